Context: an optimization exercise on an open-source flow, tuned for small area and a short achievable clock period. The choices shown serve that exercise and are no tape-out recipe. RTL that was checked went through simulation tests only; none was proved equivalent to the original. Runs are listed by start time; runs that overlapped did not see each other's results, and the first one shown may already differ from the original design. Some runs may be left out. An edit can pass the tests and still lose a function that they never use. Function not checked in runs 24 and 25: the RTL went through the layout flow alone. No activity file was given, so power comes from the tool's default toggle rates.

[design/flow/config.mk]
export PLATFORM = sky130hd
export DESIGN_NAME = ALU_TOP
export DESIGN_NICKNAME = ALU_TOP
export VERILOG_FILES = /design/flow/design.v
export SDC_FILE = /design/flow/constraint.sdc
export NUM_CORES = 4
export LEC_CHECK = 0
export CAP_MARGIN = 20
export CORE_MARGIN = 2
export CORE_UTILIZATION = 40
export SLEW_MARGIN = 20
[design/flow/constraint.sdc]
create_clock -name core_clock -period 140.0 [get_ports {CLK_TOP}]
set_input_delay 28.0000 -clock core_clock [delete_from_list [all_inputs] [get_ports {CLK_TOP}]]
set_output_delay 28.0000 -clock core_clock [all_outputs]
set_load 0.01 [all_outputs]
[design/flow/design.v]
module DECODER_UNIT #(
parameter ALU_FUN_WIDTH = 2    )      
  (
  input wire [1:0] ALU_FUN,
  output reg Arith_Enable,
  output reg Logic_Enable,
  output reg CMP_Enable,
  output reg Shift_Enable
  );
always@(*)
      begin
        Arith_Enable = 1'b0;
        Logic_Enable = 1'b0;
        CMP_Enable = 1'b0;
        Shift_Enable = 1'b0;
    case(ALU_FUN)
      2'b00: Arith_Enable = 1'b1 ;  
      2'b01: Logic_Enable = 1'b1 ; 
      2'b10: CMP_Enable = 1'b1 ; 
      2'b11: Shift_Enable = 1'b1 ; 
endcase
  end
endmodule
module ARITHMETIC_UNIT #(
parameter A_WIDTH = 16             ,  
parameter B_WIDTH = 16             ,  
parameter ALU_FUN_WIDTH = 2        ,  
parameter ALU_ARITH_OUT_WIDTH = 32 ,  
parameter ALU_ARITH_OUT_D_WIDTH = 32 )  
(  
  input wire [A_WIDTH-1:0] A,
  input wire [B_WIDTH-1:0] B,
  input wire [ALU_FUN_WIDTH-1:0] ALU_FUN,
  input wire CLK,
  input wire RST,
  input wire Arith_Enable,
  output reg [ALU_ARITH_OUT_WIDTH-1:0] Arith_OUT,
  output reg Carry_OUT,
  output reg Arith_Flag
  );
  reg [ALU_ARITH_OUT_D_WIDTH-1:0] Arith_D;
  reg Carry_OUT_D;
always@(posedge CLK or negedge RST)
begin
  if(!RST)
    begin
    Arith_OUT <= 'b0;
    Carry_OUT <= 'b0;
    end
  else
    begin
    Arith_OUT <= Arith_D;
    Carry_OUT <= Carry_OUT_D;
    end
end
always@(*)
  begin
    if (Arith_Enable)
      begin
      Carry_OUT_D = 1'b0;
      Arith_Flag = 1'b0;
      Arith_D = 16'b0;
    case(ALU_FUN)
      2'b00: 
      begin
      {Carry_OUT_D,Arith_D[A_WIDTH-1:0]} = A + B;  
      Arith_Flag = 1'b1;
        end
      2'b01: 
      begin
      Arith_D = A - B;   
      Arith_Flag = 1'b1;
        end
      2'b10:
      begin
       Arith_D = A * B;   
       Arith_Flag = 1'b1;
        end
      2'b11: 
      begin
      Arith_D = (B == {B_WIDTH{1'b0}}) ? 32'h0000FFFF : A / B;   
      Arith_Flag = 1'b1;
        end
    default:
    begin
     Arith_D = 16'b0;
     Carry_OUT_D = 1'b0;
     Arith_Flag = 1'b0;
    end
  endcase
end
else
  begin
    Arith_D = 16'b0;
    Carry_OUT_D = 1'b0;
    Arith_Flag = 1'b0;
    end
  end
endmodule
module LOGIC_UNIT #(
parameter A_WIDTH = 16             ,  
parameter B_WIDTH = 16             ,  
parameter ALU_FUN_WIDTH = 2        ,  
parameter ALU_LOGIC_OUT_WIDTH = 16 ,  
parameter ALU_LOGIC_OUT_D_WIDTH = 16 )  
  (
  input wire [A_WIDTH-1:0] a,
  input wire [B_WIDTH-1:0] b,
  input wire [ALU_FUN_WIDTH-1:0] ALU_FUN,
  input wire CLK,
  input wire RST,
  input wire Logic_Enable,
  output reg [ALU_LOGIC_OUT_WIDTH-1:0] Logic_OUT,
  output reg Logic_Flag
  );
  reg [ALU_LOGIC_OUT_D_WIDTH-1:0] Logic_D;
always@(posedge CLK or negedge RST)
begin
  if(!RST)
    Logic_OUT <= 16'b0;
  else
    Logic_OUT <= Logic_D;
end
always@(*)
  begin
    if (Logic_Enable)
      begin
      Logic_D = 16'b0;
      Logic_Flag = 1'b0;
    case(ALU_FUN)
      2'b00:
      begin
       Logic_D = (a & b);  
       Logic_Flag = 1'b1;
        end
      2'b01:
      begin
       Logic_D = (a | b);   
       Logic_Flag = 1'b1;
        end
      2'b10:
      begin
       Logic_D = ~(a & b);   
       Logic_Flag = 1'b1;
        end
      2'b11:
      begin
       Logic_D = ~(a | b);   
       Logic_Flag = 1'b1;
        end
    default:
    begin
     Logic_D = 16'b0;
     Logic_Flag = 1'b0;
      end
  endcase
end
else
  begin
    Logic_D = 16'b0;
    Logic_Flag = 1'b0;
  end
  end
endmodule
module CMP_UNIT #(
parameter A_WIDTH = 16             ,  
parameter B_WIDTH = 16             ,  
parameter ALU_FUN_WIDTH = 2        ,  
parameter ALU_CMP_OUT_WIDTH = 2 ,  
parameter ALU_CMP_OUT_D_WIDTH = 2 )  
  (
  input wire [A_WIDTH-1:0] A,
  input wire [B_WIDTH-1:0] B,
  input wire [ALU_FUN_WIDTH-1:0] ALU_FUN,
  input wire CLK,
  input wire RST,
  input wire CMP_Enable,
  output reg [ALU_CMP_OUT_WIDTH-1:0] CMP_OUT,
  output reg CMP_Flag
  );
  reg [ALU_CMP_OUT_D_WIDTH-1:0] CMP_D;
always@(posedge CLK or negedge RST)
begin
  if(!RST)
    CMP_OUT <= 16'b0;
  else
    CMP_OUT <= CMP_D;
end
always@(*)
  begin
    if (CMP_Enable)
      begin
    case(ALU_FUN)
      2'b01:
      begin
       CMP_D = (A == B) ? 16'b1 : 16'b0;   
       CMP_Flag = 1'b1;
        end
      2'b10: 
      begin
       CMP_D = (A > B) ? 16'b10 : 16'b0 ;   
       CMP_Flag = 1'b1;
       end
      2'b11:
      begin
       CMP_D = (A < B) ? 16'b11 : 16'b0;   
       CMP_Flag = 1'b1;
        end
    default:
    begin
     CMP_D = 16'b0;
     CMP_Flag = 1'b1;
    end
  endcase
  end
else
  begin
    CMP_D = 16'b0;
    CMP_Flag = 1'b0;
  end
  end
endmodule
module SHIFT_UNIT #(
parameter A_WIDTH = 16             ,  
parameter B_WIDTH = 16             ,  
parameter ALU_FUN_WIDTH = 2        ,  
parameter ALU_SHIFT_OUT_WIDTH = 16 ,  
parameter ALU_SHIFT_OUT_D_WIDTH = 16 )  
  (
  input wire [A_WIDTH-1:0] A,
  input wire [B_WIDTH-1:0] B,
  input wire [ALU_FUN_WIDTH-1:0] ALU_FUN,
  input wire CLK,
  input wire RST,
  input wire Shift_Enable,
  output reg [ALU_SHIFT_OUT_WIDTH-1:0] Shift_OUT,
  output reg Shift_Flag
  );
  reg [ALU_SHIFT_OUT_D_WIDTH-1:0] Shift_D;
always@(posedge CLK or negedge RST)
begin
  if(!RST)
    Shift_OUT <= 16'b0;
  else
    Shift_OUT <= Shift_D;
end
always@(*)
  begin
    if (Shift_Enable)
      begin
    case(ALU_FUN)
      2'b00:
      begin
       Shift_D = A >> 1 ; 
       Shift_Flag = 1'b1;
         end
      2'b01:
      begin
       Shift_D = A << 1;   
       Shift_Flag = 1'b1;
        end
      2'b10:
      begin
       Shift_D = B >> 1;   
       Shift_Flag = 1'b1;
        end
      2'b11:
      begin
       Shift_D = B << 1;   
       Shift_Flag = 1'b1;
        end
    default:
    begin
     Shift_D = 16'b0;
     Shift_Flag = 1'b0;
      end
  endcase
  end
else
  begin
    Shift_D = 16'b0;
    Shift_Flag = 1'b0;
  end
  end
endmodule
module ALU_TOP #(
parameter A_WIDTH = 16             ,  
parameter B_WIDTH = 16             ,  
parameter ALU_FUN_WIDTH = 4        ,  
parameter ALU_ARITH_OUT_WIDTH = 32 ,  
parameter ALU_LOGIC_OUT_WIDTH = 16 ,  
parameter ALU_CMP_OUT_WIDTH   = 2  ,  
parameter ALU_SHIFT_OUT_WIDTH = 16 )  
( 
  input wire [A_WIDTH-1:0] A_TOP,
  input wire [B_WIDTH-1:0] B_TOP,
  input wire [ALU_FUN_WIDTH-1:0] ALU_FUN_TOP,
  input wire CLK_TOP,
  input wire RST_TOP,
  output wire [ALU_ARITH_OUT_WIDTH-1:0] Arith_OUT_TOP,
  output wire Carry_OUT_TOP,
  output wire Arith_Flag_TOP,
  output wire [ALU_LOGIC_OUT_WIDTH-1:0] Logic_OUT_TOP,
  output wire Logic_Flag_TOP, 
  output wire [ALU_CMP_OUT_WIDTH-1:0] CMP_OUT_TOP,
  output wire CMP_Flag_TOP,
  output wire [ALU_SHIFT_OUT_WIDTH-1:0] Shift_OUT_TOP,
  output wire Shift_Flag_TOP
   );
wire                                   Arith_Enable_TOP ;  
wire                                   Logic_Enable_TOP ; 
wire                                   CMP_Enable_TOP   ;  
wire                                   Shift_Enable_TOP ; 
DECODER_UNIT  U_decoder_unit  (
.ALU_FUN(ALU_FUN_TOP[3:2]),
.Arith_Enable(Arith_Enable_TOP),
.Logic_Enable(Logic_Enable_TOP),
.CMP_Enable(CMP_Enable_TOP),
.Shift_Enable(Shift_Enable_TOP)
);  
ARITHMETIC_UNIT U_arithmetic_unit (
.A(A_TOP),
.B(B_TOP),
.ALU_FUN(ALU_FUN_TOP[1:0]),
.CLK(CLK_TOP),
.RST(RST_TOP),
.Arith_Enable(Arith_Enable_TOP),
.Arith_OUT(Arith_OUT_TOP),
.Carry_OUT(Carry_OUT_TOP),
.Arith_Flag(Arith_Flag_TOP)
);
LOGIC_UNIT U_logic_unit (
.a(A_TOP),
.b(B_TOP),
.ALU_FUN(ALU_FUN_TOP[1:0]),
.CLK(CLK_TOP),
.RST(RST_TOP),
.Logic_Enable(Logic_Enable_TOP),
.Logic_OUT(Logic_OUT_TOP),
.Logic_Flag(Logic_Flag_TOP)
);
CMP_UNIT U_cmp_unit (
.A(A_TOP),
.B(B_TOP),
.ALU_FUN(ALU_FUN_TOP[1:0]),
.CLK(CLK_TOP),
.RST(RST_TOP),
.CMP_Enable(CMP_Enable_TOP),
.CMP_OUT(CMP_OUT_TOP),
.CMP_Flag(CMP_Flag_TOP)
);
SHIFT_UNIT U_shifter_unit (
.A(A_TOP),
.B(B_TOP),
.ALU_FUN(ALU_FUN_TOP[1:0]),
.CLK(CLK_TOP),
.RST(RST_TOP),
.Shift_Enable(Shift_Enable_TOP),
.Shift_OUT(Shift_OUT_TOP),
.Shift_Flag(Shift_Flag_TOP)
);
 endmodule
[design/flow/run.sh]
#!/bin/bash
# synth_recipe.tcl (not shown) runs the flow's synth.tcl, then flattens the netlist and writes it again
# the make line also repeats each setting of config.mk as NAME=value (left out here)
make -C /OpenROAD-flow-scripts/flow DESIGN_CONFIG=/design/flow/config.mk WORK_HOME=/design/flow/orfs CLKGATE_MAP_FILE= SYNTH_SCRIPT=/design/flow/synth_recipe.tcl finish
==> results of run 1 <==
-- state kept, by name, indices dropped and copies added (netlist names) --
register,flops
U_logic_unit.Logic_OUT,16
U_shifter_unit.Shift_OUT,16
U_arithmetic_unit.Carry_OUT,1
U_arithmetic_unit.Arith_OUT,32
U_cmp_unit.CMP_OUT,2
-- layer usage --
metal | vias up | share of wire, %
met4 | 0 | 3.4
met5 | - | 0
li1 | 16600 | -
met2 | 928 | 47
met3 | 190 | 5.5
met1 | 16200 | 44
-- critical path: cells and delay by family --
kind,cells,cell delay (ns)
fa+ha+maj,31,9.75
buf+inv,16,4.51
compound gates,261,59.42
simple gates,105,21.74
mux,10,3.50
-- area by class of cell --
type                       instances  area (um^2)
fill                            8769        48000
multi-input combinational       4012        31100
sequential                        67         1680
timing repair buffer             185         1650
tap                             1144         1430
inverter                         337         1260
clock buffer                       9          225
clock inverter                     7         80.1
-- through the flow --
stage | util [%] | hold slack (ns)
2_1_floorplan | - | 27.70
3_3_place_gp | 43.5 | 27.91
3_5_place_dp | 43.5 | 27.91
4_1_cts | 43.8 | 27.48
5_1_grt | 43.8 | 27.49
6_report | 43.8 | 27.47
-- cells in the final DEF, fill, tap and decap left out, types with 12 or more instances in the layout --
cell / instances
ha_1: 546
nand2_1: 486
nor2_1: 446
inv_1: 325
a21oi_1: 275
nor3_1: 223
o21a_1: 197
fa_1: 196
xnor2_1: 156
o21ai_0: 151
o31ai_1: 112
clkdlybuf4s50_1: 105
a21o_1: 103
mux2_2: 83
buf_4: 79
xor2_1: 78
nand3_1: 72
dfrtp_1: 67
nor2b_1: 54
or3_1: 51
or2_2: 49
o211ai_1: 46
a211oi_1: 45
nand2b_1: 41
a31oi_1: 39
mux2i_1: 36
and2_1: 34
o21bai_1: 29
and3_1: 28
nand4_1: 28
nor4_1: 27
o21ai_1: 22
a221oi_1: 20
conb_1: 16
o2111ai_1: 14
a21boi_0: 14
mux4_2: 14
a31o_2: 13
a211o_1: 12
-- logic make-up after synthesis --
kind of cell | Yosys count | share of synthesized area, %
compound gates | 1255 | 25.3
xor+xnor | 234 | 5.92
fa+ha+maj | 743 | 31.1
buf+inv | 497 | 5.50
flops | 67 | 4.84
mux | 138 | 4.86
other cells | 1 | 0.0108
simple gates | 1626 | 22.5
-- worst min-delay path by stage --
stage	startpoint	end
2_1_floorplan	RST_TOP	U_arithmetic_unit.Arith_OUT[0]
3_3_place_gp	RST_TOP	U_shifter_unit.Shift_OUT[1]
3_5_place_dp	RST_TOP	U_shifter_unit.Shift_OUT[1]
4_1_cts	RST_TOP	U_shifter_unit.Shift_OUT[1]
5_1_grt	RST_TOP	U_shifter_unit.Shift_OUT[5]
6_report	RST_TOP	U_logic_unit.Logic_OUT[6]
==> results_dict.tcl, run 1 <==
set metrics [dict create \
    setup_slack_ns 13.07 \
    syn_to_final_growth_pct 8.20 \
    rows 107 \
    post_drt_via_cell_ratio 5.89 \
    grt_pass1_wl_um 180000 \
    port_buffers 108 \
    cts-buffers-inserted 9 \
    netlist_instances 4561 \
    critPathSlowestCell "o311ai_1" \
    htreeDepth 3 \
    start_util_pct 40.5 \
    vias 33900 \
    criticalPathCategory "in2reg" \
    slew_headroom_pct 23.9 \
    cp.arrival_ns 127.21 \
    slew_violations 0 \
    cts-root-buf "clkbuf_16" \
    track_usage_pct 25.1 \
    gr-total-overflow 0 \
    ant_nets 0 \
    busiest_layer "met2" \
    cts.clk_slew.worst_paths_ns 0.08 \
    grtUsageMet2_pct 43.4 \
    drt_first_pass_iters 5 \
    rsz0062_at_grt "false" \
    post_cts_resized 0 \
    ios 109 \
    placedCellCount 5745 \
    ys_types 125 \
    crit_path_start_kind "input pin" \
    async_flop_share_pct 100 \
    cp-end-kind "register" \
    global_route.usage.met1_pct 32.5 \
    postCtsSetupBuffers 0 \
    critPathLaunch "B_TOP[10]" \
    core-area_um2 85400 \
    antenna_cells 0 \
    synth_edf_count 0 \
    yosysSeqAreaShare_pct 4.84 \
    min_path_type "in2async" \
    post-route-period-util_pct 90.7 \
    setup_viol_count_final 0 \
    synthTopCellsByArea "ha_1 20%, fa_1 11%, nand2_1 5.3%" \
    crit_path_end "U_arithmetic_unit.Arith_OUT[0]" \
    yosys_warnings 5 \
    fmax_mhz 7.88 \
    place_congestion 0.933 \
    drive_gt1_share_pct 7.26 \
    routed_wl_um 113000 \
    synth_area_leader_cell "ha_1" \
    cpPeakStageDelay_ns 0.92 \
    required_ns 140.29 \
    antenna_found_initial 1 \
    drtIter0Drc 2064 \
    path_common_cell "o21a_1" \
    synth_top_area_share_pct 19.7 \
    synth_most_common_cell "ha_1" \
    grt_max_degree 65 \
    cap_violations 0 \
    die_area_um2 88900 \
    instances_no_fill 5761 \
    cts_tree "yes" \
    cts_hold_buf 0 \
    dpl.hpwl_um 87800 \
    ys.flop_type "dfrtp_1" \
    yosys_register_bits 67 \
    finalNetCount 5392 \
    path_max_fanout 38 \
    min_period_ns 126.93 \
    status "finished clean" \
    drcViolationCount 0 \
    pre_cts_slack_ns 13.85 \
    synth_area_um2 34600 \
    finalSetupTns_ns 0 \
    clkSinkCount 67 \
    final_area_um2 37400 \
    die_width_um 298 \
    tightest_slew_ns 1.12 \
    die_h_um 298 \
    hold_viol 0 \
    grt_pass1_vias 33000 \
    synthTopCellsByCount "546 x ha_1, 486 x nand2_1, 448 x nor2_1" \
    post_drt_wl_per_cell_um 19.6 \
    clock_path_buffers 2 \
    avgSynthCellArea_um2 7.59 \
    met3_usage_pct 2.77 \
    place_area_um2 37100 \
]
Power of run 1 is left out: the tool's default activity adds up to more than one toggle a clock period on the data nets, which glitch-free logic cannot reach.
==> inputs of run 2 (changes only) <==
==> design/flow/design.v (replaced) <==
module DECODER_UNIT (
  input  wire [1:0] ALU_FUN,
  output wire       Arith_Enable,
  output wire       Logic_Enable,
  output wire       CMP_Enable,
  output wire       Shift_Enable
);
  assign Arith_Enable = ALU_FUN == 2'b00;
  assign Logic_Enable = ALU_FUN == 2'b01;
  assign CMP_Enable   = ALU_FUN == 2'b10;
  assign Shift_Enable = ALU_FUN == 2'b11;
endmodule
module ARITHMETIC_UNIT #(parameter K = 11) (
  input  wire [15:0]     A,
  input  wire [15:0]     B,
  input  wire [1:0]      ALU_FUN,
  input  wire            Arith_Enable,
  input  wire            Sub,
  input  wire [15:16-K]  QH,
  input  wire [K-1:0]    RH,
  output wire [15:0]     S,
  output wire            C16,
  output wire [31:0]     Arith_OUT,
  output wire            Carry_OUT
);
  ADDSUB U_addsub (.A(A), .B(B), .Sub(Sub), .S(S), .C16(C16));
  wire [31:0] p;
  MUL16 U_mul (.A(A), .B(B), .P(p));
  wire [15:0] q;
  assign q[15:16-K] = QH;
  DIV_TAIL #(.K(K)) U_div_tail (.A(A[15-K:0]), .B(B), .RH(RH), .Q(q[15-K:0]));
  wire [15:0] lo = ALU_FUN[1] ? (ALU_FUN[0] ? q : p[15:0]) : S;
  wire [15:0] hi = ALU_FUN[1] ? (ALU_FUN[0] ? 16'b0 : p[31:16])
                              : {16{ALU_FUN[0] & ~C16}};
  assign Arith_OUT = Arith_Enable ? {hi, lo} : 32'b0;
  assign Carry_OUT = Arith_Enable & (ALU_FUN == 2'b00) & C16;
endmodule
module ADDSUB (
  input  wire [15:0] A,
  input  wire [15:0] B,
  input  wire        Sub,
  output wire [15:0] S,
  output wire        C16
);
  wire [16:0] c;
  wire [15:0] bx = B ^ {16{Sub}};
  assign c[0] = Sub;
  genvar j;
  generate for (j = 0; j < 16; j = j + 1) begin : g
    assign S[j]   = A[j] ^ bx[j] ^ c[j];
    assign c[j+1] = (A[j] & bx[j]) | (c[j] & (A[j] ^ bx[j]));
  end endgenerate
  assign C16 = c[16];
endmodule
module MUL16 (
  input  wire [15:0] A,
  input  wire [15:0] B,
  output wire [31:0] P
);
  wire [16:0] sm [0:15];
  wire [15:0] cy [0:15];
  genvar i, j;
  generate
    for (j = 0; j < 16; j = j + 1) begin : r0
      assign sm[0][j] = A[j] & B[0];
      assign cy[0][j] = 1'b0;
    end
    assign sm[0][16] = 1'b0;
    assign P[0] = sm[0][0];
    for (i = 1; i < 16; i = i + 1) begin : row
      for (j = 0; j < 16; j = j + 1) begin : col
        wire x = A[j] & B[i];
        wire y = sm[i-1][j+1];
        wire z = cy[i-1][j];
        assign sm[i][j] = x ^ y ^ z;
        assign cy[i][j] = (x & y) | (z & (x ^ y));
      end
      assign sm[i][16] = 1'b0;
      assign P[i] = sm[i][0];
    end
  endgenerate
  wire [16:0] c;
  assign c[0] = 1'b0;
  generate for (j = 0; j < 16; j = j + 1) begin : fin
    wire y = sm[15][j+1];
    wire z = cy[15][j];
    assign P[16+j] = y ^ z ^ c[j];
    assign c[j+1]  = (y & z) | (c[j] & (y ^ z));
  end endgenerate
endmodule
module DIV_STEP #(parameter W = 1) (
  input  wire [W-1:0] T,
  input  wire [W-1:0] BL,
  input  wire         BHZ,
  output wire         Q,
  output wire [W-1:0] R
);
  wire [W:0]   c;
  wire [W-1:0] d;
  assign c[0] = 1'b1;
  genvar j;
  generate for (j = 0; j < W; j = j + 1) begin : g
    wire nb = ~BL[j];
    assign d[j]   = T[j] ^ nb ^ c[j];
    assign c[j+1] = (T[j] & nb) | (c[j] & (T[j] ^ nb));
  end endgenerate
  assign Q = BHZ & c[W];
  assign R = Q ? d : T;
endmodule
module DIV_LAST (
  input  wire [15:0] T,
  input  wire [15:0] B,
  output wire        Q
);
  wire [16:0] c;
  assign c[0] = 1'b1;
  genvar j;
  generate for (j = 0; j < 16; j = j + 1) begin : g
    wire nb = ~B[j];
    assign c[j+1] = (T[j] & nb) | (c[j] & (T[j] ^ nb));
  end endgenerate
  assign Q = c[16];
endmodule
module DIV_HEAD #(parameter K = 11) (
  input  wire [15:0]    A,
  input  wire [15:0]    B,
  output wire [15:16-K] Q,
  output wire [K-1:0]   R
);
  wire [16:1] nz;
  assign nz[16] = 1'b0;
  genvar w;
  generate
    for (w = 15; w >= 1; w = w - 1) begin : o
      assign nz[w] = nz[w+1] | B[w];
    end
    for (w = 1; w <= K; w = w + 1) begin : st
      wire [w-1:0] t;
      wire [w-1:0] r;
      if (w == 1) begin : f
        assign t = A[15];
      end else begin : n
        assign t = {st[w-1].r, A[16-w]};
      end
      DIV_STEP #(.W(w)) u (.T(t), .BL(B[w-1:0]), .BHZ(~nz[w]), .Q(Q[16-w]), .R(r));
    end
  endgenerate
  assign R = st[K].r;
endmodule
module DIV_TAIL #(parameter K = 11) (
  input  wire [15-K:0] A,
  input  wire [15:0]   B,
  input  wire [K-1:0]  RH,
  output wire [15-K:0] Q
);
  wire [16:1] nz;
  assign nz[16] = 1'b0;
  genvar w;
  generate
    for (w = 15; w >= 1; w = w - 1) begin : o
      assign nz[w] = nz[w+1] | B[w];
    end
    for (w = K + 1; w <= 15; w = w + 1) begin : st
      wire [w-1:0] t;
      wire [w-1:0] r;
      if (w == K + 1) begin : f
        assign t = {RH, A[16-w]};
      end else begin : n
        assign t = {st[w-1].r, A[16-w]};
      end
      DIV_STEP #(.W(w)) u (.T(t), .BL(B[w-1:0]), .BHZ(~nz[w]), .Q(Q[16-w]), .R(r));
    end
  endgenerate
  DIV_LAST u_last (.T({st[15].r, A[0]}), .B(B), .Q(Q[0]));
endmodule
module LOGIC_UNIT (
  input  wire [15:0] a,
  input  wire [15:0] b,
  input  wire [1:0]  ALU_FUN,
  input  wire        Logic_Enable,
  output wire [15:0] Logic_OUT
);
  wire [15:0] r = (ALU_FUN[0] ? (a | b) : (a & b)) ^ {16{ALU_FUN[1]}};
  assign Logic_OUT = Logic_Enable ? r : 16'b0;
endmodule
module CMP_UNIT (
  input  wire [15:0] S,
  input  wire        C16,
  input  wire [1:0]  ALU_FUN,
  input  wire        CMP_Enable,
  output wire [1:0]  CMP_OUT
);
  wire eq = ~|S;
  wire lt = ~C16;
  wire gt = C16 & ~eq;
  assign CMP_OUT[0] = CMP_Enable & ((ALU_FUN == 2'b01 & eq) | (ALU_FUN == 2'b11 & lt));
  assign CMP_OUT[1] = CMP_Enable & ((ALU_FUN == 2'b10 & gt) | (ALU_FUN == 2'b11 & lt));
endmodule
module SHIFT_UNIT (
  input  wire [15:0] A,
  input  wire [15:0] B,
  input  wire [1:0]  ALU_FUN,
  input  wire        Shift_Enable,
  output wire [15:0] Shift_OUT
);
  wire [15:0] x = ALU_FUN[1] ? B : A;
  wire [15:0] r = ALU_FUN[0] ? {x[14:0], 1'b0} : {1'b0, x[15:1]};
  assign Shift_OUT = Shift_Enable ? r : 16'b0;
endmodule
module ALU_TOP (
  input  wire [15:0] A_TOP,
  input  wire [15:0] B_TOP,
  input  wire [3:0]  ALU_FUN_TOP,
  input  wire        CLK_TOP,
  input  wire        RST_TOP,
  output wire [31:0] Arith_OUT_TOP,
  output wire        Carry_OUT_TOP,
  output wire        Arith_Flag_TOP,
  output wire [15:0] Logic_OUT_TOP,
  output wire        Logic_Flag_TOP,
  output wire [1:0]  CMP_OUT_TOP,
  output wire        CMP_Flag_TOP,
  output wire [15:0] Shift_OUT_TOP,
  output wire        Shift_Flag_TOP
);
  localparam DK = 11;             
  reg [15:0] a_r, b_r;
  reg [3:0]  f_r;
  reg [15:16-DK] dq_r;            
  reg [DK-1:0]   dr_r;            
  wire [15:16-DK] dq_d;
  wire [DK-1:0]   dr_d;
  always @(posedge CLK_TOP or negedge RST_TOP)
    if (!RST_TOP) begin
      a_r <= 16'b0;
      b_r <= 16'b0;
      f_r <= 4'b0;
    end else begin
      a_r <= A_TOP;
      b_r <= B_TOP;
      f_r <= ALU_FUN_TOP;
    end
  always @(posedge CLK_TOP) begin
    dq_r <= dq_d;
    dr_r <= dr_d;
  end
  DECODER_UNIT U_decoder_unit (
    .ALU_FUN(ALU_FUN_TOP[3:2]),
    .Arith_Enable(Arith_Flag_TOP),
    .Logic_Enable(Logic_Flag_TOP),
    .CMP_Enable(CMP_Flag_TOP),
    .Shift_Enable(Shift_Flag_TOP)
  );
  DIV_HEAD #(.K(DK)) U_div_head (
    .A(A_TOP), .B(B_TOP), .Q(dq_d), .R(dr_d)
  );
  wire        sub = f_r[0] | f_r[3];
  wire [15:0] s;
  wire        c16;
  ARITHMETIC_UNIT #(.K(DK)) U_arithmetic_unit (
    .A(a_r), .B(b_r), .ALU_FUN(f_r[1:0]), .Arith_Enable(f_r[3:2] == 2'b00),
    .Sub(sub), .QH(dq_r), .RH(dr_r),
    .S(s), .C16(c16),
    .Arith_OUT(Arith_OUT_TOP), .Carry_OUT(Carry_OUT_TOP)
  );
  LOGIC_UNIT U_logic_unit (
    .a(a_r), .b(b_r), .ALU_FUN(f_r[1:0]), .Logic_Enable(f_r[3:2] == 2'b01),
    .Logic_OUT(Logic_OUT_TOP)
  );
  CMP_UNIT U_cmp_unit (
    .S(s), .C16(c16), .ALU_FUN(f_r[1:0]), .CMP_Enable(f_r[3:2] == 2'b10),
    .CMP_OUT(CMP_OUT_TOP)
  );
  SHIFT_UNIT U_shifter_unit (
    .A(a_r), .B(b_r), .ALU_FUN(f_r[1:0]), .Shift_Enable(f_r[3:2] == 2'b11),
    .Shift_OUT(Shift_OUT_TOP)
  );
endmodule
==> results_dict.tcl, run 2 <==
set metrics [dict create \
    status "finished clean" \
    grt_pass1_wl_um 71000 \
    setup_viol_count_final 0 \
    post-route-period-util_pct 42.5 \
    required_ns 140.25 \
    synth_area_um2 14900 \
    syn_to_final_growth_pct 12.4 \
    ys_types 82 \
    drtIter0Drc 751 \
    die_h_um 197 \
    synth_most_common_cell "fa_1" \
    antenna_cells 0 \
    synth_top_area_share_pct 46.1 \
    ys.flop_type "dfrtp_1" \
    synthTopCellsByCount "344 x fa_1, 140 x nor2_1, 139 x inv_1" \
    cts-buffers-inserted 9 \
    slew_violations 0 \
    critPathSlowestCell "clkdlybuf4s50_1" \
    cts_hold_buf 0 \
    tightest_slew_ns 0.990 \
    clock_path_buffers 2 \
    yosysSeqAreaShare_pct 8.98 \
    antenna_found_initial 0 \
    async_flop_share_pct 62.1 \
    cap_violations 0 \
    yosys_warnings 2 \
    cpPeakStageDelay_ns 0.74 \
    postCtsSetupBuffers 0 \
    critPathLaunch "B_TOP[5]" \
    place_congestion 0.964 \
    hold_viol 0 \
    cts.clk_slew.worst_paths_ns 0.06 \
    min_period_ns 59.51 \
    rsz0062_at_grt "false" \
    die_width_um 197 \
    final_cell_mix "344 x fa_1, 140 x nor2_1, 139 x inv_1, 130 x and2_1, 120 x nand2_1" \
    vias 11100 \
    crit_cells 110 \
    path_common_cell "fa_1" \
    finalSetupTns_ns 0 \
    grt_pass1_vias 12300 \
    cp.arrival_ns 59.76 \
    synthTopCellsByArea "fa_1 46%, dfrtp_1 6.0%, and2_1 5.4%" \
    whs_ns 27.81 \
    critPathTopFamily "adder cells" \
    synth_area_leader_cell "fa_1" \
    core-area_um2 36700 \
    yosys_register_bits 58 \
    ant_nets 0 \
    dpl.hpwl_um 35100 \
    drive_gt1_share_pct 8.68 \
    synth_edf_count 0 \
    fillCellCount 3499 \
    routed_wl_um 43900 \
    clkSinkCount 58 \
    netlist_instances 1465 \
    post_drt_via_cell_ratio 5.54 \
    track_usage_pct 24.2 \
    crit_path_start_kind "input pin" \
    instances_no_fill 2011 \
    path_max_fanout 15 \
    min_path_type "in2async" \
    final_common_cell "fa_1" \
    criticalPathCategory "in2reg" \
    start_util_pct 40.7 \
    grt_max_degree 60 \
    placedCellCount 1995 \
    finalNetCount 1973 \
    cts-root-buf "clkbuf_16" \
    ios 109 \
    fmax_mhz 16.8 \
    drcViolationCount 0 \
    rows 70 \
    post_drt_wl_per_cell_um 21.9 \
    cp-end-kind "register" \
    reg.largest.list "a_r (16), b_r (16)" \
    htreeDepth 3 \
    gr-total-overflow 0 \
    drt_first_pass_iters 6 \
    slew_headroom_pct 34.0 \
    port_buffers 108 \
    cts_tree "yes" \
    post_cts_resized 0 \
    avgSynthCellArea_um2 10.2 \
    cp_num_buf_inv 17 \
    crit_path_end "dr_r[9]" \
    die_area_um2 38900 \
]
## run 2: kinds of logic (layout without fill, tap and decap cells)
| group | Yosys count | count (layout) | share of synthesized area, % |
|---|---|---|---|
| fa+ha+maj | 407 | 407 | 51.2 |
| buf+inv | 222 | 300 | 5.88 |
| mux | 95 | 95 | 7.68 |
| flops | 58 | 58 | 8.98 |
| compound gates | 159 | 159 | 7.27 |
| simple gates | 493 | 493 | 17.1 |
| xor+xnor | 31 | 31 | 1.82 |
## run 2: worst min path at each step
stage                 start  endpoint  cells past startpoint
floorplan           RST_TOP    a_r[0]                      0
global placement    RST_TOP    b_r[5]                      1
detailed placement  RST_TOP    b_r[5]                      1
CTS                 RST_TOP    b_r[5]                      1
global route        RST_TOP    b_r[5]                      1
finish              RST_TOP    b_r[5]                      1
## run 2: per-stage QoR
step                      worst slack, ns  cell area, um^2  utilization, %
after floorplan                     83.80            14900               -
after global placement              81.34            16500            45.0
after detailed placement            80.62            16500            45.0
after CTS                           80.90            16800            45.7
after global routing                78.46            16800            45.7
final                               80.49            16800            45.7
## run 2: layout make-up
type | instances | area, um^2 | area share [%]
repair buffers | 140 | 1320 | 7.84
clock buffers | 10 | 239 | 1.42
multi-input cells | 1185 | 12700 | 75.8
flip-flops and latches | 58 | 1340 | 8.01
inverters | 144 | 541 | 3.22
clock inverters | 6 | 41.3 | 0.246
well taps | 468 | 586 | 3.49
## run 2: per-layer routing
layer / vias up / track usage (%) / wire (um)
met2: 379 / 39.8 / 21000
met5: - / 0 / 0
met1: 5838 / 33.0 / 18900
met3: 58 / 4.73 / 2960
li1: 4874 / - / -
met4: 0 / 5.85 / 1080
Power of run 2 is not shown: the default activity estimate is doubtful for this run.
==> inputs of run 3 (changes only) <==
--- a/design/flow/design.v
+++ b/design/flow/design.v
@@ -53,40 +53,4 @@
   assign C16 = c[16];
 endmodule
-module MUL16 (
-  input  wire [15:0] A,
-  input  wire [15:0] B,
-  output wire [31:0] P
-);
-  wire [16:0] sm [0:15];
-  wire [15:0] cy [0:15];
-  genvar i, j;
-  generate
-    for (j = 0; j < 16; j = j + 1) begin : r0
-      assign sm[0][j] = A[j] & B[0];
-      assign cy[0][j] = 1'b0;
-    end
-    assign sm[0][16] = 1'b0;
-    assign P[0] = sm[0][0];
-    for (i = 1; i < 16; i = i + 1) begin : row
-      for (j = 0; j < 16; j = j + 1) begin : col
-        wire x = A[j] & B[i];
-        wire y = sm[i-1][j+1];
-        wire z = cy[i-1][j];
-        assign sm[i][j] = x ^ y ^ z;
-        assign cy[i][j] = (x & y) | (z & (x ^ y));
-      end
-      assign sm[i][16] = 1'b0;
-      assign P[i] = sm[i][0];
-    end
-  endgenerate
-  wire [16:0] c;
-  assign c[0] = 1'b0;
-  generate for (j = 0; j < 16; j = j + 1) begin : fin
-    wire y = sm[15][j+1];
-    wire z = cy[15][j];
-    assign P[16+j] = y ^ z ^ c[j];
-    assign c[j+1]  = (y & z) | (c[j] & (y ^ z));
-  end endgenerate
-endmodule
 module DIV_STEP #(parameter W = 1) (
   input  wire [W-1:0] T,
@@ -174,4 +138,1074 @@
   DIV_LAST u_last (.T({st[15].r, A[0]}), .B(B), .Q(Q[0]));
 endmodule
+module MUL16 (
+  input  wire [15:0] A,
+  input  wire [15:0] B,
+  output wire [31:0] P
+);
+  wire x1_0;
+  wire x2_0;
+  wire ng_0;
+  wire pp1;
+  wire pp2;
+  wire pp3;
+  wire pp4;
+  wire pp5;
+  wire pp6;
+  wire pp7;
+  wire pp8;
+  wire pp9;
+  wire pp10;
+  wire pp11;
+  wire pp12;
+  wire pp13;
+  wire pp14;
+  wire pp15;
+  wire pp16;
+  wire pp17;
+  wire sn18;
+  wire x1_1;
+  wire x2_1;
+  wire ng_1;
+  wire pp19;
+  wire pp20;
+  wire pp21;
+  wire pp22;
+  wire pp23;
+  wire pp24;
+  wire pp25;
+  wire pp26;
+  wire pp27;
+  wire pp28;
+  wire pp29;
+  wire pp30;
+  wire pp31;
+  wire pp32;
+  wire pp33;
+  wire pp34;
+  wire pp35;
+  wire sn36;
+  wire x1_2;
+  wire x2_2;
+  wire ng_2;
+  wire pp37;
+  wire pp38;
+  wire pp39;
+  wire pp40;
+  wire pp41;
+  wire pp42;
+  wire pp43;
+  wire pp44;
+  wire pp45;
+  wire pp46;
+  wire pp47;
+  wire pp48;
+  wire pp49;
+  wire pp50;
+  wire pp51;
+  wire pp52;
+  wire pp53;
+  wire sn54;
+  wire x1_3;
+  wire x2_3;
+  wire ng_3;
+  wire pp55;
+  wire pp56;
+  wire pp57;
+  wire pp58;
+  wire pp59;
+  wire pp60;
+  wire pp61;
+  wire pp62;
+  wire pp63;
+  wire pp64;
+  wire pp65;
+  wire pp66;
+  wire pp67;
+  wire pp68;
+  wire pp69;
+  wire pp70;
+  wire pp71;
+  wire sn72;
+  wire x1_4;
+  wire x2_4;
+  wire ng_4;
+  wire pp73;
+  wire pp74;
+  wire pp75;
+  wire pp76;
+  wire pp77;
+  wire pp78;
+  wire pp79;
+  wire pp80;
+  wire pp81;
+  wire pp82;
+  wire pp83;
+  wire pp84;
+  wire pp85;
+  wire pp86;
+  wire pp87;
+  wire pp88;
+  wire pp89;
+  wire sn90;
+  wire x1_5;
+  wire x2_5;
+  wire ng_5;
+  wire pp91;
+  wire pp92;
+  wire pp93;
+  wire pp94;
+  wire pp95;
+  wire pp96;
+  wire pp97;
+  wire pp98;
+  wire pp99;
+  wire pp100;
+  wire pp101;
+  wire pp102;
+  wire pp103;
+  wire pp104;
+  wire pp105;
+  wire pp106;
+  wire pp107;
+  wire sn108;
+  wire x1_6;
+  wire x2_6;
+  wire ng_6;
+  wire pp109;
+  wire pp110;
+  wire pp111;
+  wire pp112;
+  wire pp113;
+  wire pp114;
+  wire pp115;
+  wire pp116;
+  wire pp117;
+  wire pp118;
+  wire pp119;
+  wire pp120;
+  wire pp121;
+  wire pp122;
+  wire pp123;
+  wire pp124;
+  wire pp125;
+  wire sn126;
+  wire x1_7;
+  wire x2_7;
+  wire ng_7;
+  wire pp127;
+  wire pp128;
+  wire pp129;
+  wire pp130;
+  wire pp131;
+  wire pp132;
+  wire pp133;
+  wire pp134;
+  wire pp135;
+  wire pp136;
+  wire pp137;
+  wire pp138;
+  wire pp139;
+  wire pp140;
+  wire pp141;
+  wire pp142;
+  wire pp143;
+  wire sn144;
+  wire pr145;
+  wire pr146;
+  wire pr147;
+  wire pr148;
+  wire pr149;
+  wire pr150;
+  wire pr151;
+  wire pr152;
+  wire pr153;
+  wire pr154;
+  wire pr155;
+  wire pr156;
+  wire pr157;
+  wire pr158;
+  wire pr159;
+  wire pr160;
+  wire s161;
+  wire c162;
+  wire s163;
+  wire c164;
+  wire s165;
+  wire c166;
+  wire s167;
+  wire c168;
+  wire s169;
+  wire c170;
+  wire s171;
+  wire c172;
+  wire s173;
+  wire c174;
+  wire s175;
+  wire c176;
+  wire s177;
+  wire c178;
+  wire s179;
+  wire c180;
+  wire s181;
+  wire c182;
+  wire s183;
+  wire c184;
+  wire s185;
+  wire c186;
+  wire s187;
+  wire c188;
+  wire s189;
+  wire c190;
+  wire s191;
+  wire c192;
+  wire s193;
+  wire c194;
+  wire s195;
+  wire c196;
+  wire s197;
+  wire c198;
+  wire s199;
+  wire c200;
+  wire s201;
+  wire c202;
+  wire s203;
+  wire c204;
+  wire s205;
+  wire c206;
+  wire s207;
+  wire c208;
+  wire s209;
+  wire c210;
+  wire s211;
+  wire c212;
+  wire s213;
+  wire c214;
+  wire s215;
+  wire c216;
+  wire s217;
+  wire c218;
+  wire s219;
+  wire c220;
+  wire s221;
+  wire c222;
+  wire s223;
+  wire c224;
+  wire s225;
+  wire c226;
+  wire s227;
+  wire c228;
+  wire s229;
+  wire c230;
+  wire s231;
+  wire c232;
+  wire s233;
+  wire c234;
+  wire s235;
+  wire c236;
+  wire s237;
+  wire c238;
+  wire s239;
+  wire c240;
+  wire s241;
+  wire c242;
+  wire s243;
+  wire c244;
+  wire s245;
+  wire c246;
+  wire s247;
+  wire c248;
+  wire s249;
+  wire c250;
+  wire s251;
+  wire c252;
+  wire s253;
+  wire c254;
+  wire s255;
+  wire c256;
+  wire s257;
+  wire c258;
+  wire s259;
+  wire c260;
+  wire s261;
+  wire c262;
+  wire s263;
+  wire c264;
+  wire s265;
+  wire c266;
+  wire s267;
+  wire c268;
+  wire s269;
+  wire c270;
+  wire s271;
+  wire c272;
+  wire s273;
+  wire c274;
+  wire s275;
+  wire c276;
+  wire s277;
+  wire c278;
+  wire s279;
+  wire c280;
+  wire s281;
+  wire c282;
+  wire s283;
+  wire c284;
+  wire s285;
+  wire c286;
+  wire s287;
+  wire c288;
+  wire s289;
+  wire c290;
+  wire s291;
+  wire c292;
+  wire s293;
+  wire c294;
+  wire s295;
+  wire c296;
+  wire s297;
+  wire c298;
+  wire s299;
+  wire c300;
+  wire s301;
+  wire c302;
+  wire s303;
+  wire c304;
+  wire s305;
+  wire c306;
+  wire s307;
+  wire c308;
+  wire s309;
+  wire c310;
+  wire s311;
+  wire c312;
+  wire s313;
+  wire c314;
+  wire s315;
+  wire c316;
+  wire s317;
+  wire c318;
+  wire s319;
+  wire c320;
+  wire s321;
+  wire c322;
+  wire s323;
+  wire c324;
+  wire s325;
+  wire c326;
+  wire s327;
+  wire c328;
+  wire s329;
+  wire c330;
+  wire s331;
+  wire c332;
+  wire s333;
+  wire c334;
+  wire s335;
+  wire c336;
+  wire s337;
+  wire c338;
+  wire s339;
+  wire c340;
+  wire s341;
+  wire c342;
+  wire s343;
+  wire c344;
+  wire s345;
+  wire c346;
+  wire s347;
+  wire c348;
+  wire s349;
+  wire c350;
+  wire s351;
+  wire c352;
+  wire s353;
+  wire c354;
+  wire s355;
+  wire c356;
+  wire s357;
+  wire c358;
+  wire s359;
+  wire c360;
+  wire s361;
+  wire c362;
+  wire s363;
+  wire c364;
+  wire s365;
+  wire c366;
+  wire s367;
+  wire c368;
+  wire s369;
+  wire c370;
+  wire s371;
+  wire c372;
+  wire s373;
+  wire c374;
+  wire s375;
+  wire c376;
+  wire s377;
+  wire c378;
+  wire s379;
+  wire c380;
+  wire s381;
+  wire c382;
+  wire s383;
+  wire c384;
+  wire s385;
+  wire c386;
+  wire s387;
+  wire c388;
+  wire s389;
+  wire c390;
+  wire s391;
+  wire c392;
+  wire s393;
+  wire c394;
+  wire s395;
+  wire c396;
+  wire s397;
+  wire c398;
+  wire s399;
+  wire c400;
+  wire s401;
+  wire c402;
+  wire s403;
+  wire c404;
+  wire s405;
+  wire c406;
+  wire s407;
+  wire c408;
+  wire s409;
+  wire c410;
+  wire s411;
+  wire c412;
+  wire s413;
+  wire c414;
+  wire s415;
+  wire c416;
+  wire s417;
+  wire c418;
+  wire s419;
+  wire c420;
+  wire s421;
+  wire c422;
+  wire s423;
+  wire c424;
+  wire s425;
+  wire c426;
+  wire s427;
+  wire c428;
+  wire f429;
+  wire fc430;
+  wire f431;
+  wire fc432;
+  wire f433;
+  wire fc434;
+  wire f435;
+  wire fc436;
+  wire f437;
+  wire fc438;
+  wire f439;
+  wire fc440;
+  wire f441;
+  wire fc442;
+  wire f443;
+  wire fc444;
+  wire f445;
+  wire fc446;
+  wire f447;
+  wire fc448;
+  wire f449;
+  wire fc450;
+  wire f451;
+  wire fc452;
+  wire f453;
+  wire fc454;
+  wire f455;
+  wire fc456;
+  wire f457;
+  wire fc458;
+  wire f459;
+  wire fc460;
+  wire f461;
+  wire fc462;
+  wire f463;
+  wire fc464;
+  wire f465;
+  wire fc466;
+  wire f467;
+  wire fc468;
+  wire f469;
+  wire fc470;
+  wire f471;
+  wire fc472;
+  wire f473;
+  wire fc474;
+  wire f475;
+  wire fc476;
+  wire f477;
+  wire fc478;
+  wire f479;
+  wire fc480;
+  wire f481;
+  wire fc482;
+  wire f483;
+  wire fc484;
+  wire f485;
+  wire fc486;
+  wire f487;
+  wire fc488;
+  wire f489;
+  wire fc490;
+  wire f491;
+  wire fc492;
+  assign x1_0 = B[0] ^ 1'b0;
+  assign x2_0 = (B[1] & ~B[0] & ~1'b0) | (~B[1] & B[0] & 1'b0);
+  assign ng_0 = B[1];
+  assign pp1 = ((x1_0 & A[0])) ^ ng_0;
+  assign pp2 = ((x1_0 & A[1]) | (x2_0 & A[0])) ^ ng_0;
+  assign pp3 = ((x1_0 & A[2]) | (x2_0 & A[1])) ^ ng_0;
+  assign pp4 = ((x1_0 & A[3]) | (x2_0 & A[2])) ^ ng_0;
+  assign pp5 = ((x1_0 & A[4]) | (x2_0 & A[3])) ^ ng_0;
+  assign pp6 = ((x1_0 & A[5]) | (x2_0 & A[4])) ^ ng_0;
+  assign pp7 = ((x1_0 & A[6]) | (x2_0 & A[5])) ^ ng_0;
+  assign pp8 = ((x1_0 & A[7]) | (x2_0 & A[6])) ^ ng_0;
+  assign pp9 = ((x1_0 & A[8]) | (x2_0 & A[7])) ^ ng_0;
+  assign pp10 = ((x1_0 & A[9]) | (x2_0 & A[8])) ^ ng_0;
+  assign pp11 = ((x1_0 & A[10]) | (x2_0 & A[9])) ^ ng_0;
+  assign pp12 = ((x1_0 & A[11]) | (x2_0 & A[10])) ^ ng_0;
+  assign pp13 = ((x1_0 & A[12]) | (x2_0 & A[11])) ^ ng_0;
+  assign pp14 = ((x1_0 & A[13]) | (x2_0 & A[12])) ^ ng_0;
+  assign pp15 = ((x1_0 & A[14]) | (x2_0 & A[13])) ^ ng_0;
+  assign pp16 = ((x1_0 & A[15]) | (x2_0 & A[14])) ^ ng_0;
+  assign pp17 = ((x2_0 & A[15])) ^ ng_0;
+  assign sn18 = ~ng_0;
+  assign x1_1 = B[2] ^ B[1];
+  assign x2_1 = (B[3] & ~B[2] & ~B[1]) | (~B[3] & B[2] & B[1]);
+  assign ng_1 = B[3];
+  assign pp19 = ((x1_1 & A[0])) ^ ng_1;
+  assign pp20 = ((x1_1 & A[1]) | (x2_1 & A[0])) ^ ng_1;
+  assign pp21 = ((x1_1 & A[2]) | (x2_1 & A[1])) ^ ng_1;
+  assign pp22 = ((x1_1 & A[3]) | (x2_1 & A[2])) ^ ng_1;
+  assign pp23 = ((x1_1 & A[4]) | (x2_1 & A[3])) ^ ng_1;
+  assign pp24 = ((x1_1 & A[5]) | (x2_1 & A[4])) ^ ng_1;
+  assign pp25 = ((x1_1 & A[6]) | (x2_1 & A[5])) ^ ng_1;
+  assign pp26 = ((x1_1 & A[7]) | (x2_1 & A[6])) ^ ng_1;
+  assign pp27 = ((x1_1 & A[8]) | (x2_1 & A[7])) ^ ng_1;
+  assign pp28 = ((x1_1 & A[9]) | (x2_1 & A[8])) ^ ng_1;
+  assign pp29 = ((x1_1 & A[10]) | (x2_1 & A[9])) ^ ng_1;
+  assign pp30 = ((x1_1 & A[11]) | (x2_1 & A[10])) ^ ng_1;
+  assign pp31 = ((x1_1 & A[12]) | (x2_1 & A[11])) ^ ng_1;
+  assign pp32 = ((x1_1 & A[13]) | (x2_1 & A[12])) ^ ng_1;
+  assign pp33 = ((x1_1 & A[14]) | (x2_1 & A[13])) ^ ng_1;
+  assign pp34 = ((x1_1 & A[15]) | (x2_1 & A[14])) ^ ng_1;
+  assign pp35 = ((x2_1 & A[15])) ^ ng_1;
+  assign sn36 = ~ng_1;
+  assign x1_2 = B[4] ^ B[3];
+  assign x2_2 = (B[5] & ~B[4] & ~B[3]) | (~B[5] & B[4] & B[3]);
+  assign ng_2 = B[5];
+  assign pp37 = ((x1_2 & A[0])) ^ ng_2;
+  assign pp38 = ((x1_2 & A[1]) | (x2_2 & A[0])) ^ ng_2;
+  assign pp39 = ((x1_2 & A[2]) | (x2_2 & A[1])) ^ ng_2;
+  assign pp40 = ((x1_2 & A[3]) | (x2_2 & A[2])) ^ ng_2;
+  assign pp41 = ((x1_2 & A[4]) | (x2_2 & A[3])) ^ ng_2;
+  assign pp42 = ((x1_2 & A[5]) | (x2_2 & A[4])) ^ ng_2;
+  assign pp43 = ((x1_2 & A[6]) | (x2_2 & A[5])) ^ ng_2;
+  assign pp44 = ((x1_2 & A[7]) | (x2_2 & A[6])) ^ ng_2;
+  assign pp45 = ((x1_2 & A[8]) | (x2_2 & A[7])) ^ ng_2;
+  assign pp46 = ((x1_2 & A[9]) | (x2_2 & A[8])) ^ ng_2;
+  assign pp47 = ((x1_2 & A[10]) | (x2_2 & A[9])) ^ ng_2;
+  assign pp48 = ((x1_2 & A[11]) | (x2_2 & A[10])) ^ ng_2;
+  assign pp49 = ((x1_2 & A[12]) | (x2_2 & A[11])) ^ ng_2;
+  assign pp50 = ((x1_2 & A[13]) | (x2_2 & A[12])) ^ ng_2;
+  assign pp51 = ((x1_2 & A[14]) | (x2_2 & A[13])) ^ ng_2;
+  assign pp52 = ((x1_2 & A[15]) | (x2_2 & A[14])) ^ ng_2;
+  assign pp53 = ((x2_2 & A[15])) ^ ng_2;
+  assign sn54 = ~ng_2;
+  assign x1_3 = B[6] ^ B[5];
+  assign x2_3 = (B[7] & ~B[6] & ~B[5]) | (~B[7] & B[6] & B[5]);
+  assign ng_3 = B[7];
+  assign pp55 = ((x1_3 & A[0])) ^ ng_3;
+  assign pp56 = ((x1_3 & A[1]) | (x2_3 & A[0])) ^ ng_3;
+  assign pp57 = ((x1_3 & A[2]) | (x2_3 & A[1])) ^ ng_3;
+  assign pp58 = ((x1_3 & A[3]) | (x2_3 & A[2])) ^ ng_3;
+  assign pp59 = ((x1_3 & A[4]) | (x2_3 & A[3])) ^ ng_3;
+  assign pp60 = ((x1_3 & A[5]) | (x2_3 & A[4])) ^ ng_3;
+  assign pp61 = ((x1_3 & A[6]) | (x2_3 & A[5])) ^ ng_3;
+  assign pp62 = ((x1_3 & A[7]) | (x2_3 & A[6])) ^ ng_3;
+  assign pp63 = ((x1_3 & A[8]) | (x2_3 & A[7])) ^ ng_3;
+  assign pp64 = ((x1_3 & A[9]) | (x2_3 & A[8])) ^ ng_3;
+  assign pp65 = ((x1_3 & A[10]) | (x2_3 & A[9])) ^ ng_3;
+  assign pp66 = ((x1_3 & A[11]) | (x2_3 & A[10])) ^ ng_3;
+  assign pp67 = ((x1_3 & A[12]) | (x2_3 & A[11])) ^ ng_3;
+  assign pp68 = ((x1_3 & A[13]) | (x2_3 & A[12])) ^ ng_3;
+  assign pp69 = ((x1_3 & A[14]) | (x2_3 & A[13])) ^ ng_3;
+  assign pp70 = ((x1_3 & A[15]) | (x2_3 & A[14])) ^ ng_3;
+  assign pp71 = ((x2_3 & A[15])) ^ ng_3;
+  assign sn72 = ~ng_3;
+  assign x1_4 = B[8] ^ B[7];
+  assign x2_4 = (B[9] & ~B[8] & ~B[7]) | (~B[9] & B[8] & B[7]);
+  assign ng_4 = B[9];
+  assign pp73 = ((x1_4 & A[0])) ^ ng_4;
+  assign pp74 = ((x1_4 & A[1]) | (x2_4 & A[0])) ^ ng_4;
+  assign pp75 = ((x1_4 & A[2]) | (x2_4 & A[1])) ^ ng_4;
+  assign pp76 = ((x1_4 & A[3]) | (x2_4 & A[2])) ^ ng_4;
+  assign pp77 = ((x1_4 & A[4]) | (x2_4 & A[3])) ^ ng_4;
+  assign pp78 = ((x1_4 & A[5]) | (x2_4 & A[4])) ^ ng_4;
+  assign pp79 = ((x1_4 & A[6]) | (x2_4 & A[5])) ^ ng_4;
+  assign pp80 = ((x1_4 & A[7]) | (x2_4 & A[6])) ^ ng_4;
+  assign pp81 = ((x1_4 & A[8]) | (x2_4 & A[7])) ^ ng_4;
+  assign pp82 = ((x1_4 & A[9]) | (x2_4 & A[8])) ^ ng_4;
+  assign pp83 = ((x1_4 & A[10]) | (x2_4 & A[9])) ^ ng_4;
+  assign pp84 = ((x1_4 & A[11]) | (x2_4 & A[10])) ^ ng_4;
+  assign pp85 = ((x1_4 & A[12]) | (x2_4 & A[11])) ^ ng_4;
+  assign pp86 = ((x1_4 & A[13]) | (x2_4 & A[12])) ^ ng_4;
+  assign pp87 = ((x1_4 & A[14]) | (x2_4 & A[13])) ^ ng_4;
+  assign pp88 = ((x1_4 & A[15]) | (x2_4 & A[14])) ^ ng_4;
+  assign pp89 = ((x2_4 & A[15])) ^ ng_4;
+  assign sn90 = ~ng_4;
+  assign x1_5 = B[10] ^ B[9];
+  assign x2_5 = (B[11] & ~B[10] & ~B[9]) | (~B[11] & B[10] & B[9]);
+  assign ng_5 = B[11];
+  assign pp91 = ((x1_5 & A[0])) ^ ng_5;
+  assign pp92 = ((x1_5 & A[1]) | (x2_5 & A[0])) ^ ng_5;
+  assign pp93 = ((x1_5 & A[2]) | (x2_5 & A[1])) ^ ng_5;
+  assign pp94 = ((x1_5 & A[3]) | (x2_5 & A[2])) ^ ng_5;
+  assign pp95 = ((x1_5 & A[4]) | (x2_5 & A[3])) ^ ng_5;
+  assign pp96 = ((x1_5 & A[5]) | (x2_5 & A[4])) ^ ng_5;
+  assign pp97 = ((x1_5 & A[6]) | (x2_5 & A[5])) ^ ng_5;
+  assign pp98 = ((x1_5 & A[7]) | (x2_5 & A[6])) ^ ng_5;
+  assign pp99 = ((x1_5 & A[8]) | (x2_5 & A[7])) ^ ng_5;
+  assign pp100 = ((x1_5 & A[9]) | (x2_5 & A[8])) ^ ng_5;
+  assign pp101 = ((x1_5 & A[10]) | (x2_5 & A[9])) ^ ng_5;
+  assign pp102 = ((x1_5 & A[11]) | (x2_5 & A[10])) ^ ng_5;
+  assign pp103 = ((x1_5 & A[12]) | (x2_5 & A[11])) ^ ng_5;
+  assign pp104 = ((x1_5 & A[13]) | (x2_5 & A[12])) ^ ng_5;
+  assign pp105 = ((x1_5 & A[14]) | (x2_5 & A[13])) ^ ng_5;
+  assign pp106 = ((x1_5 & A[15]) | (x2_5 & A[14])) ^ ng_5;
+  assign pp107 = ((x2_5 & A[15])) ^ ng_5;
+  assign sn108 = ~ng_5;
+  assign x1_6 = B[12] ^ B[11];
+  assign x2_6 = (B[13] & ~B[12] & ~B[11]) | (~B[13] & B[12] & B[11]);
+  assign ng_6 = B[13];
+  assign pp109 = ((x1_6 & A[0])) ^ ng_6;
+  assign pp110 = ((x1_6 & A[1]) | (x2_6 & A[0])) ^ ng_6;
+  assign pp111 = ((x1_6 & A[2]) | (x2_6 & A[1])) ^ ng_6;
+  assign pp112 = ((x1_6 & A[3]) | (x2_6 & A[2])) ^ ng_6;
+  assign pp113 = ((x1_6 & A[4]) | (x2_6 & A[3])) ^ ng_6;
+  assign pp114 = ((x1_6 & A[5]) | (x2_6 & A[4])) ^ ng_6;
+  assign pp115 = ((x1_6 & A[6]) | (x2_6 & A[5])) ^ ng_6;
+  assign pp116 = ((x1_6 & A[7]) | (x2_6 & A[6])) ^ ng_6;
+  assign pp117 = ((x1_6 & A[8]) | (x2_6 & A[7])) ^ ng_6;
+  assign pp118 = ((x1_6 & A[9]) | (x2_6 & A[8])) ^ ng_6;
+  assign pp119 = ((x1_6 & A[10]) | (x2_6 & A[9])) ^ ng_6;
+  assign pp120 = ((x1_6 & A[11]) | (x2_6 & A[10])) ^ ng_6;
+  assign pp121 = ((x1_6 & A[12]) | (x2_6 & A[11])) ^ ng_6;
+  assign pp122 = ((x1_6 & A[13]) | (x2_6 & A[12])) ^ ng_6;
+  assign pp123 = ((x1_6 & A[14]) | (x2_6 & A[13])) ^ ng_6;
+  assign pp124 = ((x1_6 & A[15]) | (x2_6 & A[14])) ^ ng_6;
+  assign pp125 = ((x2_6 & A[15])) ^ ng_6;
+  assign sn126 = ~ng_6;
+  assign x1_7 = B[14] ^ B[13];
+  assign x2_7 = (B[15] & ~B[14] & ~B[13]) | (~B[15] & B[14] & B[13]);
+  assign ng_7 = B[15];
+  assign pp127 = ((x1_7 & A[0])) ^ ng_7;
+  assign pp128 = ((x1_7 & A[1]) | (x2_7 & A[0])) ^ ng_7;
+  assign pp129 = ((x1_7 & A[2]) | (x2_7 & A[1])) ^ ng_7;
+  assign pp130 = ((x1_7 & A[3]) | (x2_7 & A[2])) ^ ng_7;
+  assign pp131 = ((x1_7 & A[4]) | (x2_7 & A[3])) ^ ng_7;
+  assign pp132 = ((x1_7 & A[5]) | (x2_7 & A[4])) ^ ng_7;
+  assign pp133 = ((x1_7 & A[6]) | (x2_7 & A[5])) ^ ng_7;
+  assign pp134 = ((x1_7 & A[7]) | (x2_7 & A[6])) ^ ng_7;
+  assign pp135 = ((x1_7 & A[8]) | (x2_7 & A[7])) ^ ng_7;
+  assign pp136 = ((x1_7 & A[9]) | (x2_7 & A[8])) ^ ng_7;
+  assign pp137 = ((x1_7 & A[10]) | (x2_7 & A[9])) ^ ng_7;
+  assign pp138 = ((x1_7 & A[11]) | (x2_7 & A[10])) ^ ng_7;
+  assign pp139 = ((x1_7 & A[12]) | (x2_7 & A[11])) ^ ng_7;
+  assign pp140 = ((x1_7 & A[13]) | (x2_7 & A[12])) ^ ng_7;
+  assign pp141 = ((x1_7 & A[14]) | (x2_7 & A[13])) ^ ng_7;
+  assign pp142 = ((x1_7 & A[15]) | (x2_7 & A[14])) ^ ng_7;
+  assign pp143 = ((x2_7 & A[15])) ^ ng_7;
+  assign sn144 = ~ng_7;
+  assign pr145 = B[15] & A[0];
+  assign pr146 = B[15] & A[1];
+  assign pr147 = B[15] & A[2];
+  assign pr148 = B[15] & A[3];
+  assign pr149 = B[15] & A[4];
+  assign pr150 = B[15] & A[5];
+  assign pr151 = B[15] & A[6];
+  assign pr152 = B[15] & A[7];
+  assign pr153 = B[15] & A[8];
+  assign pr154 = B[15] & A[9];
+  assign pr155 = B[15] & A[10];
+  assign pr156 = B[15] & A[11];
+  assign pr157 = B[15] & A[12];
+  assign pr158 = B[15] & A[13];
+  assign pr159 = B[15] & A[14];
+  assign pr160 = B[15] & A[15];
+  assign s161 = sn18 ^ pp34;
+  assign c162 = sn18 & pp34;
+  assign s163 = pp35 ^ pp51;
+  assign c164 = pp35 & pp51;
+  assign s165 = pp11 ^ pp27;
+  assign c166 = pp11 & pp27;
+  assign s167 = pp12 ^ pp28;
+  assign c168 = pp12 & pp28;
+  assign s169 = pp13 ^ pp29 ^ pp45;
+  assign c170 = (pp13 & pp29) | (pp45 & (pp13 ^ pp29));
+  assign s171 = pp61 ^ pp77;
+  assign c172 = pp61 & pp77;
+  assign s173 = pp14 ^ pp30 ^ pp46;
+  assign c174 = (pp14 & pp30) | (pp46 & (pp14 ^ pp30));
+  assign s175 = pp62 ^ pp78;
+  assign c176 = pp62 & pp78;
+  assign s177 = pp15 ^ pp31 ^ pp47;
+  assign c178 = (pp15 & pp31) | (pp47 & (pp15 ^ pp31));
+  assign s179 = pp63 ^ pp79 ^ pp95;
+  assign c180 = (pp63 & pp79) | (pp95 & (pp63 ^ pp79));
+  assign s181 = pp111 ^ pp127;
+  assign c182 = pp111 & pp127;
+  assign s183 = pp16 ^ pp32 ^ pp48;
+  assign c184 = (pp16 & pp32) | (pp48 & (pp16 ^ pp32));
+  assign s185 = pp64 ^ pp80 ^ pp96;
+  assign c186 = (pp64 & pp80) | (pp96 & (pp64 ^ pp80));
+  assign s187 = pp112 ^ pp128;
+  assign c188 = pp112 & pp128;
+  assign s189 = pp17 ^ pp33 ^ pp49;
+  assign c190 = (pp17 & pp33) | (pp49 & (pp17 ^ pp33));
+  assign s191 = pp65 ^ pp81 ^ pp97;
+  assign c192 = (pp65 & pp81) | (pp97 & (pp65 ^ pp81));
+  assign s193 = pp113 ^ pp129 ^ pr145;
+  assign c194 = (pp113 & pp129) | (pr145 & (pp113 ^ pp129));
+  assign s195 = s161 ^ pp50 ^ pp66;
+  assign c196 = (s161 & pp50) | (pp66 & (s161 ^ pp50));
+  assign s197 = pp82 ^ pp98 ^ pp114;
+  assign c198 = (pp82 & pp98) | (pp114 & (pp82 ^ pp98));
+  assign s199 = pp130 ^ pr146 ^ 1'b1;
+  assign c200 = (pp130 & pr146) | (1'b1 & (pp130 ^ pr146));
+  assign s201 = c162 ^ s163 ^ pp67;
+  assign c202 = (c162 & s163) | (pp67 & (c162 ^ s163));
+  assign s203 = pp83 ^ pp99 ^ pp115;
+  assign c204 = (pp83 & pp99) | (pp115 & (pp83 ^ pp99));
+  assign s205 = pp131 ^ pr147 ^ 1'b1;
+  assign c206 = (pp131 & pr147) | (1'b1 & (pp131 ^ pr147));
+  assign s207 = c164 ^ sn36 ^ pp52;
+  assign c208 = (c164 & sn36) | (pp52 & (c164 ^ sn36));
+  assign s209 = pp68 ^ pp84 ^ pp100;
+  assign c210 = (pp68 & pp84) | (pp100 & (pp68 ^ pp84));
+  assign s211 = pp116 ^ pp132 ^ pr148;
+  assign c212 = (pp116 & pp132) | (pr148 & (pp116 ^ pp132));
+  assign s213 = pp53 ^ pp69 ^ pp85;
+  assign c214 = (pp53 & pp69) | (pp85 & (pp53 ^ pp69));
+  assign s215 = pp101 ^ pp117 ^ pp133;
+  assign c216 = (pp101 & pp117) | (pp133 & (pp101 ^ pp117));
+  assign s217 = pr149 ^ 1'b1;
+  assign c218 = pr149 & 1'b1;
+  assign s219 = sn54 ^ pp70 ^ pp86;
+  assign c220 = (sn54 & pp70) | (pp86 & (sn54 ^ pp70));
+  assign s221 = pp102 ^ pp118 ^ pp134;
+  assign c222 = (pp102 & pp118) | (pp134 & (pp102 ^ pp118));
+  assign s223 = pp71 ^ pp87 ^ pp103;
+  assign c224 = (pp71 & pp87) | (pp103 & (pp71 ^ pp87));
+  assign s225 = pp119 ^ pp135;
+  assign c226 = pp119 & pp135;
+  assign s227 = sn72 ^ pp88 ^ pp104;
+  assign c228 = (sn72 & pp88) | (pp104 & (sn72 ^ pp88));
+  assign s229 = pp89 ^ pp105;
+  assign c230 = pp89 & pp105;
+  assign s231 = pp7 ^ pp23;
+  assign c232 = pp7 & pp23;
+  assign s233 = pp8 ^ pp24;
+  assign c234 = pp8 & pp24;
+  assign s235 = pp9 ^ pp25 ^ pp41;
+  assign c236 = (pp9 & pp25) | (pp41 & (pp9 ^ pp25));
+  assign s237 = pp57 ^ pp73;
+  assign c238 = pp57 & pp73;
+  assign s239 = pp10 ^ pp26 ^ pp42;
+  assign c240 = (pp10 & pp26) | (pp42 & (pp10 ^ pp26));
+  assign s241 = pp58 ^ pp74;
+  assign c242 = pp58 & pp74;
+  assign s243 = s165 ^ pp43 ^ pp59;
+  assign c244 = (s165 & pp43) | (pp59 & (s165 ^ pp43));
+  assign s245 = pp75 ^ pp91 ^ ng_5;
+  assign c246 = (pp75 & pp91) | (ng_5 & (pp75 ^ pp91));
+  assign s247 = c166 ^ s167 ^ pp44;
+  assign c248 = (c166 & s167) | (pp44 & (c166 ^ s167));
+  assign s249 = pp60 ^ pp76 ^ pp92;
+  assign c250 = (pp60 & pp76) | (pp92 & (pp60 ^ pp76));
+  assign s251 = c168 ^ s169 ^ s171;
+  assign c252 = (c168 & s169) | (s171 & (c168 ^ s169));
+  assign s253 = pp93 ^ pp109 ^ ng_6;
+  assign c254 = (pp93 & pp109) | (ng_6 & (pp93 ^ pp109));
+  assign s255 = c170 ^ c172 ^ s173;
+  assign c256 = (c170 & c172) | (s173 & (c170 ^ c172));
+  assign s257 = s175 ^ pp94 ^ pp110;
+  assign c258 = (s175 & pp94) | (pp110 & (s175 ^ pp94));
+  assign s259 = c174 ^ c176 ^ s177;
+  assign c260 = (c174 & c176) | (s177 & (c174 ^ c176));
+  assign s261 = s179 ^ s181 ^ ng_7;
+  assign c262 = (s179 & s181) | (ng_7 & (s179 ^ s181));
+  assign s263 = c178 ^ c180 ^ c182;
+  assign c264 = (c178 & c180) | (c182 & (c178 ^ c180));
+  assign s265 = s183 ^ s185 ^ s187;
+  assign c266 = (s183 & s185) | (s187 & (s183 ^ s185));
+  assign s267 = c184 ^ c186 ^ c188;
+  assign c268 = (c184 & c186) | (c188 & (c184 ^ c186));
+  assign s269 = s189 ^ s191 ^ s193;
+  assign c270 = (s189 & s191) | (s193 & (s189 ^ s191));
+  assign s271 = c190 ^ c192 ^ c194;
+  assign c272 = (c190 & c192) | (c194 & (c190 ^ c192));
+  assign s273 = s195 ^ s197 ^ s199;
+  assign c274 = (s195 & s197) | (s199 & (s195 ^ s197));
+  assign s275 = c196 ^ c198 ^ c200;
+  assign c276 = (c196 & c198) | (c200 & (c196 ^ c198));
+  assign s277 = s201 ^ s203 ^ s205;
+  assign c278 = (s201 & s203) | (s205 & (s201 ^ s203));
+  assign s279 = c202 ^ c204 ^ c206;
+  assign c280 = (c202 & c204) | (c206 & (c202 ^ c204));
+  assign s281 = s207 ^ s209 ^ s211;
+  assign c282 = (s207 & s209) | (s211 & (s207 ^ s209));
+  assign s283 = c208 ^ c210 ^ c212;
+  assign c284 = (c208 & c210) | (c212 & (c208 ^ c210));
+  assign s285 = s213 ^ s215 ^ s217;
+  assign c286 = (s213 & s215) | (s217 & (s213 ^ s215));
+  assign s287 = c214 ^ c216 ^ c218;
+  assign c288 = (c214 & c216) | (c218 & (c214 ^ c216));
+  assign s289 = s219 ^ s221 ^ pr150;
+  assign c290 = (s219 & s221) | (pr150 & (s219 ^ s221));
+  assign s291 = c220 ^ c222 ^ s223;
+  assign c292 = (c220 & c222) | (s223 & (c220 ^ c222));
+  assign s293 = s225 ^ pr151 ^ 1'b1;
+  assign c294 = (s225 & pr151) | (1'b1 & (s225 ^ pr151));
+  assign s295 = c224 ^ c226 ^ s227;
+  assign c296 = (c224 & c226) | (s227 & (c224 ^ c226));
+  assign s297 = pp120 ^ pp136 ^ pr152;
+  assign c298 = (pp120 & pp136) | (pr152 & (pp120 ^ pp136));
+  assign s299 = c228 ^ s229 ^ pp121;
+  assign c300 = (c228 & s229) | (pp121 & (c228 ^ s229));
+  assign s301 = pp137 ^ pr153 ^ 1'b1;
+  assign c302 = (pp137 & pr153) | (1'b1 & (pp137 ^ pr153));
+  assign s303 = c230 ^ sn90 ^ pp106;
+  assign c304 = (c230 & sn90) | (pp106 & (c230 ^ sn90));
+  assign s305 = pp122 ^ pp138 ^ pr154;
+  assign c306 = (pp122 & pp138) | (pr154 & (pp122 ^ pp138));
+  assign s307 = pp107 ^ pp123 ^ pp139;
+  assign c308 = (pp107 & pp123) | (pp139 & (pp107 ^ pp123));
+  assign s309 = pr155 ^ 1'b1;
+  assign c310 = pr155 & 1'b1;
+  assign s311 = sn108 ^ pp124 ^ pp140;
+  assign c312 = (sn108 & pp124) | (pp140 & (sn108 ^ pp124));
+  assign s313 = pp125 ^ pp141;
+  assign c314 = pp125 & pp141;
+  assign s315 = pp5 ^ pp21;
+  assign c316 = pp5 & pp21;
+  assign s317 = pp6 ^ pp22;
+  assign c318 = pp6 & pp22;
+  assign s319 = s231 ^ pp39 ^ pp55;
+  assign c320 = (s231 & pp39) | (pp55 & (s231 ^ pp39));
+  assign s321 = c232 ^ s233 ^ pp40;
+  assign c322 = (c232 & s233) | (pp40 & (c232 ^ s233));
+  assign s323 = c234 ^ s235 ^ s237;
+  assign c324 = (c234 & s235) | (s237 & (c234 ^ s235));
+  assign s325 = c236 ^ c238 ^ s239;
+  assign c326 = (c236 & c238) | (s239 & (c236 ^ c238));
+  assign s327 = c240 ^ c242 ^ s243;
+  assign c328 = (c240 & c242) | (s243 & (c240 ^ c242));
+  assign s329 = c244 ^ c246 ^ s247;
+  assign c330 = (c244 & c246) | (s247 & (c244 ^ c246));
+  assign s331 = c248 ^ c250 ^ s251;
+  assign c332 = (c248 & c250) | (s251 & (c248 ^ c250));
+  assign s333 = c252 ^ c254 ^ s255;
+  assign c334 = (c252 & c254) | (s255 & (c252 ^ c254));
+  assign s335 = c256 ^ c258 ^ s259;
+  assign c336 = (c256 & c258) | (s259 & (c256 ^ c258));
+  assign s337 = c260 ^ c262 ^ s263;
+  assign c338 = (c260 & c262) | (s263 & (c260 ^ c262));
+  assign s339 = c264 ^ c266 ^ s267;
+  assign c340 = (c264 & c266) | (s267 & (c264 ^ c266));
+  assign s341 = c268 ^ c270 ^ s271;
+  assign c342 = (c268 & c270) | (s271 & (c268 ^ c270));
+  assign s343 = c272 ^ c274 ^ s275;
+  assign c344 = (c272 & c274) | (s275 & (c272 ^ c274));
+  assign s345 = c276 ^ c278 ^ s279;
+  assign c346 = (c276 & c278) | (s279 & (c276 ^ c278));
+  assign s347 = c280 ^ c282 ^ s283;
+  assign c348 = (c280 & c282) | (s283 & (c280 ^ c282));
+  assign s349 = c284 ^ c286 ^ s287;
+  assign c350 = (c284 & c286) | (s287 & (c284 ^ c286));
+  assign s351 = c288 ^ c290 ^ s291;
+  assign c352 = (c288 & c290) | (s291 & (c288 ^ c290));
+  assign s353 = c292 ^ c294 ^ s295;
+  assign c354 = (c292 & c294) | (s295 & (c292 ^ c294));
+  assign s355 = c296 ^ c298 ^ s299;
+  assign c356 = (c296 & c298) | (s299 & (c296 ^ c298));
+  assign s357 = c300 ^ c302 ^ s303;
+  assign c358 = (c300 & c302) | (s303 & (c300 ^ c302));
+  assign s359 = c304 ^ c306 ^ s307;
+  assign c360 = (c304 & c306) | (s307 & (c304 ^ c306));
+  assign s361 = c308 ^ c310 ^ s311;
+  assign c362 = (c308 & c310) | (s311 & (c308 ^ c310));
+  assign s363 = c312 ^ s313 ^ pr157;
+  assign c364 = (c312 & s313) | (pr157 & (c312 ^ s313));
+  assign s365 = c314 ^ sn126 ^ pp142;
+  assign c366 = (c314 & sn126) | (pp142 & (c314 ^ sn126));
+  assign s367 = pp143 ^ pr159;
+  assign c368 = pp143 & pr159;
+  assign s369 = pp3 ^ pp19;
+  assign c370 = pp3 & pp19;
+  assign s371 = pp4 ^ pp20;
+  assign c372 = pp4 & pp20;
+  assign s373 = s315 ^ pp37 ^ ng_2;
+  assign c374 = (s315 & pp37) | (ng_2 & (s315 ^ pp37));
+  assign s375 = c316 ^ s317 ^ pp38;
+  assign c376 = (c316 & s317) | (pp38 & (c316 ^ s317));
+  assign s377 = c318 ^ s319 ^ ng_3;
+  assign c378 = (c318 & s319) | (ng_3 & (c318 ^ s319));
+  assign s379 = c320 ^ s321 ^ pp56;
+  assign c380 = (c320 & s321) | (pp56 & (c320 ^ s321));
+  assign s381 = c322 ^ s323 ^ ng_4;
+  assign c382 = (c322 & s323) | (ng_4 & (c322 ^ s323));
+  assign s383 = c324 ^ s325 ^ s241;
+  assign c384 = (c324 & s325) | (s241 & (c324 ^ s325));
+  assign s385 = c326 ^ s327 ^ s245;
+  assign c386 = (c326 & s327) | (s245 & (c326 ^ s327));
+  assign s387 = c328 ^ s329 ^ s249;
+  assign c388 = (c328 & s329) | (s249 & (c328 ^ s329));
+  assign s389 = c330 ^ s331 ^ s253;
+  assign c390 = (c330 & s331) | (s253 & (c330 ^ s331));
+  assign s391 = c332 ^ s333 ^ s257;
+  assign c392 = (c332 & s333) | (s257 & (c332 ^ s333));
+  assign s393 = c334 ^ s335 ^ s261;
+  assign c394 = (c334 & s335) | (s261 & (c334 ^ s335));
+  assign s395 = c336 ^ s337 ^ s265;
+  assign c396 = (c336 & s337) | (s265 & (c336 ^ s337));
+  assign s397 = c338 ^ s339 ^ s269;
+  assign c398 = (c338 & s339) | (s269 & (c338 ^ s339));
+  assign s399 = c340 ^ s341 ^ s273;
+  assign c400 = (c340 & s341) | (s273 & (c340 ^ s341));
+  assign s401 = c342 ^ s343 ^ s277;
+  assign c402 = (c342 & s343) | (s277 & (c342 ^ s343));
+  assign s403 = c344 ^ s345 ^ s281;
+  assign c404 = (c344 & s345) | (s281 & (c344 ^ s345));
+  assign s405 = c346 ^ s347 ^ s285;
+  assign c406 = (c346 & s347) | (s285 & (c346 ^ s347));
+  assign s407 = c348 ^ s349 ^ s289;
+  assign c408 = (c348 & s349) | (s289 & (c348 ^ s349));
+  assign s409 = c350 ^ s351 ^ s293;
+  assign c410 = (c350 & s351) | (s293 & (c350 ^ s351));
+  assign s411 = c352 ^ s353 ^ s297;
+  assign c412 = (c352 & s353) | (s297 & (c352 ^ s353));
+  assign s413 = c354 ^ s355 ^ s301;
+  assign c414 = (c354 & s355) | (s301 & (c354 ^ s355));
+  assign s415 = c356 ^ s357 ^ s305;
+  assign c416 = (c356 & s357) | (s305 & (c356 ^ s357));
+  assign s417 = c358 ^ s359 ^ s309;
+  assign c418 = (c358 & s359) | (s309 & (c358 ^ s359));
+  assign s419 = c360 ^ s361 ^ pr156;
+  assign c420 = (c360 & s361) | (pr156 & (c360 ^ s361));
+  assign s421 = c362 ^ s363 ^ 1'b1;
+  assign c422 = (c362 & s363) | (1'b1 & (c362 ^ s363));
+  assign s423 = c364 ^ s365 ^ pr158;
+  assign c424 = (c364 & s365) | (pr158 & (c364 ^ s365));
+  assign s425 = c366 ^ s367 ^ 1'b1;
+  assign c426 = (c366 & s367) | (1'b1 & (c366 ^ s367));
+  assign s427 = c368 ^ sn144 ^ pr160;
+  assign c428 = (c368 & sn144) | (pr160 & (c368 ^ sn144));
+  assign f429 = pp1 ^ ng_0;
+  assign fc430 = pp1 & ng_0;
+  assign f431 = pp2 ^ fc430;
+  assign fc432 = pp2 & fc430;
+  assign f433 = s369 ^ ng_1 ^ fc432;
+  assign fc434 = (s369 & ng_1) | (fc432 & (s369 ^ ng_1));
+  assign f435 = c370 ^ s371 ^ fc434;
+  assign fc436 = (c370 & s371) | (fc434 & (c370 ^ s371));
+  assign f437 = c372 ^ s373 ^ fc436;
+  assign fc438 = (c372 & s373) | (fc436 & (c372 ^ s373));
+  assign f439 = c374 ^ s375 ^ fc438;
+  assign fc440 = (c374 & s375) | (fc438 & (c374 ^ s375));
+  assign f441 = c376 ^ s377 ^ fc440;
+  assign fc442 = (c376 & s377) | (fc440 & (c376 ^ s377));
+  assign f443 = c378 ^ s379 ^ fc442;
+  assign fc444 = (c378 & s379) | (fc442 & (c378 ^ s379));
+  assign f445 = c380 ^ s381 ^ fc444;
+  assign fc446 = (c380 & s381) | (fc444 & (c380 ^ s381));
+  assign f447 = c382 ^ s383 ^ fc446;
+  assign fc448 = (c382 & s383) | (fc446 & (c382 ^ s383));
+  assign f449 = c384 ^ s385 ^ fc448;
+  assign fc450 = (c384 & s385) | (fc448 & (c384 ^ s385));
+  assign f451 = c386 ^ s387 ^ fc450;
+  assign fc452 = (c386 & s387) | (fc450 & (c386 ^ s387));
+  assign f453 = c388 ^ s389 ^ fc452;
+  assign fc454 = (c388 & s389) | (fc452 & (c388 ^ s389));
+  assign f455 = c390 ^ s391 ^ fc454;
+  assign fc456 = (c390 & s391) | (fc454 & (c390 ^ s391));
+  assign f457 = c392 ^ s393 ^ fc456;
+  assign fc458 = (c392 & s393) | (fc456 & (c392 ^ s393));
+  assign f459 = c394 ^ s395 ^ fc458;
+  assign fc460 = (c394 & s395) | (fc458 & (c394 ^ s395));
+  assign f461 = c396 ^ s397 ^ fc460;
+  assign fc462 = (c396 & s397) | (fc460 & (c396 ^ s397));
+  assign f463 = c398 ^ s399 ^ fc462;
+  assign fc464 = (c398 & s399) | (fc462 & (c398 ^ s399));
+  assign f465 = c400 ^ s401 ^ fc464;
+  assign fc466 = (c400 & s401) | (fc464 & (c400 ^ s401));
+  assign f467 = c402 ^ s403 ^ fc466;
+  assign fc468 = (c402 & s403) | (fc466 & (c402 ^ s403));
+  assign f469 = c404 ^ s405 ^ fc468;
+  assign fc470 = (c404 & s405) | (fc468 & (c404 ^ s405));
+  assign f471 = c406 ^ s407 ^ fc470;
+  assign fc472 = (c406 & s407) | (fc470 & (c406 ^ s407));
+  assign f473 = c408 ^ s409 ^ fc472;
+  assign fc474 = (c408 & s409) | (fc472 & (c408 ^ s409));
+  assign f475 = c410 ^ s411 ^ fc474;
+  assign fc476 = (c410 & s411) | (fc474 & (c410 ^ s411));
+  assign f477 = c412 ^ s413 ^ fc476;
+  assign fc478 = (c412 & s413) | (fc476 & (c412 ^ s413));
+  assign f479 = c414 ^ s415 ^ fc478;
+  assign fc480 = (c414 & s415) | (fc478 & (c414 ^ s415));
+  assign f481 = c416 ^ s417 ^ fc480;
+  assign fc482 = (c416 & s417) | (fc480 & (c416 ^ s417));
+  assign f483 = c418 ^ s419 ^ fc482;
+  assign fc484 = (c418 & s419) | (fc482 & (c418 ^ s419));
+  assign f485 = c420 ^ s421 ^ fc484;
+  assign fc486 = (c420 & s421) | (fc484 & (c420 ^ s421));
+  assign f487 = c422 ^ s423 ^ fc486;
+  assign fc488 = (c422 & s423) | (fc486 & (c422 ^ s423));
+  assign f489 = c424 ^ s425 ^ fc488;
+  assign fc490 = (c424 & s425) | (fc488 & (c424 ^ s425));
+  assign f491 = c426 ^ s427 ^ fc490;
+  assign fc492 = (c426 & s427) | (fc490 & (c426 ^ s427));
+  assign P[0] = f429;
+  assign P[1] = f431;
+  assign P[2] = f433;
+  assign P[3] = f435;
+  assign P[4] = f437;
+  assign P[5] = f439;
+  assign P[6] = f441;
+  assign P[7] = f443;
+  assign P[8] = f445;
+  assign P[9] = f447;
+  assign P[10] = f449;
+  assign P[11] = f451;
+  assign P[12] = f453;
+  assign P[13] = f455;
+  assign P[14] = f457;
+  assign P[15] = f459;
+  assign P[16] = f461;
+  assign P[17] = f463;
+  assign P[18] = f465;
+  assign P[19] = f467;
+  assign P[20] = f469;
+  assign P[21] = f471;
+  assign P[22] = f473;
+  assign P[23] = f475;
+  assign P[24] = f477;
+  assign P[25] = f479;
+  assign P[26] = f481;
+  assign P[27] = f483;
+  assign P[28] = f485;
+  assign P[29] = f487;
+  assign P[30] = f489;
+  assign P[31] = f491;
+endmodule
 module LOGIC_UNIT (
   input  wire [15:0] a,
--- a/design/flow/config.mk
+++ b/design/flow/config.mk
@@ -6,4 +6,5 @@
 export NUM_CORES = 4
 export LEC_CHECK = 0
+export ABC_AREA = 1
 export CAP_MARGIN = 20
 export CORE_MARGIN = 2
==> results_dict.tcl, run 3 <==
set metrics [dict create \
    wl_met2_um 18400 \
    cts_hold_buf 0 \
    critPathTopFamily "buffers and inverters" \
    criticalPathCategory "in2out" \
    p_leak_nw 6.88 \
    synthTopCellsByCount "249 x fa_1, 247 x nand2_1, 175 x inv_1" \
    cp.arrival_ns 29.26 \
    place_area_um2 15100 \
    avgSynthCellArea_um2 8.70 \
    synthTopCellsByArea "fa_1 37%, xor2_1 9.8%, nand2_1 6.8%" \
    synth_area_leader_cell "fa_1" \
    final_common_cell "fa_1" \
    clkSinkCount 58 \
    cp_cell_sequence "clkdlybuf4s50_1 -> inv_1 -> nor2_1 -> clkdlybuf4s50_1" \
    final_area_um2 15500 \
    rsz0062_at_grt "false" \
    maxUsedRoutingLayer "met4" \
    cap_violations 0 \
    netlist_instances 1566 \
    status "finished clean" \
    routed_wl_um 41100 \
    grt_pass1_vias 11600 \
    drcViolationCount 0 \
    synth_top_area_share_pct 36.6 \
    drtIter0Drc 1008 \
    antenna_cells 0 \
    seq_area_um2 1340 \
    yosys_register_bits 58 \
    htreeDepth 3 \
    dpl.hpwl_um 32600 \
    internal_power_w 0.000106 \
    cts_tree "yes" \
    post_cts_resized 0 \
    drive_gt1_share_pct 6.86 \
    cp_num_buf_inv 3 \
    port_buffers 108 \
    ys_types 49 \
    antenna_found_initial 0 \
    path_max_fanout 5 \
    hold_viol 0 \
    clock_path_buffers 2 \
    post_drt_via_cell_ratio 5.48 \
    sw_frac_of_total_pct 46.9 \
    synth_area_um2 13600 \
    p_total_w 0.000199 \
    seqPwrFrac_pct 9.6 \
    post-route-period-util_pct 40.9 \
    grt_max_degree 56 \
    cts.clk_slew.worst_paths_ns 0.05 \
    instances_no_fill 2080 \
    finalSetupTns_ns 0 \
    clockPowerShare_pct 11.9 \
    gr-total-overflow 0 \
    post_drt_wl_per_cell_um 19.8 \
    placedCellCount 2064 \
    die_area_um2 35600 \
    setup_viol_count_final 0 \
    final_cell_mix "249 x fa_1, 247 x nand2_1, 175 x inv_1, 153 x xor2_1, 141 x o22ai_1" \
    power_frac_comb_pct 78.6 \
    cpPeakStageDelay_ns 0.56 \
    grt_pass1_wl_um 66000 \
    wl_met1_um 17300 \
    required_ns 112.00 \
    slew_headroom_pct 33.0 \
    cts-root-buf "clkbuf_16" \
    ios 109 \
    syn_to_final_growth_pct 13.5 \
    core-area_um2 33500 \
    start_util_pct 40.6 \
    cts-buffers-inserted 9 \
    dr_wl_met3_um 3890 \
    ant_nets 0 \
    p_switching_w 0.0000934 \
    track_usage_pct 24.0 \
    critPathSlowestCell "clkdlybuf4s50_1" \
    fillCellCount 3279 \
    slew_violations 0 \
    min_path_type "in2async" \
    die_width_um 189 \
    cp-end-kind "output pin" \
    path_common_cell "clkdlybuf4s50_1" \
    fmax_mhz 17.5 \
    multi_input_comb_area_um2 11200 \
    reg.largest.list "a_r (16), b_r (16)" \
    synth_edf_count 0 \
    power_density_nw_per_um2 12.9 \
    async_flop_share_pct 62.1 \
    synth_most_common_cell "fa_1" \
    min_period_ns 57.26 \
    postCtsSetupBuffers 0 \
    fin_util_pct 46.1 \
    rows 67 \
    yosysSeqAreaShare_pct 9.84 \
    crit_path_start_kind "input pin" \
    drt_first_pass_iters 5 \
    place_congestion 0.910 \
    yosys_warnings 1 \
    ys.flop_type "dfrtp_1" \
    tightest_slew_ns 1.00 \
    finalNetCount 1980 \
    ir_drop_v 0.0000137 \
    die_h_um 189 \
    vias 11400 \
]
[run 3: changes by cell type in the layout (fill, tap and decap cells not counted), sizes merged, moves of 41 or more]
cell   delta
o22ai   +138
xor2    +153
nand2   +135
and2    -121
o21ai    +41
fa       -95
[run 3: metrics by stage]
step	hold slack (ns)	setup slack, ns
final	27.80	82.74
after detailed placement	28.17	82.73
after global routing	27.87	82.51
after CTS	27.82	82.73
after global placement	28.16	82.79
after floorplan	27.70	83.82
[run 3: kinds of logic (layout without fill, tap and decap cells)]
| logic type | count (synthesis) | after routing | share of synthesized area [%] |
|---|---|---|---|
| AOI/OAI and AO/OA | 292 | 292 | 13.0 |
| xor gates and xnor gates | 156 | 156 | 10.0 |
| adders and majority gates | 315 | 315 | 42.6 |
| buffers and inverters | 285 | 351 | 7.90 |
| DFF | 58 | 58 | 9.84 |
| muxes | 30 | 30 | 2.24 |
| and+or+nand+nor | 430 | 430 | 14.4 |
[run 3: metal layers]
metal	up-vias	global-route usage (%)
met5	-	0
met4	0	9.25
met3	77	5.29
met2	506	36.7
met1	5607	33.3
li1	5198	-
[run 3: cell type report]
class / count / share of cell area (%)
Timing Repair Buffer: 133 / 8.17
Clock buffer: 11 / 1.57
Multi-Input combinational cell: 1223 / 72.5
Clock inverter: 5 / 0.510
Inverter: 202 / 4.92
Tap cell: 448 / 3.62
Sequential cell: 58 / 8.68
[run 3: worst max path at each step]
| stage | to | from | cells past startpoint |
|---|---|---|---|
| after floorplan | CMP_Flag_TOP | ALU_FUN_TOP[3] | 2 |
| after global placement | Logic_Flag_TOP | ALU_FUN_TOP[2] | 4 |
| after detailed placement | CMP_Flag_TOP | ALU_FUN_TOP[3] | 4 |
| after CTS | CMP_Flag_TOP | ALU_FUN_TOP[3] | 4 |
| after global routing | Arith_OUT_TOP[0] | a_r[4] | 101 |
| final | CMP_Flag_TOP | ALU_FUN_TOP[3] | 4 |
[run 3: power by group through the flow]
stage | Clock [W] | Combinational, W | Sequential [W]
finish | 0.0000236 | 0.000157 | 0.0000191
global route | 0.0000247 | 0.000187 | 0.0000192
CTS | 0.0000238 | 0.000163 | 0.0000191
global placement | 0 | 0.000161 | 0.0000194
floorplan | 0 | 0.000116 | 0.0000187
detailed placement | 0 | 0.000162 | 0.0000194
==> inputs of run 4 (changes only) <==
--- a/design/flow/config.mk
+++ b/design/flow/config.mk
@@ -9,4 +9,4 @@
 export CAP_MARGIN = 20
 export CORE_MARGIN = 2
-export CORE_UTILIZATION = 40
+export CORE_UTILIZATION = 65
 export SLEW_MARGIN = 20
==> results_dict.tcl, run 4 <==
set metrics [dict create \
    cpPeakStageDelay_ns 0.55 \
    grt_max_degree 56 \
    syn_to_final_growth_pct 11.5 \
    synth_area_um2 13600 \
    placedCellCount 1882 \
    core-area_um2 20400 \
    critPathLaunch "ALU_FUN_TOP[2]" \
    yosys_register_bits 58 \
    rsz0062_at_grt "false" \
    setup_viol_count_final 0 \
    track_usage_pct 39.3 \
    sw_frac_of_total_pct 48.4 \
    dpl.hpwl_um 31600 \
    fmax_mhz 17.5 \
    crit_path_start_kind "input pin" \
    internal_power_w 0.000108 \
    p_leak_nw 6.85 \
    critPathSlowestCell "clkdlybuf4s50_1" \
    instances_no_fill 1898 \
    grt_pass1_vias 12200 \
    cts.clk_slew.worst_paths_ns 0.06 \
    yosys_warnings 1 \
    port_buffers 108 \
    synth_area_leader_cell "fa_1" \
    antenna_found_initial 0 \
    seq_area_um2 1340 \
    routed_wl_um 41700 \
    p_total_w 0.000209 \
    finalNetCount 1976 \
    cp_cell_sequence "clkdlybuf4s50_1 -> inv_1 -> nor2_1 -> clkdlybuf4s50_1" \
    netlist_instances 1566 \
    yosysSeqAreaShare_pct 9.84 \
    die_h_um 149 \
    die_area_um2 22100 \
    post_drt_via_cell_ratio 6.28 \
    cts-root-buf "clkbuf_16" \
    avgSynthCellArea_um2 8.70 \
    antenna_cells 0 \
    async_flop_share_pct 62.1 \
    cp-end-kind "output pin" \
    start_util_pct 66.7 \
    path_common_cell "clkdlybuf4s50_1" \
    cts_tree "yes" \
    die_width_um 149 \
    synth_edf_count 0 \
    required_ns 112.00 \
    vias 11900 \
    gr-total-overflow 0 \
    drcViolationCount 0 \
    min_path_type "in2async" \
    slew_violations 0 \
    rows 52 \
    clkSinkCount 58 \
    clockPowerShare_pct 10.5 \
    final_cell_mix "249 x fa_1, 247 x nand2_1, 175 x inv_1, 153 x xor2_1, 141 x o22ai_1" \
    power_frac_comb_pct 80.3 \
    hold_viol 0 \
    final_area_um2 15200 \
    power_density_nw_per_um2 13.8 \
    cap_violations 0 \
    cp.arrival_ns 29.28 \
    finalSetupTns_ns 0 \
    htreeDepth 3 \
    crit_path_end "Logic_Flag_TOP" \
    drive_gt1_share_pct 6.63 \
    slew_headroom_pct 31.5 \
    ant_nets 0 \
    ys_types 49 \
    ir_drop_v 0.0000217 \
    tightest_slew_ns 1.02 \
    drt_first_pass_iters 5 \
    place_area_um2 14900 \
    multi_input_comb_area_um2 11200 \
    place_congestion 0.987 \
    final_common_cell "fa_1" \
    synth_top_area_share_pct 36.6 \
    postCtsSetupBuffers 0 \
    grt_pass1_wl_um 66200 \
    drtIter0Drc 1281 \
    min_period_ns 57.28 \
    cts_hold_buf 0 \
    post-route-period-util_pct 40.9 \
    seqPwrFrac_pct 9.2 \
    synthTopCellsByArea "fa_1 37%, xor2_1 9.8%, nand2_1 6.8%" \
    post_drt_wl_per_cell_um 22.0 \
    criticalPathCategory "in2out" \
    clock_path_buffers 2 \
    ios 109 \
    ys.flop_type "dfrtp_1" \
    fillCellCount 1602 \
    post_cts_resized 0 \
    path_max_fanout 5 \
    p_switching_w 0.000101 \
    synth_most_common_cell "fa_1" \
    cts-buffers-inserted 9 \
    reg.largest.list "a_r (16), b_r (16)" \
    status "finished clean" \
    synthTopCellsByCount "249 x fa_1, 247 x nand2_1, 175 x inv_1" \
]
==> run 4: cell counts after synthesis <==
Identical to the previous run, type by type.
==> run 4: worst min-delay path by stage <==
stage / start / endpoint / slack [ns] / cells after the start
2_1_floorplan: RST_TOP / a_r[0] / 27.70 / 0
3_3_place_gp: RST_TOP / b_r[7] / 28.18 / 1
3_5_place_dp: RST_TOP / b_r[7] / 28.18 / 1
4_1_cts: RST_TOP / b_r[7] / 27.83 / 1
5_1_grt: RST_TOP / b_r[6] / 27.87 / 1
6_report: RST_TOP / b_r[5] / 27.82 / 1
==> run 4: layer usage <==
| metal | GRT usage (%) | routed length, um |
|---|---|---|
| met5 | 0 | 0 |
| met4 | 18.5 | 2270 |
| met3 | 9.14 | 4760 |
| met2 | 59.7 | 18600 |
| met1 | 53.8 | 16100 |
==> run 4: through the flow <==
stage                     utilization, %  hold WS [ns]  setup slack, ns
after floorplan                        -         27.70            83.82
after global placement              72.9         28.18            82.79
after detailed placement            72.9         28.18            82.72
after CTS                           74.3         27.83            82.73
after global routing                74.3         27.87            82.51
final                               74.3         27.82            82.72
==> run 4: power by group through the flow <==
stage                     Clock (W)  Sequential [W]  Combinational [W]
after floorplan                   0       0.0000187           0.000116
after global placement            0       0.0000194           0.000165
after detailed placement          0       0.0000195           0.000168
after CTS                 0.0000222       0.0000191           0.000171
after global routing      0.0000230       0.0000193           0.000193
final                     0.0000221       0.0000192           0.000168
==> run 4: cells by family (layout without fill, tap and decap cells) <==
group | after synthesis | count (layout) | share of synthesized area, %
simple gates | 430 | 430 | 14.4
buf+inv | 285 | 347 | 7.90
mux | 30 | 30 | 2.24
compound gates | 292 | 292 | 13.0
fa+ha+maj | 315 | 315 | 42.6
xor+xnor | 156 | 156 | 10.0
flops | 58 | 58 | 9.84
==> run 4: layout make-up <==
class	instances	share of cell area (%)
clock inverter	7	0.461
inverter	202	5.01
clock buffer	9	1.48
timing repair buffer	129	8.12
multi-input combinational	1223	73.9
sequential	58	8.84
tap	270	2.22
==> run 4: worst max-delay path: cells and delay by family <==
family | cells | cell delay (ns)
simple gates | 1 | 0.11
buf+inv | 3 | 1.16
==> inputs of run 5 (changes only) <==
--- a/design/flow/design.v
+++ b/design/flow/design.v
@@ -54,35 +54,33 @@
 endmodule
 module DIV_STEP #(parameter W = 1) (
-  input  wire [W-1:0] T,
+  input  wire [W-1:0] U,
   input  wire [W-1:0] BL,
   input  wire         BHZ,
   output wire         Q,
-  output wire [W-1:0] R
+  output wire [W-1:0] UN
 );
   wire [W:0]   c;
-  wire [W-1:0] d;
-  assign c[0] = 1'b1;
+  wire [W-1:0] s;
+  assign c[0] = 1'b0;
   genvar j;
   generate for (j = 0; j < W; j = j + 1) begin : g
-    wire nb = ~BL[j];
-    assign d[j]   = T[j] ^ nb ^ c[j];
-    assign c[j+1] = (T[j] & nb) | (c[j] & (T[j] ^ nb));
+    assign s[j]   = U[j] ^ BL[j] ^ c[j];
+    assign c[j+1] = (U[j] & BL[j]) | (c[j] & (U[j] ^ BL[j]));
   end endgenerate
-  assign Q = BHZ & c[W];
-  assign R = Q ? d : T;
+  assign Q  = BHZ & ~c[W];
+  assign UN = Q ? s : U;
 endmodule
 module DIV_LAST (
-  input  wire [15:0] T,
+  input  wire [15:0] U,
   input  wire [15:0] B,
   output wire        Q
 );
   wire [16:0] c;
-  assign c[0] = 1'b1;
+  assign c[0] = 1'b0;
   genvar j;
   generate for (j = 0; j < 16; j = j + 1) begin : g
-    wire nb = ~B[j];
-    assign c[j+1] = (T[j] & nb) | (c[j] & (T[j] ^ nb));
+    assign c[j+1] = (U[j] & B[j]) | (c[j] & (U[j] ^ B[j]));
   end endgenerate
-  assign Q = c[16];
+  assign Q = ~c[16];
 endmodule
 module DIV_HEAD #(parameter K = 11) (
@@ -103,9 +101,9 @@
       wire [w-1:0] r;
       if (w == 1) begin : f
-        assign t = A[15];
+        assign t = ~A[15];
       end else begin : n
-        assign t = {st[w-1].r, A[16-w]};
+        assign t = {st[w-1].r, ~A[16-w]};
       end
-      DIV_STEP #(.W(w)) u (.T(t), .BL(B[w-1:0]), .BHZ(~nz[w]), .Q(Q[16-w]), .R(r));
+      DIV_STEP #(.W(w)) u (.U(t), .BL(B[w-1:0]), .BHZ(~nz[w]), .Q(Q[16-w]), .UN(r));
     end
   endgenerate
@@ -129,12 +127,12 @@
       wire [w-1:0] r;
       if (w == K + 1) begin : f
-        assign t = {RH, A[16-w]};
+        assign t = {RH, ~A[16-w]};
       end else begin : n
-        assign t = {st[w-1].r, A[16-w]};
+        assign t = {st[w-1].r, ~A[16-w]};
       end
-      DIV_STEP #(.W(w)) u (.T(t), .BL(B[w-1:0]), .BHZ(~nz[w]), .Q(Q[16-w]), .R(r));
+      DIV_STEP #(.W(w)) u (.U(t), .BL(B[w-1:0]), .BHZ(~nz[w]), .Q(Q[16-w]), .UN(r));
     end
   endgenerate
-  DIV_LAST u_last (.T({st[15].r, A[0]}), .B(B), .Q(Q[0]));
+  DIV_LAST u_last (.U({st[15].r, ~A[0]}), .B(B), .Q(Q[0]));
 endmodule
 module MUL16 (
@@ -1215,6 +1213,8 @@
   output wire [15:0] Logic_OUT
 );
-  wire [15:0] r = (ALU_FUN[0] ? (a | b) : (a & b)) ^ {16{ALU_FUN[1]}};
-  assign Logic_OUT = Logic_Enable ? r : 16'b0;
+  wire        k1 = Logic_Enable & ~ALU_FUN[1];
+  wire        k0 = Logic_Enable & ALU_FUN[1];
+  wire [15:0] m  = (a & b) | (a & {16{ALU_FUN[0]}}) | (b & {16{ALU_FUN[0]}});
+  assign Logic_OUT = (m & {16{k1}}) | (~m & {16{k0}});
 endmodule
 module CMP_UNIT (
@@ -1266,14 +1266,11 @@
   wire [DK-1:0]   dr_d;
   always @(posedge CLK_TOP or negedge RST_TOP)
-    if (!RST_TOP) begin
-      a_r <= 16'b0;
-      b_r <= 16'b0;
-      f_r <= 4'b0;
-    end else begin
-      a_r <= A_TOP;
-      b_r <= B_TOP;
+    if (!RST_TOP)
+      f_r <= 4'b1000;
+    else
       f_r <= ALU_FUN_TOP;
-    end
   always @(posedge CLK_TOP) begin
+    a_r  <= A_TOP;
+    b_r  <= B_TOP;
     dq_r <= dq_d;
     dr_r <= dr_d;
--- a/design/flow/config.mk
+++ b/design/flow/config.mk
@@ -9,4 +9,4 @@
 export CAP_MARGIN = 20
 export CORE_MARGIN = 2
-export CORE_UTILIZATION = 65
+export CORE_UTILIZATION = 60
 export SLEW_MARGIN = 20
==> results_dict.tcl, run 5 <==
set metrics [dict create \
    status "finished clean" \
    path_max_fanout 5 \
    die_width_um 153 \
    final_cell_mix "279 x nand2_1, 249 x fa_1, 182 x inv_1, 142 x o22ai_1, 139 x xor2_1" \
    cts-root-buf "clkbuf_16" \
    yosys_warnings 1 \
    antenna_found_initial 3 \
    clkSinkCount 58 \
    dpl.hpwl_um 31000 \
    p_leak_nw 6.78 \
    power_density_nw_per_um2 15.7 \
    drt_first_pass_iters 8 \
    fillCellCount 1858 \
    core-area_um2 21800 \
    htreeDepth 3 \
    reg.largest.list "a_r (16), b_r (16)" \
    clock_path_buffers 2 \
    min_path_type "in2async" \
    routed_wl_um 39800 \
    drtIter0Drc 1055 \
    fin_util_pct 68.6 \
    ys_types 46 \
    finalNetCount 1989 \
    synth_area_leader_cell "fa_1" \
    synthTopCellsByArea "fa_1 37%, xor2_1 9.1%, dfxtp_1 8.1%" \
    hold_viol 0 \
    place_congestion 1.01 \
    tightest_slew_ns 0.857 \
    grt_pass1_vias 11800 \
    placedCellCount 1907 \
    post_drt_via_cell_ratio 6.03 \
    grt_max_degree 48 \
    ios 109 \
    cap_violations 0 \
    cts.clk_slew.worst_paths_ns 0.06 \
    criticalPathCategory "in2out" \
    crit_path_start_kind "input pin" \
    ys.flop_type "dfxtp_1" \
    slew_headroom_pct 42.7 \
    required_ns 112.00 \
    drive_gt1_share_pct 5.78 \
    post_cts_resized 0 \
    postCtsSetupBuffers 0 \
    vias 11600 \
    setup_viol_count_final 0 \
    async_flop_share_pct 6.90 \
    synth_edf_count 0 \
    cp.arrival_ns 29.23 \
    cts_tree "yes" \
    gr-total-overflow 0 \
    rsz0062_at_grt "false" \
    die_area_um2 23400 \
    min_period_ns 57.23 \
    grt_pass1_wl_um 64500 \
    avgSynthCellArea_um2 8.44 \
    rows 54 \
    finalSetupTns_ns 0 \
    final_common_cell "nand2_1" \
    start_util_pct 61.0 \
    die_h_um 153 \
    ir_drop_v 0.0000173 \
    synth_area_um2 13300 \
    port_buffers 108 \
    cts-buffers-inserted 9 \
    cp-end-kind "output pin" \
    post-route-period-util_pct 40.9 \
    ant_nets 0 \
    track_usage_pct 35.3 \
    synth_most_common_cell "nand2_1" \
    yosys_register_bits 58 \
    post_drt_wl_per_cell_um 20.7 \
    fmax_mhz 17.5 \
    instances_no_fill 1925 \
    yosysSeqAreaShare_pct 8.87 \
    netlist_instances 1578 \
    synthTopCellsByCount "279 x nand2_1, 249 x fa_1, 182 x inv_1" \
    syn_to_final_growth_pct 12.4 \
    cts_hold_buf 0 \
    slew_violations 0 \
    synth_top_area_share_pct 37.4 \
    drcViolationCount 0 \
]
[run 5: changes by cell type after synthesis, moves of 15 or more]
cell      delta
o21ai_0     +27
nand2_1     +32
nor2_1      -21
dfrtp_1     -33
dfxtp_1     +32
clkbuf_1    +15
[run 5: logic make-up after synthesis]
group | after synthesis | synth area share [%]
and+or+nand+nor | 440 | 14.4
buffers and inverters | 292 | 8.29
DFF | 58 | 8.87
muxes | 29 | 2.19
AOI/OAI and AO/OA | 305 | 13.5
adders and majority gates | 313 | 43.4
xor gates and xnor gates | 141 | 9.27
[run 5: final cells by class]
type	count	area, um^2	area share (%)
multi-input cells	1228	11000	73.7
repair buffers	137	1300	8.67
flip-flops and latches	58	1180	7.90
inverters	204	771	5.15
well taps	280	350	2.34
clock buffers	12	256	1.71
clock inverters	4	73.8	0.493
diodes	2	5.00	0.0334
[run 5: through the flow]
stage | hold WS [ns] | setup slack, ns | total power [W] | cell area (um^2)
floorplan | 27.70 | 83.82 | 0.000135 | 13300
global placement | 28.21 | 82.78 | 0.000200 | 14600
detailed placement | 28.21 | 82.76 | 0.000201 | 14600
CTS | 27.85 | 82.77 | 0.000229 | 15000
global route | 27.86 | 81.82 | 0.000259 | 15000
finish | 27.85 | 82.77 | 0.000236 | 15000
[run 5: final timing paths]
path	from	endpoint	slack (ns)	depth (start not counted)
hold / removal	RST_TOP	f_r[2]	27.85	1
min in group core_clock	ALU_FUN_TOP[0]	f_r[0]	28.10	1
setup / recovery	ALU_FUN_TOP[2]	Logic_Flag_TOP	82.77	4
max in group asynchronous	RST_TOP	f_r[3]	111.92	1
[run 5: critical path: stages]
cell             delay, ns
clkdlybuf4s50_1       0.54
inv_1                 0.05
nor2_1                0.09
clkdlybuf4s50_1       0.55
[run 5: where the power goes]
part           internal, W  switching [W]
Clock            0.0000165     0.00000802
Sequential       0.0000173     0.00000128
Combinational    0.0000826       0.000110
[run 5: routing by layer]
metal	track usage (%)	share of wire, %	wire length [um]
met3	10.1	12	4680
met4	12.4	3.9	1540
met2	52.9	44	17400
met1	49.5	41	16200
met5	0	0.020	8
==> inputs of run 6 (changes only) <==
==> design/flow/flow/run.sh (new file) <==
#!/bin/bash
# The standard layout (standard.sh), with two changes: the port
# buffers are sky130_fd_sc_hd__buf_1 cells, and Yosys's synth skips its
# generic "abc -fast" pass before full-adder extraction (ABC still maps the
# design to cells afterwards).  Each tool's output is in this folder's logs.
set -euo pipefail
export BUFFER_PORTS_ARGS="-buffer_cell sky130_fd_sc_hd__buf_1"
export SYNTH_ARGS="-noabc"
bash standard.sh > standard.log 2>&1
==> design/flow/standard.sh (new file) <==
#!/bin/bash
# synth_recipe.tcl (not shown) runs the flow's synth.tcl, then flattens the netlist and writes it again
# the make line also repeats each setting of config.mk as NAME=value (left out here)
make -C /OpenROAD-flow-scripts/flow DESIGN_CONFIG=/design/flow/config.mk WORK_HOME=/design/flow/orfs CLKGATE_MAP_FILE= SYNTH_SCRIPT=/design/flow/synth_recipe.tcl "${@:-finish}"
removed: design/flow/run.sh
==> results_dict.tcl, run 6 <==
set metrics [dict create \
    ios 109 \
    fin_util_pct 65.5 \
    crit_path_start_kind "input pin" \
    die_width_um 153 \
    antenna_found_initial 0 \
    die_area_um2 23300 \
    synth_area_leader_cell "fa_1" \
    antenna_cells 0 \
    die_h_um 153 \
    gr-total-overflow 0 \
    path_common_cell "fa_1" \
    ant_nets 0 \
    synthTopCellsByArea "fa_1 39%, xor2_1 9.7%, nand2_1 9.4%" \
    synthTopCellsByCount "333 x nand2_1, 255 x fa_1, 147 x inv_1, 147 x xor2_1, 128 x o22ai_1" \
    synth_mux_area_share_pct 1.21 \
    finalNetCount 1995 \
    required_ns 140.20 \
    setup_slack_ns 81.83 \
    vias 11300 \
    cts-root-buf "clkbuf_16" \
    track_usage_pct 33.3 \
    cp-end-kind "register" \
    clkSinkCount 58 \
    dr_wl_met3_um 3520 \
    tightest_slew_ns 1.05 \
    finalSetupTns_ns 0 \
    synth-compound-area-share_pct 12.7 \
    min_path_type "in2async" \
    synth_most_common_cell "nand2_1" \
    hold_viol 0 \
    synth_top_family_by_area "adder cells" \
    cp.arrival_ns 58.37 \
    clock_path_buffers 2 \
    htreeDepth 3 \
    fmax_mhz 17.2 \
    slew_violations 0 \
    min_period_ns 58.17 \
    maxUsedRoutingLayer "met4" \
    place_congestion 0.938 \
    netlist_instances 1572 \
    syn_to_final_growth_pct 7.54 \
    synth_top_area_share_pct 38.5 \
    synth-adder-area-share_pct 44.5 \
    status "finished clean" \
    yosys_register_bits 58 \
    setup_viol_count_final 0 \
    synth_simple_gate_area_share_pct 15.5 \
    power_density_nw_per_um2 15.3 \
    async_flop_share_pct 6.90 \
    cts_tree "yes" \
    post_drt_wl_per_cell_um 19.7 \
    drt_first_pass_iters 6 \
    drcViolationCount 0 \
    grt_pass1_wl_um 61400 \
    pre_cts_slack_ns 81.39 \
    criticalPathCategory "in2reg" \
    synth_edf_count 0 \
    final_cell_mix "333 x nand2_1, 255 x fa_1, 147 x inv_1, 147 x xor2_1, 128 x o22ai_1" \
    synthXorXnorAreaFrac_pct 9.85 \
    synth_area_um2 13300 \
    core-area_um2 21800 \
    wl_met1_um 16400 \
    cts-buffers-inserted 9 \
    placedCellCount 1908 \
    path_max_fanout 13 \
    post_cts_resized 0 \
    yosysSeqAreaShare_pct 8.92 \
    grt_pass1_vias 11300 \
    final_common_cell "nand2_1" \
    instances_no_fill 1924 \
    avgSynthCellArea_um2 8.43 \
    start_util_pct 60.9 \
    rows 54 \
    cpPeakStageDelay_ns 0.49 \
    wl_met2_um 17100 \
    dpl.hpwl_um 29500 \
    p_leak_nw 6.43 \
    drive_gt1_share_pct 5.11 \
    cts.clk_slew.worst_paths_ns 0.06 \
    drtIter0Drc 967 \
    ys.flop_type "dfxtp_1" \
    slew_headroom_pct 30.1 \
    post_drt_via_cell_ratio 5.86 \
    grt_max_degree 39 \
    cap_violations 0 \
    yosys_warnings 1 \
    reg.largest.list "a_r (16), b_r (16)" \
    port_buffers 108 \
    ir_drop_v 0.0000179 \
    critPathSlowestCell "nor2_1" \
    routed_wl_um 37800 \
    postCtsSetupBuffers 0 \
    cts_hold_buf 0 \
    ys_types 42 \
    rsz0062_at_grt "false" \
    post-route-period-util_pct 41.6 \
]
==> run 6: logic make-up after synthesis <==
| family | count (synthesis) |
|---|---|
| simple gates | 502 |
| fa+ha+maj | 318 |
| compound gates | 273 |
| buf+inv | 256 |
| xor+xnor | 149 |
| flops | 58 |
| mux | 16 |
==> run 6: path summary, 6_finish.rpt <==
path,start,to,slack [ns],cells after the start
min in group core_clock,ALU_FUN_TOP[0],f_r[0],27.76,1
min,RST_TOP,f_r[1],27.48,1
max,B_TOP[13],dr_r[6],81.83,94
max in group asynchronous,RST_TOP,f_r[3],112.27,1
==> run 6: power by group <==
part | switching [W] | internal, W
clock | 0.00000843 | 0.0000157
combinational | 0.0000991 | 0.0000763
sequential | 0.00000134 | 0.0000173
total | 0.000109 | 0.000109
==> run 6: critical path: cells and delay by family <==
| kind | cells | cell delay (ns) |
|---|---|---|
| buf+inv | 5 | 1.01 |
| fa+ha+maj | 54 | 22.77 |
| compound gates | 8 | 1.26 |
| simple gates | 27 | 5.31 |
==> run 6: final cells by class <==
class | count | area (um^2)
inverters | 172 | 658
flip-flops and latches | 58 | 1180
multi-input cells | 1258 | 11100
fillers | 1941 | 7500
repair buffers | 140 | 646
well taps | 280 | 350
clock inverters | 7 | 101
clock buffers | 9 | 225
==> run 6: stage by stage <==
step,power [W],area (um^2),hold slack [ns]
finish,0.000218,14300,27.48
global route,0.000246,14300,27.49
CTS,0.000222,14300,27.48
detailed placement,0.000195,13900,27.84
global placement,0.000194,13900,27.83
floorplan,0.000141,13300,27.70
==> run 6: metal layers <==
| metal | GRT usage (%) | vias to the layer above |
|---|---|---|
| li1 | - | 5217 |
| met1 | 49.1 | 5443 |
| met2 | 52.1 | 546 |
| met3 | 5.75 | 64 |
| met4 | 7.72 | 0 |
| met5 | 0 | - |
==> inputs of run 7 (changes only) <==
--- a/design/flow/design.v
+++ b/design/flow/design.v
@@ -84,4 +84,26 @@
   assign Q = ~c[16];
 endmodule
+module HIGH_OR (
+  input  wire [15:0] B,
+  output wire [15:1] NZ
+);
+  wire [15:0] p;        
+  wire [3:0]  above;    
+  genvar k;
+  generate for (k = 0; k < 4; k = k + 1) begin : g
+    assign p[4*k+3] = B[4*k+3];
+    assign p[4*k+2] = B[4*k+3] | B[4*k+2];
+    assign p[4*k+1] = p[4*k+2] | B[4*k+1];
+    assign p[4*k]   = p[4*k+2] | (B[4*k+1] | B[4*k]);
+  end endgenerate
+  assign above[3] = 1'b0;
+  assign above[2] = p[12];
+  assign above[1] = p[12] | p[8];
+  assign above[0] = p[12] | (p[8] | p[4]);
+  genvar w;
+  generate for (w = 1; w < 16; w = w + 1) begin : o
+    assign NZ[w] = above[w/4] | p[w];
+  end endgenerate
+endmodule
 module DIV_HEAD #(parameter K = 11) (
   input  wire [15:0]    A,
@@ -90,11 +112,8 @@
   output wire [K-1:0]   R
 );
-  wire [16:1] nz;
-  assign nz[16] = 1'b0;
+  wire [15:1] nz;
+  HIGH_OR U_nz (.B(B), .NZ(nz));
   genvar w;
   generate
-    for (w = 15; w >= 1; w = w - 1) begin : o
-      assign nz[w] = nz[w+1] | B[w];
-    end
     for (w = 1; w <= K; w = w + 1) begin : st
       wire [w-1:0] t;
@@ -116,11 +135,8 @@
   output wire [15-K:0] Q
 );
-  wire [16:1] nz;
-  assign nz[16] = 1'b0;
+  wire [15:1] nz;
+  HIGH_OR U_nz (.B(B), .NZ(nz));
   genvar w;
   generate
-    for (w = 15; w >= 1; w = w - 1) begin : o
-      assign nz[w] = nz[w+1] | B[w];
-    end
     for (w = K + 1; w <= 15; w = w + 1) begin : st
       wire [w-1:0] t;
--- a/design/flow/config.mk
+++ b/design/flow/config.mk
@@ -10,3 +10,3 @@
 export CORE_MARGIN = 2
 export CORE_UTILIZATION = 60
-export SLEW_MARGIN = 20
+export SLEW_MARGIN = 60
==> results_dict.tcl, run 7 <==
set metrics [dict create \
    status "finished clean" \
    post_drt_wl_per_cell_um 19.6 \
    setup_viol_count_final 0 \
    dpl.hpwl_um 29600 \
    gr-total-overflow 0 \
    cp-end-kind "register" \
    path_common_cell "fa_1" \
    synth_edf_count 0 \
    grt_pass1_vias 11600 \
    yosys_warnings 1 \
    ir_drop_v 0.0000194 \
    synth_most_common_cell "nand2_1" \
    track_usage_pct 33.7 \
    grt_max_degree 42 \
    htreeDepth 3 \
    cts-root-buf "clkbuf_16" \
    die_area_um2 23200 \
    antenna_cells 0 \
    cts_hold_buf 0 \
    min_period_ns 57.63 \
    vias 11300 \
    synth_mux_area_share_pct 1.21 \
    async_flop_share_pct 6.90 \
    netlist_instances 1560 \
    yosysSeqAreaShare_pct 8.95 \
    port_buffers 108 \
    final_cell_mix "336 x nand2_1, 255 x fa_1, 147 x xor2_1, 132 x inv_1, 130 x o22ai_1" \
    synthXorXnorAreaFrac_pct 9.81 \
    critPathLaunch "B_TOP[15]" \
    antenna_found_initial 1 \
    rows 54 \
    critPathSlowestCell "fa_1" \
    p_leak_nw 6.39 \
    postCtsSetupBuffers 0 \
    ant_nets 0 \
    slew_violations 0 \
    finalNetCount 1986 \
    min_path_type "in2async" \
    reg.largest.list "a_r (16), b_r (16)" \
    final_common_cell "nand2_1" \
    cap_violations 0 \
    drcViolationCount 0 \
    fillCellCount 1903 \
    drt_first_pass_iters 6 \
    synth-adder-area-share_pct 44.6 \
    criticalPathCategory "in2reg" \
    ys.flop_type "dfxtp_1" \
    synth_simple_gate_area_share_pct 15.0 \
    fmax_mhz 17.4 \
    post_drt_via_cell_ratio 5.88 \
    core-area_um2 21700 \
    synth-compound-area-share_pct 13.2 \
    drtIter0Drc 1001 \
    rsz0062_at_grt "false" \
    cts-buffers-inserted 9 \
    post-route-period-util_pct 41.2 \
    synth_top_family_by_area "adder cells" \
    ios 109 \
    p_total_w 0.000218 \
    slew_headroom_pct 59.8 \
    required_ns 140.20 \
    place_congestion 0.939 \
    die_width_um 152 \
    hold_viol 0 \
    crit_path_start_kind "input pin" \
    synth_top_area_share_pct 38.6 \
    final_area_um2 14200 \
    grt_pass1_wl_um 62000 \
    cts_tree "yes" \
    tightest_slew_ns 0.596 \
    drive_gt1_share_pct 7.46 \
    cp.arrival_ns 57.83 \
    clkSinkCount 58 \
    finalSetupTns_ns 0 \
    path_max_fanout 14 \
    synth_area_um2 13200 \
    yosys_register_bits 58 \
    cts.clk_slew.worst_paths_ns 0.06 \
    start_util_pct 60.9 \
    avgSynthCellArea_um2 8.47 \
    clock_path_buffers 2 \
    multi_input_comb_area_um2 11100 \
    cpPeakStageDelay_ns 0.46 \
    synthTopCellsByCount "339 x nand2_1, 255 x fa_1, 147 x xor2_1" \
    seq_area_um2 1190 \
    synthTopCellsByArea "fa_1 39%, xor2_1 9.7%, nand2_1 9.6%" \
    syn_to_final_growth_pct 7.80 \
    synth_area_leader_cell "fa_1" \
    power_density_nw_per_um2 15.3 \
    place_area_um2 13900 \
    post_cts_resized 0 \
    routed_wl_um 37500 \
    ys_types 43 \
    die_h_um 152 \
]
run 7: cell type report:
| class | count | share of cell area, % |
|---|---|---|
| flip-flops and latches | 58 | 8.34 |
| repair buffers | 143 | 4.73 |
| multi-input cells | 1252 | 77.9 |
| well taps | 280 | 2.46 |
| clock inverters | 7 | 0.536 |
| clock buffers | 9 | 1.58 |
| inverters | 166 | 4.45 |
run 7: final timing paths:
check                      slack, ns  depth (start not counted)  endpoint
max in group asynchronous     112.28                          1    f_r[3]
worst min-delay path           27.47                          1    f_r[2]
min in group core_clock        27.75                          1    a_r[4]
worst max-delay path           82.37                         92   dr_r[7]
run 7: worst max-delay path, delay by kind of cell:
| kind | cells | cell delay [ns] |
|---|---|---|
| adders and majority gates | 55 | 23.34 |
| buffers and inverters | 4 | 0.53 |
| AOI/OAI and AO/OA | 9 | 1.41 |
| and+or+nand+nor | 24 | 4.55 |
run 7: layer usage:
layer  share of wire (%)  track usage (%)  up-vias
met4                 2.5             7.74        2
met1                  43             48.8     5473
met5               0.019                0        -
li1                    -                -     5182
met3                 9.5             7.11       67
met2                  45             52.6      527
run 7: kinds of logic (layout without fill, tap and decap cells):
family,after synthesis,count (layout)
compound gates,281,281
flops,58,58
xor+xnor,148,148
buf+inv,250,325
fa+ha+maj,318,318
mux,16,16
simple gates,489,489
run 7: power by group:
group	internal [W]	total, W	leakage, nW	switching [W]
combinational	0.0000768	0.000177	5.75	0.000100
clock	0.0000139	0.0000227	0.142	0.00000886
sequential	0.0000174	0.0000186	0.497	0.00000127
total	0.000108	0.000218	6.39	0.000110
run 7: through the flow:
| stage | utilization [%] | setup WS [ns] | hold WS, ns | instances |
|---|---|---|---|---|
| 2_1_floorplan | - | 83.55 | 27.70 | 1560 |
| 3_3_place_gp | 64.1 | 82.35 | 27.84 | 1899 |
| 3_5_place_dp | 64.2 | 81.94 | 27.84 | 1899 |
| 4_1_cts | 65.6 | 82.16 | 27.47 | 1915 |
| 5_1_grt | 65.7 | 80.78 | 27.48 | 1915 |
| 6_report | 65.7 | 82.37 | 27.47 | 1915 |
==> inputs of run 8 (changes only) <==
--- a/design/flow/config.mk
+++ b/design/flow/config.mk
@@ -10,3 +10,3 @@
 export CORE_MARGIN = 2
 export CORE_UTILIZATION = 60
-export SLEW_MARGIN = 60
+export SLEW_MARGIN = 20
==> results_dict.tcl, run 8 <==
set metrics [dict create \
    status "finished clean" \
    dpl.hpwl_um 29500 \
    synthTopCellsByCount "339 x nand2_1, 255 x fa_1, 147 x xor2_1" \
    min_period_ns 57.69 \
    fmax_mhz 17.3 \
    avgSynthCellArea_um2 8.47 \
    synth_area_um2 13200 \
    seq_area_um2 1180 \
    finalNetCount 1986 \
    grt_pass1_vias 11500 \
    port_buffers 108 \
    yosysSeqAreaShare_pct 8.95 \
    die_width_um 152 \
    drt_first_pass_iters 6 \
    power_density_nw_per_um2 15.4 \
    track_usage_pct 33.7 \
    synth_top_area_share_pct 38.6 \
    vias 11200 \
    fillCellCount 1926 \
    cts_hold_buf 0 \
    ir_drop_v 0.0000193 \
    synthTopCellsByArea "fa_1 39%, xor2_1 9.7%, nand2_1 9.6%" \
    drive_gt1_share_pct 5.99 \
    post-route-period-util_pct 41.2 \
    drtIter0Drc 953 \
    syn_to_final_growth_pct 7.55 \
    gr-total-overflow 0 \
    synth_area_leader_cell "fa_1" \
    cp-end-kind "register" \
    p_switching_w 0.000110 \
    synth_edf_count 0 \
    setup_slack_ns 82.31 \
    start_util_pct 60.9 \
    cts-root-buf "clkbuf_16" \
    final_area_um2 14200 \
    reg.largest.list "a_r (16), b_r (16)" \
    die_h_um 152 \
    yosys_register_bits 58 \
    pre_cts_slack_ns 81.79 \
    path_common_cell "fa_1" \
    final_common_cell "nand2_1" \
    async_flop_share_pct 6.90 \
    cpPeakStageDelay_ns 0.45 \
    crit_path_start_kind "input pin" \
    post_drt_wl_per_cell_um 19.6 \
    routed_wl_um 37600 \
    slew_violations 0 \
    setup_viol_count_final 0 \
    internal_power_w 0.000108 \
    rsz0062_at_grt "false" \
    post_cts_resized 0 \
    path_max_fanout 14 \
    postCtsSetupBuffers 0 \
    ios 109 \
    clockPowerShare_pct 10.4 \
    grt_pass1_wl_um 62100 \
    antenna_found_initial 1 \
    power_frac_comb_pct 81.1 \
    critPathSlowestCell "fa_1" \
    ys.flop_type "dfxtp_1" \
    synth_most_common_cell "nand2_1" \
    clkSinkCount 58 \
    cts_tree "yes" \
    required_ns 140.20 \
    cts.clk_slew.worst_paths_ns 0.06 \
    finalSetupTns_ns 0 \
    antenna_cells 0 \
    yosys_warnings 1 \
    criticalPathCategory "in2reg" \
    cap_violations 0 \
    min_path_type "in2async" \
    sw_frac_of_total_pct 50.5 \
    seqPwrFrac_pct 8.5 \
    place_congestion 0.939 \
    htreeDepth 3 \
    rows 54 \
    die_area_um2 23200 \
    post_drt_via_cell_ratio 5.82 \
    ant_nets 0 \
    ys_types 43 \
    core-area_um2 21700 \
    grt_max_degree 42 \
    netlist_instances 1560 \
    slew_headroom_pct 39.4 \
    p_leak_nw 6.36 \
    instances_no_fill 1915 \
    clock_path_buffers 2 \
    placedCellCount 1899 \
    cts-buffers-inserted 9 \
    p_total_w 0.000218 \
    hold_viol 0 \
    final_cell_mix "339 x nand2_1, 255 x fa_1, 147 x xor2_1, 135 x inv_1, 130 x o22ai_1" \
    multi_input_comb_area_um2 11100 \
    tightest_slew_ns 0.908 \
    drcViolationCount 0 \
    cp.arrival_ns 57.89 \
    place_area_um2 13900 \
]
run 8: changes by cell type in the layout (fill, tap and decap cells not counted), sizes merged:
cell    before  now
inv        148  145
clkinv      22   25
run 8: routing by layer:
layer	global-route usage (%)	up-vias	part of all wire [%]
li1	-	5179	-
met1	47.7	5418	43
met5	0	-	0.021
met3	8.16	51	9.4
met2	53.4	501	46
met4	7.39	2	2.0
run 8: logic make-up (layout without fill, tap and decap cells):
kind of cell,count (synthesis),count (layout),share of synthesized area (%)
simple gates,489,489,15.0
fa+ha+maj,318,318,44.6
compound gates,281,281,13.2
buf+inv,250,325,7.22
xor+xnor,148,148,9.81
flops,58,58,8.95
mux,16,16,1.21
run 8: final timing paths:
| kind | startpoint | to | slack, ns |
|---|---|---|---|
| worst max-delay path | B_TOP[15] | dr_r[4] | 82.31 |
| worst min-delay path | RST_TOP | f_r[2] | 27.48 |
| max in group asynchronous | RST_TOP | f_r[3] | 112.27 |
| min in group core_clock | A_TOP[4] | a_r[4] | 27.75 |
run 8: layout make-up:
type | count | share of cell area [%]
multi-input cells | 1252 | 78.0
flip-flops and latches | 58 | 8.32
repair buffers | 143 | 4.70
inverters | 166 | 4.42
well taps | 280 | 2.47
clock buffers | 9 | 1.59
clock inverters | 7 | 0.537
run 8: critical path: cells and delay by family:
| family | cells | cell delay (ns) |
|---|---|---|
| simple gates | 24 | 4.58 |
| fa+ha+maj | 55 | 23.28 |
| compound gates | 9 | 1.41 |
| buf+inv | 4 | 0.53 |
run 8: through the flow:
step	utilization [%]	hold WS, ns
CTS	65.5	27.48
floorplan	-	27.70
finish	65.5	27.48
global route	65.5	27.47
global placement	64.1	27.84
detailed placement	64.1	27.84
run 8: power by group through the flow:
stage	clock network, W	registers, W	logic (W)
floorplan	0	0.0000187	0.000122
global placement	0	0.0000189	0.000174
detailed placement	0	0.0000189	0.000177
CTS	0.0000229	0.0000186	0.000180
global route	0.0000237	0.0000187	0.000204
finish	0.0000227	0.0000186	0.000177
==> inputs of run 9 (changes only) <==
==> design/flow/flow/run.sh (replaced) <==
#!/bin/bash
# The standard layout (standard.sh) with these changes:
# - the port buffers are sky130_fd_sc_hd__buf_1 cells;
# - Yosys's synth skips its generic "abc -fast" pass before full-adder
#   extraction (ABC still maps the design to cells afterwards);
set -euo pipefail
export BUFFER_PORTS_ARGS="-buffer_cell sky130_fd_sc_hd__buf_1"
export SYNTH_ARGS="-noabc"
export SETUP_SLACK_MARGIN=82.8
bash standard.sh > standard.log 2>&1
==> results_dict.tcl, run 9 <==
set metrics [dict create \
    status "finished clean" \
    netlist_instances 1560 \
    placedCellCount 1899 \
    fillCellCount 1912 \
    antenna_cells 0 \
    setup_viol_count_final 0 \
    ios 109 \
    die_area_um2 23200 \
    yosys_warnings 1 \
    clock_path_buffers 2 \
    final_area_um2 14400 \
    core-area_um2 21700 \
    finalNetCount 2001 \
    grt_pass1_wl_um 62100 \
    cts_tree "yes" \
    drt_first_pass_iters 6 \
    place_congestion 0.939 \
    drcViolationCount 0 \
    ys.flop_type "dfxtp_1" \
    yosys_register_bits 58 \
    power_density_nw_per_um2 15.2 \
    syn_to_final_growth_pct 8.95 \
    slew_headroom_pct 40.1 \
    dpl.hpwl_um 29500 \
    clkSinkCount 58 \
    ant_nets 0 \
    criticalPathCategory "in2out" \
    synth_edf_count 0 \
    required_ns 112.00 \
    ir_drop_v 0.0000193 \
    tightest_slew_ns 0.898 \
    finalSetupTns_ns 0 \
    htreeDepth 3 \
    grt_pass1_vias 11600 \
    drtIter0Drc 900 \
    synthTopCellsByArea "fa_1 39%, xor2_1 9.7%, nand2_1 9.6%" \
    drive_gt1_share_pct 8.00 \
    cts-buffers-inserted 9 \
    gr-total-overflow 0 \
    synth_top_area_share_pct 38.6 \
    slew_violations 0 \
    reg.largest.list "a_r (16), b_r (16)" \
    antenna_found_initial 1 \
    path_max_fanout 5 \
    hold_viol 0 \
    post_drt_via_cell_ratio 5.85 \
    min_period_ns 56.46 \
    final_common_cell "nand2_1" \
    track_usage_pct 33.8 \
    ys_types 43 \
    final_cell_mix "337 x nand2_1, 252 x fa_1, 147 x xor2_1, 133 x inv_1, 130 x o22ai_1" \
    cap_violations 0 \
    cp-end-kind "output pin" \
    yosysSeqAreaShare_pct 8.95 \
    grt_max_degree 42 \
    async_flop_share_pct 6.90 \
    synth_most_common_cell "nand2_1" \
    rows 54 \
    min_path_type "in2async" \
    place_area_um2 13900 \
    post_drt_wl_per_cell_um 19.6 \
    p_leak_nw 6.43 \
    instances_no_fill 1930 \
    synth_area_leader_cell "fa_1" \
    rsz0062_at_grt "false" \
    die_width_um 152 \
    die_h_um 152 \
    synth_area_um2 13200 \
    vias 11300 \
    fmax_mhz 17.7 \
    avgSynthCellArea_um2 8.47 \
    port_buffers 108 \
    routed_wl_um 37900 \
    post-route-period-util_pct 40.3 \
    synthTopCellsByCount "339 x nand2_1, 255 x fa_1, 147 x xor2_1" \
    cts.clk_slew.worst_paths_ns 0.06 \
    cp.arrival_ns 28.46 \
    start_util_pct 60.9 \
    cts-root-buf "clkbuf_16" \
    crit_path_start_kind "input pin" \
]
==> run 9: critical path: stages <==
cell and delay, ns:
buf_1 0.16, inv_1 0.06, nor2_1 0.08, buf_1 0.15
==> run 9: worst paths after layout <==
check                                from            to  slack [ns]  cells after the start
min in group core_clock    ALU_FUN_TOP[0]        f_r[0]       27.75                      1
max in group asynchronous         RST_TOP        f_r[3]      112.27                      1
worst max-delay path       ALU_FUN_TOP[3]  CMP_Flag_TOP       83.54                      4
worst min-delay path              RST_TOP        f_r[2]       27.48                      1
==> run 9: cell type report <==
cell class	count	area, um^2	area share, %
clock inverters	7	76.3	0.530
repair buffers	156	767	5.33
clock buffers	9	225	1.56
flip-flops and latches	58	1180	8.22
inverters	166	646	4.49
multi-input cells	1252	11100	77.3
repair inverters	2	12.5	0.0869
well taps	280	350	2.43
==> run 9: cell families (layout without fill, tap and decap cells) <==
logic type	after synthesis	in the layout	synth area share, %
AO/OA/AOI/OAI	281	281	13.2
flip-flops	58	58	8.95
adder cells (fa/ha/maj)	318	318	44.6
XOR/XNOR	148	148	9.81
buffers and inverters	250	340	7.22
multiplexers	16	16	1.21
AND/OR/NAND/NOR	489	489	15.0
==> run 9: through the flow <==
step / hold WS (ns) / setup WS [ns] / utilization (%) / total power (W)
finish: 27.48 / 83.54 / 66.4 / 0.000219
CTS: 27.48 / 82.82 / 65.6 / 0.000221
global placement: 27.84 / 82.35 / 64.1 / 0.000193
global route: 27.47 / 82.75 / 66.4 / 0.000246
floorplan: 27.70 / 83.55 / - / 0.000141
detailed placement: 27.84 / 81.79 / 64.1 / 0.000196
==> run 9: layer usage <==
| metal | global-route usage, % | vias to the layer above | routed length (um) |
|---|---|---|---|
| met5 | 0 | - | 8 |
| met4 | 7.48 | 2 | 788 |
| met3 | 8.19 | 61 | 3270 |
| met2 | 53.4 | 486 | 17500 |
| met1 | 47.7 | 5521 | 16300 |
| li1 | - | 5212 | - |
==> run 9: report_power, final <==
group	leakage [nW]	internal (W)	switching, W
Clock	0.142	0.0000139	0.00000882
Combinational	5.79	0.0000770	0.000101
Sequential	0.497	0.0000173	0.00000124
Total	6.43	0.000108	0.000111
==> run 9: what timing repair did <==
item                       4_1_cts  5_1_grt
cloned                           0        2
gates resized for setup          8       22
buffers inserted                 0       13
pin swaps                        0       10
setup endpoints to repair       13       13
hold buffers                     0        0
==> inputs of run 10 (changes only) <==
--- a/design/flow/flow/run.sh
+++ b/design/flow/flow/run.sh
@@ -7,4 +7,4 @@
 export BUFFER_PORTS_ARGS="-buffer_cell sky130_fd_sc_hd__buf_1"
 export SYNTH_ARGS="-noabc"
-export SETUP_SLACK_MARGIN=82.8
+export SETUP_SLACK_MARGIN=83.5
 bash standard.sh > standard.log 2>&1
==> results_dict.tcl, run 10 <==
set metrics [dict create \
    routed_wl_um 38300 \
    grt_max_degree 42 \
    cpPeakStageDelay_ns 0.16 \
    yosysSeqAreaShare_pct 8.95 \
    cts-buffers-inserted 9 \
    cp_cell_sequence "buf_1 -> inv_1 -> nor2_1 -> buf_1" \
    clock_path_buffers 2 \
    start_util_pct 60.9 \
    dpl.hpwl_um 29500 \
    ir_drop_v 0.0000193 \
    finalNetCount 2010 \
    post_drt_via_cell_ratio 5.87 \
    finalSetupTns_ns 0 \
    pre_cts_slack_ns 81.79 \
    grt_pass1_vias 11600 \
    required_ns 112.00 \
    cap_violations 0 \
    sw_frac_of_total_pct 50.5 \
    status "finished clean" \
    path_common_cell "buf_1" \
    cp_num_buf_inv 3 \
    vias 11400 \
    yosys_warnings 1 \
    seq_area_um2 1190 \
    min_period_ns 56.46 \
    die_area_um2 23200 \
    p_switching_w 0.000111 \
    synthTopCellsByArea "fa_1 39%, xor2_1 9.7%, nand2_1 9.6%" \
    drtIter0Drc 950 \
    cts_tree "yes" \
    post-route-period-util_pct 40.3 \
    syn_to_final_growth_pct 9.85 \
    place_congestion 0.939 \
    die_width_um 152 \
    internal_power_w 0.000109 \
    crit_path_start_kind "input pin" \
    critPathTopFamily "buffers and inverters" \
    final_cell_mix "337 x nand2_1, 243 x fa_1, 147 x xor2_1, 132 x inv_1, 130 x o22ai_1" \
    cts_hold_buf 0 \
    seqPwrFrac_pct 8.5 \
    die_h_um 152 \
    ys_types 43 \
    async_flop_share_pct 6.90 \
    tightest_slew_ns 0.909 \
    clkSinkCount 58 \
    criticalPathCategory "in2out" \
    port_buffers 108 \
    ys.flop_type "dfxtp_1" \
    slew_violations 0 \
    netlist_instances 1560 \
    power_frac_comb_pct 81.2 \
    ant_nets 0 \
    hold_viol 0 \
    synth_most_common_cell "nand2_1" \
    setup_viol_count_final 0 \
    final_common_cell "nand2_1" \
    slew_headroom_pct 39.3 \
    setup_slack_ns 83.54 \
    min_path_type "in2async" \
    reg.largest.list "a_r (16), b_r (16)" \
    avgSynthCellArea_um2 8.47 \
    fillCellCount 1895 \
    antenna_found_initial 1 \
    cts.clk_slew.worst_paths_ns 0.06 \
    rows 54 \
    synth_area_um2 13200 \
    p_leak_nw 6.48 \
    fmax_mhz 17.7 \
    post_drt_wl_per_cell_um 19.8 \
    yosys_register_bits 58 \
    synth_area_leader_cell "fa_1" \
    drive_gt1_share_pct 9.22 \
    p_total_w 0.000219 \
    critPathSlowestCell "buf_1" \
    core-area_um2 21700 \
    path_max_fanout 5 \
    power_density_nw_per_um2 15.1 \
    ios 109 \
    cts-root-buf "clkbuf_16" \
    synthTopCellsByCount "339 x nand2_1, 255 x fa_1, 147 x xor2_1" \
    synth_top_area_share_pct 38.6 \
    synth_edf_count 0 \
    rsz0062_at_grt "true" \
    cp-end-kind "output pin" \
    gr-total-overflow 0 \
    track_usage_pct 33.9 \
    cp.arrival_ns 28.46 \
    clockPowerShare_pct 10.3 \
    multi_input_comb_area_um2 11200 \
    antenna_cells 0 \
    drcViolationCount 0 \
    htreeDepth 3 \
    grt_pass1_wl_um 62400 \
    drt_first_pass_iters 5 \
]
-- run 10: cell types whose count changed in the layout (fill, tap and decap cells not counted), moves of 2 or more --
cell and change:
nor2_4 +2, buf_4 +8, fa_1 -9, o21ai_0 -2
nor2_2 -2, fa_2 +9
-- run 10: kinds of logic after synthesis --
logic type / Yosys count / synth area share [%]
flip-flops: 58 / 8.95
AO/OA/AOI/OAI: 281 / 13.2
XOR/XNOR: 148 / 9.81
AND/OR/NAND/NOR: 489 / 15.0
adder cells (fa/ha/maj): 318 / 44.6
buffers and inverters: 250 / 7.22
multiplexers: 16 / 1.21
-- run 10: timing repair --
action                                  4_1_cts  5_1_grt
gates cloned                                  1        1
pin swaps                                     4        9
buffers inserted                              4       18
endpoints found under the setup margin       13       14
resized for setup                            18       32
-- run 10: final timing paths --
check	from	endpoint	slack [ns]	cells past startpoint
hold / removal	RST_TOP	f_r[2]	27.48	1
min in group core_clock	A_TOP[4]	a_r[4]	27.75	1
max in group asynchronous	RST_TOP	f_r[3]	112.27	1
setup / recovery	ALU_FUN_TOP[3]	CMP_Flag_TOP	83.54	4
-- run 10: final cells by class --
class	count	area share (%)
Timing Repair inverter	2	0.0862
Clock buffer	9	1.55
Tap cell	280	2.41
Inverter	166	4.50
Clock inverter	7	0.526
Sequential cell	58	8.17
Multi-Input combinational cell	1252	77.0
Timing Repair Buffer	165	5.78
-- run 10: per-stage QoR --
step	hold slack (ns)	cells	instance area (um^2)	util (%)
6_report	27.48	1939	14500	66.9
5_1_grt	27.47	1939	14500	66.9
4_1_cts	27.48	1920	14300	65.9
2_1_floorplan	27.70	1560	13200	-
3_5_place_dp	27.84	1899	13900	64.1
3_3_place_gp	27.84	1899	13900	64.1
-- run 10: routing by layer --
metal	routed length, um	track usage (%)
met4	815	7.48
met3	3690	8.19
met2	17800	53.8
met5	8	0
met1	16100	47.8
-- run 10: power groups by stage --
stage	clock (W)	combinational, W	sequential [W]
floorplan	0	0.000122	0.0000187
global placement	0	0.000174	0.0000189
detailed placement	0	0.000177	0.0000189
CTS	0.0000229	0.000180	0.0000186
global route	0.0000237	0.000205	0.0000187
finish	0.0000227	0.000178	0.0000186
==> inputs of run 11 (changes only) <==
--- a/design/flow/flow/run.sh
+++ b/design/flow/flow/run.sh
@@ -7,4 +7,4 @@
 export BUFFER_PORTS_ARGS="-buffer_cell sky130_fd_sc_hd__buf_1"
 export SYNTH_ARGS="-noabc"
-export SETUP_SLACK_MARGIN=83.5
+export SETUP_SLACK_MARGIN=82.8
 bash standard.sh > standard.log 2>&1
--- a/design/flow/config.mk
+++ b/design/flow/config.mk
@@ -10,3 +10,4 @@
 export CORE_MARGIN = 2
 export CORE_UTILIZATION = 60
+export CTS_BUF_LIST = sky130_fd_sc_hd__clkbuf_8
 export SLEW_MARGIN = 20
==> results_dict.tcl, run 11 <==
set metrics [dict create \
    cp_cell_sequence "buf_1 -> inv_1 -> nor2_1 -> buf_1" \
    vias 11200 \
    cts_tree "yes" \
    avgSynthCellArea_um2 8.47 \
    hold_viol 0 \
    ys_types 43 \
    cts-buffers-inserted 9 \
    routed_wl_um 37800 \
    slew_violations 0 \
    finalNetCount 2000 \
    cap_violations 0 \
    maxUsedRoutingLayer "met5" \
    place_area_um2 13900 \
    htreeDepth 3 \
    place_congestion 0.939 \
    fmax_mhz 17.7 \
    p_leak_nw 6.38 \
    ir_drop_v 0.0000193 \
    final_area_um2 14300 \
    cp.arrival_ns 28.46 \
    die_h_um 152 \
    critPathTopFamily "buffers and inverters" \
    reg.largest.list "a_r (16), b_r (16)" \
    critPathSlowestCell "buf_1" \
    rows 54 \
    cts_hold_buf 0 \
    clkSinkCount 58 \
    criticalPathCategory "in2out" \
    drcViolationCount 0 \
    syn_to_final_growth_pct 8.13 \
    grt_pass1_wl_um 62100 \
    path_common_cell "buf_1" \
    cts-root-buf "clkbuf_8" \
    cpPeakStageDelay_ns 0.16 \
    placedCellCount 1899 \
    clock_path_buffers 2 \
    drtIter0Drc 930 \
    fillCellCount 1923 \
    grt_pass1_vias 11600 \
    rsz0062_at_grt "false" \
    ant_nets 0 \
    synth_top_area_share_pct 38.6 \
    synthTopCellsByCount "339 x nand2_1, 255 x fa_1, 147 x xor2_1" \
    antenna_cells 0 \
    min_period_ns 56.46 \
    power_density_nw_per_um2 14.8 \
    antenna_found_initial 1 \
    core-area_um2 21700 \
    setup_viol_count_final 0 \
    cp-end-kind "output pin" \
    crit_path_start_kind "input pin" \
    ys.flop_type "dfxtp_1" \
    drive_gt1_share_pct 7.94 \
    synth_area_um2 13200 \
    min_path_type "in2async" \
    start_util_pct 60.9 \
    cts.clk_slew.worst_paths_ns 0.08 \
    synth_most_common_cell "nand2_1" \
    path_max_fanout 5 \
    die_width_um 152 \
    async_flop_share_pct 6.90 \
    post_drt_via_cell_ratio 5.82 \
    port_buffers 108 \
    wl_met1_um 16100 \
    slew_headroom_pct 40.0 \
    wl_met2_um 17400 \
    yosys_warnings 1 \
    drt_first_pass_iters 6 \
    synth_edf_count 0 \
    netlist_instances 1560 \
    yosys_register_bits 58 \
    status "finished clean" \
    final_cell_mix "337 x nand2_1, 252 x fa_1, 147 x xor2_1, 133 x inv_1, 130 x o22ai_1" \
    die_area_um2 23200 \
    gr-total-overflow 0 \
    post_drt_wl_per_cell_um 19.6 \
    finalSetupTns_ns 0 \
    dr_wl_met3_um 3490 \
    yosysSeqAreaShare_pct 8.95 \
    track_usage_pct 33.7 \
    instances_no_fill 1929 \
    post-route-period-util_pct 40.3 \
    cp_num_buf_inv 3 \
    tightest_slew_ns 0.899 \
    required_ns 112.00 \
    ios 109 \
    final_common_cell "nand2_1" \
    dpl.hpwl_um 29500 \
    synthTopCellsByArea "fa_1 39%, xor2_1 9.7%, nand2_1 9.6%" \
    grt_max_degree 42 \
    synth_area_leader_cell "fa_1" \
]
## run 11: cell types whose count changed in the layout (fill, tap and decap cells not counted), moves of 2 or more
cell	previous run	this run
fa_1	243	252
o21ai_0	53	55
clkbuf_8	0	9
nor2_2	1	3
clkbuf_16	9	0
fa_2	12	3
buf_4	56	47
nor2_4	11	9
## run 11: cell families after synthesis
family                   after synthesis  synth area share (%)
AO/OA/AOI/OAI                        281                  13.2
XOR/XNOR                             148                  9.81
adder cells (fa/ha/maj)              318                  44.6
buffers and inverters                250                  7.22
flip-flops                            58                  8.95
multiplexers                          16                  1.21
AND/OR/NAND/NOR                      489                  15.0
## run 11: worst max path at each step
stage | startpoint | slack (ns) | depth (start not counted) | to
6_report | ALU_FUN_TOP[3] | 83.54 | 4 | CMP_Flag_TOP
3_3_place_gp | B_TOP[5] | 82.35 | 89 | dr_r[2]
2_1_floorplan | B_TOP[13] | 83.55 | 92 | dr_r[9]
5_1_grt | B_TOP[13] | 82.75 | 92 | dr_r[4]
4_1_cts | B_TOP[15] | 82.84 | 92 | dr_r[4]
3_5_place_dp | B_TOP[5] | 81.79 | 89 | dr_r[7]
## run 11: area by class of cell
| class | count | area, um^2 | area share (%) |
|---|---|---|---|
| clock inverters | 7 | 76.3 | 0.534 |
| repair buffers | 155 | 759 | 5.32 |
| multi-input cells | 1252 | 11100 | 77.9 |
| well taps | 280 | 350 | 2.45 |
| inverters | 166 | 646 | 4.52 |
| repair inverters | 2 | 12.5 | 0.0876 |
| flip-flops and latches | 58 | 1180 | 8.29 |
| clock buffers | 9 | 124 | 0.867 |
## run 11: per-stage QoR
| step | power, W | hold WS, ns | util (%) | worst slack (ns) |
|---|---|---|---|---|
| global route | 0.000240 | 27.44 | 65.9 | 82.75 |
| global placement | 0.000193 | 27.84 | 64.1 | 82.35 |
| finish | 0.000212 | 27.45 | 65.9 | 83.54 |
| floorplan | 0.000141 | 27.70 | - | 83.55 |
| detailed placement | 0.000196 | 27.84 | 64.1 | 81.79 |
| CTS | 0.000215 | 27.44 | 65.1 | 82.84 |
## run 11: per-layer routing
layer,track usage [%],vias up
met5,0,-
met4,8.06,2
met3,8.05,51
met2,53.4,508
met1,47.4,5450
li1,-,5216
## run 11: report_power, final
group / total [W] / switching (W) / internal (W)
clock network: 0.0000163 / 0.00000794 / 0.00000832
registers: 0.0000186 / 0.00000125 / 0.0000173
logic: 0.000177 / 0.000100 / 0.0000770
total: 0.000212 / 0.000109 / 0.000103
## run 11: repair_timing
item,CTS,global route
endpoints found under the setup margin,13,13
pin swaps,0,10
setup buffers,0,12
cloned,0,2
gates resized for setup,8,22
==> inputs of run 12 (changes only) <==
--- a/design/flow/config.mk
+++ b/design/flow/config.mk
@@ -7,7 +7,7 @@
 export LEC_CHECK = 0
 export ABC_AREA = 1
-export CAP_MARGIN = 20
+export CAP_MARGIN = 5
 export CORE_MARGIN = 2
 export CORE_UTILIZATION = 60
 export CTS_BUF_LIST = sky130_fd_sc_hd__clkbuf_8
-export SLEW_MARGIN = 20
+export SLEW_MARGIN = 5
==> results_dict.tcl, run 12 <==
set metrics [dict create \
    ys_types 43 \
    required_ns 112.00 \
    status "finished clean" \
    cp.arrival_ns 28.46 \
    cts.clk_slew.worst_paths_ns 0.08 \
    cts_tree "yes" \
    post-route-period-util_pct 40.3 \
    post_drt_via_cell_ratio 5.82 \
    synth_most_common_cell "nand2_1" \
    die_area_um2 23200 \
    dr_wl_met3_um 3490 \
    ant_nets 0 \
    rsz0062_at_grt "false" \
    track_usage_pct 33.7 \
    whs_ns 27.45 \
    rows 54 \
    yosysSeqAreaShare_pct 8.95 \
    final_area_um2 14300 \
    vias 11200 \
    drive_gt1_share_pct 7.94 \
    cts-root-buf "clkbuf_8" \
    dpl.hpwl_um 29500 \
    ys.flop_type "dfxtp_1" \
    clock_path_buffers 2 \
    ios 109 \
    finalSetupTns_ns 0 \
    fmax_mhz 17.7 \
    avgSynthCellArea_um2 8.47 \
    pre_cts_slack_ns 81.79 \
    synth_area_um2 13200 \
    gr-total-overflow 0 \
    drcViolationCount 0 \
    place_congestion 0.939 \
    start_util_pct 60.9 \
    final_common_cell "nand2_1" \
    yosys_register_bits 58 \
    final_cell_mix "337 x nand2_1, 252 x fa_1, 147 x xor2_1, 133 x inv_1, 130 x o22ai_1" \
    maxUsedRoutingLayer "met5" \
    core-area_um2 21700 \
    drtIter0Drc 930 \
    post_drt_wl_per_cell_um 19.6 \
    synth_edf_count 0 \
    setup_viol_count_final 0 \
    drt_first_pass_iters 6 \
    htreeDepth 3 \
    cts-buffers-inserted 9 \
    grt_pass1_wl_um 62100 \
    fillCellCount 1923 \
    yosys_warnings 1 \
    antenna_found_initial 1 \
    tightest_slew_ns 0.899 \
    fin_util_pct 65.9 \
    power_density_nw_per_um2 14.8 \
    slew_violations 0 \
    criticalPathCategory "in2out" \
    hold_viol 0 \
    cp-end-kind "output pin" \
    p_leak_nw 6.38 \
    min_path_type "in2async" \
    netlist_instances 1560 \
    grt_pass1_vias 11600 \
    slew_headroom_pct 40.0 \
    async_flop_share_pct 6.90 \
    ir_drop_v 0.0000193 \
    port_buffers 108 \
    synthTopCellsByCount "339 x nand2_1, 255 x fa_1, 147 x xor2_1" \
    setup_slack_ns 83.54 \
    antenna_cells 0 \
    place_area_um2 13900 \
    crit_path_start_kind "input pin" \
    path_max_fanout 5 \
    synth_top_area_share_pct 38.6 \
    reg.largest.list "a_r (16), b_r (16)" \
    grt_max_degree 42 \
    syn_to_final_growth_pct 8.13 \
    synthTopCellsByArea "fa_1 39%, xor2_1 9.7%, nand2_1 9.6%" \
    routed_wl_um 37800 \
    wl_met1_um 16100 \
    die_h_um 152 \
    min_period_ns 56.46 \
    clkSinkCount 58 \
    die_width_um 152 \
    cap_violations 0 \
    wl_met2_um 17400 \
    finalNetCount 2000 \
    cts_hold_buf 0 \
    synth_area_leader_cell "fa_1" \
]
-- run 12: cell counts in the layout (fill, tap and decap cells not counted) --
Identical to the previous run, type by type.
-- run 12: logic make-up (layout without fill, tap and decap cells) --
logic type                 after synthesis  after routing  share of synthesized area, %
and+or+nand+nor                        489            489                          15.0
DFF                                     58             58                          8.95
AOI/OAI and AO/OA                      281            281                          13.2
buffers and inverters                  250            339                          7.22
muxes                                   16             16                          1.21
adders and majority gates              318            318                          44.6
xor gates and xnor gates               148            148                          9.81
-- run 12: repair_timing --
item	in CTS	in global routing
gates cloned	0	2
gates resized for setup	8	22
endpoints found under the setup margin	13	13
pin swaps	0	10
buffers inserted	0	12
-- run 12: layer usage --
layer  GRT usage (%)  vias to the layer above
li1                -                     5216
met1            47.4                     5450
met2            53.4                      508
met3            8.05                       51
met4            8.06                        2
met5               0                        -
-- run 12: final cells by class --
| class | instances | area (um^2) | area share (%) |
|---|---|---|---|
| clock inverter | 7 | 76.3 | 0.534 |
| inverter | 166 | 646 | 4.52 |
| clock buffer | 9 | 124 | 0.867 |
| sequential | 58 | 1180 | 8.29 |
| tap | 280 | 350 | 2.45 |
| multi-input combinational | 1252 | 11100 | 77.9 |
| timing repair inverter | 2 | 12.5 | 0.0876 |
| timing repair buffer | 155 | 759 | 5.32 |
-- run 12: critical path: stages --
cell and delay [ns]:
buf_1 0.16, inv_1 0.06, nor2_1 0.08, buf_1 0.15
-- run 12: per-stage QoR --
step,std cells,power [W]
6_report,1929,0.000212
5_1_grt,1929,0.000240
4_1_cts,1915,0.000215
3_5_place_dp,1899,0.000196
3_3_place_gp,1899,0.000193
2_1_floorplan,1560,0.000141
-- run 12: worst paths after layout --
check	startpoint	end	slack [ns]	cells past startpoint
min in group core_clock	ALU_FUN_TOP[0]	f_r[0]	27.73	1
max	ALU_FUN_TOP[3]	CMP_Flag_TOP	83.54	4
max in group asynchronous	RST_TOP	f_r[3]	112.30	1
min	RST_TOP	f_r[2]	27.45	1
-- run 12: power breakdown --
| part | leakage [nW] | switching [W] | total [W] | internal, W |
|---|---|---|---|---|
| sequential | 0.497 | 0.00000125 | 0.0000186 | 0.0000173 |
| clock | 0.0962 | 0.00000794 | 0.0000163 | 0.00000832 |
| combinational | 5.78 | 0.000100 | 0.000177 | 0.0000770 |
| total | 6.38 | 0.000109 | 0.000212 | 0.000103 |
==> inputs of run 13 (changes only) <==
--- a/design/flow/config.mk
+++ b/design/flow/config.mk
@@ -7,7 +7,7 @@
 export LEC_CHECK = 0
 export ABC_AREA = 1
-export CAP_MARGIN = 5
+export CAP_MARGIN = 20
 export CORE_MARGIN = 2
 export CORE_UTILIZATION = 60
-export CTS_BUF_LIST = sky130_fd_sc_hd__clkbuf_8
-export SLEW_MARGIN = 5
+export CTS_BUF_LIST = sky130_fd_sc_hd__clkbuf_4 sky130_fd_sc_hd__clkbuf_8
+export SLEW_MARGIN = 20
==> results_dict.tcl, run 13 <==
set metrics [dict create \
    status "finished clean" \
    synth_area_um2 13200 \
    cp.arrival_ns 28.46 \
    pre_cts_slack_ns 81.79 \
    port_buffers 108 \
    path_max_fanout 5 \
    power_density_nw_per_um2 14.8 \
    final_cell_mix "337 x nand2_1, 252 x fa_1, 147 x xor2_1, 133 x inv_1, 130 x o22ai_1" \
    ys.flop_type "dfxtp_1" \
    synthTopCellsByArea "fa_1 39%, xor2_1 9.7%, nand2_1 9.6%" \
    yosysSeqAreaShare_pct 8.95 \
    grt_max_degree 42 \
    yosys_warnings 1 \
    dpl.hpwl_um 29500 \
    cp-end-kind "output pin" \
    netlist_instances 1560 \
    critPathTopFamily "buffers and inverters" \
    avgSynthCellArea_um2 8.47 \
    final_common_cell "nand2_1" \
    grt_pass1_vias 11600 \
    gr-total-overflow 0 \
    setup_viol_count_final 0 \
    clock_path_buffers 2 \
    setup_slack_ns 83.54 \
    drive_gt1_share_pct 7.94 \
    criticalPathCategory "in2out" \
    cts-buffers-inserted 9 \
    ios 109 \
    ant_nets 0 \
    synth_edf_count 0 \
    post_drt_wl_per_cell_um 19.6 \
    synth_top_area_share_pct 38.6 \
    wl_met2_um 17400 \
    rows 54 \
    cpPeakStageDelay_ns 0.16 \
    vias 11200 \
    start_util_pct 60.9 \
    min_period_ns 56.46 \
    yosys_register_bits 58 \
    die_h_um 152 \
    async_flop_share_pct 6.90 \
    hold_viol 0 \
    p_leak_nw 6.38 \
    slew_violations 0 \
    synthTopCellsByCount "339 x nand2_1, 255 x fa_1, 147 x xor2_1" \
    ir_drop_v 0.0000193 \
    clkSinkCount 58 \
    reg.largest.list "a_r (16), b_r (16)" \
    core-area_um2 21700 \
    seq_area_um2 1180 \
    cts.clk_slew.worst_paths_ns 0.08 \
    routed_wl_um 37800 \
    cts-root-buf "clkbuf_8" \
    min_path_type "in2async" \
    drcViolationCount 0 \
    finalNetCount 2000 \
    path_common_cell "buf_1" \
    cp_num_buf_inv 3 \
    htreeDepth 3 \
    cts_tree "yes" \
    cap_violations 0 \
    wl_met1_um 16100 \
    grt_pass1_wl_um 62100 \
    dr_wl_met3_um 3490 \
    cp_cell_sequence "buf_1 -> inv_1 -> nor2_1 -> buf_1" \
    crit_path_start_kind "input pin" \
    slew_headroom_pct 40.0 \
    multi_input_comb_area_um2 11100 \
    drt_first_pass_iters 6 \
    antenna_found_initial 1 \
    post-route-period-util_pct 40.3 \
    die_area_um2 23200 \
    rsz0062_at_grt "false" \
    maxUsedRoutingLayer "met5" \
    drtIter0Drc 930 \
    required_ns 112.00 \
    fmax_mhz 17.7 \
    tightest_slew_ns 0.899 \
    ys_types 43 \
    post_drt_via_cell_ratio 5.82 \
    track_usage_pct 33.7 \
    syn_to_final_growth_pct 8.13 \
    finalSetupTns_ns 0 \
    place_congestion 0.939 \
    synth_area_leader_cell "fa_1" \
    synth_most_common_cell "nand2_1" \
    fillCellCount 1923 \
    antenna_cells 0 \
    die_width_um 152 \
    critPathSlowestCell "buf_1" \
]
[run 13: final cells by class]
type / count / share of cell area (%)
Sequential cell: 58 / 8.29
Multi-Input combinational cell: 1252 / 77.9
Clock buffer: 9 / 0.867
Clock inverter: 7 / 0.534
Tap cell: 280 / 2.45
Inverter: 166 / 4.52
Timing Repair Buffer: 155 / 5.32
Timing Repair inverter: 2 / 0.0876
[run 13: metal layers]
layer  track usage [%]  vias to the layer above
met5                 0                        -
li1                  -                     5216
met1              47.4                     5450
met2              53.4                      508
met4              8.06                        2
met3              8.05                       51
[run 13: path summary, 6_finish.rpt]
kind	startpoint	to	cells past startpoint	slack, ns
worst max-delay path	ALU_FUN_TOP[3]	CMP_Flag_TOP	4	83.54
min in group core_clock	ALU_FUN_TOP[0]	f_r[0]	1	27.73
worst min-delay path	RST_TOP	f_r[2]	1	27.45
max in group asynchronous	RST_TOP	f_r[3]	1	112.30
[run 13: repair_timing]
action / in CTS / in global routing
resized for setup: 8 / 22
pin swaps: 0 / 10
endpoints found under the setup margin: 13 / 13
endpoints found under the hold margin: 0 / 0
cloned: 0 / 2
hold buffers: 0 / 0
buffers inserted: 0 / 12
[run 13: where the power goes]
group / switching, W / internal [W]
logic: 0.000100 / 0.0000770
clock network: 0.00000794 / 0.00000832
registers: 0.00000125 / 0.0000173
[run 13: through the flow]
step	instances	power, W	instance area [um^2]	utilization, %	hold WS (ns)
3_3_place_gp	1899	0.000193	13900	64.1	27.84
3_5_place_dp	1899	0.000196	13900	64.1	27.84
5_1_grt	1929	0.000240	14300	65.9	27.44
2_1_floorplan	1560	0.000141	13200	-	27.70
6_report	1929	0.000212	14300	65.9	27.45
4_1_cts	1915	0.000215	14100	65.1	27.44
[run 13: kinds of logic after synthesis]
family / count (synthesis) / synth area share, %
AO/OA/AOI/OAI: 281 / 13.2
buffers and inverters: 250 / 7.22
AND/OR/NAND/NOR: 489 / 15.0
adder cells (fa/ha/maj): 318 / 44.6
XOR/XNOR: 148 / 9.81
flip-flops: 58 / 8.95
multiplexers: 16 / 1.21
==> inputs of run 14 (changes only) <==
--- a/design/flow/flow/run.sh
+++ b/design/flow/flow/run.sh
@@ -4,5 +4,11 @@
 # - Yosys's synth skips its generic "abc -fast" pass before full-adder
 #   extraction (ABC still maps the design to cells afterwards);
+# - ABC's area script (ABC_AREA = 1) is replaced by an area-recovering
+#   mapping without ABC's buffering and sizing: strash; dch; map -a; topo
+#   (a copy of ORFS's scripts folder, with only abc_area.script changed);
 set -euo pipefail
+cp -r "$FLOW_HOME/scripts" orfs_scripts
+printf 'strash\ndch\nmap -a\ntopo\n' > orfs_scripts/abc_area.script
+export SCRIPTS_DIR="$PWD/orfs_scripts"
 export BUFFER_PORTS_ARGS="-buffer_cell sky130_fd_sc_hd__buf_1"
 export SYNTH_ARGS="-noabc"
--- a/design/flow/config.mk
+++ b/design/flow/config.mk
@@ -10,4 +10,4 @@
 export CORE_MARGIN = 2
 export CORE_UTILIZATION = 60
-export CTS_BUF_LIST = sky130_fd_sc_hd__clkbuf_4 sky130_fd_sc_hd__clkbuf_8
+export CTS_BUF_LIST = sky130_fd_sc_hd__clkbuf_8
 export SLEW_MARGIN = 20
==> results_dict.tcl, run 14 <==
set metrics [dict create \
    p_leak_nw 5.46 \
    synth_top_area_share_pct 40.9 \
    criticalPathCategory "in2out" \
    die_area_um2 21900 \
    async_flop_share_pct 6.90 \
    hold_viol 0 \
    netlist_instances 1386 \
    cts.clk_slew.worst_paths_ns 0.08 \
    core-area_um2 20300 \
    clock_path_buffers 2 \
    cts-buffers-inserted 9 \
    syn_to_final_growth_pct 12.5 \
    drcViolationCount 0 \
    port_buffers 108 \
    clkSinkCount 58 \
    finalSetupTns_ns 0 \
    ys.flop_type "dfxtp_1" \
    cp.arrival_ns 28.53 \
    power_density_nw_per_um2 16.0 \
    drtIter0Drc 1091 \
    post_drt_wl_per_cell_um 20.4 \
    synth_area_leader_cell "fa_1" \
    synthTopCellsByArea "fa_1 41%, xor2_1 9.6%, dfxtp_1 8.7%" \
    die_width_um 148 \
    die_h_um 148 \
    antenna_cells 0 \
    ant_nets 0 \
    cp-end-kind "output pin" \
    antenna_found_initial 0 \
    setup_viol_count_final 0 \
    slew_violations 0 \
    post_drt_via_cell_ratio 6.13 \
    track_usage_pct 35.5 \
    rsz0062_at_grt "false" \
    final_cell_mix "245 x fa_1, 231 x nand2_1, 136 x xor2_1, 130 x o22ai_1, 118 x clkinv_1" \
    drt_first_pass_iters 5 \
    slew_headroom_pct 30.5 \
    path_max_fanout 4 \
    synth_area_um2 12500 \
    yosysSeqAreaShare_pct 9.48 \
    finalNetCount 1912 \
    synth_edf_count 0 \
    synth_most_common_cell "fa_1" \
    htreeDepth 3 \
    ios 109 \
    ys_types 26 \
    cts_tree "yes" \
    ir_drop_v 0.0000161 \
    post-route-period-util_pct 40.4 \
    dpl.hpwl_um 28500 \
    start_util_pct 61.4 \
    vias 11200 \
    fmax_mhz 17.7 \
    yosys_register_bits 58 \
    avgSynthCellArea_um2 8.99 \
    reg.largest.list "a_r (16), b_r (16)" \
    status "finished clean" \
    place_congestion 0.979 \
    fin_util_pct 69.1 \
    drive_gt1_share_pct 7.43 \
    tightest_slew_ns 1.04 \
    min_path_type "in2async" \
    min_period_ns 56.53 \
    fillCellCount 1713 \
    crit_path_start_kind "input pin" \
    final_common_cell "fa_1" \
    cap_violations 0 \
    yosys_warnings 1 \
    grt_max_degree 36 \
    rows 52 \
    cts-root-buf "clkbuf_8" \
    gr-total-overflow 0 \
    required_ns 112.00 \
    grt_pass1_vias 11100 \
    grt_pass1_wl_um 60600 \
    synthTopCellsByCount "255 x fa_1, 232 x nand2_1, 136 x xor2_1" \
    routed_wl_um 37300 \
]
## run 14: cell count changes after synthesis, moves of 14 or more
cell / before / now
xnor2_1: 1 / 15
a21boi_0: 0 / 14
clkinv_1: 22 / 127
a21oi_1: 21 / 39
clkbuf_1: 71 / 0
a22oi_1: 1 / 17
nand2_1: 339 / 232
inv_1: 135 / 0
mux2i_1: 16 / 0
o21ai_0: 59 / 105
## run 14: how the worst max path moves through the flow
stage	startpoint	end	slack, ns	cells after the start
after global placement	B_TOP[15]	dr_r[8]	81.36	89
after CTS	B_TOP[15]	dr_r[6]	82.79	88
final	ALU_FUN_TOP[2]	Shift_Flag_TOP	83.47	4
after floorplan	B_TOP[15]	dr_r[4]	82.80	88
after global routing	b_r[0]	Arith_OUT_TOP[0]	82.75	83
after detailed placement	B_TOP[15]	dr_r[6]	80.84	88
## run 14: power breakdown
part           switching [W]  leakage [nW]  internal (W)
clock network     0.00000781        0.0921    0.00000833
logic               0.000109          4.87     0.0000813
registers         0.00000148         0.497     0.0000173
## run 14: what timing repair did
item,in CTS,in global routing
pin swaps,9,8
buffers inserted,12,7
hold buffers,0,0
setup endpoints to repair,13,13
resized for setup,13,40
cloned,0,1
## run 14: layer usage
| metal | GRT usage (%) | up-vias | share of wire (%) |
|---|---|---|---|
| met5 | 0 | - | 0 |
| met1 | 53.2 | 5507 | 43 |
| met4 | 7.71 | 0 | 2.3 |
| met2 | 54.7 | 561 | 46 |
| li1 | - | 5078 | - |
| met3 | 6.26 | 76 | 8.9 |
## run 14: final cells by class
| cell class | count | area (um^2) | share of cell area, % |
|---|---|---|---|
| clock buffers | 9 | 124 | 0.883 |
| clock inverters | 7 | 78.8 | 0.562 |
| multi-input cells | 1201 | 11000 | 78.3 |
| repair buffers | 159 | 800 | 5.70 |
| flip-flops and latches | 58 | 1190 | 8.46 |
| well taps | 270 | 338 | 2.41 |
| inverters | 127 | 513 | 3.66 |
## run 14: stage by stage
stage | setup WS [ns] | area, um^2 | hold slack (ns) | power, W | std cells
2_1_floorplan | 82.80 | 12600 | 27.70 | 0.000139 | 1386
4_1_cts | 82.79 | 13900 | 27.46 | 0.000225 | 1823
3_3_place_gp | 81.36 | 13500 | 27.84 | 0.000199 | 1795
3_5_place_dp | 80.84 | 13500 | 27.84 | 0.000205 | 1795
6_report | 83.47 | 14000 | 27.46 | 0.000225 | 1831
5_1_grt | 82.75 | 14000 | 27.46 | 0.000248 | 1831
## run 14: cell families (layout without fill, tap and decap cells)
family | count (synthesis) | count (layout) | share of synthesized area (%)
AO/OA/AOI/OAI | 358 | 358 | 17.0
XOR/XNOR | 151 | 151 | 10.6
adder cells (fa/ha/maj) | 318 | 318 | 47.3
buffers and inverters | 127 | 302 | 3.82
flip-flops | 58 | 58 | 9.48
multiplexers | 1 | 1 | 0.0903
AND/OR/NAND/NOR | 373 | 373 | 11.7
## run 14: critical path, cell delays in order
cell and delay, ns:
buf_1 0.15, clkinv_1 0.11, nor2_1 0.11, buf_1 0.15
==> inputs of run 15 (changes only) <==
--- a/design/flow/flow/run.sh
+++ b/design/flow/flow/run.sh
@@ -5,9 +5,9 @@
 #   extraction (ABC still maps the design to cells afterwards);
 # - ABC's area script (ABC_AREA = 1) is replaced by an area-recovering
-#   mapping without ABC's buffering and sizing: strash; dch; map -a; topo
+#   mapping without ABC's buffering and sizing: strash; dch; map -a; strash; dch; map -a; topo
 #   (a copy of ORFS's scripts folder, with only abc_area.script changed);
 set -euo pipefail
 cp -r "$FLOW_HOME/scripts" orfs_scripts
-printf 'strash\ndch\nmap -a\ntopo\n' > orfs_scripts/abc_area.script
+printf 'strash\ndch\nmap -a\nstrash\ndch\nmap -a\ntopo\n' > orfs_scripts/abc_area.script
 export SCRIPTS_DIR="$PWD/orfs_scripts"
 export BUFFER_PORTS_ARGS="-buffer_cell sky130_fd_sc_hd__buf_1"
==> results_dict.tcl, run 15 <==
set metrics [dict create \
    core-area_um2 20300 \
    status "finished clean" \
    post-route-period-util_pct 40.4 \
    htreeDepth 3 \
    cts_tree "yes" \
    grt_pass1_vias 10700 \
    finalSetupTns_ns 0 \
    yosysSeqAreaShare_pct 9.49 \
    yosys_warnings 1 \
    final_common_cell "nand2_1" \
    synth_edf_count 0 \
    clock_path_buffers 2 \
    clkSinkCount 58 \
    fillCellCount 1717 \
    grt_max_degree 36 \
    power_density_nw_per_um2 16.1 \
    p_switching_w 0.000116 \
    slew_headroom_pct 29.5 \
    crit_path_start_kind "input pin" \
    post_drt_wl_per_cell_um 19.4 \
    drive_gt1_share_pct 6.78 \
    async_flop_share_pct 6.90 \
    ant_nets 0 \
    syn_to_final_growth_pct 12.2 \
    hold_viol 0 \
    routed_wl_um 35500 \
    final_cell_mix "262 x nand2_1, 249 x fa_1, 130 x o22ai_1, 129 x xor2_1, 115 x clkinv_1" \
    reg.largest.list "a_r (16), b_r (16)" \
    path_max_fanout 4 \
    antenna_cells 0 \
    ys_types 28 \
    criticalPathCategory "in2out" \
    ys.flop_type "dfxtp_1" \
    clockPowerShare_pct 8.9 \
    cp-end-kind "output pin" \
    cts-root-buf "clkbuf_8" \
    synth_most_common_cell "nand2_1" \
    pre_cts_slack_ns 80.35 \
    grt_pass1_wl_um 57400 \
    avgSynthCellArea_um2 8.96 \
    required_ns 112.00 \
    fmax_mhz 17.7 \
    synth_area_leader_cell "fa_1" \
    die_area_um2 21900 \
    place_congestion 0.953 \
    synthTopCellsByCount "264 x nand2_1, 255 x fa_1, 130 x o22ai_1" \
    cts.clk_slew.worst_paths_ns 0.08 \
    cp.arrival_ns 28.54 \
    post_drt_via_cell_ratio 5.99 \
    cts_hold_buf 0 \
    min_path_type "in2async" \
    netlist_instances 1391 \
    ir_drop_v 0.0000182 \
    vias 11000 \
    finalNetCount 1914 \
    drtIter0Drc 827 \
    die_h_um 148 \
    rsz0062_at_grt "false" \
    synth_area_um2 12500 \
    ios 109 \
    die_width_um 148 \
    rows 52 \
    port_buffers 108 \
    cts-buffers-inserted 9 \
    dpl.hpwl_um 27400 \
    track_usage_pct 33.4 \
    slew_violations 0 \
    tightest_slew_ns 1.06 \
    setup_slack_ns 83.46 \
    sw_frac_of_total_pct 51.9 \
    start_util_pct 61.4 \
    synthTopCellsByArea "fa_1 41%, xor2_1 9.1%, dfxtp_1 8.7%" \
    drcViolationCount 0 \
    setup_viol_count_final 0 \
    p_leak_nw 5.53 \
    power_frac_comb_pct 82.7 \
    seqPwrFrac_pct 8.4 \
    min_period_ns 56.54 \
    gr-total-overflow 0 \
    internal_power_w 0.000108 \
    drt_first_pass_iters 5 \
    yosys_register_bits 58 \
    antenna_found_initial 0 \
    cap_violations 0 \
    synth_top_area_share_pct 41.0 \
]
-- run 15: changes by cell type in the layout (fill, tap and decap cells not counted), sizes merged, moves of 3 or more --
cell / delta
nand2: +33
nor2: -16
o21a: -12
o21ai: -12
a21oi: +9
xor2: -7
o31ai: +6
o21bai: +4
buf: -3
clkinv: -3
clkinvlp: -3
-- run 15: cells by family (layout without fill, tap and decap cells) --
kind of cell	Yosys count	in the layout	synth area share [%]
adder cells (fa/ha/maj)	318	318	47.3
buffers and inverters	124	295	3.74
multiplexers	2	2	0.181
AND/OR/NAND/NOR	388	389	12.1
flip-flops	58	58	9.49
AO/OA/AOI/OAI	356	356	16.9
XOR/XNOR	145	145	10.2
-- run 15: final timing paths --
kind / slack [ns] / startpoint / depth (start not counted) / endpoint
worst max-delay path: 83.46 / ALU_FUN_TOP[2] / 4 / Shift_Flag_TOP
min in group core_clock: 27.74 / A_TOP[0] / 1 / a_r[0]
worst min-delay path: 27.45 / RST_TOP / 1 / f_r[0]
max in group asynchronous: 112.30 / RST_TOP / 1 / f_r[3]
-- run 15: per-layer routing --
metal  wire length (um)  GRT usage [%]
met5                  0              0
met4                765           7.38
met3               3240           7.52
met2              16200           51.7
met1              15300           48.8
-- run 15: layout make-up --
class | count | area [um^2] | share of cell area (%)
clock inverters | 7 | 125 | 0.895
flip-flops and latches | 58 | 1180 | 8.48
repair buffers | 154 | 762 | 5.45
repair inverters | 1 | 5.00 | 0.0358
inverters | 124 | 488 | 3.49
well taps | 270 | 338 | 2.42
clock buffers | 9 | 124 | 0.886
multi-input cells | 1210 | 11000 | 78.3
-- run 15: power by group through the flow --
| stage | Combinational [W] | Sequential [W] | Clock, W |
|---|---|---|---|
| final | 0.000186 | 0.0000187 | 0.0000200 |
| after global routing | 0.000209 | 0.0000189 | 0.0000206 |
| after CTS | 0.000185 | 0.0000187 | 0.0000201 |
| after detailed placement | 0.000181 | 0.0000191 | 0 |
| after global placement | 0.000180 | 0.0000191 | 0 |
| after floorplan | 0.000118 | 0.0000196 | 0 |
-- run 15: through the flow --
stage | hold WS (ns) | total power [W] | instances | cell area [um^2] | util [%]
floorplan | 27.70 | 0.000138 | 1391 | 12500 | -
CTS | 27.45 | 0.000224 | 1822 | 13800 | 68.1
finish | 27.45 | 0.000224 | 1833 | 14000 | 68.9
global route | 27.47 | 0.000249 | 1833 | 14000 | 68.9
detailed placement | 27.83 | 0.000200 | 1800 | 13500 | 66.3
global placement | 27.83 | 0.000199 | 1799 | 13400 | 66.2
-- run 15: what timing repair did --
action	4_1_cts	5_1_grt
gates resized for setup	19	38
buffers inserted	6	9
pin swaps	5	6
endpoints found under the setup margin	13	13
gates cloned	0	2
-- run 15: critical path: stages --
cell and delay, ns:
buf_1 0.17, clkinv_1 0.11, nor2_1 0.10, buf_1 0.16
==> inputs of run 16 (changes only) <==
--- a/design/flow/flow/run.sh
+++ b/design/flow/flow/run.sh
@@ -7,4 +7,6 @@
 #   mapping without ABC's buffering and sizing: strash; dch; map -a; strash; dch; map -a; topo
 #   (a copy of ORFS's scripts folder, with only abc_area.script changed);
+# - CTS builds a clock tree of clkbuf_8 cells, up to 20 registers per leaf buffer, without dummy loads
+#   (CTS_ARGS: -sink_clustering_enable -repair_clock_nets -buf_list sky130_fd_sc_hd__clkbuf_8 -sink_clustering_size 20 -sink_clustering_max_diameter 100 -dont_use_dummy_load);
 set -euo pipefail
 cp -r "$FLOW_HOME/scripts" orfs_scripts
@@ -14,3 +16,4 @@
 export SYNTH_ARGS="-noabc"
 export SETUP_SLACK_MARGIN=82.8
+export CTS_ARGS="-sink_clustering_enable -repair_clock_nets -buf_list sky130_fd_sc_hd__clkbuf_8 -sink_clustering_size 20 -sink_clustering_max_diameter 100 -dont_use_dummy_load"
 bash standard.sh > standard.log 2>&1
==> results_dict.tcl, run 16 <==
set metrics [dict create \
    status "finished clean" \
    yosys_register_bits 58 \
    clkSinkCount 58 \
    synth_top_area_share_pct 41.0 \
    min_path_type "in2async" \
    rsz0062_at_grt "false" \
    critPathLaunch "ALU_FUN_TOP[2]" \
    clock_path_buffers 2 \
    synth_area_leader_cell "fa_1" \
    post_drt_via_cell_ratio 6.03 \
    power_density_nw_per_um2 15.7 \
    port_buffers 108 \
    die_h_um 148 \
    place_congestion 0.953 \
    cpPeakStageDelay_ns 0.17 \
    netlist_instances 1391 \
    die_area_um2 21900 \
    gr-total-overflow 0 \
    ios 109 \
    grt_max_degree 36 \
    cp_cell_sequence "buf_1 -> clkinv_1 -> nor2_1 -> buf_1" \
    ys_types 28 \
    die_width_um 148 \
    synth_most_common_cell "nand2_1" \
    yosysSeqAreaShare_pct 9.49 \
    core-area_um2 20300 \
    ant_nets 0 \
    ir_drop_v 0.0000181 \
    path_common_cell "buf_1" \
    grt_pass1_wl_um 57300 \
    rows 52 \
    setup_viol_count_final 0 \
    final_common_cell "nand2_1" \
    cts-root-buf "clkbuf_8" \
    p_leak_nw 5.47 \
    required_ns 112.00 \
    finalSetupTns_ns 0 \
    grt_pass1_vias 10700 \
    finalNetCount 1914 \
    cts.clk_slew.worst_paths_ns 0.06 \
    final_cell_mix "262 x nand2_1, 248 x fa_1, 130 x o22ai_1, 129 x xor2_1, 115 x clkinv_1" \
    post-route-period-util_pct 40.4 \
    cp.arrival_ns 28.55 \
    track_usage_pct 33.3 \
    drtIter0Drc 781 \
    cp-end-kind "output pin" \
    antenna_found_initial 0 \
    min_period_ns 56.55 \
    fmax_mhz 17.7 \
    hold_viol 0 \
    synthTopCellsByCount "264 x nand2_1, 255 x fa_1, 130 x o22ai_1" \
    slew_violations 0 \
    cts_hold_buf 0 \
    slew_headroom_pct 29.4 \
    synth_edf_count 0 \
    antenna_cells 0 \
    routed_wl_um 35400 \
    drcViolationCount 0 \
    cts_tree "yes" \
    crit_path_start_kind "input pin" \
    path_max_fanout 4 \
    htreeDepth 3 \
    cap_violations 0 \
    async_flop_share_pct 6.90 \
    drt_first_pass_iters 5 \
    drive_gt1_share_pct 6.49 \
    criticalPathCategory "in2out" \
    critPathSlowestCell "buf_1" \
    start_util_pct 61.4 \
    reg.largest.list "a_r (16), b_r (16)" \
    fin_util_pct 68.3 \
    post_drt_wl_per_cell_um 19.4 \
    tightest_slew_ns 1.06 \
    vias 11000 \
    syn_to_final_growth_pct 11.3 \
    avgSynthCellArea_um2 8.96 \
    cts-buffers-inserted 9 \
    yosys_warnings 1 \
    synthTopCellsByArea "fa_1 41%, xor2_1 9.1%, dfxtp_1 8.7%" \
    fillCellCount 1734 \
    ys.flop_type "dfxtp_1" \
    synth_area_um2 12500 \
    dpl.hpwl_um 27400 \
]
## run 16: cell counts after synthesis
Identical to the previous run, type by type.
## run 16: area by class of cell
type,count,area (um^2),share of cell area [%]
Sequential cell,58,1180,8.55
Clock buffer,9,124,0.894
Multi-Input combinational cell,1210,11000,79.0
Timing Repair inverter,1,5.00,0.0361
Timing Repair Buffer,154,766,5.52
Tap cell,270,338,2.44
Inverter,124,488,3.52
## run 16: power by group
group / switching [W] / total, W / internal, W
Sequential: 0.00000143 / 0.0000188 / 0.0000173
Clock: 0.00000609 / 0.0000118 / 0.00000571
Combinational: 0.000108 / 0.000186 / 0.0000787
## run 16: path summary, 6_finish.rpt
| path | end | cells past startpoint |
|---|---|---|
| setup / recovery | Shift_Flag_TOP | 4 |
| hold / removal | f_r[0] | 1 |
| max in group asynchronous | f_r[3] | 1 |
| min in group core_clock | a_r[0] | 1 |
## run 16: worst max-delay path, delay by kind of cell
kind          cells  cell delay, ns
buf+inv           3            0.44
simple gates      1            0.11
## run 16: logic make-up (layout without fill, tap and decap cells)
family                     after synthesis  count (layout)  synth area share, %
and+or+nand+nor                        388             389                 12.1
DFF                                     58              58                 9.49
adders and majority gates              318             318                 47.3
AOI/OAI and AO/OA                      356             356                 16.9
xor gates and xnor gates               145             145                 10.2
muxes                                    2               2                0.181
buffers and inverters                  124             288                 3.74
## run 16: stage by stage
| stage | setup slack [ns] | hold WS (ns) | cells | area (um^2) | power (W) |
|---|---|---|---|---|---|
| final | 83.45 | 27.47 | 1826 | 13900 | 0.000217 |
| after global routing | 82.79 | 27.49 | 1826 | 13900 | 0.000241 |
| after CTS | 82.81 | 27.48 | 1815 | 13700 | 0.000216 |
| after detailed placement | 80.35 | 27.83 | 1800 | 13500 | 0.000200 |
| after global placement | 80.86 | 27.83 | 1799 | 13400 | 0.000199 |
| after floorplan | 82.88 | 27.70 | 1391 | 12500 | 0.000138 |
## run 16: what timing repair did
action / CTS / global route
gates resized for setup: 19 / 41
endpoints found under the setup margin: 13 / 13
pin swaps: 5 / 7
cloned: 0 / 2
endpoints found under the hold margin: 0 / 0
setup buffers: 6 / 9
## run 16: metal layers
metal | up-vias | GRT usage, % | part of all wire (%)
met5 | - | 0 | 0
met4 | 0 | 7.10 | 2.3
met3 | 55 | 6.90 | 9.3
met2 | 487 | 51.6 | 46
met1 | 5389 | 49.1 | 43
li1 | 5083 | - | -
==> inputs of run 17 (changes only) <==
==> design/flow/flow/run.sh (replaced) <==
#!/bin/bash
# The standard layout (standard.sh) with these changes:
# - the port buffers are sky130_fd_sc_hd__buf_1 cells;
# - Yosys's synth skips its generic "abc -fast" pass before full-adder
#   extraction (ABC still maps the design to cells afterwards);
# - ABC's area script (ABC_AREA = 1) is replaced by an area-recovering
#   mapping without ABC's buffering and sizing: strash; dch; amap; topo
#   (a copy of ORFS's scripts folder, with only abc_area.script changed);
# - CTS builds a clock tree of clkbuf_8 cells without dummy loads
#   (CTS_ARGS: -sink_clustering_enable -repair_clock_nets -buf_list sky130_fd_sc_hd__clkbuf_8 -dont_use_dummy_load);
set -euo pipefail
cp -r "$FLOW_HOME/scripts" orfs_scripts
printf 'strash\ndch\namap\ntopo\n' > orfs_scripts/abc_area.script
export SCRIPTS_DIR="$PWD/orfs_scripts"
export BUFFER_PORTS_ARGS="-buffer_cell sky130_fd_sc_hd__buf_1"
export SYNTH_ARGS="-noabc"
export SETUP_SLACK_MARGIN=82.8
export CTS_ARGS="-sink_clustering_enable -repair_clock_nets -buf_list sky130_fd_sc_hd__clkbuf_8 -dont_use_dummy_load"
bash standard.sh > standard.log 2>&1
==> results_dict.tcl, run 17 <==
set metrics [dict create \
    dpl.hpwl_um 28800 \
    finalSetupTns_ns 0 \
    path_max_fanout 4 \
    cp_num_buf_inv 3 \
    htreeDepth 3 \
    drive_gt1_share_pct 10.6 \
    cts-buffers-inserted 9 \
    die_width_um 146 \
    port_buffers 108 \
    drcViolationCount 0 \
    routed_wl_um 40500 \
    yosys_warnings 1 \
    place_congestion 0.942 \
    track_usage_pct 38.3 \
    vias 11900 \
    synth_edf_count 0 \
    die_area_um2 21400 \
    min_period_ns 56.51 \
    tightest_slew_ns 0.998 \
    critPathLaunch "ALU_FUN_TOP[2]" \
    p_leak_nw 5.02 \
    antenna_cells 0 \
    path_common_cell "buf_1" \
    rsz0062_at_grt "false" \
    netlist_instances 1374 \
    cp.arrival_ns 28.51 \
    ios 109 \
    cap_violations 0 \
    whs_ns 27.47 \
    cp_cell_sequence "buf_1 -> clkinv_1 -> nor2_1 -> buf_1" \
    multi_input_comb_area_um2 10700 \
    final_area_um2 13900 \
    die_h_um 146 \
    cp-end-kind "output pin" \
    placedCellCount 1784 \
    synth_area_um2 12100 \
    rows 51 \
    ant_nets 0 \
    antenna_found_initial 0 \
    cpPeakStageDelay_ns 0.16 \
    core-area_um2 19700 \
    final_cell_mix "226 x fa_1, 189 x o22ai_1, 161 x nor2_1, 128 x nand2_1, 120 x clkinv_1" \
    synth_top_area_share_pct 42.1 \
    clock_path_buffers 2 \
    grt_max_degree 47 \
    finalNetCount 1926 \
    ys.flop_type "dfxtp_1" \
    crit_path_start_kind "input pin" \
    post_drt_wl_per_cell_um 22.1 \
    final_common_cell "fa_1" \
    status "finished clean" \
    ys_types 28 \
    synthTopCellsByCount "255 x fa_1, 197 x o22ai_1, 171 x nor2_1" \
    grt_pass1_vias 11500 \
    synth_area_leader_cell "fa_1" \
    critPathSlowestCell "buf_1" \
    power_density_nw_per_um2 12.9 \
    min_path_type "in2async" \
    synth_most_common_cell "fa_1" \
    criticalPathCategory "in2out" \
    setup_viol_count_final 0 \
    seq_area_um2 1190 \
    avgSynthCellArea_um2 8.82 \
    p_total_w 0.000180 \
    fmax_mhz 17.7 \
    hold_viol 0 \
    cts-root-buf "clkbuf_8" \
    clkSinkCount 58 \
    reg.largest.list "a_r (16), b_r (16)" \
    critPathTopFamily "buffers and inverters" \
    ir_drop_v 0.00000997 \
    fillCellCount 1624 \
    cts_tree "yes" \
    yosys_register_bits 58 \
    gr-total-overflow 0 \
    cts.clk_slew.worst_paths_ns 0.07 \
    post-route-period-util_pct 40.4 \
    syn_to_final_growth_pct 14.8 \
    slew_violations 0 \
    synthTopCellsByArea "fa_1 42%, o22ai_1 10%, dfxtp_1 8.9%" \
    instances_no_fill 1833 \
    grt_pass1_wl_um 63800 \
    async_flop_share_pct 6.90 \
    slew_headroom_pct 33.4 \
    yosysSeqAreaShare_pct 9.76 \
    cts_hold_buf 0 \
    required_ns 112.00 \
    start_util_pct 61.7 \
    drt_first_pass_iters 6 \
    place_area_um2 13300 \
    drtIter0Drc 1367 \
    post_drt_via_cell_ratio 6.50 \
]
==> run 17: logic make-up after synthesis <==
kind of cell | after synthesis | synth area share, %
flops | 58 | 9.76
fa+ha+maj | 318 | 48.6
buf+inv | 129 | 4.00
simple gates | 342 | 11.2
compound gates | 526 | 26.3
xor+xnor | 1 | 0.0723
==> run 17: repair_timing <==
| action | in CTS | in global routing |
|---|---|---|
| pin swaps | 11 | 12 |
| resized for setup | 11 | 50 |
| cloned | 0 | 3 |
| buffers inserted | 19 | 18 |
| setup endpoints to repair | 13 | 13 |
==> run 17: layer usage <==
| layer | share of wire (%) | global-route usage [%] | up-vias |
|---|---|---|---|
| li1 | - | - | 5353 |
| met1 | 40 | 55.9 | 5646 |
| met2 | 44 | 56.1 | 793 |
| met3 | 12 | 8.88 | 119 |
| met4 | 4.8 | 14.4 | 0 |
| met5 | 0 | 0 | - |
==> run 17: worst paths after layout <==
| path | to | slack [ns] | cells after the start |
|---|---|---|---|
| setup / recovery | Shift_Flag_TOP | 83.49 | 4 |
| hold / removal | f_r[1] | 27.47 | 1 |
| max in group asynchronous | f_r[3] | 112.26 | 1 |
| min in group core_clock | a_r[4] | 27.72 | 1 |
==> run 17: power by group <==
| part | total, W | internal [W] | switching, W |
|---|---|---|---|
| logic | 0.000148 | 0.0000658 | 0.0000826 |
| registers | 0.0000191 | 0.0000173 | 0.00000176 |
| clock network | 0.0000122 | 0.00000571 | 0.00000651 |
==> run 17: stage by stage <==
stage | util [%] | setup slack, ns
after detailed placement | 67.7 | 81.23
after global routing | 70.8 | 82.68
after floorplan | - | 82.83
after CTS | 69.3 | 82.80
after global placement | 67.7 | 81.89
final | 70.8 | 83.49
==> run 17: cell type report <==
class / count / share of cell area [%]
Sequential cell: 58 / 8.57
Multi-Input combinational cell: 1187 / 77.2
Timing Repair Buffer: 185 / 7.25
Inverter: 129 / 3.69
Tap cell: 265 / 2.38
Clock buffer: 9 / 0.890
==> inputs of run 18 (changes only) <==
--- a/design/flow/flow/run.sh
+++ b/design/flow/flow/run.sh
@@ -5,5 +5,5 @@
 #   extraction (ABC still maps the design to cells afterwards);
 # - ABC's area script (ABC_AREA = 1) is replaced by an area-recovering
-#   mapping without ABC's buffering and sizing: strash; dch; amap; topo
+#   mapping without ABC's buffering and sizing: strash; &get -n; &deepsyn -T 30; &put; dch; amap; topo
 #   (a copy of ORFS's scripts folder, with only abc_area.script changed);
 # - CTS builds a clock tree of clkbuf_8 cells without dummy loads
@@ -11,5 +11,5 @@
 set -euo pipefail
 cp -r "$FLOW_HOME/scripts" orfs_scripts
-printf 'strash\ndch\namap\ntopo\n' > orfs_scripts/abc_area.script
+printf 'strash\n&get -n\n&deepsyn -T 30\n&put\ndch\namap\ntopo\n' > orfs_scripts/abc_area.script
 export SCRIPTS_DIR="$PWD/orfs_scripts"
 export BUFFER_PORTS_ARGS="-buffer_cell sky130_fd_sc_hd__buf_1"
==> results_dict.tcl, run 18 <==
set metrics [dict create \
    status "finished clean" \
    yosysSeqAreaShare_pct 9.71 \
    routed_wl_um 39900 \
    synthTopCellsByArea "fa_1 42%, o22ai_1 10%, dfxtp_1 8.9%" \
    synth_area_leader_cell "fa_1" \
    async_flop_share_pct 6.90 \
    post-route-period-util_pct 40.4 \
    cts_hold_buf 0 \
    cp-end-kind "output pin" \
    ys_types 28 \
    busiest_layer "met2" \
    clock_path_buffers 2 \
    synth_area_um2 12200 \
    internal_power_w 0.0000870 \
    power_frac_comb_pct 82.4 \
    power_density_nw_per_um2 12.5 \
    synth_top_area_share_pct 41.9 \
    netlist_instances 1401 \
    drcViolationCount 0 \
    synthTopCellsByCount "255 x fa_1, 211 x nor2_1, 203 x o22ai_1" \
    start_util_pct 60.6 \
    grtUsageMet2_pct 57.1 \
    gr-total-overflow 0 \
    die_area_um2 21400 \
    rsz0062_at_grt "false" \
    post_drt_via_cell_ratio 6.41 \
    clkSinkCount 58 \
    tightest_slew_ns 1.03 \
    required_ns 112.00 \
    cts_tree "yes" \
    final_cell_mix "201 x nor2_1, 197 x fa_1, 193 x o22ai_1, 134 x clkinv_1, 127 x o21ai_0" \
    post_drt_wl_per_cell_um 21.6 \
    min_path_type "in2async" \
    criticalPathCategory "in2out" \
    finalSetupTns_ns 0 \
    grt_max_degree 44 \
    ys.flop_type "dfxtp_1" \
    die_width_um 146 \
    grt_pass1_vias 11300 \
    rows 52 \
    drt_first_pass_iters 7 \
    crit_path_start_kind "input pin" \
    cts-root-buf "clkbuf_8" \
    cap_violations 0 \
    min_period_ns 56.53 \
    finalNetCount 1933 \
    setup_viol_count_final 0 \
    global_route.usage.met1_pct 55.5 \
    cts.clk_slew.worst_paths_ns 0.07 \
    seqPwrFrac_pct 10.8 \
    reg.largest.list "a_r (16), b_r (16)" \
    port_buffers 108 \
    synth_most_common_cell "fa_1" \
    track_usage_pct 37.5 \
    synth_edf_count 0 \
    place_congestion 0.985 \
    final_common_cell "nor2_1" \
    ios 109 \
    ir_drop_v 0.0000174 \
    cts-buffers-inserted 9 \
    grt_pass1_wl_um 62800 \
    whs_ns 27.48 \
    p_leak_nw 4.93 \
    slew_violations 0 \
    yosys_register_bits 58 \
    hold_viol 0 \
    path_max_fanout 4 \
    ant_nets 0 \
    clockPowerShare_pct 6.8 \
    yosys_warnings 1 \
    syn_to_final_growth_pct 14.3 \
    drive_gt1_share_pct 11.0 \
    sw_frac_of_total_pct 50.0 \
    dpl.hpwl_um 30100 \
    htreeDepth 3 \
    fmax_mhz 17.7 \
    p_switching_w 0.0000869 \
    die_h_um 146 \
    met3_usage_pct 8.22 \
    antenna_cells 0 \
    core-area_um2 20100 \
    avgSynthCellArea_um2 8.69 \
    antenna_found_initial 0 \
    cp.arrival_ns 28.53 \
    drtIter0Drc 1525 \
    slew_headroom_pct 30.7 \
    vias 11800 \
    fin_util_pct 69.2 \
]
run 18: cell types whose count changed in the layout (fill, tap and decap cells not counted), moves of 17 or more:
cell     delta
o22a_1     -18
nor2_1     +40
nand2_1    -35
fa_2       +29
buf_4      -17
fa_1       -29
o21ai_0    +20
run 18: per-layer routing:
layer | share of wire (%) | wire length [um] | vias to the layer above
li1 | - | - | 5372
met1 | 41 | 16200 | 5673
met2 | 45 | 17900 | 684
met3 | 12 | 4700 | 91
met4 | 2.9 | 1150 | 0
met5 | 0 | 0 | -
run 18: power by group through the flow:
stage	Combinational (W)	Sequential, W	Clock, W
2_1_floorplan	0.0000973	0.0000197	0
3_3_place_gp	0.000135	0.0000192	0
3_5_place_dp	0.000140	0.0000192	0
4_1_cts	0.000142	0.0000188	0.0000119
5_1_grt	0.000162	0.0000189	0.0000125
6_report	0.000143	0.0000189	0.0000118
run 18: cell families (layout without fill, tap and decap cells):
family	after synthesis	in the layout	synth area share, %
buffers and inverters	147	321	4.53
adder cells (fa/ha/maj)	318	318	48.4
AND/OR/NAND/NOR	351	351	11.6
AO/OA/AOI/OAI	527	527	25.8
flip-flops	58	58	9.71
run 18: metrics by stage:
step / setup WS (ns) / total power (W) / std cells / cell area, um^2
final: 83.47 / 0.000174 / 1845 / 13900
after global routing: 82.73 / 0.000194 / 1845 / 13900
after CTS: 82.84 / 0.000173 / 1832 / 13700
after detailed placement: 80.84 / 0.000160 / 1809 / 13400
after global placement: 81.01 / 0.000154 / 1809 / 13400
after floorplan: 82.81 / 0.000117 / 1401 / 12400
run 18: worst max-delay path by stage:
stage / from / end / slack (ns) / cells past startpoint
2_1_floorplan: B_TOP[11] / dr_r[2] / 82.81 / 105
3_3_place_gp: a_r[4] / Arith_OUT_TOP[0] / 81.01 / 92
3_5_place_dp: a_r[4] / Arith_OUT_TOP[0] / 80.84 / 92
4_1_cts: B_TOP[11] / dr_r[9] / 82.84 / 106
5_1_grt: B_TOP[11] / dr_r[2] / 82.73 / 106
6_report: ALU_FUN_TOP[2] / Logic_Flag_TOP / 83.47 / 4
run 18: timing repair:
action,4_1_cts,5_1_grt
setup buffers,14,10
resized for setup,8,47
setup endpoints to repair,13,13
pin swaps,11,7
cloned,0,2
run 18: cell type report:
class	instances	area, um^2
flip-flops and latches	58	1190
inverters	147	577
multi-input cells	1196	10800
repair buffers	165	878
well taps	270	338
fillers	1700	6190
clock buffers	9	124
run 18: critical path: stages:
cell	delay, ns
buf_1	0.14
clkinv_1	0.10
nor2_1	0.12
buf_1	0.17
==> inputs of run 19 (changes only) <==
--- a/design/flow/flow/run.sh
+++ b/design/flow/flow/run.sh
@@ -5,5 +5,5 @@
 #   extraction (ABC still maps the design to cells afterwards);
 # - ABC's area script (ABC_AREA = 1) is replaced by an area-recovering
-#   mapping without ABC's buffering and sizing: strash; &get -n; &deepsyn -T 30; &put; dch; amap; topo
+#   mapping without ABC's buffering and sizing: strash; dch; amap; topo
 #   (a copy of ORFS's scripts folder, with only abc_area.script changed);
 # - CTS builds a clock tree of clkbuf_8 cells without dummy loads
@@ -11,5 +11,5 @@
 set -euo pipefail
 cp -r "$FLOW_HOME/scripts" orfs_scripts
-printf 'strash\n&get -n\n&deepsyn -T 30\n&put\ndch\namap\ntopo\n' > orfs_scripts/abc_area.script
+printf 'strash\ndch\namap\ntopo\n' > orfs_scripts/abc_area.script
 export SCRIPTS_DIR="$PWD/orfs_scripts"
 export BUFFER_PORTS_ARGS="-buffer_cell sky130_fd_sc_hd__buf_1"
--- a/design/flow/config.mk
+++ b/design/flow/config.mk
@@ -10,4 +10,4 @@
 export CORE_MARGIN = 2
 export CORE_UTILIZATION = 60
-export CTS_BUF_LIST = sky130_fd_sc_hd__clkbuf_8
+export GPL_TIMING_DRIVEN = 0
 export SLEW_MARGIN = 20
==> results_dict.tcl, run 19 <==
set metrics [dict create \
    rows 51 \
    path_max_fanout 4 \
    yosysSeqAreaShare_pct 9.76 \
    cp.arrival_ns 28.52 \
    cts.clk_slew.worst_paths_ns 0.05 \
    drtIter0Drc 1222 \
    setup_viol_count_final 0 \
    required_ns 112.00 \
    p_leak_nw 4.96 \
    cts_hold_buf 0 \
    clock_path_buffers 2 \
    hold_viol 0 \
    slew_headroom_pct 26.8 \
    whs_ns 27.48 \
    final_cell_mix "228 x fa_1, 186 x o22ai_1, 159 x nor2_1, 127 x nand2_1, 118 x a21oi_1" \
    finalSetupTns_ns 0 \
    yosys_register_bits 58 \
    synth_area_um2 12100 \
    fillCellCount 1618 \
    syn_to_final_growth_pct 15.0 \
    criticalPathCategory "in2out" \
    die_h_um 146 \
    vias 11700 \
    synthTopCellsByArea "fa_1 42%, o22ai_1 10%, dfxtp_1 8.9%" \
    status "finished clean" \
    ys_types 28 \
    core-area_um2 19700 \
    track_usage_pct 37.5 \
    synth_edf_count 0 \
    grt_max_degree 41 \
    reg.largest.list "a_r (16), b_r (16)" \
    cts-root-buf "clkbuf_8" \
    grt_pass1_wl_um 62800 \
    dr_wl_met3_um 4350 \
    antenna_found_initial 0 \
    p_total_w 0.000180 \
    post_drt_wl_per_cell_um 21.7 \
    rsz0062_at_grt "false" \
    synth_most_common_cell "fa_1" \
    gr-total-overflow 0 \
    htreeDepth 3 \
    final_common_cell "fa_1" \
    drt_first_pass_iters 6 \
    fmax_mhz 17.7 \
    routed_wl_um 39200 \
    ios 109 \
    synth_top_area_share_pct 42.1 \
    min_period_ns 56.52 \
    post-route-period-util_pct 40.4 \
    maxUsedRoutingLayer "met4" \
    post_drt_via_cell_ratio 6.49 \
    cp-end-kind "output pin" \
    dpl.hpwl_um 29900 \
    synth_area_leader_cell "fa_1" \
    ir_drop_v 0.0000150 \
    drcViolationCount 0 \
    cap_violations 0 \
    power_density_nw_per_um2 12.9 \
    finalNetCount 1899 \
    wl_met1_um 16100 \
    wl_met2_um 17400 \
    port_buffers 108 \
    synthTopCellsByCount "255 x fa_1, 197 x o22ai_1, 171 x nor2_1" \
    netlist_instances 1374 \
    ys.flop_type "dfxtp_1" \
    grt_pass1_vias 11400 \
    antenna_cells 0 \
    avgSynthCellArea_um2 8.82 \
    cts_tree "yes" \
    crit_path_start_kind "input pin" \
    ant_nets 0 \
    yosys_warnings 1 \
    start_util_pct 61.7 \
    async_flop_share_pct 6.90 \
    cts-buffers-inserted 9 \
    place_congestion 0.998 \
    die_width_um 146 \
    slew_violations 0 \
    clkSinkCount 58 \
    die_area_um2 21400 \
    tightest_slew_ns 1.10 \
    min_path_type "in2async" \
    drive_gt1_share_pct 10.4 \
]
## run 19: changes by cell type after synthesis, moves of 8 or more
cell	change
a31oi_1	+12
o22a_1	+18
nor2_1	-40
nand2_1	+35
a221oi_1	-11
clkinv_1	-18
o21ai_0	-13
a222oi_1	+8
## run 19: logic make-up (layout without fill, tap and decap cells)
logic type                 Yosys count  in the layout  synth area share [%]
AOI/OAI and AO/OA                  526            526                  26.3
and+or+nand+nor                    342            345                  11.2
adders and majority gates          318            318                  48.6
buffers and inverters              129            293                  4.00
DFF                                 58             58                  9.76
xor gates and xnor gates             1              1                0.0723
## run 19: metal layers
metal	GRT usage, %	up-vias
met4	12.8	0
met3	9.09	96
met2	55.8	725
met5	0	-
met1	54.3	5598
li1	-	5307
## run 19: timing repair
item                                    CTS  global route
buffers inserted                         19             9
cloned                                    2             2
resized for setup                        17            46
endpoints found under the setup margin   13            13
pin swaps                                15            17
endpoints found under the hold margin     0             0
## run 19: worst max-delay path by stage
| stage | start | end | slack [ns] | cells after the start |
|---|---|---|---|---|
| floorplan | B_TOP[11] | dr_r[10] | 82.83 | 88 |
| global placement | a_r[4] | Arith_OUT_TOP[0] | 79.69 | 90 |
| detailed placement | a_r[4] | Arith_OUT_TOP[0] | 80.21 | 90 |
| CTS | a_r[4] | Arith_OUT_TOP[0] | 82.79 | 91 |
| global route | a_r[4] | Arith_OUT_TOP[0] | 82.82 | 92 |
| finish | ALU_FUN_TOP[2] | Logic_Flag_TOP | 83.48 | 4 |
## run 19: where the power goes
part           internal, W   total, W  switching (W)
clock network   0.00000570  0.0000121     0.00000644
registers        0.0000173  0.0000200     0.00000268
logic            0.0000656   0.000148      0.0000826
total            0.0000887   0.000180      0.0000917
## run 19: final cells by class
class                           instances  area, um^2  share of cell area, %
Tap cell                              265         332                   2.38
Timing Repair Buffer                  155         908                   6.52
Clock buffer                            9         124                  0.889
Sequential cell                        58        1200                   8.61
Multi-Input combinational cell       1190       10900                   77.9
Inverter                              129         514                   3.69
## run 19: worst max-delay path, cell delays in order
cell and delay, ns:
buf_1 0.15, clkinv_1 0.10, nor2_1 0.11, buf_1 0.16
## run 19: stage by stage
step / instances / utilization (%) / instance area (um^2) / worst slack (ns)
CTS: 1795 / 69.8 / 13700 / 82.79
detailed placement: 1765 / 68.2 / 13400 / 80.21
global placement: 1747 / 66.1 / 13000 / 79.69
floorplan: 1374 / - / 12300 / 82.83
global route: 1806 / 70.9 / 13900 / 82.82
finish: 1806 / 70.9 / 13900 / 83.48
==> inputs of run 20 (changes only) <==
--- a/design/flow/flow/run.sh
+++ b/design/flow/flow/run.sh
@@ -5,5 +5,5 @@
 #   extraction (ABC still maps the design to cells afterwards);
 # - ABC's area script (ABC_AREA = 1) is replaced by an area-recovering
-#   mapping without ABC's buffering and sizing: strash; dch; amap; topo
+#   mapping without ABC's buffering and sizing: strash; dch; map -a; strash; dch; map -a; topo
 #   (a copy of ORFS's scripts folder, with only abc_area.script changed);
 # - CTS builds a clock tree of clkbuf_8 cells without dummy loads
@@ -11,5 +11,5 @@
 set -euo pipefail
 cp -r "$FLOW_HOME/scripts" orfs_scripts
-printf 'strash\ndch\namap\ntopo\n' > orfs_scripts/abc_area.script
+printf 'strash\ndch\nmap -a\nstrash\ndch\nmap -a\ntopo\n' > orfs_scripts/abc_area.script
 export SCRIPTS_DIR="$PWD/orfs_scripts"
 export BUFFER_PORTS_ARGS="-buffer_cell sky130_fd_sc_hd__buf_1"
==> results_dict.tcl, run 20 <==
set metrics [dict create \
    status "finished clean" \
    grt_max_degree 36 \
    die_h_um 148 \
    grt_pass1_vias 11000 \
    core-area_um2 20300 \
    dpl.hpwl_um 27800 \
    drive_gt1_share_pct 6.87 \
    synth_edf_count 0 \
    ant_nets 0 \
    setup_viol_count_final 0 \
    min_path_type "in2async" \
    drt_first_pass_iters 5 \
    antenna_found_initial 0 \
    fillCellCount 1732 \
    criticalPathCategory "in2out" \
    avgSynthCellArea_um2 8.96 \
    cap_violations 0 \
    yosysSeqAreaShare_pct 9.49 \
    die_width_um 148 \
    ios 109 \
    p_leak_nw 5.45 \
    ys_types 28 \
    gr-total-overflow 0 \
    cts_tree "yes" \
    ir_drop_v 0.0000268 \
    synth_area_leader_cell "fa_1" \
    crit_path_end "Shift_Flag_TOP" \
    critPathLaunch "ALU_FUN_TOP[2]" \
    synth_area_um2 12500 \
    min_period_ns 56.57 \
    yosys_warnings 1 \
    cp.arrival_ns 28.57 \
    antenna_cells 0 \
    final_area_um2 13900 \
    die_area_um2 21900 \
    path_max_fanout 4 \
    final_cell_mix "260 x nand2_1, 245 x fa_1, 130 x o22ai_1, 129 x xor2_1, 114 x clkinv_1" \
    tightest_slew_ns 1.07 \
    async_flop_share_pct 6.90 \
    seq_area_um2 1190 \
    post_drt_via_cell_ratio 6.03 \
    ys.flop_type "dfxtp_1" \
    whs_ns 27.48 \
    crit_path_start_kind "input pin" \
    rsz0062_at_grt "false" \
    syn_to_final_growth_pct 11.7 \
    synth_most_common_cell "nand2_1" \
    fmax_mhz 17.7 \
    synthTopCellsByCount "264 x nand2_1, 255 x fa_1, 130 x o22ai_1" \
    finalSetupTns_ns 0 \
    track_usage_pct 34.3 \
    drtIter0Drc 957 \
    cts.clk_slew.worst_paths_ns 0.06 \
    clkSinkCount 58 \
    synthTopCellsByArea "fa_1 41%, xor2_1 9.1%, dfxtp_1 8.7%" \
    final_common_cell "nand2_1" \
    post_drt_wl_per_cell_um 19.7 \
    cp-end-kind "output pin" \
    htreeDepth 3 \
    routed_wl_um 35800 \
    drcViolationCount 0 \
    port_buffers 108 \
    power_density_nw_per_um2 15.7 \
    cts-root-buf "clkbuf_8" \
    hold_viol 0 \
    slew_headroom_pct 28.2 \
    slew_violations 0 \
    netlist_instances 1391 \
    synth_top_area_share_pct 41.0 \
    rows 52 \
    grt_pass1_wl_um 58800 \
    cts-buffers-inserted 9 \
    required_ns 112.00 \
    start_util_pct 61.4 \
    multi_input_comb_area_um2 11000 \
    place_congestion 0.942 \
    cts_hold_buf 0 \
    finalNetCount 1901 \
    vias 10900 \
    reg.largest.list "a_r (16), b_r (16)" \
    setup_slack_ns 83.43 \
    pre_cts_slack_ns 79.64 \
    yosys_register_bits 58 \
    place_area_um2 13400 \
    post-route-period-util_pct 40.4 \
    clock_path_buffers 2 \
]
## run 20: cell types whose count changed after synthesis, moves of 16 or more
cell     change
a22oi_1     +17
nand3_1     +16
o22a_1      -45
xnor2_1     +16
o21ai_0     -25
a21oi_1     -70
nand2_1    +136
xor2_1     +128
a31oi_1     +25
nor2_1      -84
o22ai_1     -67
## run 20: logic make-up (layout without fill, tap and decap cells)
group | after synthesis | count (layout) | share of synthesized area, %
compound gates | 356 | 356 | 16.9
xor+xnor | 145 | 145 | 10.2
fa+ha+maj | 318 | 318 | 47.3
buf+inv | 124 | 275 | 3.74
flops | 58 | 58 | 9.49
mux | 2 | 2 | 0.181
simple gates | 388 | 389 | 12.1
## run 20: metrics by stage
stage          total power, W  instances  utilization (%)
2_1_floorplan        0.000138       1391                -
3_3_place_gp         0.000199       1769             65.1
3_5_place_dp         0.000202       1778             66.1
4_1_cts              0.000217       1798             67.5
5_1_grt              0.000244       1813             68.6
6_report             0.000218       1813             68.6
## run 20: cell type report
cell class / instances / share of cell area, %
multi-input combinational: 1210 / 79.0
sequential: 58 / 8.58
timing repair buffer: 142 / 5.53
inverter: 124 / 3.53
tap: 270 / 2.43
clock buffer: 9 / 0.890
## run 20: report_power, final
| part | internal [W] | leakage [nW] | switching, W | total, W |
|---|---|---|---|---|
| combinational | 0.0000789 | 4.89 | 0.000108 | 0.000187 |
| clock | 0.00000570 | 0.0647 | 0.00000584 | 0.0000115 |
| sequential | 0.0000174 | 0.497 | 0.00000246 | 0.0000198 |
## run 20: worst max-delay path, stage by stage
cell and delay (ns):
buf_1 0.18, clkinv_1 0.12, nor2_1 0.12, buf_1 0.16
## run 20: how the worst min path moves through the flow
stage / cells past startpoint / slack, ns / to / startpoint
after floorplan: 0 / 27.70 / f_r[0] / RST_TOP
after global placement: 1 / 27.83 / f_r[0] / RST_TOP
after detailed placement: 1 / 27.83 / f_r[0] / RST_TOP
after CTS: 1 / 27.48 / f_r[0] / RST_TOP
after global routing: 1 / 27.50 / f_r[0] / RST_TOP
final: 1 / 27.48 / f_r[0] / RST_TOP
## run 20: layer usage
| metal | wire length (um) | vias to the layer above | track usage [%] |
|---|---|---|---|
| met5 | 0 | - | 0 |
| met4 | 809 | 0 | 8.00 |
| met3 | 3530 | 66 | 8.93 |
| met2 | 16700 | 483 | 53.9 |
| met1 | 14700 | 5328 | 48.3 |
| li1 | - | 5059 | - |
## run 20: repair_timing
| action | CTS | global route |
|---|---|---|
| gates cloned | 1 | 0 |
| pin swaps | 9 | 9 |
| buffers inserted | 10 | 14 |
| endpoints found under the hold margin | 0 | 0 |
| gates resized for setup | 27 | 37 |
| setup endpoints to repair | 13 | 13 |
==> inputs of run 21 (changes only) <==
--- a/design/flow/config.mk
+++ b/design/flow/config.mk
@@ -10,4 +10,4 @@
 export CORE_MARGIN = 2
 export CORE_UTILIZATION = 60
-export GPL_TIMING_DRIVEN = 0
+export CTS_BUF_LIST = sky130_fd_sc_hd__clkbuf_8
 export SLEW_MARGIN = 20
==> results_dict.tcl, run 21 <==
set metrics [dict create \
    status "finished clean" \
    post-route-period-util_pct 40.4 \
    power_density_nw_per_um2 15.7 \
    clock_path_buffers 2 \
    placedCellCount 1800 \
    crit_path_start_kind "input pin" \
    gr-total-overflow 0 \
    slew_violations 0 \
    post_drt_via_cell_ratio 6.03 \
    dpl.hpwl_um 27400 \
    routed_wl_um 35400 \
    post_drt_wl_per_cell_um 19.4 \
    avgSynthCellArea_um2 8.96 \
    synth_area_um2 12500 \
    final_cell_mix "262 x nand2_1, 248 x fa_1, 130 x o22ai_1, 129 x xor2_1, 115 x clkinv_1" \
    cts-buffers-inserted 9 \
    tightest_slew_ns 1.06 \
    vias 11000 \
    htreeDepth 3 \
    synth_area_leader_cell "fa_1" \
    cap_violations 0 \
    whs_ns 27.47 \
    ios 109 \
    instances_no_fill 1826 \
    path_max_fanout 4 \
    cp-end-kind "output pin" \
    fmax_mhz 17.7 \
    yosys_warnings 1 \
    seq_area_um2 1180 \
    drt_first_pass_iters 5 \
    clkSinkCount 58 \
    criticalPathCategory "in2out" \
    drcViolationCount 0 \
    die_width_um 148 \
    synthTopCellsByCount "264 x nand2_1, 255 x fa_1, 130 x o22ai_1" \
    die_h_um 148 \
    cts.clk_slew.worst_paths_ns 0.06 \
    port_buffers 108 \
    multi_input_comb_area_um2 11000 \
    p_leak_nw 5.47 \
    track_usage_pct 33.3 \
    setup_viol_count_final 0 \
    finalSetupTns_ns 0 \
    die_area_um2 21900 \
    place_congestion 0.953 \
    ys.flop_type "dfxtp_1" \
    async_flop_share_pct 6.90 \
    cts_tree "yes" \
    synth_most_common_cell "nand2_1" \
    cp.arrival_ns 28.55 \
    p_total_w 0.000217 \
    antenna_cells 0 \
    final_common_cell "nand2_1" \
    finalNetCount 1914 \
    required_ns 112.00 \
    slew_headroom_pct 29.4 \
    yosys_register_bits 58 \
    grt_pass1_vias 10700 \
    ant_nets 0 \
    rows 52 \
    drive_gt1_share_pct 6.49 \
    grt_pass1_wl_um 57300 \
    grt_max_degree 36 \
    ir_drop_v 0.0000181 \
    core-area_um2 20300 \
    drtIter0Drc 781 \
    cts-root-buf "clkbuf_8" \
    yosysSeqAreaShare_pct 9.49 \
    antenna_found_initial 0 \
    fin_util_pct 68.3 \
    synth_edf_count 0 \
    fillCellCount 1734 \
    ys_types 28 \
    syn_to_final_growth_pct 11.3 \
    rsz0062_at_grt "false" \
    hold_viol 0 \
    start_util_pct 61.4 \
    netlist_instances 1391 \
    reg.largest.list "a_r (16), b_r (16)" \
    cts_hold_buf 0 \
    synth_top_area_share_pct 41.0 \
    synthTopCellsByArea "fa_1 41%, xor2_1 9.1%, dfxtp_1 8.7%" \
    min_path_type "in2async" \
    min_period_ns 56.55 \
]
-- run 21: cell types whose count changed in the layout (fill, tap and decap cells not counted), sizes merged --
cell	delta
buf	+12
clkinv	-1
clkinvlp	+1
inv	+1
nand2	+1
nor2	-1
-- run 21: critical path, stage by stage --
cell      delay [ns]
buf_1           0.17
clkinv_1        0.11
nor2_1          0.11
buf_1           0.16
-- run 21: routing by layer --
metal / global-route usage (%) / wire length (um) / vias up
met1: 49.1 / 15100 / 5389
met5: 0 / 0 / -
met3: 6.90 / 3310 / 55
li1: - / - / 5083
met4: 7.10 / 815 / 0
met2: 51.6 / 16200 / 487
-- run 21: layout make-up --
| class | instances | area share [%] |
|---|---|---|
| Inverter | 124 | 3.52 |
| Clock buffer | 9 | 0.894 |
| Timing Repair inverter | 1 | 0.0361 |
| Sequential cell | 58 | 8.55 |
| Tap cell | 270 | 2.44 |
| Timing Repair Buffer | 154 | 5.52 |
| Multi-Input combinational cell | 1210 | 79.0 |
-- run 21: cell families after synthesis --
kind of cell | count (synthesis) | synth area share, %
simple gates | 388 | 12.1
buf+inv | 124 | 3.74
mux | 2 | 0.181
fa+ha+maj | 318 | 47.3
compound gates | 356 | 16.9
xor+xnor | 145 | 10.2
flops | 58 | 9.49
-- run 21: worst paths after layout --
path / from / end / slack [ns] / cells after the start
worst max-delay path: ALU_FUN_TOP[2] / Shift_Flag_TOP / 83.45 / 4
worst min-delay path: RST_TOP / f_r[0] / 27.47 / 1
max in group asynchronous: RST_TOP / f_r[3] / 112.28 / 1
min in group core_clock: A_TOP[0] / a_r[0] / 27.76 / 1
-- run 21: metrics by stage --
stage / setup slack, ns / instance area [um^2]
2_1_floorplan: 82.88 / 12500
3_3_place_gp: 80.86 / 13400
3_5_place_dp: 80.35 / 13500
4_1_cts: 82.81 / 13700
5_1_grt: 82.79 / 13900
6_report: 83.45 / 13900
-- run 21: timing repair --
action / CTS / global route
resized for setup: 19 / 41
gates cloned: 0 / 2
setup buffers: 6 / 9
pin swaps: 5 / 7
setup endpoints to repair: 13 / 13
-- run 21: report_power, final --
part	internal (W)	switching, W	total [W]
registers	0.0000173	0.00000143	0.0000188
clock network	0.00000571	0.00000609	0.0000118
logic	0.0000787	0.000108	0.000186
==> inputs of run 22 (changes only) <==
--- a/design/flow/design.v
+++ b/design/flow/design.v
@@ -53,34 +53,35 @@
   assign C16 = c[16];
 endmodule
-module DIV_STEP #(parameter W = 1) (
-  input  wire [W-1:0] U,
+module DIV_STEP #(parameter W = 1, parameter INV = 1) (
+  input  wire [W-1:0] X,
   input  wire [W-1:0] BL,
   input  wire         BHZ,
   output wire         Q,
-  output wire [W-1:0] UN
+  output wire [W-1:0] XN
 );
   wire [W:0]   c;
   wire [W-1:0] s;
-  assign c[0] = 1'b0;
+  wire [W-1:0] y = INV ? BL : ~BL;
+  assign c[0] = INV ? 1'b0 : 1'b1;
   genvar j;
   generate for (j = 0; j < W; j = j + 1) begin : g
-    assign s[j]   = U[j] ^ BL[j] ^ c[j];
-    assign c[j+1] = (U[j] & BL[j]) | (c[j] & (U[j] ^ BL[j]));
+    assign s[j]   = X[j] ^ y[j] ^ c[j];
+    assign c[j+1] = (X[j] & y[j]) | (c[j] & (X[j] ^ y[j]));
   end endgenerate
-  assign Q  = BHZ & ~c[W];
-  assign UN = Q ? s : U;
+  assign Q  = BHZ & (INV ? ~c[W] : c[W]);
+  assign XN = ~(Q ? s : X);
 endmodule
 module DIV_LAST (
-  input  wire [15:0] U,
+  input  wire [15:0] T,
   input  wire [15:0] B,
   output wire        Q
 );
   wire [16:0] c;
-  assign c[0] = 1'b0;
+  assign c[0] = 1'b1;
   genvar j;
   generate for (j = 0; j < 16; j = j + 1) begin : g
-    assign c[j+1] = (U[j] & B[j]) | (c[j] & (U[j] ^ B[j]));
+    assign c[j+1] = (T[j] & ~B[j]) | (c[j] & (T[j] ^ ~B[j]));
   end endgenerate
-  assign Q = ~c[16];
+  assign Q = c[16];
 endmodule
 module HIGH_OR (
@@ -121,8 +122,10 @@
       if (w == 1) begin : f
         assign t = ~A[15];
-      end else begin : n
+      end else if (w % 2) begin : n
         assign t = {st[w-1].r, ~A[16-w]};
+      end else begin : p
+        assign t = {st[w-1].r, A[16-w]};
       end
-      DIV_STEP #(.W(w)) u (.U(t), .BL(B[w-1:0]), .BHZ(~nz[w]), .Q(Q[16-w]), .UN(r));
+      DIV_STEP #(.W(w), .INV(w % 2)) u (.X(t), .BL(B[w-1:0]), .BHZ(~nz[w]), .Q(Q[16-w]), .XN(r));
     end
   endgenerate
@@ -143,12 +146,18 @@
       wire [w-1:0] r;
       if (w == K + 1) begin : f
-        assign t = {RH, ~A[16-w]};
-      end else begin : n
+        if (w % 2) begin : n
+          assign t = {RH, ~A[16-w]};
+        end else begin : p
+          assign t = {RH, A[16-w]};
+        end
+      end else if (w % 2) begin : n
         assign t = {st[w-1].r, ~A[16-w]};
+      end else begin : p
+        assign t = {st[w-1].r, A[16-w]};
       end
-      DIV_STEP #(.W(w)) u (.U(t), .BL(B[w-1:0]), .BHZ(~nz[w]), .Q(Q[16-w]), .UN(r));
+      DIV_STEP #(.W(w), .INV(w % 2)) u (.X(t), .BL(B[w-1:0]), .BHZ(~nz[w]), .Q(Q[16-w]), .XN(r));
     end
   endgenerate
-  DIV_LAST u_last (.U({st[15].r, ~A[0]}), .B(B), .Q(Q[0]));
+  DIV_LAST u_last (.T({st[15].r, A[0]}), .B(B), .Q(Q[0]));
 endmodule
 module MUL16 (
==> results_dict.tcl, run 22 <==
set metrics [dict create \
    status "finished clean" \
    grt_pass1_wl_um 62900 \
    setup_viol_count_final 0 \
    cts.clk_slew.worst_paths_ns 0.08 \
    instances_no_fill 1762 \
    ys.flop_type "dfxtp_1" \
    post_drt_wl_per_cell_um 22.5 \
    p_switching_w 0.000112 \
    clock_path_buffers 2 \
    sw_frac_of_total_pct 52.4 \
    fmax_mhz 17.7 \
    track_usage_pct 37.4 \
    antenna_found_initial 0 \
    setup_slack_ns 83.48 \
    htreeDepth 3 \
    yosys_warnings 1 \
    synth_area_leader_cell "fa_1" \
    place_congestion 0.934 \
    internal_power_w 0.000102 \
    synth_top_area_share_pct 40.7 \
    finalSetupTns_ns 0 \
    reg.largest.list "a_r (16), b_r (16)" \
    synthTopCellsByCount "255 x fa_1, 190 x nand2_1, 139 x clkinv_1" \
    crit_path_start_kind "input pin" \
    rsz0062_at_grt "false" \
    yosys_register_bits 58 \
    post_drt_via_cell_ratio 6.27 \
    finalNetCount 1854 \
    drcViolationCount 0 \
    drt_first_pass_iters 5 \
    cts-buffers-inserted 9 \
    power_frac_comb_pct 85.6 \
    grt_pass1_vias 11200 \
    gr-total-overflow 0 \
    async_flop_share_pct 6.90 \
    slew_violations 0 \
    ios 109 \
    synth_area_um2 12500 \
    avgSynthCellArea_um2 9.41 \
    dpl.hpwl_um 30600 \
    seqPwrFrac_pct 8.7 \
    tightest_slew_ns 0.838 \
    cp-end-kind "output pin" \
    syn_to_final_growth_pct 10.6 \
    critPathLaunch "ALU_FUN_TOP[3]" \
    synthTopCellsByArea "fa_1 41%, xor2_1 8.9%, dfxtp_1 8.6%" \
    required_ns 112.00 \
    slew_headroom_pct 44.1 \
    power_density_nw_per_um2 15.4 \
    die_area_um2 22100 \
    clkSinkCount 58 \
    clockPowerShare_pct 5.7 \
    synth_edf_count 0 \
    pre_cts_slack_ns 81.60 \
    yosysSeqAreaShare_pct 9.44 \
    drive_gt1_share_pct 5.56 \
    ant_nets 0 \
    final_common_cell "fa_1" \
    drtIter0Drc 821 \
    p_leak_nw 5.37 \
    ys_types 24 \
    antenna_cells 0 \
    cts_tree "yes" \
    cap_violations 0 \
    port_buffers 108 \
    die_h_um 149 \
    placedCellCount 1742 \
    min_period_ns 56.52 \
    post-route-period-util_pct 40.4 \
    fin_util_pct 68.1 \
    cts-root-buf "clkbuf_8" \
    netlist_instances 1331 \
    final_cell_mix "255 x fa_1, 185 x nand2_1, 132 x clkinv_1, 130 x o22ai_1, 127 x xor2_1" \
    die_width_um 149 \
    routed_wl_um 39700 \
    core-area_um2 20400 \
    ir_drop_v 0.0000180 \
    start_util_pct 61.5 \
    path_max_fanout 4 \
    cp.arrival_ns 28.52 \
    grt_max_degree 37 \
    rows 52 \
    hold_viol 0 \
    min_path_type "in2async" \
    vias 11000 \
    criticalPathCategory "in2out" \
    synth_most_common_cell "fa_1" \
]
-- run 22: per-layer routing --
| layer | up-vias | part of all wire [%] | global-route usage (%) |
|---|---|---|---|
| li1 | 4848 | - | - |
| met1 | 5463 | 41 | 53.7 |
| met2 | 646 | 46 | 58.2 |
| met3 | 88 | 11 | 8.47 |
| met4 | 0 | 2.6 | 9.76 |
| met5 | - | 0 | 0 |
-- run 22: worst paths after layout --
path	to	slack (ns)	cells past startpoint
setup / recovery	Shift_Flag_TOP	83.48	4
hold / removal	f_r[0]	27.44	1
max in group asynchronous	f_r[3]	112.32	1
min in group core_clock	f_r[1]	27.74	1
-- run 22: worst max-delay path: stages --
cell	delay [ns]
buf_1	0.15
clkinv_1	0.11
nor2_1	0.11
buf_1	0.16
-- run 22: cells by family (layout without fill, tap and decap cells) --
kind of cell / count (synthesis) / after routing / share of synthesized area, %
muxes: 63 / 63 / 5.03
adders and majority gates: 322 / 322 / 47.4
DFF: 58 / 58 / 9.44
xor gates and xnor gates: 146 / 146 / 10.2
and+or+nand+nor: 294 / 294 / 9.28
buffers and inverters: 139 / 300 / 4.16
AOI/OAI and AO/OA: 309 / 309 / 14.5
-- run 22: layout make-up --
type                    instances  area (um^2)
repair buffers                152          757
well taps                     270          338
fillers                      1768         6500
clock buffers                   9          124
inverters                     139          536
multi-input cells            1134        10900
flip-flops and latches         58         1180
-- run 22: metrics by stage --
| step | cell area, um^2 | hold slack [ns] | total power [W] |
|---|---|---|---|
| after CTS | 13700 | 27.44 | 0.000213 |
| final | 13900 | 27.44 | 0.000214 |
| after global routing | 13900 | 27.44 | 0.000240 |
| after global placement | 13500 | 27.83 | 0.000196 |
| after detailed placement | 13500 | 27.83 | 0.000198 |
| after floorplan | 12500 | 27.70 | 0.000139 |
-- run 22: repair_timing --
item	in CTS	in global routing
cloned	0	0
endpoints found under the hold margin	0	0
pin swaps	1	2
endpoints found under the setup margin	13	13
buffers inserted	1	10
gates resized for setup	8	27
hold buffers	0	0
-- run 22: power groups by stage --
stage | Clock, W | Sequential (W) | Combinational (W)
after floorplan | 0 | 0.0000194 | 0.000120
after global placement | 0 | 0.0000190 | 0.000177
after detailed placement | 0 | 0.0000190 | 0.000179
after CTS | 0.0000122 | 0.0000186 | 0.000183
after global routing | 0.0000129 | 0.0000187 | 0.000209
final | 0.0000122 | 0.0000187 | 0.000183
==> inputs of run 23 (changes only) <==
--- a/design/flow/flow/run.sh
+++ b/design/flow/flow/run.sh
@@ -5,5 +5,5 @@
 #   extraction (ABC still maps the design to cells afterwards);
 # - ABC's area script (ABC_AREA = 1) is replaced by an area-recovering
-#   mapping without ABC's buffering and sizing: strash; dch; map -a; strash; dch; map -a; topo
+#   mapping without ABC's buffering and sizing: strash; dch; amap; topo
 #   (a copy of ORFS's scripts folder, with only abc_area.script changed);
 # - CTS builds a clock tree of clkbuf_8 cells without dummy loads
@@ -11,5 +11,5 @@
 set -euo pipefail
 cp -r "$FLOW_HOME/scripts" orfs_scripts
-printf 'strash\ndch\nmap -a\nstrash\ndch\nmap -a\ntopo\n' > orfs_scripts/abc_area.script
+printf 'strash\ndch\namap\ntopo\n' > orfs_scripts/abc_area.script
 export SCRIPTS_DIR="$PWD/orfs_scripts"
 export BUFFER_PORTS_ARGS="-buffer_cell sky130_fd_sc_hd__buf_1"
==> results_dict.tcl, run 23 <==
set metrics [dict create \
    status "finished clean" \
    antenna_cells 0 \
    die_width_um 146 \
    yosysSeqAreaShare_pct 9.83 \
    wl_met1_um 16000 \
    wl_met2_um 17800 \
    crit_path_start_kind "input pin" \
    async_flop_share_pct 6.90 \
    yosys_register_bits 58 \
    fmax_mhz 17.7 \
    p_leak_nw 4.95 \
    synth_top_family_by_area "adder cells" \
    grt_pass1_wl_um 64500 \
    synth_top_area_share_pct 42.4 \
    cts-root-buf "clkbuf_8" \
    synthTopCellsByCount "262 x o22ai_1, 255 x fa_1, 169 x nor2_1" \
    post_drt_wl_per_cell_um 23.0 \
    cts-buffers-inserted 9 \
    netlist_instances 1359 \
    final_cell_mix "259 x o22ai_1, 242 x fa_1, 161 x nor2_1, 127 x clkinv_1, 119 x a21oi_1" \
    cp_num_buf_inv 3 \
    die_h_um 146 \
    synth_edf_count 0 \
    syn_to_final_growth_pct 13.3 \
    clkSinkCount 58 \
    min_path_type "in2async" \
    post_drt_via_cell_ratio 6.71 \
    critPathSlowestCell "buf_1" \
    reg.largest.list "a_r (16), b_r (16)" \
    finalSetupTns_ns 0 \
    criticalPathCategory "in2out" \
    vias 12100 \
    p_switching_w 0.0000866 \
    pre_cts_slack_ns 80.14 \
    cp-end-kind "output pin" \
    core-area_um2 19600 \
    htreeDepth 3 \
    rows 51 \
    drtIter0Drc 1203 \
    clockPowerShare_pct 6.6 \
    yosys_warnings 1 \
    cts.clk_slew.worst_paths_ns 0.05 \
    grt_pass1_vias 11800 \
    slew_headroom_pct 23.8 \
    seqPwrFrac_pct 11.0 \
    final_common_cell "o22ai_1" \
    finalNetCount 1898 \
    drt_first_pass_iters 6 \
    maxUsedRoutingLayer "met4" \
    critPathTopFamily "buffers and inverters" \
    dpl.hpwl_um 30800 \
    cp_cell_sequence "buf_1 -> clkinv_1 -> nor2_1 -> buf_1" \
    instances_no_fill 1801 \
    drcViolationCount 0 \
    cts_hold_buf 0 \
    ios 109 \
    cpPeakStageDelay_ns 0.15 \
    ys.flop_type "dfxtp_1" \
    grt_max_degree 44 \
    synth-compound-area-share_pct 26.0 \
    required_ns 112.00 \
    sw_frac_of_total_pct 50.1 \
    gr-total-overflow 0 \
    setup_slack_ns 83.49 \
    synth_most_common_cell "o22ai_1" \
    synth-adder-area-share_pct 49.4 \
    synth_area_leader_cell "fa_1" \
    power_frac_comb_pct 82.4 \
    synthXorXnorAreaFrac_pct 0 \
    whs_ns 27.50 \
    dr_wl_met3_um 5410 \
    cap_violations 0 \
    path_common_cell "buf_1" \
    post-route-period-util_pct 40.4 \
    ys_types 28 \
    cts_tree "yes" \
    placedCellCount 1761 \
    synth_mux_area_share_pct 0 \
    ir_drop_v 0.0000113 \
    ant_nets 0 \
    place_congestion 0.948 \
    cp.arrival_ns 28.51 \
    slew_violations 0 \
    power_density_nw_per_um2 12.7 \
    path_max_fanout 4 \
    setup_viol_count_final 0 \
    clock_path_buffers 2 \
    synthTopCellsByArea "fa_1 42%, o22ai_1 14%, dfxtp_1 9.0%" \
    tightest_slew_ns 1.14 \
    p_total_w 0.000173 \
    drive_gt1_share_pct 7.75 \
    internal_power_w 0.0000862 \
    synth_simple_gate_area_share_pct 10.5 \
    hold_viol 0 \
    min_period_ns 56.51 \
    avgSynthCellArea_um2 8.85 \
    routed_wl_um 41400 \
    antenna_found_initial 0 \
    die_area_um2 21200 \
    start_util_pct 61.4 \
    synth_area_um2 12000 \
    port_buffers 108 \
    rsz0062_at_grt "false" \
    track_usage_pct 39.1 \
]
[run 23: changes by cell type after synthesis, moves of 20 or more]
cell,change
a21oi_1,+63
a22o_1,+20
mux2i_1,-63
nand2_1,-81
nor2_1,+103
o22ai_1,+132
xor2_1,-127
[run 23: routing by layer]
metal	up-vias	track usage (%)
met1	5713	55.5
met3	176	10.1
met4	0	17.2
met2	887	57.1
met5	-	0
li1	5315	-
[run 23: cell type report]
class,instances,area (um^2)
multi-input cells,1168,10600
inverters,135,538
clock buffers,9,124
fillers,1671,5970
repair buffers,166,852
flip-flops and latches,58,1190
well taps,265,332
[run 23: power groups by stage]
stage	sequential, W	clock, W	combinational [W]
2_1_floorplan	0.0000194	0	0.0000970
3_3_place_gp	0.0000192	0	0.000133
3_5_place_dp	0.0000192	0	0.000139
4_1_cts	0.0000188	0.0000115	0.000142
5_1_grt	0.0000190	0.0000122	0.000162
6_report	0.0000190	0.0000114	0.000142
[run 23: logic make-up (layout without fill, tap and decap cells)]
family	after synthesis	after routing
compound gates	527	527
fa+ha+maj	322	322
buf+inv	135	310
flops	58	58
simple gates	317	319
[run 23: repair_timing]
item,CTS,global route
cloned,0,3
buffers inserted,4,24
endpoints found under the setup margin,13,13
pin swaps,4,9
gates resized for setup,32,37
[run 23: path summary, 6_finish.rpt]
check,startpoint,end,cells after the start
hold / removal,RST_TOP,f_r[0],1
max in group asynchronous,RST_TOP,f_r[3],1
setup / recovery,ALU_FUN_TOP[3],CMP_Flag_TOP,4
min in group core_clock,A_TOP[2],a_r[2],1
[run 23: through the flow]
stage	cell area, um^2	utilization [%]
finish	13600	69.5
global route	13600	69.5
CTS	13300	67.9
detailed placement	13000	66.5
global placement	13000	66.5
floorplan	12000	-
==> inputs of run 24 (changes only) <==
--- a/design/flow/design.v
+++ b/design/flow/design.v
@@ -73,15 +73,15 @@
 endmodule
 module DIV_LAST (
-  input  wire [15:0] T,
+  input  wire [15:0] U,
   input  wire [15:0] B,
   output wire        Q
 );
   wire [16:0] c;
-  assign c[0] = 1'b1;
+  assign c[0] = 1'b0;
   genvar j;
   generate for (j = 0; j < 16; j = j + 1) begin : g
-    assign c[j+1] = (T[j] & ~B[j]) | (c[j] & (T[j] ^ ~B[j]));
+    assign c[j+1] = (U[j] & B[j]) | (c[j] & (U[j] ^ B[j]));
   end endgenerate
-  assign Q = c[16];
+  assign Q = ~c[16];
 endmodule
 module HIGH_OR (
@@ -121,11 +121,11 @@
       wire [w-1:0] r;
       if (w == 1) begin : f
-        assign t = ~A[15];
-      end else if (w % 2) begin : n
+        assign t = A[15];
+      end else if (w % 2 == 0) begin : n
         assign t = {st[w-1].r, ~A[16-w]};
       end else begin : p
         assign t = {st[w-1].r, A[16-w]};
       end
-      DIV_STEP #(.W(w), .INV(w % 2)) u (.X(t), .BL(B[w-1:0]), .BHZ(~nz[w]), .Q(Q[16-w]), .XN(r));
+      DIV_STEP #(.W(w), .INV(1 - w % 2)) u (.X(t), .BL(B[w-1:0]), .BHZ(~nz[w]), .Q(Q[16-w]), .XN(r));
     end
   endgenerate
@@ -146,18 +146,18 @@
       wire [w-1:0] r;
       if (w == K + 1) begin : f
-        if (w % 2) begin : n
+        if (w % 2 == 0) begin : n
           assign t = {RH, ~A[16-w]};
         end else begin : p
           assign t = {RH, A[16-w]};
         end
-      end else if (w % 2) begin : n
+      end else if (w % 2 == 0) begin : n
         assign t = {st[w-1].r, ~A[16-w]};
       end else begin : p
         assign t = {st[w-1].r, A[16-w]};
       end
-      DIV_STEP #(.W(w), .INV(w % 2)) u (.X(t), .BL(B[w-1:0]), .BHZ(~nz[w]), .Q(Q[16-w]), .XN(r));
+      DIV_STEP #(.W(w), .INV(1 - w % 2)) u (.X(t), .BL(B[w-1:0]), .BHZ(~nz[w]), .Q(Q[16-w]), .XN(r));
     end
   endgenerate
-  DIV_LAST u_last (.T({st[15].r, A[0]}), .B(B), .Q(Q[0]));
+  DIV_LAST u_last (.U({st[15].r, ~A[0]}), .B(B), .Q(Q[0]));
 endmodule
 module MUL16 (
==> results_dict.tcl, run 24 <==
set metrics [dict create \
    ys_types 29 \
    hold_viol 0 \
    die_h_um 145 \
    post_drt_via_cell_ratio 6.73 \
    cpPeakStageDelay_ns 0.18 \
    track_usage_pct 40.2 \
    final_common_cell "o22ai_1" \
    gr-total-overflow 0 \
    drcViolationCount 0 \
    die_area_um2 21100 \
    grt_pass1_wl_um 66100 \
    synthTopCellsByArea "fa_1 43%, o22ai_1 12%, dfxtp_1 9.0%" \
    min_path_type "in2async" \
    dpl.hpwl_um 29800 \
    p_switching_w 0.0000850 \
    cts_hold_buf 0 \
    internal_power_w 0.0000852 \
    synth_top_area_share_pct 42.6 \
    drt_first_pass_iters 8 \
    die_width_um 145 \
    clkSinkCount 58 \
    antenna_cells 0 \
    setup_viol_count_final 0 \
    cp_cell_sequence "buf_1 -> clkinv_1 -> nor2_1 -> buf_1" \
    path_common_cell "buf_1" \
    slew_violations 0 \
    power_density_nw_per_um2 12.2 \
    place_congestion 0.971 \
    routed_wl_um 42500 \
    drive_gt1_share_pct 11.8 \
    rsz0062_at_grt "false" \
    p_leak_nw 5.10 \
    yosys_warnings 1 \
    avgSynthCellArea_um2 8.99 \
    multi_input_comb_area_um2 10700 \
    syn_to_final_growth_pct 15.9 \
    finalNetCount 1902 \
    crit_path_start_kind "input pin" \
    reg.largest.list "a_r (16), b_r (16)" \
    post-route-period-util_pct 40.4 \
    p_total_w 0.000170 \
    vias 12200 \
    start_util_pct 61.4 \
    place_area_um2 13100 \
    cts-root-buf "clkbuf_8" \
    finalSetupTns_ns 0 \
    cts-buffers-inserted 9 \
    antenna_found_initial 0 \
    final_cell_mix "231 x o22ai_1, 218 x fa_1, 171 x nor2_1, 124 x a21oi_1, 118 x clkinv_1" \
    cts.clk_slew.worst_paths_ns 0.06 \
    synthTopCellsByCount "255 x fa_1, 238 x o22ai_1, 175 x nor2_1" \
    cts_tree "yes" \
    criticalPathCategory "in2out" \
    fmax_mhz 17.7 \
    core-area_um2 19500 \
    cp.arrival_ns 28.58 \
    final_area_um2 13900 \
    ys.flop_type "dfxtp_1" \
    power_frac_comb_pct 82.0 \
    yosysSeqAreaShare_pct 9.86 \
    rows 51 \
    ant_nets 0 \
    htreeDepth 3 \
    sw_frac_of_total_pct 50.0 \
    path_max_fanout 4 \
    port_buffers 108 \
    synth_area_um2 12000 \
    seq_area_um2 1190 \
    placedCellCount 1736 \
    instances_no_fill 1807 \
    clock_path_buffers 2 \
    synth_edf_count 0 \
    cp-end-kind "output pin" \
    synth_area_leader_cell "fa_1" \
    slew_headroom_pct 29.0 \
    fillCellCount 1555 \
    async_flop_share_pct 6.90 \
    status "finished clean" \
    ios 109 \
    cap_violations 0 \
    tightest_slew_ns 1.06 \
    yosys_register_bits 58 \
    grt_max_degree 46 \
    critPathSlowestCell "buf_1" \
    post_drt_wl_per_cell_um 23.5 \
    grt_pass1_vias 11800 \
    netlist_instances 1334 \
    drtIter0Drc 1514 \
    ir_drop_v 0.0000116 \
    required_ns 112.00 \
    min_period_ns 56.58 \
    whs_ns 27.52 \
    clockPowerShare_pct 6.8 \
    synth_most_common_cell "fa_1" \
    seqPwrFrac_pct 11.1 \
]
[run 24: area by class of cell]
class | instances | share of cell area [%]
inverter | 123 | 3.42
timing repair inverter | 1 | 0.0450
clock buffer | 9 | 0.891
sequential | 58 | 8.56
multi-input combinational | 1153 | 76.8
timing repair buffer | 198 | 7.93
tap | 265 | 2.39
[run 24: cells by family (layout without fill, tap and decap cells)]
logic type,after synthesis,in the layout,share of synthesized area [%]
AOI/OAI and AO/OA,527,527,26.6
adders and majority gates,320,320,49.3
buffers and inverters,123,331,3.85
DFF,58,58,9.86
and+or+nand+nor,306,306,10.3
[run 24: worst max-delay path: cells and delay by family]
family        cells  cell delay, ns
simple gates      1            0.12
buf+inv           3            0.46
[run 24: worst paths after layout]
path / start / endpoint / slack (ns) / depth (start not counted)
min: RST_TOP / f_r[2] / 27.52 / 1
max: ALU_FUN_TOP[3] / Shift_Flag_TOP / 83.42 / 4
min in group core_clock: A_TOP[0] / a_r[0] / 27.75 / 1
max in group asynchronous: RST_TOP / f_r[3] / 112.18 / 1
[run 24: metal layers]
layer  vias to the layer above  global-route usage, %  part of all wire (%)
met2                       931                   58.8                    43
li1                       5305                      -                     -
met3                       157                   12.2                    15
met4                         0                   15.4                   4.7
met5                         -                      0                     0
met1                      5767                   56.9                    37
[run 24: timing repair]
| item | in CTS | in global routing |
|---|---|---|
| endpoints found under the setup margin | 13 | 13 |
| setup buffers | 55 | 6 |
| gates resized for setup | 21 | 37 |
| cloned | 1 | 0 |
| hold endpoints to repair | 0 | 0 |
| pin swaps | 6 | 11 |
[run 24: power by group through the flow]
stage	registers, W	clock network, W	logic [W]
after floorplan	0.0000196	0	0.0000973
after global placement	0.0000192	0	0.000134
after detailed placement	0.0000192	0	0.000137
after CTS	0.0000189	0.0000115	0.000139
after global routing	0.0000190	0.0000120	0.000160
final	0.0000190	0.0000116	0.000140
[run 24: stage by stage]
step | util [%] | worst slack (ns)
finish | 71.2 | 83.42
global placement | 67.3 | 81.22
global route | 71.2 | 82.71
detailed placement | 67.3 | 80.83
CTS | 70.4 | 82.85
floorplan | - | 82.83
==> inputs of run 25 (changes only) <==
--- a/design/flow/flow/run.sh
+++ b/design/flow/flow/run.sh
@@ -7,6 +7,6 @@
 #   mapping without ABC's buffering and sizing: strash; dch; amap; topo
 #   (a copy of ORFS's scripts folder, with only abc_area.script changed);
-# - CTS builds a clock tree of clkbuf_8 cells without dummy loads
-#   (CTS_ARGS: -sink_clustering_enable -repair_clock_nets -buf_list sky130_fd_sc_hd__clkbuf_8 -dont_use_dummy_load);
+# - CTS builds a clock tree of clkbuf_4 cells, at most 5 registers per leaf buffer, without dummy loads
+#   (CTS_ARGS: -sink_clustering_enable -repair_clock_nets -buf_list sky130_fd_sc_hd__clkbuf_4 -sink_clustering_size 5 -sink_clustering_max_diameter 40 -dont_use_dummy_load);
 set -euo pipefail
 cp -r "$FLOW_HOME/scripts" orfs_scripts
@@ -16,4 +16,4 @@
 export SYNTH_ARGS="-noabc"
 export SETUP_SLACK_MARGIN=82.8
-export CTS_ARGS="-sink_clustering_enable -repair_clock_nets -buf_list sky130_fd_sc_hd__clkbuf_8 -dont_use_dummy_load"
+export CTS_ARGS="-sink_clustering_enable -repair_clock_nets -buf_list sky130_fd_sc_hd__clkbuf_4 -sink_clustering_size 5 -sink_clustering_max_diameter 40 -dont_use_dummy_load"
 bash standard.sh > standard.log 2>&1
==> results_dict.tcl, run 25 <==
set metrics [dict create \
    status "finished clean" \
    finalSetupTns_ns 0 \
    netlist_instances 1334 \
    slew_violations 0 \
    p_switching_w 0.0000847 \
    synth_area_um2 12000 \
    critPathTopFamily "buffers and inverters" \
    synthTopCellsByArea "fa_1 43%, o22ai_1 12%, dfxtp_1 9.0%" \
    fmax_mhz 17.7 \
    ir_drop_v 0.0000107 \
    tightest_slew_ns 1.06 \
    rows 51 \
    htreeDepth 3 \
    power_frac_comb_pct 83.7 \
    cp-end-kind "output pin" \
    criticalPathCategory "in2out" \
    min_path_type "in2async" \
    post-route-period-util_pct 40.4 \
    die_width_um 145 \
    clock_path_buffers 2 \
    cts-buffers-inserted 9 \
    grt_pass1_vias 11700 \
    core-area_um2 19500 \
    die_h_um 145 \
    ys.flop_type "dfxtp_1" \
    post_drt_via_cell_ratio 6.73 \
    min_period_ns 56.56 \
    ant_nets 0 \
    routed_wl_um 42000 \
    synth_area_leader_cell "fa_1" \
    drive_gt1_share_pct 12.2 \
    gr-total-overflow 0 \
    cp.arrival_ns 28.56 \
    dpl.hpwl_um 29800 \
    drt_first_pass_iters 7 \
    drtIter0Drc 1466 \
    port_buffers 108 \
    synth_top_area_share_pct 42.6 \
    drcViolationCount 0 \
    path_max_fanout 4 \
    cts_hold_buf 0 \
    track_usage_pct 39.7 \
    path_common_cell "buf_1" \
    reg.largest.list "a_r (16), b_r (16)" \
    whs_ns 27.45 \
    synth_most_common_cell "fa_1" \
    ys_types 29 \
    final_common_cell "o22ai_1" \
    finalNetCount 1908 \
    power_density_nw_per_um2 12.1 \
    cp_num_buf_inv 3 \
    post_drt_wl_per_cell_um 23.2 \
    setup_viol_count_final 0 \
    async_flop_share_pct 6.90 \
    cts-root-buf "clkbuf_4" \
    yosys_warnings 1 \
    final_cell_mix "231 x o22ai_1, 218 x fa_1, 171 x nor2_1, 124 x a21oi_1, 118 x clkinv_1" \
    grt_max_degree 46 \
    die_area_um2 21100 \
    synth_edf_count 0 \
    seqPwrFrac_pct 11.3 \
    rsz0062_at_grt "false" \
    antenna_found_initial 0 \
    clkSinkCount 58 \
    antenna_cells 0 \
    vias 12200 \
    place_area_um2 13100 \
    cts.clk_slew.worst_paths_ns 0.09 \
    slew_headroom_pct 29.0 \
    crit_path_start_kind "input pin" \
    crit_cells 4 \
    start_util_pct 61.4 \
    ios 109 \
    avgSynthCellArea_um2 8.99 \
    required_ns 112.00 \
    yosysSeqAreaShare_pct 9.86 \
    place_congestion 0.971 \
    final_area_um2 13900 \
    cts_tree "yes" \
    clockPowerShare_pct 5.0 \
    critPathSlowestCell "buf_1" \
    cap_violations 0 \
    yosys_register_bits 58 \
    synthTopCellsByCount "255 x fa_1, 238 x o22ai_1, 175 x nor2_1" \
    sw_frac_of_total_pct 50.7 \
    hold_viol 0 \
    p_leak_nw 5.10 \
    cp_cell_sequence "buf_1 -> clkinv_1 -> nor2_1 -> buf_1" \
    internal_power_w 0.0000825 \
    grt_pass1_wl_um 65100 \
    cpPeakStageDelay_ns 0.17 \
    syn_to_final_growth_pct 15.7 \
]
run 25: timing repair:
item	4_1_cts	5_1_grt
gates cloned	1	0
pin swaps	6	9
setup buffers	54	13
endpoints found under the setup margin	13	13
resized for setup	18	40
run 25: path summary, 6_finish.rpt:
path,startpoint,endpoint,slack [ns]
max in group asynchronous,RST_TOP,f_r[3],112.25
min,RST_TOP,f_r[2],27.45
min in group core_clock,A_TOP[0],a_r[0],27.68
max,ALU_FUN_TOP[3],Shift_Flag_TOP,83.44
run 25: area by class of cell:
cell class,instances,area [um^2]
repair buffers,204,1140
fillers,1565,5660
well taps,265,332
inverters,123,478
flip-flops and latches,58,1190
clock buffers,9,67.6
multi-input cells,1153,10700
repair inverters,1,6.26
run 25: kinds of logic after synthesis:
logic type / synth area share, %
compound gates: 26.6
fa+ha+maj: 49.3
simple gates: 10.3
buf+inv: 3.85
flops: 9.86
run 25: through the flow:
stage / instances / setup WS, ns / power (W) / utilization, %
2_1_floorplan: 1334 / 82.83 / 0.000117 / -
3_3_place_gp: 1736 / 81.22 / 0.000153 / 67.3
3_5_place_dp: 1736 / 80.83 / 0.000156 / 67.3
4_1_cts: 1800 / 82.85 / 0.000166 / 70.0
5_1_grt: 1813 / 82.70 / 0.000188 / 71.0
6_report: 1813 / 83.44 / 0.000167 / 71.0
run 25: metal layers:
layer	wire length, um	up-vias	GRT usage (%)	part of all wire (%)
met5	0	-	0	0
li1	-	5316	-	-
met2	18300	947	57.7	43
met1	15900	5795	56.1	38
met3	6000	138	12.6	14
met4	1890	0	15.0	4.5
run 25: power groups by stage:
| stage | sequential, W | combinational (W) | clock, W |
|---|---|---|---|
| final | 0.0000189 | 0.000140 | 0.00000841 |
| after global routing | 0.0000190 | 0.000160 | 0.00000893 |
| after CTS | 0.0000188 | 0.000139 | 0.00000847 |
| after detailed placement | 0.0000192 | 0.000137 | 0 |
| after global placement | 0.0000192 | 0.000134 | 0 |
| after floorplan | 0.0000196 | 0.0000973 | 0 |
==> inputs of run 26 (changes only) <==
--- a/design/flow/design.v
+++ b/design/flow/design.v
@@ -73,15 +73,15 @@
 endmodule
 module DIV_LAST (
-  input  wire [15:0] U,
+  input  wire [15:0] T,
   input  wire [15:0] B,
   output wire        Q
 );
   wire [16:0] c;
-  assign c[0] = 1'b0;
+  assign c[0] = 1'b1;
   genvar j;
   generate for (j = 0; j < 16; j = j + 1) begin : g
-    assign c[j+1] = (U[j] & B[j]) | (c[j] & (U[j] ^ B[j]));
+    assign c[j+1] = (T[j] & ~B[j]) | (c[j] & (T[j] ^ ~B[j]));
   end endgenerate
-  assign Q = ~c[16];
+  assign Q = c[16];
 endmodule
 module HIGH_OR (
@@ -121,11 +121,11 @@
       wire [w-1:0] r;
       if (w == 1) begin : f
-        assign t = A[15];
-      end else if (w % 2 == 0) begin : n
+        assign t = ~A[15];
+      end else if (w % 2) begin : n
         assign t = {st[w-1].r, ~A[16-w]};
       end else begin : p
         assign t = {st[w-1].r, A[16-w]};
       end
-      DIV_STEP #(.W(w), .INV(1 - w % 2)) u (.X(t), .BL(B[w-1:0]), .BHZ(~nz[w]), .Q(Q[16-w]), .XN(r));
+      DIV_STEP #(.W(w), .INV(w % 2)) u (.X(t), .BL(B[w-1:0]), .BHZ(~nz[w]), .Q(Q[16-w]), .XN(r));
     end
   endgenerate
@@ -146,18 +146,18 @@
       wire [w-1:0] r;
       if (w == K + 1) begin : f
-        if (w % 2 == 0) begin : n
+        if (w % 2) begin : n
           assign t = {RH, ~A[16-w]};
         end else begin : p
           assign t = {RH, A[16-w]};
         end
-      end else if (w % 2 == 0) begin : n
+      end else if (w % 2) begin : n
         assign t = {st[w-1].r, ~A[16-w]};
       end else begin : p
         assign t = {st[w-1].r, A[16-w]};
       end
-      DIV_STEP #(.W(w), .INV(1 - w % 2)) u (.X(t), .BL(B[w-1:0]), .BHZ(~nz[w]), .Q(Q[16-w]), .XN(r));
+      DIV_STEP #(.W(w), .INV(w % 2)) u (.X(t), .BL(B[w-1:0]), .BHZ(~nz[w]), .Q(Q[16-w]), .XN(r));
     end
   endgenerate
-  DIV_LAST u_last (.U({st[15].r, ~A[0]}), .B(B), .Q(Q[0]));
+  DIV_LAST u_last (.T({st[15].r, A[0]}), .B(B), .Q(Q[0]));
 endmodule
 module MUL16 (
==> design/flow/flow/run.sh (replaced) <==
#!/bin/bash
# The standard layout (standard.sh) with these changes:
# - the port buffers are sky130_fd_sc_hd__buf_1 cells;
# - Yosys's synth skips its generic "abc -fast" pass before full-adder
#   extraction (ABC still maps the design to cells afterwards);
# - ABC's area script (ABC_AREA = 1) is replaced by an area-recovering
#   mapping without ABC's buffering and sizing: strash; dch; amap; topo
#   (a copy of ORFS's scripts folder, with only abc_area.script changed);
# - CTS builds a clock tree of clkbuf_8 cells without dummy loads
#   (CTS_ARGS: -sink_clustering_enable -repair_clock_nets -buf_list sky130_fd_sc_hd__clkbuf_8 -dont_use_dummy_load);
set -euo pipefail
cp -r "$FLOW_HOME/scripts" orfs_scripts
printf 'strash\ndch\namap\ntopo\n' > orfs_scripts/abc_area.script
export SCRIPTS_DIR="$PWD/orfs_scripts"
export BUFFER_PORTS_ARGS="-buffer_cell sky130_fd_sc_hd__buf_1"
export SYNTH_ARGS="-noabc"
export SETUP_SLACK_MARGIN=82.3
export CTS_ARGS="-sink_clustering_enable -repair_clock_nets -buf_list sky130_fd_sc_hd__clkbuf_8 -dont_use_dummy_load"
bash standard.sh > standard.log 2>&1
==> results_dict.tcl, run 26 <==
set metrics [dict create \
    cts_hold_buf 0 \
    gr-total-overflow 0 \
    slew_headroom_pct 26.5 \
    cts-buffers-inserted 9 \
    setup_slack_ns 83.26 \
    post-route-period-util_pct 40.5 \
    synthTopCellsByArea "fa_1 42%, o22ai_1 14%, dfxtp_1 9.0%" \
    grt_max_degree 44 \
    crit_path_start_kind "input pin" \
    async_flop_share_pct 6.90 \
    htreeDepth 3 \
    power_density_nw_per_um2 12.5 \
    die_area_um2 21200 \
    drcViolationCount 0 \
    clock_path_buffers 2 \
    antenna_cells 0 \
    cts.clk_slew.worst_paths_ns 0.06 \
    core-area_um2 19600 \
    track_usage_pct 38.7 \
    ant_nets 0 \
    fillCellCount 1641 \
    syn_to_final_growth_pct 13.0 \
    hold_viol 0 \
    clkSinkCount 58 \
    post_drt_wl_per_cell_um 23.0 \
    tightest_slew_ns 1.10 \
    cp-end-kind "register" \
    status "finished clean" \
    path_max_fanout 12 \
    rows 51 \
    grt_pass1_wl_um 64100 \
    antenna_found_initial 0 \
    synth_most_common_cell "o22ai_1" \
    slew_violations 0 \
    yosys_register_bits 58 \
    cpPeakStageDelay_ns 0.47 \
    final_common_cell "o22ai_1" \
    p_leak_nw 4.97 \
    synth_area_leader_cell "fa_1" \
    pre_cts_slack_ns 79.56 \
    drtIter0Drc 1265 \
    cts-root-buf "clkbuf_8" \
    port_buffers 108 \
    synth_top_area_share_pct 42.4 \
    ys_types 28 \
    setup_viol_count_final 0 \
    ios 109 \
    avgSynthCellArea_um2 8.85 \
    min_period_ns 56.74 \
    vias 12200 \
    dpl.hpwl_um 30200 \
    synth_area_um2 12000 \
    reg.largest.list "a_r (16), b_r (16)" \
    final_cell_mix "258 x o22ai_1, 253 x fa_1, 161 x nor2_1, 127 x clkinv_1, 120 x a21oi_1" \
    cap_violations 0 \
    path_common_cell "fa_1" \
    fmax_mhz 17.6 \
    rsz0062_at_grt "false" \
    routed_wl_um 41400 \
    synthTopCellsByCount "262 x o22ai_1, 255 x fa_1, 169 x nor2_1" \
    synth_edf_count 0 \
    criticalPathCategory "in2reg" \
    place_congestion 0.988 \
    cts_tree "yes" \
    netlist_instances 1359 \
    cp.arrival_ns 56.95 \
    die_h_um 146 \
    required_ns 140.21 \
    yosysSeqAreaShare_pct 9.83 \
    critPathSlowestCell "fa_1" \
    ir_drop_v 0.0000112 \
    post_drt_via_cell_ratio 6.75 \
    finalNetCount 1899 \
    yosys_warnings 1 \
    min_path_type "in2async" \
    grt_pass1_vias 11600 \
    start_util_pct 61.4 \
    die_width_um 146 \
    ys.flop_type "dfxtp_1" \
    drive_gt1_share_pct 7.03 \
    drt_first_pass_iters 6 \
    finalSetupTns_ns 0 \
]
-- run 26: area by class of cell --
cell class                 instances  area, um^2  share of cell area [%]
clock buffer                       9         124                   0.912
inverter                         135         527                    3.88
multi-input combinational       1166       10500                    77.6
sequential                        58        1190                    8.73
tap                              265         332                    2.44
timing repair buffer             169         882                    6.49
-- run 26: power by group --
group / switching, W / internal, W
Sequential: 0.00000162 / 0.0000173
Clock: 0.00000568 / 0.00000570
Combinational: 0.0000772 / 0.0000617
Total: 0.0000845 / 0.0000847
-- run 26: path summary, 6_finish.rpt --
path,startpoint,endpoint,slack [ns]
min in group core_clock,A_TOP[4],a_r[4],27.74
worst min-delay path,RST_TOP,f_r[0],27.50
max in group asynchronous,RST_TOP,f_r[3],112.23
worst max-delay path,B_TOP[13],dr_r[5],83.26
-- run 26: layer usage --
layer | global-route usage, % | vias to the layer above | share of wire [%]
met4 | 14.1 | 0 | 4.4
met2 | 58.1 | 924 | 44
met3 | 10.0 | 168 | 14
met5 | 0 | - | 0
li1 | - | 5313 | -
met1 | 54.7 | 5752 | 38
-- run 26: logic make-up after synthesis --
group / after synthesis / synth area share (%)
AND/OR/NAND/NOR: 317 / 10.5
adder cells (fa/ha/maj): 322 / 49.4
AO/OA/AOI/OAI: 527 / 26.0
flip-flops: 58 / 9.83
buffers and inverters: 135 / 4.21
-- run 26: repair_timing --
action | CTS | global route
setup buffers | 1 | 31
pin swaps | 1 | 8
setup endpoints to repair | 13 | 13
gates resized for setup | 23 | 31
cloned | 0 | 1
-- run 26: through the flow --
stage	area (um^2)	util, %	total power [W]	hold WS, ns	cells
finish	13600	69.4	0.000169	27.50	1802
global route	13600	69.4	0.000190	27.50	1802
CTS	13200	67.5	0.000168	27.50	1769
detailed placement	13000	66.4	0.000155	27.85	1759
global placement	13000	66.4	0.000152	27.84	1759
floorplan	12000	-	0.000116	27.70	1359
-- run 26: worst max-delay path, delay by kind of cell --
family	cells	cell delay, ns
compound gates	11	1.51
fa+ha+maj	55	23.19
buf+inv	6	0.51
simple gates	22	3.70
==> inputs of run 27 (changes only) <==
--- a/design/flow/flow/run.sh
+++ b/design/flow/flow/run.sh
@@ -15,5 +15,5 @@
 export BUFFER_PORTS_ARGS="-buffer_cell sky130_fd_sc_hd__buf_1"
 export SYNTH_ARGS="-noabc"
-export SETUP_SLACK_MARGIN=82.3
+export SETUP_SLACK_MARGIN=81.5
 export CTS_ARGS="-sink_clustering_enable -repair_clock_nets -buf_list sky130_fd_sc_hd__clkbuf_8 -dont_use_dummy_load"
 bash standard.sh > standard.log 2>&1
==> results_dict.tcl, run 27 <==
set metrics [dict create \
    hold_viol 0 \
    cts_hold_buf 0 \
    status "finished clean" \
    synth_top_area_share_pct 42.4 \
    final_common_cell "o22ai_1" \
    port_buffers 108 \
    final_cell_mix "259 x o22ai_1, 255 x fa_1, 162 x nor2_1, 128 x clkinv_1, 120 x a21oi_1" \
    clockPowerShare_pct 6.8 \
    synth_edf_count 0 \
    power_frac_comb_pct 82.0 \
    slew_headroom_pct 27.2 \
    ys.flop_type "dfxtp_1" \
    tightest_slew_ns 1.09 \
    yosys_warnings 1 \
    required_ns 140.23 \
    ys_types 28 \
    clock_path_buffers 2 \
    start_util_pct 61.4 \
    drive_gt1_share_pct 5.65 \
    multi_input_comb_area_um2 10500 \
    seqPwrFrac_pct 11.2 \
    path_common_cell "fa_1" \
    drcViolationCount 0 \
    die_width_um 146 \
    reg.largest.list "a_r (16), b_r (16)" \
    synth_area_um2 12000 \
    cp.arrival_ns 57.50 \
    post-route-period-util_pct 40.9 \
    cts-buffers-inserted 9 \
    slew_violations 0 \
    critPathSlowestCell "or3_4" \
    internal_power_w 0.0000845 \
    path_max_fanout 12 \
    rsz0062_at_grt "false" \
    cts-root-buf "clkbuf_8" \
    grt_max_degree 44 \
    seq_area_um2 1180 \
    drt_first_pass_iters 6 \
    ant_nets 0 \
    power_density_nw_per_um2 12.6 \
    cts_tree "yes" \
    fillCellCount 1665 \
    p_leak_nw 4.87 \
    synth_area_leader_cell "fa_1" \
    setup_viol_count_final 0 \
    p_switching_w 0.0000840 \
    drtIter0Drc 1312 \
    clkSinkCount 58 \
    fmax_mhz 17.5 \
    grt_pass1_vias 11600 \
    antenna_found_initial 0 \
    vias 12000 \
    async_flop_share_pct 6.90 \
    cp-end-kind "register" \
    synth_most_common_cell "o22ai_1" \
    netlist_instances 1359 \
    min_period_ns 57.27 \
    yosysSeqAreaShare_pct 9.83 \
    criticalPathCategory "in2reg" \
    cts.clk_slew.worst_paths_ns 0.08 \
    synthTopCellsByArea "fa_1 42%, o22ai_1 14%, dfxtp_1 9.0%" \
    die_area_um2 21200 \
    avgSynthCellArea_um2 8.85 \
    rows 51 \
    track_usage_pct 38.6 \
    yosys_register_bits 58 \
    cap_violations 0 \
    ios 109 \
    dpl.hpwl_um 30200 \
    syn_to_final_growth_pct 11.5 \
    finalSetupTns_ns 0 \
    htreeDepth 3 \
    ir_drop_v 0.0000112 \
    die_h_um 146 \
    sw_frac_of_total_pct 49.8 \
    place_congestion 0.988 \
    antenna_cells 0 \
    synthTopCellsByCount "262 x o22ai_1, 255 x fa_1, 169 x nor2_1" \
    routed_wl_um 40800 \
    core-area_um2 19600 \
    whs_ns 27.50 \
    crit_path_start_kind "input pin" \
    post_drt_via_cell_ratio 6.70 \
    post_drt_wl_per_cell_um 22.8 \
    grt_pass1_wl_um 64000 \
    cpPeakStageDelay_ns 0.45 \
    gr-total-overflow 0 \
    min_path_type "in2async" \
    finalNetCount 1883 \
]
==> run 27: cell counts after synthesis <==
Identical to the previous run, type by type.
==> run 27: worst paths after layout <==
| kind | startpoint | to | depth (start not counted) |
|---|---|---|---|
| min | RST_TOP | f_r[0] | 1 |
| min in group core_clock | A_TOP[4] | a_r[4] | 1 |
| max | B_TOP[13] | dr_r[8] | 94 |
| max in group asynchronous | RST_TOP | f_r[3] | 1 |
==> run 27: power by group through the flow <==
| stage | Clock, W | Sequential [W] | Combinational (W) |
|---|---|---|---|
| 6_report | 0.0000114 | 0.0000189 | 0.000138 |
| 4_1_cts | 0.0000114 | 0.0000188 | 0.000138 |
| 2_1_floorplan | 0 | 0.0000194 | 0.0000969 |
| 5_1_grt | 0.0000123 | 0.0000189 | 0.000158 |
| 3_5_place_dp | 0 | 0.0000192 | 0.000136 |
| 3_3_place_gp | 0 | 0.0000192 | 0.000133 |
==> run 27: critical path: cells and delay by family <==
kind	cells	cell delay (ns)
compound gates	11	1.62
fa+ha+maj	55	23.09
buf+inv	6	0.65
simple gates	22	4.05
==> run 27: cells by family (layout without fill, tap and decap cells) <==
family	Yosys count	count (layout)	share of synthesized area [%]
adder cells (fa/ha/maj)	322	322	49.4
buffers and inverters	135	297	4.21
AND/OR/NAND/NOR	317	317	10.5
flip-flops	58	58	9.83
AO/OA/AOI/OAI	527	527	26.0
==> run 27: cell type report <==
class / count / share of cell area [%]
inverter: 135 / 3.89
clock buffer: 9 / 0.923
tap: 265 / 2.47
multi-input combinational: 1166 / 78.2
sequential: 58 / 8.82
timing repair buffer: 153 / 5.69
==> run 27: what timing repair did <==
action                                  in CTS  in global routing
gates cloned                                 0                  0
pin swaps                                    0                  5
endpoints found under the setup margin      13                 13
setup buffers                                0                 17
gates resized for setup                     11                 24
hold endpoints to repair                     0                  0
==> run 27: stage by stage <==
stage / total power (W) / area [um^2] / instances / util, % / setup slack [ns]
after floorplan: 0.000116 / 12000 / 1359 / - / 82.48
after global placement: 0.000152 / 13000 / 1759 / 66.4 / 80.40
after detailed placement: 0.000155 / 13000 / 1759 / 66.4 / 79.56
after CTS: 0.000168 / 13200 / 1768 / 67.3 / 81.51
after global routing: 0.000189 / 13400 / 1786 / 68.5 / 81.37
final: 0.000169 / 13400 / 1786 / 68.5 / 82.73
==> run 27: routing by layer <==
layer | track usage (%) | vias to the layer above | part of all wire (%)
met3 | 9.97 | 139 | 13
met4 | 14.2 | 0 | 4.3
met5 | 0 | - | 0
met1 | 54.6 | 5675 | 38
li1 | - | 5269 | -
met2 | 57.9 | 882 | 44
==> inputs of run 28 (changes only) <==
--- a/design/flow/flow/run.sh
+++ b/design/flow/flow/run.sh
@@ -15,5 +15,5 @@
 export BUFFER_PORTS_ARGS="-buffer_cell sky130_fd_sc_hd__buf_1"
 export SYNTH_ARGS="-noabc"
-export SETUP_SLACK_MARGIN=81.5
+export SETUP_SLACK_MARGIN=82.8
 export CTS_ARGS="-sink_clustering_enable -repair_clock_nets -buf_list sky130_fd_sc_hd__clkbuf_8 -dont_use_dummy_load"
 bash standard.sh > standard.log 2>&1
--- a/design/flow/config.mk
+++ b/design/flow/config.mk
@@ -9,5 +9,4 @@
 export CAP_MARGIN = 20
 export CORE_MARGIN = 2
-export CORE_UTILIZATION = 60
-export CTS_BUF_LIST = sky130_fd_sc_hd__clkbuf_8
+export CORE_UTILIZATION = 72
 export SLEW_MARGIN = 20
==> results_dict.tcl, run 28 <==
set metrics [dict create \
    status "finished clean" \
    p_leak_nw 5.00 \
    ys.flop_type "dfxtp_1" \
    instances_no_fill 1764 \
    critPathTopFamily "buffers and inverters" \
    die_width_um 133 \
    vias 12800 \
    track_usage_pct 47.3 \
    htreeDepth 3 \
    power_density_nw_per_um2 12.9 \
    grt_pass1_vias 12300 \
    grt_max_degree 44 \
    path_common_cell "buf_1" \
    post_drt_via_cell_ratio 7.25 \
    core-area_um2 16500 \
    synthTopCellsByArea "fa_1 42%, o22ai_1 14%, dfxtp_1 9.0%" \
    rows 47 \
    start_util_pct 73.1 \
    synth_edf_count 0 \
    post_drt_wl_per_cell_um 24.3 \
    final_cell_mix "260 x o22ai_1, 238 x fa_1, 160 x nor2_1, 127 x clkinv_1, 120 x a21oi_1" \
    port_buffers 108 \
    yosys_register_bits 58 \
    avgSynthCellArea_um2 8.85 \
    cts-buffers-inserted 9 \
    placedCellCount 1716 \
    setup_viol_count_final 0 \
    slew_violations 0 \
    criticalPathCategory "in2out" \
    cp-end-kind "output pin" \
    drtIter0Drc 2147 \
    post-route-period-util_pct 40.5 \
    ant_nets 0 \
    min_period_ns 56.63 \
    yosysSeqAreaShare_pct 9.83 \
    ir_drop_v 0.0000130 \
    drive_gt1_share_pct 8.42 \
    tightest_slew_ns 1.12 \
    yosys_warnings 1 \
    required_ns 112.00 \
    cts_tree "yes" \
    cp.arrival_ns 28.63 \
    cp_num_buf_inv 3 \
    syn_to_final_growth_pct 13.4 \
    cpPeakStageDelay_ns 0.19 \
    rsz0062_at_grt "false" \
    fmax_mhz 17.7 \
    antenna_cells 0 \
    dpl.hpwl_um 30200 \
    synth_top_area_share_pct 42.4 \
    clkSinkCount 58 \
    min_path_type "in2async" \
    place_area_um2 13000 \
    async_flop_share_pct 6.90 \
    drcViolationCount 0 \
    finalNetCount 1906 \
    cap_violations 0 \
    cts.clk_slew.worst_paths_ns 0.05 \
    hold_viol 0 \
    final_common_cell "o22ai_1" \
    path_max_fanout 4 \
    crit_path_start_kind "input pin" \
    antenna_found_initial 0 \
    synth_area_leader_cell "fa_1" \
    final_area_um2 13600 \
    netlist_instances 1359 \
    die_area_um2 17800 \
    synth_most_common_cell "o22ai_1" \
    reg.largest.list "a_r (16), b_r (16)" \
    ys_types 28 \
    die_h_um 133 \
    drt_first_pass_iters 13 \
    slew_headroom_pct 24.7 \
    cp_cell_sequence "buf_1 -> clkinv_1 -> nor2_1 -> buf_1" \
    synthTopCellsByCount "262 x o22ai_1, 255 x fa_1, 169 x nor2_1" \
    routed_wl_um 42900 \
    cts_hold_buf 0 \
    cts-root-buf "clkbuf_8" \
    critPathSlowestCell "buf_1" \
    clock_path_buffers 2 \
    place_congestion 1.02 \
    synth_area_um2 12000 \
    ios 109 \
    gr-total-overflow 0 \
    finalSetupTns_ns 0 \
    grt_pass1_wl_um 64900 \
]
[run 28: cell counts after synthesis]
Identical to the previous run, type by type.
[run 28: cell families (layout without fill, tap and decap cells)]
logic type	Yosys count	in the layout	synth area share (%)
adders and majority gates	322	322	49.4
buffers and inverters	135	319	4.21
AOI/OAI and AO/OA	527	527	26.0
DFF	58	58	9.83
and+or+nand+nor	317	318	10.5
[run 28: layout make-up]
class                   instances  area, um^2
repair buffers                175         937
fillers                      1070        2820
multi-input cells            1167       10600
well taps                     220         275
clock buffers                   9         124
inverters                     135         538
flip-flops and latches         58        1190
[run 28: what timing repair did]
action                                 in CTS  in global routing
gates resized for setup                    35                 39
endpoints found under the hold margin       0                  0
setup endpoints to repair                  13                 13
cloned                                      0                  3
pin swaps                                   5                  8
buffers inserted                            5                 30
[run 28: worst max-delay path by stage]
stage,from,end,slack (ns),cells past startpoint
floorplan,B_TOP[11],dr_r[10],82.87,93
global placement,B_TOP[11],dr_r[3],81.17,94
detailed placement,B_TOP[11],dr_r[7],79.92,94
CTS,B_TOP[13],dr_r[7],82.81,94
global route,a_r[4],Arith_OUT_TOP[0],82.68,95
finish,ALU_FUN_TOP[3],Shift_Flag_TOP,83.37,4
[run 28: stage by stage]
step           total power [W]  hold slack (ns)  setup WS, ns  utilization, %
3_5_place_dp          0.000156            27.84         79.92            78.7
6_report              0.000176            27.48         83.37            82.9
5_1_grt               0.000194            27.49         82.68            82.9
2_1_floorplan         0.000116            27.70         82.87               -
4_1_cts               0.000170            27.49         82.81            80.4
3_3_place_gp          0.000150            27.84         81.17            78.7
[run 28: per-layer routing]
metal | global-route usage (%) | vias up | wire, um
li1 | - | 5307 | -
met5 | 0 | - | 0
met1 | 64.0 | 5926 | 14500
met3 | 13.6 | 323 | 6930
met4 | 22.8 | 0 | 3120
met2 | 70.9 | 1230 | 18400
[run 28: where the power goes]
part | leakage, nW | switching, W | internal, W
clock network | 0.0647 | 0.00000585 | 0.00000570
registers | 0.497 | 0.00000161 | 0.0000173
logic | 4.44 | 0.0000814 | 0.0000640
==> inputs of run 29 (changes only) <==
--- a/design/flow/config.mk
+++ b/design/flow/config.mk
@@ -9,4 +9,4 @@
 export CAP_MARGIN = 20
 export CORE_MARGIN = 2
-export CORE_UTILIZATION = 72
+export CORE_UTILIZATION = 50
 export SLEW_MARGIN = 20
==> results_dict.tcl, run 29 <==
set metrics [dict create \
    slew_violations 0 \
    vias 11800 \
    syn_to_final_growth_pct 14.5 \
    cp-end-kind "output pin" \
    cp_num_buf_inv 3 \
    grt_pass1_vias 11700 \
    start_util_pct 51.1 \
    cts_tree "yes" \
    final_cell_mix "259 x o22ai_1, 238 x fa_1, 159 x nor2_1, 127 x clkinv_1, 120 x a21oi_1" \
    status "finished clean" \
    rsz0062_at_grt "false" \
    hold_viol 0 \
    min_path_type "in2async" \
    finalNetCount 1906 \
    gr-total-overflow 0 \
    track_usage_pct 34.4 \
    cap_violations 0 \
    die_h_um 159 \
    cts-root-buf "clkbuf_8" \
    required_ns 112.00 \
    synth_top_area_share_pct 42.4 \
    clkSinkCount 58 \
    ys.flop_type "dfxtp_1" \
    synth_edf_count 0 \
    cp_cell_sequence "buf_1 -> clkinv_1 -> nor2_1 -> buf_1" \
    fmax_mhz 17.7 \
    yosys_warnings 1 \
    ant_nets 0 \
    port_buffers 108 \
    synthTopCellsByCount "262 x o22ai_1, 255 x fa_1, 169 x nor2_1" \
    setup_viol_count_final 0 \
    final_common_cell "o22ai_1" \
    synth_most_common_cell "o22ai_1" \
    die_area_um2 25300 \
    cpPeakStageDelay_ns 0.15 \
    crit_path_start_kind "input pin" \
    power_density_nw_per_um2 12.3 \
    post_drt_via_cell_ratio 6.35 \
    fillCellCount 2229 \
    synthTopCellsByArea "fa_1 42%, o22ai_1 14%, dfxtp_1 9.0%" \
    avgSynthCellArea_um2 8.85 \
    path_common_cell "buf_1" \
    post_drt_wl_per_cell_um 23.1 \
    rows 56 \
    grt_pass1_wl_um 67700 \
    grt_max_degree 44 \
    core-area_um2 23500 \
    ys_types 28 \
    synth_area_um2 12000 \
    place_congestion 0.925 \
    die_width_um 159 \
    criticalPathCategory "in2out" \
    drcViolationCount 0 \
    antenna_found_initial 0 \
    finalSetupTns_ns 0 \
    async_flop_share_pct 6.90 \
    drt_first_pass_iters 6 \
    cts-buffers-inserted 9 \
    critPathTopFamily "buffers and inverters" \
    clock_path_buffers 2 \
    synth_area_leader_cell "fa_1" \
    netlist_instances 1359 \
    cts.clk_slew.worst_paths_ns 0.05 \
    routed_wl_um 43000 \
    yosys_register_bits 58 \
    slew_headroom_pct 28.7 \
    reg.largest.list "a_r (16), b_r (16)" \
    tightest_slew_ns 1.07 \
    p_total_w 0.000170 \
    critPathSlowestCell "buf_1" \
    p_leak_nw 5.00 \
    drive_gt1_share_pct 8.48 \
    yosysSeqAreaShare_pct 9.83 \
    post-route-period-util_pct 40.4 \
    htreeDepth 3 \
    path_max_fanout 4 \
    drtIter0Drc 1123 \
    ios 109 \
    cp.arrival_ns 28.51 \
    antenna_cells 0 \
    ir_drop_v 0.0000117 \
    min_period_ns 56.51 \
    dpl.hpwl_um 32200 \
    whs_ns 27.50 \
]
## run 29: cell counts after synthesis
No cell type changed its count.
## run 29: power by group
part | switching, W | internal, W
combinational | 0.0000777 | 0.0000621
sequential | 0.00000161 | 0.0000173
clock | 0.00000555 | 0.00000568
## run 29: cell families (layout without fill, tap and decap cells)
family,count (synthesis),count (layout),synth area share [%]
AND/OR/NAND/NOR,317,318,10.5
adder cells (fa/ha/maj),322,322,49.4
AO/OA/AOI/OAI,527,527,26.0
buffers and inverters,135,319,4.21
flip-flops,58,58,9.83
## run 29: final cells by class
cell class | count | area, um^2 | share of cell area [%]
multi-input combinational | 1167 | 10600 | 76.9
sequential | 58 | 1190 | 8.61
timing repair buffer | 175 | 930 | 6.75
inverter | 135 | 543 | 3.94
tap | 319 | 399 | 2.90
clock buffer | 9 | 124 | 0.899
## run 29: worst max-delay path by stage
stage	start	end	slack (ns)	cells past startpoint
after floorplan	B_TOP[11]	dr_r[10]	82.87	93
after global placement	B_TOP[11]	dr_r[10]	80.77	94
after detailed placement	B_TOP[11]	dr_r[8]	79.98	94
after CTS	B_TOP[13]	dr_r[3]	82.81	94
after global routing	B_TOP[11]	dr_r[3]	82.77	97
final	ALU_FUN_TOP[3]	CMP_Flag_TOP	83.49	4
## run 29: metal layers
metal	track usage, %	part of all wire, %	up-vias
met3	6.30	9.8	111
met5	0	0	-
met4	10.1	2.9	0
li1	-	-	5312
met2	52.1	44	660
met1	50.6	43	5746
## run 29: metrics by stage
stage,utilization [%],setup slack [ns],instances,instance area [um^2]
floorplan,-,82.87,1359,12000
CTS,56.9,82.81,1832,13400
global route,58.5,82.77,1863,13800
detailed placement,55.8,79.98,1819,13100
finish,58.5,83.49,1863,13800
global placement,55.8,80.77,1819,13100
## run 29: repair_timing
item	CTS	global route
hold buffers	0	0
pin swaps	4	11
setup endpoints to repair	13	13
gates resized for setup	33	42
gates cloned	0	3
setup buffers	4	28
==> inputs of run 30 (changes only) <==
--- a/design/flow/flow/run.sh
+++ b/design/flow/flow/run.sh
@@ -9,4 +9,6 @@
 # - CTS builds a clock tree of clkbuf_8 cells without dummy loads
 #   (CTS_ARGS: -sink_clustering_enable -repair_clock_nets -buf_list sky130_fd_sc_hd__clkbuf_8 -dont_use_dummy_load);
+# - buf_4 and larger plain buffers are added to the platform's don't-use
+#   cells, so the repair steps buffer with smaller cells;
 set -euo pipefail
 cp -r "$FLOW_HOME/scripts" orfs_scripts
@@ -16,4 +18,5 @@
 export SYNTH_ARGS="-noabc"
 export SETUP_SLACK_MARGIN=82.8
+export DONT_USE_CELLS="sky130_fd_sc_hd__buf_4 sky130_fd_sc_hd__buf_6 sky130_fd_sc_hd__buf_8 sky130_fd_sc_hd__buf_12 sky130_fd_sc_hd__buf_16"
 export CTS_ARGS="-sink_clustering_enable -repair_clock_nets -buf_list sky130_fd_sc_hd__clkbuf_8 -dont_use_dummy_load"
 bash standard.sh > standard.log 2>&1
--- a/design/flow/config.mk
+++ b/design/flow/config.mk
@@ -9,4 +9,5 @@
 export CAP_MARGIN = 20
 export CORE_MARGIN = 2
-export CORE_UTILIZATION = 50
+export CORE_UTILIZATION = 60
+export CTS_BUF_LIST = sky130_fd_sc_hd__clkbuf_8
 export SLEW_MARGIN = 20
==> results_dict.tcl, run 30 <==
set metrics [dict create \
    status "finished clean" \
    grt_max_degree 44 \
    multi_input_comb_area_um2 10600 \
    min_path_type "in2async" \
    p_total_w 0.000173 \
    cts_hold_buf 0 \
    cp-end-kind "output pin" \
    path_common_cell "buf_1" \
    cts-buffers-inserted 9 \
    criticalPathCategory "in2out" \
    antenna_found_initial 0 \
    cts.clk_slew.worst_paths_ns 0.05 \
    async_flop_share_pct 6.90 \
    finalSetupTns_ns 0 \
    yosys_warnings 1 \
    cts-root-buf "clkbuf_8" \
    crit_path_start_kind "input pin" \
    ios 109 \
    cts_tree "yes" \
    path_max_fanout 4 \
    dpl.hpwl_um 30800 \
    rows 51 \
    routed_wl_um 41400 \
    reg.largest.list "a_r (16), b_r (16)" \
    synth_area_leader_cell "fa_1" \
    slew_violations 0 \
    final_common_cell "o22ai_1" \
    clock_path_buffers 2 \
    yosys_register_bits 58 \
    hold_viol 0 \
    rsz0062_at_grt "false" \
    critPathLaunch "ALU_FUN_TOP[3]" \
    ir_drop_v 0.0000113 \
    post_drt_wl_per_cell_um 23.0 \
    seq_area_um2 1190 \
    fillCellCount 1671 \
    cp.arrival_ns 28.51 \
    post_drt_via_cell_ratio 6.71 \
    ys_types 28 \
    htreeDepth 3 \
    die_width_um 146 \
    post-route-period-util_pct 40.4 \
    synth_most_common_cell "o22ai_1" \
    cp_num_buf_inv 3 \
    drive_gt1_share_pct 7.75 \
    final_cell_mix "259 x o22ai_1, 242 x fa_1, 161 x nor2_1, 127 x clkinv_1, 119 x a21oi_1" \
    power_density_nw_per_um2 12.7 \
    cpPeakStageDelay_ns 0.15 \
    setup_viol_count_final 0 \
    gr-total-overflow 0 \
    syn_to_final_growth_pct 13.3 \
    port_buffers 108 \
    cp_cell_sequence "buf_1 -> clkinv_1 -> nor2_1 -> buf_1" \
    cap_violations 0 \
    min_period_ns 56.51 \
    vias 12100 \
    netlist_instances 1359 \
    avgSynthCellArea_um2 8.85 \
    tightest_slew_ns 1.14 \
    drt_first_pass_iters 6 \
    yosysSeqAreaShare_pct 9.83 \
    grt_pass1_vias 11800 \
    critPathTopFamily "buffers and inverters" \
    clkSinkCount 58 \
    slew_headroom_pct 23.8 \
    track_usage_pct 39.1 \
    die_h_um 146 \
    drtIter0Drc 1203 \
    core-area_um2 19600 \
    ant_nets 0 \
    finalNetCount 1898 \
    critPathSlowestCell "buf_1" \
    grt_pass1_wl_um 64500 \
    ys.flop_type "dfxtp_1" \
    synthTopCellsByCount "262 x o22ai_1, 255 x fa_1, 169 x nor2_1" \
    die_area_um2 21200 \
    required_ns 112.00 \
    synthTopCellsByArea "fa_1 42%, o22ai_1 14%, dfxtp_1 9.0%" \
    drcViolationCount 0 \
    fmax_mhz 17.7 \
    p_leak_nw 4.95 \
    synth_edf_count 0 \
    synth_top_area_share_pct 42.4 \
    antenna_cells 0 \
    place_congestion 0.948 \
    start_util_pct 61.4 \
    synth_area_um2 12000 \
]
## run 30: cells by family (layout without fill, tap and decap cells)
family | count (synthesis) | in the layout | share of synthesized area [%]
AOI/OAI and AO/OA | 527 | 527 | 26.0
DFF | 58 | 58 | 9.83
adders and majority gates | 322 | 322 | 49.4
and+or+nand+nor | 317 | 319 | 10.5
buffers and inverters | 135 | 310 | 4.21
## run 30: final cells by class
cell class                      count  area share (%)
Multi-Input combinational cell   1168            77.7
Sequential cell                    58            8.71
Timing Repair Buffer              166            6.25
Inverter                          135            3.95
Tap cell                          265            2.43
Clock buffer                        9           0.909
## run 30: final timing paths
check / slack (ns) / end / cells past startpoint
max in group asynchronous: 112.24 / f_r[3] / 1
worst min-delay path: 27.50 / f_r[0] / 1
min in group core_clock: 27.75 / a_r[2] / 1
worst max-delay path: 83.49 / CMP_Flag_TOP / 4
## run 30: metal layers
metal | track usage [%] | share of wire, %
met1 | 55.5 | 39
met2 | 57.1 | 43
met3 | 10.1 | 13
met4 | 17.2 | 5.2
met5 | 0 | 0
## run 30: per-stage QoR
stage / hold slack [ns] / instance area (um^2) / worst slack, ns / std cells / util (%)
after floorplan: 27.70 / 12000 / 82.87 / 1359 / -
after global routing: 27.50 / 13600 / 82.72 / 1801 / 69.5
after detailed placement: 27.84 / 13000 / 80.14 / 1761 / 66.5
after CTS: 27.49 / 13300 / 82.82 / 1774 / 67.9
final: 27.50 / 13600 / 83.49 / 1801 / 69.5
after global placement: 27.84 / 13000 / 80.96 / 1761 / 66.5
## run 30: power breakdown
part	switching, W	leakage, nW	total, W	internal [W]
Clock	0.00000572	0.0647	0.0000114	0.00000570
Combinational	0.0000792	4.39	0.000142	0.0000632
Sequential	0.00000165	0.497	0.0000190	0.0000173
Total	0.0000866	4.95	0.000173	0.0000862
## run 30: timing repair
item | in CTS | in global routing
gates cloned | 0 | 3
endpoints found under the setup margin | 13 | 13
gates resized for setup | 32 | 37
buffers inserted | 4 | 24
pin swaps | 4 | 9
==> inputs of run 31 (changes only) <==
--- a/design/flow/flow/run.sh
+++ b/design/flow/flow/run.sh
@@ -9,6 +9,4 @@
 # - CTS builds a clock tree of clkbuf_8 cells without dummy loads
 #   (CTS_ARGS: -sink_clustering_enable -repair_clock_nets -buf_list sky130_fd_sc_hd__clkbuf_8 -dont_use_dummy_load);
-# - buf_4 and larger plain buffers are added to the platform's don't-use
-#   cells, so the repair steps buffer with smaller cells;
 set -euo pipefail
 cp -r "$FLOW_HOME/scripts" orfs_scripts
@@ -17,6 +15,5 @@
 export BUFFER_PORTS_ARGS="-buffer_cell sky130_fd_sc_hd__buf_1"
 export SYNTH_ARGS="-noabc"
-export SETUP_SLACK_MARGIN=82.8
-export DONT_USE_CELLS="sky130_fd_sc_hd__buf_4 sky130_fd_sc_hd__buf_6 sky130_fd_sc_hd__buf_8 sky130_fd_sc_hd__buf_12 sky130_fd_sc_hd__buf_16"
+export SETUP_SLACK_MARGIN=83.3
 export CTS_ARGS="-sink_clustering_enable -repair_clock_nets -buf_list sky130_fd_sc_hd__clkbuf_8 -dont_use_dummy_load"
 bash standard.sh > standard.log 2>&1
==> results_dict.tcl, run 31 <==
set metrics [dict create \
    ios 109 \
    synthTopCellsByArea "fa_1 42%, o22ai_1 14%, dfxtp_1 9.0%" \
    drtIter0Drc 1331 \
    cp-end-kind "output pin" \
    ys_types 28 \
    p_total_w 0.000169 \
    core-area_um2 19600 \
    ys.flop_type "dfxtp_1" \
    final_area_um2 13700 \
    ir_drop_v 0.0000132 \
    dpl.hpwl_um 30200 \
    htreeDepth 3 \
    start_util_pct 61.4 \
    rsz0062_at_grt "true" \
    cp.arrival_ns 28.52 \
    routed_wl_um 40900 \
    min_period_ns 56.52 \
    path_common_cell "buf_1" \
    antenna_cells 0 \
    yosys_register_bits 58 \
    place_congestion 0.926 \
    required_ns 112.00 \
    die_width_um 146 \
    clkSinkCount 58 \
    port_buffers 108 \
    final_common_cell "o22ai_1" \
    instances_no_fill 1803 \
    finalSetupTns_ns 0 \
    cts-root-buf "clkbuf_8" \
    rows 51 \
    grt_pass1_vias 11500 \
    hold_viol 0 \
    yosysSeqAreaShare_pct 9.83 \
    finalNetCount 1900 \
    netlist_instances 1359 \
    tightest_slew_ns 1.16 \
    drcViolationCount 0 \
    synth_edf_count 0 \
    yosys_warnings 1 \
    post_drt_wl_per_cell_um 22.7 \
    synth_most_common_cell "o22ai_1" \
    cap_violations 0 \
    placedCellCount 1759 \
    status "finished clean" \
    vias 12000 \
    post-route-period-util_pct 40.4 \
    die_h_um 146 \
    critPathSlowestCell "buf_1" \
    syn_to_final_growth_pct 13.6 \
    cts.clk_slew.worst_paths_ns 0.05 \
    cp_cell_sequence "buf_1 -> clkinv_1 -> nor2_1 -> buf_1" \
    cpPeakStageDelay_ns 0.16 \
    setup_viol_count_final 0 \
    place_area_um2 13000 \
    grt_max_degree 44 \
    track_usage_pct 38.7 \
    slew_headroom_pct 22.2 \
    gr-total-overflow 0 \
    reg.largest.list "a_r (16), b_r (16)" \
    drt_first_pass_iters 7 \
    async_flop_share_pct 6.90 \
    synth_area_leader_cell "fa_1" \
    slew_violations 0 \
    power_density_nw_per_um2 12.4 \
    drive_gt1_share_pct 8.58 \
    final_cell_mix "259 x o22ai_1, 231 x fa_1, 160 x nor2_1, 127 x clkinv_1, 120 x a21oi_1" \
    cts_tree "yes" \
    criticalPathCategory "in2out" \
    ant_nets 0 \
    synth_area_um2 12000 \
    crit_path_start_kind "input pin" \
    antenna_found_initial 0 \
    p_leak_nw 4.96 \
    fin_util_pct 69.8 \
    post_drt_via_cell_ratio 6.66 \
    synthTopCellsByCount "262 x o22ai_1, 255 x fa_1, 169 x nor2_1" \
    cts_hold_buf 0 \
    grt_pass1_wl_um 64200 \
    cts-buffers-inserted 9 \
    min_path_type "in2async" \
    fmax_mhz 17.7 \
    synth_top_area_share_pct 42.4 \
    clock_path_buffers 2 \
    path_max_fanout 4 \
    avgSynthCellArea_um2 8.85 \
    die_area_um2 21200 \
]
run 31: cell counts after synthesis:
No cell type changed its count.
run 31: worst max path at each step:
stage,startpoint,endpoint,slack (ns),cells past startpoint
global placement,B_TOP[11],dr_r[9],81.69,94
global route,b_r[0],Arith_OUT_TOP[0],83.20,95
CTS,B_TOP[13],dr_r[10],83.32,94
detailed placement,B_TOP[11],dr_r[10],80.92,94
floorplan,B_TOP[11],dr_r[10],83.32,93
finish,ALU_FUN_TOP[3],Shift_Flag_TOP,83.48,4
run 31: cell type report:
type / count / area (um^2)
multi-input cells: 1167 / 10600
fillers: 1683 / 5920
flip-flops and latches: 58 / 1190
repair buffers: 169 / 876
inverters: 135 / 549
well taps: 265 / 332
clock buffers: 9 / 124
run 31: metrics by stage:
stage                     hold WS, ns  setup WS (ns)
after floorplan                 27.70          83.32
after detailed placement        27.84          80.92
after global placement          27.84          81.69
after global routing            27.50          83.20
final                           27.50          83.48
after CTS                       27.49          83.32
run 31: where the power goes:
part | total [W] | internal (W) | switching [W]
registers | 0.0000189 | 0.0000173 | 0.00000160
logic | 0.000139 | 0.0000619 | 0.0000772
clock network | 0.0000113 | 0.00000568 | 0.00000559
total | 0.000169 | 0.0000849 | 0.0000844
run 31: kinds of logic (layout without fill, tap and decap cells):
logic type	after synthesis	count (layout)	share of synthesized area [%]
DFF	58	58	9.83
AOI/OAI and AO/OA	527	527	26.0
and+or+nand+nor	317	318	10.5
adders and majority gates	322	322	49.4
buffers and inverters	135	313	4.21
run 31: timing repair:
item	in CTS	in global routing
buffers inserted	7	25
endpoints found under the setup margin	13	13
gates cloned	0	3
pin swaps	8	10
resized for setup	37	40
run 31: routing by layer:
layer | wire length, um | global-route usage (%)
met1 | 16100 | 56.6
met2 | 17700 | 57.2
met3 | 5120 | 8.43
met4 | 1890 | 14.5
met5 | 0 | 0
run 31: critical path, delay by kind of cell:
| kind | cells | cell delay (ns) |
|---|---|---|
| buffers and inverters | 3 | 0.42 |
| AND/OR/NAND/NOR | 1 | 0.11 |
==> inputs of run 32 (changes only) <==
--- a/design/flow/flow/run.sh
+++ b/design/flow/flow/run.sh
@@ -15,5 +15,5 @@
 export BUFFER_PORTS_ARGS="-buffer_cell sky130_fd_sc_hd__buf_1"
 export SYNTH_ARGS="-noabc"
-export SETUP_SLACK_MARGIN=83.3
+export SETUP_SLACK_MARGIN=82.8
 export CTS_ARGS="-sink_clustering_enable -repair_clock_nets -buf_list sky130_fd_sc_hd__clkbuf_8 -dont_use_dummy_load"
 bash standard.sh > standard.log 2>&1
--- a/design/flow/config.mk
+++ b/design/flow/config.mk
@@ -10,4 +10,4 @@
 export CORE_MARGIN = 2
 export CORE_UTILIZATION = 60
-export CTS_BUF_LIST = sky130_fd_sc_hd__clkbuf_8
+export GPL_ROUTABILITY_DRIVEN = 0
 export SLEW_MARGIN = 20
==> results_dict.tcl, run 32 <==
set metrics [dict create \
    hold_viol 0 \
    cts-root-buf "clkbuf_8" \
    path_common_cell "buf_1" \
    yosys_warnings 1 \
    final_common_cell "o22ai_1" \
    track_usage_pct 38.9 \
    clockPowerShare_pct 6.6 \
    ios 109 \
    vias 12000 \
    final_cell_mix "259 x o22ai_1, 239 x fa_1, 160 x nor2_1, 127 x clkinv_1, 120 x a21oi_1" \
    wl_met1_um 15700 \
    synthTopCellsByArea "fa_1 42%, o22ai_1 14%, dfxtp_1 9.0%" \
    cpPeakStageDelay_ns 0.16 \
    clkSinkCount 58 \
    cts.clk_slew.worst_paths_ns 0.06 \
    cts_tree "yes" \
    setup_slack_ns 83.47 \
    required_ns 112.00 \
    maxUsedRoutingLayer "met4" \
    p_leak_nw 4.95 \
    seqPwrFrac_pct 11.2 \
    power_frac_comb_pct 82.1 \
    fmax_mhz 17.7 \
    rows 51 \
    setup_viol_count_final 0 \
    post_drt_wl_per_cell_um 22.8 \
    htreeDepth 3 \
    post_drt_via_cell_ratio 6.67 \
    async_flop_share_pct 6.90 \
    synthTopCellsByCount "262 x o22ai_1, 255 x fa_1, 169 x nor2_1" \
    ys_types 28 \
    min_path_type "in2async" \
    tightest_slew_ns 1.09 \
    power_density_nw_per_um2 12.4 \
    grt_pass1_vias 11800 \
    drcViolationCount 0 \
    yosysSeqAreaShare_pct 9.83 \
    drtIter0Drc 1370 \
    dpl.hpwl_um 30400 \
    status "finished clean" \
    post-route-period-util_pct 40.4 \
    grt_max_degree 44 \
    cts-buffers-inserted 9 \
    cap_violations 0 \
    die_h_um 146 \
    synth_top_area_share_pct 42.4 \
    die_area_um2 21200 \
    yosys_register_bits 58 \
    ant_nets 0 \
    cp.arrival_ns 28.53 \
    rsz0062_at_grt "false" \
    gr-total-overflow 0 \
    path_max_fanout 4 \
    synth_most_common_cell "o22ai_1" \
    synth_area_leader_cell "fa_1" \
    wl_met2_um 17900 \
    p_switching_w 0.0000841 \
    ir_drop_v 0.0000101 \
    port_buffers 108 \
    drt_first_pass_iters 9 \
    die_width_um 146 \
    dr_wl_met3_um 5460 \
    drive_gt1_share_pct 7.70 \
    start_util_pct 61.4 \
    grt_pass1_wl_um 64500 \
    min_period_ns 56.53 \
    finalSetupTns_ns 0 \
    core-area_um2 19600 \
    synth_area_um2 12000 \
    ys.flop_type "dfxtp_1" \
    antenna_found_initial 0 \
    clock_path_buffers 2 \
    crit_path_start_kind "input pin" \
    cp-end-kind "output pin" \
    reg.largest.list "a_r (16), b_r (16)" \
    slew_headroom_pct 26.9 \
    finalNetCount 1894 \
    syn_to_final_growth_pct 13.2 \
    sw_frac_of_total_pct 49.8 \
    pre_cts_slack_ns 80.02 \
    internal_power_w 0.0000848 \
    slew_violations 0 \
    routed_wl_um 41100 \
    critPathSlowestCell "buf_1" \
    cts_hold_buf 0 \
    criticalPathCategory "in2out" \
    avgSynthCellArea_um2 8.85 \
    synth_edf_count 0 \
    netlist_instances 1359 \
    cp_cell_sequence "buf_1 -> clkinv_1 -> nor2_1 -> buf_1" \
]
==> run 32: cell types whose count changed in the layout (fill, tap and decap cells not counted), moves of 3 or more <==
cell / before / now
fa_2: 24 / 16
buf_4: 56 / 50
o21ai_1: 6 / 3
o21ai_0: 83 / 86
fa_1: 231 / 239
==> run 32: kinds of logic (layout without fill, tap and decap cells) <==
| group | after synthesis | count (layout) | synth area share (%) |
|---|---|---|---|
| buffers and inverters | 135 | 307 | 4.21 |
| DFF | 58 | 58 | 9.83 |
| adders and majority gates | 322 | 322 | 49.4 |
| AOI/OAI and AO/OA | 527 | 527 | 26.0 |
| other | 0 | 1 | 0 |
| and+or+nand+nor | 317 | 318 | 10.5 |
==> run 32: cell type report <==
type / instances / area, um^2
Antenna cell: 1 / 2.50
Clock buffer: 9 / 124
Tap cell: 265 / 332
Multi-Input combinational cell: 1167 / 10600
Inverter: 135 / 532
Timing Repair Buffer: 163 / 855
Sequential cell: 58 / 1190
Fill cell: 1636 / 5970
==> run 32: routing by layer <==
layer | global-route usage (%) | vias to the layer above
met5 | 0 | -
met4 | 15.9 | 0
met3 | 10.9 | 150
met2 | 58.1 | 867
met1 | 54.1 | 5670
li1 | - | 5306
==> run 32: critical path: cells and delay by family <==
family	cells	cell delay (ns)
buffers and inverters	3	0.41
AND/OR/NAND/NOR	1	0.12
==> run 32: repair_timing <==
| action | CTS | global route |
|---|---|---|
| setup endpoints to repair | 13 | 13 |
| pin swaps | 6 | 11 |
| gates resized for setup | 32 | 38 |
| cloned | 0 | 2 |
| buffers inserted | 5 | 21 |
==> run 32: through the flow <==
step	cell area [um^2]	util, %	hold WS, ns	power (W)	cells
after floorplan	12000	-	27.70	0.000116	1359
after global placement	13000	66.5	27.83	0.000152	1759
after detailed placement	13000	66.5	27.83	0.000155	1759
after CTS	13300	67.9	27.48	0.000169	1773
after global routing	13600	69.5	27.48	0.000192	1797
final	13600	69.5	27.48	0.000169	1798
==> run 32: power by group through the flow <==
stage / registers (W) / clock network, W / logic [W]
2_1_floorplan: 0.0000194 / 0 / 0.0000970
3_3_place_gp: 0.0000191 / 0 / 0.000133
3_5_place_dp: 0.0000191 / 0 / 0.000136
4_1_cts: 0.0000188 / 0.0000113 / 0.000138
5_1_grt: 0.0000189 / 0.0000121 / 0.000161
6_report: 0.0000189 / 0.0000112 / 0.000139
==> run 32: worst max-delay path by stage <==
stage / from / to / slack, ns / cells after the start
2_1_floorplan: B_TOP[11] / dr_r[10] / 82.87 / 93
3_3_place_gp: B_TOP[11] / dr_r[9] / 81.22 / 94
3_5_place_dp: B_TOP[11] / dr_r[6] / 80.02 / 94
4_1_cts: B_TOP[13] / dr_r[4] / 82.84 / 94
5_1_grt: B_TOP[11] / dr_r[4] / 82.81 / 94
6_report: ALU_FUN_TOP[2] / Logic_Flag_TOP / 83.47 / 4

-- afterwards: timing with drivers on the ports --
The flow's constraints put no driver on any port. The routed layouts listed below were extracted and timed again, unchanged, in two steps.
Step 1, drivers: a clkbuf_16 drives CLK_TOP and a buf_2 each remaining input, both assumed.
Step 2 times the ports against the registers' clock, not the clock port: input delays grow and output delays shrink by t, the midpoint of the rising clock arrivals with the driver on.
Three values: ideal ports, drivers, drivers and shift; two values: the first two.
run	t, ns	setup WS [ns]	worst setup path at the end
run 1	0.466	13.074 / 13.107 / 12.641	input to register
run 2	0.388	80.488 / 80.512 / 80.124	input to register
run 3	0.354	82.741 / 82.709 / 82.709	input to output
run 4	0.377	82.724 / 82.703 / 82.703	input to output
run 5	0.372	82.770 / 82.745 / 82.745	input to output
run 6	0.365	81.828 / 81.844 / 81.478	input to register
run 7	0.375	82.373 / 82.388 / 82.013	input to register
run 8	0.377	82.314 / 82.330 / 81.954	input to register
run 9	0.380	83.544 / 83.523 / 83.523	input to output
run 10	0.377	83.544 / 83.523 / 83.523	input to output
run 11	0.392	83.541 / 83.520 / 83.520	input to output
run 12	0.392	83.541 / 83.520 / 83.520	input to output
run 13	0.392	83.541 / 83.520 / 83.520	input to output
run 14	0.372	83.473 / 83.446 / 83.446	input to output
run 15	0.370	83.458 / 83.438 / 83.438	input to output
run 16	0.357	83.449 / 83.429 / 83.429	input to output
run 17	0.391	83.488 / 83.464 / 83.464	input to output
run 18	0.355	83.470 / 83.448 / 83.448	input to output
run 19	0.380	83.479 / 83.453 / 83.453	input to output
run 20	0.356	83.427 / 83.405 / 83.405	input to output
run 21	0.357	83.449 / 83.429 / 83.429	input to output
run 22	0.382	83.478 / 83.456 / 83.456	input to output
run 23	0.360	83.487 / 83.465 / 83.465	input to output
run 24	0.364	83.419 / 83.397 / 83.344	input to register
run 25	0.430	83.442 / 83.420 / 83.262	input to register
run 26	0.351	83.258 / 83.265 / 82.914	input to register
run 27	0.350	82.732 / 82.739 / 82.389	input to register
run 28	0.367	83.366 / 83.340 / 83.289	input to register
run 29	0.360	83.492 / 83.470 / 83.470	input to output
run 30	0.360	83.487 / 83.465 / 83.465	input to output
run 31	0.365	83.476 / 83.455 / 83.455	input to output
run 32	0.349	83.466 / 83.444 / 83.444	input to output
After both steps every run listed still meets setup and hold. The setup slack of run 1, which loses most, moves by +0.033 ns with the drivers and by -0.433 ns with both steps.
